Background: an optimization exercise with open tools, aiming at small area, a short achievable clock period and few clock cycles per item. Do not read the settings as production practice.
RTL that was checked went through simulation tests only; none was proved equivalent to the original.
Order is by start time. A run may have started before the one above it ended, and the first run may already hold edits.
Not every run is shown, and edits may drop behaviour that the tests do not exercise.
Function not checked in runs 1, 5, 6, 14, 15, 23, 25, 30 to 33 and 36 to 38: the RTL went through the layout flow alone.
No activity file was given, so power comes from the tool's default toggle rates.

[config.mk]
export PLATFORM = sky130hd
export DESIGN_NAME = header_parser
export DESIGN_NICKNAME = header_parser
export VERILOG_FILES = /design/flow/design.v
export SDC_FILE = /design/flow/constraint.sdc
export NUM_CORES = 4
export LEC_CHECK = 0
export CAP_MARGIN = 20
export CORE_MARGIN = 2
export CORE_UTILIZATION = 25
export PLACE_DENSITY = 0.5
export SLEW_MARGIN = 20
[design.v]
module cycle_counter ( 
    input logic clk, rst_n,
    output logic [31:0] cycle_count
);
    always_ff @(posedge clk or negedge rst_n) begin
        if(!rst_n) cycle_count <= 0;
        else cycle_count <= cycle_count + 1;
    end
endmodule
module filter_config (
    input  logic        clk,         
    input  logic        rst_n,       
    input  logic        cfg_we,      
    input  logic [3:0]  cfg_waddr,   
    input  logic [31:0] cfg_wdata,   
    input  logic [3:0]  cfg_raddr,   
    output logic [31:0] cfg_rdata,   
    output logic [47:0] local_mac,       
    output logic [15:0] ethertype,       
    output logic [7:0]  ip_protocol,     
    output logic [31:0] ip_base,         
    output logic [31:0] ip_mask,         
    output logic [15:0] udp_dst_port     
);
    logic [31:0] mac_lo;     
    logic [15:0] mac_hi;     
    always_ff @(posedge clk or negedge rst_n) begin
        if (!rst_n) begin
            mac_lo         <= 32'hDEADBEEF;   
            mac_hi         <= 16'hCAFE;       
            ethertype      <= 16'h0800;       
            ip_protocol    <= 8'h11;          
            ip_base        <= 32'h0A000100;   
            ip_mask        <= 32'hFFFFFFFC;   
            udp_dst_port   <= 16'd25565;      
        end else if (cfg_we) begin
            case (cfg_waddr)
                4'h0: mac_lo         <= cfg_wdata;            
                4'h1: mac_hi         <= cfg_wdata[15:0];      
                4'h2: ethertype      <= cfg_wdata[15:0];      
                4'h3: ip_protocol    <= cfg_wdata[7:0];       
                4'h4: ip_base        <= cfg_wdata;            
                4'h5: ip_mask        <= cfg_wdata;            
                4'h6: udp_dst_port   <= cfg_wdata[15:0];      
                default: ;                                    
            endcase
        end
    end
    always_comb begin
        case (cfg_raddr)
            4'h0: cfg_rdata = mac_lo;                         
            4'h1: cfg_rdata = {16'h0, mac_hi};               
            4'h2: cfg_rdata = {16'h0, ethertype};            
            4'h3: cfg_rdata = {24'h0, ip_protocol};          
            4'h4: cfg_rdata = ip_base;                       
            4'h5: cfg_rdata = ip_mask;                       
            4'h6: cfg_rdata = {16'h0, udp_dst_port};         
            default: cfg_rdata = 32'hDEADBEEF;               
        endcase
    end
    assign local_mac = {mac_hi, mac_lo};
endmodule
module filter_core(
    input  logic        clk,         
    input  logic        rst_n,       
    input  logic [0:511] data,       
    input  logic        cfg_we,      
    input  logic [3:0]  cfg_waddr,   
    input  logic [31:0] cfg_wdata,   
    input  logic [3:0]  cfg_raddr,   
    output logic [31:0] cfg_rdata,   
    output logic        filters_valid   
);
    localparam IP_VERSION = 4;       
    localparam HEADER_LENGTH = 5;    
    logic        eth_valid, ip_valid, udp_valid;
    logic [47:0] cfg_local_mac;      
    logic [15:0] cfg_ethertype;      
    logic [7:0]  cfg_ip_protocol;    
    logic [31:0] cfg_ip_base;        
    logic [31:0] cfg_ip_mask;        
    logic [15:0] cfg_dest_port;      
    filter_config my_configuration (
        .clk, 
        .rst_n, 
        .cfg_we, 
        .cfg_waddr, 
        .cfg_wdata, 
        .cfg_raddr, 
        .cfg_rdata, 
        .local_mac(cfg_local_mac), 
        .ethertype(cfg_ethertype), 
        .ip_protocol(cfg_ip_protocol), 
        .ip_base(cfg_ip_base), 
        .ip_mask(cfg_ip_mask), 
        .udp_dst_port(cfg_dest_port)
    );
    assign eth_valid = (data[464:511]  == cfg_local_mac &&  
                        data[400:415] == cfg_ethertype);         
    assign ip_valid = data[396:399] == IP_VERSION &&            
                      data[392:395] == HEADER_LENGTH &&         
                      data[320:327] == cfg_ip_protocol &&       
                      (data[240:271] & cfg_ip_mask) == cfg_ip_base;   
    assign udp_valid = (data[208:223] == cfg_dest_port);
    assign filters_valid = (eth_valid && ip_valid && udp_valid);
endmodule
module fifo #(
    parameter WIDTH = 256,           
    parameter DEPTH_LOG2 = 2         
)(
    input  logic              clk,       
    input  logic              rst_n,     
    input  logic              wr_en,     
    input  logic [WIDTH-1:0]  wr_data,   
    input  logic [31:0]       wr_keep,   
    input  logic              wr_last,   
    output logic              full,      
    input  logic              rd_en,     
    output logic [WIDTH-1:0]  rd_data,   
    output logic [31:0]       rd_keep,   
    output logic              rd_last,   
    output logic              empty,     
    output logic [DEPTH_LOG2:0] count    
);
    localparam DEPTH = 1 << DEPTH_LOG2;
    logic [WIDTH-1:0] data_mem [0:DEPTH-1];
    logic [31:0]      keep_mem [0:DEPTH-1];
    logic             last_mem [0:DEPTH-1];
    logic [DEPTH_LOG2-1:0] rd_ptr, wr_ptr;   
    assign empty = (count == 0);             
    assign full  = (count == DEPTH);         
    wire do_wr = wr_en && !full;
    wire do_rd = rd_en && !empty;
    always_ff @(posedge clk) begin
        if (do_wr) begin
            data_mem[wr_ptr] <= wr_data;
            keep_mem[wr_ptr] <= wr_keep;
            last_mem[wr_ptr] <= wr_last;
        end
    end
    assign rd_data = data_mem[rd_ptr];
    assign rd_keep = keep_mem[rd_ptr];
    assign rd_last = last_mem[rd_ptr];
    always_ff @(posedge clk or negedge rst_n) begin
        if (!rst_n) begin
            rd_ptr <= 0;
            wr_ptr <= 0;
            count  <= 0;
        end else begin
            if (do_wr) wr_ptr <= wr_ptr + 1'b1;
            if (do_rd) rd_ptr <= rd_ptr + 1'b1;
            if (do_wr && !do_rd) count <= count + 1'b1;
            if (do_rd && !do_wr) count <= count - 1'b1;
        end
    end
endmodule
module header_parser (
    input  logic         clk,         
    input  logic         rst_n,       
    input  logic  [0:255]  in_data,   
    input  logic  [31:0]   in_keep,   
    input  logic           in_valid,  
    input  logic           in_last,   
    output logic  [0:255]  out_data,  
    output logic  [0:31]   out_keep,  
    output logic           out_valid, 
    output logic           out_last,  
    output logic           timestamp_valid,   
    output logic  [31:0]   timestamp,        
    input  logic           out_ready,        
    output logic           in_ready,         
    input  logic           cfg_we,
    input  logic  [3:0]    cfg_waddr,
    input  logic  [31:0]   cfg_wdata,
    input  logic  [3:0]    cfg_raddr,
    output logic  [31:0]   cfg_rdata
);
    localparam [5:0]  HEADER_SIZE = 42-32;                  
    localparam [31:0] HEADER_KEEP = (32'd1 << HEADER_SIZE) - 1;
    localparam        FIFO_DEPTH  = 4;
    typedef enum logic[1:0] {
        IDLE,            
        PARSE_HEADER,    
        STREAM_PAYLOAD,  
        DROP             
    } parse_state;
    parse_state state;
    logic [31:0]  cycle_count;               
    logic [31:0]  packet_start_timestamp;    
    cycle_counter timestamper(.clk, .rst_n, .cycle_count);
    logic in_accept;
    assign in_accept = in_valid && in_ready;
    logic         in_valid_d1;
    logic [0:255] in_data_d1;
    logic [31:0]  in_keep_d1;
    logic         in_last_d1;
    always_ff @(posedge clk or negedge rst_n) begin
        if (~rst_n)
            in_valid_d1 <= 1'b0;
        else
            in_valid_d1 <= in_accept;
    end
    always_ff @(posedge clk) begin
        if (in_accept) begin
            in_data_d1 <= in_data;
            in_keep_d1 <= in_keep;
            in_last_d1 <= in_last;
        end
    end
    logic [0:255] header_beat;
    logic         header_full;      
    logic         filters_valid, header_valid;
    logic [0:511] packet_buffer;     
    assign packet_buffer[0:255]   = in_data_d1;
    assign packet_buffer[256:511] = header_beat;
    filter_core my_filter_core(
        .clk,
        .rst_n,
        .data(packet_buffer),
        .cfg_we,
        .cfg_waddr,
        .cfg_wdata,
        .cfg_raddr,
        .cfg_rdata,
        .filters_valid
    );
    assign header_valid = filters_valid && header_full && ~in_last_d1;
    logic         stream_valid;
    logic [0:255] stream_data;
    logic [31:0]  stream_keep;
    logic         stream_last;
    always_ff @(posedge clk or negedge rst_n) begin
        if(~rst_n) begin
            state                  <= IDLE;
            packet_start_timestamp <= 32'b0;
            timestamp_valid        <= 1'b0;
            stream_valid           <= 1'b0;
            header_full            <= 1'b0;
        end else begin
            timestamp_valid <= 1'b0;
            stream_valid    <= 1'b0;
            if (in_valid_d1) begin
                case (state)
                    IDLE: begin
                        packet_start_timestamp <= cycle_count;
                        header_full            <= &in_keep_d1;
                        if (~in_last_d1)
                            state <= PARSE_HEADER;
                    end
                    PARSE_HEADER: begin
                        if (in_last_d1) begin
                            state <= IDLE;
                        end else if (header_valid) begin
                            state        <= STREAM_PAYLOAD;
                            stream_valid <= 1'b1;
                        end else begin
                            state <= DROP;
                        end
                    end
                    STREAM_PAYLOAD: begin
                        stream_valid <= 1'b1;
                        if (in_last_d1) begin
                            state           <= IDLE;
                            timestamp_valid <= 1'b1;
                        end
                    end
                    default: begin
                        if (in_last_d1)
                            state <= IDLE;
                    end
                endcase
            end
        end
    end
    always_ff @(posedge clk) begin
        if (in_valid_d1 && state == IDLE)
            header_beat <= in_data_d1;
        if (in_valid_d1 && state == STREAM_PAYLOAD && in_last_d1)
            timestamp <= (cycle_count + 1) - packet_start_timestamp;
        if (in_valid_d1) begin
            stream_data <= in_data_d1;
            stream_keep <= (state == PARSE_HEADER) ? (in_keep_d1 & ~HEADER_KEEP) : in_keep_d1;
            stream_last <= in_last_d1;
        end
    end
    logic         fifo_full, fifo_empty;
    logic [2:0]   fifo_count;
    logic [0:255] fifo_data;
    logic [31:0]  fifo_keep;
    logic         fifo_last;
    fifo payload_fifo (
        .clk       (clk),
        .rst_n     (rst_n),
        .wr_en     (stream_valid),
        .wr_data   (stream_data),
        .wr_keep   (stream_keep),
        .wr_last   (stream_last),
        .full      (fifo_full),
        .rd_en     (out_ready),
        .rd_data   (fifo_data),
        .rd_keep   (fifo_keep),
        .rd_last   (fifo_last),
        .empty     (fifo_empty),
        .count     (fifo_count)
    );
    assign out_valid = ~fifo_empty;
    assign out_data  = fifo_data;
    assign out_keep  = fifo_keep;
    assign out_last  = fifo_last;
    assign in_ready = ({1'b0, fifo_count} + in_valid_d1 + stream_valid) < FIFO_DEPTH;
endmodule
[run.sh]
#!/bin/bash
# synth_recipe.tcl (not shown) runs the flow's synth.tcl, then flattens the netlist and writes it again
# the make line also repeats each setting of config.mk as NAME=value (left out here)
make -C /OpenROAD-flow-scripts/flow DESIGN_CONFIG=/design/flow/config.mk WORK_HOME=/design/flow/orfs CLKGATE_MAP_FILE= SYNTH_SCRIPT=/design/flow/synth_recipe.tcl finish
[constraint.sdc]
create_clock -name core_clock -period 5.0 [get_ports {clk}]
set_input_delay 1.0000 -clock core_clock [delete_from_list [all_inputs] [get_ports {clk}]]
set_output_delay 1.0000 -clock core_clock [all_outputs]
set_load 0.01 [all_outputs]
==> out/metrics.cfg, run 1 <==
[synth]
synthTopCellsByArea=edfxtp_1 74%, mux4_2 8.6%, dfrtp_1 4.9%
synth_edf_count=1862
synthesis.nets=3842
postSynthCellCount=3465
syn-mean-instance-area_um2=21.9
yosys.area.top_type_share_pct=73.8
yosys_register_bits=2091
async_flop_share_pct=11.0
yosysTopAreaCell=edfxtp_1
post_synth_instance_area_mm2=0.0758
yosys.cell_types.count=71
ys_warn_count=4
synthFlopType=edfxtp_1
synth_sequential_area_ratio_pct=81.5

[cells_and_area]
nFillCells=28988
syn2layout_area_growth_pct=27.1
finish.net_count=4758
final_layout_size_suffix_gt1_share_pct=21.6
stdcell_count=8572
final_design_area_no_fill_mm2=0.0963
final_core_utilization_pct=31.9

[clocking]
clkLatencyLatePin_ns=0.89
cts_hold_repair.buffers=0
root_buffer=clkbuf_16
cts_resized=0
cts_tree=built
tritoncts_num_sinks=2091
cts_buffer_depth=4
cts_made_buffers=231
clkSlewWorstSetupHoldPaths_ns=0.06
cts_htree_levels=4
post_cts_buffers=0

[timing]
tns_ns=0
period_share_pct=89.1
skew_ns=0.0478
max_freq_ghz=0.225
worstMarginPinSlew_ns=1.00
final-max-slew-violation-count=0
slew_headroom_pct=33.1
final_hold_viol_count=0
timing.final.ws_setup_ns=0.547
final-setup-viol-count=0
post-route-min-period_ns=4.45
hold_ws_ns=0.197
unrepaired_setup_endpoints_after_global_routing=false

[placed_design]
portBuffers=689
dp_cells=8126
place_congestion=0.814
place_hpwl_um=146000
postPlaceCellArea_mm2=0.0887
pre_cts_ws_ns=0.571

[detailed_routing]
post_detailed_routing_wire_length_um=219000
route.vias.total=36806
routedWlPerCell_um=25.6
drtIter0Drc=2942
vias_per_cell=4.29
drc_errors=0
drtAntennaViolNets=0
drt_first_pass_iters=6

[power]
peakVddDrop_mv=0.360
post-layout-total-power_mw=51.9
cellPowerDensity_mw_per_mm2=539
leakage_nw=31.6

[worst_hold_path]
worst_hold_path_type=in2async

[status]
outcome=finished clean

[critical_path]
cp.arrival_ns=3.45
crit_slowest_cell=dfrtp_4
worst-endpoint-required_ns=4.00
timing.critical_path.mode_cell=buf_12
r2r_setup_slack_ns=0.85
cp-end-kind=primary output
cp_slowest_stage_delay_ns=0.71
cp_cell_sequence=buf_12 > buf_12 > mux4_2 > clkdlybuf4s50_1
path_class=reg2out
critPathMaxFanout=30
worst_setup_path_start_kind=flop

[die]
floorplan.die_area_mm2=0.308
core_area_mm2=0.302
row_count=202
die_height_um=555
chipWidth_um=555
initial_utilization_pct=25.1
floorplan.io_pins=690

[global_route]
largest_net_degree_at_the_start_of_global_routing=103
grt_pass1_vias=38393
track_usage_pct=13.9
antenna_found_initial=84
first_pass_grt_wire_length_um=303000
overflow=0

[job]
cap_viol_max_count=0

-- Yosys cell counts, drive strengths merged, types with 36 or more instances --
cell type / n
buf: 42
xnor2: 82
inv: 80
a21oi: 36
xor2: 71
dfstp: 81
edfxtp: 1862
a22oi: 46
nand2: 122
clkbuf: 61
mux2: 149
mux4: 289
dfrtp: 148
ha: 41
nand4: 48
o21ai: 50
-- critical path: cells and delay by family, from the launching register on --
kind / cells / cell delay [ns]
mux: 1 / 0.57
flops: 1 / 0.71
buf+inv: 3 / 1.18
-- layer usage --
metal  track usage [%]  share of wire (%)
met1              17.3                 41
met2              23.5                 49
met3              4.17                7.3
met4              3.55                2.2
met5                 0               0.16
-- placed cells by master (no fill, tap or decap), types with 68 or more instances in the layout --
cell and count:
nand2_1 120, inv_1 78, clkbuf_16 234, clkdlybuf4s50_1 664, buf_4 68, edfxtp_1 1862, dfstp_2 81, xnor2_1 82
dfrtp_1 145, mux2_2 129, mux4_2 289, xor2_1 71
-- cell families (layout without fill, tap and decap cells) --
kind of cell | after synthesis | after routing | synth area share [%]
xor gates and xnor gates | 154 | 154 | 1.80
and+or+nand+nor | 325 | 325 | 2.19
AOI/OAI and AO/OA | 229 | 229 | 2.09
other | 0 | 16 | 0
adders and majority gates | 43 | 43 | 0.730
buffers and inverters | 185 | 1298 | 0.923
DFF | 2091 | 2091 | 81.5
muxes | 438 | 438 | 10.8
-- cell type report --
cell class	instances	area [µm²]	share of cell area [%]
Multi-Input combinational cell	1189	13400	13.9
Clock buffer	289	6090	6.32
Clock inverter	141	1510	1.57
Sequential cell	2091	61800	64.1
Tap cell	3978	4980	5.17
Inverter	82	314	0.326
Antenna cell	16	40.0	0.0416
Timing Repair Buffer	786	8230	8.55
-- state kept, by name, summed over array words and instances, names as in the netlist, 3 cells and up --
register / cells
payload_fifo.keep_mem: 128
my_filter_core.my_configuration.mac_hi: 16
payload_fifo.data_mem: 1024
stream_keep: 32
my_filter_core.my_configuration.udp_dst_port: 16
in_data_d1: 256
my_filter_core.my_configuration.ip_mask: 32
payload_fifo.count: 3
stream_data: 256
timestamp: 32
my_filter_core.my_configuration.ethertype: 16
header_beat: 96
my_filter_core.my_configuration.ip_base: 32
payload_fifo.last_mem: 4
in_keep_d1: 32
packet_start_timestamp: 32
my_filter_core.my_configuration.ip_protocol: 8
timestamper.cycle_count: 32
my_filter_core.my_configuration.mac_lo: 32
-- worst paths after layout --
check | from | end | cells after the start
max | payload_fifo.rd_ptr[0] | out_data[147] | 4
min | rst_n | packet_start_timestamp[28] | 1
max reg2reg | timestamper.cycle_count[0] | timestamp[31] | 18
min reg2reg | in_data_d1[77] | stream_data[77] | 0
max in group asynchronous | rst_n | my_filter_core.my_configuration.ethertype[14] | 2
min in group core_clock | in_data_d1[77] | stream_data[77] | 0
-- power breakdown --
part | total [mW] | internal (mW) | leakage (nW) | switching [mW]
clock | 17.0 | 9.83 | 3.67 | 7.20
sequential | 23.4 | 22.0 | 19.7 | 1.47
combinational | 11.4 | 5.44 | 8.17 | 5.98
total | 51.9 | 37.2 | 31.6 | 14.6
==> run 2: changes to the inputs <==
==> design.v (replaced) <==
module cycle_counter (
    input  logic        clk,
    input  logic        load,
    input  logic        inc,
    output logic [31:0] cycle_count
);
    always_ff @(posedge clk) begin
        if (load)     cycle_count <= 32'd2;
        else if (inc) cycle_count <= cycle_count + 32'd1;
    end
endmodule
module filter_config (
    input  logic        clk,         
    input  logic        rst_n,       
    input  logic        cfg_we,      
    input  logic [3:0]  cfg_waddr,   
    input  logic [31:0] cfg_wdata,   
    input  logic [3:0]  cfg_raddr,   
    output logic [31:0] cfg_rdata,   
    output logic [47:0] local_mac,       
    output logic [15:0] ethertype,       
    output logic [7:0]  ip_protocol,     
    output logic [31:0] ip_base,         
    output logic [31:0] ip_mask,         
    output logic [15:0] udp_dst_port     
);
    logic [31:0] mac_lo;     
    logic [15:0] mac_hi;     
    always_ff @(posedge clk or negedge rst_n) begin
        if (!rst_n) begin
            mac_lo         <= 32'hDEADBEEF;   
            mac_hi         <= 16'hCAFE;       
            ethertype      <= 16'h0800;       
            ip_protocol    <= 8'h11;          
            ip_base        <= 32'h0A000100;   
            ip_mask        <= 32'hFFFFFFFC;   
            udp_dst_port   <= 16'd25565;      
        end else if (cfg_we) begin
            case (cfg_waddr)
                4'h0: mac_lo         <= cfg_wdata;            
                4'h1: mac_hi         <= cfg_wdata[15:0];      
                4'h2: ethertype      <= cfg_wdata[15:0];      
                4'h3: ip_protocol    <= cfg_wdata[7:0];       
                4'h4: ip_base        <= cfg_wdata;            
                4'h5: ip_mask        <= cfg_wdata;            
                4'h6: udp_dst_port   <= cfg_wdata[15:0];      
                default: ;                                    
            endcase
        end
    end
    always_comb begin
        case (cfg_raddr)
            4'h0: cfg_rdata = mac_lo;                         
            4'h1: cfg_rdata = {16'h0, mac_hi};               
            4'h2: cfg_rdata = {16'h0, ethertype};            
            4'h3: cfg_rdata = {24'h0, ip_protocol};          
            4'h4: cfg_rdata = ip_base;                       
            4'h5: cfg_rdata = ip_mask;                       
            4'h6: cfg_rdata = {16'h0, udp_dst_port};         
            default: cfg_rdata = 32'hDEADBEEF;               
        endcase
    end
    assign local_mac = {mac_hi, mac_lo};
endmodule
module filter_core(
    input  logic         clk,
    input  logic         rst_n,
    input  logic [255:0] data,
    input  logic         cfg_we,
    input  logic [3:0]   cfg_waddr,
    input  logic [31:0]  cfg_wdata,
    input  logic [3:0]   cfg_raddr,
    output logic [31:0]  cfg_rdata,
    output logic         beat0_ok,
    output logic         beat1_ok
);
    logic [47:0] cfg_local_mac;
    logic [15:0] cfg_ethertype;
    logic [7:0]  cfg_ip_protocol;
    logic [31:0] cfg_ip_base;
    logic [31:0] cfg_ip_mask;
    logic [15:0] cfg_dest_port;
    filter_config my_configuration (
        .clk,
        .rst_n,
        .cfg_we,
        .cfg_waddr,
        .cfg_wdata,
        .cfg_raddr,
        .cfg_rdata,
        .local_mac(cfg_local_mac),
        .ethertype(cfg_ethertype),
        .ip_protocol(cfg_ip_protocol),
        .ip_base(cfg_ip_base),
        .ip_mask(cfg_ip_mask),
        .udp_dst_port(cfg_dest_port)
    );
    assign beat0_ok = (data[47:0]    == cfg_local_mac) &&                     
                      (data[111:96]  == cfg_ethertype) &&                     
                      (data[119:112] == 8'h54) &&                             
                      (data[191:184] == cfg_ip_protocol) &&                   
                      ((data[255:240] & cfg_ip_mask[15:0]) == cfg_ip_base[15:0]);  
    assign beat1_ok = ((data[15:0] & cfg_ip_mask[31:16]) == cfg_ip_base[31:16]) &&  
                      (data[47:32] == cfg_dest_port);                              
endmodule
module header_parser (
    input  logic         clk,
    input  logic         rst_n,
    input  logic  [0:255]  in_data,
    input  logic  [31:0]   in_keep,
    input  logic           in_valid,
    input  logic           in_last,
    output logic  [0:255]  out_data,
    output logic  [0:31]   out_keep,
    output logic           out_valid,
    output logic           out_last,
    output logic           timestamp_valid,
    output logic  [31:0]   timestamp,
    input  logic           out_ready,
    output logic           in_ready,
    input  logic           cfg_we,
    input  logic  [3:0]    cfg_waddr,
    input  logic  [31:0]   cfg_wdata,
    input  logic  [3:0]    cfg_raddr,
    output logic  [31:0]   cfg_rdata
);
    localparam [31:0] HEADER_KEEP = 32'h0000_03FF;    
    typedef enum logic [1:0] {
        IDLE,     
        HDR1,     
        STREAM,   
        DROP      
    } parse_state;
    parse_state state;
    logic [255:0] d;
    assign d = in_data;
    logic beat0_ok, beat1_ok;
    filter_core my_filter_core (
        .clk,
        .rst_n,
        .data(d),
        .cfg_we,
        .cfg_waddr,
        .cfg_wdata,
        .cfg_raddr,
        .cfg_rdata,
        .beat0_ok,
        .beat1_ok
    );
    logic in_accept;
    assign in_accept = in_valid && in_ready;
    assign in_ready  = out_ready || (state == IDLE) || (state == DROP);
    assign out_valid = in_valid && ((state == STREAM) || (state == HDR1 && beat1_ok && !in_last));
    assign out_data  = in_data;
    assign out_keep  = (state == HDR1) ? (in_keep & ~HEADER_KEEP) : in_keep;
    assign out_last  = in_last;
    always_ff @(posedge clk or negedge rst_n) begin
        if (!rst_n) begin
            state           <= IDLE;
            timestamp_valid <= 1'b0;
        end else begin
            timestamp_valid <= in_accept && in_last && (state == STREAM);
            if (in_accept) begin
                if (in_last)
                    state <= IDLE;
                else case (state)
                    IDLE:    state <= beat0_ok ? HDR1 : DROP;
                    HDR1:    state <= beat1_ok ? STREAM : DROP;
                    default: ;
                endcase
            end
        end
    end
    cycle_counter timestamper (
        .clk,
        .load(in_accept && state == IDLE),
        .inc(state != IDLE && !(in_accept && in_last)),
        .cycle_count(timestamp)
    );
endmodule
==> out/metrics.cfg, run 2 <==
[status]
outcome=finished clean

[synth]
yosys_register_bits=187  ; -91%
synthesized_area_fraction_occupied_by_ao_oa_aoi_and_oai_cells_pct=9.04  ; +7.0 points
synth-simple-area-share_pct=11.3  ; +9.1 points
postSynthCellCount=1177  ; -66%
synth_fa_ha_area_share_pct=0.104  ; -0.63 points
yosysTopAreaCell=dfstp_2
syn-mean-instance-area_um2=10.2  ; -53%
synthesis.nets=1512  ; -61%
dominant_combinational_cell_family_by_area_after_synthesis=buffers and inverters
synthTopCellsByArea=dfstp_2 18%, buf_4 17%, dfrtp_1 15%
synth_common_cells=279 x buf_4, 142 x mux2_2, 81 x dfstp_2, 74 x dfrtp_1, 58 x xor2_1

[cells_and_area]
multi_input_comb_area_mm2=0.00503  ; -62%
final_layout_size_suffix_gt1_share_pct=24.9  ; +3.3 points
final_design_area_no_fill_mm2=0.0148  ; -85%
layout_common_cells=324 x clkdlybuf4s50_1, 142 x mux2_2, 81 x dfstp_2
final_core_utilization_pct=31.2  ; -0.66 points
n_antenna_cell=0  ; -16
syn2layout_area_growth_pct=23.8
most_frequent_standard_cell_in_the_layout_excluding_fill_and_tap_cells=clkdlybuf4s50_1
sequential_cell_area_mm2=0.00462  ; -93%
finish.net_count=1582  ; -67%

[timing]
worstMarginPinSlew_ns=1.04  ; +0.0365 ns
slew_headroom_pct=30.8  ; -2.3 points
timing.final.ws_setup_ns=0.267  ; -0.280 ns
tns_ns=0  ; unchanged
period_share_pct=94.7  ; +5.6 points
post-route-min-period_ns=4.73  ; +0.280 ns
final_hold_viol_count=0  ; unchanged
unrepaired_setup_endpoints_after_global_routing=false

[placed_design]
place_congestion=0.908  ; +12%
pre_cts_ws_ns=-0.137  ; -0.708 ns
portBuffers=325  ; -53%

[detailed_routing]
drt_first_pass_iters=5  ; -1
post_detailed_routing_wire_length_um=64300  ; -71%
route.vias.total=9528  ; -74%
drc_errors=0  ; unchanged

[global_route]
track_usage_pct=25.0  ; +11 points
largest_net_degree_at_the_start_of_global_routing=106  ; +2.9%
first_pass_grt_wire_length_um=84600  ; -72%
overflow=0  ; unchanged
antenna_found_initial=4  ; -95%
grt_pass1_vias=9559  ; -75%

[critical_path]
cp-end-kind=primary output
timing.rr.end=state[1]
crit_slowest_cell=clkdlybuf4s50_1
path_class=in2out
crit_path_start=in_data[208]
cp_slowest_stage_delay_ns=0.60  ; -0.11 ns
cp_cell_sequence=clkdlybuf4s50_1 > xor2_1 > nor4_2 > buf_4 > nand3_1 > nor4_2 > nand2_1 > a21boi_1 > clkdlybuf4s50_1
r2r_setup_slack_ns=2.39  ; +1.54 ns
worst_setup_path_start_kind=input port
cp.arrival_ns=3.73  ; +0.28 ns
rr_worst_depth=6  ; -12
critical_path.endpoint=out_valid
worst-endpoint-required_ns=4.00  ; about the same

[die]
die_height_um=223  ; -60%
row_count=80  ; -60%
chipWidth_um=223  ; -60%
floorplan.die_area_mm2=0.0497  ; -84%
floorplan.io_pins=690  ; unchanged

[power]
peakVddDrop_mv=0.263  ; -27%
leakage_nw=5.72  ; -82%

[clocking]
cts_buffer_depth=2  ; -2
cts_htree_levels=4  ; unchanged
clkLatencyLatePin_ns=0.45  ; -0.44 ns
root_buffer=clkbuf_16
post_cts_buffers=0  ; unchanged
clkSlewWorstSetupHoldPaths_ns=0.07  ; about the same

[worst_hold_path]
worst_hold_path_type=reg2reg

[job]
cap_viol_max_count=0  ; unchanged

==> run 2: layer usage <==
layer | wire, µm | global-route usage, % | vias up
li1 | - | - | 4012
met1 | 22400 | 26.4 | 4733
met2 | 29800 | 40.3 | 703
met3 | 10700 | 17.7 | 72
met4 | 1260 | 5.59 | 8
met5 | 128 | 1.56 | -
==> run 2: logic make-up after synthesis <==
logic type      count (synthesis)
buf+inv                       350
simple gates                  249
flops                         187
mux                           152
compound gates                144
xor+xnor                       94
fa+ha+maj                       1
==> run 2: where the power goes <==
| group | total [mW] | leakage (nW) | internal [mW] | switching, mW |
|---|---|---|---|---|
| combinational | 1.40 | 3.36 | 0.731 | 0.668 |
| clock | 1.56 | 0.338 | 0.932 | 0.632 |
| sequential | 2.29 | 2.02 | 1.94 | 0.355 |
| total | 5.25 | 5.72 | 3.60 | 1.65 |
==> run 2: repair_timing <==
item,4_1_cts,5_1_grt
endpoints found under the setup margin,1,1
hold buffers,0,0
gates resized for setup,1,1
endpoints found under the hold margin,0,0
==> run 2: critical path, delay by kind of cell <==
family                 cells  cell delay, ns
buffers and inverters      3            1.26
AND/OR/NAND/NOR            4            1.05
AO/OA/AOI/OAI              1            0.23
XOR/XNOR                   1            0.20
==> run 2: worst min path at each step <==
stage,start,to,slack [ns]
final,timestamper.cycle_count[28],timestamper.cycle_count[28],0.52
after global routing,timestamper.cycle_count[16],timestamper.cycle_count[16],0.56
after CTS,timestamper.cycle_count[28],timestamper.cycle_count[28],0.52
after detailed placement,timestamper.cycle_count[28],timestamper.cycle_count[28],0.51
after global placement,timestamper.cycle_count[6],timestamper.cycle_count[6],0.49
after floorplan,my_filter_core.my_configuration.udp_dst_port[11],my_filter_core.my_configuration.udp_dst_port[11],0.50
==> run 2: layout make-up <==
cell class / instances / share of cell area, %
Multi-Input combinational cell: 640 / 33.9
Sequential cell: 187 / 31.1
Timing Repair Buffer: 365 / 24.3
Tap cell: 615 / 5.19
Clock buffer: 24 / 3.74
Inverter: 36 / 0.911
Clock inverter: 8 / 0.810
Testbench counts for the RTL of run 2, summed over its fixed seeds: cycles 26,111, packets 2,400.
==> run 3: changes to the inputs <==
--- a/config.mk
+++ b/config.mk
@@ -6,7 +6,9 @@
 export NUM_CORES = 4
 export LEC_CHECK = 0
+export ABC_CLOCK_PERIOD_IN_PS = 2500
 export CAP_MARGIN = 20
 export CORE_MARGIN = 2
-export CORE_UTILIZATION = 25
-export PLACE_DENSITY = 0.5
+export CORE_UTILIZATION = 50
+export PLACE_DENSITY = 0.7
+export SETUP_SLACK_MARGIN = 2.0
 export SLEW_MARGIN = 20
==> out/metrics.cfg, run 3 <==
[synth]
yosys_register_bits=187  ; unchanged
synth_sequential_area_ratio_pct=38.6
postSynthCellCount=1177  ; unchanged
yosys.cell_count.top_type=buf_4
synth_common_cells=279 x buf_4, 142 x mux2_2, 81 x dfstp_2, 74 x dfrtp_1, 58 x xor2_1
synthTopCellsByArea=dfstp_2 18%, buf_4 17%, dfrtp_1 15%
ys_warn_count=3
syn-mean-instance-area_um2=10.2  ; unchanged
async_flop_share_pct=82.9
yosysTopAreaCell=dfstp_2
yosys.area.top_type_share_pct=17.8
yosys.cell_types.count=60
post_synth_instance_area_mm2=0.0120
synth_edf_count=0
synthesis.nets=1512  ; unchanged
synthFlopType=dfstp_2

[status]
error_message=[ERROR PPL-0024] Number of IO pins (690) exceeds maximum number of available positions (568). Increase the die perimeter from 635.22um to 938.40um.
outcome=aborted with a tool error
last-stage-reached=3_2_place_iop

[die]
initial_utilization_pct=51.1
row_count=56  ; -30%
die_height_um=159  ; -29%
chipWidth_um=159  ; -29%

[run 3: cell counts after synthesis]
Identical to the previous run, type by type.
[run 3: logic make-up after synthesis]
kind of cell / Yosys count / share of synthesized area [%]
xor gates and xnor gates: 94 / 6.87
buffers and inverters: 350 / 19.9
adders and majority gates: 1 / 0.104
AOI/OAI and AO/OA: 144 / 9.04
and+or+nand+nor: 249 / 11.3
muxes: 152 / 14.3
DFF: 187 / 38.6
==> run 4: changes to the inputs <==
--- a/config.mk
+++ b/config.mk
@@ -6,9 +6,8 @@
 export NUM_CORES = 4
 export LEC_CHECK = 0
-export ABC_CLOCK_PERIOD_IN_PS = 2500
 export CAP_MARGIN = 20
 export CORE_MARGIN = 2
-export CORE_UTILIZATION = 50
-export PLACE_DENSITY = 0.7
+export CORE_UTILIZATION = 25
+export PLACE_DENSITY = 0.5
 export SETUP_SLACK_MARGIN = 2.0
 export SLEW_MARGIN = 20
==> out/metrics.cfg, run 4 <==
[power]
power_frac_clock_pct=26.8
powerClk_mw=1.40
power_frac_comb_pct=28.7
cellPowerDensity_mw_per_mm2=321
cellInternalPower_mw=3.49
total_switching_power_mw=1.74
peakVddDrop_mv=0.187
power.largest_group=registers
seq_power_share_pct=44.5
pwr.group.sequential_mw=2.33
leakage_nw=6.66
post-layout-total-power_mw=5.23
power.combinational.total_mw=1.50
power.switching_fraction_pct=33.3

[die]
floorplan.io_pins=690
row_count=80  ; +43%
core_area_mm2=0.0475
die_height_um=223  ; +40%
initial_utilization_pct=25.2  ; -26 points
floorplan.die_area_mm2=0.0497
chipWidth_um=223  ; +40%

[timing]
final-setup-viol-count=0
slew_headroom_pct=46.9
max_freq_ghz=0.274
timing.final.ws_setup_ns=1.35
skew_ns=0.00797
unrepaired_setup_endpoints_after_global_routing=true
post-route-min-period_ns=3.65
worstMarginPinSlew_ns=0.796
final-max-slew-violation-count=0
hold_ws_ns=0.509
final_hold_viol_count=0
period_share_pct=73.0
tns_ns=0

[global_route]
track_usage_pct=27.1
largest_net_degree_at_the_start_of_global_routing=80
first_pass_grt_wire_length_um=91200
antenna_found_initial=5
overflow=0
grt_pass1_vias=10072

[worst_hold_path]
worstHoldPathCells=2
worstHoldStart=timestamper.cycle_count[6]
worst_hold_path_type=reg2reg
hold-path-endpoint=timestamper.cycle_count[6]

[critical_path]
cp-end-kind=primary output
crit-reg2reg-launch=my_filter_core.my_configuration.mac_lo[9]
crit_slowest_cell=nor4_4
cp_slowest_stage_delay_ns=0.34
cp.arrival_ns=2.65
r2r_setup_slack_ns=2.61
worst_setup_path_start_kind=input port
timing.rr.end=state[1]
cp_cell_sequence=buf_2 > xor2_1 > nor4_4 > nand3_2 > nor4_4 > nand2_1 > a21boi_2 > buf_2
worst-endpoint-required_ns=4.00
path_class=in2out
critPathMaxFanout=3
rr_worst_depth=6

[cells_and_area]
layout_common_cells=176 x clkdlybuf4s50_1, 142 x mux2_2, 81 x dfstp_2
sequential_cell_area_mm2=0.00462
final_core_utilization_pct=34.3
stdcell_count=1966
final_design_area_no_fill_mm2=0.0163
most_frequent_standard_cell_in_the_layout_excluding_fill_and_tap_cells=clkdlybuf4s50_1
syn2layout_area_growth_pct=36.1
multi_input_comb_area_mm2=0.00562
finish.net_count=1670
nFillCells=4724
final_layout_size_suffix_gt1_share_pct=40.6

[detailed_routing]
vias_per_cell=5.14
drc_errors=0
route.vias.total=10112
post_detailed_routing_wire_length_um=69900
routedWlPerCell_um=35.5
drtAntennaViolNets=0
drtIter0Drc=934
drt_first_pass_iters=5

[synth]
async_flop_share_pct=82.9  ; unchanged
yosysTopAreaCell=dfstp_2
yosys_register_bits=187  ; unchanged
postSynthCellCount=1177  ; unchanged
post_synth_instance_area_mm2=0.0120  ; unchanged
ys_warn_count=3  ; unchanged
synthesis.nets=1512  ; unchanged
synthTopCellsByArea=dfstp_2 18%, buf_4 17%, dfrtp_1 15%
syn-mean-instance-area_um2=10.2  ; unchanged
yosys.cell_count.top_type=buf_4
yosys.cell_types.count=60  ; unchanged
yosys.area.top_type_share_pct=17.8  ; unchanged
synth_edf_count=0  ; unchanged
synth_common_cells=279 x buf_4, 142 x mux2_2, 81 x dfstp_2, 74 x dfrtp_1, 58 x xor2_1
synthFlopType=dfstp_2
synth_sequential_area_ratio_pct=38.6  ; unchanged

[job]
cap_viol_max_count=0

[clocking]
cts_hold_repair.buffers=0
tritoncts_num_sinks=187
clkLatencyLatePin_ns=0.44
cts_tree=built
clkSlewWorstSetupHoldPaths_ns=0.07
cts_buffer_depth=2
root_buffer=clkbuf_16
cts_htree_levels=4
cts_made_buffers=17

[status]
outcome=finished clean

[placed_design]
postPlaceCellArea_mm2=0.0141
place_hpwl_um=53800
pre_cts_ws_ns=0.130
portBuffers=325
dp_cells=1833
place_congestion=0.980

==> run 4: how the worst max path moves through the flow <==
stage                       from             to  slack (ns)  depth (start not counted)
finish              in_data[217]      out_valid        1.35                          8
global route        in_data[217]      out_valid        1.23                          8
CTS                 in_data[218]      out_valid        1.37                          8
detailed placement  in_data[211]      out_valid        0.13                          8
global placement    in_data[211]      out_valid        0.13                          8
floorplan           cfg_raddr[0]  cfg_rdata[10]        2.00                          5
==> run 4: what timing repair did <==
| item | in CTS | in global routing |
|---|---|---|
| endpoints found under the setup margin | 143 | 38 |
| endpoints found under the hold margin | 0 | 0 |
| buffers inserted | 65 | 23 |
| gates cloned | 9 | 1 |
| pin swaps | 63 | 54 |
| resized for setup | 502 | 55 |
==> run 4: cells by family (layout without fill, tap and decap cells) <==
| family | Yosys count | in the layout | share of synthesized area [%] |
|---|---|---|---|
| buf+inv | 350 | 521 | 19.9 |
| fa+ha+maj | 1 | 1 | 0.104 |
| simple gates | 249 | 249 | 11.3 |
| compound gates | 144 | 144 | 9.04 |
| xor+xnor | 94 | 94 | 6.87 |
| other cells | 0 | 3 | 0 |
| flops | 187 | 187 | 38.6 |
| mux | 152 | 152 | 14.3 |
==> run 4: layer usage <==
layer / part of all wire (%) / up-vias / GRT usage, %
met1: 33 / 4971 / 27.7
met3: 18 / 111 / 20.9
met2: 45 / 833 / 42.6
li1: - / 4185 / -
met4: 2.8 / 12 / 7.49
met5: 0.64 / - / 5.96
==> run 4: layout make-up <==
class | instances | share of cell area, %
clock buffers | 27 | 3.28
clock inverters | 5 | 0.338
diodes | 3 | 0.0460
multi-input cells | 640 | 34.4
inverters | 36 | 0.829
flip-flops and latches | 187 | 28.3
well taps | 615 | 4.72
repair buffers | 453 | 28.0
==> run 4: worst max-delay path: cells and delay by family <==
kind / cells / cell delay [ns]
compound gates: 1 / 0.19
buf+inv: 2 / 0.30
simple gates: 4 / 0.95
xor+xnor: 1 / 0.20
==> run 5: changes to the inputs <==
--- a/design.v
+++ b/design.v
@@ -150,6 +150,9 @@
     logic in_accept;
     assign in_accept = in_valid && in_ready;
-    assign in_ready  = out_ready || (state == IDLE) || (state == DROP);
-    assign out_valid = in_valid && ((state == STREAM) || (state == HDR1 && beat1_ok && !in_last));
+    logic b1_chk, b1_pass;
+    assign in_ready  = (state == IDLE) || (state == DROP) ||
+                       (state == STREAM && out_ready) ||
+                       (state == HDR1 && b1_chk && (out_ready || !b1_pass));
+    assign out_valid = in_valid && ((state == STREAM) || (state == HDR1 && b1_chk && b1_pass));
     assign out_data  = in_data;
     assign out_keep  = (state == HDR1) ? (in_keep & ~HEADER_KEEP) : in_keep;
@@ -159,6 +162,8 @@
             state           <= IDLE;
             timestamp_valid <= 1'b0;
+            b1_chk          <= 1'b0;
         end else begin
             timestamp_valid <= in_accept && in_last && (state == STREAM);
+            b1_chk          <= (state == HDR1) && in_valid && !in_accept;
             if (in_accept) begin
                 if (in_last)
@@ -166,9 +171,13 @@
                 else case (state)
                     IDLE:    state <= beat0_ok ? HDR1 : DROP;
-                    HDR1:    state <= beat1_ok ? STREAM : DROP;
+                    HDR1:    state <= b1_pass ? STREAM : DROP;
                     default: ;
                 endcase
             end
         end
+    end
+    always_ff @(posedge clk) begin
+        if (state == HDR1 && in_valid)
+            b1_pass <= beat1_ok && !in_last;
     end
     cycle_counter timestamper (
--- a/config.mk
+++ b/config.mk
@@ -10,4 +10,4 @@
 export CORE_UTILIZATION = 25
 export PLACE_DENSITY = 0.5
-export SETUP_SLACK_MARGIN = 2.0
+export SETUP_SLACK_MARGIN = 2.5
 export SLEW_MARGIN = 20
==> out/metrics.cfg, run 5 <==
[detailed_routing]
post_detailed_routing_wire_length_um=70600  ; +1.0%
vias_per_cell=5.11  ; -0.64%
drc_errors=0  ; unchanged
drtAntennaViolNets=0  ; unchanged
drt_first_pass_iters=7  ; +2
route.vias.total=10109  ; -0.030%

[synth]
postSynthCellCount=1192  ; +1.3%
yosys.area.top_type_share_pct=17.5  ; -0.25 points
ys_warn_count=3  ; unchanged
async_flop_share_pct=82.5  ; -0.35 points
synthTopCellsByArea=dfstp_2 18%, buf_4 17%, dfrtp_1 15%
synthFlopType=dfstp_2
synth_edf_count=1  ; +1
synth_common_cells=279 x buf_4, 149 x mux2_2, 81 x dfstp_2, 75 x dfrtp_1, 73 x nand2_1
synthesis.nets=1530  ; +1.2%
yosys_register_bits=189  ; +1.1%
yosys.cell_types.count=60  ; unchanged
yosys.cell_count.top_type=buf_4
synth_sequential_area_ratio_pct=38.5  ; -0.083 points

[global_route]
largest_net_degree_at_the_start_of_global_routing=96  ; +20%
overflow=0  ; unchanged
grt_pass1_vias=10073  ; +0.0099%
antenna_found_initial=5  ; unchanged

[timing]
tns_ns=0  ; unchanged
skew_ns=0.00890  ; +0.000926 ns
post-route-min-period_ns=3.42  ; -0.225 ns
final-setup-viol-count=0  ; unchanged
max_freq_ghz=0.292  ; +6.6%
worstMarginPinSlew_ns=0.963  ; +0.166 ns
slew_headroom_pct=35.3  ; -12 points

[critical_path]
crit-reg2reg-launch=state[0]
timing.rr.end=timestamper.cycle_count[31]
cp-end-kind=primary output
crit_slowest_cell=a221oi_2
cp.arrival_ns=2.42  ; -0.23 ns
top_family_by_delay_on_critical_path=buffers and inverters
cp_cell_sequence=buf_12 > nand2b_4 > nor2_4 > buf_12 > buf_16 > buf_8 > buf_6 > buf_6 > a221oi_2 > nand4_1 > buf_4
path_class=in2out
cp_slowest_stage_delay_ns=0.21  ; -0.13 ns
cp_num_buf_inv=7  ; +5
critPathMaxFanout=5  ; +2

[die]
chipWidth_um=224  ; +0.69%
floorplan.io_pins=690  ; unchanged
die_height_um=224  ; +0.69%
initial_utilization_pct=25.4  ; +0.19 points

[power]
post-layout-total-power_mw=6.05  ; +16%
cellInternalPower_mw=3.90  ; +12%
power_frac_clock_pct=24.0  ; -2.8 points
total_switching_power_mw=2.15  ; +24%
seq_power_share_pct=39.8  ; -4.7 points
pwr.group.sequential_mw=2.41  ; +3%
power.switching_fraction_pct=35.5  ; +2.3 points
cellPowerDensity_mw_per_mm2=365  ; +14%
leakage_nw=6.90  ; +3.6%
powerClk_mw=1.45  ; +4%
power.largest_group=registers

[status]
outcome=finished clean

[cells_and_area]
sequential_cell_area_mm2=0.00470  ; +1.6%
most_frequent_standard_cell_in_the_layout_excluding_fill_and_tap_cells=mux2_2
finish.net_count=1687  ; +1.0%
syn2layout_area_growth_pct=36.3
nFillCells=4860  ; +2.9%

[placed_design]
place_congestion=0.895  ; -8.7%
portBuffers=325  ; unchanged

[clocking]
cts_hold_repair.buffers=0  ; unchanged
cts_made_buffers=17  ; unchanged
clkLatencyLatePin_ns=0.46  ; +0.02 ns
tritoncts_num_sinks=189  ; +1.1%
cts_htree_levels=4  ; unchanged

[worst_hold_path]
worstHoldPathCells=1  ; -1
worstHoldStart=timestamper.cycle_count[0]

-- run 5: cell types whose count changed after synthesis, moves of 6 or more --
| cell | change |
|---|---|
| mux2_1 | -7 |
| and3_1 | -7 |
| nand2b_1 | -14 |
| xor2_1 | -6 |
| nand3_1 | -8 |
| nand2_1 | +18 |
| and2_1 | -9 |
| xnor2_1 | +28 |
| nor3_1 | +9 |
| buf_2 | -9 |
| mux2_2 | +7 |
| nor2b_1 | +23 |
-- run 5: layer usage --
layer  vias up  part of all wire (%)  track usage [%]
li1       4210                     -                -
met1      5028                    36             29.4
met2       770                    44             40.7
met3        91                    18             20.7
met4        10                   2.4             6.62
met5         -                  0.31             2.54
-- run 5: kinds of logic (layout without fill, tap and decap cells) --
logic type / after synthesis / count (layout) / share of synthesized area (%)
buffers and inverters: 349 / 518 / 19.5
muxes: 151 / 151 / 14.0
and+or+nand+nor: 263 / 264 / 11.7
other: 0 / 1 / 0
adders and majority gates: 4 / 4 / 0.412
AOI/OAI and AO/OA: 120 / 120 / 7.58
xor gates and xnor gates: 116 / 116 / 8.36
DFF: 189 / 189 / 38.5
-- run 5: cell type report --
class,instances,share of cell area [%]
sequential,189,28.4
clock buffer,22,2.80
timing repair buffer,449,27.0
inverter,37,0.854
tap,615,4.65
clock inverter,10,0.824
antenna,1,0.0151
multi-input combinational,655,35.5
-- run 5: per-stage QoR --
| step | std cells | utilization [%] | setup WS (ns) | cell area (µm²) | hold slack, ns |
|---|---|---|---|---|---|
| after CTS | 1955 | 33.7 | 1.57 | 16100 | 0.506 |
| after global placement | 1836 | 30.1 | 0.522 | 14400 | 0.483 |
| after floorplan | 1192 | - | 2.15 | 12500 | 0.491 |
| final | 1978 | 34.6 | 1.58 | 16600 | 0.506 |
| after global routing | 1977 | 34.6 | 1.54 | 16600 | 0.527 |
| after detailed placement | 1836 | 30.1 | 0.473 | 14400 | 0.496 |
-- run 5: what timing repair did --
item                       CTS  global route
pin swaps                   43            51
resized for setup          988            87
cloned                       4             1
buffers inserted            83            21
setup endpoints to repair  270           128
==> run 6: changes to the inputs <==
--- a/config.mk
+++ b/config.mk
@@ -10,4 +10,4 @@
 export CORE_UTILIZATION = 25
 export PLACE_DENSITY = 0.5
-export SETUP_SLACK_MARGIN = 2.5
+export SETUP_SLACK_MARGIN = 3.0
 export SLEW_MARGIN = 20
==> out/metrics.cfg, run 6 <==
[detailed_routing]
vias_per_cell=5.03  ; -1.6%
drtAntennaViolNets=0  ; unchanged
drt_first_pass_iters=5  ; -2
drc_errors=0  ; unchanged
route.vias.total=10501  ; +3.9%
post_detailed_routing_wire_length_um=65600  ; -7.0%

[timing]
final-setup-viol-count=0  ; unchanged
post-route-min-period_ns=3.23  ; -0.189 ns
skew_ns=0.00686  ; -0.00204 ns
slew_headroom_pct=45.8  ; +11 points
tns_ns=0  ; unchanged
worstMarginPinSlew_ns=0.812  ; -0.150 ns
final_hold_viol_count=0
hold_ws_ns=0.479  ; -0.0271 ns
max_freq_ghz=0.309  ; +5.9%

[critical_path]
timing.rr.end=timestamper.cycle_count[22]
path_class=in2out
crit_slowest_cell=nor4_4
cp_cell_sequence=buf_12 > nor4_4 > buf_6 > buf_12 > buf_6 > a22oi_2 > nand4_1 > buf_2
crit-reg2reg-launch=state[1]
cp_slowest_stage_delay_ns=0.27  ; +0.06 ns
top_family_by_delay_on_critical_path=buffers and inverters
cp_num_buf_inv=5  ; -2
cp.arrival_ns=2.23  ; -0.19 ns
cp-end-kind=primary output
critPathMaxFanout=6  ; +1

[status]
outcome=finished clean

[cells_and_area]
most_frequent_standard_cell_in_the_layout_excluding_fill_and_tap_cells=buf_6
finish.net_count=1797  ; +6.5%
nFillCells=4572  ; -5.9%
syn2layout_area_growth_pct=56.3

[synth]
synth_sequential_area_ratio_pct=38.5  ; unchanged
synthFlopType=dfstp_2
synthTopCellsByArea=dfstp_2 18%, buf_4 17%, dfrtp_1 15%
async_flop_share_pct=82.5  ; unchanged
synthesis.nets=1530  ; unchanged
synth_edf_count=1  ; unchanged
yosys.cell_types.count=60  ; unchanged
yosys.cell_count.top_type=buf_4
synth_common_cells=279 x buf_4, 149 x mux2_2, 81 x dfstp_2, 75 x dfrtp_1, 73 x nand2_1
yosys_register_bits=189  ; unchanged
ys_warn_count=3  ; unchanged
yosys.area.top_type_share_pct=17.5  ; unchanged
postSynthCellCount=1192  ; unchanged

[clocking]
cts_htree_levels=4  ; unchanged
clkLatencyLatePin_ns=0.46  ; about the same
cts_made_buffers=17  ; unchanged
cts_buffer_depth=2
tritoncts_num_sinks=189  ; unchanged
root_buffer=clkbuf_16

[worst_hold_path]
worstHoldPathCells=1  ; unchanged
worstHoldStart=timestamper.cycle_count[0]

[power]
cellPowerDensity_mw_per_mm2=344  ; -5.8%
cellInternalPower_mw=4.28  ; +9.7%
power_frac_clock_pct=23.4  ; -0.6 points
total_switching_power_mw=2.26  ; +5.1%
power.switching_fraction_pct=34.6  ; -0.96 points
seq_power_share_pct=37.1  ; -2.7 points
leakage_nw=8.25  ; +19%

[global_route]
overflow=0  ; unchanged
grt_pass1_vias=10566  ; +4.9%
largest_net_degree_at_the_start_of_global_routing=79  ; -18%
antenna_found_initial=5  ; unchanged

[placed_design]
place_congestion=0.854  ; -4.6%
portBuffers=325  ; unchanged

[die]
floorplan.die_area_mm2=0.0504
initial_utilization_pct=25.4  ; unchanged
row_count=80
chipWidth_um=224  ; unchanged
floorplan.io_pins=690  ; unchanged
die_height_um=224  ; unchanged

==> run 6: kinds of logic (layout without fill, tap and decap cells) <==
kind of cell	Yosys count	count (layout)	share of synthesized area (%)
multiplexers	151	151	14.0
other	0	2	0
adder cells (fa/ha/maj)	4	4	0.412
buffers and inverters	349	627	19.5
AO/OA/AOI/OAI	120	120	7.58
flip-flops	189	189	38.5
AND/OR/NAND/NOR	263	265	11.7
XOR/XNOR	116	116	8.36
==> run 6: final cells by class <==
class / count / area [µm²] / area share (%)
multi-input combinational: 656 / 6560 / 34.5
tap: 615 / 769 / 4.05
inverter: 37 / 141 / 0.744
clock inverter: 11 / 161 / 0.850
antenna: 2 / 5.00 / 0.0264
clock buffer: 21 / 482 / 2.54
timing repair buffer: 558 / 6110 / 32.2
sequential: 189 / 4760 / 25.1
==> run 6: timing repair <==
item | in CTS | in global routing
hold buffers | 0 | 0
endpoints found under the setup margin | 544 | 407
cloned | 8 | 1
pin swaps | 90 | 56
resized for setup | 1807 | 64
buffers inserted | 146 | 60
==> run 6: power by group through the flow <==
stage | logic [mW] | registers (mW) | clock network (mW)
after floorplan | 1.34 | 2.26 | 0
after CTS | 2.38 | 2.41 | 1.55
after global placement | 1.87 | 2.41 | 0
final | 2.58 | 2.42 | 1.53
after global routing | 2.72 | 2.46 | 1.60
after detailed placement | 1.89 | 2.40 | 0
==> run 6: metrics by stage <==
stage	cell area (µm²)	instances	worst slack, ns	total power, mW	utilization (%)
2_1_floorplan	14100	1192	2.15	3.60	-
3_3_place_gp	14800	1840	0.571	4.29	31.0
3_5_place_dp	14800	1840	0.522	4.29	31.0
4_1_cts	18200	2026	1.74	6.34	38.1
5_1_grt	19000	2087	1.70	6.78	39.7
6_report	19000	2089	1.77	6.54	39.7
==> run 6: per-layer routing <==
layer / track usage (%) / up-vias / routed length [µm]
met5: 3.32 / - / 245
met4: 7.69 / 10 / 1990
met3: 14.6 / 117 / 9420
met2: 40.1 / 691 / 30400
met1: 28.0 / 5264 / 23600
li1: - / 4419 / -
==> run 7: changes to the inputs <==
--- a/design.v
+++ b/design.v
@@ -2,10 +2,9 @@
     input  logic        clk,
     input  logic        load,
-    input  logic        inc,
     output logic [31:0] cycle_count
 );
     always_ff @(posedge clk) begin
-        if (load)     cycle_count <= 32'd2;
-        else if (inc) cycle_count <= cycle_count + 32'd1;
+        if (load) cycle_count <= 32'd1;
+        else      cycle_count <= cycle_count + 32'd1;
     end
 endmodule
@@ -126,11 +125,14 @@
 );
     localparam [31:0] HEADER_KEEP = 32'h0000_03FF;    
-    typedef enum logic [1:0] {
+    typedef enum logic [2:0] {
         IDLE,     
         HDR1,     
+        HDR1_OK,  
+        HDR1_NG,  
         STREAM,   
         DROP      
     } parse_state;
-    parse_state state;
+    parse_state state, state_next;
+    logic free, pass, b1;
     logic [255:0] d;
     assign d = in_data;
@@ -150,39 +152,37 @@
     logic in_accept;
     assign in_accept = in_valid && in_ready;
-    logic b1_chk, b1_pass;
-    assign in_ready  = (state == IDLE) || (state == DROP) ||
-                       (state == STREAM && out_ready) ||
-                       (state == HDR1 && b1_chk && (out_ready || !b1_pass));
-    assign out_valid = in_valid && ((state == STREAM) || (state == HDR1 && b1_chk && b1_pass));
+    assign in_ready  = free || (pass && out_ready);
+    assign out_valid = in_valid && pass;
     assign out_data  = in_data;
-    assign out_keep  = (state == HDR1) ? (in_keep & ~HEADER_KEEP) : in_keep;
+    assign out_keep  = b1 ? (in_keep & ~HEADER_KEEP) : in_keep;
     assign out_last  = in_last;
+    always_comb begin
+        state_next = state;
+        case (state)
+            IDLE:    if (in_accept) state_next = in_last ? IDLE : (beat0_ok ? HDR1 : DROP);
+            HDR1:    if (in_valid)  state_next = (beat1_ok && !in_last) ? HDR1_OK : HDR1_NG;
+            HDR1_OK: if (in_accept) state_next = STREAM;    
+            HDR1_NG: if (in_accept) state_next = in_last ? IDLE : DROP;
+            default: if (in_accept && in_last) state_next = IDLE;
+        endcase
+    end
     always_ff @(posedge clk or negedge rst_n) begin
         if (!rst_n) begin
             state           <= IDLE;
+            free            <= 1'b1;
+            pass            <= 1'b0;
+            b1              <= 1'b0;
             timestamp_valid <= 1'b0;
-            b1_chk          <= 1'b0;
         end else begin
+            state           <= state_next;
+            free            <= (state_next == IDLE) || (state_next == HDR1_NG) || (state_next == DROP);
+            pass            <= (state_next == HDR1_OK) || (state_next == STREAM);
+            b1              <= (state_next == HDR1_OK);
             timestamp_valid <= in_accept && in_last && (state == STREAM);
-            b1_chk          <= (state == HDR1) && in_valid && !in_accept;
-            if (in_accept) begin
-                if (in_last)
-                    state <= IDLE;
-                else case (state)
-                    IDLE:    state <= beat0_ok ? HDR1 : DROP;
-                    HDR1:    state <= b1_pass ? STREAM : DROP;
-                    default: ;
-                endcase
-            end
         end
-    end
-    always_ff @(posedge clk) begin
-        if (state == HDR1 && in_valid)
-            b1_pass <= beat1_ok && !in_last;
     end
     cycle_counter timestamper (
         .clk,
         .load(in_accept && state == IDLE),
-        .inc(state != IDLE && !(in_accept && in_last)),
         .cycle_count(timestamp)
     );
--- a/config.mk
+++ b/config.mk
@@ -10,4 +10,4 @@
 export CORE_UTILIZATION = 25
 export PLACE_DENSITY = 0.5
-export SETUP_SLACK_MARGIN = 3.0
+export SETUP_SLACK_MARGIN = 2.5
 export SLEW_MARGIN = 20
==> out/metrics.cfg, run 7 <==
[power]
power.combinational.total_mw=1.96  ; -24%
total_switching_power_mw=2.20  ; -2.7%
power_frac_clock_pct=23.3  ; about the same
pwr.group.sequential_mw=2.66  ; +9.9%
leakage_nw=6.29  ; -24%
powerClk_mw=1.40  ; -8%
seq_power_share_pct=44.2  ; +7.1 points
power.switching_fraction_pct=36.5  ; +1.9 points
power.largest_group=registers
cellPowerDensity_mw_per_mm2=394  ; +14%

[timing]
final_hold_viol_count=0  ; unchanged
timing.final.ws_setup_ns=1.66  ; -0.105 ns
max_freq_ghz=0.300  ; -3.1%
worstMarginPinSlew_ns=1.00  ; +0.192 ns
tns_ns=0  ; unchanged
final-setup-viol-count=0  ; unchanged
post-route-min-period_ns=3.34  ; +0.105 ns
slew_headroom_pct=33.0  ; -13 points
skew_ns=0.0150  ; +0.00815 ns

[die]
die_height_um=222  ; -1.0%
floorplan.io_pins=690  ; unchanged
initial_utilization_pct=25.5  ; +0.058 points
row_count=79  ; -1.3%
core_area_mm2=0.0468

[synth]
postSynthCellCount=1144  ; -4.0%
async_flop_share_pct=83.2  ; +0.71 points
synth_sequential_area_ratio_pct=39.7  ; +1.2 points
ys_warn_count=3  ; unchanged
synthFlopType=dfstp_2
yosys_register_bits=191  ; +1.1%
synth_edf_count=0  ; -1
synthesis.nets=1479  ; -3.3%
yosys.cell_types.count=52  ; -13%
synth_common_cells=279 x buf_4, 152 x mux2_2, 83 x xor2_1, 82 x dfstp_2, 77 x dfrtp_1
yosys.cell_count.top_type=buf_4
synthTopCellsByArea=dfstp_2 18%, buf_4 18%, dfrtp_1 16%

[status]
outcome=finished clean

[placed_design]
portBuffers=325  ; unchanged
place_congestion=0.878  ; +2.9%
pre_cts_ws_ns=0.660  ; +0.139 ns

[cells_and_area]
multi_input_comb_area_mm2=0.00566  ; -14%
most_frequent_standard_cell_in_the_layout_excluding_fill_and_tap_cells=mux2_2
final_design_area_no_fill_mm2=0.0153  ; -19%
sequential_cell_area_mm2=0.00473  ; -0.74%
finish.net_count=1572  ; -13%
stdcell_count=1859  ; -11%
syn2layout_area_growth_pct=28.6
nFillCells=4779  ; +4.5%

[detailed_routing]
route.vias.total=9184  ; -13%
post_detailed_routing_wire_length_um=64100  ; -2.4%
drc_errors=0  ; unchanged
drt_first_pass_iters=5  ; unchanged
vias_per_cell=4.94  ; -1.7%
drtAntennaViolNets=0  ; unchanged

[clocking]
cts_made_buffers=17  ; unchanged
tritoncts_num_sinks=191  ; +1.1%
clkLatencyLatePin_ns=0.46  ; about the same
cts_htree_levels=4  ; unchanged
root_buffer=clkbuf_16
cts_buffer_depth=2  ; unchanged

[critical_path]
crit-reg2reg-launch=timestamper.cycle_count[2]
crit_slowest_cell=nor4_4
cp-end-kind=primary output
path_class=in2out
cp_cell_sequence=buf_8 > buf_6 > nor4_4 > buf_6 > buf_12 > buf_16 > a221oi_2 > nand4_1 > buf_2
timing.rr.end=timestamper.cycle_count[26]

[global_route]
antenna_found_initial=7  ; +2
grt_pass1_vias=9428  ; -11%
largest_net_degree_at_the_start_of_global_routing=104  ; +32%
overflow=0  ; unchanged

[worst_hold_path]
worstHoldStart=timestamper.cycle_count[0]

==> run 7: changes by cell type after synthesis, sizes merged, moves of 6 or more <==
| cell | change |
|---|---|
| nor2b | -14 |
| xnor2 | -12 |
| inv | -30 |
| nand2 | -8 |
| nor3 | -8 |
| xor2 | +31 |
| o22ai | -6 |
| nor2 | +6 |
==> run 7: what timing repair did <==
item | 4_1_cts | 5_1_grt
resized for setup | 934 | 88
endpoints found under the setup margin | 225 | 81
gates cloned | 3 | 1
setup buffers | 21 | 11
pin swaps | 75 | 34
hold buffers | 0 | 0
endpoints found under the hold margin | 0 | 0
==> run 7: worst max-delay path: cells and delay by family <==
family	cells	cell delay [ns]
compound gates	1	0.06
simple gates	2	0.43
buf+inv	6	0.83
==> run 7: through the flow <==
| stage | util [%] | hold slack [ns] | total power [mW] |
|---|---|---|---|
| after floorplan | - | 0.466 | 3.60 |
| after global placement | 30.1 | 0.477 | 4.57 |
| after detailed placement | 30.1 | 0.494 | 4.59 |
| after CTS | 32.4 | 0.467 | 6.04 |
| after global routing | 32.7 | 0.482 | 6.33 |
| final | 32.7 | 0.465 | 6.03 |
==> run 7: metal layers <==
metal  vias up  global-route usage, %  share of wire (%)
li1       3912                      -                  -
met1      4557                   25.9                 35
met2       610                   39.5                 45
met3        93                   19.4                 17
met4        12                   7.11                2.6
met5         -                   2.15               0.31
==> run 7: cell families (layout without fill, tap and decap cells) <==
group,Yosys count,in the layout,share of synthesized area [%]
buffers and inverters,318,424,18.8
xor gates and xnor gates,135,135,9.93
AOI/OAI and AO/OA,106,106,6.60
muxes,152,152,14.4
DFF,191,191,39.7
other,0,2,0
and+or+nand+nor,241,241,10.5
adders and majority gates,1,1,0.105
==> run 7: area by class of cell <==
class                   instances  share of cell area, %
well taps                     607                   4.96
clock buffers                  24                   3.43
flip-flops and latches        191                   30.9
diodes                          2                 0.0327
repair buffers                385                   23.1
multi-input cells             635                   37.0
clock inverters                 8                  0.409
inverters                       7                  0.172
Testbench counts for the RTL of run 7, summed over its fixed seeds: cycles 28,240, packets 2,400.
==> run 8: changes to the inputs <==
==> flow/run.sh (new file) <==
#!/bin/bash
cp standard.sh standard_sh.txt
export BUFFER_PORTS_ARGS="-buffer_cell sky130_fd_sc_hd__buf_1"
bash standard.sh > standard.log 2>&1
==> standard.sh (new file) <==
#!/bin/bash
# synth_recipe.tcl (not shown) runs the flow's synth.tcl, then flattens the netlist and writes it again
# the make line also repeats each setting of config.mk as NAME=value (left out here)
make -C /OpenROAD-flow-scripts/flow DESIGN_CONFIG=/design/flow/config.mk WORK_HOME=/design/flow/orfs CLKGATE_MAP_FILE= SYNTH_SCRIPT=/design/flow/synth_recipe.tcl "${@:-finish}"
removed: run.sh
==> out/metrics.cfg, run 8 <==
[status]
outcome=finished clean

[clocking]
cts_htree_levels=4  ; unchanged
clkLatencyLatePin_ns=0.46  ; about the same
tritoncts_num_sinks=191  ; unchanged
cts_hold_repair.buffers=0  ; unchanged
cts_made_buffers=17  ; unchanged
cts_buffer_depth=2  ; unchanged
root_buffer=clkbuf_16

[power]
seq_power_share_pct=45.3  ; +1.1 points
power_frac_comb_pct=29.8
pwr.group.sequential_mw=2.63  ; about the same
power.largest_group=registers
cellPowerDensity_mw_per_mm2=423  ; +7.5%
total_switching_power_mw=2.17  ; -1.2%
leakage_nw=5.34  ; -15%
power_frac_clock_pct=25.0  ; +1.7 points
post-layout-total-power_mw=5.80  ; -3.7%
power.combinational.total_mw=1.73  ; -12%
power.switching_fraction_pct=37.4  ; +0.94 points

[timing]
final-setup-viol-count=0  ; unchanged
tns_ns=0  ; unchanged
max_freq_ghz=0.295  ; -1.7%
worstMarginPinSlew_ns=1.14  ; +0.134 ns
slew_headroom_pct=24.0  ; -9.0 points
timing.final.ws_setup_ns=1.60  ; -0.0574 ns
skew_ns=0.0133  ; -0.00174 ns
post-route-min-period_ns=3.40  ; +0.0574 ns

[cells_and_area]
finish.net_count=1579  ; +0.45%
final_design_area_no_fill_mm2=0.0137  ; -10%
stdcell_count=1864  ; +0.27%
syn2layout_area_growth_pct=15.2
n_antenna_cell=0  ; -2
most_frequent_standard_cell_in_the_layout_excluding_fill_and_tap_cells=buf_1

[synth]
synth_sequential_area_ratio_pct=39.7  ; unchanged
yosys-mux-area-fraction_pct=14.4  ; unchanged
yosys.area_share.xor_xnor_pct=9.93  ; unchanged
synthFlopType=dfstp_2
synth-simple-area-share_pct=10.5  ; unchanged
yosys_register_bits=191  ; unchanged
synth_edf_count=0  ; unchanged
yosys.cell_types.count=52  ; unchanged
synthTopCellsByArea=dfstp_2 18%, buf_4 18%, dfrtp_1 16%
async_flop_share_pct=83.2  ; unchanged
synth_fa_ha_area_share_pct=0.105  ; unchanged
synthesized_area_fraction_occupied_by_ao_oa_aoi_and_oai_cells_pct=6.60  ; unchanged
yosys.cell_count.top_type=buf_4
dominant_combinational_cell_family_by_area_after_synthesis=buffers and inverters
synthesis.nets=1479  ; unchanged

[detailed_routing]
vias_per_cell=4.96  ; +0.43%
drtAntennaViolNets=0  ; unchanged
route.vias.total=9248  ; +0.70%
drc_errors=0  ; unchanged
post_detailed_routing_wire_length_um=63900  ; -0.24%

[die]
core_area_mm2=0.0468  ; unchanged
chipWidth_um=222
die_height_um=222  ; unchanged
row_count=79  ; unchanged
initial_utilization_pct=25.5  ; unchanged

[global_route]
groute.layer.met2.usage_pct=38.8  ; -0.71 points
antenna_found_initial=4  ; -3
gr-usage-met3_pct=19.1  ; -0.28 points
overflow=0  ; unchanged
global_route.peak_usage_layer=met2
grt_pass1_vias=8879  ; -5.8%

[critical_path]
crit-reg2reg-launch=timestamper.cycle_count[2]
timing.rr.end=timestamper.cycle_count[30]
cp-end-kind=primary output
worst_setup_path_start_kind=input port
path_class=in2out

[placed_design]
pre_cts_ws_ns=1.10  ; +0.443 ns
portBuffers=325  ; unchanged

run 8: changes by cell type in the layout (fill, tap and decap cells not counted), moves of 4 or more:
cell and delta:
clkdlybuf4s15_2 -86, clkbuf_2 -9, xor2_2 -5, clkdlybuf4s15_1 -12, buf_12 +7, buf_2 -26, nor2b_1 +4, buf_1 +248
dlygate4sd2_1 -51, xnor2_2 -9, xnor2_1 +10, buf_6 -13, xor2_1 +8, clkdlybuf4s50_1 -49
run 8: how the worst max path moves through the flow:
stage / to / from / cells past startpoint / slack, ns
after detailed placement: cfg_rdata[13] / cfg_raddr[2] / 7 / 1.10
after floorplan: cfg_rdata[0] / cfg_raddr[0] / 6 / 2.14
after CTS: cfg_rdata[29] / cfg_raddr[3] / 8 / 1.67
after global routing: cfg_rdata[13] / cfg_raddr[3] / 7 / 1.58
final: cfg_rdata[29] / cfg_raddr[3] / 8 / 1.60
after global placement: cfg_rdata[13] / cfg_raddr[2] / 7 / 1.13
run 8: worst max-delay path, stage by stage:
cell	delay, ns
buf_12	0.08
nand2b_4	0.15
nor3_4	0.07
buf_12	0.13
buf_16	0.13
a222oi_1	0.59
inv_1	0.08
buf_2	0.16
run 8: per-layer routing:
metal / vias up / share of wire, %
li1: 3920 / -
met1: 4589 / 34
met2: 634 / 46
met3: 99 / 18
met4: 6 / 2.7
met5: - / 0.21
run 8: layout make-up:
cell class,instances,area [µm²]
timing repair buffer,392,2280
sequential,191,4720
clock buffer,21,493
clock inverter,11,114
multi-input combinational,635,5320
fill,4906,33000
inverter,7,26.3
tap,607,759
run 8: logic make-up after synthesis:
| logic type | after synthesis |
|---|---|
| xor gates and xnor gates | 135 |
| buffers and inverters | 318 |
| AOI/OAI and AO/OA | 106 |
| muxes | 152 |
| and+or+nand+nor | 241 |
| DFF | 191 |
| adders and majority gates | 1 |
run 8: what timing repair did:
action                                  CTS  global route
endpoints found under the setup margin  101            44
buffers inserted                         21            25
pin swaps                                30            30
resized for setup                       120            70
endpoints found under the hold margin     0             0
cloned                                    2             4
==> run 9: changes to the inputs <==
--- a/config.mk
+++ b/config.mk
@@ -6,4 +6,5 @@
 export NUM_CORES = 4
 export LEC_CHECK = 0
+export ABC_CLOCK_PERIOD_IN_PS = 1000
 export CAP_MARGIN = 20
 export CORE_MARGIN = 2
==> out/metrics.cfg, run 9 <==
[global_route]
antenna_found_initial=4  ; unchanged
grt_pass1_vias=8879  ; unchanged
overflow=0  ; unchanged
grt_util_met1_pct=25.0
groute.layer.met2.usage_pct=38.8  ; unchanged
gr-usage-met3_pct=19.1  ; unchanged
track_usage_pct=24.6
global_route.peak_usage_layer=met2

[synth]
ys_warn_count=3
synth_fa_ha_area_share_pct=0.105  ; unchanged
syn-mean-instance-area_um2=10.4
yosys.cell_types.count=52  ; unchanged
synth_sequential_area_ratio_pct=39.7  ; unchanged
dominant_combinational_cell_family_by_area_after_synthesis=buffers and inverters
synthTopCellsByArea=dfstp_2 18%, buf_4 18%, dfrtp_1 16%
yosys-mux-area-fraction_pct=14.4  ; unchanged
yosys_register_bits=191  ; unchanged
synth_edf_count=0  ; unchanged
yosys.area_share.xor_xnor_pct=9.93  ; unchanged
synthFlopType=dfstp_2
synth_common_cells=279 x buf_4, 152 x mux2_2, 83 x xor2_1, 82 x dfstp_2, 77 x dfrtp_1
synthesized_area_fraction_occupied_by_ao_oa_aoi_and_oai_cells_pct=6.60  ; unchanged
yosys.cell_count.top_type=buf_4
synth-simple-area-share_pct=10.5  ; unchanged

[cells_and_area]
finish.net_count=1579  ; unchanged
final_layout_size_suffix_gt1_share_pct=37.8
syn2layout_area_growth_pct=15.2  ; unchanged
n_antenna_cell=0  ; unchanged
nFillCells=4906  ; unchanged
final_design_area_no_fill_mm2=0.0137  ; unchanged
most_frequent_standard_cell_in_the_layout_excluding_fill_and_tap_cells=buf_1

[status]
outcome=finished clean

[critical_path]
top_family_by_delay_on_critical_path=compound AO/OA/AOI/OAI gates
worst_setup_path_start_kind=input port
critPathMaxFanout=6
timing.critical_path.mode_cell=buf_12
crit_path_start=cfg_raddr[3]
cp_cell_sequence=buf_12 > nand2b_4 > nor3_4 > buf_12 > buf_16 > a222oi_1 > inv_1 > buf_2
crit-reg2reg-launch=timestamper.cycle_count[2]
crit_slowest_cell=a222oi_1
path_class=in2out
cp_slowest_stage_delay_ns=0.59  ; about the same
cp-end-kind=primary output
cp_num_buf_inv=5  ; unchanged

[timing]
skew_ns=0.0133  ; unchanged
worstMarginPinSlew_ns=1.14  ; unchanged
slew_headroom_pct=24.0  ; unchanged
final-setup-viol-count=0  ; unchanged
max_freq_ghz=0.295  ; unchanged
period_share_pct=67.9
tns_ns=0  ; unchanged
post-route-min-period_ns=3.40  ; unchanged

[clocking]
root_buffer=clkbuf_16
clkLatencyLatePin_ns=0.46  ; about the same
cts_made_buffers=17  ; unchanged
cts_buffer_depth=2  ; unchanged
cts_htree_levels=4  ; unchanged

[detailed_routing]
post_detailed_routing_wire_length_um=63900  ; unchanged
drc_errors=0  ; unchanged
drt_first_pass_iters=5
route.vias.total=9248  ; unchanged
vias_per_cell=4.96  ; unchanged

[die]
floorplan.die_area_mm2=0.0494
die_height_um=222  ; unchanged
core_area_mm2=0.0468  ; unchanged
row_count=79  ; unchanged
initial_utilization_pct=25.5  ; unchanged
chipWidth_um=222  ; unchanged

[power]
cellPowerDensity_mw_per_mm2=423  ; unchanged
leakage_nw=5.34  ; unchanged

[job]
cap_viol_max_count=0

-- run 9: cell counts after synthesis --
No cell type changed its count.
-- run 9: through the flow --
stage / util (%) / worst slack [ns] / hold slack, ns / power [mW] / std cells
3_3_place_gp: 25.6 / 1.13 / 0.469 / 4.21 / 1779
6_report: 29.3 / 1.60 / 0.485 / 5.80 / 1864
2_1_floorplan: - / 2.14 / 0.466 / 3.60 / 1144
4_1_cts: 28.3 / 1.67 / 0.490 / 5.78 / 1835
5_1_grt: 29.3 / 1.58 / 0.517 / 6.06 / 1864
3_5_place_dp: 25.6 / 1.10 / 0.470 / 4.24 / 1780
-- run 9: worst paths after layout --
path,to,slack [ns],cells after the start
setup / recovery,cfg_rdata[29],1.60,8
hold / removal,timestamper.cycle_count[0],0.48,1
setup reg to reg,timestamper.cycle_count[30],2.63,6
hold reg to reg,timestamper.cycle_count[0],0.48,1
max in group asynchronous,free,3.45,2
min in group asynchronous,my_filter_core.my_configuration.ethertype[8],0.61,1
-- run 9: final cells by class --
class	count	area [µm²]	share of cell area (%)
inverters	7	26.3	0.192
clock buffers	21	493	3.60
repair buffers	392	2280	16.6
clock inverters	11	114	0.830
flip-flops and latches	191	4720	34.4
well taps	607	759	5.54
multi-input cells	635	5320	38.8
-- run 9: repair_timing --
item | 4_1_cts | 5_1_grt
hold endpoints to repair | 0 | 0
hold buffers | 0 | 0
pin swaps | 30 | 30
endpoints found under the setup margin | 101 | 44
resized for setup | 120 | 70
cloned | 2 | 4
setup buffers | 21 | 25
-- run 9: report_power, final --
part           leakage, nW  total, mW  switching [mW]  internal (mW)
Combinational         2.96       1.73           0.972          0.755
Sequential            2.07       2.63           0.527           2.10
Clock                0.305       1.45           0.672          0.775
-- run 9: layer usage --
layer | part of all wire [%] | wire length, µm
met5 | 0.21 | 137
met4 | 2.7 | 1710
met3 | 18 | 11400
met2 | 46 | 29200
met1 | 34 | 21500
==> run 10: changes to the inputs <==
--- a/config.mk
+++ b/config.mk
@@ -6,5 +6,5 @@
 export NUM_CORES = 4
 export LEC_CHECK = 0
-export ABC_CLOCK_PERIOD_IN_PS = 1000
+export ABC_CLOCK_PERIOD_IN_PS = 1500
 export CAP_MARGIN = 20
 export CORE_MARGIN = 2
==> out/metrics.cfg, run 10 <==
[detailed_routing]
drt_first_pass_iters=5  ; unchanged
drtIter0Drc=549
wl_met2_um=29200  ; unchanged
drc_errors=0  ; unchanged
routed-wl-met3_um=11400  ; unchanged
maxUsedRoutingLayer=met5
post_detailed_routing_wire_length_um=63900  ; unchanged
met1_length_um=21500  ; unchanged

[global_route]
track_usage_pct=24.6  ; unchanged
antenna_found_initial=4  ; unchanged
grt_pass1_vias=8879  ; unchanged
overflow=0  ; unchanged

[synth]
synthesized_area_fraction_occupied_by_ao_oa_aoi_and_oai_cells_pct=6.60  ; unchanged
synth_common_cells=279 x buf_4, 152 x mux2_2, 83 x xor2_1, 82 x dfstp_2, 77 x dfrtp_1
ys_warn_count=3  ; unchanged
post_synth_instance_area_mm2=0.0119
yosys.area_share.xor_xnor_pct=9.93  ; unchanged
dominant_combinational_cell_family_by_area_after_synthesis=buffers and inverters
syn-mean-instance-area_um2=10.4  ; unchanged
synthTopCellsByArea=dfstp_2 18%, buf_4 18%, dfrtp_1 16%
synth_sequential_area_ratio_pct=39.7  ; unchanged
yosys-mux-area-fraction_pct=14.4  ; unchanged
yosys_register_bits=191  ; unchanged
yosys.cell_count.top_type=buf_4
synth_edf_count=0  ; unchanged
yosys.cell_types.count=52  ; unchanged
synth_fa_ha_area_share_pct=0.105  ; unchanged

[timing]
hold_ws_ns=0.485  ; unchanged
worstMarginPinSlew_ns=1.14  ; unchanged
max_freq_ghz=0.295  ; unchanged
period_share_pct=67.9  ; unchanged
post-route-min-period_ns=3.40  ; unchanged
skew_ns=0.0133  ; unchanged
timing.final.ws_setup_ns=1.60  ; unchanged
tns_ns=0  ; unchanged
slew_headroom_pct=24.0  ; unchanged

[cells_and_area]
sequential_cell_area_mm2=0.00472  ; unchanged
final_core_utilization_pct=29.3  ; unchanged
syn2layout_area_growth_pct=15.2  ; unchanged
most_frequent_standard_cell_in_the_layout_excluding_fill_and_tap_cells=buf_1
final_design_area_no_fill_mm2=0.0137  ; unchanged
n_antenna_cell=0  ; unchanged
finish.net_count=1579  ; unchanged
nFillCells=4906  ; unchanged
multi_input_comb_area_mm2=0.00532  ; unchanged
final_layout_size_suffix_gt1_share_pct=37.8  ; unchanged

[job]
cap_viol_max_count=0  ; unchanged

[status]
outcome=finished clean

[clocking]
root_buffer=clkbuf_16
cts_buffer_depth=2  ; unchanged
cts_htree_levels=4  ; unchanged
clkLatencyLatePin_ns=0.46  ; about the same
cts_made_buffers=17  ; unchanged

[worst_hold_path]
worst_hold_path_type=reg2reg

[die]
chipWidth_um=222  ; unchanged
row_count=79  ; unchanged
core_area_mm2=0.0468  ; unchanged
initial_utilization_pct=25.5  ; unchanged
die_height_um=222  ; unchanged
floorplan.die_area_mm2=0.0494  ; unchanged

[power]
leakage_nw=5.34  ; unchanged
post-layout-total-power_mw=5.80  ; unchanged
cellPowerDensity_mw_per_mm2=423  ; unchanged

[critical_path]
critPathMaxFanout=6  ; unchanged
cp-end-kind=primary output
path_class=in2out
cp.arrival_ns=2.40

[placed_design]
pre_cts_ws_ns=1.10  ; unchanged
dp_cells=1780  ; unchanged
postPlaceCellArea_mm2=0.0120
portBuffers=325

==> run 10: cell counts after synthesis <==
No cell type changed its count.
==> run 10: layout make-up <==
| cell class | instances | share of cell area, % |
|---|---|---|
| flip-flops and latches | 191 | 34.4 |
| clock buffers | 21 | 3.60 |
| repair buffers | 392 | 16.6 |
| clock inverters | 11 | 0.830 |
| well taps | 607 | 5.54 |
| inverters | 7 | 0.192 |
| multi-input cells | 635 | 38.8 |
==> run 10: worst paths after layout <==
path	start	to	slack (ns)	depth (start not counted)
setup reg to reg	timestamper.cycle_count[2]	timestamper.cycle_count[30]	2.63	6
hold / removal	timestamper.cycle_count[0]	timestamper.cycle_count[0]	0.48	1
min in group asynchronous	rst_n	my_filter_core.my_configuration.ethertype[8]	0.61	1
hold reg to reg	timestamper.cycle_count[0]	timestamper.cycle_count[0]	0.48	1
setup / recovery	cfg_raddr[3]	cfg_rdata[29]	1.60	8
max in group asynchronous	rst_n	free	3.45	2
==> run 10: cells by family after synthesis <==
kind of cell | Yosys count
AO/OA/AOI/OAI | 106
AND/OR/NAND/NOR | 241
XOR/XNOR | 135
multiplexers | 152
buffers and inverters | 318
adder cells (fa/ha/maj) | 1
flip-flops | 191
==> run 10: worst max-delay path: stages <==
cell and delay [ns]:
buf_12 0.08, nand2b_4 0.15, nor3_4 0.07, buf_12 0.13, buf_16 0.13, a222oi_1 0.59, inv_1 0.08, buf_2 0.16
==> run 10: layer usage <==
metal  track usage, %  vias up
met5             1.86        -
met4             6.97        6
met3             19.1       99
met2             38.8      634
met1             25.0     4589
li1                 -     3920
==> run 10: what timing repair did <==
item                                    4_1_cts  5_1_grt
endpoints found under the setup margin      101       44
setup buffers                                21       25
pin swaps                                    30       30
gates cloned                                  2        4
gates resized for setup                     120       70
hold endpoints to repair                      0        0
hold buffers                                  0        0
==> run 10: report_power, final <==
group	leakage (nW)	switching, mW	internal, mW	total (mW)
registers	2.07	0.527	2.10	2.63
logic	2.96	0.972	0.755	1.73
clock network	0.305	0.672	0.775	1.45
total	5.34	2.17	3.63	5.80
==> run 11: changes to the inputs <==
--- a/design.v
+++ b/design.v
@@ -48,16 +48,12 @@
         end
     end
-    always_comb begin
-        case (cfg_raddr)
-            4'h0: cfg_rdata = mac_lo;                         
-            4'h1: cfg_rdata = {16'h0, mac_hi};               
-            4'h2: cfg_rdata = {16'h0, ethertype};            
-            4'h3: cfg_rdata = {24'h0, ip_protocol};          
-            4'h4: cfg_rdata = ip_base;                       
-            4'h5: cfg_rdata = ip_mask;                       
-            4'h6: cfg_rdata = {16'h0, udp_dst_port};         
-            default: cfg_rdata = 32'hDEADBEEF;               
-        endcase
-    end
+    logic [31:0] r01, r23, r45, r67, r03, r47;
+    assign r01 = cfg_raddr[0] ? {16'h0, mac_hi} : mac_lo;
+    assign r23 = cfg_raddr[0] ? {24'h0, ip_protocol} : {16'h0, ethertype};
+    assign r45 = cfg_raddr[0] ? ip_mask : ip_base;
+    assign r67 = cfg_raddr[0] ? 32'hDEADBEEF : {16'h0, udp_dst_port};
+    assign r03 = cfg_raddr[1] ? r23 : r01;
+    assign r47 = cfg_raddr[1] ? r67 : r45;
+    assign cfg_rdata = cfg_raddr[3] ? 32'hDEADBEEF : (cfg_raddr[2] ? r47 : r03);
     assign local_mac = {mac_hi, mac_lo};
 endmodule
--- a/config.mk
+++ b/config.mk
@@ -6,5 +6,4 @@
 export NUM_CORES = 4
 export LEC_CHECK = 0
-export ABC_CLOCK_PERIOD_IN_PS = 1500
 export CAP_MARGIN = 20
 export CORE_MARGIN = 2
==> out/metrics.cfg, run 11 <==
[timing]
worstMarginPinSlew_ns=0.795  ; -0.344 ns
period_share_pct=67.1  ; -0.84 points
slew_headroom_pct=47.0  ; +23 points
post-route-min-period_ns=3.35  ; -0.0419 ns
skew_ns=0.0134  ; +0.000134 ns
tns_ns=0  ; unchanged
max_freq_ghz=0.298  ; +1.2%

[detailed_routing]
post_detailed_routing_wire_length_um=62500  ; -2.2%
drt_first_pass_iters=5  ; unchanged
drc_errors=0  ; unchanged
drtIter0Drc=493  ; -10%

[synth]
yosys.cell_count.top_type=buf_4
yosys_register_bits=191  ; unchanged
dominant_combinational_cell_family_by_area_after_synthesis=buffers and inverters
yosys-mux-area-fraction_pct=18.2  ; +3.8 points
yosys.area_share.xor_xnor_pct=9.34  ; -0.59 points
post_synth_instance_area_mm2=0.0125  ; +4.6%
syn-mean-instance-area_um2=10.3  ; -0.99%
ys_warn_count=3  ; unchanged
synth_common_cells=279 x buf_4, 168 x mux2_2, 89 x nor2_1, 82 x dfstp_2, 77 x dfrtp_1
synth_fa_ha_area_share_pct=0.100  ; -0.0047 points
yosys.cell_types.count=64  ; +23%
synthTopCellsByArea=dfstp_2 17%, buf_4 17%, dfrtp_1 15%
synthesized_area_fraction_occupied_by_ao_oa_aoi_and_oai_cells_pct=5.85  ; -0.75 points

[clocking]
cts_hold_repair.buffers=0  ; unchanged
cts_made_buffers=17  ; unchanged
cts_buffer_depth=2  ; unchanged
root_buffer=clkbuf_16
cts_htree_levels=4  ; unchanged
clkLatencyLatePin_ns=0.46  ; about the same

[critical_path]
path_class=in2out
cp_slowest_stage_delay_ns=0.52  ; -0.07 ns
crit_path_start=cfg_raddr[0]
critPathMaxFanout=6  ; unchanged
critical_path.endpoint=cfg_rdata[2]
r2r_setup_slack_ns=2.69  ; +0.06 ns
cp-end-kind=primary output
crit_slowest_cell=mux4_2
timing.rr.end=free
top_family_by_delay_on_critical_path=multiplexers
cp_num_buf_inv=3  ; -2
critical_path_cell_count=7  ; -1

[global_route]
groute.layer.met2.usage_pct=35.9  ; -3.0 points
grt_util_met1_pct=24.4  ; -0.60 points
grt_pass1_vias=9210  ; +3.7%
gr-usage-met3_pct=20.4  ; +1.3 points
overflow=0  ; unchanged
track_usage_pct=23.6  ; -0.99 points

[power]
seq_power_share_pct=43.0  ; -2.3 points
power_frac_comb_pct=32.2  ; +2.4 points
total_switching_power_mw=2.28  ; +4.9%
power_frac_clock_pct=24.9  ; about the same
cellPowerDensity_mw_per_mm2=427  ; +0.99%
cellInternalPower_mw=3.79  ; +4.3%
power.switching_fraction_pct=37.6  ; +0.13 points
leakage_nw=5.48  ; +2.6%

[cells_and_area]
nFillCells=5277  ; +7.6%
final_design_area_no_fill_mm2=0.0142  ; +3.5%
most_frequent_standard_cell_in_the_layout_excluding_fill_and_tap_cells=buf_1
final_layout_size_suffix_gt1_share_pct=39.6  ; +1.8 points

[die]
floorplan.die_area_mm2=0.0516  ; +4.6%
core_area_mm2=0.0491  ; +4.9%

[status]
outcome=finished clean

[job]
cap_viol_max_count=0  ; unchanged

[worst_hold_path]
worstHoldStart=timestamper.cycle_count[0]
worstHoldPathCells=1  ; unchanged
hold-path-endpoint=timestamper.cycle_count[0]
worst_hold_path_type=reg2reg

[placed_design]
portBuffers=325  ; unchanged
postPlaceCellArea_mm2=0.0126  ; +4.9%
dp_cells=1894  ; +6.4%

run 11: per-stage QoR:
| step | worst slack [ns] | hold slack, ns |
|---|---|---|
| 2_1_floorplan | 2.01 | 0.442 |
| 3_3_place_gp | 1.10 | 0.416 |
| 3_5_place_dp | 1.08 | 0.424 |
| 4_1_cts | 1.64 | 0.442 |
| 5_1_grt | 1.60 | 0.466 |
| 6_report | 1.65 | 0.443 |
run 11: cell type report:
type / count / area [µm²] / share of cell area [%]
Sequential cell: 191 / 4720 / 33.3
Tap cell: 664 / 831 / 5.85
Inverter: 10 / 46.3 / 0.326
Multi-Input combinational cell: 692 / 6020 / 42.4
Timing Repair Buffer: 359 / 1940 / 13.7
Clock inverter: 14 / 194 / 1.37
Clock buffer: 18 / 439 / 3.09
Antenna cell: 1 / 2.50 / 0.0176
run 11: routing by layer:
metal | routed length, µm | vias up | share of wire, %
met2 | 27800 | 592 | 44
met5 | 213 | - | 0.34
met4 | 1130 | 8 | 1.8
met1 | 21600 | 4628 | 35
li1 | - | 4008 | -
met3 | 11800 | 82 | 19
run 11: cell families (layout without fill, tap and decap cells):
kind of cell / count (synthesis) / count (layout)
AOI/OAI and AO/OA: 111 / 111
other: 0 / 1
xor gates and xnor gates: 132 / 132
and+or+nand+nor: 252 / 253
buffers and inverters: 327 / 401
adders and majority gates: 1 / 1
muxes: 195 / 195
DFF: 191 / 191
run 11: power by group through the flow:
stage                     Combinational, mW  Clock, mW  Sequential (mW)
after global placement                 1.79          0             2.59
after CTS                              1.94       1.54             2.59
after detailed placement               1.81          0             2.60
after global routing                   2.11       1.60             2.67
final                                  1.95       1.51             2.61
after floorplan                        1.28          0             2.51
run 11: repair_timing:
| item | in CTS | in global routing |
|---|---|---|
| resized for setup | 152 | 58 |
| setup buffers | 16 | 1 |
| pin swaps | 20 | 13 |
| cloned | 4 | 0 |
| endpoints found under the setup margin | 111 | 41 |
Testbench counts for the RTL of run 11, summed over its fixed seeds: cycles 28,240, packets 2,400.
==> run 12: changes to the inputs <==
--- a/config.mk
+++ b/config.mk
@@ -6,4 +6,5 @@
 export NUM_CORES = 4
 export LEC_CHECK = 0
+export ABC_AREA = 1
 export CAP_MARGIN = 20
 export CORE_MARGIN = 2
==> out/metrics.cfg, run 12 <==
[power]
total_switching_power_mw=2.00  ; -12%
cellInternalPower_mw=3.27  ; -14%
pwr.group.sequential_mw=2.30  ; -12%
power_frac_comb_pct=30.1  ; -2.1 points
power.combinational.total_mw=1.58  ; -19%
power.largest_group=registers
power.switching_fraction_pct=37.9  ; +0.33 points
peakVddDrop_mv=0.224
seq_power_share_pct=43.7  ; +0.7 points
powerClk_mw=1.38  ; -9%

[timing]
post-route-min-period_ns=3.15  ; -0.202 ns
timing.final.ws_setup_ns=1.85  ; +0.202 ns
hold_ws_ns=0.440  ; -0.00260 ns
worstMarginPinSlew_ns=1.22  ; +0.423 ns
skew_ns=0.0110  ; -0.00241 ns
slew_headroom_pct=18.7  ; -28 points
period_share_pct=63.0  ; -4.0 points
max_freq_ghz=0.317  ; +6.4%
unrepaired_setup_endpoints_after_global_routing=true

[critical_path]
critPathMaxFanout=8  ; +2
top_family_by_delay_on_critical_path=buffers and inverters
cp-end-kind=primary output
path_class=in2out
cp_num_buf_inv=4  ; +1
r2r_setup_slack_ns=2.83  ; +0.14 ns
crit_slowest_cell=a2111oi_4
cp_slowest_stage_delay_ns=0.36  ; -0.16 ns
crit-reg2reg-launch=free

[synth]
synth_sequential_area_ratio_pct=36.3
synthTopCellsByArea=dfstp_2 17%, buf_4 16%, dfrtp_1 15%
yosys_register_bits=191  ; unchanged
syn-mean-instance-area_um2=7.31  ; -29%
yosys.cell_types.count=46  ; -28%
synth_common_cells=389 x nand2_1, 279 x buf_4, 202 x o21ai_0, 177 x inv_1, 141 x nor2_1
post_synth_instance_area_mm2=0.0130  ; +4.4%
yosys.cell_count.top_type=nand2_1
ys_warn_count=3  ; unchanged

[status]
outcome=finished clean

[global_route]
track_usage_pct=21.4  ; -2.2 points
grt_pass1_vias=11236  ; +22%
overflow=0  ; unchanged

[detailed_routing]
post_detailed_routing_wire_length_um=59300  ; -5.1%
routed-wl-met3_um=5800  ; -51%
wl_met2_um=27800  ; +0.23%
maxUsedRoutingLayer=met5
drtIter0Drc=860  ; +74%
met1_length_um=23200  ; +7.2%
drc_errors=0  ; unchanged
drt_first_pass_iters=7  ; +2

[placed_design]
pre_cts_ws_ns=1.21  ; +0.125 ns
dp_cells=2461  ; +30%
portBuffers=325  ; unchanged
postPlaceCellArea_mm2=0.0131  ; +4.4%

[job]
cap_viol_max_count=0  ; unchanged

[die]
floorplan.die_area_mm2=0.0538  ; +4.3%
initial_utilization_pct=25.3
core_area_mm2=0.0514  ; +4.8%

[clocking]
cts_buffer_depth=2  ; unchanged
cts_htree_levels=4  ; unchanged
cts_made_buffers=17  ; unchanged
cts_tree=built
clkLatencyLatePin_ns=0.49  ; +0.03 ns
root_buffer=clkbuf_16

[worst_hold_path]
worst_hold_path_type=reg2reg
worstHoldPathCells=1  ; unchanged
hold-path-endpoint=timestamper.cycle_count[0]
worstHoldStart=timestamper.cycle_count[0]

[cells_and_area]
finish.net_count=2171
final_core_utilization_pct=29.1
final_design_area_no_fill_mm2=0.0150  ; +5.4%
most_frequent_standard_cell_in_the_layout_excluding_fill_and_tap_cells=nand2_1

[run 12: cell count changes in the layout (fill, tap and decap cells not counted), moves of 17 or more]
cell | previous run | this run
nand3_1 | 13 | 65
mux2_2 | 158 | 0
nor2_1 | 74 | 125
o21ai_0 | 9 | 173
o21ai_1 | 0 | 22
nand2_1 | 41 | 383
xor2_1 | 64 | 24
mux2i_1 | 18 | 1
inv_1 | 7 | 172
nand3_2 | 1 | 26
a21oi_1 | 22 | 46
[run 12: area by class of cell]
type,count,area (µm²)
diodes,2,5.00
clock buffers,19,433
clock inverters,13,130
fillers,5598,36500
inverters,181,747
multi-input cells,1067,5860
flip-flops and latches,191,4720
well taps,680,851
repair buffers,375,2170
repair inverters,3,28.8
[run 12: layer usage]
| layer | vias to the layer above | track usage [%] |
|---|---|---|
| met5 | - | 1.56 |
| met4 | 14 | 8.39 |
| met3 | 116 | 8.91 |
| met2 | 555 | 34.8 |
| met1 | 5565 | 24.8 |
| li1 | 5521 | - |
[run 12: what timing repair did]
item / 4_1_cts / 5_1_grt
hold buffers: 0 / 0
endpoints found under the setup margin: 56 / 65
cloned: 8 / 3
gates resized for setup: 178 / 74
buffers inserted: 22 / 3
pin swaps: 36 / 31
[run 12: cell families (layout without fill, tap and decap cells)]
logic type,after synthesis,after routing,share of synthesized area [%]
simple gates,679,680,22.2
buf+inv,522,591,23.1
compound gates,304,304,12.7
flops,191,191,36.3
xor+xnor,80,80,5.39
mux,2,2,0.154
fa+ha+maj,1,1,0.0962
other cells,0,2,0
[run 12: worst max-delay path by stage]
stage                            start  depth (start not counted)  slack (ns)             to
after floorplan           cfg_raddr[2]                          5        2.23  cfg_rdata[14]
after global placement    cfg_raddr[1]                          5        1.27  cfg_rdata[14]
after detailed placement  cfg_raddr[1]                          5        1.21  cfg_rdata[14]
after CTS                 cfg_raddr[0]                          5        1.86  cfg_rdata[17]
after global routing      cfg_raddr[0]                          8        1.82   cfg_rdata[8]
final                     cfg_raddr[0]                          7        1.85  cfg_rdata[14]
==> run 13: changes to the inputs <==
--- a/config.mk
+++ b/config.mk
@@ -6,9 +6,8 @@
 export NUM_CORES = 4
 export LEC_CHECK = 0
-export ABC_AREA = 1
 export CAP_MARGIN = 20
 export CORE_MARGIN = 2
 export CORE_UTILIZATION = 25
 export PLACE_DENSITY = 0.5
-export SETUP_SLACK_MARGIN = 2.5
+export SETUP_SLACK_MARGIN = 3.0
 export SLEW_MARGIN = 20
==> out/metrics.cfg, run 13 <==
[status]
outcome=finished clean

[synth]
synthTopCellsByArea=dfstp_2 17%, buf_4 17%, dfrtp_1 15%
ys_warn_count=3  ; unchanged
yosys_register_bits=191  ; unchanged
synth_sequential_area_ratio_pct=37.9  ; +1.6 points
yosys.cell_types.count=64  ; +39%
post_synth_instance_area_mm2=0.0125  ; -4.2%
syn-mean-instance-area_um2=10.3  ; +41%
synth_common_cells=279 x buf_4, 168 x mux2_2, 89 x nor2_1, 82 x dfstp_2, 77 x dfrtp_1

[power]
power.largest_group=registers
pwr.group.sequential_mw=2.67  ; +16%
power_frac_comb_pct=36.8  ; +6.7 points
total_switching_power_mw=2.25  ; +13%
powerClk_mw=1.40  ; about the same
seq_power_share_pct=41.5  ; -2.2 points
peakVddDrop_mv=0.308  ; +38%
power.switching_fraction_pct=35.0  ; -2.9 points
power.combinational.total_mw=2.37  ; +50%
cellInternalPower_mw=4.19  ; +28%

[critical_path]
top_family_by_delay_on_critical_path=multiplexers
cp_num_buf_inv=3  ; -1
critPathMaxFanout=5  ; -3
cp_slowest_stage_delay_ns=0.52  ; +0.16 ns
crit_slowest_cell=mux4_2
r2r_setup_slack_ns=2.67  ; -0.16 ns
crit_path_start=cfg_raddr[0]
critical_path.endpoint=cfg_rdata[1]
critical_path_cell_count=7  ; unchanged
crit-reg2reg-launch=my_filter_core.my_configuration.ip_mask[10]
path_class=in2out
cp-end-kind=primary output

[job]
cap_viol_max_count=0  ; unchanged

[clocking]
root_buffer=clkbuf_16
cts_buffer_depth=2  ; unchanged
cts_resized=818  ; +360%
cts_hold_repair.buffers=0  ; unchanged
cts_htree_levels=4  ; unchanged
clkLatencyLatePin_ns=0.46  ; -0.03 ns
post_cts_buffers=55  ; +150%
cts_made_buffers=17  ; unchanged
cts_tree=built

[detailed_routing]
drc_errors=0  ; unchanged
routed-wl-met3_um=6700  ; +15%
drtIter0Drc=489  ; -43%
drt_first_pass_iters=4  ; -3
wl_met2_um=27900  ; +0.36%
post_detailed_routing_wire_length_um=58700  ; -1.1%
maxUsedRoutingLayer=met5
met1_length_um=21300  ; -8.2%

[global_route]
gr-usage-met3_pct=10.5  ; +1.5 points
grt_pass1_vias=10059  ; -10%
groute.layer.met2.usage_pct=35.5  ; +0.76 points
overflow=0  ; unchanged
track_usage_pct=21.8  ; +0.42 points
first_pass_grt_wire_length_um=78000
grt_util_met1_pct=24.5  ; -0.25 points

[timing]
unrepaired_setup_endpoints_after_global_routing=true
hold_ws_ns=0.457  ; +0.0169 ns
worstMarginPinSlew_ns=1.01  ; -0.208 ns
period_share_pct=67.2  ; +4.1 points
slew_headroom_pct=32.7  ; +14 points
skew_ns=0.0128  ; +0.00177 ns
max_freq_ghz=0.298  ; -6.2%

[worst_hold_path]
worst_hold_path_type=reg2reg
worstHoldPathCells=1  ; unchanged

[die]
floorplan.die_area_mm2=0.0516  ; -4.1%
initial_utilization_pct=25.4  ; +0.10 points

[cells_and_area]
nFillCells=4871  ; -13%
finish.net_count=1666  ; -23%
most_frequent_standard_cell_in_the_layout_excluding_fill_and_tap_cells=buf_6

[placed_design]
portBuffers=325  ; unchanged

[run 13: cell count changes in the layout (fill, tap and decap cells not counted), sizes merged, moves of 13 or more]
cell	previous run	this run
nor2	149	89
nand2	395	44
mux2i	2	18
inv	189	14
mux2	0	169
buf	361	401
nor2b	0	13
o21ai	206	20
xor2	24	64
o22ai	3	20
a21oi	57	34
nand3	93	14
[run 13: logic make-up (layout without fill, tap and decap cells)]
group,after synthesis,in the layout,share of synthesized area (%)
AO/OA/AOI/OAI,111,111,5.85
XOR/XNOR,132,132,9.34
adder cells (fa/ha/maj),1,1,0.100
buffers and inverters,327,460,18.3
flip-flops,191,191,37.9
multiplexers,195,195,18.2
other,0,1,0
AND/OR/NAND/NOR,252,254,10.3
[run 13: final cells by class]
type                            count  area [µm²]  share of cell area [%]
Multi-Input combinational cell    693        6500                    37.6
Sequential cell                   191        4790                    27.7
Timing Repair Buffer              418        4520                    26.2
Tap cell                          664         831                    4.81
Clock buffer                       23         520                    3.01
Clock inverter                      9        66.3                   0.384
Inverter                           10        48.8                   0.282
Antenna cell                        1        2.50                  0.0145
[run 13: worst min path at each step]
stage,end,startpoint
after global placement,timestamper.cycle_count[0],timestamper.cycle_count[0]
after CTS,timestamper.cycle_count[0],timestamper.cycle_count[0]
final,timestamper.cycle_count[0],timestamper.cycle_count[0]
after global routing,timestamper.cycle_count[0],timestamper.cycle_count[0]
after floorplan,timestamper.cycle_count[0],timestamper.cycle_count[0]
after detailed placement,timestamper.cycle_count[0],timestamper.cycle_count[0]
[run 13: per-stage QoR]
step / instance area [µm²] / util, % / total power [mW] / worst slack [ns] / instances
finish: 17300 / 35.2 / 6.44 / 1.64 / 2009
CTS: 16800 / 34.2 / 6.35 / 1.65 / 1992
global placement: 12900 / 26.2 / 4.39 / 1.26 / 1898
floorplan: 14100 / - / 3.95 / 2.01 / 1209
global route: 17300 / 35.2 / 6.76 / 1.61 / 2008
detailed placement: 12900 / 26.3 / 4.42 / 1.26 / 1900
==> run 14: changes to the inputs <==
--- a/design.v
+++ b/design.v
@@ -121,9 +121,7 @@
 );
     localparam [31:0] HEADER_KEEP = 32'h0000_03FF;    
-    typedef enum logic [2:0] {
+    typedef enum logic [1:0] {
         IDLE,     
         HDR1,     
-        HDR1_OK,  
-        HDR1_NG,  
         STREAM,   
         DROP      
@@ -148,6 +146,6 @@
     logic in_accept;
     assign in_accept = in_valid && in_ready;
-    assign in_ready  = free || (pass && out_ready);
-    assign out_valid = in_valid && pass;
+    assign in_ready  = free || out_ready;
+    assign out_valid = in_valid && (pass || (b1 && beat1_ok && !in_last));
     assign out_data  = in_data;
     assign out_keep  = b1 ? (in_keep & ~HEADER_KEEP) : in_keep;
@@ -157,7 +155,5 @@
         case (state)
             IDLE:    if (in_accept) state_next = in_last ? IDLE : (beat0_ok ? HDR1 : DROP);
-            HDR1:    if (in_valid)  state_next = (beat1_ok && !in_last) ? HDR1_OK : HDR1_NG;
-            HDR1_OK: if (in_accept) state_next = STREAM;    
-            HDR1_NG: if (in_accept) state_next = in_last ? IDLE : DROP;
+            HDR1:    if (in_accept) state_next = in_last ? IDLE : (beat1_ok ? STREAM : DROP);
             default: if (in_accept && in_last) state_next = IDLE;
         endcase
@@ -172,7 +168,7 @@
         end else begin
             state           <= state_next;
-            free            <= (state_next == IDLE) || (state_next == HDR1_NG) || (state_next == DROP);
-            pass            <= (state_next == HDR1_OK) || (state_next == STREAM);
-            b1              <= (state_next == HDR1_OK);
+            free            <= (state_next == IDLE) || (state_next == DROP);
+            pass            <= (state_next == STREAM);
+            b1              <= (state_next == HDR1);
             timestamp_valid <= in_accept && in_last && (state == STREAM);
         end
==> flow/run.sh (replaced) <==
#!/bin/bash
cp standard.sh standard_sh.txt
export BUFFER_PORTS_ARGS="-buffer_cell sky130_fd_sc_hd__buf_1"
bash standard.sh IO_CONSTRAINTS=$PWD/flow/io.tcl > standard.log 2>&1
==> flow/io.tcl (new file) <==
# Keep the configuration read port together so the read mux sits next to its pins.
set_io_pin_constraint -group -pin_names {cfg_raddr[0] cfg_raddr[1] cfg_raddr[2] cfg_raddr[3] cfg_rdata[0] cfg_rdata[1] cfg_rdata[2] cfg_rdata[3] cfg_rdata[4] cfg_rdata[5] cfg_rdata[6] cfg_rdata[7] cfg_rdata[8] cfg_rdata[9] cfg_rdata[10] cfg_rdata[11] cfg_rdata[12] cfg_rdata[13] cfg_rdata[14] cfg_rdata[15] cfg_rdata[16] cfg_rdata[17] cfg_rdata[18] cfg_rdata[19] cfg_rdata[20] cfg_rdata[21] cfg_rdata[22] cfg_rdata[23] cfg_rdata[24] cfg_rdata[25] cfg_rdata[26] cfg_rdata[27] cfg_rdata[28] cfg_rdata[29] cfg_rdata[30] cfg_rdata[31]}
--- a/config.mk
+++ b/config.mk
@@ -10,4 +10,4 @@
 export CORE_UTILIZATION = 25
 export PLACE_DENSITY = 0.5
-export SETUP_SLACK_MARGIN = 3.0
+export SETUP_SLACK_MARGIN = 2.5
 export SLEW_MARGIN = 20
==> out/metrics.cfg, run 14 <==
[detailed_routing]
drtIter0Drc=654  ; +34%
routedWlPerCell_um=31.6
route.vias.total=9746
wl_met2_um=29400  ; +5.3%
met1_length_um=21600  ; +1.5%
drtAntennaViolNets=0
routed-wl-met3_um=9070  ; +35%
post_detailed_routing_wire_length_um=62400  ; +6.4%
drt_first_pass_iters=5  ; +1
vias_per_cell=4.94
drc_errors=0  ; unchanged
maxUsedRoutingLayer=met5

[power]
power.combinational.total_mw=1.67  ; -30%
power.largest_group=registers
power.switching_fraction_pct=35.8  ; +0.77 points
leakage_nw=5.75
power_frac_comb_pct=30.3  ; -6.5 points
peakVddDrop_mv=0.297  ; -3.5%
cellInternalPower_mw=3.53  ; -16%
powerClk_mw=1.44  ; +3%
seq_power_share_pct=43.5  ; +2.0 points
pwr.group.sequential_mw=2.39  ; -10%
total_switching_power_mw=1.97  ; -13%

[timing]
worstMarginPinSlew_ns=1.09  ; +0.0763 ns
final_hold_viol_count=0
skew_ns=0.0121  ; -0.000677 ns
post-route-min-period_ns=3.65
slew_headroom_pct=27.5  ; -5.2 points
tns_ns=0
final-setup-viol-count=0
unrepaired_setup_endpoints_after_global_routing=true
period_share_pct=73.0  ; +5.9 points
max_freq_ghz=0.274  ; -8.1%

[global_route]
first_pass_grt_wire_length_um=80700  ; +3.4%
gr-usage-met3_pct=14.5  ; +4.1 points
grt_util_met1_pct=23.9  ; -0.66 points
groute.layer.met2.usage_pct=37.9  ; +2.4 points
largest_net_degree_at_the_start_of_global_routing=71
overflow=0  ; unchanged
grt_pass1_vias=9371  ; -6.8%
track_usage_pct=23.2  ; +1.4 points
antenna_found_initial=3

[job]
cap_viol_max_count=0  ; unchanged

[clocking]
cts_buffer_depth=2  ; unchanged
cts_hold_repair.buffers=0  ; unchanged
cts_tree=built
tritoncts_num_sinks=190
cts_made_buffers=17  ; unchanged
cts_htree_levels=4  ; unchanged
clkLatencyLatePin_ns=0.47  ; about the same
root_buffer=clkbuf_16

[critical_path]
cp.arrival_ns=2.65
r2r_setup_slack_ns=2.49  ; -0.18 ns
crit_path_start=in_data[220]
crit-reg2reg-launch=my_filter_core.my_configuration.ip_mask[19]
path_class=in2out
cp-end-kind=primary output
critPathMaxFanout=3  ; -2
timing.rr.end=b1
worst_setup_path_start_kind=input port
top_family_by_delay_on_critical_path=simple AND/OR/NAND/NOR gates
cp_num_buf_inv=3  ; unchanged
critical_path_cell_count=8  ; +1
cp_slowest_stage_delay_ns=0.36  ; -0.16 ns
rr_worst_depth=6
critical_path.endpoint=out_valid
timing.critical_path.mode_cell=nor4_4
worst-endpoint-required_ns=4.00
crit_slowest_cell=nor4_4

[synth]
async_flop_share_pct=83.2
synthFlopType=dfstp_2
yosysTopAreaCell=dfstp_2
post_synth_instance_area_mm2=0.0125  ; about the same
synth_sequential_area_ratio_pct=37.7  ; -0.21 points
yosys.cell_types.count=54  ; -16%
synth_common_cells=279 x buf_4, 169 x mux2_2, 82 x dfstp_2, 77 x nor2_1, 76 x dfrtp_1
yosys.area.top_type_share_pct=17.3
yosys_register_bits=190  ; -0.52%
synthTopCellsByArea=dfstp_2 17%, buf_4 17%, mux2_2 15%
syn-mean-instance-area_um2=10.2  ; -0.64%
synth_edf_count=0
yosys.cell_count.top_type=buf_4
ys_warn_count=3  ; unchanged

[cells_and_area]
syn2layout_area_growth_pct=20.8
stdcell_count=1974  ; -1.7%
final_layout_size_suffix_gt1_share_pct=43.4
most_frequent_standard_cell_in_the_layout_excluding_fill_and_tap_cells=buf_1
finish.net_count=1632  ; -2.0%

[die]
row_count=81
floorplan.io_pins=690
chipWidth_um=227
initial_utilization_pct=25.4  ; about the same
floorplan.die_area_mm2=0.0516  ; about the same
core_area_mm2=0.0491

[worst_hold_path]
worstHoldPathCells=1  ; unchanged
worstHoldStart=timestamper.cycle_count[0]
worst_hold_path_type=reg2reg
hold-path-endpoint=timestamper.cycle_count[0]

[placed_design]
dp_cells=1906  ; +0.32%
place_congestion=0.872
portBuffers=325  ; unchanged

[status]
outcome=finished clean

## run 14: changes by cell type after synthesis, moves of 5 or more
cell     change
xnor2_1     -11
and3_1      +15
nor4_1      +11
nand2_1     -22
a21oi_1     +17
nor2_1      -12
and2_1       -5
xor2_1       -9
nand3_1      +5
## run 14: cell families (layout without fill, tap and decap cells)
| group | after synthesis | in the layout | share of synthesized area (%) |
|---|---|---|---|
| buffers and inverters | 331 | 421 | 18.4 |
| muxes | 195 | 195 | 18.2 |
| other | 0 | 2 | 0 |
| and+or+nand+nor | 248 | 249 | 10.7 |
| adders and majority gates | 3 | 3 | 0.301 |
| xor gates and xnor gates | 111 | 111 | 7.81 |
| DFF | 190 | 190 | 37.7 |
| AOI/OAI and AO/OA | 139 | 139 | 6.89 |
## run 14: final cells by class
class	instances	area (µm²)
multi-input cells	697	6550
fillers	5132	34000
well taps	664	831
flip-flops and latches	190	4700
inverters	10	48.8
clock inverters	14	155
clock buffers	18	439
diodes	2	5.00
repair buffers	379	2310
## run 14: per-stage QoR
step | hold slack (ns) | worst slack (ns) | area [µm²] | utilization (%) | total power, mW
2_1_floorplan | 0.452 | 1.91 | 13000 | - | 3.38
3_3_place_gp | 0.460 | 0.782 | 12700 | 26.0 | 3.75
3_5_place_dp | 0.470 | 0.800 | 12800 | 26.0 | 3.77
4_1_cts | 0.447 | 1.39 | 14600 | 29.8 | 5.43
5_1_grt | 0.480 | 1.32 | 15000 | 30.7 | 5.72
6_report | 0.447 | 1.35 | 15000 | 30.7 | 5.50
## run 14: worst register-to-register path: cells and delay by family, from the launching register on
| kind | cells | cell delay, ns |
|---|---|---|
| AND/OR/NAND/NOR | 3 | 1.30 |
| flip-flops | 1 | 0.58 |
| AO/OA/AOI/OAI | 2 | 0.29 |
| adder cells (fa/ha/maj) | 1 | 0.25 |
## run 14: what timing repair did
action	in CTS	in global routing
setup endpoints to repair	72	42
setup buffers	17	9
gates cloned	7	1
gates resized for setup	242	78
pin swaps	51	33
==> run 15: changes to the inputs <==
--- a/config.mk
+++ b/config.mk
@@ -6,4 +6,5 @@
 export NUM_CORES = 4
 export LEC_CHECK = 0
+export ABC_AREA = 1
 export CAP_MARGIN = 20
 export CORE_MARGIN = 2
==> out/metrics.cfg, run 15 <==
[cells_and_area]
syn2layout_area_growth_pct=19.8
layout_common_cells=439 x nand2_1, 235 x buf_1, 200 x inv_1
nFillCells=5725  ; +12%
final_core_utilization_pct=30.2  ; -0.51 points
final_layout_size_suffix_gt1_share_pct=23.4  ; -20 points
finish.net_count=2262  ; +39%
final_design_area_no_fill_mm2=0.0158  ; +4.9%
n_antenna_cell=0  ; -2
stdcell_count=2626  ; +33%
most_frequent_standard_cell_in_the_layout_excluding_fill_and_tap_cells=nand2_1

[synth]
yosys.cell_count.top_type=nand2_1
synth_sequential_area_ratio_pct=35.7  ; -2.0 points
synth_edf_count=0  ; unchanged
syn-mean-instance-area_um2=7.12  ; -30%
postSynthCellCount=1850
yosysTopAreaCell=dfstp_2
synthFlopType=dfstp_2
synth_common_cells=459 x nand2_1, 280 x buf_4, 222 x o21ai_0, 205 x inv_1, 142 x nor2_1
yosys.area.top_type_share_pct=16.4  ; -0.94 points
yosys.cell_types.count=45  ; -17%
synthesis.nets=2187
yosys_register_bits=190  ; unchanged
post_synth_instance_area_mm2=0.0132  ; +5.7%
async_flop_share_pct=83.2  ; unchanged
synthTopCellsByArea=dfstp_2 16%, buf_4 16%, dfrtp_1 14%
ys_warn_count=3  ; unchanged

[placed_design]
dp_cells=2540  ; +33%
place_hpwl_um=55600
portBuffers=325  ; unchanged
place_congestion=0.907  ; +4.0%
postPlaceCellArea_mm2=0.0132  ; +3.6%
pre_cts_ws_ns=1.13  ; +0.330 ns

[detailed_routing]
drc_errors=0  ; unchanged
drt_first_pass_iters=8  ; +3
routedWlPerCell_um=26.7  ; -15%
drtIter0Drc=953  ; +46%
route.vias.total=12613  ; +29%
post_detailed_routing_wire_length_um=70200  ; +12%
drtAntennaViolNets=0  ; unchanged
vias_per_cell=4.80  ; -2.7%

[clocking]
cts_tree=built
root_buffer=clkbuf_16
tritoncts_num_sinks=190  ; unchanged
clkLatencyLatePin_ns=0.48  ; about the same
cts_htree_levels=4  ; unchanged
cts_buffer_depth=2  ; unchanged
clkSlewWorstSetupHoldPaths_ns=0.08
cts_made_buffers=17  ; unchanged

[die]
die_height_um=234
chipWidth_um=234  ; +2.8%
core_area_mm2=0.0523  ; +6.7%
floorplan.io_pins=690  ; unchanged
initial_utilization_pct=25.2  ; -0.23 points
floorplan.die_area_mm2=0.0545  ; +5.6%
row_count=84  ; +3.7%

[timing]
final-setup-viol-count=0  ; unchanged
final-max-slew-violation-count=0
unrepaired_setup_endpoints_after_global_routing=true
final_hold_viol_count=0  ; unchanged
skew_ns=0.0130  ; +0.000910 ns
timing.final.ws_setup_ns=1.68  ; +0.335 ns
max_freq_ghz=0.301  ; +10%
tns_ns=0  ; unchanged
period_share_pct=66.4  ; -6.7 points
slew_headroom_pct=31.3  ; +3.8 points
hold_ws_ns=0.493  ; +0.0463 ns
post-route-min-period_ns=3.32  ; -0.335 ns
worstMarginPinSlew_ns=1.03  ; -0.0579 ns

[status]
outcome=finished clean

[global_route]
track_usage_pct=24.9  ; +1.6 points
first_pass_grt_wire_length_um=93700  ; +16%
grt_pass1_vias=11792  ; +26%
overflow=0  ; unchanged
largest_net_degree_at_the_start_of_global_routing=68  ; -4.2%
antenna_found_initial=1  ; -2

[critical_path]
cp.arrival_ns=2.32  ; -0.33 ns
worst-endpoint-required_ns=4.00  ; about the same
crit-reg2reg-launch=my_filter_core.my_configuration.mac_hi[0]
cp-end-kind=primary output
worst_setup_path_start_kind=input port
crit_path_start=in_data[209]
path_class=in2out
critPathMaxFanout=3  ; unchanged

[worst_hold_path]
worst_hold_path_type=reg2reg
worstHoldStart=my_filter_core.my_configuration.ip_base[12]

[power]
peakVddDrop_mv=0.263  ; -12%
leakage_nw=6.71  ; +17%
cellPowerDensity_mw_per_mm2=349
post-layout-total-power_mw=5.51  ; +0.29%

[job]
cap_viol_max_count=0  ; unchanged

[run 15: final cells by class]
type	count	area, µm²	share of cell area, %
inverter	216	878	5.57
tap	688	861	5.45
timing repair buffer	384	2380	15.1
timing repair inverter	8	87.6	0.555
multi-input combinational	1108	6300	39.9
clock buffer	19	464	2.94
clock inverter	13	119	0.753
sequential	190	4700	29.8
[run 15: cells by family (layout without fill, tap and decap cells)]
family	after synthesis	after routing	share of synthesized area (%)
AOI/OAI and AO/OA	320	320	13.1
xor gates and xnor gates	63	63	4.19
adders and majority gates	3	3	0.285
buffers and inverters	552	640	23.8
DFF	190	190	35.7
and+or+nand+nor	722	722	23.0
[run 15: final timing paths]
kind	slack, ns	endpoint	cells after the start
max	1.68	out_valid	8
min	0.49	my_filter_core.my_configuration.ip_base[12]	2
max reg2reg	2.76	free	10
min reg2reg	0.49	my_filter_core.my_configuration.ip_base[12]	2
max in group asynchronous	3.27	my_filter_core.my_configuration.ip_mask[19]	2
min in group asynchronous	0.69	my_filter_core.my_configuration.mac_hi[10]	1
[run 15: power breakdown]
part | total, mW | internal, mW | switching, mW
logic | 1.73 | 0.628 | 1.10
registers | 2.34 | 1.95 | 0.393
clock network | 1.43 | 0.703 | 0.732
total | 5.51 | 3.28 | 2.23
[run 15: layer usage]
| metal | wire length, µm | vias to the layer above | GRT usage, % |
|---|---|---|---|
| li1 | - | 5716 | - |
| met1 | 25500 | 6012 | 27.6 |
| met2 | 33500 | 744 | 41.7 |
| met3 | 7980 | 141 | 10.3 |
| met4 | 3150 | 0 | 10.8 |
| met5 | 0 | - | 0 |
[run 15: what timing repair did]
item	4_1_cts	5_1_grt
setup endpoints to repair	56	45
resized for setup	301	115
gates cloned	15	1
pin swaps	38	44
setup buffers	27	11
hold buffers	0	0
[run 15: worst max-delay path, stage by stage]
cell and delay, ns:
buf_2 0.15, xor2_2 0.17, nor3_2 0.23, nand2_2 0.11, nor2_4 0.25, nand3_4 0.11
a21boi_2 0.16, buf_6 0.13
==> run 16: changes to the inputs <==
--- a/design.v
+++ b/design.v
@@ -121,7 +121,9 @@
 );
     localparam [31:0] HEADER_KEEP = 32'h0000_03FF;    
-    typedef enum logic [1:0] {
+    typedef enum logic [2:0] {
         IDLE,     
         HDR1,     
+        HDR1_OK,  
+        HDR1_NG,  
         STREAM,   
         DROP      
@@ -146,6 +148,6 @@
     logic in_accept;
     assign in_accept = in_valid && in_ready;
-    assign in_ready  = free || out_ready;
-    assign out_valid = in_valid && (pass || (b1 && beat1_ok && !in_last));
+    assign in_ready  = free || (pass && out_ready);
+    assign out_valid = in_valid && pass;
     assign out_data  = in_data;
     assign out_keep  = b1 ? (in_keep & ~HEADER_KEEP) : in_keep;
@@ -155,5 +157,7 @@
         case (state)
             IDLE:    if (in_accept) state_next = in_last ? IDLE : (beat0_ok ? HDR1 : DROP);
-            HDR1:    if (in_accept) state_next = in_last ? IDLE : (beat1_ok ? STREAM : DROP);
+            HDR1:    if (in_valid)  state_next = (beat1_ok && !in_last) ? HDR1_OK : HDR1_NG;
+            HDR1_OK: if (in_accept) state_next = STREAM;    
+            HDR1_NG: if (in_accept) state_next = in_last ? IDLE : DROP;
             default: if (in_accept && in_last) state_next = IDLE;
         endcase
@@ -168,7 +172,7 @@
         end else begin
             state           <= state_next;
-            free            <= (state_next == IDLE) || (state_next == DROP);
-            pass            <= (state_next == STREAM);
-            b1              <= (state_next == HDR1);
+            free            <= (state_next == IDLE) || (state_next == HDR1_NG) || (state_next == DROP);
+            pass            <= (state_next == HDR1_OK) || (state_next == STREAM);
+            b1              <= (state_next == HDR1_OK);
             timestamp_valid <= in_accept && in_last && (state == STREAM);
         end
--- a/config.mk
+++ b/config.mk
@@ -6,5 +6,4 @@
 export NUM_CORES = 4
 export LEC_CHECK = 0
-export ABC_AREA = 1
 export CAP_MARGIN = 20
 export CORE_MARGIN = 2
==> out/metrics.cfg, run 16 <==
[synth]
async_flop_share_pct=83.2  ; +0.088 points
synth_common_cells=279 x buf_4, 168 x mux2_2, 89 x nor2_1, 82 x dfstp_2, 77 x dfrtp_1
synthesis.nets=1544  ; -29%
post_synth_instance_area_mm2=0.0125  ; -5.4%
yosys.area.top_type_share_pct=17.3  ; +0.94 points
yosys.cell_types.count=64  ; +42%
synth_sequential_area_ratio_pct=37.9  ; +2.3 points
synthTopCellsByArea=dfstp_2 17%, buf_4 17%, dfrtp_1 15%
yosys.cell_count.top_type=buf_4
synth_edf_count=0  ; unchanged
yosysTopAreaCell=dfstp_2
synthFlopType=dfstp_2
syn-mean-instance-area_um2=10.3  ; +45%

[cells_and_area]
multi_input_gate_count=691  ; -38%
nFillCells=5153  ; -10%
syn2layout_area_growth_pct=13.6
count_of_clock_buffers_in_the_final_design=20  ; +1
finish.net_count=1610  ; -29%
stdcell_count=1954  ; -26%
n_antenna_cell=2  ; +2
multi_input_area_share_pct=42.4  ; +2.5 points
layout.buffer.nonclock.area_share_pct=13.6  ; -1.4 points
layout_common_cells=254 x buf_1, 156 x mux2_2, 82 x dfstp_2
most_frequent_standard_cell_in_the_layout_excluding_fill_and_tap_cells=buf_1
design.seq.count=191  ; +0.53%
layout.cells.largest_class=multi-input combinational cells

[timing]
final-max-slew-violation-count=0  ; unchanged
skew_ns=0.0115  ; -0.00153 ns
final-setup-viol-count=0  ; unchanged
tns_ns=0  ; unchanged
timing.final.ws_setup_ns=1.59  ; -0.0875 ns
slew_headroom_pct=25.4  ; -5.9 points
max_freq_ghz=0.294  ; -2.6%
unrepaired_setup_endpoints_after_global_routing=true
period_share_pct=68.1  ; +1.8 points

[status]
outcome=finished clean

[placed_design]
pre_cts_ws_ns=1.25  ; +0.117 ns
place_congestion=0.914  ; +0.86%
portBuffers=325  ; unchanged
dp_cells=1894  ; -25%
postPlaceCellArea_mm2=0.0126  ; -4.7%

[global_route]
overflow=0  ; unchanged
largest_net_degree_at_the_start_of_global_routing=91  ; +34%
antenna_found_initial=3  ; +2
first_pass_grt_wire_length_um=81200  ; -13%

[power]
peakVddDrop_mv=0.286  ; +8.8%
cellInternalPower_mw=3.78  ; +15%
leakage_nw=5.48  ; -18%
cellPowerDensity_mw_per_mm2=433  ; +24%
power_frac_comb_pct=33.3  ; +1.9 points

[clocking]
cts_htree_levels=4  ; unchanged
cts_hold_repair.buffers=0  ; unchanged
root_buffer=clkbuf_16
cts_made_buffers=17  ; unchanged
clkLatencyLatePin_ns=0.48  ; about the same

[critical_path]
critPathMaxFanout=6  ; +3
cp-end-kind=primary output
worst_setup_path_start_kind=input port
worst-endpoint-required_ns=4.00  ; about the same
cp.arrival_ns=2.41  ; +0.09 ns

[detailed_routing]
drtIter0Drc=688  ; -28%
post_detailed_routing_wire_length_um=62200  ; -11%
routedWlPerCell_um=31.8  ; +19%
drtAntennaViolNets=0  ; unchanged
drt_first_pass_iters=5  ; -3

[die]
row_count=81  ; -3.6%
floorplan.die_area_mm2=0.0516  ; -5.4%
floorplan.io_pins=690  ; unchanged
die_height_um=227  ; -2.7%
chipWidth_um=227  ; -2.7%

[worst_hold_path]
worstHoldStart=timestamper.cycle_count[0]

[run 16: cell types whose count changed in the layout (fill, tap and decap cells not counted), moves of 23 or more]
| cell | previous run | this run |
|---|---|---|
| inv_1 | 200 | 7 |
| xnor2_1 | 13 | 67 |
| nor2_1 | 117 | 81 |
| mux2_2 | 0 | 156 |
| buf_6 | 40 | 16 |
| a21oi_1 | 48 | 22 |
| o21ai_1 | 23 | 0 |
| o21ai_0 | 181 | 9 |
| nand2_1 | 439 | 41 |
[run 16: kinds of logic after synthesis]
logic type,share of synthesized area (%)
compound gates,5.85
xor+xnor,9.34
fa+ha+maj,0.100
buf+inv,18.3
flops,37.9
mux,18.2
simple gates,10.3
[run 16: per-layer routing]
metal	vias up	wire length, µm	GRT usage [%]
li1	4033	-	-
met1	4628	21000	24.8
met2	669	28500	36.6
met3	95	11100	17.6
met4	12	1350	5.50
met5	-	315	3.98
[run 16: worst paths after layout]
check / to / slack (ns) / depth (start not counted)
setup / recovery: cfg_rdata[2] / 1.59 / 7
hold / removal: timestamper.cycle_count[0] / 0.46 / 1
setup reg to reg: free / 2.65 / 7
hold reg to reg: timestamper.cycle_count[0] / 0.46 / 1
max in group asynchronous: my_filter_core.my_configuration.ip_base[25] / 3.28 / 2
min in group asynchronous: my_filter_core.my_configuration.ip_base[12] / 0.66 / 1
[run 16: worst max-delay path, stage by stage]
cell       delay (ns)
clkbuf_16        0.16
buf_12           0.14
mux4_2           0.51
nor2_2           0.11
a21oi_2          0.05
or2_4            0.29
buf_6            0.13
[run 16: repair_timing]
action,in CTS,in global routing
pin swaps,18,26
setup buffers,18,3
gates cloned,4,1
gates resized for setup,131,66
endpoints found under the setup margin,62,47
[run 16: power by group through the flow]
stage,Clock [mW],Combinational [mW],Sequential (mW)
after floorplan,0,1.28,2.51
after global placement,0,1.80,2.64
after detailed placement,0,1.82,2.65
after CTS,1.48,1.97,2.63
after global routing,1.54,2.20,2.70
final,1.44,2.04,2.64
Testbench counts for the RTL of run 16, summed over its fixed seeds: cycles 28,240, packets 2,400.
==> run 17: changes to the inputs <==
--- a/config.mk
+++ b/config.mk
@@ -10,4 +10,4 @@
 export CORE_UTILIZATION = 25
 export PLACE_DENSITY = 0.5
-export SETUP_SLACK_MARGIN = 2.5
+export SETUP_SLACK_MARGIN = 2.0
 export SLEW_MARGIN = 20
==> out/metrics.cfg, run 17 <==
[critical_path]
worst-endpoint-required_ns=4.00  ; about the same
top_family_by_delay_on_critical_path=multiplexers
cp-end-kind=primary output
cp_slowest_stage_delay_ns=0.51  ; about the same
cp.arrival_ns=2.37  ; -0.04 ns
crit_slowest_cell=mux4_2
worst_setup_path_start_kind=input port
critPathMaxFanout=13  ; +7
cp_cell_sequence=clkbuf_16 > buf_8 > mux4_2 > nor2_1 > a21oi_1 > or2_4 > buf_1
cp_num_buf_inv=3  ; unchanged
r2r_setup_slack_ns=2.19  ; -0.46 ns

[cells_and_area]
final_design_area_no_fill_mm2=0.0137
stdcell_count=1942  ; -0.61%
nFillCells=5247  ; +1.8%
syn2layout_area_growth_pct=9.83
layout_common_cells=298 x buf_1, 168 x mux2_2, 82 x dfstp_2
finish.net_count=1598  ; -0.75%

[synth]
yosys.cell_count.top_type=buf_4
synthTopCellsByArea=dfstp_2 17%, buf_4 17%, dfrtp_1 15%
synth_fa_ha_area_share_pct=0.100  ; unchanged
yosysTopAreaCell=dfstp_2
async_flop_share_pct=83.2  ; unchanged
synthesis.nets=1544  ; unchanged
yosys.area_share.xor_xnor_pct=9.34  ; unchanged
yosys.cell_types.count=64  ; unchanged
synth_common_cells=279 x buf_4, 168 x mux2_2, 89 x nor2_1, 82 x dfstp_2, 77 x dfrtp_1
post_synth_instance_area_mm2=0.0125  ; unchanged
synth-simple-area-share_pct=10.3  ; unchanged
dominant_combinational_cell_family_by_area_after_synthesis=buffers and inverters
yosys.area.top_type_share_pct=17.3  ; unchanged
synthesized_area_fraction_occupied_by_ao_oa_aoi_and_oai_cells_pct=5.85  ; unchanged
synthFlopType=dfstp_2
yosys-mux-area-fraction_pct=18.2  ; unchanged
synth_sequential_area_ratio_pct=37.9  ; unchanged
synth_edf_count=0  ; unchanged
syn-mean-instance-area_um2=10.3  ; unchanged

[die]
floorplan.die_area_mm2=0.0516  ; unchanged
chipWidth_um=227  ; unchanged
die_height_um=227  ; unchanged

[global_route]
overflow=0  ; unchanged
largest_net_degree_at_the_start_of_global_routing=160  ; +76%
antenna_found_initial=6  ; +3
first_pass_grt_wire_length_um=82200  ; +1.3%

[clocking]
post_cts_buffers=7  ; -11
cts_hold_repair.buffers=0  ; unchanged
cts_made_buffers=17  ; unchanged
root_buffer=clkbuf_16
cts_resized=95  ; -27%
clkLatencyLatePin_ns=0.47  ; about the same
cts_htree_levels=4  ; unchanged

[placed_design]
portBuffers=325  ; unchanged
postPlaceCellArea_mm2=0.0124  ; -1.2%
dp_cells=1895  ; +0.053%
pre_cts_ws_ns=0.943  ; -0.304 ns
place_congestion=0.893  ; -2.3%

[timing]
max_freq_ghz=0.296  ; +0.93%
final-setup-viol-count=0  ; unchanged
unrepaired_setup_endpoints_after_global_routing=true
final-max-slew-violation-count=0  ; unchanged
slew_headroom_pct=30.7  ; +5.3 points
tns_ns=0  ; unchanged
timing.final.ws_setup_ns=1.63  ; +0.0314 ns
period_share_pct=67.5  ; -0.63 points
skew_ns=0.0120  ; +0.000565 ns

[detailed_routing]
drt_first_pass_iters=5  ; unchanged
routedWlPerCell_um=32.7  ; +2.8%
post_detailed_routing_wire_length_um=63500  ; +2.2%
drtIter0Drc=699  ; +1.6%
drtAntennaViolNets=0  ; unchanged

[status]
outcome=finished clean

[power]
cellPowerDensity_mw_per_mm2=432  ; -0.27%

==> run 17: cell count changes in the layout (fill, tap and decap cells not counted), moves of 6 or more <==
cell / before / now
buf_1: 254 / 298
buf_2: 45 / 15
buf_4: 26 / 13
mux2_2: 156 / 168
mux2_4: 12 / 0
nor2b_1: 3 / 13
nor2b_4: 10 / 0
buf_6: 16 / 8
a21oi_2: 11 / 4
mux2i_1: 18 / 12
==> run 17: routing by layer <==
metal  track usage (%)  part of all wire [%]  vias to the layer above
li1                  -                     -                     4004
met1              24.8                    34                     4685
met2              35.9                    44                      665
met3              18.8                    19                      112
met4              8.48                   3.2                       12
met5              3.23                  0.34                        -
==> run 17: layout make-up <==
class | instances | area, µm² | area share (%)
Clock inverter | 11 | 128 | 0.933
Clock buffer | 21 | 450 | 3.29
Tap cell | 664 | 831 | 6.07
Multi-Input combinational cell | 692 | 5850 | 42.8
Inverter | 10 | 48.8 | 0.357
Timing Repair Buffer | 351 | 1640 | 12.0
Antenna cell | 2 | 5.00 | 0.0366
Sequential cell | 191 | 4720 | 34.5
==> run 17: cell families after synthesis <==
| family | count (synthesis) |
|---|---|
| buffers and inverters | 327 |
| DFF | 191 |
| and+or+nand+nor | 252 |
| adders and majority gates | 1 |
| xor gates and xnor gates | 132 |
| AOI/OAI and AO/OA | 111 |
| muxes | 195 |
==> run 17: path summary, 6_finish.rpt <==
path | from | endpoint | cells after the start
worst max-delay path | cfg_raddr[0] | cfg_rdata[6] | 7
worst min-delay path | timestamper.cycle_count[0] | timestamper.cycle_count[0] | 1
worst max register to register | my_filter_core.my_configuration.ip_mask[5] | free | 7
worst min register to register | timestamper.cycle_count[0] | timestamper.cycle_count[0] | 1
max in group asynchronous | rst_n | my_filter_core.my_configuration.mac_lo[17] | 2
min in group asynchronous | rst_n | my_filter_core.my_configuration.ip_base[11] | 2
==> run 17: power by group <==
group,switching [mW],leakage (nW),internal (mW)
sequential,0.536,2.07,2.10
clock,0.660,0.287,0.756
combinational,1.01,2.76,0.838
==> run 18: changes to the inputs <==
--- a/config.mk
+++ b/config.mk
@@ -10,4 +10,4 @@
 export CORE_UTILIZATION = 25
 export PLACE_DENSITY = 0.5
-export SETUP_SLACK_MARGIN = 2.0
+export SETUP_SLACK_MARGIN = 1.5
 export SLEW_MARGIN = 20
==> out/metrics.cfg, run 18 <==
[status]
outcome=finished clean

[synth]
synth_fa_ha_area_share_pct=0.100  ; unchanged
synth_common_cells=279 x buf_4, 168 x mux2_2, 89 x nor2_1, 82 x dfstp_2, 77 x dfrtp_1
synth-simple-area-share_pct=10.3  ; unchanged
yosys.area.top_type_share_pct=17.3  ; unchanged
post_synth_instance_area_mm2=0.0125  ; unchanged
syn-mean-instance-area_um2=10.3  ; unchanged
yosys.cell_count.top_type=buf_4
synthesized_area_fraction_occupied_by_ao_oa_aoi_and_oai_cells_pct=5.85  ; unchanged
synth_edf_count=0  ; unchanged
yosys-mux-area-fraction_pct=18.2  ; unchanged
yosys.area_share.xor_xnor_pct=9.34  ; unchanged
synthFlopType=dfstp_2
yosysTopAreaCell=dfstp_2
synth_sequential_area_ratio_pct=37.9  ; unchanged
synthesis.nets=1544  ; unchanged
synthTopCellsByArea=dfstp_2 17%, buf_4 17%, dfrtp_1 15%

[worst_hold_path]
worstHoldStart=timestamper.cycle_count[0]
hold-path-endpoint=timestamper.cycle_count[0]

[die]
floorplan.die_area_mm2=0.0516  ; unchanged
die_height_um=227  ; unchanged
core_area_mm2=0.0491
chipWidth_um=227  ; unchanged

[critical_path]
r2r_setup_slack_ns=2.29  ; +0.10 ns
rr_worst_depth=7  ; unchanged
worst-endpoint-required_ns=4.00  ; about the same
timing.rr.end=free
critPathMaxFanout=41  ; +28
crit_path_start=cfg_raddr[1]
cp-end-kind=primary output
worst_setup_path_start_kind=input port
cp.arrival_ns=2.56  ; +0.19 ns
crit-reg2reg-launch=my_filter_core.my_configuration.ethertype[12]

[cells_and_area]
nFillCells=5311  ; +1.2%
n_antenna_cell=0  ; -2
final_design_area_no_fill_mm2=0.0131  ; -4.2%
stdcell_count=1927  ; -0.77%
finish.net_count=1585  ; -0.81%
layout_common_cells=321 x buf_1, 168 x mux2_2, 88 x nor2_1

[detailed_routing]
drt_first_pass_iters=5  ; unchanged
post_detailed_routing_wire_length_um=63700  ; +0.20%
drtIter0Drc=716  ; +2.4%
drtAntennaViolNets=0  ; unchanged
routedWlPerCell_um=33.0  ; +0.98%

[placed_design]
postPlaceCellArea_mm2=0.0124  ; -0.30%
pre_cts_ws_ns=0.968  ; +0.0250 ns
place_congestion=0.896  ; +0.30%
place_hpwl_um=53300
portBuffers=325  ; unchanged

[power]
seq_power_share_pct=45.2  ; +0.5 points
cellPowerDensity_mw_per_mm2=449  ; +4.0%
peakVddDrop_mv=0.224
power_frac_clock_pct=24.5  ; +0.5 points
power.switching_fraction_pct=38.2  ; +0.75 points
power_frac_comb_pct=30.3  ; -1.0 points
cellInternalPower_mw=3.64  ; -1.6%
total_switching_power_mw=2.24  ; +1.6%

[global_route]
overflow=0  ; unchanged
antenna_found_initial=5  ; -1
first_pass_grt_wire_length_um=81800  ; -0.57%
largest_net_degree_at_the_start_of_global_routing=127  ; -21%

[timing]
final-setup-viol-count=0  ; unchanged
final-max-slew-violation-count=0  ; unchanged
timing.final.ws_setup_ns=1.44  ; -0.182 ns
max_freq_ghz=0.281  ; -5.1%
tns_ns=0  ; unchanged

[clocking]
root_buffer=clkbuf_16
cts_tree=built
cts_hold_repair.buffers=0  ; unchanged
cts_htree_levels=4  ; unchanged
cts_made_buffers=17  ; unchanged

-- run 18: changes by cell type in the layout (fill, tap and decap cells not counted), moves of 10 or more --
cell,before,now
or2_2,1,13
buf_1,298,321
o21ai_2,10,0
buf_2,15,0
or2_4,12,0
o21ai_0,9,20
-- run 18: logic make-up after synthesis --
group	after synthesis
multiplexers	195
AND/OR/NAND/NOR	252
AO/OA/AOI/OAI	111
adder cells (fa/ha/maj)	1
flip-flops	191
XOR/XNOR	132
buffers and inverters	327
-- run 18: area by class of cell --
cell class                 instances  area (µm²)  area share [%]
inverter                          10        37.5           0.286
sequential                       191        4720            36.0
clock inverter                    15         173            1.32
tap                              664         831            6.34
clock buffer                      17         425            3.25
timing repair buffer             339        1420            10.9
multi-input combinational        691        5490            41.9
-- run 18: per-layer routing --
layer	wire, µm	vias to the layer above	GRT usage, %
li1	-	3968	-
met1	22100	4641	26.0
met2	27700	690	35.3
met3	12000	108	18.9
met4	1530	14	6.35
met5	338	-	4.08
-- run 18: worst max-delay path by stage --
stage / end / slack, ns / depth (start not counted)
final: cfg_rdata[1] / 1.44 / 7
after global routing: cfg_rdata[2] / 1.37 / 7
after CTS: cfg_rdata[4] / 1.51 / 8
after detailed placement: cfg_rdata[15] / 0.97 / 7
after global placement: cfg_rdata[15] / 1.00 / 7
after floorplan: cfg_rdata[10] / 1.67 / 6
-- run 18: power groups by stage --
stage	registers [mW]	logic, mW	clock network (mW)
final	2.66	1.78	1.44
after global routing	2.71	1.91	1.53
after CTS	2.65	1.79	1.47
after detailed placement	2.67	1.77	0
after global placement	2.66	1.75	0
after floorplan	2.51	1.24	0
-- run 18: critical path, cell delays in order --
cell      delay, ns
clkbuf_2       0.10
buf_6          0.31
nand2_2        0.30
o22ai_1        0.24
a21oi_1        0.11
or2_2          0.32
buf_1          0.14
-- run 18: repair_timing --
action | 4_1_cts | 5_1_grt
gates cloned | 1 | 0
setup endpoints to repair | 32 | 16
hold endpoints to repair | 0 | 0
buffers inserted | 0 | 0
gates resized for setup | 13 | 1
==> run 19: changes to the inputs <==
--- a/config.mk
+++ b/config.mk
@@ -10,4 +10,4 @@
 export CORE_UTILIZATION = 25
 export PLACE_DENSITY = 0.5
-export SETUP_SLACK_MARGIN = 1.5
+export SETUP_SLACK_MARGIN = 1.0
 export SLEW_MARGIN = 20
==> out/metrics.cfg, run 19 <==
[clocking]
cts_hold_repair.buffers=0  ; unchanged
root_buffer=clkbuf_16
clkSlewWorstSetupHoldPaths_ns=0.07
cts_htree_levels=4  ; unchanged
cts_made_buffers=17  ; unchanged
post_cts_buffers=0  ; unchanged
tritoncts_num_sinks=191
cts_tree=built
cts_resized=1  ; -12
clkLatencyLatePin_ns=0.47
cts_buffer_depth=2

[global_route]
largest_net_degree_at_the_start_of_global_routing=127  ; unchanged
antenna_found_initial=5  ; unchanged
overflow=0  ; unchanged
first_pass_grt_wire_length_um=81500  ; -0.31%
track_usage_pct=23.8
grt_pass1_vias=8974

[synth]
postSynthCellCount=1209
syn-mean-instance-area_um2=10.3  ; unchanged
synth_sequential_area_ratio_pct=37.9  ; unchanged
async_flop_share_pct=83.2
synth_common_cells=279 x buf_4, 168 x mux2_2, 89 x nor2_1, 82 x dfstp_2, 77 x dfrtp_1
yosys.cell_count.top_type=buf_4
synthesis.nets=1544  ; unchanged
synth_edf_count=0  ; unchanged
yosys.cell_types.count=64
synthTopCellsByArea=dfstp_2 17%, buf_4 17%, dfrtp_1 15%
post_synth_instance_area_mm2=0.0125  ; unchanged
yosysTopAreaCell=dfstp_2
ys_warn_count=3
synthFlopType=dfstp_2
yosys_register_bits=191
yosys.area.top_type_share_pct=17.3  ; unchanged

[detailed_routing]
drc_errors=0
drtAntennaViolNets=0  ; unchanged
vias_per_cell=4.88
routedWlPerCell_um=33.0  ; -0.21%
post_detailed_routing_wire_length_um=63500  ; -0.26%
route.vias.total=9407
drt_first_pass_iters=6  ; +1
drtIter0Drc=815  ; +14%

[critical_path]
cp_slowest_stage_delay_ns=0.54  ; +0.22 ns
cp.arrival_ns=2.89  ; +0.33 ns
path_class=in2out
cp-end-kind=primary output
r2r_setup_slack_ns=2.29  ; about the same
cp_cell_sequence=buf_2 > buf_6 > mux4_2 > nor2_1 > a21oi_1 > or2_2 > buf_1
worst-endpoint-required_ns=4.00  ; about the same
critPathMaxFanout=22  ; -46%
worst_setup_path_start_kind=input port
crit_slowest_cell=mux4_2

[die]
core_area_mm2=0.0491  ; unchanged
chipWidth_um=227  ; unchanged
floorplan.die_area_mm2=0.0516  ; unchanged
row_count=81
floorplan.io_pins=690
initial_utilization_pct=25.4
die_height_um=227  ; unchanged

[cells_and_area]
nFillCells=5318  ; +0.13%
most_frequent_standard_cell_in_the_layout_excluding_fill_and_tap_cells=buf_1
n_antenna_cell=0  ; unchanged
layout_common_cells=321 x buf_1, 168 x mux2_2, 88 x nor2_1
syn2layout_area_growth_pct=4.51
finish.net_count=1584  ; -0.063%
final_layout_size_suffix_gt1_share_pct=26.9
final_core_utilization_pct=26.5
multi_input_comb_area_mm2=0.00548  ; -0.25%
sequential_cell_area_mm2=0.00472  ; unchanged

[power]
cellPowerDensity_mw_per_mm2=451  ; +0.47%
peakVddDrop_mv=0.224  ; +0.21%
leakage_nw=4.85

[placed_design]
portBuffers=325  ; unchanged
place_congestion=0.896  ; unchanged
place_hpwl_um=53300  ; unchanged

[timing]
final-setup-viol-count=0  ; unchanged
max_freq_ghz=0.257  ; -8.6%
slew_headroom_pct=23.6
worstMarginPinSlew_ns=1.15
period_share_pct=77.8
skew_ns=0.0126
post-route-min-period_ns=3.89
tns_ns=0  ; unchanged
final_hold_viol_count=0
final-max-slew-violation-count=0  ; unchanged
unrepaired_setup_endpoints_after_global_routing=false

[worst_hold_path]
worst_hold_path_type=reg2reg

[job]
cap_viol_max_count=0

[status]
outcome=finished clean

run 19: cell families after synthesis:
family	count (synthesis)	synth area share [%]
flip-flops	191	37.9
buffers and inverters	327	18.3
multiplexers	195	18.2
XOR/XNOR	132	9.34
adder cells (fa/ha/maj)	1	0.100
AO/OA/AOI/OAI	111	5.85
AND/OR/NAND/NOR	252	10.3
run 19: stage by stage:
stage                     power, mW  area [µm²]  instances  hold slack [ns]  setup WS [ns]
after CTS                      5.90       13000       1926            0.444           1.03
after global routing           6.14       13000       1926            0.455           1.01
after detailed placement       4.44       12400       1894            0.426          0.968
final                          5.87       13000       1926            0.440           1.11
after floorplan                3.74       12500       1209            0.442           1.67
after global placement         4.41       12400       1893            0.414           1.00
run 19: critical path, delay by kind of cell:
kind	cells	cell delay (ns)
compound gates	1	0.06
buf+inv	3	0.85
mux	1	0.54
simple gates	2	0.43
run 19: layout make-up:
class / count / area share [%]
multi-input cells: 691 / 42.1
flip-flops and latches: 191 / 36.3
well taps: 664 / 6.38
repair buffers: 338 / 10.4
clock buffers: 17 / 3.27
inverters: 10 / 0.288
clock inverters: 15 / 1.33
run 19: path summary, 6_finish.rpt:
check	start	to	cells past startpoint
setup / recovery	cfg_raddr[0]	cfg_rdata[2]	7
hold / removal	timestamper.cycle_count[0]	timestamper.cycle_count[0]	1
setup reg to reg	my_filter_core.my_configuration.ethertype[12]	free	7
hold reg to reg	timestamper.cycle_count[0]	timestamper.cycle_count[0]	1
max in group asynchronous	rst_n	my_filter_core.my_configuration.mac_lo[29]	2
min in group asynchronous	rst_n	my_filter_core.my_configuration.ip_base[11]	1
run 19: report_power, final:
part           switching, mW  internal (mW)
logic                  0.996          0.775
clock network          0.691          0.754
registers              0.553           2.10
total                   2.24           3.63
run 19: per-layer routing:
metal | global-route usage [%] | part of all wire [%]
met1 | 26.1 | 35
met2 | 35.2 | 44
met3 | 18.7 | 19
met4 | 6.22 | 2.4
met5 | 4.36 | 0.58
==> run 20: changes to the inputs <==
--- a/config.mk
+++ b/config.mk
@@ -9,5 +9,6 @@
 export CORE_MARGIN = 2
 export CORE_UTILIZATION = 25
+export CTS_CLUSTER_SIZE = 30
 export PLACE_DENSITY = 0.5
-export SETUP_SLACK_MARGIN = 1.0
+export SETUP_SLACK_MARGIN = 2.0
 export SLEW_MARGIN = 20
==> out/metrics.cfg, run 20 <==
[global_route]
track_usage_pct=23.9  ; +0.073 points
grt_pass1_vias=9176  ; +2.3%
antenna_found_initial=6  ; +1
overflow=0  ; unchanged
largest_net_degree_at_the_start_of_global_routing=160  ; +26%
first_pass_grt_wire_length_um=82200  ; +0.89%

[detailed_routing]
drt_first_pass_iters=5  ; -1
drtAntennaViolNets=0  ; unchanged
drtIter0Drc=699  ; -14%
route.vias.total=9478  ; +0.75%
drc_errors=0  ; unchanged
post_detailed_routing_wire_length_um=63500  ; about the same

[placed_design]
postPlaceCellArea_mm2=0.0124  ; +0.30%
place_hpwl_um=52200  ; -2.2%

[critical_path]
top_family_by_delay_on_critical_path=multiplexers
crit-reg2reg-launch=my_filter_core.my_configuration.ip_mask[5]
timing.rr.end=free
cp_slowest_stage_delay_ns=0.51  ; -0.03 ns
critical_path_cell_count=7  ; unchanged
cp.arrival_ns=2.37  ; -0.52 ns
worst-endpoint-required_ns=4.00  ; about the same
worst_setup_path_start_kind=input port
rr_worst_depth=7  ; unchanged
r2r_setup_slack_ns=2.19  ; -0.10 ns
cp_num_buf_inv=3  ; unchanged
critPathMaxFanout=13  ; -41%
cp-end-kind=primary output
crit_path_start=cfg_raddr[0]

[synth]
yosysTopAreaCell=dfstp_2
yosys.cell_count.top_type=buf_4
synth_fa_ha_area_share_pct=0.100  ; unchanged
yosys_register_bits=191  ; unchanged
synth_sequential_area_ratio_pct=37.9  ; unchanged
async_flop_share_pct=83.2  ; unchanged
synthFlopType=dfstp_2
synth-simple-area-share_pct=10.3  ; unchanged
synth_edf_count=0  ; unchanged
synthesized_area_fraction_occupied_by_ao_oa_aoi_and_oai_cells_pct=5.85  ; unchanged
dominant_combinational_cell_family_by_area_after_synthesis=buffers and inverters
synthTopCellsByArea=dfstp_2 17%, buf_4 17%, dfrtp_1 15%
yosys-mux-area-fraction_pct=18.2  ; unchanged
yosys.area_share.xor_xnor_pct=9.34  ; unchanged
yosys.cell_types.count=64  ; unchanged
synthesis.nets=1544  ; unchanged
post_synth_instance_area_mm2=0.0125  ; unchanged
synth_common_cells=279 x buf_4, 168 x mux2_2, 89 x nor2_1, 82 x dfstp_2, 77 x dfrtp_1

[clocking]
cts_buffer_depth=2  ; unchanged
cts_tree=built
cts_hold_repair.buffers=0  ; unchanged
tritoncts_num_sinks=191  ; unchanged

[timing]
final-max-slew-violation-count=0  ; unchanged
skew_ns=0.0120  ; -0.000546 ns
period_share_pct=67.5  ; -10 points
final_hold_viol_count=0  ; unchanged
worstMarginPinSlew_ns=1.04  ; -0.108 ns

[power]
cellPowerDensity_mw_per_mm2=432  ; -4.3%
power.combinational.total_mw=1.85  ; +5%
power_frac_comb_pct=31.3  ; +1.1 points
cellInternalPower_mw=3.70  ; +1.8%
powerClk_mw=1.42  ; about the same
peakVddDrop_mv=0.253  ; +13%
power.switching_fraction_pct=37.4  ; -0.75 points
pwr.group.sequential_mw=2.64  ; about the same

[status]
outcome=finished clean

[cells_and_area]
syn2layout_area_growth_pct=9.83
finish.net_count=1598  ; +0.88%
final_design_area_no_fill_mm2=0.0137  ; +5.1%
final_core_utilization_pct=27.9  ; +1.3 points
most_frequent_standard_cell_in_the_layout_excluding_fill_and_tap_cells=buf_1

[die]
floorplan.die_area_mm2=0.0516  ; unchanged
chipWidth_um=227  ; unchanged

-- run 20: cell counts after synthesis --
Identical to the previous run, type by type.
-- run 20: what timing repair did --
action,CTS,global route
setup buffers,7,2
pin swaps,9,6
endpoints found under the setup margin,33,34
gates cloned,2,1
resized for setup,95,48
-- run 20: per-layer routing --
layer / track usage, % / up-vias / wire (µm)
met3: 18.8 / 112 / 11900
met4: 8.48 / 12 / 2010
met1: 24.8 / 4685 / 21400
li1: - / 4004 / -
met2: 35.9 / 665 / 28000
met5: 3.23 / - / 218
-- run 20: cell type report --
class / count / area (µm²) / share of cell area [%]
diodes: 2 / 5.00 / 0.0366
clock buffers: 21 / 450 / 3.29
clock inverters: 11 / 128 / 0.933
inverters: 10 / 48.8 / 0.357
multi-input cells: 692 / 5850 / 42.8
flip-flops and latches: 191 / 4720 / 34.5
well taps: 664 / 831 / 6.07
repair buffers: 351 / 1640 / 12.0
-- run 20: how the worst min path moves through the flow --
stage,startpoint,endpoint,cells past startpoint
floorplan,timestamper.cycle_count[0],timestamper.cycle_count[0],1
global placement,timestamper.cycle_count[0],timestamper.cycle_count[0],1
detailed placement,timestamper.cycle_count[0],timestamper.cycle_count[0],1
CTS,timestamper.cycle_count[0],timestamper.cycle_count[0],1
global route,timestamper.cycle_count[0],timestamper.cycle_count[0],1
finish,timestamper.cycle_count[0],timestamper.cycle_count[0],1
-- run 20: cells by family after synthesis --
kind of cell / Yosys count
and+or+nand+nor: 252
buffers and inverters: 327
AOI/OAI and AO/OA: 111
DFF: 191
xor gates and xnor gates: 132
adders and majority gates: 1
muxes: 195
-- run 20: stage by stage --
step	total power [mW]	cells	hold WS, ns	worst slack [ns]
floorplan	3.75	1209	0.442	1.95
global placement	4.34	1893	0.411	0.937
detailed placement	4.38	1895	0.426	0.943
CTS	5.89	1936	0.446	1.64
global route	6.18	1941	0.460	1.60
finish	5.90	1942	0.440	1.63
==> run 21: changes to the inputs <==
==> flow/run.sh (replaced) <==
#!/bin/bash
set -euo pipefail
cp standard.sh standard_sh.txt
export BUFFER_PORTS_ARGS="-buffer_cell sky130_fd_sc_hd__buf_1"
ARGS="IO_CONSTRAINTS=$PWD/flow/io.tcl"
bash standard.sh $ARGS synth > synth.log 2>&1
R=$PWD/orfs/results/$FLOW_PLATFORM/header_parser/base
cp $R/1_2_yosys.v standard_synth.v
LIB=$FLOW_HOME/platforms/$FLOW_PLATFORM/lib/sky130_fd_sc_hd__tt_025C_1v80.lib \
IN=$PWD/standard_synth.v OUT=$PWD/remapped.v TOP=$FLOW_TOP ABC_SCRIPT=$PWD/flow/remap.abc \
  yosys -c flow/remap.tcl > remap.log 2>&1
cp remapped.v $R/1_2_yosys.v
rm -f $R/1_synth.odb $R/1_synth.sdc
bash standard.sh $ARGS > standard.log 2>&1
==> flow/remap.abc (new file) <==
strash
dch
map -D 1200
buffer -p
upsize -D 1200
dnsize -D 1200
==> flow/remap.tcl (new file) <==
# Re-map the combinational logic of the standard synthesis netlist with ABC
# (delay-targeted map, then sizing). Flip-flops are kept as they are: the
# flip-flop cells are read as black boxes, so their instances, names and
# types do not change. Run by yosys -c with LIB, IN and OUT in the environment.
yosys read_liberty -ignore_miss_func $::env(LIB)
yosys read_verilog $::env(IN)
yosys hierarchy -top $::env(TOP)
yosys blackbox sky130_fd_sc_hd__df*
yosys flatten
yosys rename -hide w:_*_.*
yosys opt_clean
yosys cd $::env(TOP)
yosys abc -liberty $::env(LIB) -dont_use sky130_fd_sc_hd__probe_p_8 -dont_use sky130_fd_sc_hd__probec_p_8 -dont_use sky130_fd_sc_hd__lpflow_bleeder_1 -dont_use sky130_fd_sc_hd__lpflow_clkbufkapwr_1 -dont_use sky130_fd_sc_hd__lpflow_clkbufkapwr_16 -dont_use sky130_fd_sc_hd__lpflow_clkbufkapwr_2 -dont_use sky130_fd_sc_hd__lpflow_clkbufkapwr_4 -dont_use sky130_fd_sc_hd__lpflow_clkbufkapwr_8 -dont_use sky130_fd_sc_hd__lpflow_clkinvkapwr_1 -dont_use sky130_fd_sc_hd__lpflow_clkinvkapwr_16 -dont_use sky130_fd_sc_hd__lpflow_clkinvkapwr_2 -dont_use sky130_fd_sc_hd__lpflow_clkinvkapwr_4 -dont_use sky130_fd_sc_hd__lpflow_clkinvkapwr_8 -dont_use sky130_fd_sc_hd__lpflow_decapkapwr_12 -dont_use sky130_fd_sc_hd__lpflow_decapkapwr_3 -dont_use sky130_fd_sc_hd__lpflow_decapkapwr_4 -dont_use sky130_fd_sc_hd__lpflow_decapkapwr_6 -dont_use sky130_fd_sc_hd__lpflow_decapkapwr_8 -dont_use sky130_fd_sc_hd__lpflow_inputiso0n_1 -dont_use sky130_fd_sc_hd__lpflow_inputiso0p_1 -dont_use sky130_fd_sc_hd__lpflow_inputiso1n_1 -dont_use sky130_fd_sc_hd__lpflow_inputiso1p_1 -dont_use sky130_fd_sc_hd__lpflow_inputisolatch_1 -dont_use sky130_fd_sc_hd__lpflow_isobufsrc_1 -dont_use sky130_fd_sc_hd__lpflow_isobufsrc_16 -dont_use sky130_fd_sc_hd__lpflow_isobufsrc_2 -dont_use sky130_fd_sc_hd__lpflow_isobufsrc_4 -dont_use sky130_fd_sc_hd__lpflow_isobufsrc_8 -dont_use sky130_fd_sc_hd__lpflow_isobufsrckapwr_16 -dont_use sky130_fd_sc_hd__lpflow_lsbuf_lh_hl_isowell_tap_1 -dont_use sky130_fd_sc_hd__lpflow_lsbuf_lh_hl_isowell_tap_2 -dont_use sky130_fd_sc_hd__lpflow_lsbuf_lh_hl_isowell_tap_4 -dont_use sky130_fd_sc_hd__lpflow_lsbuf_lh_isowell_4 -dont_use sky130_fd_sc_hd__lpflow_lsbuf_lh_isowell_tap_1 -dont_use sky130_fd_sc_hd__lpflow_lsbuf_lh_isowell_tap_2 -dont_use sky130_fd_sc_hd__lpflow_lsbuf_lh_isowell_tap_4  -script $::env(ABC_SCRIPT)
yosys opt_clean -purge
yosys stat -liberty $::env(LIB)
yosys cd
yosys select $::env(TOP)
yosys write_verilog -noattr -selected $::env(OUT)
--- a/config.mk
+++ b/config.mk
@@ -9,5 +9,4 @@
 export CORE_MARGIN = 2
 export CORE_UTILIZATION = 25
-export CTS_CLUSTER_SIZE = 30
 export PLACE_DENSITY = 0.5
 export SETUP_SLACK_MARGIN = 2.0
==> out/metrics.cfg, run 21 <==
[cells_and_area]
final_layout_size_suffix_gt1_share_pct=14.5
n_antenna_cell=0  ; -2
final_core_utilization_pct=33.0  ; +5.1 points
multi_input_comb_area_mm2=0.00485  ; -17%
sequential_cell_area_mm2=0.00472  ; unchanged
most_frequent_standard_cell_in_the_layout_excluding_fill_and_tap_cells=buf_1
final_design_area_no_fill_mm2=0.0130  ; -4.6%
layout_common_cells=307 x buf_1, 198 x nand2_1, 163 x o21ai_0
stdcell_count=2115  ; +8.9%
syn2layout_area_growth_pct=30.7
finish.net_count=1911  ; +20%
nFillCells=4247

[critical_path]
top_family_by_delay_on_critical_path=buffers and inverters
cp.arrival_ns=2.38  ; about the same
r2r_setup_slack_ns=2.04  ; -0.15 ns
critPathMaxFanout=12  ; -1
crit_path_start=cfg_raddr[0]
cp_cell_sequence=buf_8 > buf_12 > clkinvlp_4 > buf_12 > o21ai_4 > buf_4 > o311ai_2 > buf_2
cp-end-kind=primary output
critical_path_cell_count=8  ; +1
critical_path.endpoint=cfg_rdata[10]
timing.critical_path.mode_cell=buf_12
cp_slowest_stage_delay_ns=0.34  ; -0.17 ns
rr_worst_depth=9  ; +2
worst_setup_path_start_kind=input port
crit-reg2reg-launch=my_filter_core.my_configuration.ip_mask[5]
path_class=in2out
timing.rr.end=free
crit_slowest_cell=o311ai_2
worst-endpoint-required_ns=4.00  ; about the same
cp_num_buf_inv=6  ; +3

[timing]
tns_ns=0
worstMarginPinSlew_ns=0.930  ; -0.107 ns
unrepaired_setup_endpoints_after_global_routing=true
final_hold_viol_count=0  ; unchanged
max_freq_ghz=0.295
period_share_pct=67.7  ; +0.22 points
final-setup-viol-count=0
skew_ns=0.0156  ; +0.00352 ns
final-max-slew-violation-count=0  ; unchanged
slew_headroom_pct=38.0
post-route-min-period_ns=3.38

[clocking]
cts_made_buffers=17
clkSlewWorstSetupHoldPaths_ns=0.07
cts_buffer_depth=2  ; unchanged
clkLatencyLatePin_ns=0.46
cts_htree_levels=4
cts_hold_repair.buffers=0  ; unchanged
root_buffer=clkbuf_16
cts_tree=built
tritoncts_num_sinks=191  ; unchanged

[power]
power_frac_clock_pct=27.9
seq_power_share_pct=47.4
total_switching_power_mw=1.84
powerClk_mw=1.39  ; about the same
power.largest_group=registers
leakage_nw=5.38
power_frac_comb_pct=24.8  ; -6.5 points
pwr.group.sequential_mw=2.37  ; -10%
post-layout-total-power_mw=5.00  ; -15%
peakVddDrop_mv=0.270  ; +6.5%
cellInternalPower_mw=3.16  ; -15%
power.combinational.total_mw=1.24  ; -33%
cellPowerDensity_mw_per_mm2=383  ; -11%
power.switching_fraction_pct=36.9  ; -0.53 points

[die]
die_height_um=204
core_area_mm2=0.0395
floorplan.io_pins=690
chipWidth_um=204  ; -10%
floorplan.die_area_mm2=0.0415  ; -20%
row_count=73
initial_utilization_pct=25.2

[placed_design]
place_hpwl_um=51200  ; -1.9%
dp_cells=2056  ; +8.5%
portBuffers=325
postPlaceCellArea_mm2=0.0119  ; -4.8%
place_congestion=1.03

[global_route]
track_usage_pct=30.2  ; +6.3 points
largest_net_degree_at_the_start_of_global_routing=65  ; -59%
antenna_found_initial=1  ; -5
overflow=0  ; unchanged
grt_pass1_vias=10097  ; +10%
first_pass_grt_wire_length_um=84700  ; +3.0%

[status]
outcome=finished clean

[synth]
postSynthCellCount=1233
syn-mean-instance-area_um2=8.09
post_synth_instance_area_mm2=0.00998  ; -20%
synthesis.nets=1567  ; +1.5%
ys_warn_count=3

[detailed_routing]
drtIter0Drc=1034  ; +48%
routedWlPerCell_um=30.4
vias_per_cell=5.21
drt_first_pass_iters=7  ; +2
drc_errors=0  ; unchanged
post_detailed_routing_wire_length_um=64200  ; +1.0%
drtAntennaViolNets=0  ; unchanged
route.vias.total=11018  ; +16%

[worst_hold_path]
worst_hold_path_type=reg2reg
worstHoldPathCells=1  ; unchanged

[job]
cap_viol_max_count=0

==> run 21: cell types whose count changed in the layout (fill, tap and decap cells not counted), moves of 13 or more <==
cell / previous run / this run
o21ai_1: 0 / 19
mux2_2: 168 / 0
nor2b_1: 13 / 0
o21ai_0: 9 / 163
o211ai_1: 1 / 16
xnor2_1: 67 / 24
inv_1: 7 / 112
nor3_1: 6 / 28
a21oi_1: 25 / 65
nand2_1: 41 / 198
nor2_1: 79 / 132
==> run 21: per-stage QoR <==
step / setup WS [ns] / hold slack (ns)
2_1_floorplan: 1.91 / 0.423
3_3_place_gp: 1.20 / 0.408
3_5_place_dp: 1.08 / 0.412
4_1_cts: 1.68 / 0.429
5_1_grt: 1.62 / 0.464
6_report: 1.62 / 0.428
==> run 21: repair_timing <==
action                     CTS  global route
setup buffers               15             7
gates cloned                 3             2
resized for setup           82            49
pin swaps                    6            11
setup endpoints to repair   33            35
==> run 21: layer usage <==
layer | up-vias | global-route usage (%) | share of wire, %
li1 | 4867 | - | -
met1 | 5109 | 36.1 | 38
met2 | 841 | 40.1 | 39
met3 | 191 | 15.5 | 14
met4 | 10 | 22.1 | 8.2
met5 | - | 10.8 | 0.93
==> run 21: layout make-up <==
cell class | instances | area share (%)
inverters | 118 | 3.58
repair buffers | 370 | 13.6
flip-flops and latches | 191 | 36.2
clock inverters | 12 | 1.05
multi-input cells | 879 | 37.1
well taps | 525 | 5.03
clock buffers | 20 | 3.35
==> run 21: worst min-delay path by stage <==
stage | startpoint | slack [ns] | to
final | timestamper.cycle_count[0] | 0.43 | timestamper.cycle_count[0]
after detailed placement | timestamper.cycle_count[0] | 0.41 | timestamper.cycle_count[0]
after global placement | timestamper.cycle_count[0] | 0.41 | timestamper.cycle_count[0]
after floorplan | state[1] | 0.42 | timestamp_valid
after CTS | timestamper.cycle_count[0] | 0.43 | timestamper.cycle_count[0]
after global routing | timestamper.cycle_count[0] | 0.46 | timestamper.cycle_count[0]
==> run 22: changes to the inputs <==
==> flow/run.sh (replaced) <==
#!/bin/bash
cp standard.sh standard_sh.txt
export BUFFER_PORTS_ARGS="-buffer_cell sky130_fd_sc_hd__buf_1"
bash standard.sh IO_CONSTRAINTS=$PWD/flow/io.tcl > standard.log 2>&1
--- a/config.mk
+++ b/config.mk
@@ -9,5 +9,5 @@
 export CORE_MARGIN = 2
 export CORE_UTILIZATION = 25
-export PLACE_DENSITY = 0.5
+export PLACE_DENSITY = 0.8
 export SETUP_SLACK_MARGIN = 2.0
 export SLEW_MARGIN = 20
removed: flow/remap.abc
removed: flow/remap.tcl
==> out/metrics.cfg, run 22 <==
[status]
outcome=finished clean

[critical_path]
crit-reg2reg-launch=my_filter_core.my_configuration.ip_mask[5]
cp.arrival_ns=2.41  ; +0.03 ns
crit_slowest_cell=a211oi_2
rr_worst_depth=7  ; -2
cp-end-kind=primary output
worst_setup_path_start_kind=input port
worst-endpoint-required_ns=4.00  ; about the same
r2r_setup_slack_ns=2.27  ; +0.23 ns
timing.rr.end=free
cp_cell_sequence=clkbuf_16 > buf_4 > clkinvlp_4 > buf_4 > buf_4 > o22ai_1 > nor2_1 > a21oi_1 > a211oi_2 > buf_2
top_family_by_delay_on_critical_path=buffers and inverters

[synth]
ys_warn_count=3  ; unchanged
syn-mean-instance-area_um2=10.3  ; +27%
synthesis.nets=1544  ; -1.5%
post_synth_instance_area_mm2=0.0125  ; +25%

[cells_and_area]
seq_area_share_pct=33.9  ; -2.3 points
most_frequent_standard_cell_in_the_layout_excluding_fill_and_tap_cells=buf_1
finish.net_count=1609  ; -16%
syn2layout_area_growth_pct=11.7
final_design_area_no_fill_mm2=0.0139  ; +6.7%
n_all_inverters=10  ; -92%
nFillCells=5081  ; +20%
design.seq.count=191  ; unchanged
layout_common_cells=297 x buf_1, 167 x mux2_2, 83 x nor2_1
sequential_cell_area_mm2=0.00472  ; unchanged
multi_input_gate_count=692  ; -21%
clock_area_share_pct=4.52  ; +0.12 points
n_antenna_cell=5  ; +5
count_of_clock_buffers_in_the_final_design=17  ; -15%

[clocking]
cts_tree=built
cts_hold_repair.buffers=0  ; unchanged
cts_made_buffers=17  ; unchanged
clkSlewWorstSetupHoldPaths_ns=0.08  ; about the same
root_buffer=clkbuf_16
clkLatencyLatePin_ns=0.44  ; -0.02 ns
cts_htree_levels=4  ; unchanged
tritoncts_num_sinks=191  ; unchanged

[detailed_routing]
routedWlPerCell_um=34.0  ; +12%
routed-wl-met3_um=13800  ; +55%
met1_length_um=19900  ; -18%
vias_per_cell=5.20  ; -0.21%
drt_first_pass_iters=5  ; -2
route.vias.total=10168  ; -7.7%

[global_route]
antenna_found_initial=8  ; +7
largest_net_degree_at_the_start_of_global_routing=68  ; +4.6%
grt_pass1_vias=9694  ; -4.0%
gr-usage-met3_pct=18.8  ; +3.4 points
overflow=0  ; unchanged
grt_util_met1_pct=24.3  ; -12 points
global_route.peak_usage_layer=met2

[die]
core_area_mm2=0.0491  ; +24%
row_count=81  ; +11%
floorplan.io_pins=690  ; unchanged
die_height_um=227  ; +11%

[timing]
final-setup-viol-count=0  ; unchanged
tns_ns=0  ; unchanged
slew_headroom_pct=21.1  ; -17 points
final_hold_viol_count=0  ; unchanged
skew_ns=0.0115  ; -0.00408 ns

[placed_design]
place_hpwl_um=55200  ; +7.9%
portBuffers=325  ; unchanged
place_congestion=0.991  ; -4.2%

[power]
seq_power_share_pct=44.7  ; -2.7 points
total_switching_power_mw=2.37  ; +28%
power.switching_fraction_pct=39.3  ; +2.4 points
power_frac_comb_pct=31.4  ; +6.6 points
cellInternalPower_mw=3.65  ; +16%

[worst_hold_path]
hold-path-endpoint=timestamper.cycle_count[0]
worstHoldStart=timestamper.cycle_count[0]
worst_hold_path_type=reg2reg

## run 22: how the worst max path moves through the flow
stage | from | slack, ns | end | cells past startpoint
final | cfg_raddr[0] | 1.59 | cfg_rdata[14] | 10
after global routing | cfg_raddr[0] | 1.60 | cfg_rdata[8] | 10
after CTS | cfg_raddr[0] | 1.66 | cfg_rdata[1] | 7
after detailed placement | cfg_raddr[0] | 1.22 | cfg_rdata[1] | 7
after global placement | cfg_raddr[0] | 1.25 | cfg_rdata[13] | 7
after floorplan | cfg_raddr[0] | 1.95 | cfg_rdata[10] | 6
## run 22: logic make-up (layout without fill, tap and decap cells)
kind of cell / after synthesis / count (layout) / share of synthesized area (%)
compound gates: 111 / 111 / 5.85
xor+xnor: 132 / 132 / 9.34
fa+ha+maj: 1 / 1 / 0.100
buf+inv: 327 / 404 / 18.3
flops: 191 / 191 / 37.9
mux: 195 / 195 / 18.2
other cells: 0 / 5 / 0
simple gates: 252 / 253 / 10.3
## run 22: through the flow
step / setup WS [ns] / std cells / total power [mW] / util (%) / hold slack (ns)
finish: 1.59 / 1956 / 6.02 / 28.4 / 0.453
global route: 1.60 / 1952 / 6.25 / 28.3 / 0.479
CTS: 1.66 / 1937 / 5.91 / 27.6 / 0.444
detailed placement: 1.22 / 1893 / 4.41 / 25.3 / 0.425
global placement: 1.25 / 1893 / 4.34 / 25.3 / 0.419
floorplan: 1.95 / 1209 / 3.75 / - / 0.442
## run 22: timing repair
action                     4_1_cts  5_1_grt
gates cloned                     4        2
setup endpoints to repair       35       34
setup buffers                    8       12
gates resized for setup         96       52
pin swaps                       15       15
## run 22: power groups by stage
stage          sequential, mW  combinational [mW]  clock [mW]
2_1_floorplan            2.51                1.25           0
3_3_place_gp             2.65                1.69           0
3_5_place_dp             2.68                1.73           0
4_1_cts                  2.66                1.81        1.44
5_1_grt                  2.73                2.02        1.50
6_report                 2.69                1.89        1.44
==> run 23: changes to the inputs <==
--- a/design.v
+++ b/design.v
@@ -121,9 +121,7 @@
 );
     localparam [31:0] HEADER_KEEP = 32'h0000_03FF;    
-    typedef enum logic [2:0] {
+    typedef enum logic [1:0] {
         IDLE,     
         HDR1,     
-        HDR1_OK,  
-        HDR1_NG,  
         STREAM,   
         DROP      
@@ -148,6 +146,6 @@
     logic in_accept;
     assign in_accept = in_valid && in_ready;
-    assign in_ready  = free || (pass && out_ready);
-    assign out_valid = in_valid && pass;
+    assign in_ready  = free || out_ready;
+    assign out_valid = in_valid && (pass || (b1 && beat1_ok && !in_last));
     assign out_data  = in_data;
     assign out_keep  = b1 ? (in_keep & ~HEADER_KEEP) : in_keep;
@@ -157,7 +155,5 @@
         case (state)
             IDLE:    if (in_accept) state_next = in_last ? IDLE : (beat0_ok ? HDR1 : DROP);
-            HDR1:    if (in_valid)  state_next = (beat1_ok && !in_last) ? HDR1_OK : HDR1_NG;
-            HDR1_OK: if (in_accept) state_next = STREAM;    
-            HDR1_NG: if (in_accept) state_next = in_last ? IDLE : DROP;
+            HDR1:    if (in_accept) state_next = in_last ? IDLE : (beat1_ok ? STREAM : DROP);
             default: if (in_accept && in_last) state_next = IDLE;
         endcase
@@ -172,7 +168,7 @@
         end else begin
             state           <= state_next;
-            free            <= (state_next == IDLE) || (state_next == HDR1_NG) || (state_next == DROP);
-            pass            <= (state_next == HDR1_OK) || (state_next == STREAM);
-            b1              <= (state_next == HDR1_OK);
+            free            <= (state_next == IDLE) || (state_next == DROP);
+            pass            <= (state_next == STREAM);
+            b1              <= (state_next == HDR1);
             timestamp_valid <= in_accept && in_last && (state == STREAM);
         end
==> flow/run.sh (replaced) <==
#!/bin/bash
set -euo pipefail
cp standard.sh standard_sh.txt
export BUFFER_PORTS_ARGS="-buffer_cell sky130_fd_sc_hd__buf_1"
ARGS="IO_CONSTRAINTS=$PWD/flow/io.tcl"
bash standard.sh $ARGS synth > synth.log 2>&1
R=$PWD/orfs/results/$FLOW_PLATFORM/header_parser/base
cp $R/1_2_yosys.v standard_synth.v
LIB=$FLOW_HOME/platforms/$FLOW_PLATFORM/lib/sky130_fd_sc_hd__tt_025C_1v80.lib \
IN=$PWD/standard_synth.v OUT=$PWD/remapped.v TOP=$FLOW_TOP ABC_SCRIPT=$PWD/flow/remap.abc \
  yosys -c flow/remap.tcl > remap.log 2>&1
cp remapped.v $R/1_2_yosys.v
rm -f $R/1_synth.odb $R/1_synth.sdc
bash standard.sh $ARGS > standard.log 2>&1
==> flow/remap.abc (new file) <==
strash
dch
map -D 1200
buffer -p
upsize -D 1200
dnsize -D 1200
==> flow/remap.tcl: back to that of run 21 <==
--- a/config.mk
+++ b/config.mk
@@ -9,5 +9,5 @@
 export CORE_MARGIN = 2
 export CORE_UTILIZATION = 25
-export PLACE_DENSITY = 0.8
+export PLACE_DENSITY = 0.5
 export SETUP_SLACK_MARGIN = 2.0
 export SLEW_MARGIN = 20
==> out/metrics.cfg, run 23 <==
[critical_path]
cp_num_buf_inv=3
path_class=in2out
top_family_by_delay_on_critical_path=simple AND/OR/NAND/NOR gates
crit_slowest_cell=nor4_4
cp_slowest_stage_delay_ns=0.31
worst-endpoint-required_ns=4.00  ; about the same
critPathMaxFanout=3
cp_cell_sequence=buf_1 > buf_6 > xnor2_2 > nand4_1 > nor4_4 > and3_4 > nand4_1 > nand2_1 > buf_6
cp.arrival_ns=2.48  ; +0.07 ns
cp-end-kind=primary output
worst_setup_path_start_kind=input port

[global_route]
grt_pass1_vias=10104  ; +4.2%
antenna_found_initial=0  ; -8
largest_net_degree_at_the_start_of_global_routing=129  ; +90%
overflow=0  ; unchanged
first_pass_grt_wire_length_um=79700
track_usage_pct=28.0

[cells_and_area]
final_layout_size_suffix_gt1_share_pct=20.8
stdcell_count=2114  ; +8.1%
n_antenna_cell=0  ; -5
layout_common_cells=268 x buf_1, 198 x nand2_1, 141 x nor2_1
finish.net_count=1910  ; +19%
syn2layout_area_growth_pct=37.2
final_design_area_no_fill_mm2=0.0137  ; -1.7%
most_frequent_standard_cell_in_the_layout_excluding_fill_and_tap_cells=buf_1

[placed_design]
dp_cells=2052  ; +8.4%
portBuffers=325  ; unchanged
place_hpwl_um=46500  ; -16%
place_congestion=0.957  ; -3.5%
postPlaceCellArea_mm2=0.0119

[synth]
synthesis.nets=1561  ; +1.1%
ys_warn_count=3  ; unchanged
syn-mean-instance-area_um2=8.13  ; -21%
postSynthCellCount=1227
post_synth_instance_area_mm2=0.00997  ; -20%

[timing]
final-max-slew-violation-count=0
final_hold_viol_count=0  ; unchanged
hold_ws_ns=0.496  ; +0.0424 ns
period_share_pct=69.6
slew_headroom_pct=46.5  ; +25 points
skew_ns=0.0124  ; +0.000978 ns
post-route-min-period_ns=3.48
tns_ns=0  ; unchanged
final-setup-viol-count=0  ; unchanged
worstMarginPinSlew_ns=0.801
unrepaired_setup_endpoints_after_global_routing=true
max_freq_ghz=0.287

[detailed_routing]
drtIter0Drc=1168
drtAntennaViolNets=0
post_detailed_routing_wire_length_um=59600
drt_first_pass_iters=8  ; +3
drc_errors=0
route.vias.total=11137  ; +9.5%
routedWlPerCell_um=28.2  ; -17%
vias_per_cell=5.27  ; +1.3%

[power]
peakVddDrop_mv=0.271
cellPowerDensity_mw_per_mm2=380
leakage_nw=5.64

[die]
row_count=73  ; -9.9%
initial_utilization_pct=25.2
chipWidth_um=204
floorplan.io_pins=690  ; unchanged
core_area_mm2=0.0395  ; -19%
die_height_um=204  ; -10%
floorplan.die_area_mm2=0.0415

[clocking]
tritoncts_num_sinks=190  ; -0.52%
cts_htree_levels=4  ; unchanged
cts_tree=built
clkLatencyLatePin_ns=0.47  ; +0.03 ns
root_buffer=clkbuf_16
cts_made_buffers=17  ; unchanged
clkSlewWorstSetupHoldPaths_ns=0.07  ; about the same
cts_buffer_depth=2

[job]
cap_viol_max_count=0

[status]
outcome=finished clean

[worst_hold_path]
worst_hold_path_type=reg2reg

run 23: routing by layer:
layer / track usage, % / part of all wire (%) / routed length (µm) / up-vias
met5: 9.17 / 0.82 / 489 / -
met4: 16.9 / 6.5 / 3860 / 8
met3: 15.4 / 15 / 8800 / 179
met2: 35.9 / 39 / 23000 / 901
met1: 35.2 / 39 / 23500 / 5229
li1: - / - / - / 4820
run 23: what timing repair did:
action                                  CTS  global route
hold buffers                              0             0
gates cloned                              9             2
pin swaps                                32            37
resized for setup                       200            63
buffers inserted                          9            10
endpoints found under the setup margin   35            35
run 23: worst paths after layout:
path	start	end	slack, ns	cells past startpoint
worst min-delay path	timestamper.cycle_count[13]	timestamper.cycle_count[13]	0.50	1
worst max-delay path	in_data[217]	out_valid	1.52	9
worst max register to register	my_filter_core.my_configuration.ip_mask[14]	pass	2.35	6
min in group asynchronous	rst_n	timestamp_valid	0.52	1
max in group asynchronous	rst_n	my_filter_core.my_configuration.udp_dst_port[10]	3.39	2
worst min register to register	timestamper.cycle_count[13]	timestamper.cycle_count[13]	0.50	1
run 23: metrics by stage:
stage                     utilization [%]  total power, mW  setup slack, ns
after floorplan                         -             2.96             2.01
after global placement               30.0             3.64            0.903
after detailed placement             30.0             3.65            0.948
after CTS                            33.7             5.15             1.52
after global routing                 34.6             5.45             1.46
final                                34.6             5.20             1.52
run 23: worst reg2reg max path, delay by kind of cell (launching register included):
family	cells	cell delay, ns
DFF	1	0.56
and+or+nand+nor	4	0.96
AOI/OAI and AO/OA	2	1.02
run 23: final cells by class:
cell class | count | area (µm²)
flip-flops and latches | 190 | 4700
inverters | 110 | 440
clock buffers | 21 | 493
repair buffers | 374 | 2080
well taps | 525 | 657
clock inverters | 11 | 73.8
fillers | 4122 | 25900
multi-input cells | 881 | 5230
repair inverters | 2 | 16.3
run 23: power by group:
group          leakage, nW  internal (mW)  total, mW  switching, mW
logic                 3.28          0.563       1.42          0.858
registers             2.08           1.97       2.42          0.447
clock network        0.289          0.712       1.36          0.648
==> run 24: changes to the inputs <==
--- a/design.v
+++ b/design.v
@@ -121,7 +121,9 @@
 );
     localparam [31:0] HEADER_KEEP = 32'h0000_03FF;    
-    typedef enum logic [1:0] {
+    typedef enum logic [2:0] {
         IDLE,     
         HDR1,     
+        HDR1_OK,  
+        HDR1_NG,  
         STREAM,   
         DROP      
@@ -146,6 +148,6 @@
     logic in_accept;
     assign in_accept = in_valid && in_ready;
-    assign in_ready  = free || out_ready;
-    assign out_valid = in_valid && (pass || (b1 && beat1_ok && !in_last));
+    assign in_ready  = free || (pass && out_ready);
+    assign out_valid = in_valid && pass;
     assign out_data  = in_data;
     assign out_keep  = b1 ? (in_keep & ~HEADER_KEEP) : in_keep;
@@ -155,5 +157,7 @@
         case (state)
             IDLE:    if (in_accept) state_next = in_last ? IDLE : (beat0_ok ? HDR1 : DROP);
-            HDR1:    if (in_accept) state_next = in_last ? IDLE : (beat1_ok ? STREAM : DROP);
+            HDR1:    if (in_valid)  state_next = (beat1_ok && !in_last) ? HDR1_OK : HDR1_NG;
+            HDR1_OK: if (in_accept) state_next = STREAM;    
+            HDR1_NG: if (in_accept) state_next = in_last ? IDLE : DROP;
             default: if (in_accept && in_last) state_next = IDLE;
         endcase
@@ -168,7 +172,7 @@
         end else begin
             state           <= state_next;
-            free            <= (state_next == IDLE) || (state_next == DROP);
-            pass            <= (state_next == STREAM);
-            b1              <= (state_next == HDR1);
+            free            <= (state_next == IDLE) || (state_next == HDR1_NG) || (state_next == DROP);
+            pass            <= (state_next == HDR1_OK) || (state_next == STREAM);
+            b1              <= (state_next == HDR1_OK);
             timestamp_valid <= in_accept && in_last && (state == STREAM);
         end
--- a/flow/run.sh
+++ b/flow/run.sh
@@ -3,5 +3,5 @@
 cp standard.sh standard_sh.txt
 export BUFFER_PORTS_ARGS="-buffer_cell sky130_fd_sc_hd__buf_1"
-ARGS="IO_CONSTRAINTS=$PWD/flow/io.tcl"
+ARGS="IO_CONSTRAINTS=$PWD/flow/io.tcl RECOVER_POWER=100"
 bash standard.sh $ARGS synth > synth.log 2>&1
 R=$PWD/orfs/results/$FLOW_PLATFORM/header_parser/base
==> out/metrics.cfg, run 24 <==
[status]
outcome=complete, but fails checks
layout.failed_checks=capacitance limit, slew limit

[timing]
post-route-min-period_ns=4.10  ; +0.617 ns
max_freq_ghz=0.244  ; -15%
slew_headroom_pct=-101  ; -150 points
final-max-slew-violation-count=266  ; +266
skew_ns=0.0163  ; +0.00389 ns
tns_ns=0  ; unchanged
final-setup-viol-count=0  ; unchanged
worstMarginPinSlew_ns=3.02  ; +2.22 ns
timing.final.ws_setup_ns=0.904  ; -0.617 ns
unrepaired_setup_endpoints_after_global_routing=true
period_share_pct=81.9  ; +12 points
final_hold_viol_count=0  ; unchanged

[placed_design]
pre_cts_ws_ns=1.08  ; +0.131 ns
place_hpwl_um=51200  ; +10%
place_congestion=1.03  ; +8.2%
portBuffers=325  ; unchanged
postPlaceCellArea_mm2=0.0119  ; -0.11%

[critical_path]
cp_cell_sequence=buf_8 > clkbuf_1 > clkinvlp_2 > clkbuf_1 > nand2_1 > nand2_1 > o211ai_1 > o311ai_0 > buf_2
r2r_setup_slack_ns=1.82  ; -0.53 ns
worst-endpoint-required_ns=4.00  ; about the same
crit_slowest_cell=clkinvlp_2
worst_setup_path_start_kind=input port
top_family_by_delay_on_critical_path=buffers and inverters
cp-end-kind=primary output
critPathMaxFanout=6  ; +3
path_class=in2out
cp_slowest_stage_delay_ns=0.45  ; +0.14 ns
timing.rr.end=free
crit-reg2reg-launch=my_filter_core.my_configuration.ip_mask[5]
cp.arrival_ns=3.10  ; +0.62 ns
rr_worst_depth=9  ; +3
cp_num_buf_inv=5  ; +2

[detailed_routing]
drtIter0Drc=1150  ; -1.5%
routedWlPerCell_um=30.5  ; +8.2%
drc_errors=0  ; unchanged
drt_first_pass_iters=8  ; unchanged
post_detailed_routing_wire_length_um=64600  ; +8.3%
vias_per_cell=5.28  ; +0.16%
route.vias.total=11160  ; +0.21%
drtAntennaViolNets=0  ; unchanged

[synth]
postSynthCellCount=1233  ; +0.49%
synthesis.nets=1567  ; +0.38%
post_synth_instance_area_mm2=0.00998  ; about the same
syn-mean-instance-area_um2=8.09  ; -0.40%
ys_warn_count=3  ; unchanged

[worst_hold_path]
worstHoldPathCells=1  ; unchanged
hold-path-endpoint=timestamper.cycle_count[0]
worstHoldStart=timestamper.cycle_count[0]
worst_hold_path_type=reg2reg

[cells_and_area]
final_layout_size_suffix_gt1_share_pct=12.9  ; -7.9 points
layout_common_cells=266 x buf_1, 199 x nand2_1, 168 x o21ai_0
finish.net_count=1911  ; +0.052%
most_frequent_standard_cell_in_the_layout_excluding_fill_and_tap_cells=buf_1
syn2layout_area_growth_pct=29.5
final_design_area_no_fill_mm2=0.0129  ; -5.6%
n_antenna_cell=0  ; unchanged

[power]
leakage_nw=5.30  ; -6.0%
peakVddDrop_mv=0.270  ; -0.22%
cellPowerDensity_mw_per_mm2=387  ; +1.8%

[clocking]
clkLatencyLatePin_ns=0.46  ; about the same
cts_htree_levels=4  ; unchanged
tritoncts_num_sinks=191  ; +0.53%
clkSlewWorstSetupHoldPaths_ns=0.07  ; about the same
cts_tree=built
cts_buffer_depth=2  ; unchanged
cts_made_buffers=17  ; unchanged
root_buffer=clkbuf_16
cts_hold_repair.buffers=0  ; unchanged

[die]
floorplan.die_area_mm2=0.0415  ; about the same
floorplan.io_pins=690  ; unchanged
initial_utilization_pct=25.2  ; about the same
row_count=73  ; unchanged
chipWidth_um=204  ; about the same
die_height_um=204  ; about the same
core_area_mm2=0.0395  ; unchanged

[global_route]
overflow=0  ; unchanged
track_usage_pct=30.2  ; +2.2 points
largest_net_degree_at_the_start_of_global_routing=65  ; -50%
first_pass_grt_wire_length_um=84700  ; +6.2%
antenna_found_initial=1  ; +1
grt_pass1_vias=10097  ; -0.069%

[job]
cap_viol_max_count=5  ; +5

run 24: per-stage QoR:
step | std cells | power [mW] | util (%) | hold slack, ns
4_1_cts | 2106 | 4.97 | 32.5 | 0.429
2_1_floorplan | 1233 | 2.82 | - | 0.423
5_1_grt | 2115 | 5.21 | 32.7 | 0.460
3_5_place_dp | 2056 | 3.51 | 30.0 | 0.412
6_report | 2115 | 5.00 | 32.7 | 0.423
3_3_place_gp | 2056 | 3.50 | 30.0 | 0.408
run 24: final cells by class:
cell class | count | area, µm²
timing repair buffer | 370 | 1700
fill | 4274 | 26600
tap | 525 | 657
clock buffer | 20 | 437
clock inverter | 12 | 138
multi-input combinational | 879 | 4800
sequential | 191 | 4720
inverter | 118 | 464
run 24: how the worst max path moves through the flow:
stage	slack, ns	startpoint	cells after the start	end
CTS	1.68	cfg_raddr[1]	10	cfg_rdata[10]
floorplan	1.91	cfg_raddr[1]	4	cfg_rdata[10]
global placement	1.20	cfg_raddr[0]	7	cfg_rdata[15]
finish	0.90	cfg_raddr[0]	9	cfg_rdata[10]
global route	0.84	cfg_we	8	my_filter_core.my_configuration.ip_mask[31]
detailed placement	1.08	cfg_raddr[0]	7	cfg_rdata[15]
run 24: repair_timing:
action,in CTS,in global routing
endpoints found under the setup margin,33,35
setup buffers,15,7
cloned,3,2
resized for setup,82,49
pin swaps,6,11
run 24: metal layers:
layer / track usage [%] / share of wire, % / up-vias
met5: 10.8 / 0.93 / -
met4: 22.1 / 8.3 / 10
met3: 15.5 / 13 / 192
met2: 40.1 / 39 / 823
met1: 36.1 / 38 / 5264
li1: - / - / 4871
run 24: power by group:
part | internal, mW | switching, mW
Clock | 0.742 | 0.656
Sequential | 1.96 | 0.416
Combinational | 0.451 | 0.776
Testbench counts for the RTL of run 24, summed over its fixed seeds: cycles 28,240, packets 2,400.
==> run 25: changes to the inputs <==
--- a/design.v
+++ b/design.v
@@ -48,12 +48,25 @@
         end
     end
-    logic [31:0] r01, r23, r45, r67, r03, r47;
-    assign r01 = cfg_raddr[0] ? {16'h0, mac_hi} : mac_lo;
-    assign r23 = cfg_raddr[0] ? {24'h0, ip_protocol} : {16'h0, ethertype};
-    assign r45 = cfg_raddr[0] ? ip_mask : ip_base;
-    assign r67 = cfg_raddr[0] ? 32'hDEADBEEF : {16'h0, udp_dst_port};
-    assign r03 = cfg_raddr[1] ? r23 : r01;
-    assign r47 = cfg_raddr[1] ? r67 : r45;
-    assign cfg_rdata = cfg_raddr[3] ? 32'hDEADBEEF : (cfg_raddr[2] ? r47 : r03);
+    logic [15:0] lo, hi;
+    always_comb begin
+        case (cfg_raddr)
+            4'h0: lo = mac_lo[15:0];
+            4'h1: lo = mac_hi;
+            4'h2: lo = ethertype;
+            4'h3: lo = {8'h0, ip_protocol};
+            4'h4: lo = ip_base[15:0];
+            4'h5: lo = ip_mask[15:0];
+            4'h6: lo = udp_dst_port;
+            default: lo = 16'hBEEF;
+        endcase
+        case (cfg_raddr)
+            4'h0: hi = mac_lo[31:16];
+            4'h4: hi = ip_base[31:16];
+            4'h5: hi = ip_mask[31:16];
+            4'h1, 4'h2, 4'h3, 4'h6: hi = 16'h0;
+            default: hi = 16'hDEAD;
+        endcase
+    end
+    assign cfg_rdata = {hi, lo};
     assign local_mac = {mac_hi, mac_lo};
 endmodule
--- a/flow/run.sh
+++ b/flow/run.sh
@@ -3,5 +3,5 @@
 cp standard.sh standard_sh.txt
 export BUFFER_PORTS_ARGS="-buffer_cell sky130_fd_sc_hd__buf_1"
-ARGS="IO_CONSTRAINTS=$PWD/flow/io.tcl RECOVER_POWER=100"
+ARGS="IO_CONSTRAINTS=$PWD/flow/io.tcl"
 bash standard.sh $ARGS synth > synth.log 2>&1
 R=$PWD/orfs/results/$FLOW_PLATFORM/header_parser/base
==> flow/remap.abc (replaced) <==
strash
dch
map -a
==> out/metrics.cfg, run 25 <==
[timing]
timing.final.ws_setup_ns=1.61  ; +0.707 ns
slew_headroom_pct=32.4  ; +130 points
period_share_pct=67.8  ; -14 points
skew_ns=0.0140  ; -0.00236 ns
hold_ws_ns=0.434  ; +0.0113 ns
final-setup-viol-count=0  ; unchanged
post-route-min-period_ns=3.39  ; -0.707 ns
final-max-slew-violation-count=0  ; -100%
unrepaired_setup_endpoints_after_global_routing=true
worstMarginPinSlew_ns=1.01  ; -2.01 ns
max_freq_ghz=0.295  ; +21%
tns_ns=0  ; unchanged
final_hold_viol_count=0  ; unchanged

[clocking]
cts_made_buffers=17  ; unchanged
cts_htree_levels=4  ; unchanged
root_buffer=clkbuf_16
cts_tree=built
cts_hold_repair.buffers=0  ; unchanged
cts_buffer_depth=2  ; unchanged
tritoncts_num_sinks=191  ; unchanged
clkSlewWorstSetupHoldPaths_ns=0.07  ; about the same
clkLatencyLatePin_ns=0.46  ; about the same

[detailed_routing]
drc_errors=0  ; unchanged
vias_per_cell=5.22  ; -0.99%
post_detailed_routing_wire_length_um=62100  ; -3.8%
drt_first_pass_iters=5  ; -3
routedWlPerCell_um=29.7  ; -2.7%
drtAntennaViolNets=0  ; unchanged
drtIter0Drc=1023  ; -11%
route.vias.total=10924  ; -2.1%

[critical_path]
rr_worst_depth=12  ; +3
cp-end-kind=primary output
worst_setup_path_start_kind=input port
worst-endpoint-required_ns=4.00  ; about the same
r2r_setup_slack_ns=2.22  ; +0.40 ns
cp.arrival_ns=2.39  ; -0.71 ns
crit-reg2reg-launch=my_filter_core.my_configuration.ip_mask[7]
timing.rr.end=free
path_class=in2out
critPathMaxFanout=4  ; -2

[synth]
syn-mean-instance-area_um2=8.26  ; +2.1%
synthesis.nets=1495  ; -4.6%
post_synth_instance_area_mm2=0.00959  ; -3.9%
ys_warn_count=3  ; unchanged
postSynthCellCount=1161  ; -5.8%

[cells_and_area]
nFillCells=4030  ; -5.7%
final_core_utilization_pct=36.2  ; +3.5 points
final_design_area_no_fill_mm2=0.0137  ; +5.8%
finish.net_count=1901  ; -0.52%
n_antenna_cell=0  ; unchanged
syn2layout_area_growth_pct=42.5
layout_common_cells=286 x buf_1, 203 x nand2_1, 150 x o21ai_0
stdcell_count=2091  ; -1.1%
final_layout_size_suffix_gt1_share_pct=20.1  ; +7.2 points
most_frequent_standard_cell_in_the_layout_excluding_fill_and_tap_cells=buf_1

[placed_design]
portBuffers=325  ; unchanged
dp_cells=2012  ; -2.1%
pre_cts_ws_ns=0.818  ; -0.260 ns
place_congestion=0.931  ; -10%
place_hpwl_um=48300  ; -5.7%
postPlaceCellArea_mm2=0.0118  ; about the same

[worst_hold_path]
worstHoldPathCells=1  ; unchanged
worstHoldStart=timestamper.cycle_count[0]
hold-path-endpoint=timestamper.cycle_count[0]
worst_hold_path_type=reg2reg

[power]
cellPowerDensity_mw_per_mm2=405  ; +4.6%
post-layout-total-power_mw=5.53  ; +11%
peakVddDrop_mv=0.262  ; -3.1%
leakage_nw=5.28  ; -0.49%

[global_route]
grt_pass1_vias=10072  ; -0.25%
largest_net_degree_at_the_start_of_global_routing=75  ; +15%
overflow=0  ; unchanged
first_pass_grt_wire_length_um=82600  ; -2.4%
track_usage_pct=30.7  ; +0.49 points
antenna_found_initial=4  ; +3

[die]
row_count=71  ; -2.7%
core_area_mm2=0.0378  ; -4.5%
floorplan.die_area_mm2=0.0400  ; -3.8%
floorplan.io_pins=690  ; unchanged
initial_utilization_pct=25.4  ; +0.18 points
die_height_um=200  ; -1.9%
chipWidth_um=200  ; -1.9%

[status]
outcome=finished clean

[job]
cap_viol_max_count=0  ; -5

==> run 25: changes by cell type in the layout (fill, tap and decap cells not counted), sizes merged, moves of 24 or more <==
cell	delta
nor2	-24
o21ai	-31
clkinv	+126
clkbuf	-55
buf	+70
inv	-104
==> run 25: timing repair <==
item                                   in CTS  in global routing
buffers inserted                           32                 11
gates cloned                                4                  0
setup endpoints to repair                  33                 41
pin swaps                                  23                 24
resized for setup                         113                 77
endpoints found under the hold margin       0                  0
==> run 25: final cells by class <==
type                    instances  area (µm²)  share of cell area [%]
clock buffers                  20         457                    3.34
clock inverters                12         170                    1.24
inverters                     136         614                    4.49
multi-input cells             835        4970                    36.4
flip-flops and latches        191        4720                    34.5
well taps                     511         639                    4.68
repair buffers                384        2080                    15.2
repair inverters                2        17.5                   0.128
==> run 25: how the worst max path moves through the flow <==
stage	endpoint	slack (ns)	from
2_1_floorplan	cfg_rdata[12]	1.79	cfg_raddr[2]
4_1_cts	cfg_rdata[14]	1.58	cfg_raddr[2]
3_5_place_dp	cfg_rdata[6]	0.82	cfg_raddr[2]
5_1_grt	cfg_rdata[2]	1.56	cfg_raddr[2]
3_3_place_gp	cfg_rdata[9]	0.80	cfg_raddr[1]
6_report	cfg_rdata[14]	1.61	cfg_raddr[2]
==> run 25: report_power, final <==
group	leakage [nW]	switching (mW)	internal [mW]
logic	2.88	0.969	0.554
clock network	0.303	0.673	0.829
registers	2.09	0.491	2.02
total	5.28	2.13	3.40
==> run 25: worst max-delay path, cell delays in order <==
cell and delay (ns):
buf_12 0.11, clkinv_16 0.05, nor2_4 0.09, inv_4 0.05, nor2_4 0.09, inv_4 0.05
nor2_4 0.21, buf_12 0.15, nor2_4 0.03, o311ai_4 0.35, buf_2 0.20
==> run 25: per-layer routing <==
metal	GRT usage, %	wire, µm
met5	6.54	362
met4	13.5	2730
met3	18.7	9630
met2	38.2	23000
met1	40.8	26400
==> run 26: changes to the inputs <==
--- a/design.v
+++ b/design.v
@@ -48,25 +48,16 @@
         end
     end
-    logic [15:0] lo, hi;
     always_comb begin
         case (cfg_raddr)
-            4'h0: lo = mac_lo[15:0];
-            4'h1: lo = mac_hi;
-            4'h2: lo = ethertype;
-            4'h3: lo = {8'h0, ip_protocol};
-            4'h4: lo = ip_base[15:0];
-            4'h5: lo = ip_mask[15:0];
-            4'h6: lo = udp_dst_port;
-            default: lo = 16'hBEEF;
-        endcase
-        case (cfg_raddr)
-            4'h0: hi = mac_lo[31:16];
-            4'h4: hi = ip_base[31:16];
-            4'h5: hi = ip_mask[31:16];
-            4'h1, 4'h2, 4'h3, 4'h6: hi = 16'h0;
-            default: hi = 16'hDEAD;
+            4'h0: cfg_rdata = mac_lo;                         
+            4'h1: cfg_rdata = {16'h0, mac_hi};               
+            4'h2: cfg_rdata = {16'h0, ethertype};            
+            4'h3: cfg_rdata = {24'h0, ip_protocol};          
+            4'h4: cfg_rdata = ip_base;                       
+            4'h5: cfg_rdata = ip_mask;                       
+            4'h6: cfg_rdata = {16'h0, udp_dst_port};         
+            default: cfg_rdata = 32'hDEADBEEF;               
         endcase
     end
-    assign cfg_rdata = {hi, lo};
     assign local_mac = {mac_hi, mac_lo};
 endmodule
==> out/metrics.cfg, run 26 <==
[status]
outcome=finished clean

[critical_path]
crit-reg2reg-launch=my_filter_core.my_configuration.mac_hi[4]
timing.rr.end=pass
path_class=in2out
top_family_by_delay_on_critical_path=buffers and inverters
cp_slowest_stage_delay_ns=0.39  ; +0.04 ns
worst-endpoint-required_ns=4.00  ; about the same
cp_cell_sequence=buf_6 > nor2_4 > clkinv_4 > nor3_4 > buf_4 > clkinv_2 > o211ai_1 > buf_1
rr_worst_depth=12  ; unchanged
worst_setup_path_start_kind=input port
cp-end-kind=primary output
cp.arrival_ns=2.41  ; +0.02 ns
critPathMaxFanout=5  ; +1
r2r_setup_slack_ns=2.13  ; -0.09 ns
critical_path_cell_count=8  ; -3

[global_route]
first_pass_grt_wire_length_um=77800  ; -5.9%
largest_net_degree_at_the_start_of_global_routing=86  ; +15%
groute.layer.met2.usage_pct=39.7  ; +1.5 points
track_usage_pct=29.0  ; -1.7 points
grt_pass1_vias=9702  ; -3.7%

[die]
die_height_um=199  ; -0.66%
initial_utilization_pct=25.2  ; -0.16 points
floorplan.tapcells=511  ; unchanged
row_count=71  ; unchanged
chipWidth_um=199  ; -0.66%
core_area_mm2=0.0375  ; -0.71%

[cells_and_area]
layout.buffer.nonclock.area_share_pct=14.9  ; -0.34 points
multi_input_comb_area_mm2=0.00478  ; -3.9%
count_of_non_cts_buffers_in_the_layout=381  ; -0.78%
multi_input_area_share_pct=36.0  ; -0.38 points
nFillCells=3976  ; -1.3%
layout_common_cells=285 x buf_1, 209 x nand2_1, 161 x o21ai_0
design.seq.count=191  ; unchanged
sequential_cell_area_mm2=0.00472  ; unchanged
syn2layout_area_growth_pct=40.3
multi_input_gate_count=799  ; -4.3%
seq_area_share_pct=35.6  ; +1.0 points
final_core_utilization_pct=35.4  ; -0.79 points
clock_area_share_pct=4.23  ; -0.35 points
finish.net_count=1867  ; -1.8%
layout.cells.largest_class=multi-input combinational cells
count_of_clock_buffers_in_the_final_design=21  ; +5.0%
n_antenna_cell=0  ; unchanged

[synth]
syn-mean-instance-area_um2=8.38  ; +1.5%
postSynthCellCount=1129  ; -2.8%
post_synth_instance_area_mm2=0.00946  ; -1.3%
ys_warn_count=3  ; unchanged

[worst_hold_path]
worstHoldPathCells=1  ; unchanged
worstHoldStart=timestamper.cycle_count[0]
hold-path-endpoint=timestamper.cycle_count[0]
worst_hold_path_type=reg2reg

[detailed_routing]
drt_first_pass_iters=5  ; unchanged
drc_errors=0  ; unchanged
routedWlPerCell_um=28.5  ; -3.9%
drtAntennaViolNets=0  ; unchanged

[power]
post-layout-total-power_mw=5.14  ; -7.1%
leakage_nw=5.02  ; -4.8%

[clocking]
tritoncts_num_sinks=191  ; unchanged
cts_tree=built
cts_made_buffers=17  ; unchanged
cts_htree_levels=4  ; unchanged

[timing]
final-setup-viol-count=0  ; unchanged
skew_ns=0.0161  ; +0.00210 ns
slew_headroom_pct=50.2  ; +18 points
post-route-min-period_ns=3.41  ; +0.0199 ns
period_share_pct=68.2  ; +0.40 points
hold_ws_ns=0.437  ; +0.00307 ns
final-max-slew-violation-count=0  ; unchanged
max_freq_ghz=0.293  ; -0.58%
worstMarginPinSlew_ns=0.747  ; -0.265 ns

[placed_design]
portBuffers=325  ; unchanged

run 26: cell count changes in the layout (fill, tap and decap cells not counted), moves of 7 or more:
cell | previous run | this run
nand2_2 | 12 | 3
o21ai_0 | 150 | 161
nor2_1 | 103 | 88
a22oi_1 | 20 | 31
buf_6 | 30 | 23
a221oi_2 | 6 | 13
a21oi_1 | 66 | 43
buf_4 | 26 | 36
nor2_4 | 15 | 5
run 26: power by group:
group,internal (mW),total [mW],switching (mW)
logic,0.494,1.37,0.872
clock network,0.707,1.36,0.649
registers,1.98,2.42,0.443
total,3.18,5.14,1.96
run 26: metal layers:
| metal | wire length (µm) | vias to the layer above |
|---|---|---|
| met5 | 244 | - |
| met4 | 3350 | 10 |
| met3 | 8970 | 149 |
| met2 | 23500 | 840 |
| met1 | 22600 | 4939 |
| li1 | - | 4714 |
run 26: worst reg2reg max path, stage by stage (launching register included):
cell and delay (ns):
dfstp_2 0.59, inv_2 0.08, a22oi_2 0.17, o221ai_2 0.12
a2111oi_2 0.38, nand4_1 0.20, nor4_4 0.36, nand4_1 0.27
nand2_1 0.16, o21ai_2 0.08, or2_4 0.24, nand2_1 0.06
nor2_1 0.04
run 26: repair_timing:
item / 4_1_cts / 5_1_grt
endpoints found under the setup margin: 34 / 35
cloned: 4 / 1
pin swaps: 21 / 35
resized for setup: 100 / 85
buffers inserted: 29 / 15
run 26: how the worst max path moves through the flow:
| stage | from | endpoint | slack [ns] |
|---|---|---|---|
| 6_report | cfg_raddr[3] | cfg_rdata[25] | 1.59 |
| 5_1_grt | cfg_raddr[2] | cfg_rdata[14] | 1.55 |
| 4_1_cts | cfg_raddr[2] | cfg_rdata[28] | 1.55 |
| 3_5_place_dp | cfg_raddr[2] | cfg_rdata[28] | 0.78 |
| 3_3_place_gp | cfg_raddr[2] | cfg_rdata[28] | 0.82 |
| 2_1_floorplan | cfg_raddr[2] | cfg_rdata[16] | 1.76 |
Testbench counts for the RTL of run 26, summed over its fixed seeds: cycles 28,240, packets 2,400.
==> run 27: changes to the inputs <==
==> flow/io.tcl (replaced) <==
# Keep the configuration port, the timestamp and the clock and reset on one
# edge, so the registers they feed cluster there, and keep the read port together.
set_io_pin_constraint -region left:* -pin_names {cfg_raddr[0] cfg_raddr[1] cfg_raddr[2] cfg_raddr[3] cfg_rdata[0] cfg_rdata[1] cfg_rdata[2] cfg_rdata[3] cfg_rdata[4] cfg_rdata[5] cfg_rdata[6] cfg_rdata[7] cfg_rdata[8] cfg_rdata[9] cfg_rdata[10] cfg_rdata[11] cfg_rdata[12] cfg_rdata[13] cfg_rdata[14] cfg_rdata[15] cfg_rdata[16] cfg_rdata[17] cfg_rdata[18] cfg_rdata[19] cfg_rdata[20] cfg_rdata[21] cfg_rdata[22] cfg_rdata[23] cfg_rdata[24] cfg_rdata[25] cfg_rdata[26] cfg_rdata[27] cfg_rdata[28] cfg_rdata[29] cfg_rdata[30] cfg_rdata[31] cfg_we cfg_waddr[0] cfg_waddr[1] cfg_waddr[2] cfg_waddr[3] cfg_wdata[0] cfg_wdata[1] cfg_wdata[2] cfg_wdata[3] cfg_wdata[4] cfg_wdata[5] cfg_wdata[6] cfg_wdata[7] cfg_wdata[8] cfg_wdata[9] cfg_wdata[10] cfg_wdata[11] cfg_wdata[12] cfg_wdata[13] cfg_wdata[14] cfg_wdata[15] cfg_wdata[16] cfg_wdata[17] cfg_wdata[18] cfg_wdata[19] cfg_wdata[20] cfg_wdata[21] cfg_wdata[22] cfg_wdata[23] cfg_wdata[24] cfg_wdata[25] cfg_wdata[26] cfg_wdata[27] cfg_wdata[28] cfg_wdata[29] cfg_wdata[30] cfg_wdata[31] timestamp_valid timestamp[0] timestamp[1] timestamp[2] timestamp[3] timestamp[4] timestamp[5] timestamp[6] timestamp[7] timestamp[8] timestamp[9] timestamp[10] timestamp[11] timestamp[12] timestamp[13] timestamp[14] timestamp[15] timestamp[16] timestamp[17] timestamp[18] timestamp[19] timestamp[20] timestamp[21] timestamp[22] timestamp[23] timestamp[24] timestamp[25] timestamp[26] timestamp[27] timestamp[28] timestamp[29] timestamp[30] timestamp[31] clk rst_n}
set_io_pin_constraint -group -pin_names {cfg_raddr[0] cfg_raddr[1] cfg_raddr[2] cfg_raddr[3] cfg_rdata[0] cfg_rdata[1] cfg_rdata[2] cfg_rdata[3] cfg_rdata[4] cfg_rdata[5] cfg_rdata[6] cfg_rdata[7] cfg_rdata[8] cfg_rdata[9] cfg_rdata[10] cfg_rdata[11] cfg_rdata[12] cfg_rdata[13] cfg_rdata[14] cfg_rdata[15] cfg_rdata[16] cfg_rdata[17] cfg_rdata[18] cfg_rdata[19] cfg_rdata[20] cfg_rdata[21] cfg_rdata[22] cfg_rdata[23] cfg_rdata[24] cfg_rdata[25] cfg_rdata[26] cfg_rdata[27] cfg_rdata[28] cfg_rdata[29] cfg_rdata[30] cfg_rdata[31]}
==> out/metrics.cfg, run 27 <==
[die]
die_height_um=199  ; unchanged
floorplan.die_area_mm2=0.0394
floorplan.io_pins=690
row_count=71  ; unchanged
chipWidth_um=199  ; unchanged
initial_utilization_pct=25.2  ; unchanged
core_area_mm2=0.0375  ; unchanged

[clocking]
cts_buffer_depth=2
tritoncts_num_sinks=191  ; unchanged
cts_htree_levels=4  ; unchanged
cts_made_buffers=17  ; unchanged
root_buffer=clkbuf_16
clkSlewWorstSetupHoldPaths_ns=0.08
cts_tree=built
clkLatencyLatePin_ns=0.45

[synth]
post_synth_instance_area_mm2=0.00946  ; unchanged
syn-mean-instance-area_um2=8.38  ; unchanged
synthesis.nets=1463
postSynthCellCount=1129  ; unchanged
ys_warn_count=3  ; unchanged

[detailed_routing]
drtAntennaViolNets=0  ; unchanged
drtIter0Drc=902
drt_first_pass_iters=5  ; unchanged
routedWlPerCell_um=28.4  ; -0.42%
drc_errors=0  ; unchanged
post_detailed_routing_wire_length_um=58400
route.vias.total=10479
vias_per_cell=5.10

[timing]
final-setup-viol-count=0  ; unchanged
hold_ws_ns=0.434  ; -0.00375 ns
worstMarginPinSlew_ns=1.10  ; +0.351 ns
max_freq_ghz=0.303  ; +3.3%
period_share_pct=66.0  ; -2.2 points
final_hold_viol_count=0
post-route-min-period_ns=3.30  ; -0.109 ns
skew_ns=0.0134  ; -0.00268 ns
timing.final.ws_setup_ns=1.70
tns_ns=0
slew_headroom_pct=26.1  ; -24 points
final-max-slew-violation-count=0  ; unchanged
unrepaired_setup_endpoints_after_global_routing=true

[critical_path]
crit_path_start=cfg_raddr[2]
worst_setup_path_start_kind=input port
r2r_setup_slack_ns=2.15  ; +0.02 ns
cp.arrival_ns=2.30  ; -0.11 ns
crit-reg2reg-launch=my_filter_core.my_configuration.mac_hi[4]
critPathMaxFanout=8  ; +3
path_class=in2out
worst-endpoint-required_ns=4.00  ; about the same
cp-end-kind=primary output

[global_route]
track_usage_pct=29.1  ; +0.11 points
first_pass_grt_wire_length_um=77200  ; -0.72%
antenna_found_initial=10
overflow=0
grt_pass1_vias=9562  ; -1.4%
largest_net_degree_at_the_start_of_global_routing=77  ; -10%

[cells_and_area]
final_core_utilization_pct=35.4  ; about the same
finish.net_count=1864  ; -0.16%
syn2layout_area_growth_pct=40.2  ; about the same
final_layout_size_suffix_gt1_share_pct=19.8
nFillCells=4044  ; +1.7%
layout_common_cells=280 x buf_1, 205 x nand2_1, 158 x o21ai_0
final_design_area_no_fill_mm2=0.0133
most_frequent_standard_cell_in_the_layout_excluding_fill_and_tap_cells=buf_1
stdcell_count=2056

[job]
cap_viol_max_count=0

[placed_design]
pre_cts_ws_ns=0.888
place_congestion=1.00
postPlaceCellArea_mm2=0.0116
portBuffers=325  ; unchanged
dp_cells=1979
place_hpwl_um=47300

[power]
post-layout-total-power_mw=5.19  ; +0.99%
leakage_nw=5.07  ; +0.89%
peakVddDrop_mv=0.195
cellPowerDensity_mw_per_mm2=391

[status]
outcome=finished clean

[worst_hold_path]
worstHoldStart=timestamper.cycle_count[0]
worst_hold_path_type=reg2reg

## run 27: area by class of cell
cell class,count,area [µm²],area share [%]
repair inverters,2,13.8,0.104
clock inverters,12,134,1.01
inverters,140,591,4.45
multi-input cells,800,4700,35.4
flip-flops and latches,191,4720,35.6
well taps,511,639,4.82
diodes,2,5.00,0.0377
clock buffers,20,468,3.53
repair buffers,378,1990,15.0
## run 27: timing repair
action / 4_1_cts / 5_1_grt
endpoints found under the setup margin: 35 / 39
pin swaps: 24 / 30
hold endpoints to repair: 0 / 0
buffers inserted: 24 / 13
gates resized for setup: 132 / 74
cloned: 6 / 0
hold buffers: 0 / 0
## run 27: final timing paths
path,endpoint,depth (start not counted)
setup / recovery,cfg_rdata[2],10
hold / removal,timestamper.cycle_count[0],1
setup reg to reg,pass,12
hold reg to reg,timestamper.cycle_count[0],1
max in group asynchronous,my_filter_core.my_configuration.mac_hi[11],2
min in group asynchronous,my_filter_core.my_configuration.mac_lo[29],1
## run 27: per-layer routing
layer / vias to the layer above / GRT usage (%) / wire [µm]
li1: 4709 / - / -
met1: 4871 / 36.1 / 23400
met2: 751 / 38.8 / 22800
met3: 126 / 17.5 / 8810
met4: 22 / 14.5 / 3060
met5: - / 5.36 / 357
## run 27: worst max-delay path, stage by stage
cell	delay [ns]
buf_12	0.12
nor2_4	0.12
clkinv_4	0.08
nor3_4	0.30
buf_6	0.20
nand2_2	0.06
o21ai_2	0.06
a221oi_2	0.05
nand3_1	0.15
buf_6	0.14
## run 27: where the power goes
part | total [mW] | switching, mW | internal (mW)
clock network | 1.43 | 0.676 | 0.752
registers | 2.42 | 0.442 | 1.98
logic | 1.35 | 0.851 | 0.496
total | 5.19 | 1.97 | 3.22
==> run 28: changes to the inputs <==
--- a/design.v
+++ b/design.v
@@ -48,16 +48,12 @@
         end
     end
-    always_comb begin
-        case (cfg_raddr)
-            4'h0: cfg_rdata = mac_lo;                         
-            4'h1: cfg_rdata = {16'h0, mac_hi};               
-            4'h2: cfg_rdata = {16'h0, ethertype};            
-            4'h3: cfg_rdata = {24'h0, ip_protocol};          
-            4'h4: cfg_rdata = ip_base;                       
-            4'h5: cfg_rdata = ip_mask;                       
-            4'h6: cfg_rdata = {16'h0, udp_dst_port};         
-            default: cfg_rdata = 32'hDEADBEEF;               
-        endcase
-    end
+    logic [31:0] r01, r23, r45, r67, r03, r47;
+    assign r01 = cfg_raddr[0] ? {16'h0, mac_hi} : mac_lo;
+    assign r23 = cfg_raddr[0] ? {24'h0, ip_protocol} : {16'h0, ethertype};
+    assign r45 = cfg_raddr[0] ? ip_mask : ip_base;
+    assign r67 = cfg_raddr[0] ? 32'hDEADBEEF : {16'h0, udp_dst_port};
+    assign r03 = cfg_raddr[1] ? r23 : r01;
+    assign r47 = cfg_raddr[1] ? r67 : r45;
+    assign cfg_rdata = cfg_raddr[3] ? 32'hDEADBEEF : (cfg_raddr[2] ? r47 : r03);
     assign local_mac = {mac_hi, mac_lo};
 endmodule
==> flow/io.tcl (replaced) <==
# Keep the configuration read port together so the read mux sits next to its pins.
set_io_pin_constraint -group -pin_names {cfg_raddr[0] cfg_raddr[1] cfg_raddr[2] cfg_raddr[3] cfg_rdata[0] cfg_rdata[1] cfg_rdata[2] cfg_rdata[3] cfg_rdata[4] cfg_rdata[5] cfg_rdata[6] cfg_rdata[7] cfg_rdata[8] cfg_rdata[9] cfg_rdata[10] cfg_rdata[11] cfg_rdata[12] cfg_rdata[13] cfg_rdata[14] cfg_rdata[15] cfg_rdata[16] cfg_rdata[17] cfg_rdata[18] cfg_rdata[19] cfg_rdata[20] cfg_rdata[21] cfg_rdata[22] cfg_rdata[23] cfg_rdata[24] cfg_rdata[25] cfg_rdata[26] cfg_rdata[27] cfg_rdata[28] cfg_rdata[29] cfg_rdata[30] cfg_rdata[31]}
==> out/metrics.cfg, run 28 <==
[placed_design]
place_congestion=0.959  ; -4.3%
pre_cts_ws_ns=0.920  ; +0.0320 ns
portBuffers=325  ; unchanged

[cells_and_area]
sequential_cell_area_mm2=0.00472  ; about the same
final_layout_size_suffix_gt1_share_pct=18.2  ; -1.6 points
most_frequent_standard_cell_in_the_layout_excluding_fill_and_tap_cells=buf_1
layout_common_cells=291 x buf_1, 201 x nand2_1, 172 x o21ai_0
finish.net_count=1901  ; +2.0%
nFillCells=4111  ; +1.7%

[global_route]
global_route.peak_usage_layer=met2
groute.layer.met2.usage_pct=39.7  ; +0.85 points
largest_net_degree_at_the_start_of_global_routing=160  ; +110%
grt_pass1_vias=10111  ; +5.7%
first_pass_grt_wire_length_um=81300  ; +5.3%
overflow=0  ; unchanged
antenna_found_initial=2  ; -8

[detailed_routing]
route.vias.total=11009  ; +5.1%
routed-wl-met3_um=8450  ; -4.2%
wl_met2_um=23700  ; +4.2%
drtAntennaViolNets=0  ; unchanged
routedWlPerCell_um=28.6  ; +0.66%
drt_first_pass_iters=6  ; +1
drtIter0Drc=1087  ; +21%
post_detailed_routing_wire_length_um=59800  ; +2.4%
maxUsedRoutingLayer=met5
drc_errors=0  ; unchanged

[timing]
hold_ws_ns=0.422  ; -0.0114 ns
final_hold_viol_count=0  ; unchanged
max_freq_ghz=0.302  ; -0.26%
final-max-slew-violation-count=0  ; unchanged
final-setup-viol-count=0  ; unchanged
post-route-min-period_ns=3.31  ; +0.00847 ns
slew_headroom_pct=31.5  ; +5.4 points
period_share_pct=66.2  ; +0.17 points
skew_ns=0.0151  ; +0.00173 ns
unrepaired_setup_endpoints_after_global_routing=true

[die]
chipWidth_um=200  ; +0.88%
initial_utilization_pct=25.5  ; +0.21 points
die_height_um=200  ; +0.88%
floorplan.die_area_mm2=0.0401  ; +1.8%
floorplan.io_pins=690  ; unchanged
row_count=71  ; unchanged
core_area_mm2=0.0378  ; +0.95%

[clocking]
cts_made_buffers=17  ; unchanged
cts_buffer_depth=2  ; unchanged
cts_tree=built
tritoncts_num_sinks=191  ; unchanged
cts_htree_levels=4  ; unchanged
root_buffer=clkbuf_16
clkLatencyLatePin_ns=0.45  ; about the same
clkSlewWorstSetupHoldPaths_ns=0.07  ; about the same

[synth]
ys_warn_count=3  ; unchanged
syn-mean-instance-area_um2=8.23  ; -1.8%
post_synth_instance_area_mm2=0.00963  ; +1.8%

[critical_path]
cp-end-kind=primary output
cp_cell_sequence=buf_8 > buf_8 > buf_12 > nor2_4 > clkinv_4 > o211ai_1 > o311ai_2 > buf_2
crit_path_start=cfg_raddr[0]
critPathMaxFanout=6  ; -2
worst-endpoint-required_ns=4.00  ; about the same
path_class=in2out
timing.rr.end=timestamper.cycle_count[31]
crit-reg2reg-launch=timestamper.cycle_count[0]
crit_slowest_cell=o211ai_1
rr_worst_depth=30  ; +18
critical_path.endpoint=cfg_rdata[11]
cp_slowest_stage_delay_ns=0.23  ; -0.07 ns
worst_setup_path_start_kind=input port
cp.arrival_ns=2.31  ; about the same

[power]
leakage_nw=5.11  ; +0.86%
cellPowerDensity_mw_per_mm2=382  ; -2.4%

[status]
outcome=finished clean

-- run 28: cell count changes in the layout (fill, tap and decap cells not counted), sizes merged, moves of 10 or more --
cell    before  now
a22oi       45   11
a21oi       47   61
xnor2       20   30
a221oi      17    2
clkinv     138  117
nor3        32   22
nor2        97  150
o21ai      171  190
-- run 28: final cells by class --
type | instances | share of cell area [%]
diodes | 1 | 0.0190
clock buffers | 21 | 3.41
repair inverters | 5 | 0.332
clock inverters | 10 | 0.683
inverters | 120 | 3.90
flip-flops and latches | 191 | 35.8
repair buffers | 370 | 13.7
multi-input cells | 862 | 37.3
well taps | 511 | 4.84
-- run 28: report_power, final --
part / internal (mW) / switching (mW) / leakage, nW
sequential: 1.98 / 0.458 / 2.09
clock: 0.697 / 0.621 / 0.260
combinational: 0.489 / 0.799 / 2.76
total: 3.16 / 1.88 / 5.11
-- run 28: timing repair --
item / CTS / global route
resized for setup: 127 / 78
pin swaps: 17 / 17
cloned: 8 / 1
buffers inserted: 20 / 12
hold endpoints to repair: 0 / 0
endpoints found under the setup margin: 40 / 38
-- run 28: worst min-delay path by stage --
stage	start	endpoint	slack, ns	cells after the start
after floorplan	timestamper.cycle_count[0]	timestamper.cycle_count[0]	0.43	1
after global placement	timestamper.cycle_count[0]	timestamper.cycle_count[0]	0.40	1
after detailed placement	timestamper.cycle_count[0]	timestamper.cycle_count[0]	0.41	1
after CTS	timestamper.cycle_count[0]	timestamper.cycle_count[0]	0.43	1
after global routing	timestamper.cycle_count[0]	timestamper.cycle_count[0]	0.44	1
final	timestamper.cycle_count[0]	timestamper.cycle_count[0]	0.42	1
-- run 28: through the flow --
step	area (µm²)	util, %
2_1_floorplan	9680	-
3_3_place_gp	11700	30.8
3_5_place_dp	11700	30.8
4_1_cts	12800	33.8
5_1_grt	13200	34.9
6_report	13200	34.9
-- run 28: worst max-delay path: cells and delay by family --
kind	cells	cell delay [ns]
AO/OA/AOI/OAI	2	0.42
buffers and inverters	5	0.66
AND/OR/NAND/NOR	1	0.21
Testbench counts for the RTL of run 28, summed over its fixed seeds: cycles 28,240, packets 2,400.
==> run 29: changes to the inputs <==
--- a/design.v
+++ b/design.v
@@ -48,12 +48,16 @@
         end
     end
-    logic [31:0] r01, r23, r45, r67, r03, r47;
-    assign r01 = cfg_raddr[0] ? {16'h0, mac_hi} : mac_lo;
-    assign r23 = cfg_raddr[0] ? {24'h0, ip_protocol} : {16'h0, ethertype};
-    assign r45 = cfg_raddr[0] ? ip_mask : ip_base;
-    assign r67 = cfg_raddr[0] ? 32'hDEADBEEF : {16'h0, udp_dst_port};
-    assign r03 = cfg_raddr[1] ? r23 : r01;
-    assign r47 = cfg_raddr[1] ? r67 : r45;
-    assign cfg_rdata = cfg_raddr[3] ? 32'hDEADBEEF : (cfg_raddr[2] ? r47 : r03);
+    always_comb begin
+        case (cfg_raddr)
+            4'h0: cfg_rdata = mac_lo;                         
+            4'h1: cfg_rdata = {16'h0, mac_hi};               
+            4'h2: cfg_rdata = {16'h0, ethertype};            
+            4'h3: cfg_rdata = {24'h0, ip_protocol};          
+            4'h4: cfg_rdata = ip_base;                       
+            4'h5: cfg_rdata = ip_mask;                       
+            4'h6: cfg_rdata = {16'h0, udp_dst_port};         
+            default: cfg_rdata = 32'hDEADBEEF;               
+        endcase
+    end
     assign local_mac = {mac_hi, mac_lo};
 endmodule
--- a/flow/run.sh
+++ b/flow/run.sh
@@ -7,8 +7,10 @@
 R=$PWD/orfs/results/$FLOW_PLATFORM/header_parser/base
 cp $R/1_2_yosys.v standard_synth.v
+python3 flow/rmux.py cut standard_synth.v cut.v > rmux_cut.log 2>&1
 LIB=$FLOW_HOME/platforms/$FLOW_PLATFORM/lib/sky130_fd_sc_hd__tt_025C_1v80.lib \
-IN=$PWD/standard_synth.v OUT=$PWD/remapped.v TOP=$FLOW_TOP ABC_SCRIPT=$PWD/flow/remap.abc \
+IN=$PWD/cut.v OUT=$PWD/remapped.v TOP=$FLOW_TOP ABC_SCRIPT=$PWD/flow/remap.abc \
   yosys -c flow/remap.tcl > remap.log 2>&1
-cp remapped.v $R/1_2_yosys.v
+python3 flow/rmux.py add remapped.v final_synth.v > rmux_add.log 2>&1
+cp final_synth.v $R/1_2_yosys.v
 rm -f $R/1_synth.odb $R/1_synth.sdc
 bash standard.sh $ARGS > standard.log 2>&1
==> flow/io.tcl (replaced) <==
# Keep the configuration port, the timestamp and the clock and reset on one
# edge, so the registers they feed cluster there, and keep the read port together.
set_io_pin_constraint -region left:* -pin_names {cfg_raddr[0] cfg_raddr[1] cfg_raddr[2] cfg_raddr[3] cfg_rdata[0] cfg_rdata[1] cfg_rdata[2] cfg_rdata[3] cfg_rdata[4] cfg_rdata[5] cfg_rdata[6] cfg_rdata[7] cfg_rdata[8] cfg_rdata[9] cfg_rdata[10] cfg_rdata[11] cfg_rdata[12] cfg_rdata[13] cfg_rdata[14] cfg_rdata[15] cfg_rdata[16] cfg_rdata[17] cfg_rdata[18] cfg_rdata[19] cfg_rdata[20] cfg_rdata[21] cfg_rdata[22] cfg_rdata[23] cfg_rdata[24] cfg_rdata[25] cfg_rdata[26] cfg_rdata[27] cfg_rdata[28] cfg_rdata[29] cfg_rdata[30] cfg_rdata[31] cfg_we cfg_waddr[0] cfg_waddr[1] cfg_waddr[2] cfg_waddr[3] cfg_wdata[0] cfg_wdata[1] cfg_wdata[2] cfg_wdata[3] cfg_wdata[4] cfg_wdata[5] cfg_wdata[6] cfg_wdata[7] cfg_wdata[8] cfg_wdata[9] cfg_wdata[10] cfg_wdata[11] cfg_wdata[12] cfg_wdata[13] cfg_wdata[14] cfg_wdata[15] cfg_wdata[16] cfg_wdata[17] cfg_wdata[18] cfg_wdata[19] cfg_wdata[20] cfg_wdata[21] cfg_wdata[22] cfg_wdata[23] cfg_wdata[24] cfg_wdata[25] cfg_wdata[26] cfg_wdata[27] cfg_wdata[28] cfg_wdata[29] cfg_wdata[30] cfg_wdata[31] timestamp_valid timestamp[0] timestamp[1] timestamp[2] timestamp[3] timestamp[4] timestamp[5] timestamp[6] timestamp[7] timestamp[8] timestamp[9] timestamp[10] timestamp[11] timestamp[12] timestamp[13] timestamp[14] timestamp[15] timestamp[16] timestamp[17] timestamp[18] timestamp[19] timestamp[20] timestamp[21] timestamp[22] timestamp[23] timestamp[24] timestamp[25] timestamp[26] timestamp[27] timestamp[28] timestamp[29] timestamp[30] timestamp[31] clk rst_n}
set_io_pin_constraint -group -pin_names {cfg_raddr[0] cfg_raddr[1] cfg_raddr[2] cfg_raddr[3] cfg_rdata[0] cfg_rdata[1] cfg_rdata[2] cfg_rdata[3] cfg_rdata[4] cfg_rdata[5] cfg_rdata[6] cfg_rdata[7] cfg_rdata[8] cfg_rdata[9] cfg_rdata[10] cfg_rdata[11] cfg_rdata[12] cfg_rdata[13] cfg_rdata[14] cfg_rdata[15] cfg_rdata[16] cfg_rdata[17] cfg_rdata[18] cfg_rdata[19] cfg_rdata[20] cfg_rdata[21] cfg_rdata[22] cfg_rdata[23] cfg_rdata[24] cfg_rdata[25] cfg_rdata[26] cfg_rdata[27] cfg_rdata[28] cfg_rdata[29] cfg_rdata[30] cfg_rdata[31]}
==> flow/rmux.py (new file) <==
#!/usr/bin/env python3
"""Replace the configuration read mux of a gate netlist by a hand-built one.

cut IN OUT : the cells that drive cfg_rdata now drive rmx_old instead, so the
             next synthesis step drops them as unused logic.
add IN OUT : adds the read mux, built from sky130 cells, driving cfg_rdata:
             a one-hot decode of cfg_raddr (one 4-input gate per register),
             then per bit AND-OR-INVERT gates of (select, register bit) pairs
             and a final NAND. Register bits are found as the Q nets of the
             flip-flops my_filter_core.my_configuration.<reg>[i].
"""
import re, sys

P = 'sky130_fd_sc_hd__'
DB = 0xDEADBEEF
# (address, register, width)
REGS = [(0, 'mac_lo', 32), (1, 'mac_hi', 16), (2, 'ethertype', 16), (3, 'ip_protocol', 8),
        (4, 'ip_base', 32), (5, 'ip_mask', 32), (6, 'udp_dst_port', 16)]


def cut(src):
    head, sep, body = src.partition('  wire [31:0] cfg_rdata;\n')
    assert sep, 'cfg_rdata declaration not found'
    n = body.count('(cfg_rdata[')
    assert n == 32, f'expected 32 cfg_rdata drivers, found {n}'
    body = body.replace('(cfg_rdata[', '(rmx_old[')
    return head + sep + '  wire [31:0] rmx_old;\n' + body


def add(src):
    q = {}
    for m in re.finditer(r'\n\s*' + P + r'df\w+\s+\\my_filter_core\.my_configuration\.(\w+)\[(\d+)\]\S*\s*\((.*?)\);', src, re.S):
        qm = re.search(r'\.Q\(\s*(.*?)\s*\)', m.group(3), re.S)
        q[(m.group(1), int(m.group(2)))] = qm.group(1)
    for _, r, w in REGS:
        for i in range(w):
            assert (r, i) in q, f'no flip-flop for {r}[{i}]'
    cells, wires = [], []
    def net(n):
        wires.append(n)
        return n
    def cell(typ, pins):
        name = f'rmx_c{len(cells)}'
        conns = ', '.join(f'.{p}({n} )' if n.startswith('\\') else f'.{p}({n})' for p, n in pins)
        cells.append(f'  {P}{typ} {name} ({conns});\n')
    a = [f'cfg_raddr[{i}]' for i in range(4)]
    sel = {}
    # one-hot decode, a3 must be 0 for addresses 0..6
    sel[0] = net('rmx_sel0'); cell('nor4_2', [('A', a[0]), ('B', a[1]), ('C', a[2]), ('D', a[3]), ('Y', sel[0])])
    sel[1] = net('rmx_sel1'); cell('nor4b_2', [('A', a[1]), ('B', a[2]), ('C', a[3]), ('D_N', a[0]), ('Y', sel[1])])
    sel[2] = net('rmx_sel2'); cell('nor4b_2', [('A', a[0]), ('B', a[2]), ('C', a[3]), ('D_N', a[1]), ('Y', sel[2])])
    sel[3] = net('rmx_sel3'); cell('and4bb_2', [('A_N', a[3]), ('B_N', a[2]), ('C', a[1]), ('D', a[0]), ('X', sel[3])])
    sel[4] = net('rmx_sel4'); cell('nor4b_2', [('A', a[0]), ('B', a[1]), ('C', a[3]), ('D_N', a[2]), ('Y', sel[4])])
    sel[5] = net('rmx_sel5'); cell('and4bb_2', [('A_N', a[3]), ('B_N', a[1]), ('C', a[2]), ('D', a[0]), ('X', sel[5])])
    sel[6] = net('rmx_sel6'); cell('and4bb_2', [('A_N', a[3]), ('B_N', a[0]), ('C', a[2]), ('D', a[1]), ('X', sel[6])])
    # low when the address reads the default value (7..15)
    nseld = net('rmx_nseld'); cell('a31oi_2', [('A1', a[2]), ('A2', a[1]), ('A3', a[0]), ('B1', a[3]), ('Y', nseld)])
    for i in range(32):
        pairs = [(sel[ad], q[(r, i)]) for ad, r, w in REGS if i < w]
        parts = []
        k = 0
        while k < len(pairs):
            grp = pairs[k:k + 3]
            k += len(grp)
            o = net(f'rmx_p{i}_{len(parts)}')
            if len(grp) == 3:
                cell('a222oi_1', [('A1', grp[0][0]), ('A2', grp[0][1]), ('B1', grp[1][0]), ('B2', grp[1][1]),
                                  ('C1', grp[2][0]), ('C2', grp[2][1]), ('Y', o)])
            elif len(grp) == 2:
                cell('a22oi_1', [('A1', grp[0][0]), ('A2', grp[0][1]), ('B1', grp[1][0]), ('B2', grp[1][1]), ('Y', o)])
            else:
                cell('nand2_1', [('A', grp[0][0]), ('B', grp[0][1]), ('Y', o)])
            parts.append(o)
        if (DB >> i) & 1:
            parts.append(nseld)
        out = f'cfg_rdata[{i}]'
        if len(parts) == 1:
            cell('inv_1', [('A', parts[0]), ('Y', out)])
        else:
            typ = {2: 'nand2_1', 3: 'nand3_1', 4: 'nand4_1'}[len(parts)]
            cell(typ, [(p, n) for p, n in zip('ABCD', parts)] + [('Y', out)])
    body, sep, tail = src.rpartition('endmodule')
    assert sep
    decl = ''.join(f'  wire {w};\n' for w in wires)
    return body + decl + ''.join(cells) + sep + tail


if __name__ == '__main__':
    mode, fin, fout = sys.argv[1:4]
    src = open(fin).read()
    open(fout, 'w').write({'cut': cut, 'add': add}[mode](src))
==> out/metrics.cfg, run 29 <==
[timing]
skew_ns=0.0126  ; -0.00249 ns
final-max-slew-violation-count=0  ; unchanged
tns_ns=0
slew_headroom_pct=31.6  ; +0.094 points
hold_ws_ns=0.437  ; +0.0143 ns
max_freq_ghz=0.270  ; -11%
period_share_pct=74.1  ; +7.9 points
unrepaired_setup_endpoints_after_global_routing=true
final_hold_viol_count=0  ; unchanged
worstMarginPinSlew_ns=1.03
timing.final.ws_setup_ns=1.30
post-route-min-period_ns=3.70  ; +0.395 ns
final-setup-viol-count=0  ; unchanged

[critical_path]
critical_path.endpoint=cfg_rdata[13]
timing.rr.end=free
cp_slowest_stage_delay_ns=0.68  ; +0.45 ns
worst_setup_path_start_kind=input port
cp_cell_sequence=buf_12 > nor4b_4 > buf_12 > buf_12 > a222oi_1 > nand3_1 > buf_2
cp.arrival_ns=2.70  ; +0.39 ns
top_family_by_delay_on_critical_path=compound AO/OA/AOI/OAI gates
cp-end-kind=primary output
crit_slowest_cell=a222oi_1
worst-endpoint-required_ns=4.00  ; about the same
crit_path_start=cfg_raddr[2]
critical_path_cell_count=7  ; -1
crit-reg2reg-launch=my_filter_core.my_configuration.ip_mask[3]
critPathMaxFanout=6  ; unchanged
r2r_setup_slack_ns=2.31
rr_worst_depth=9  ; -70%
timing.critical_path.mode_cell=buf_12
path_class=in2out
cp_num_buf_inv=4  ; -1

[worst_hold_path]
hold-path-endpoint=timestamper.cycle_count[0]
worstHoldStart=timestamper.cycle_count[0]
worstHoldPathCells=1  ; unchanged
worst_hold_path_type=reg2reg

[clocking]
tritoncts_num_sinks=191  ; unchanged
cts_htree_levels=4  ; unchanged
root_buffer=clkbuf_16
cts_tree=built
cts_hold_repair.buffers=0
cts_made_buffers=17  ; unchanged
clkSlewWorstSetupHoldPaths_ns=0.08  ; about the same
clkLatencyLatePin_ns=0.45  ; about the same
cts_buffer_depth=2  ; unchanged

[die]
chipWidth_um=197  ; -1.7%
die_height_um=197  ; -1.7%
core_area_mm2=0.0366  ; -3.3%
floorplan.io_pins=690  ; unchanged
floorplan.die_area_mm2=0.0388  ; -3.3%
row_count=70  ; -1.4%
initial_utilization_pct=25.4  ; -0.034 points

[power]
power_frac_comb_pct=25.1  ; -0.5 points
peakVddDrop_mv=0.244
cellPowerDensity_mw_per_mm2=401  ; +4.9%
leakage_nw=4.89  ; -4.3%
seq_power_share_pct=47.4  ; -0.9 points
total_switching_power_mw=1.86  ; -0.81%
cellInternalPower_mw=3.18  ; +0.65%
power_frac_clock_pct=27.5  ; +1.3 points
power.switching_fraction_pct=36.9  ; -0.34 points

[placed_design]
portBuffers=325  ; unchanged
place_congestion=0.973  ; +1.5%
pre_cts_ws_ns=0.777  ; -0.143 ns
place_hpwl_um=44600

[synth]
ys_warn_count=3  ; unchanged
post_synth_instance_area_mm2=0.00931  ; -3.4%
synthesis.nets=1377
postSynthCellCount=1043
syn-mean-instance-area_um2=8.92  ; +8.4%

[detailed_routing]
post_detailed_routing_wire_length_um=57300  ; -4.2%
vias_per_cell=5.47
drt_first_pass_iters=10  ; +4
route.vias.total=10538  ; -4.3%
routedWlPerCell_um=29.8  ; +4.0%
drc_errors=0  ; unchanged
drtIter0Drc=1469  ; +35%
drtAntennaViolNets=0  ; unchanged

[cells_and_area]
most_frequent_standard_cell_in_the_layout_excluding_fill_and_tap_cells=buf_1
layout_common_cells=305 x buf_1, 195 x nand2_1, 131 x o21ai_0
nFillCells=3830  ; -6.8%
final_core_utilization_pct=34.4  ; -0.47 points
finish.net_count=1778  ; -6.5%
final_layout_size_suffix_gt1_share_pct=15.2  ; -3.0 points
syn2layout_area_growth_pct=35.3

[global_route]
grt_pass1_vias=9400  ; -7.0%
overflow=0  ; unchanged
track_usage_pct=28.7
largest_net_degree_at_the_start_of_global_routing=160  ; unchanged
antenna_found_initial=3  ; +1
first_pass_grt_wire_length_um=76300  ; -6.1%

[job]
cap_viol_max_count=0

[status]
outcome=finished clean

## run 29: timing repair
item	4_1_cts	5_1_grt
resized for setup	40	61
buffers inserted	13	26
pin swaps	16	25
cloned	2	3
setup endpoints to repair	35	39
## run 29: through the flow
step / power, mW / std cells / area (µm²)
finish: 5.05 / 1926 / 12600
global route: 5.30 / 1925 / 12600
CTS: 5.00 / 1896 / 12100
detailed placement: 3.57 / 1849 / 11300
global placement: 3.58 / 1849 / 11300
floorplan: 2.92 / 1043 / 9340
## run 29: per-layer routing
layer / share of wire, % / track usage (%)
met5: 0.71 / 7.66
met4: 3.6 / 9.72
met3: 18 / 19.3
met2: 35 / 33.9
met1: 43 / 39.5
## run 29: power groups by stage
| stage | Combinational [mW] | Clock, mW | Sequential [mW] |
|---|---|---|---|
| 2_1_floorplan | 0.687 | 0 | 2.23 |
| 3_3_place_gp | 1.17 | 0 | 2.41 |
| 3_5_place_dp | 1.18 | 0 | 2.40 |
| 4_1_cts | 1.21 | 1.42 | 2.37 |
| 5_1_grt | 1.40 | 1.48 | 2.42 |
| 6_report | 1.27 | 1.39 | 2.39 |
## run 29: final cells by class
cell class | count | area [µm²] | share of cell area (%)
Multi-Input combinational cell | 761 | 4410 | 35.0
Tap cell | 468 | 586 | 4.65
Timing Repair Buffer | 379 | 1940 | 15.4
Sequential cell | 191 | 4720 | 37.5
Clock buffer | 18 | 439 | 3.49
Inverter | 94 | 353 | 2.80
Clock inverter | 14 | 145 | 1.15
Antenna cell | 1 | 2.50 | 0.0199
Testbench counts for the RTL of run 29, summed over its fixed seeds: cycles 28,240, packets 2,400.
==> run 30: changes to the inputs <==
==> design.v: back to that of run 14 <==
==> out/metrics.cfg, run 30 <==
[status]
outcome=finished clean

[critical_path]
cp_slowest_stage_delay_ns=0.52  ; -0.16 ns
crit_slowest_cell=a222oi_1
worst_setup_path_start_kind=input port
path_class=in2out
cp.arrival_ns=2.53  ; -0.17 ns
critPathMaxFanout=7  ; +1
cp-end-kind=primary output
cp_cell_sequence=buf_12 > nor4b_4 > buf_6 > buf_6 > buf_16 > buf_8 > a222oi_1 > nand2_1 > buf_1
crit-reg2reg-launch=my_filter_core.my_configuration.mac_hi[14]
r2r_setup_slack_ns=2.44  ; +0.13 ns
timing.rr.end=free
worst-endpoint-required_ns=4.00  ; about the same
rr_worst_depth=8  ; -1
timing.critical_path.mode_cell=buf_6

[timing]
worstMarginPinSlew_ns=0.967  ; -0.0596 ns
final_hold_viol_count=0  ; unchanged
max_freq_ghz=0.283  ; +4.9%
post-route-min-period_ns=3.53  ; -0.172 ns
slew_headroom_pct=35.5  ; +4.0 points
timing.final.ws_setup_ns=1.47  ; +0.172 ns
period_share_pct=70.6  ; -3.4 points
final-setup-viol-count=0  ; unchanged
tns_ns=0  ; unchanged
final-max-slew-violation-count=0  ; unchanged
hold_ws_ns=0.434  ; -0.00207 ns
skew_ns=0.0131  ; +0.000446 ns
unrepaired_setup_endpoints_after_global_routing=true

[die]
initial_utilization_pct=25.4  ; -0.062 points
die_height_um=196  ; -0.24%
floorplan.io_pins=690  ; unchanged
row_count=70  ; unchanged
chipWidth_um=196  ; -0.24%
floorplan.die_area_mm2=0.0386  ; -0.47%
core_area_mm2=0.0365  ; -0.24%

[cells_and_area]
final_core_utilization_pct=34.9  ; +0.48 points
most_frequent_standard_cell_in_the_layout_excluding_fill_and_tap_cells=buf_1
final_layout_size_suffix_gt1_share_pct=17.2  ; +2.0 points
finish.net_count=1785  ; +0.39%
layout_common_cells=279 x buf_1, 190 x nand2_1, 132 x o21ai_0
syn2layout_area_growth_pct=37.6
final_design_area_no_fill_mm2=0.0127  ; +1.2%
stdcell_count=1934  ; +0.42%

[worst_hold_path]
hold-path-endpoint=timestamper.cycle_count[0]
worst_hold_path_type=reg2reg
worstHoldPathCells=1  ; unchanged
worstHoldStart=timestamper.cycle_count[0]

[detailed_routing]
routedWlPerCell_um=28.7  ; -3.6%
vias_per_cell=5.34  ; -2.3%
post_detailed_routing_wire_length_um=55500  ; -3.2%
drc_errors=0  ; unchanged
drt_first_pass_iters=6  ; -4
route.vias.total=10336  ; -1.9%
drtIter0Drc=1121  ; -24%
drtAntennaViolNets=0  ; unchanged

[global_route]
grt_pass1_vias=9645  ; +2.6%
first_pass_grt_wire_length_um=74800  ; -2.0%
overflow=0  ; unchanged
largest_net_degree_at_the_start_of_global_routing=68  ; -57%
antenna_found_initial=5  ; +2
track_usage_pct=28.1  ; -0.60 points

[placed_design]
place_congestion=0.856  ; -12%
postPlaceCellArea_mm2=0.0113  ; about the same
portBuffers=325  ; unchanged
dp_cells=1868  ; +1.0%
place_hpwl_um=43100  ; -3.4%
pre_cts_ws_ns=0.965  ; +0.188 ns

[synth]
post_synth_instance_area_mm2=0.00926  ; -0.48%
ys_warn_count=3  ; unchanged
syn-mean-instance-area_um2=8.79  ; -1.5%
synthesis.nets=1388  ; +0.80%
postSynthCellCount=1054  ; +1.1%

[power]
leakage_nw=5.04  ; +3.1%
peakVddDrop_mv=0.287  ; +18%
cellPowerDensity_mw_per_mm2=380  ; -5.1%
post-layout-total-power_mw=4.84  ; -4.0%

[clocking]
clkLatencyLatePin_ns=0.44  ; about the same
cts_buffer_depth=2  ; unchanged
cts_made_buffers=17  ; unchanged
cts_tree=built
root_buffer=clkbuf_16
cts_htree_levels=4  ; unchanged
clkSlewWorstSetupHoldPaths_ns=0.06  ; -0.02 ns
tritoncts_num_sinks=190  ; -0.52%
cts_hold_repair.buffers=0  ; unchanged

[job]
cap_viol_max_count=0  ; unchanged

run 30: critical path: cells and delay by family:
family	cells	cell delay (ns)
compound gates	1	0.52
buf+inv	6	0.78
simple gates	2	0.22
run 30: layer usage:
metal,routed length [µm],global-route usage (%),part of all wire [%]
met2,21100,36.4,38
met5,289,5.11,0.52
met1,23100,37.8,42
met4,1930,10.0,3.5
met3,9110,16.1,16
run 30: cell type report:
| type | count | area (µm²) |
|---|---|---|
| fill | 3791 | 23800 |
| timing repair buffer | 376 | 2040 |
| antenna | 2 | 5.00 |
| clock inverter | 4 | 25.0 |
| multi-input combinational | 758 | 4450 |
| clock buffer | 28 | 528 |
| inverter | 108 | 405 |
| tap | 468 | 586 |
| sequential | 190 | 4700 |
run 30: how the worst max path moves through the flow:
stage	end	depth (start not counted)	startpoint
finish	cfg_rdata[31]	9	cfg_raddr[2]
CTS	out_valid	10	in_data[240]
floorplan	cfg_rdata[10]	3	cfg_raddr[0]
global route	out_valid	9	in_data[242]
detailed placement	out_valid	10	in_data[253]
global placement	out_valid	10	in_data[240]
run 30: where the power goes:
part	internal (mW)	total (mW)	switching [mW]
clock	0.722	1.31	0.590
sequential	1.97	2.33	0.362
combinational	0.470	1.20	0.732
run 30: what timing repair did:
item	CTS	global route
setup buffers	15	8
gates cloned	9	0
endpoints found under the setup margin	39	45
pin swaps	41	34
resized for setup	114	43
==> run 31: changes to the inputs <==
--- a/flow/rmux.py
+++ b/flow/rmux.py
@@ -6,6 +6,6 @@
 add IN OUT : adds the read mux, built from sky130 cells, driving cfg_rdata:
              a one-hot decode of cfg_raddr (one 4-input gate per register),
-             then per bit AND-OR-INVERT gates of (select, register bit) pairs
-             and a final NAND. Register bits are found as the Q nets of the
+             then per bit AND-OR-INVERT gates (a22oi, sizable) of (select, register
+             bit) pairs and a final NAND. Register bits are found as the Q nets of the
              flip-flops my_filter_core.my_configuration.<reg>[i].
 """
@@ -54,23 +54,29 @@
     sel[5] = net('rmx_sel5'); cell('and4bb_2', [('A_N', a[3]), ('B_N', a[1]), ('C', a[2]), ('D', a[0]), ('X', sel[5])])
     sel[6] = net('rmx_sel6'); cell('and4bb_2', [('A_N', a[3]), ('B_N', a[0]), ('C', a[2]), ('D', a[1]), ('X', sel[6])])
-    # low when the address reads the default value (7..15)
+    # high when the address reads the default value (7..15), and its inverse
+    seld = net('rmx_seld'); cell('a31o_2', [('A1', a[2]), ('A2', a[1]), ('A3', a[0]), ('B1', a[3]), ('X', seld)])
     nseld = net('rmx_nseld'); cell('a31oi_2', [('A1', a[2]), ('A2', a[1]), ('A3', a[0]), ('B1', a[3]), ('Y', nseld)])
     for i in range(32):
         pairs = [(sel[ad], q[(r, i)]) for ad, r, w in REGS if i < w]
+        db = (DB >> i) & 1
         parts = []
-        k = 0
-        while k < len(pairs):
-            grp = pairs[k:k + 3]
-            k += len(grp)
+        # active-low partial sums: a22oi for two (select, bit) pairs; a left-over
+        # pair takes the default term in an a21oi, or a nand2 without it
+        while len(pairs) >= 2:
+            (s0, q0), (s1, q1) = pairs[:2]
+            pairs = pairs[2:]
             o = net(f'rmx_p{i}_{len(parts)}')
-            if len(grp) == 3:
-                cell('a222oi_1', [('A1', grp[0][0]), ('A2', grp[0][1]), ('B1', grp[1][0]), ('B2', grp[1][1]),
-                                  ('C1', grp[2][0]), ('C2', grp[2][1]), ('Y', o)])
-            elif len(grp) == 2:
-                cell('a22oi_1', [('A1', grp[0][0]), ('A2', grp[0][1]), ('B1', grp[1][0]), ('B2', grp[1][1]), ('Y', o)])
+            cell('a22oi_1', [('A1', s0), ('A2', q0), ('B1', s1), ('B2', q1), ('Y', o)])
+            parts.append(o)
+        if pairs:
+            (s0, q0), = pairs
+            o = net(f'rmx_p{i}_{len(parts)}')
+            if db:
+                cell('a21oi_1', [('A1', s0), ('A2', q0), ('B1', seld), ('Y', o)])
+                db = 0
             else:
-                cell('nand2_1', [('A', grp[0][0]), ('B', grp[0][1]), ('Y', o)])
+                cell('nand2_1', [('A', s0), ('B', q0), ('Y', o)])
             parts.append(o)
-        if (DB >> i) & 1:
+        if db:
             parts.append(nseld)
         out = f'cfg_rdata[{i}]'
==> out/metrics.cfg, run 31 <==
[status]
outcome=finished clean

[detailed_routing]
drt_first_pass_iters=5  ; -1
drc_errors=0  ; unchanged
routedWlPerCell_um=29.4  ; +2.5%
vias_per_cell=5.38  ; +0.61%
drtIter0Drc=980  ; -13%
post_detailed_routing_wire_length_um=58300  ; +5.0%
route.vias.total=10657  ; +3.1%
drtAntennaViolNets=0  ; unchanged

[cells_and_area]
final_design_area_no_fill_mm2=0.0133  ; +4.4%
syn2layout_area_growth_pct=42.1
stdcell_count=1982  ; +2.5%
final_layout_size_suffix_gt1_share_pct=22.1  ; +4.9 points
finish.net_count=1834  ; +2.7%
layout_common_cells=267 x buf_1, 187 x nand2_1, 132 x o21ai_0
final_core_utilization_pct=36.2  ; +1.3 points
most_frequent_standard_cell_in_the_layout_excluding_fill_and_tap_cells=buf_1

[global_route]
overflow=0  ; unchanged
grt_pass1_vias=9811  ; +1.7%
antenna_found_initial=4  ; -1
largest_net_degree_at_the_start_of_global_routing=65  ; -4.4%
first_pass_grt_wire_length_um=77400  ; +3.4%
track_usage_pct=28.9  ; +0.82 points

[synth]
post_synth_instance_area_mm2=0.00937  ; +1.1%
ys_warn_count=3  ; unchanged
postSynthCellCount=1087  ; +3.1%
syn-mean-instance-area_um2=8.62  ; -2.0%
synthesis.nets=1421  ; +2.4%

[critical_path]
critPathMaxFanout=3  ; -4
path_class=in2out
cp-end-kind=primary output
r2r_setup_slack_ns=2.25  ; -0.19 ns
crit_path_start=in_data[254]
worst-endpoint-required_ns=4.00  ; about the same
worst_setup_path_start_kind=input port
critical_path.endpoint=out_valid
timing.rr.end=free
rr_worst_depth=8  ; unchanged
cp.arrival_ns=2.55  ; +0.02 ns
crit-reg2reg-launch=my_filter_core.my_configuration.mac_hi[14]

[timing]
unrepaired_setup_endpoints_after_global_routing=true
slew_headroom_pct=34.1  ; -1.4 points
post-route-min-period_ns=3.55  ; +0.0198 ns
timing.final.ws_setup_ns=1.45  ; -0.0198 ns
final_hold_viol_count=0  ; unchanged
final-max-slew-violation-count=0  ; unchanged
tns_ns=0  ; unchanged
period_share_pct=71.0  ; +0.40 points
skew_ns=0.0159  ; +0.00277 ns
final-setup-viol-count=0  ; unchanged
max_freq_ghz=0.282  ; -0.56%
worstMarginPinSlew_ns=0.988  ; +0.0216 ns
hold_ws_ns=0.428  ; -0.00678 ns

[power]
cellPowerDensity_mw_per_mm2=377  ; -0.75%
post-layout-total-power_mw=5.02  ; +3.7%
seq_power_share_pct=47.4  ; -0.7 points
cellInternalPower_mw=3.13  ; -0.98%
peakVddDrop_mv=0.281  ; -2.1%
power_frac_clock_pct=27.9  ; +0.8 points
power.switching_fraction_pct=37.7  ; +2.9 points
power_frac_comb_pct=24.6  ; -0.2 points
leakage_nw=5.20  ; +3.1%
total_switching_power_mw=1.89  ; +12%

[clocking]
cts_buffer_depth=2  ; unchanged
cts_made_buffers=17  ; unchanged
clkSlewWorstSetupHoldPaths_ns=0.08  ; +0.02 ns
root_buffer=clkbuf_16
tritoncts_num_sinks=190  ; unchanged
cts_htree_levels=4  ; unchanged
clkLatencyLatePin_ns=0.45  ; about the same
cts_hold_repair.buffers=0  ; unchanged
cts_tree=built

[placed_design]
place_congestion=0.914  ; +6.7%
dp_cells=1897  ; +1.6%
place_hpwl_um=45100  ; +4.5%
postPlaceCellArea_mm2=0.0113  ; +0.64%
portBuffers=325  ; unchanged
pre_cts_ws_ns=1.03  ; +0.0607 ns

[die]
chipWidth_um=198  ; +0.54%
core_area_mm2=0.0368  ; +0.72%
initial_utilization_pct=25.5  ; +0.098 points
floorplan.die_area_mm2=0.0390  ; +1.1%
die_height_um=198  ; +0.54%
row_count=70  ; unchanged
floorplan.io_pins=690  ; unchanged

[worst_hold_path]
worstHoldPathCells=1  ; unchanged
worstHoldStart=timestamper.cycle_count[0]
hold-path-endpoint=timestamper.cycle_count[0]
worst_hold_path_type=reg2reg

[job]
cap_viol_max_count=0  ; unchanged

-- run 31: cell types whose count changed in the layout (fill, tap and decap cells not counted), moves of 6 or more --
cell | before | now
a22oi_2 | 0 | 38
buf_6 | 19 | 34
nand4_1 | 24 | 31
a22oi_1 | 6 | 32
buf_1 | 279 | 267
nand3_1 | 17 | 11
a222oi_1 | 48 | 0
buf_4 | 27 | 40
a21oi_1 | 60 | 73
-- run 31: cell type report --
type | instances | area, µm²
multi-input combinational | 795 | 4790
tap | 468 | 586
inverter | 103 | 387
sequential | 190 | 4700
clock inverter | 14 | 165
antenna | 1 | 2.50
clock buffer | 18 | 429
timing repair buffer | 393 | 2250
fill | 3804 | 23500
-- run 31: power by group through the flow --
stage | Sequential, mW | Clock (mW) | Combinational (mW)
2_1_floorplan | 2.22 | 0 | 0.618
3_3_place_gp | 2.37 | 0 | 1.10
3_5_place_dp | 2.36 | 0 | 1.11
4_1_cts | 2.36 | 1.41 | 1.20
5_1_grt | 2.42 | 1.48 | 1.35
6_report | 2.38 | 1.40 | 1.24
-- run 31: per-layer routing --
metal	vias to the layer above	track usage, %	share of wire [%]
met2	926	37.4	38
li1	4616	-	-
met3	110	16.9	17
met4	14	12.4	4.5
met5	-	8.68	0.73
met1	4991	37.5	40
-- run 31: critical path, stage by stage --
cell     delay [ns]
buf_8          0.11
nand2_4        0.07
nor2_2         0.04
a31oi_1        0.16
nand4_1        0.24
nor3_2         0.30
nand2_1        0.13
nor3_4         0.20
nand4_1        0.11
nand2_1        0.08
buf_2          0.12
-- run 31: timing repair --
action | CTS | global route
setup endpoints to repair | 43 | 43
resized for setup | 191 | 37
pin swaps | 45 | 30
gates cloned | 8 | 2
buffers inserted | 24 | 18
endpoints found under the hold margin | 0 | 0
==> run 32: changes to the inputs <==
--- a/flow/io.tcl
+++ b/flow/io.tcl
@@ -3,2 +3,5 @@
 set_io_pin_constraint -region left:* -pin_names {cfg_raddr[0] cfg_raddr[1] cfg_raddr[2] cfg_raddr[3] cfg_rdata[0] cfg_rdata[1] cfg_rdata[2] cfg_rdata[3] cfg_rdata[4] cfg_rdata[5] cfg_rdata[6] cfg_rdata[7] cfg_rdata[8] cfg_rdata[9] cfg_rdata[10] cfg_rdata[11] cfg_rdata[12] cfg_rdata[13] cfg_rdata[14] cfg_rdata[15] cfg_rdata[16] cfg_rdata[17] cfg_rdata[18] cfg_rdata[19] cfg_rdata[20] cfg_rdata[21] cfg_rdata[22] cfg_rdata[23] cfg_rdata[24] cfg_rdata[25] cfg_rdata[26] cfg_rdata[27] cfg_rdata[28] cfg_rdata[29] cfg_rdata[30] cfg_rdata[31] cfg_we cfg_waddr[0] cfg_waddr[1] cfg_waddr[2] cfg_waddr[3] cfg_wdata[0] cfg_wdata[1] cfg_wdata[2] cfg_wdata[3] cfg_wdata[4] cfg_wdata[5] cfg_wdata[6] cfg_wdata[7] cfg_wdata[8] cfg_wdata[9] cfg_wdata[10] cfg_wdata[11] cfg_wdata[12] cfg_wdata[13] cfg_wdata[14] cfg_wdata[15] cfg_wdata[16] cfg_wdata[17] cfg_wdata[18] cfg_wdata[19] cfg_wdata[20] cfg_wdata[21] cfg_wdata[22] cfg_wdata[23] cfg_wdata[24] cfg_wdata[25] cfg_wdata[26] cfg_wdata[27] cfg_wdata[28] cfg_wdata[29] cfg_wdata[30] cfg_wdata[31] timestamp_valid timestamp[0] timestamp[1] timestamp[2] timestamp[3] timestamp[4] timestamp[5] timestamp[6] timestamp[7] timestamp[8] timestamp[9] timestamp[10] timestamp[11] timestamp[12] timestamp[13] timestamp[14] timestamp[15] timestamp[16] timestamp[17] timestamp[18] timestamp[19] timestamp[20] timestamp[21] timestamp[22] timestamp[23] timestamp[24] timestamp[25] timestamp[26] timestamp[27] timestamp[28] timestamp[29] timestamp[30] timestamp[31] clk rst_n}
 set_io_pin_constraint -group -pin_names {cfg_raddr[0] cfg_raddr[1] cfg_raddr[2] cfg_raddr[3] cfg_rdata[0] cfg_rdata[1] cfg_rdata[2] cfg_rdata[3] cfg_rdata[4] cfg_rdata[5] cfg_rdata[6] cfg_rdata[7] cfg_rdata[8] cfg_rdata[9] cfg_rdata[10] cfg_rdata[11] cfg_rdata[12] cfg_rdata[13] cfg_rdata[14] cfg_rdata[15] cfg_rdata[16] cfg_rdata[17] cfg_rdata[18] cfg_rdata[19] cfg_rdata[20] cfg_rdata[21] cfg_rdata[22] cfg_rdata[23] cfg_rdata[24] cfg_rdata[25] cfg_rdata[26] cfg_rdata[27] cfg_rdata[28] cfg_rdata[29] cfg_rdata[30] cfg_rdata[31]}
+# Keep the handshake pins and the data bits the beat-1 check reads next to
+# the configuration edge, so the out_valid logic is short.
+set_io_pin_constraint -region bottom:0-90 -pin_names {in_valid in_last out_valid out_ready in_ready out_last in_data[240] in_data[241] in_data[242] in_data[243] in_data[244] in_data[245] in_data[246] in_data[247] in_data[248] in_data[249] in_data[250] in_data[251] in_data[252] in_data[253] in_data[254] in_data[255] in_data[208] in_data[209] in_data[210] in_data[211] in_data[212] in_data[213] in_data[214] in_data[215] in_data[216] in_data[217] in_data[218] in_data[219] in_data[220] in_data[221] in_data[222] in_data[223] out_data[240] out_data[241] out_data[242] out_data[243] out_data[244] out_data[245] out_data[246] out_data[247] out_data[248] out_data[249] out_data[250] out_data[251] out_data[252] out_data[253] out_data[254] out_data[255] out_data[208] out_data[209] out_data[210] out_data[211] out_data[212] out_data[213] out_data[214] out_data[215] out_data[216] out_data[217] out_data[218] out_data[219] out_data[220] out_data[221] out_data[222] out_data[223]}
==> flow/rmux.py: back to that of run 29 <==
==> out/metrics.cfg, run 32 <==
[detailed_routing]
vias_per_cell=5.42  ; +0.76%
drc_errors=0  ; unchanged
route.vias.total=10478  ; -1.7%
drt_first_pass_iters=12  ; +7
post_detailed_routing_wire_length_um=58100  ; -0.29%
routedWlPerCell_um=30.0  ; +2.2%

[clocking]
root_buffer=clkbuf_16
cts_made_buffers=17  ; unchanged
cts_hold_repair.buffers=0  ; unchanged
clkLatencyLatePin_ns=0.46  ; about the same
tritoncts_num_sinks=190  ; unchanged
cts_tree=built
cts_htree_levels=4  ; unchanged

[critical_path]
crit_slowest_cell=a222oi_1
worst-endpoint-required_ns=4.00  ; about the same
timing.rr.end=free
crit-reg2reg-launch=free
path_class=in2out
worst_setup_path_start_kind=input port
critPathMaxFanout=8  ; +5
r2r_setup_slack_ns=2.19  ; -0.06 ns
crit_path_start=cfg_raddr[2]
cp.arrival_ns=2.51  ; -0.04 ns
cp_cell_sequence=buf_12 > and4bb_4 > a222oi_1 > nand4_1 > buf_2
critical_path.endpoint=cfg_rdata[1]

[power]
seq_power_share_pct=48.2  ; +0.8 points
cellInternalPower_mw=3.19  ; +2.1%
leakage_nw=5.05  ; -2.8%
power.switching_fraction_pct=36.8  ; -0.92 points
cellPowerDensity_mw_per_mm2=396  ; +5.1%
peakVddDrop_mv=0.276  ; -2.1%
power_frac_comb_pct=23.4  ; -1.2 points

[cells_and_area]
layout_common_cells=273 x buf_1, 190 x nand2_1, 132 x o21ai_0
n_antenna_cell=0  ; -1
final_layout_size_suffix_gt1_share_pct=17.7  ; -4.4 points
finish.net_count=1787  ; -2.6%
syn2layout_area_growth_pct=37.6
final_design_area_no_fill_mm2=0.0127  ; -4.2%
final_core_utilization_pct=34.9  ; -1.3 points

[synth]
syn-mean-instance-area_um2=8.79  ; +2.0%

[die]
chipWidth_um=196  ; -0.54%
core_area_mm2=0.0365  ; -0.71%
initial_utilization_pct=25.4  ; -0.098 points
row_count=70  ; unchanged
floorplan.io_pins=690  ; unchanged
die_height_um=196  ; -0.54%

[placed_design]
portBuffers=325  ; unchanged
postPlaceCellArea_mm2=0.0113  ; -0.62%
pre_cts_ws_ns=1.10  ; +0.0775 ns
place_congestion=0.993  ; +8.7%
dp_cells=1864  ; -1.7%

[global_route]
grt_pass1_vias=9505  ; -3.1%
track_usage_pct=29.0  ; +0.064 points
largest_net_degree_at_the_start_of_global_routing=67  ; +3.1%
global_route.peak_usage_layer=met2
groute.layer.met2.usage_pct=39.0  ; +1.6 points
gr-usage-met3_pct=14.4  ; -2.4 points
grt_util_met1_pct=37.9  ; +0.39 points

[timing]
slew_headroom_pct=33.1  ; -1.0 points
worstMarginPinSlew_ns=0.995  ; +0.00616 ns
hold_ws_ns=0.433  ; +0.00499 ns
max_freq_ghz=0.285  ; +1.2%
final-setup-viol-count=0  ; unchanged
period_share_pct=70.2  ; -0.86 points
final-max-slew-violation-count=0  ; unchanged
final_hold_viol_count=0  ; unchanged
unrepaired_setup_endpoints_after_global_routing=true
skew_ns=0.0255  ; +0.00961 ns

[job]
cap_viol_max_count=0  ; unchanged

[status]
outcome=finished clean

[worst_hold_path]
worst_hold_path_type=reg2reg

run 32: cell count changes in the layout (fill, tap and decap cells not counted), moves of 4 or more:
cell | before | now
buf_1 | 267 | 273
nand3_1 | 11 | 15
a222oi_1 | 0 | 48
clkinv_8 | 5 | 0
xnor2_1 | 23 | 27
a21oi_2 | 5 | 0
buf_6 | 34 | 22
inv_1 | 0 | 5
buf_4 | 40 | 28
a21oi_1 | 73 | 60
a22oi_2 | 38 | 0
nand4_1 | 31 | 24
a22oi_1 | 32 | 6
run 32: layout make-up:
cell class                 instances  area [µm²]
clock buffer                      21         483
clock inverter                    11         115
fill                            3812       23800
inverter                         108         405
multi-input combinational        759        4430
sequential                       190        4700
tap                              468         586
timing repair buffer             377        2040
run 32: worst min-delay path by stage:
stage,start,slack (ns),end,depth (start not counted)
finish,timestamper.cycle_count[0],0.43,timestamper.cycle_count[0],1
global route,timestamper.cycle_count[0],0.46,timestamper.cycle_count[0],1
CTS,timestamper.cycle_count[0],0.43,timestamper.cycle_count[0],1
detailed placement,timestamper.cycle_count[0],0.41,timestamper.cycle_count[0],1
global placement,timestamper.cycle_count[0],0.40,timestamper.cycle_count[0],1
floorplan,timestamper.cycle_count[0],0.43,timestamper.cycle_count[0],1
run 32: per-layer routing:
layer,share of wire (%),up-vias
met2,39,913
met1,40,4907
met5,0.55,-
li1,-,4501
met4,4.9,10
met3,15,147
run 32: power groups by stage:
stage / logic (mW) / registers, mW / clock network (mW)
4_1_cts: 1.16 / 2.42 / 1.45
3_5_place_dp: 1.09 / 2.43 / 0
2_1_floorplan: 0.619 / 2.22 / 0
3_3_place_gp: 1.08 / 2.45 / 0
6_report: 1.18 / 2.44 / 1.43
5_1_grt: 1.30 / 2.45 / 1.50
run 32: critical path, delay by kind of cell:
kind                   cells  cell delay [ns]
AND/OR/NAND/NOR            2             0.56
AO/OA/AOI/OAI              1             0.63
buffers and inverters      2             0.32
==> run 33: changes to the inputs <==
--- a/design.v
+++ b/design.v
@@ -155,5 +155,5 @@
         case (state)
             IDLE:    if (in_accept) state_next = in_last ? IDLE : (beat0_ok ? HDR1 : DROP);
-            HDR1:    if (in_accept) state_next = in_last ? IDLE : (beat1_ok ? STREAM : DROP);
+            HDR1:    if (in_accept) state_next = in_last ? IDLE : (out_valid ? STREAM : DROP);
             default: if (in_accept && in_last) state_next = IDLE;
         endcase
==> flow/io.tcl (replaced) <==
# Keep the configuration port, the timestamp and the clock and reset on one
# edge, so the registers they feed cluster there, and keep the read port together.
set_io_pin_constraint -region left:* -pin_names {cfg_raddr[0] cfg_raddr[1] cfg_raddr[2] cfg_raddr[3] cfg_rdata[0] cfg_rdata[1] cfg_rdata[2] cfg_rdata[3] cfg_rdata[4] cfg_rdata[5] cfg_rdata[6] cfg_rdata[7] cfg_rdata[8] cfg_rdata[9] cfg_rdata[10] cfg_rdata[11] cfg_rdata[12] cfg_rdata[13] cfg_rdata[14] cfg_rdata[15] cfg_rdata[16] cfg_rdata[17] cfg_rdata[18] cfg_rdata[19] cfg_rdata[20] cfg_rdata[21] cfg_rdata[22] cfg_rdata[23] cfg_rdata[24] cfg_rdata[25] cfg_rdata[26] cfg_rdata[27] cfg_rdata[28] cfg_rdata[29] cfg_rdata[30] cfg_rdata[31] cfg_we cfg_waddr[0] cfg_waddr[1] cfg_waddr[2] cfg_waddr[3] cfg_wdata[0] cfg_wdata[1] cfg_wdata[2] cfg_wdata[3] cfg_wdata[4] cfg_wdata[5] cfg_wdata[6] cfg_wdata[7] cfg_wdata[8] cfg_wdata[9] cfg_wdata[10] cfg_wdata[11] cfg_wdata[12] cfg_wdata[13] cfg_wdata[14] cfg_wdata[15] cfg_wdata[16] cfg_wdata[17] cfg_wdata[18] cfg_wdata[19] cfg_wdata[20] cfg_wdata[21] cfg_wdata[22] cfg_wdata[23] cfg_wdata[24] cfg_wdata[25] cfg_wdata[26] cfg_wdata[27] cfg_wdata[28] cfg_wdata[29] cfg_wdata[30] cfg_wdata[31] timestamp_valid timestamp[0] timestamp[1] timestamp[2] timestamp[3] timestamp[4] timestamp[5] timestamp[6] timestamp[7] timestamp[8] timestamp[9] timestamp[10] timestamp[11] timestamp[12] timestamp[13] timestamp[14] timestamp[15] timestamp[16] timestamp[17] timestamp[18] timestamp[19] timestamp[20] timestamp[21] timestamp[22] timestamp[23] timestamp[24] timestamp[25] timestamp[26] timestamp[27] timestamp[28] timestamp[29] timestamp[30] timestamp[31] clk rst_n}
set_io_pin_constraint -group -pin_names {cfg_raddr[0] cfg_raddr[1] cfg_raddr[2] cfg_raddr[3] cfg_rdata[0] cfg_rdata[1] cfg_rdata[2] cfg_rdata[3] cfg_rdata[4] cfg_rdata[5] cfg_rdata[6] cfg_rdata[7] cfg_rdata[8] cfg_rdata[9] cfg_rdata[10] cfg_rdata[11] cfg_rdata[12] cfg_rdata[13] cfg_rdata[14] cfg_rdata[15] cfg_rdata[16] cfg_rdata[17] cfg_rdata[18] cfg_rdata[19] cfg_rdata[20] cfg_rdata[21] cfg_rdata[22] cfg_rdata[23] cfg_rdata[24] cfg_rdata[25] cfg_rdata[26] cfg_rdata[27] cfg_rdata[28] cfg_rdata[29] cfg_rdata[30] cfg_rdata[31]}
--- a/flow/rmux.py
+++ b/flow/rmux.py
@@ -4,8 +4,10 @@
 cut IN OUT : the cells that drive cfg_rdata now drive rmx_old instead, so the
              next synthesis step drops them as unused logic.
-add IN OUT : adds the read mux, built from sky130 cells, driving cfg_rdata:
+           The cell that drives out_valid is cut the same way, and a black-box
+           placeholder drives out_valid until the add step.
+add IN OUT : adds the out_valid logic (the beat-1 check) and the read mux, built from sky130 cells, driving cfg_rdata:
              a one-hot decode of cfg_raddr (one 4-input gate per register),
-             then per bit AND-OR-INVERT gates of (select, register bit) pairs
-             and a final NAND. Register bits are found as the Q nets of the
+             then per bit AND-OR-INVERT gates (a22oi, sizable) of (select, register
+             bit) pairs and a final NAND. Register bits are found as the Q nets of the
              flip-flops my_filter_core.my_configuration.<reg>[i].
 """
@@ -25,5 +27,12 @@
     assert n == 32, f'expected 32 cfg_rdata drivers, found {n}'
     body = body.replace('(cfg_rdata[', '(rmx_old[')
-    return head + sep + '  wire [31:0] rmx_old;\n' + body
+    # out_valid: its driver now drives ovx_old; a black-box placeholder drives
+    # out_valid (other logic may read it) until the add step replaces it
+    body, n = re.subn(r'\.([XY])\(out_valid\)', r'.\1(ovx_old)', body)
+    assert n == 1, f'expected one out_valid driver, found {n}'
+    body, sep2, tail = body.rpartition('endmodule')
+    body += '  RMX_HOLD rmx_hold (.Y(out_valid));\n'
+    tail += '\n(* blackbox *)\nmodule RMX_HOLD(Y);\n  output Y;\nendmodule\n'
+    return head + sep + '  wire [31:0] rmx_old;\n  wire ovx_old;\n' + body + sep2 + tail
 
 
@@ -54,23 +63,29 @@
     sel[5] = net('rmx_sel5'); cell('and4bb_2', [('A_N', a[3]), ('B_N', a[1]), ('C', a[2]), ('D', a[0]), ('X', sel[5])])
     sel[6] = net('rmx_sel6'); cell('and4bb_2', [('A_N', a[3]), ('B_N', a[0]), ('C', a[2]), ('D', a[1]), ('X', sel[6])])
-    # low when the address reads the default value (7..15)
+    # high when the address reads the default value (7..15), and its inverse
+    seld = net('rmx_seld'); cell('a31o_2', [('A1', a[2]), ('A2', a[1]), ('A3', a[0]), ('B1', a[3]), ('X', seld)])
     nseld = net('rmx_nseld'); cell('a31oi_2', [('A1', a[2]), ('A2', a[1]), ('A3', a[0]), ('B1', a[3]), ('Y', nseld)])
     for i in range(32):
         pairs = [(sel[ad], q[(r, i)]) for ad, r, w in REGS if i < w]
+        db = (DB >> i) & 1
         parts = []
-        k = 0
-        while k < len(pairs):
-            grp = pairs[k:k + 3]
-            k += len(grp)
+        # active-low partial sums: a22oi for two (select, bit) pairs; a left-over
+        # pair takes the default term in an a21oi, or a nand2 without it
+        while len(pairs) >= 2:
+            (s0, q0), (s1, q1) = pairs[:2]
+            pairs = pairs[2:]
             o = net(f'rmx_p{i}_{len(parts)}')
-            if len(grp) == 3:
-                cell('a222oi_1', [('A1', grp[0][0]), ('A2', grp[0][1]), ('B1', grp[1][0]), ('B2', grp[1][1]),
-                                  ('C1', grp[2][0]), ('C2', grp[2][1]), ('Y', o)])
-            elif len(grp) == 2:
-                cell('a22oi_1', [('A1', grp[0][0]), ('A2', grp[0][1]), ('B1', grp[1][0]), ('B2', grp[1][1]), ('Y', o)])
+            cell('a22oi_1', [('A1', s0), ('A2', q0), ('B1', s1), ('B2', q1), ('Y', o)])
+            parts.append(o)
+        if pairs:
+            (s0, q0), = pairs
+            o = net(f'rmx_p{i}_{len(parts)}')
+            if db:
+                cell('a21oi_1', [('A1', s0), ('A2', q0), ('B1', seld), ('Y', o)])
+                db = 0
             else:
-                cell('nand2_1', [('A', grp[0][0]), ('B', grp[0][1]), ('Y', o)])
+                cell('nand2_1', [('A', s0), ('B', q0), ('Y', o)])
             parts.append(o)
-        if (DB >> i) & 1:
+        if db:
             parts.append(nseld)
         out = f'cfg_rdata[{i}]'
@@ -80,4 +95,39 @@
             typ = {2: 'nand2_1', 3: 'nand3_1', 4: 'nand4_1'}[len(parts)]
             cell(typ, [(p, n) for p, n in zip('ABCD', parts)] + [('Y', out)])
+    # out_valid = in_valid & (pass | b1 & !in_last & beat1_ok), with beat1_ok
+    # the beat-1 check: ip bytes 32,33 ({d[15:8], d[7:0]} & ip_mask[31:16] ==
+    # ip_base[31:16]) and the UDP port (d[47:32] == udp_dst_port); d[k] is
+    # in_data[255-k]. Mismatch bits, then a NOR/NAND tree.
+    def ffq(name):
+        m = re.search(r'\n\s*' + P + r'df\w+\s+\\' + re.escape(name) + r'\$\S*\s*\((.*?)\);', src, re.S)
+        assert m, f'no flip-flop {name}'
+        return re.search(r'\.Q\(\s*(.*?)\s*\)', m.group(1), re.S).group(1)
+    qpass, qb1 = ffq('pass'), ffq('b1')
+    mm = []
+    for i in range(16):
+        d = f'in_data[{255 - i}]'
+        # mismatch = (d & mask) ^ base = xnor(nand(d, mask), base)
+        x = net(f'ovx_x{i}'); cell('nand2_1', [('A', d), ('B', q[('ip_mask', 16 + i)]), ('Y', x)])
+        m = net(f'ovx_m{i}'); cell('xnor2_1', [('A', x), ('B', q[('ip_base', 16 + i)]), ('Y', m)])
+        mm.append(m)
+    for i in range(16):
+        d = f'in_data[{255 - 32 - i}]'
+        m = net(f'ovx_m{16 + i}'); cell('xor2_1', [('A', d), ('B', q[('udp_dst_port', i)]), ('X', m)])
+        mm.append(m)
+    lvl, pol = mm, 1          # pol 1: signals are high on a mismatch
+    n = 0
+    while len(lvl) > 2:
+        nxt = []
+        for j in range(0, len(lvl), 2):
+            o = net(f'ovx_t{n}'); n += 1
+            cell('nor2_1' if pol else 'nand2_1', [('A', lvl[j]), ('B', lvl[j + 1]), ('Y', o)])
+            nxt.append(o)
+        lvl, pol = nxt, 1 - pol
+    assert pol == 1 and len(lvl) == 2
+    b1n = net('ovx_b1n'); cell('inv_1', [('A', qb1), ('Y', b1n)])
+    t = net('ovx_t'); cell('nor4_2', [('A', b1n), ('B', 'in_last'), ('C', lvl[0]), ('D', lvl[1]), ('Y', t)])
+    cell('o21a_2', [('A1', qpass), ('A2', t), ('B1', 'in_valid'), ('X', 'out_valid')])
+    src, nh = re.subn(r'\n\s*RMX_HOLD\s+\\?rmx_hold\s*\(.*?\);', '', src, flags=re.S)
+    assert nh == 1, 'placeholder not found'
     body, sep, tail = src.rpartition('endmodule')
     assert sep
==> out/metrics.cfg, run 33 <==
[die]
floorplan.die_area_mm2=0.0412
die_height_um=203  ; +3.3%
row_count=72  ; +2.9%
floorplan.io_pins=690  ; unchanged
core_area_mm2=0.0388  ; +6.3%
chipWidth_um=203  ; +3.3%
initial_utilization_pct=25.5  ; +0.12 points

[clocking]
cts_buffer_depth=2
cts_made_buffers=17  ; unchanged
cts_htree_levels=4  ; unchanged
clkSlewWorstSetupHoldPaths_ns=0.07
cts_tree=built
cts_hold_repair.buffers=0  ; unchanged
root_buffer=clkbuf_16
tritoncts_num_sinks=190  ; unchanged
clkLatencyLatePin_ns=0.44  ; -0.02 ns

[cells_and_area]
layout_common_cells=258 x buf_1, 207 x nand2_1, 144 x o21ai_0
multi_input_comb_area_mm2=0.00532  ; +20%
final_design_area_no_fill_mm2=0.0141  ; +11%
nFillCells=4059  ; +6.5%
most_frequent_standard_cell_in_the_layout_excluding_fill_and_tap_cells=buf_1
finish.net_count=1948  ; +9.0%
stdcell_count=2146
final_layout_size_suffix_gt1_share_pct=23.4  ; +5.6 points
sequential_cell_area_mm2=0.00470  ; +0.16%
syn2layout_area_growth_pct=42.8

[timing]
final_hold_viol_count=0  ; unchanged
max_freq_ghz=0.298  ; +4.7%
worstMarginPinSlew_ns=0.953  ; -0.0417 ns
period_share_pct=67.0  ; -3.1 points
final-setup-viol-count=0  ; unchanged
tns_ns=0
unrepaired_setup_endpoints_after_global_routing=true
final-max-slew-violation-count=0  ; unchanged
slew_headroom_pct=36.5  ; +3.4 points
skew_ns=0.00828  ; -0.0172 ns
post-route-min-period_ns=3.35

[detailed_routing]
post_detailed_routing_wire_length_um=60600  ; +4.3%
met1_length_um=25100  ; +8.0%
routedWlPerCell_um=28.2  ; -6.0%
route.vias.total=11485  ; +9.6%
drt_first_pass_iters=6  ; -6
routed-wl-met3_um=8480  ; -4.7%
wl_met2_um=24100  ; +6.0%
drtAntennaViolNets=0
vias_per_cell=5.35  ; -1.2%
maxUsedRoutingLayer=met5
drc_errors=0  ; unchanged
drtIter0Drc=1162

[global_route]
track_usage_pct=28.1  ; -0.87 points
antenna_found_initial=8
overflow=0
groute.layer.met2.usage_pct=38.4  ; -0.65 points
grt_util_met1_pct=36.9  ; -0.98 points
global_route.peak_usage_layer=met2
largest_net_degree_at_the_start_of_global_routing=74  ; +10%
gr-usage-met3_pct=13.6  ; -0.81 points
first_pass_grt_wire_length_um=80100
grt_pass1_vias=10379  ; +9.2%

[placed_design]
place_congestion=0.932  ; -6.1%
dp_cells=2052  ; +10%
portBuffers=325  ; unchanged
postPlaceCellArea_mm2=0.0119  ; +5.9%
place_hpwl_um=46500

[synth]
ys_warn_count=3
syn-mean-instance-area_um2=8.28  ; -5.8%
postSynthCellCount=1195
synthesis.nets=1529
post_synth_instance_area_mm2=0.00989

[power]
leakage_nw=5.52  ; +9.3%
cellPowerDensity_mw_per_mm2=368  ; -7.1%
peakVddDrop_mv=0.261  ; -5.2%
seq_power_share_pct=46.7  ; -1.5 points
power_frac_clock_pct=27.7
power_frac_comb_pct=25.5  ; +2.1 points
total_switching_power_mw=1.89
power.switching_fraction_pct=36.3  ; -0.45 points
cellInternalPower_mw=3.31  ; +3.8%

[critical_path]
cp_slowest_stage_delay_ns=0.25
worst_setup_path_start_kind=input port
path_class=in2out
critPathMaxFanout=3  ; -5
critical_path_cell_count=11  ; +6
crit-reg2reg-launch=timestamper.cycle_count[0]
cp_cell_sequence=buf_1 > buf_6 > nand2_4 > xnor2_1 > nor2_1 > nand2_1 > nor2_1 > nand2_2 > nor4_4 > o21a_2 > buf_6
cp_num_buf_inv=3  ; +1
cp.arrival_ns=2.35  ; -0.16 ns
worst-endpoint-required_ns=4.00  ; about the same
top_family_by_delay_on_critical_path=simple AND/OR/NAND/NOR gates
crit_path_start=in_data[240]
crit_slowest_cell=nor4_4
cp-end-kind=primary output
rr_worst_depth=28

[worst_hold_path]
worstHoldPathCells=1  ; unchanged
worst_hold_path_type=reg2reg
worstHoldStart=timestamper.cycle_count[0]

[status]
outcome=finished clean

[job]
cap_viol_max_count=0  ; unchanged

[run 33: cell types whose count changed in the layout (fill, tap and decap cells not counted), sizes merged, moves of 16 or more]
cell / previous run / this run
nand2: 200 / 235
nor2: 111 / 134
a222oi: 48 / 0
a22oi: 6 / 75
clkinv: 104 / 121
buf: 374 / 390
[run 33: final timing paths]
path | to | slack [ns]
setup / recovery | out_valid | 1.65
hold / removal | timestamper.cycle_count[0] | 0.44
hold reg to reg | timestamper.cycle_count[0] | 0.44
max in group asynchronous | my_filter_core.my_configuration.mac_hi[9] | 3.28
setup reg to reg | timestamper.cycle_count[12] | 2.13
min in group asynchronous | my_filter_core.my_configuration.ip_base[23] | 0.72
[run 33: power groups by stage]
stage                     clock network, mW  logic [mW]  registers (mW)
after floorplan                           0       0.675            2.22
after CTS                              1.46        1.25            2.39
after global routing                   1.52        1.46            2.46
final                                  1.44        1.33            2.43
after global placement                    0        1.16            2.40
after detailed placement                  0        1.17            2.39
[run 33: final cells by class]
class	count	share of cell area [%]
Antenna cell	1	0.0177
Clock buffer	23	3.38
Clock inverter	9	0.947
Inverter	127	3.44
Multi-Input combinational cell	882	37.7
Sequential cell	190	33.3
Tap cell	518	4.59
Timing Repair Buffer	396	16.7
[run 33: timing repair]
item | CTS | global route
endpoints found under the setup margin | 46 | 53
cloned | 11 | 3
setup buffers | 21 | 26
resized for setup | 171 | 101
pin swaps | 39 | 59
[run 33: stage by stage]
stage | hold slack [ns] | util, % | worst slack (ns) | power, mW
final | 0.439 | 36.4 | 1.65 | 5.21
after global routing | 0.453 | 36.4 | 1.58 | 5.44
after CTS | 0.419 | 34.8 | 1.72 | 5.10
after detailed placement | 0.411 | 30.7 | 0.901 | 3.57
after global placement | 0.405 | 30.7 | 0.943 | 3.56
after floorplan | 0.431 | - | 1.70 | 2.89
==> run 34: changes to the inputs <==
==> design.v: back to that of run 7 <==
--- a/flow/rmux.py
+++ b/flow/rmux.py
@@ -2,9 +2,10 @@
 """Replace the configuration read mux of a gate netlist by a hand-built one.
 
-cut IN OUT : the cells that drive cfg_rdata now drive rmx_old instead, so the
+cut IN OUT [ov] : the cells that drive cfg_rdata now drive rmx_old instead, so the
              next synthesis step drops them as unused logic.
-           The cell that drives out_valid is cut the same way, and a black-box
-           placeholder drives out_valid until the add step.
-add IN OUT : adds the out_valid logic (the beat-1 check) and the read mux, built from sky130 cells, driving cfg_rdata:
+           With ov, the cell that drives out_valid is cut the same way, and a
+           black-box placeholder drives out_valid until the add step.
+add IN OUT [ov] : adds the read mux (and with ov the out_valid logic, the beat-1
+             check), built from sky130 cells, driving cfg_rdata:
              a one-hot decode of cfg_raddr (one 4-input gate per register),
              then per bit AND-OR-INVERT gates (a22oi, sizable) of (select, register
@@ -21,5 +22,5 @@
 
 
-def cut(src):
+def cut(src, ov):
     head, sep, body = src.partition('  wire [31:0] cfg_rdata;\n')
     assert sep, 'cfg_rdata declaration not found'
@@ -29,4 +30,6 @@
     # out_valid: its driver now drives ovx_old; a black-box placeholder drives
     # out_valid (other logic may read it) until the add step replaces it
+    if not ov:
+        return head + sep + '  wire [31:0] rmx_old;\n' + body
     body, n = re.subn(r'\.([XY])\(out_valid\)', r'.\1(ovx_old)', body)
     assert n == 1, f'expected one out_valid driver, found {n}'
@@ -37,5 +40,5 @@
 
 
-def add(src):
+def add(src, ov):
     q = {}
     for m in re.finditer(r'\n\s*' + P + r'df\w+\s+\\my_filter_core\.my_configuration\.(\w+)\[(\d+)\]\S*\s*\((.*?)\);', src, re.S):
@@ -54,17 +57,28 @@
         cells.append(f'  {P}{typ} {name} ({conns});\n')
     a = [f'cfg_raddr[{i}]' for i in range(4)]
-    sel = {}
-    # one-hot decode, a3 must be 0 for addresses 0..6
-    sel[0] = net('rmx_sel0'); cell('nor4_2', [('A', a[0]), ('B', a[1]), ('C', a[2]), ('D', a[3]), ('Y', sel[0])])
-    sel[1] = net('rmx_sel1'); cell('nor4b_2', [('A', a[1]), ('B', a[2]), ('C', a[3]), ('D_N', a[0]), ('Y', sel[1])])
-    sel[2] = net('rmx_sel2'); cell('nor4b_2', [('A', a[0]), ('B', a[2]), ('C', a[3]), ('D_N', a[1]), ('Y', sel[2])])
-    sel[3] = net('rmx_sel3'); cell('and4bb_2', [('A_N', a[3]), ('B_N', a[2]), ('C', a[1]), ('D', a[0]), ('X', sel[3])])
-    sel[4] = net('rmx_sel4'); cell('nor4b_2', [('A', a[0]), ('B', a[1]), ('C', a[3]), ('D_N', a[2]), ('Y', sel[4])])
-    sel[5] = net('rmx_sel5'); cell('and4bb_2', [('A_N', a[3]), ('B_N', a[1]), ('C', a[2]), ('D', a[0]), ('X', sel[5])])
-    sel[6] = net('rmx_sel6'); cell('and4bb_2', [('A_N', a[3]), ('B_N', a[0]), ('C', a[2]), ('D', a[1]), ('X', sel[6])])
-    # high when the address reads the default value (7..15), and its inverse
-    seld = net('rmx_seld'); cell('a31o_2', [('A1', a[2]), ('A2', a[1]), ('A3', a[0]), ('B1', a[3]), ('X', seld)])
-    nseld = net('rmx_nseld'); cell('a31oi_2', [('A1', a[2]), ('A2', a[1]), ('A3', a[0]), ('B1', a[3]), ('Y', nseld)])
+    # one-hot decode, a3 must be 0 for addresses 0..6; one decoder per byte
+    # of cfg_rdata, so each select drives at most 8 gates
+    def decoder(g, ads):
+        sel = {}
+        def s_(k, typ, pins):
+            sel[k] = net(f'rmx_g{g}_sel{k}')
+            cell(typ, pins + [('X' if typ.startswith('and') else 'Y', sel[k])])
+        if 0 in ads: s_(0, 'nor4_2', [('A', a[0]), ('B', a[1]), ('C', a[2]), ('D', a[3])])
+        if 1 in ads: s_(1, 'nor4b_2', [('A', a[1]), ('B', a[2]), ('C', a[3]), ('D_N', a[0])])
+        if 2 in ads: s_(2, 'nor4b_2', [('A', a[0]), ('B', a[2]), ('C', a[3]), ('D_N', a[1])])
+        if 3 in ads: s_(3, 'and4bb_2', [('A_N', a[3]), ('B_N', a[2]), ('C', a[1]), ('D', a[0])])
+        if 4 in ads: s_(4, 'nor4b_2', [('A', a[0]), ('B', a[1]), ('C', a[3]), ('D_N', a[2])])
+        if 5 in ads: s_(5, 'and4bb_2', [('A_N', a[3]), ('B_N', a[1]), ('C', a[2]), ('D', a[0])])
+        if 6 in ads: s_(6, 'and4bb_2', [('A_N', a[3]), ('B_N', a[0]), ('C', a[2]), ('D', a[1])])
+        # high when the address reads the default value (7..15), and its inverse
+        sel['d'] = net(f'rmx_g{g}_seld')
+        cell('a31o_2', [('A1', a[2]), ('A2', a[1]), ('A3', a[0]), ('B1', a[3]), ('X', sel['d'])])
+        sel['nd'] = net(f'rmx_g{g}_nseld')
+        cell('a31oi_2', [('A1', a[2]), ('A2', a[1]), ('A3', a[0]), ('B1', a[3]), ('Y', sel['nd'])])
+        return sel
+    sels = [decoder(g, {ad for ad, r, w in REGS if 8 * g < w}) for g in range(4)]
     for i in range(32):
+        sel = sels[i // 8]
+        seld, nseld = sel['d'], sel['nd']
         pairs = [(sel[ad], q[(r, i)]) for ad, r, w in REGS if i < w]
         db = (DB >> i) & 1
@@ -103,4 +117,8 @@
         assert m, f'no flip-flop {name}'
         return re.search(r'\.Q\(\s*(.*?)\s*\)', m.group(1), re.S).group(1)
+    if not ov:
+        body, sep, tail = src.rpartition('endmodule')
+        decl = ''.join(f'  wire {w};\n' for w in wires)
+        return body + decl + ''.join(cells) + sep + tail
     qpass, qb1 = ffq('pass'), ffq('b1')
     mm = []
@@ -138,4 +156,5 @@
 if __name__ == '__main__':
     mode, fin, fout = sys.argv[1:4]
+    ov = sys.argv[4:5] == ['ov']      # also rebuild out_valid (no-stall design)
     src = open(fin).read()
-    open(fout, 'w').write({'cut': cut, 'add': add}[mode](src))
+    open(fout, 'w').write({'cut': cut, 'add': add}[mode](src, ov))
==> out/metrics.cfg, run 34 <==
[die]
floorplan.die_area_mm2=0.0399  ; -3.0%
initial_utilization_pct=25.4  ; -0.075 points
core_area_mm2=0.0378  ; -2.8%
floorplan.io_pins=690  ; unchanged
chipWidth_um=200  ; -1.5%
row_count=71  ; -1.4%
die_height_um=200  ; -1.5%

[cells_and_area]
final_layout_size_suffix_gt1_share_pct=21.0  ; -2.4 points
stdcell_count=2014  ; -6.2%
final_design_area_no_fill_mm2=0.0134  ; -5.1%
finish.net_count=1822  ; -6.5%
most_frequent_standard_cell_in_the_layout_excluding_fill_and_tap_cells=buf_1
final_core_utilization_pct=35.5  ; -0.89 points
nFillCells=3955  ; -2.6%
layout_common_cells=286 x buf_1, 182 x nand2_1, 131 x o21ai_0
syn2layout_area_growth_pct=39.8

[detailed_routing]
drtIter0Drc=1027  ; -12%
vias_per_cell=5.19  ; -3.1%
drtAntennaViolNets=0  ; unchanged
routedWlPerCell_um=30.6  ; +8.5%
drt_first_pass_iters=5  ; -1
route.vias.total=10448  ; -9.0%
post_detailed_routing_wire_length_um=61700  ; +1.8%
drc_errors=0  ; unchanged

[placed_design]
dp_cells=1940  ; -5.5%
place_congestion=0.989  ; +6.1%
portBuffers=325  ; unchanged
place_hpwl_um=49900  ; +7.2%
postPlaceCellArea_mm2=0.0116  ; -2.7%

[timing]
worstMarginPinSlew_ns=0.796  ; -0.157 ns
tns_ns=0  ; unchanged
max_freq_ghz=0.308  ; +3.2%
final-max-slew-violation-count=0  ; unchanged
final-setup-viol-count=0  ; unchanged
post-route-min-period_ns=3.25  ; -0.103 ns
final_hold_viol_count=0  ; unchanged
skew_ns=0.0114  ; +0.00312 ns
slew_headroom_pct=46.8  ; +10 points
unrepaired_setup_endpoints_after_global_routing=true
period_share_pct=65.0  ; -2.1 points

[global_route]
largest_net_degree_at_the_start_of_global_routing=65  ; -12%
grt_pass1_vias=9661  ; -6.9%
antenna_found_initial=5  ; -3
overflow=0  ; unchanged
track_usage_pct=30.3  ; +2.2 points
first_pass_grt_wire_length_um=80700  ; +0.72%

[clocking]
cts_tree=built
cts_htree_levels=4  ; unchanged
cts_buffer_depth=2  ; unchanged
cts_made_buffers=17  ; unchanged
tritoncts_num_sinks=191  ; +0.53%
clkLatencyLatePin_ns=0.45  ; about the same
clkSlewWorstSetupHoldPaths_ns=0.08  ; about the same
root_buffer=clkbuf_16

[critical_path]
crit_path_start=cfg_raddr[0]
cp.arrival_ns=2.25  ; -0.10 ns
crit-reg2reg-launch=my_filter_core.my_configuration.mac_lo[28]
critical_path.endpoint=cfg_rdata[9]
timing.rr.end=free
r2r_setup_slack_ns=2.20  ; +0.07 ns
path_class=in2out
worst-endpoint-required_ns=4.00  ; about the same
rr_worst_depth=11  ; -61%
cp-end-kind=primary output
worst_setup_path_start_kind=input port
critPathMaxFanout=8  ; +5

[power]
leakage_nw=5.11  ; -7.6%
cellPowerDensity_mw_per_mm2=391  ; +6.2%
peakVddDrop_mv=0.185  ; -29%
post-layout-total-power_mw=5.25  ; +0.79%

[synth]
syn-mean-instance-area_um2=8.80  ; +6.3%
postSynthCellCount=1090  ; -8.8%
synthesis.nets=1424  ; -6.9%
post_synth_instance_area_mm2=0.00959  ; -3.0%
ys_warn_count=3  ; unchanged

[worst_hold_path]
worstHoldStart=timestamper.cycle_count[0]
worst_hold_path_type=reg2reg

[job]
cap_viol_max_count=0  ; unchanged

[status]
outcome=finished clean

-- run 34: layer usage --
layer	vias up	part of all wire (%)	GRT usage [%]
li1	4596	-	-
met5	-	0.61	6.30
met1	4906	39	37.8
met3	140	16	18.8
met2	792	39	40.1
met4	14	4.9	13.8
-- run 34: how the worst min path moves through the flow --
stage,endpoint,slack [ns],cells past startpoint
2_1_floorplan,timestamp_valid,0.43,1
3_3_place_gp,timestamper.cycle_count[0],0.41,1
3_5_place_dp,timestamper.cycle_count[0],0.42,1
4_1_cts,timestamper.cycle_count[0],0.43,1
5_1_grt,timestamper.cycle_count[0],0.46,1
6_report,timestamper.cycle_count[0],0.44,1
-- run 34: area by class of cell --
| class | instances | area, µm² | share of cell area [%] |
|---|---|---|---|
| Multi-Input combinational cell | 810 | 5040 | 37.6 |
| Antenna cell | 2 | 5.00 | 0.0373 |
| Inverter | 89 | 334 | 2.49 |
| Sequential cell | 191 | 4720 | 35.2 |
| Timing Repair Buffer | 379 | 2060 | 15.4 |
| Tap cell | 511 | 639 | 4.77 |
| Clock inverter | 14 | 151 | 1.13 |
| Clock buffer | 18 | 450 | 3.36 |
-- run 34: through the flow --
stage               worst slack, ns  hold slack, ns
finish                         1.75           0.437
global route                   1.74           0.464
global placement              0.866           0.406
detailed placement            0.872           0.415
CTS                            1.81           0.435
floorplan                      2.04           0.432
-- run 34: report_power, final --
part / internal, mW / switching [mW] / leakage (nW)
Sequential: 1.98 / 0.478 / 2.09
Combinational: 0.525 / 0.837 / 2.72
Clock: 0.708 / 0.721 / 0.296
Total: 3.21 / 2.04 / 5.11
-- run 34: repair_timing --
item,CTS,global route
hold buffers,0,0
endpoints found under the setup margin,36,39
gates cloned,4,0
setup buffers,21,15
pin swaps,43,34
gates resized for setup,164,42
-- run 34: critical path, cell delays in order --
cell	delay, ns
buf_16	0.12
buf_8	0.13
nor4b_4	0.29
buf_4	0.20
a22oi_2	0.08
nand4_1	0.23
buf_4	0.19
Testbench counts for the RTL of run 34, summed over its fixed seeds: cycles 28,240, packets 2,400.
==> run 35: changes to the inputs <==
==> flow/rmux.py: back to that of run 31 <==
==> out/metrics.cfg, run 35 <==
[global_route]
track_usage_pct=29.5  ; -0.76 points
overflow=0  ; unchanged
gr-usage-met3_pct=16.7  ; -2.1 points
first_pass_grt_wire_length_um=78100  ; -3.2%
largest_net_degree_at_the_start_of_global_routing=65  ; unchanged
grt_util_met1_pct=37.4  ; -0.38 points
global_route.peak_usage_layer=met2
grt_pass1_vias=9520  ; -1.5%
groute.layer.met2.usage_pct=39.4  ; -0.73 points
antenna_found_initial=3  ; -2

[timing]
period_share_pct=64.8  ; -0.22 points
tns_ns=0  ; unchanged
final-setup-viol-count=0  ; unchanged
post-route-min-period_ns=3.24  ; -0.0108 ns
slew_headroom_pct=38.9  ; -7.9 points
max_freq_ghz=0.309  ; +0.33%
final-max-slew-violation-count=0  ; unchanged
unrepaired_setup_endpoints_after_global_routing=true
timing.final.ws_setup_ns=1.76  ; +0.0108 ns
worstMarginPinSlew_ns=0.914  ; +0.118 ns
hold_ws_ns=0.426  ; -0.0104 ns
skew_ns=0.00709  ; -0.00432 ns
final_hold_viol_count=0  ; unchanged

[clocking]
cts_tree=built
clkLatencyLatePin_ns=0.45  ; about the same
root_buffer=clkbuf_16
cts_buffer_depth=2  ; unchanged
tritoncts_num_sinks=191  ; unchanged
clkSlewWorstSetupHoldPaths_ns=0.07  ; about the same
cts_hold_repair.buffers=0  ; unchanged
cts_htree_levels=4  ; unchanged
cts_made_buffers=17  ; unchanged

[power]
leakage_nw=4.85  ; -5.0%
peakVddDrop_mv=0.219  ; +18%
cellPowerDensity_mw_per_mm2=406  ; +3.6%

[die]
die_height_um=198  ; -0.92%
initial_utilization_pct=25.2  ; -0.24 points
core_area_mm2=0.0374  ; -0.94%
chipWidth_um=198  ; -0.92%
floorplan.die_area_mm2=0.0392  ; -1.8%
row_count=71  ; unchanged
floorplan.io_pins=690  ; unchanged

[detailed_routing]
post_detailed_routing_wire_length_um=59200  ; -4.1%
met1_length_um=23100  ; -4.9%
drtAntennaViolNets=0  ; unchanged
vias_per_cell=5.27  ; +1.6%
route.vias.total=10455  ; +0.067%
drc_errors=0  ; unchanged
wl_met2_um=22900  ; -4.4%
drtIter0Drc=1148  ; +12%
maxUsedRoutingLayer=met5
routed-wl-met3_um=9690  ; -3.8%
routedWlPerCell_um=29.8  ; -2.6%
drt_first_pass_iters=6  ; +1

[critical_path]
cp-end-kind=primary output
worst_setup_path_start_kind=input port
timing.critical_path.mode_cell=buf_12
cp_slowest_stage_delay_ns=0.30  ; about the same
cp_num_buf_inv=4  ; unchanged
top_family_by_delay_on_critical_path=buffers and inverters
cp.arrival_ns=2.24  ; about the same
worst-endpoint-required_ns=4.00  ; about the same
critPathMaxFanout=7  ; -1
cp_cell_sequence=buf_12 > nor4b_4 > buf_4 > buf_12 > a22oi_2 > nand4_1 > buf_2
r2r_setup_slack_ns=2.32  ; +0.12 ns
crit_slowest_cell=nor4b_4
path_class=in2out

[job]
cap_viol_max_count=0  ; unchanged

[placed_design]
place_hpwl_um=46600  ; -6.6%
dp_cells=1925  ; -0.77%
place_congestion=0.965  ; -2.5%
portBuffers=325  ; unchanged
pre_cts_ws_ns=1.14  ; +0.271 ns

[cells_and_area]
nFillCells=3936  ; -0.48%
layout_common_cells=286 x buf_1, 195 x nand2_1, 130 x o21ai_0
finish.net_count=1791  ; -1.7%
final_layout_size_suffix_gt1_share_pct=16.1  ; -4.9 points
syn2layout_area_growth_pct=34.7
most_frequent_standard_cell_in_the_layout_excluding_fill_and_tap_cells=buf_1
stdcell_count=1983  ; -1.5%

[synth]
synthesis.nets=1410  ; -0.98%
post_synth_instance_area_mm2=0.00941  ; -1.9%
postSynthCellCount=1076  ; -1.3%
ys_warn_count=3  ; unchanged
syn-mean-instance-area_um2=8.75  ; -0.60%

[status]
outcome=finished clean

[worst_hold_path]
worst_hold_path_type=reg2reg

==> run 35: worst register-to-register path: cells and delay by family (launching register included) <==
kind,cells,cell delay [ns]
simple gates,7,1.15
compound gates,2,0.68
flops,1,0.51
xor+xnor,1,0.23
==> run 35: through the flow <==
step / area, µm² / util, % / power (mW)
final: 12700 / 33.9 / 5.14
after global routing: 12700 / 33.9 / 5.37
after CTS: 12500 / 33.5 / 5.09
after detailed placement: 11500 / 30.6 / 3.64
after global placement: 11500 / 30.6 / 3.65
after floorplan: 9440 / - / 2.92
==> run 35: final cells by class <==
cell class	count	area, µm²	area share, %
multi-input cells	799	4610	36.4
flip-flops and latches	191	4720	37.3
repair buffers	359	1770	13.9
inverters	89	334	2.64
well taps	511	639	5.05
diodes	2	5.00	0.0395
clock buffers	18	439	3.47
clock inverters	14	154	1.21
==> run 35: power breakdown <==
| group | total [mW] | internal [mW] | switching (mW) |
|---|---|---|---|
| clock | 1.41 | 0.722 | 0.685 |
| sequential | 2.47 | 1.98 | 0.494 |
| combinational | 1.26 | 0.483 | 0.780 |
| total | 5.14 | 3.18 | 1.96 |
==> run 35: worst paths after layout <==
path                                                       startpoint                                     endpoint  depth (start not counted)
max                                                      cfg_raddr[3]                                 cfg_rdata[3]                          7
min                                        timestamper.cycle_count[0]                   timestamper.cycle_count[0]                          1
max reg2reg                my_filter_core.my_configuration.mac_lo[24]                                         pass                         10
min reg2reg                                timestamper.cycle_count[0]                   timestamper.cycle_count[0]                          1
max in group asynchronous                                       rst_n  my_filter_core.my_configuration.ip_mask[15]                          2
min in group asynchronous                                       rst_n  my_filter_core.my_configuration.ip_base[20]                          1
==> run 35: repair_timing <==
action | 4_1_cts | 5_1_grt
resized for setup | 92 | 21
gates cloned | 10 | 0
endpoints found under the setup margin | 34 | 39
buffers inserted | 8 | 6
pin swaps | 24 | 11
## Run 36: large edit since run 35, in outline
changed, not shown: flow/rmux.py
--- a/design.v
+++ b/design.v
@@ -48,16 +48,12 @@
         end
     end
-    always_comb begin
-        case (cfg_raddr)
-            4'h0: cfg_rdata = mac_lo;                         
-            4'h1: cfg_rdata = {16'h0, mac_hi};               
-            4'h2: cfg_rdata = {16'h0, ethertype};            
-            4'h3: cfg_rdata = {24'h0, ip_protocol};          
-            4'h4: cfg_rdata = ip_base;                       
-            4'h5: cfg_rdata = ip_mask;                       
-            4'h6: cfg_rdata = {16'h0, udp_dst_port};         
-            default: cfg_rdata = 32'hDEADBEEF;               
-        endcase
-    end
+    logic [31:0] r01, r23, r45, r67, r03, r47;
+    assign r01 = cfg_raddr[0] ? {16'h0, mac_hi} : mac_lo;
+    assign r23 = cfg_raddr[0] ? {24'h0, ip_protocol} : {16'h0, ethertype};
+    assign r45 = cfg_raddr[0] ? ip_mask : ip_base;
+    assign r67 = cfg_raddr[0] ? 32'hDEADBEEF : {16'h0, udp_dst_port};
+    assign r03 = cfg_raddr[1] ? r23 : r01;
+    assign r47 = cfg_raddr[1] ? r67 : r45;
+    assign cfg_rdata = cfg_raddr[3] ? 32'hDEADBEEF : (cfg_raddr[2] ? r47 : r03);
     assign local_mac = {mac_hi, mac_lo};
 endmodule
@@ -125,9 +121,7 @@
 );
     localparam [31:0] HEADER_KEEP = 32'h0000_03FF;    
-    typedef enum logic [2:0] {
+    typedef enum logic [1:0] {
         IDLE,     
         HDR1,     
-        HDR1_OK,  
-        HDR1_NG,  
         STREAM,   
         DROP      
@@ -135,4 +129,5 @@
     parse_state state, state_next;
     logic free, pass, b1;
+    logic b0ok;    
     logic [255:0] d;
     assign d = in_data;
@@ -152,6 +147,6 @@
     logic in_accept;
     assign in_accept = in_valid && in_ready;
-    assign in_ready  = free || (pass && out_ready);
-    assign out_valid = in_valid && pass;
+    assign in_ready  = free || out_ready || (b1 && !b0ok);
+    assign out_valid = in_valid && (pass || (b1 && b0ok && beat1_ok && !in_last));
     assign out_data  = in_data;
     assign out_keep  = b1 ? (in_keep & ~HEADER_KEEP) : in_keep;
@@ -160,8 +155,6 @@
         state_next = state;
         case (state)
-            IDLE:    if (in_accept) state_next = in_last ? IDLE : (beat0_ok ? HDR1 : DROP);
-            HDR1:    if (in_valid)  state_next = (beat1_ok && !in_last) ? HDR1_OK : HDR1_NG;
-            HDR1_OK: if (in_accept) state_next = STREAM;    
-            HDR1_NG: if (in_accept) state_next = in_last ? IDLE : DROP;
+            IDLE:    if (in_accept) state_next = in_last ? IDLE : HDR1;
+            HDR1:    if (in_accept) state_next = in_last ? IDLE : (out_valid ? STREAM : DROP);
             default: if (in_accept && in_last) state_next = IDLE;
         endcase
@@ -176,9 +169,13 @@
         end else begin
             state           <= state_next;
-            free            <= (state_next == IDLE) || (state_next == HDR1_NG) || (state_next == DROP);
-            pass            <= (state_next == HDR1_OK) || (state_next == STREAM);
-            b1              <= (state_next == HDR1_OK);
+            free            <= (state_next == IDLE) || (state_next == DROP);
+            pass            <= (state_next == STREAM);
+            b1              <= (state_next == HDR1);
             timestamp_valid <= in_accept && in_last && (state == STREAM);
         end
+    end
+    always_ff @(posedge clk) begin
+        if (state == IDLE)
+            b0ok <= beat0_ok;
     end
     cycle_counter timestamper (
--- a/flow/run.sh
+++ b/flow/run.sh
@@ -7,9 +7,9 @@
 R=$PWD/orfs/results/$FLOW_PLATFORM/header_parser/base
 cp $R/1_2_yosys.v standard_synth.v
-python3 flow/rmux.py cut standard_synth.v cut.v > rmux_cut.log 2>&1
+python3 flow/rmux.py cut standard_synth.v cut.v ov > rmux_cut.log 2>&1
 LIB=$FLOW_HOME/platforms/$FLOW_PLATFORM/lib/sky130_fd_sc_hd__tt_025C_1v80.lib \
 IN=$PWD/cut.v OUT=$PWD/remapped.v TOP=$FLOW_TOP ABC_SCRIPT=$PWD/flow/remap.abc \
   yosys -c flow/remap.tcl > remap.log 2>&1
-python3 flow/rmux.py add remapped.v final_synth.v > rmux_add.log 2>&1
+python3 flow/rmux.py add remapped.v final_synth.v ov > rmux_add.log 2>&1
 cp final_synth.v $R/1_2_yosys.v
 rm -f $R/1_synth.odb $R/1_synth.sdc
--- a/flow/remap.tcl
+++ b/flow/remap.tcl
@@ -6,5 +6,5 @@
 yosys read_verilog $::env(IN)
 yosys hierarchy -top $::env(TOP)
-yosys blackbox sky130_fd_sc_hd__df*
+yosys blackbox sky130_fd_sc_hd__df* sky130_fd_sc_hd__edf* sky130_fd_sc_hd__sdf* sky130_fd_sc_hd__dl*
 yosys flatten
 yosys rename -hide w:_*_.*
==> out/metrics.cfg, run 36 <==
[status]
outcome=finished clean

[global_route]
track_usage_pct=30.9  ; +1.3 points
largest_net_degree_at_the_start_of_global_routing=76  ; +17%
antenna_found_initial=2  ; -1
grt_pass1_vias=10343  ; +8.6%
overflow=0  ; unchanged
first_pass_grt_wire_length_um=86800  ; +11%

[power]
powerClk_mw=1.44  ; about the same
pwr.group.sequential_mw=2.64  ; +7%
power.largest_group=registers
power.combinational.total_mw=1.37  ; +9%
leakage_nw=5.20  ; +7.3%
cellInternalPower_mw=3.24  ; +1.7%
post-layout-total-power_mw=5.44  ; +5.9%
power_frac_comb_pct=25.1  ; +0.5 points
seq_power_share_pct=48.5  ; +0.4 points
power_frac_clock_pct=26.4  ; -1.0 points

[detailed_routing]
wl_met2_um=24300  ; +6.5%
maxUsedRoutingLayer=met5
routed-wl-met3_um=10900  ; +13%
met1_length_um=27300  ; +18%
route.vias.total=11411  ; +9.1%
drt_first_pass_iters=6  ; unchanged
drc_errors=0  ; unchanged
drtAntennaViolNets=0  ; unchanged

[timing]
max_freq_ghz=0.306  ; -0.77%
worstMarginPinSlew_ns=0.821  ; -0.0932 ns
unrepaired_setup_endpoints_after_global_routing=true
skew_ns=0.0152  ; +0.00814 ns
hold_ws_ns=0.432  ; +0.00543 ns
final_hold_viol_count=0  ; unchanged
period_share_pct=65.3  ; +0.51 points
final-setup-viol-count=0  ; unchanged

[critical_path]
crit_slowest_cell=nor4_2
cp-end-kind=primary output
cp_cell_sequence=buf_4 > nand2_1 > xnor2_1 > nor2_1 > nand2_1 > nor2_2 > nand2_2 > nor4_2 > o21a_2 > buf_6
crit-reg2reg-launch=my_filter_core.my_configuration.ip_mask[23]
path_class=in2out
worst_setup_path_start_kind=input port
timing.rr.end=free
timing.critical_path.mode_cell=nand2_1
r2r_setup_slack_ns=2.10  ; -0.22 ns
cp.arrival_ns=2.26  ; +0.02 ns

[worst_hold_path]
worstHoldPathCells=1  ; unchanged
worst_hold_path_type=reg2reg

[cells_and_area]
layout_common_cells=257 x buf_1, 229 x nand2_1, 139 x nor2_1
final_core_utilization_pct=34.7  ; +0.83 points
most_frequent_standard_cell_in_the_layout_excluding_fill_and_tap_cells=buf_1
nFillCells=4194  ; +6.6%
final_layout_size_suffix_gt1_share_pct=21.6  ; +5.5 points
n_antenna_cell=0  ; -2
stdcell_count=2133  ; +7.6%

[clocking]
root_buffer=clkbuf_16
cts_htree_levels=4  ; unchanged
tritoncts_num_sinks=191  ; unchanged
cts_tree=built
clkLatencyLatePin_ns=0.48  ; +0.03 ns
clkSlewWorstSetupHoldPaths_ns=0.08  ; about the same

[die]
die_height_um=205  ; +3.8%
floorplan.die_area_mm2=0.0422  ; +7.7%
chipWidth_um=205  ; +3.8%
row_count=73  ; +2.8%
floorplan.io_pins=690  ; unchanged

[placed_design]
place_hpwl_um=54200  ; +16%
portBuffers=325  ; unchanged
place_congestion=1.04  ; +7.8%

[synth]
post_synth_instance_area_mm2=0.0101  ; +7.8%
syn-mean-instance-area_um2=8.40  ; -3.9%
ys_warn_count=3  ; unchanged
synthesis.nets=1542  ; +9.4%

[job]
cap_viol_max_count=0  ; unchanged

-- run 36: changes by cell type in the layout (fill, tap and decap cells not counted), sizes merged, moves of 4 or more --
| cell | change |
|---|---|
| a21oi | +4 |
| buf | +6 |
| nor2 | +36 |
| nand4 | +10 |
| nor3 | -5 |
| and2 | +7 |
| inv | +6 |
| xor2 | -30 |
| or2 | +19 |
| clkbuf | +4 |
| nand2 | +36 |
| xnor2 | +29 |
-- run 36: cell type report --
type                    count  area (µm²)  share of cell area, %
multi-input cells         922        5510                   39.8
flip-flops and latches    191        4730                   34.1
well taps                 525         657                   4.74
repair buffers            368        2010                   14.5
inverters                  95         357                   2.57
clock inverters            14         150                   1.08
clock buffers              18         450                   3.25
-- run 36: critical path, delay by kind of cell --
kind | cells | cell delay [ns]
AOI/OAI and AO/OA | 1 | 0.16
buffers and inverters | 2 | 0.24
xor gates and xnor gates | 1 | 0.13
and+or+nand+nor | 6 | 0.75
-- run 36: worst max path at each step --
stage                       from                                    endpoint  slack (ns)  cells after the start
floorplan                 cfg_we  my_filter_core.my_configuration.ip_mask[0]        1.60                      5
global placement    cfg_raddr[2]                               cfg_rdata[15]        1.05                      5
detailed placement  cfg_raddr[3]                                cfg_rdata[1]        0.94                      6
CTS                 in_data[218]                                   out_valid        1.73                      9
global route        in_data[251]                                   out_valid        1.67                     10
finish              in_data[251]                                   out_valid        1.74                     10
-- run 36: through the flow --
stage               setup slack [ns]  cell area, µm²
floorplan                       1.60           10200
global placement                1.05           12200
detailed placement             0.935           12200
CTS                             1.73           13600
global route                    1.67           13900
finish                          1.74           13900
-- run 36: timing repair --
action                     in CTS  in global routing
pin swaps                      49                 44
resized for setup             199                 51
setup endpoints to repair      35                 35
hold buffers                    0                  0
buffers inserted               19                  7
gates cloned                    1                  1
-- run 36: metal layers --
layer	vias to the layer above	track usage [%]
li1	4952	-
met1	5380	40.9
met2	927	38.7
met3	140	18.7
met4	12	13.0
met5	-	5.83
==> run 37: changes to the inputs <==
--- a/flow/rmux.py
+++ b/flow/rmux.py
@@ -6,5 +6,5 @@
            With ov, the cell that drives out_valid is cut the same way, and a
            black-box placeholder drives out_valid until the add step.
-add IN OUT [ov] : adds the read mux (and with ov the out_valid logic, the beat-1
+add IN OUT [ov] [dup] : adds the read mux (and with ov the out_valid logic, the beat-1
              check), built from sky130 cells, driving cfg_rdata:
              a one-hot decode of cfg_raddr (one 4-input gate per register),
@@ -40,5 +40,5 @@
 
 
-def add(src, ov):
+def add(src, ov, dup):
     q = {}
     for m in re.finditer(r'\n\s*' + P + r'\w*df\w+\s+\\my_filter_core\.my_configuration\.(\w+)\[(\d+)\]\S*\s*\((.*?)\);', src, re.S):
@@ -57,6 +57,6 @@
         cells.append(f'  {P}{typ} {name} ({conns});\n')
     a = [f'cfg_raddr[{i}]' for i in range(4)]
-    # one-hot decode, a3 must be 0 for addresses 0..6; one decoder per byte
-    # of cfg_rdata, so each select drives at most 8 gates
+    # one-hot decode, a3 must be 0 for addresses 0..6; with dup, one decoder
+    # per byte of cfg_rdata, so each select drives at most 8 gates
     def decoder(g, ads):
         sel = {}
@@ -77,5 +77,8 @@
         cell('a31oi_2', [('A1', a[2]), ('A2', a[1]), ('A3', a[0]), ('B1', a[3]), ('Y', sel['nd'])])
         return sel
-    sels = [decoder(g, {ad for ad, r, w in REGS if 8 * g < w}) for g in range(4)]
+    if dup:
+        sels = [decoder(g, {ad for ad, r, w in REGS if 8 * g < w}) for g in range(4)]
+    else:
+        sels = [decoder(0, {ad for ad, r, w in REGS})] * 4
     for i in range(32):
         sel = sels[i // 8]
@@ -162,5 +165,6 @@
 if __name__ == '__main__':
     mode, fin, fout = sys.argv[1:4]
-    ov = sys.argv[4:5] == ['ov']      # also rebuild out_valid (no-stall design)
+    ov = 'ov' in sys.argv[4:]      # also rebuild out_valid (no-stall design)
+    dup = 'dup' in sys.argv[4:]    # one read-select decoder per byte
     src = open(fin).read()
-    open(fout, 'w').write({'cut': cut, 'add': add}[mode](src, ov))
+    open(fout, 'w').write(cut(src, ov) if mode == 'cut' else add(src, ov, dup))
==> out/metrics.cfg, run 37 <==
[timing]
final_hold_viol_count=0  ; unchanged
timing.final.ws_setup_ns=1.55  ; -0.187 ns
tns_ns=0
skew_ns=0.0226  ; +0.00740 ns
period_share_pct=69.0  ; +3.7 points
hold_ws_ns=0.435  ; +0.00324 ns
worstMarginPinSlew_ns=0.881  ; +0.0602 ns
max_freq_ghz=0.290  ; -5.4%
final-setup-viol-count=0  ; unchanged
slew_headroom_pct=40.7
unrepaired_setup_endpoints_after_global_routing=true
final-max-slew-violation-count=0
post-route-min-period_ns=3.45

[detailed_routing]
drc_errors=0  ; unchanged
drtAntennaViolNets=0  ; unchanged
post_detailed_routing_wire_length_um=67300
route.vias.total=11690  ; +2.4%
vias_per_cell=5.47
drt_first_pass_iters=8  ; +2
drtIter0Drc=1335
routedWlPerCell_um=31.4

[critical_path]
crit_path_start=in_data[219]
cp.arrival_ns=2.45  ; +0.19 ns
r2r_setup_slack_ns=2.26  ; +0.16 ns
cp-end-kind=primary output
path_class=in2out
timing.rr.end=b0ok
crit-reg2reg-launch=my_filter_core.my_configuration.ip_mask[4]
critPathMaxFanout=4
worst_setup_path_start_kind=input port
critical_path.endpoint=out_valid
rr_worst_depth=6
worst-endpoint-required_ns=4.00

[global_route]
largest_net_degree_at_the_start_of_global_routing=76  ; unchanged
grt_pass1_vias=10424  ; +0.78%
first_pass_grt_wire_length_um=88800  ; +2.3%
overflow=0  ; unchanged
track_usage_pct=31.6  ; +0.74 points
antenna_found_initial=1  ; -1

[clocking]
clkSlewWorstSetupHoldPaths_ns=0.07  ; about the same
cts_tree=built
root_buffer=clkbuf_16
cts_buffer_depth=2
tritoncts_num_sinks=191  ; unchanged
cts_made_buffers=17
clkLatencyLatePin_ns=0.46  ; -0.02 ns
cts_htree_levels=4  ; unchanged

[worst_hold_path]
worst_hold_path_type=reg2reg
worstHoldPathCells=1  ; unchanged

[placed_design]
postPlaceCellArea_mm2=0.0120  ; -1.3%
place_congestion=1.04  ; about the same
portBuffers=325  ; unchanged
pre_cts_ws_ns=0.793  ; -0.143 ns
dp_cells=2060
place_hpwl_um=53400  ; -1.5%

[cells_and_area]
most_frequent_standard_cell_in_the_layout_excluding_fill_and_tap_cells=buf_1
finish.net_count=1935
layout_common_cells=264 x buf_1, 224 x nand2_1, 142 x nor2_1
n_antenna_cell=0  ; unchanged
nFillCells=4134  ; -1.4%
syn2layout_area_growth_pct=39.4
final_design_area_no_fill_mm2=0.0139  ; +0.31%
stdcell_count=2139  ; +0.28%
final_layout_size_suffix_gt1_share_pct=22.7  ; +1.1 points
final_core_utilization_pct=35.1  ; +0.43 points

[die]
row_count=73  ; unchanged
initial_utilization_pct=25.2
core_area_mm2=0.0395
chipWidth_um=204  ; -0.88%
floorplan.die_area_mm2=0.0415  ; -1.7%
floorplan.io_pins=690  ; unchanged
die_height_um=204  ; -0.88%

[power]
leakage_nw=5.23  ; +0.47%
cellPowerDensity_mw_per_mm2=389
peakVddDrop_mv=0.194
post-layout-total-power_mw=5.40  ; -0.76%

[status]
outcome=finished clean

[synth]
synthesis.nets=1528  ; -0.91%
syn-mean-instance-area_um2=8.35  ; -0.62%
ys_warn_count=3  ; unchanged
post_synth_instance_area_mm2=0.00997  ; -1.8%
postSynthCellCount=1194

[job]
cap_viol_max_count=0  ; unchanged

[run 37: worst min path at each step]
stage / start / endpoint / slack, ns
after floorplan: timestamper.cycle_count[0] / timestamper.cycle_count[0] / 0.43
after global placement: timestamper.cycle_count[0] / timestamper.cycle_count[0] / 0.40
after detailed placement: timestamper.cycle_count[0] / timestamper.cycle_count[0] / 0.41
after CTS: timestamper.cycle_count[0] / timestamper.cycle_count[0] / 0.43
after global routing: timestamper.cycle_count[0] / timestamper.cycle_count[0] / 0.47
final: timestamper.cycle_count[0] / timestamper.cycle_count[0] / 0.43
[run 37: area by class of cell]
class | instances | area [µm²] | area share (%)
clock buffer | 18 | 429 | 3.09
clock inverter | 14 | 163 | 1.17
inverter | 95 | 357 | 2.57
multi-input combinational | 912 | 5460 | 39.3
sequential | 191 | 4730 | 34.0
tap | 525 | 657 | 4.73
timing repair buffer | 384 | 2110 | 15.2
[run 37: repair_timing]
item / 4_1_cts / 5_1_grt
gates cloned: 10 / 1
resized for setup: 168 / 59
pin swaps: 41 / 37
hold buffers: 0 / 0
setup buffers: 31 / 5
setup endpoints to repair: 33 / 36
[run 37: critical path, stage by stage]
cell and delay, ns:
buf_1 0.07, buf_4 0.17, xor2_1 0.17, nor2_1 0.17
nand2_1 0.11, nor2_1 0.21, nand2_2 0.14, nor4_4 0.16
o21a_2 0.16, buf_6 0.10
[run 37: metal layers]
metal	vias up	part of all wire (%)	track usage [%]
li1	4934	-	-
met1	5421	37	39.4
met2	1134	37	39.1
met3	191	19	21.3
met4	10	6.5	17.2
met5	-	0.70	8.21
[run 37: report_power, final]
group | total (mW) | internal [mW] | leakage [nW] | switching (mW)
sequential | 2.66 | 1.98 | 2.09 | 0.676
combinational | 1.35 | 0.544 | 2.85 | 0.804
clock | 1.40 | 0.675 | 0.290 | 0.723
total | 5.40 | 3.20 | 5.23 | 2.20
==> run 38: changes to the inputs <==
--- a/design.v
+++ b/design.v
@@ -48,12 +48,16 @@
         end
     end
-    logic [31:0] r01, r23, r45, r67, r03, r47;
-    assign r01 = cfg_raddr[0] ? {16'h0, mac_hi} : mac_lo;
-    assign r23 = cfg_raddr[0] ? {24'h0, ip_protocol} : {16'h0, ethertype};
-    assign r45 = cfg_raddr[0] ? ip_mask : ip_base;
-    assign r67 = cfg_raddr[0] ? 32'hDEADBEEF : {16'h0, udp_dst_port};
-    assign r03 = cfg_raddr[1] ? r23 : r01;
-    assign r47 = cfg_raddr[1] ? r67 : r45;
-    assign cfg_rdata = cfg_raddr[3] ? 32'hDEADBEEF : (cfg_raddr[2] ? r47 : r03);
+    always_comb begin
+        case (cfg_raddr)
+            4'h0: cfg_rdata = mac_lo;                         
+            4'h1: cfg_rdata = {16'h0, mac_hi};               
+            4'h2: cfg_rdata = {16'h0, ethertype};            
+            4'h3: cfg_rdata = {24'h0, ip_protocol};          
+            4'h4: cfg_rdata = ip_base;                       
+            4'h5: cfg_rdata = ip_mask;                       
+            4'h6: cfg_rdata = {16'h0, udp_dst_port};         
+            default: cfg_rdata = 32'hDEADBEEF;               
+        endcase
+    end
     assign local_mac = {mac_hi, mac_lo};
 endmodule
@@ -121,12 +125,14 @@
 );
     localparam [31:0] HEADER_KEEP = 32'h0000_03FF;    
-    typedef enum logic [1:0] {
+    typedef enum logic [2:0] {
         IDLE,     
         HDR1,     
+        HDR1_OK,  
+        HDR1_NG,  
         STREAM,   
         DROP      
     } parse_state;
     parse_state state, state_next;
-    logic free, pass, b1;
+    logic free, pass, b1, h1;
     logic b0ok;    
     logic [255:0] d;
@@ -147,6 +153,6 @@
     logic in_accept;
     assign in_accept = in_valid && in_ready;
-    assign in_ready  = free || out_ready || (b1 && !b0ok);
-    assign out_valid = in_valid && (pass || (b1 && b0ok && beat1_ok && !in_last));
+    assign in_ready  = free || (pass && out_ready) || (h1 && !b0ok);
+    assign out_valid = in_valid && pass;
     assign out_data  = in_data;
     assign out_keep  = b1 ? (in_keep & ~HEADER_KEEP) : in_keep;
@@ -156,5 +162,11 @@
         case (state)
             IDLE:    if (in_accept) state_next = in_last ? IDLE : HDR1;
-            HDR1:    if (in_accept) state_next = in_last ? IDLE : (out_valid ? STREAM : DROP);
+            HDR1:    if (!b0ok) begin
+                         if (in_accept) state_next = in_last ? IDLE : DROP;
+                     end else if (in_valid) begin
+                         state_next = (beat1_ok && !in_last) ? HDR1_OK : HDR1_NG;
+                     end
+            HDR1_OK: if (in_accept) state_next = STREAM;    
+            HDR1_NG: if (in_accept) state_next = in_last ? IDLE : DROP;
             default: if (in_accept && in_last) state_next = IDLE;
         endcase
@@ -166,10 +178,12 @@
             pass            <= 1'b0;
             b1              <= 1'b0;
+            h1              <= 1'b0;
             timestamp_valid <= 1'b0;
         end else begin
             state           <= state_next;
-            free            <= (state_next == IDLE) || (state_next == DROP);
-            pass            <= (state_next == STREAM);
-            b1              <= (state_next == HDR1);
+            free            <= (state_next == IDLE) || (state_next == HDR1_NG) || (state_next == DROP);
+            pass            <= (state_next == HDR1_OK) || (state_next == STREAM);
+            b1              <= (state_next == HDR1_OK);
+            h1              <= (state_next == HDR1);
             timestamp_valid <= in_accept && in_last && (state == STREAM);
         end
--- a/flow/run.sh
+++ b/flow/run.sh
@@ -7,9 +7,9 @@
 R=$PWD/orfs/results/$FLOW_PLATFORM/header_parser/base
 cp $R/1_2_yosys.v standard_synth.v
-python3 flow/rmux.py cut standard_synth.v cut.v ov > rmux_cut.log 2>&1
+python3 flow/rmux.py cut standard_synth.v cut.v > rmux_cut.log 2>&1
 LIB=$FLOW_HOME/platforms/$FLOW_PLATFORM/lib/sky130_fd_sc_hd__tt_025C_1v80.lib \
 IN=$PWD/cut.v OUT=$PWD/remapped.v TOP=$FLOW_TOP ABC_SCRIPT=$PWD/flow/remap.abc \
   yosys -c flow/remap.tcl > remap.log 2>&1
-python3 flow/rmux.py add remapped.v final_synth.v ov > rmux_add.log 2>&1
+python3 flow/rmux.py add remapped.v final_synth.v > rmux_add.log 2>&1
 cp final_synth.v $R/1_2_yosys.v
 rm -f $R/1_synth.odb $R/1_synth.sdc
==> out/metrics.cfg, run 38 <==
[status]
outcome=finished clean

[detailed_routing]
post_detailed_routing_wire_length_um=60900  ; -9.4%
drtIter0Drc=1236  ; -7.4%
route.vias.total=10892  ; -6.8%
drt_first_pass_iters=6  ; -2
vias_per_cell=5.35  ; -2.1%
routedWlPerCell_um=29.9  ; -4.9%
drtAntennaViolNets=0  ; unchanged
drc_errors=0  ; unchanged

[clocking]
cts_tree=built
cts_made_buffers=17  ; unchanged
clkLatencyLatePin_ns=0.44  ; -0.02 ns
cts_hold_repair.buffers=0  ; unchanged
cts_htree_levels=4  ; unchanged
clkSlewWorstSetupHoldPaths_ns=0.08  ; about the same
tritoncts_num_sinks=193  ; +1.0%
cts_buffer_depth=2  ; unchanged
root_buffer=clkbuf_16

[timing]
hold_ws_ns=0.438  ; +0.00256 ns
timing.final.ws_setup_ns=1.75  ; +0.201 ns
unrepaired_setup_endpoints_after_global_routing=true
period_share_pct=65.0  ; -4.0 points
skew_ns=0.0110  ; -0.0117 ns
tns_ns=0  ; unchanged
max_freq_ghz=0.308  ; +6.2%
slew_headroom_pct=29.3  ; -11 points
post-route-min-period_ns=3.25  ; -0.201 ns
final_hold_viol_count=0  ; unchanged
worstMarginPinSlew_ns=1.06  ; +0.177 ns
final-max-slew-violation-count=0  ; unchanged
final-setup-viol-count=0  ; unchanged

[power]
post-layout-total-power_mw=5.14  ; -4.8%
cellPowerDensity_mw_per_mm2=399  ; +2.6%
leakage_nw=4.80  ; -8.2%
peakVddDrop_mv=0.221  ; +14%

[critical_path]
cp_num_buf_inv=5  ; +2
worst-endpoint-required_ns=4.00  ; about the same
cp_slowest_stage_delay_ns=0.33  ; +0.12 ns
cp_cell_sequence=buf_12 > nor4_4 > buf_4 > buf_6 > buf_8 > a22oi_1 > nand2_1 > buf_2
top_family_by_delay_on_critical_path=buffers and inverters
critPathMaxFanout=8  ; +4
path_class=in2out
worst_setup_path_start_kind=input port
cp-end-kind=primary output
crit_slowest_cell=nor4_4
cp.arrival_ns=2.25  ; -0.20 ns

[placed_design]
pre_cts_ws_ns=1.24  ; +0.445 ns
place_hpwl_um=48100  ; -9.8%
place_congestion=1.01  ; -2.5%
portBuffers=325  ; unchanged

[cells_and_area]
final_layout_size_suffix_gt1_share_pct=16.6  ; -6.1 points
finish.net_count=1846  ; -4.6%
syn2layout_area_growth_pct=34.2
layout_common_cells=288 x buf_1, 205 x nand2_1, 129 x o21ai_0
sequential_cell_area_mm2=0.00478  ; +1.1%
nFillCells=3954  ; -4.4%
n_antenna_cell=0  ; unchanged
most_frequent_standard_cell_in_the_layout_excluding_fill_and_tap_cells=buf_1
multi_input_comb_area_mm2=0.00466  ; -15%

[die]
chipWidth_um=200  ; -1.8%
floorplan.die_area_mm2=0.0400  ; -3.5%
initial_utilization_pct=25.5  ; +0.25 points
row_count=71  ; -2.7%
floorplan.io_pins=690  ; unchanged
core_area_mm2=0.0378  ; -4.5%
die_height_um=200  ; -1.8%

[global_route]
track_usage_pct=30.0  ; -1.6 points
grt_pass1_vias=9697  ; -7.0%
antenna_found_initial=7  ; +6
first_pass_grt_wire_length_um=80900  ; -8.8%
overflow=0  ; unchanged
largest_net_degree_at_the_start_of_global_routing=161  ; +110%

[job]
cap_viol_max_count=0  ; unchanged

[synth]
ys_warn_count=3  ; unchanged
synthesis.nets=1468  ; -3.9%
postSynthCellCount=1134  ; -5.0%
syn-mean-instance-area_um2=8.48  ; +1.5%
post_synth_instance_area_mm2=0.00961  ; -3.6%

[worst_hold_path]
worst_hold_path_type=reg2reg

==> run 38: layout make-up <==
class                           instances  share of cell area (%)
Timing Repair Buffer                  358                    14.2
Clock buffer                           22                    3.61
Inverter                              111                    3.23
Clock inverter                         10                   0.757
Multi-Input combinational cell        831                    36.2
Sequential cell                       193                    37.0
Tap cell                              511                    4.96
==> run 38: report_power, final <==
| group | switching, mW | total, mW | internal, mW |
|---|---|---|---|
| Clock | 0.649 | 1.37 | 0.725 |
| Combinational | 0.769 | 1.26 | 0.486 |
| Sequential | 0.510 | 2.51 | 2.00 |
==> run 38: path summary, 6_finish.rpt <==
check / start / to / slack (ns) / depth (start not counted)
max in group asynchronous: rst_n / my_filter_core.my_configuration.udp_dst_port[5] / 3.61 / 2
setup / recovery: cfg_raddr[2] / cfg_rdata[18] / 1.75 / 8
hold reg to reg: timestamper.cycle_count[0] / timestamper.cycle_count[0] / 0.44 / 1
min in group asynchronous: rst_n / my_filter_core.my_configuration.ip_base[7] / 0.75 / 2
setup reg to reg: my_filter_core.my_configuration.ip_mask[13] / b0ok / 2.30 / 6
hold / removal: timestamper.cycle_count[0] / timestamper.cycle_count[0] / 0.44 / 1
==> run 38: through the flow <==
stage,cell area [µm²],utilization (%),cells
6_report,12900,34.2,2036
5_1_grt,12900,34.2,2036
3_5_place_dp,11600,30.8,1983
3_3_place_gp,11600,30.8,1983
4_1_cts,12700,33.8,2030
2_1_floorplan,9640,-,1134
==> run 38: repair_timing <==
action                                  CTS  global route
cloned                                    8             1
buffers inserted                          7             5
endpoints found under the setup margin   33            35
hold endpoints to repair                  0             0
resized for setup                       100            17
pin swaps                                23            14
==> run 38: routing by layer <==
layer  GRT usage [%]  vias up  wire length (µm)
li1                -     4707                 -
met5            2.47        -               162
met4            15.7       12              3570
met3            15.4      155              9990
met2            38.9      988             23300
met1            39.8     5030             23900
==> run 39: changes to the inputs <==
--- a/design.v
+++ b/design.v
@@ -48,16 +48,12 @@
         end
     end
-    always_comb begin
-        case (cfg_raddr)
-            4'h0: cfg_rdata = mac_lo;                         
-            4'h1: cfg_rdata = {16'h0, mac_hi};               
-            4'h2: cfg_rdata = {16'h0, ethertype};            
-            4'h3: cfg_rdata = {24'h0, ip_protocol};          
-            4'h4: cfg_rdata = ip_base;                       
-            4'h5: cfg_rdata = ip_mask;                       
-            4'h6: cfg_rdata = {16'h0, udp_dst_port};         
-            default: cfg_rdata = 32'hDEADBEEF;               
-        endcase
-    end
+    logic [31:0] r01, r23, r45, r67, r03, r47;
+    assign r01 = cfg_raddr[0] ? {16'h0, mac_hi} : mac_lo;
+    assign r23 = cfg_raddr[0] ? {24'h0, ip_protocol} : {16'h0, ethertype};
+    assign r45 = cfg_raddr[0] ? ip_mask : ip_base;
+    assign r67 = cfg_raddr[0] ? 32'hDEADBEEF : {16'h0, udp_dst_port};
+    assign r03 = cfg_raddr[1] ? r23 : r01;
+    assign r47 = cfg_raddr[1] ? r67 : r45;
+    assign cfg_rdata = cfg_raddr[3] ? 32'hDEADBEEF : (cfg_raddr[2] ? r47 : r03);
     assign local_mac = {mac_hi, mac_lo};
 endmodule
@@ -128,12 +124,12 @@
         IDLE,     
         HDR1,     
-        HDR1_OK,  
-        HDR1_NG,  
+        SD,       
         STREAM,   
         DROP      
     } parse_state;
     parse_state state, state_next;
-    logic free, pass, b1, h1;
+    logic free, pass, b1, sd;
     logic b0ok;    
+    logic ov_q;    
     logic [255:0] d;
     assign d = in_data;
@@ -153,6 +149,6 @@
     logic in_accept;
     assign in_accept = in_valid && in_ready;
-    assign in_ready  = free || (pass && out_ready) || (h1 && !b0ok);
-    assign out_valid = in_valid && pass;
+    assign in_ready  = free || out_ready || (b1 && !b0ok) || (sd && !ov_q);
+    assign out_valid = in_valid && (pass || (sd && ov_q) || (b1 && b0ok && beat1_ok && !in_last));
     assign out_data  = in_data;
     assign out_keep  = b1 ? (in_keep & ~HEADER_KEEP) : in_keep;
@@ -162,11 +158,6 @@
         case (state)
             IDLE:    if (in_accept) state_next = in_last ? IDLE : HDR1;
-            HDR1:    if (!b0ok) begin
-                         if (in_accept) state_next = in_last ? IDLE : DROP;
-                     end else if (in_valid) begin
-                         state_next = (beat1_ok && !in_last) ? HDR1_OK : HDR1_NG;
-                     end
-            HDR1_OK: if (in_accept) state_next = STREAM;    
-            HDR1_NG: if (in_accept) state_next = in_last ? IDLE : DROP;
+            HDR1:    if (in_accept) state_next = in_last ? IDLE : SD;
+            SD:      if (in_accept) state_next = in_last ? IDLE : (ov_q ? STREAM : DROP);
             default: if (in_accept && in_last) state_next = IDLE;
         endcase
@@ -178,13 +169,13 @@
             pass            <= 1'b0;
             b1              <= 1'b0;
-            h1              <= 1'b0;
+            sd              <= 1'b0;
             timestamp_valid <= 1'b0;
         end else begin
             state           <= state_next;
-            free            <= (state_next == IDLE) || (state_next == HDR1_NG) || (state_next == DROP);
-            pass            <= (state_next == HDR1_OK) || (state_next == STREAM);
-            b1              <= (state_next == HDR1_OK);
-            h1              <= (state_next == HDR1);
-            timestamp_valid <= in_accept && in_last && (state == STREAM);
+            free            <= (state_next == IDLE) || (state_next == DROP);
+            pass            <= (state_next == STREAM);
+            b1              <= (state_next == HDR1);
+            sd              <= (state_next == SD);
+            timestamp_valid <= in_accept && in_last && ((state == STREAM) || (state == SD && ov_q));
         end
     end
@@ -192,4 +183,6 @@
         if (state == IDLE)
             b0ok <= beat0_ok;
+        if (b1)
+            ov_q <= out_valid;
     end
     cycle_counter timestamper (
--- a/flow/run.sh
+++ b/flow/run.sh
@@ -7,9 +7,9 @@
 R=$PWD/orfs/results/$FLOW_PLATFORM/header_parser/base
 cp $R/1_2_yosys.v standard_synth.v
-python3 flow/rmux.py cut standard_synth.v cut.v > rmux_cut.log 2>&1
+python3 flow/rmux.py cut standard_synth.v cut.v ov > rmux_cut.log 2>&1
 LIB=$FLOW_HOME/platforms/$FLOW_PLATFORM/lib/sky130_fd_sc_hd__tt_025C_1v80.lib \
 IN=$PWD/cut.v OUT=$PWD/remapped.v TOP=$FLOW_TOP ABC_SCRIPT=$PWD/flow/remap.abc \
   yosys -c flow/remap.tcl > remap.log 2>&1
-python3 flow/rmux.py add remapped.v final_synth.v > rmux_add.log 2>&1
+python3 flow/rmux.py add remapped.v final_synth.v ov > rmux_add.log 2>&1
 cp final_synth.v $R/1_2_yosys.v
 rm -f $R/1_synth.odb $R/1_synth.sdc
--- a/flow/remap.tcl
+++ b/flow/remap.tcl
@@ -8,4 +8,6 @@
 yosys blackbox sky130_fd_sc_hd__df* sky130_fd_sc_hd__edf* sky130_fd_sc_hd__sdf* sky130_fd_sc_hd__dl*
 yosys flatten
+# keep every flip-flop, also one whose output the cut logic no longer reads
+yosys setattr -set keep 1 t:sky130_fd_sc_hd__df* t:sky130_fd_sc_hd__edf* t:sky130_fd_sc_hd__sdf*
 yosys rename -hide w:_*_.*
 yosys opt_clean
--- a/flow/rmux.py
+++ b/flow/rmux.py
@@ -112,5 +112,5 @@
             typ = {2: 'nand2_1', 3: 'nand3_1', 4: 'nand4_1'}[len(parts)]
             cell(typ, [(p, n) for p, n in zip('ABCD', parts)] + [('Y', out)])
-    # out_valid = in_valid & (pass | b1 [& b0ok] & !in_last & beat1_ok), with beat1_ok
+    # out_valid = in_valid & (pass [| sd & ov_q] | b1 [& b0ok] & !in_last & beat1_ok), with beat1_ok
     # the beat-1 check: ip bytes 32,33 ({d[15:8], d[7:0]} & ip_mask[31:16] ==
     # ip_base[31:16]) and the UDP port (d[47:32] == udp_dst_port); d[k] is
@@ -154,5 +154,10 @@
         cell('inv_1', [('A', qb1), ('Y', b1n)])
     t = net('ovx_t'); cell('nor4_2', [('A', b1n), ('B', 'in_last'), ('C', lvl[0]), ('D', lvl[1]), ('Y', t)])
-    cell('o21a_2', [('A1', qpass), ('A2', t), ('B1', 'in_valid'), ('X', 'out_valid')])
+    if re.search(r'\n\s*' + P + r'\w*df\w+\s+\\sd\$', src):
+        # after beat 1, ov_q (beat 1 was sent) stands for pass until the next beat
+        sdov = net('ovx_sdov'); cell('and2_1', [('A', ffq('sd')), ('B', ffq('ov_q')), ('X', sdov)])
+        cell('o31a_2', [('A1', qpass), ('A2', sdov), ('A3', t), ('B1', 'in_valid'), ('X', 'out_valid')])
+    else:
+        cell('o21a_2', [('A1', qpass), ('A2', t), ('B1', 'in_valid'), ('X', 'out_valid')])
     src, nh = re.subn(r'\n\s*RMX_HOLD\s+\\?rmx_hold\s*\(.*?\);', '', src, flags=re.S)
     assert nh == 1, 'placeholder not found'
==> out/metrics.cfg, run 39 <==
[status]
outcome=finished clean

[global_route]
groute.layer.met2.usage_pct=40.5  ; +1.6 points
antenna_found_initial=7  ; unchanged
grt_pass1_vias=10131  ; +4.5%
overflow=0  ; unchanged
track_usage_pct=31.1  ; +1.1 points
global_route.peak_usage_layer=met2
gr-usage-met3_pct=16.7  ; +1.4 points
grt_util_met1_pct=40.3  ; +0.49 points
first_pass_grt_wire_length_um=85400  ; +5.6%
largest_net_degree_at_the_start_of_global_routing=65  ; -60%

[detailed_routing]
post_detailed_routing_wire_length_um=64400  ; +5.7%
drtAntennaViolNets=0  ; unchanged
met1_length_um=25300  ; +5.8%
drt_first_pass_iters=6  ; unchanged
vias_per_cell=5.35  ; about the same
drc_errors=0  ; unchanged
route.vias.total=11099  ; +1.9%
routed-wl-met3_um=10400  ; +4.1%
drtIter0Drc=1187  ; -4.0%
routedWlPerCell_um=31.0  ; +3.7%
maxUsedRoutingLayer=met5
wl_met2_um=24500  ; +5.3%

[critical_path]
rr_worst_depth=25  ; +19
cp-end-kind=primary output
cp.arrival_ns=2.28  ; +0.03 ns
r2r_setup_slack_ns=2.32  ; +0.02 ns
path_class=in2out
critPathMaxFanout=8  ; unchanged
worst_setup_path_start_kind=input port
timing.rr.end=timestamper.cycle_count[31]
crit-reg2reg-launch=timestamper.cycle_count[0]
worst-endpoint-required_ns=4.00  ; about the same

[clocking]
clkLatencyLatePin_ns=0.45  ; about the same
tritoncts_num_sinks=194  ; +0.52%
cts_made_buffers=17  ; unchanged
cts_htree_levels=4  ; unchanged
cts_buffer_depth=2  ; unchanged
cts_tree=built
clkSlewWorstSetupHoldPaths_ns=0.08  ; about the same
root_buffer=clkbuf_16

[synth]
syn-mean-instance-area_um2=8.45  ; -0.27%
postSynthCellCount=1138  ; +0.35%
synthesis.nets=1472  ; +0.27%
post_synth_instance_area_mm2=0.00962  ; about the same
ys_warn_count=3  ; unchanged

[power]
post-layout-total-power_mw=5.41  ; +5.3%
peakVddDrop_mv=0.226  ; +1.9%
cellPowerDensity_mw_per_mm2=390  ; -2.3%
leakage_nw=5.36  ; +12%

[timing]
final-max-slew-violation-count=0  ; unchanged
tns_ns=0  ; unchanged
skew_ns=0.0133  ; +0.00235 ns
timing.final.ws_setup_ns=1.72  ; -0.0329 ns
slew_headroom_pct=40.6  ; +11 points
post-route-min-period_ns=3.28  ; +0.0329 ns
worstMarginPinSlew_ns=0.888  ; -0.169 ns
hold_ws_ns=0.428  ; -0.00941 ns
unrepaired_setup_endpoints_after_global_routing=true
final-setup-viol-count=0  ; unchanged
period_share_pct=65.6  ; +0.66 points
final_hold_viol_count=0  ; unchanged
max_freq_ghz=0.305  ; -1.0%

[placed_design]
pre_cts_ws_ns=1.04  ; -0.196 ns
portBuffers=325  ; unchanged
place_congestion=0.955  ; -5.8%
place_hpwl_um=50000  ; +4.0%

[die]
chipWidth_um=200  ; about the same
die_height_um=200  ; about the same
row_count=71  ; unchanged
floorplan.die_area_mm2=0.0401  ; about the same
initial_utilization_pct=25.5  ; about the same
core_area_mm2=0.0378  ; unchanged
floorplan.io_pins=690  ; unchanged

[worst_hold_path]
worstHoldPathCells=1  ; unchanged
hold-path-endpoint=timestamper.cycle_count[0]
worst_hold_path_type=reg2reg
worstHoldStart=timestamper.cycle_count[0]

[cells_and_area]
syn2layout_area_growth_pct=44.4
final_layout_size_suffix_gt1_share_pct=23.6  ; +7.0 points
most_frequent_standard_cell_in_the_layout_excluding_fill_and_tap_cells=buf_1
layout_common_cells=259 x buf_1, 188 x nand2_1, 138 x nor2_1
finish.net_count=1879  ; +1.8%

[job]
cap_viol_max_count=0  ; unchanged

-- run 39: cell types whose count changed in the layout (fill, tap and decap cells not counted), sizes merged, moves of 5 or more --
cell    previous run  this run
a21oi             81        90
a22oi             73        68
buf              354       385
clkinv           114        98
diode              0         5
inv                6        13
nor2             118       149
o21ai            130       123
xor2              20        33
-- run 39: how the worst max path moves through the flow --
stage,from,endpoint,slack (ns),cells after the start
2_1_floorplan,cfg_raddr[0],cfg_rdata[0],1.70,3
3_3_place_gp,cfg_raddr[0],cfg_rdata[27],1.06,5
3_5_place_dp,cfg_raddr[0],cfg_rdata[9],1.04,5
4_1_cts,in_data[210],out_valid,1.71,9
5_1_grt,in_data[248],out_valid,1.69,10
6_report,cfg_raddr[1],cfg_rdata[10],1.72,7
-- run 39: layout make-up --
class	count	area (µm²)
Antenna cell	5	12.5
Clock buffer	22	539
Clock inverter	10	92.6
Fill cell	3887	23900
Inverter	101	382
Multi-Input combinational cell	845	5020
Sequential cell	194	4810
Tap cell	511	639
Timing Repair Buffer	386	2400
-- run 39: report_power, final --
part,total [mW],switching [mW],internal (mW),leakage (nW)
registers,2.57,0.554,2.02,2.12
logic,1.36,0.810,0.548,2.92
clock network,1.49,0.694,0.792,0.315
total,5.41,2.06,3.36,5.36
-- run 39: metrics by stage --
step | instances | utilization, % | instance area, µm²
2_1_floorplan | 1138 | - | 9650
3_3_place_gp | 1989 | 30.9 | 11700
3_5_place_dp | 1989 | 30.9 | 11700
4_1_cts | 2051 | 35.5 | 13400
5_1_grt | 2069 | 36.8 | 13900
6_report | 2074 | 36.8 | 13900
-- run 39: what timing repair did --
item | CTS | global route
resized for setup | 208 | 100
setup buffers | 18 | 18
pin swaps | 45 | 56
gates cloned | 12 | 0
endpoints found under the setup margin | 41 | 42
hold buffers | 0 | 0
-- run 39: worst max-delay path, cell delays in order --
cell and delay [ns]:
buf_12 0.12, nor4b_4 0.32, buf_4 0.18, buf_12 0.14
a22oi_2 0.06, nand4_1 0.26, buf_2 0.20
Testbench counts for the RTL of run 39, summed over its fixed seeds: cycles 26,111, packets 2,400.
==> run 40: changes to the inputs <==
==> design.v: back to that of run 7 <==
--- a/flow/run.sh
+++ b/flow/run.sh
@@ -7,9 +7,9 @@
 R=$PWD/orfs/results/$FLOW_PLATFORM/header_parser/base
 cp $R/1_2_yosys.v standard_synth.v
-python3 flow/rmux.py cut standard_synth.v cut.v ov > rmux_cut.log 2>&1
+python3 flow/rmux.py cut standard_synth.v cut.v > rmux_cut.log 2>&1
 LIB=$FLOW_HOME/platforms/$FLOW_PLATFORM/lib/sky130_fd_sc_hd__tt_025C_1v80.lib \
 IN=$PWD/cut.v OUT=$PWD/remapped.v TOP=$FLOW_TOP ABC_SCRIPT=$PWD/flow/remap.abc \
   yosys -c flow/remap.tcl > remap.log 2>&1
-python3 flow/rmux.py add remapped.v final_synth.v ov > rmux_add.log 2>&1
+python3 flow/rmux.py add remapped.v final_synth.v > rmux_add.log 2>&1
 cp final_synth.v $R/1_2_yosys.v
 rm -f $R/1_synth.odb $R/1_synth.sdc
--- a/flow/remap.tcl
+++ b/flow/remap.tcl
@@ -6,8 +6,6 @@
 yosys read_verilog $::env(IN)
 yosys hierarchy -top $::env(TOP)
-yosys blackbox sky130_fd_sc_hd__df* sky130_fd_sc_hd__edf* sky130_fd_sc_hd__sdf* sky130_fd_sc_hd__dl*
+yosys blackbox sky130_fd_sc_hd__df*
 yosys flatten
-# keep every flip-flop, also one whose output the cut logic no longer reads
-yosys setattr -set keep 1 t:sky130_fd_sc_hd__df* t:sky130_fd_sc_hd__edf* t:sky130_fd_sc_hd__sdf*
 yosys rename -hide w:_*_.*
 yosys opt_clean
==> flow/rmux.py: back to that of run 31 <==
--- a/config.mk
+++ b/config.mk
@@ -10,4 +10,4 @@
 export CORE_UTILIZATION = 25
 export PLACE_DENSITY = 0.5
-export SETUP_SLACK_MARGIN = 2.0
+export SETUP_SLACK_MARGIN = 1.7
 export SLEW_MARGIN = 20
==> out/metrics.cfg, run 40 <==
[status]
outcome=finished clean

[job]
cap_viol_max_count=0  ; unchanged

[critical_path]
critical_path.endpoint=cfg_rdata[10]
crit-reg2reg-launch=my_filter_core.my_configuration.mac_hi[2]
cp-end-kind=primary output
r2r_setup_slack_ns=2.12  ; -0.20 ns
cp.arrival_ns=2.33  ; +0.05 ns
path_class=in2out
critPathMaxFanout=10  ; +2
crit_path_start=cfg_raddr[2]
rr_worst_depth=9  ; -64%
timing.rr.end=free
worst_setup_path_start_kind=input port
worst-endpoint-required_ns=4.00  ; about the same

[detailed_routing]
drc_errors=0  ; unchanged
routedWlPerCell_um=29.6  ; -4.7%
drtIter0Drc=1278  ; +7.7%
route.vias.total=10389  ; -6.4%
post_detailed_routing_wire_length_um=58100  ; -9.8%
drt_first_pass_iters=6  ; unchanged
drtAntennaViolNets=0  ; unchanged
vias_per_cell=5.29  ; -1.2%

[global_route]
antenna_found_initial=3  ; -4
track_usage_pct=28.9  ; -2.1 points
grt_pass1_vias=9244  ; -8.8%
overflow=0  ; unchanged
first_pass_grt_wire_length_um=76400  ; -11%
largest_net_degree_at_the_start_of_global_routing=98  ; +51%

[timing]
final-max-slew-violation-count=0  ; unchanged
period_share_pct=66.6  ; +0.96 points
post-route-min-period_ns=3.33  ; +0.0482 ns
unrepaired_setup_endpoints_after_global_routing=true
final_hold_viol_count=0  ; unchanged
slew_headroom_pct=38.4  ; -2.2 points
skew_ns=0.0138  ; +0.000447 ns
tns_ns=0  ; unchanged
worstMarginPinSlew_ns=0.924  ; +0.0358 ns
timing.final.ws_setup_ns=1.67  ; -0.0482 ns
max_freq_ghz=0.300  ; -1.4%
final-setup-viol-count=0  ; unchanged

[placed_design]
place_congestion=0.999  ; +4.6%
place_hpwl_um=46900  ; -6.3%
pre_cts_ws_ns=1.24  ; +0.195 ns
portBuffers=325  ; unchanged
dp_cells=1926  ; -3.2%

[die]
die_height_um=198  ; -1.1%
row_count=71  ; unchanged
floorplan.die_area_mm2=0.0392  ; -2.1%
chipWidth_um=198  ; -1.1%
initial_utilization_pct=25.2  ; -0.32 points
floorplan.io_pins=690  ; unchanged
core_area_mm2=0.0374  ; -0.94%

[synth]
postSynthCellCount=1076  ; -5.4%
synthesis.nets=1410  ; -4.2%
post_synth_instance_area_mm2=0.00941  ; -2.2%
syn-mean-instance-area_um2=8.75  ; +3.5%
ys_warn_count=3  ; unchanged

[clocking]
cts_htree_levels=4  ; unchanged
cts_tree=built
cts_made_buffers=17  ; unchanged
clkSlewWorstSetupHoldPaths_ns=0.08  ; about the same
cts_buffer_depth=2  ; unchanged
tritoncts_num_sinks=191  ; -1.5%
clkLatencyLatePin_ns=0.45  ; about the same
root_buffer=clkbuf_16

[cells_and_area]
layout_common_cells=304 x buf_1, 197 x nand2_1, 131 x o21ai_0
syn2layout_area_growth_pct=28.8
multi_input_comb_area_mm2=0.00444  ; -11%
final_layout_size_suffix_gt1_share_pct=12.0  ; -12 points
sequential_cell_area_mm2=0.00472  ; -1.8%
stdcell_count=1964  ; -5.3%
nFillCells=3995  ; +2.8%
most_frequent_standard_cell_in_the_layout_excluding_fill_and_tap_cells=buf_1
finish.net_count=1771  ; -5.7%

[power]
cellPowerDensity_mw_per_mm2=412  ; +5.9%
leakage_nw=4.58  ; -15%
post-layout-total-power_mw=5.00  ; -7.6%
peakVddDrop_mv=0.225  ; -0.51%

[worst_hold_path]
worst_hold_path_type=reg2reg

[run 40: power by group]
group | switching [mW] | internal [mW] | total (mW)
clock | 0.663 | 0.680 | 1.34
combinational | 0.740 | 0.445 | 1.19
sequential | 0.494 | 1.98 | 2.47
total | 1.90 | 3.10 | 5.00
[run 40: how the worst min path moves through the flow]
stage,startpoint,cells after the start,slack [ns],end
CTS,timestamper.cycle_count[0],1,0.44,timestamper.cycle_count[0]
global route,timestamper.cycle_count[0],1,0.45,timestamper.cycle_count[0]
global placement,timestamper.cycle_count[0],1,0.41,timestamper.cycle_count[0]
floorplan,state[1],1,0.43,timestamp_valid
detailed placement,timestamper.cycle_count[0],1,0.42,timestamper.cycle_count[0]
finish,timestamper.cycle_count[0],1,0.44,timestamper.cycle_count[0]
[run 40: repair_timing]
action,in CTS,in global routing
setup endpoints to repair,32,21
gates cloned,0,2
buffers inserted,0,1
pin swaps,0,9
gates resized for setup,10,33
hold buffers,0,0
[run 40: layout make-up]
cell class	count	area share, %
antenna	3	0.0619
inverter	89	2.76
sequential	191	38.9
multi-input combinational	797	36.6
tap	511	5.27
clock inverter	11	0.795
timing repair buffer	341	11.7
clock buffer	21	3.80
[run 40: stage by stage]
step           util, %  area, µm²  hold WS (ns)
2_1_floorplan        -       9440         0.432
3_3_place_gp      30.6      11400         0.406
3_5_place_dp      30.6      11400         0.424
4_1_cts           32.1      12000         0.442
5_1_grt           32.4      12100         0.453
6_report          32.4      12100         0.442
[run 40: critical path, cell delays in order]
cell	delay, ns
buf_4	0.16
nor4b_4	0.14
buf_4	0.16
buf_4	0.18
a22oi_2	0.27
nand4_1	0.21
buf_2	0.20
[run 40: layer usage]
metal	global-route usage, %	routed length (µm)
met4	13.7	3230
met2	38.1	22100
met5	2.55	112
met3	15.5	8900
met1	37.9	23700
Testbench counts for the RTL of run 40, summed over its fixed seeds: cycles 28,240, packets 2,400.
==> run 41: changes to the inputs <==
==> design.v: back to that of run 39 <==
--- a/flow/run.sh
+++ b/flow/run.sh
@@ -7,9 +7,9 @@
 R=$PWD/orfs/results/$FLOW_PLATFORM/header_parser/base
 cp $R/1_2_yosys.v standard_synth.v
-python3 flow/rmux.py cut standard_synth.v cut.v > rmux_cut.log 2>&1
+python3 flow/rmux.py cut standard_synth.v cut.v ov > rmux_cut.log 2>&1
 LIB=$FLOW_HOME/platforms/$FLOW_PLATFORM/lib/sky130_fd_sc_hd__tt_025C_1v80.lib \
 IN=$PWD/cut.v OUT=$PWD/remapped.v TOP=$FLOW_TOP ABC_SCRIPT=$PWD/flow/remap.abc \
   yosys -c flow/remap.tcl > remap.log 2>&1
-python3 flow/rmux.py add remapped.v final_synth.v > rmux_add.log 2>&1
+python3 flow/rmux.py add remapped.v final_synth.v ov > rmux_add.log 2>&1
 cp final_synth.v $R/1_2_yosys.v
 rm -f $R/1_synth.odb $R/1_synth.sdc
--- a/flow/remap.tcl
+++ b/flow/remap.tcl
@@ -6,6 +6,8 @@
 yosys read_verilog $::env(IN)
 yosys hierarchy -top $::env(TOP)
-yosys blackbox sky130_fd_sc_hd__df*
+yosys blackbox sky130_fd_sc_hd__df* sky130_fd_sc_hd__edf* sky130_fd_sc_hd__sdf* sky130_fd_sc_hd__dl*
 yosys flatten
+# keep every flip-flop, also one whose output the cut logic no longer reads
+yosys setattr -set keep 1 t:sky130_fd_sc_hd__df* t:sky130_fd_sc_hd__edf* t:sky130_fd_sc_hd__sdf*
 yosys rename -hide w:_*_.*
 yosys opt_clean
==> flow/rmux.py: back to that of run 39 <==
--- a/config.mk
+++ b/config.mk
@@ -10,4 +10,4 @@
 export CORE_UTILIZATION = 25
 export PLACE_DENSITY = 0.5
-export SETUP_SLACK_MARGIN = 1.7
+export SETUP_SLACK_MARGIN = 1.3
 export SLEW_MARGIN = 20
==> out/metrics.cfg, run 41 <==
[clocking]
cts_htree_levels=4  ; unchanged
root_buffer=clkbuf_16
cts_tree=built
clkSlewWorstSetupHoldPaths_ns=0.08  ; about the same
clkLatencyLatePin_ns=0.44  ; about the same
cts_buffer_depth=2  ; unchanged
post_cts_buffers=0  ; unchanged
cts_hold_repair.buffers=0  ; unchanged
cts_made_buffers=17  ; unchanged
tritoncts_num_sinks=194  ; +1.6%

[timing]
period_share_pct=72.4  ; +5.8 points
worstMarginPinSlew_ns=0.764  ; -0.161 ns
skew_ns=0.0149  ; +0.00114 ns
post-route-min-period_ns=3.62  ; +0.289 ns
max_freq_ghz=0.276  ; -8.0%
slew_headroom_pct=49.1  ; +11 points
final_hold_viol_count=0  ; unchanged
tns_ns=0  ; unchanged
final-max-slew-violation-count=0  ; unchanged
final-setup-viol-count=0  ; unchanged
unrepaired_setup_endpoints_after_global_routing=false

[global_route]
antenna_found_initial=1  ; -2
overflow=0  ; unchanged
largest_net_degree_at_the_start_of_global_routing=94  ; -4.1%
grt_pass1_vias=9664  ; +4.5%
track_usage_pct=28.6  ; -0.35 points
first_pass_grt_wire_length_um=79300  ; +3.9%

[detailed_routing]
drtAntennaViolNets=0  ; unchanged
drtIter0Drc=1304  ; +2.0%
routedWlPerCell_um=29.2  ; -1.2%
drt_first_pass_iters=6  ; unchanged
vias_per_cell=5.26  ; -0.47%
route.vias.total=10656  ; +2.6%
post_detailed_routing_wire_length_um=59100  ; +1.9%
drc_errors=0  ; unchanged

[worst_hold_path]
worstHoldStart=timestamper.cycle_count[0]
worst_hold_path_type=reg2reg
worstHoldPathCells=1  ; unchanged
hold-path-endpoint=timestamper.cycle_count[0]

[job]
cap_viol_max_count=0  ; unchanged

[die]
core_area_mm2=0.0378  ; +0.95%
row_count=71  ; unchanged
chipWidth_um=200  ; +1.1%
floorplan.die_area_mm2=0.0401  ; +2.2%
initial_utilization_pct=25.5  ; +0.32 points
die_height_um=200  ; +1.1%
floorplan.io_pins=690  ; unchanged

[placed_design]
dp_cells=1991  ; +3.4%
place_hpwl_um=48300  ; +3.0%
portBuffers=325  ; unchanged
place_congestion=1.01  ; +1.1%

[critical_path]
worst-endpoint-required_ns=4.00  ; about the same
crit-reg2reg-launch=timestamper.cycle_count[0]
timing.critical_path.mode_cell=buf_1
critPathMaxFanout=16  ; +6
cp_cell_sequence=buf_1 > nor4b_2 > buf_4 > a22oi_1 > nand4_1 > buf_1
cp.arrival_ns=2.62  ; +0.29 ns
worst_setup_path_start_kind=input port
cp-end-kind=primary output
path_class=in2out
cp_num_buf_inv=3  ; -1
cp_slowest_stage_delay_ns=0.46  ; +0.19 ns
crit_slowest_cell=buf_1
rr_worst_depth=25  ; +16
r2r_setup_slack_ns=1.81  ; -0.31 ns
timing.rr.end=timestamper.cycle_count[31]
top_family_by_delay_on_critical_path=buffers and inverters

[synth]
ys_warn_count=3  ; unchanged
postSynthCellCount=1138  ; +5.8%
synthesis.nets=1472  ; +4.4%
syn-mean-instance-area_um2=8.45  ; -3.3%
post_synth_instance_area_mm2=0.00962  ; +2.2%

[cells_and_area]
layout_common_cells=317 x buf_1, 211 x nand2_1, 148 x nor2_1
finish.net_count=1834  ; +3.6%
nFillCells=4038  ; +1.1%
syn2layout_area_growth_pct=28.3
final_layout_size_suffix_gt1_share_pct=11.3  ; -0.70 points
n_antenna_cell=0  ; -3
stdcell_count=2024  ; +3.1%
most_frequent_standard_cell_in_the_layout_excluding_fill_and_tap_cells=buf_1

[power]
peakVddDrop_mv=0.208  ; -7.3%
leakage_nw=4.63  ; +1.1%
cellPowerDensity_mw_per_mm2=421  ; +2.0%

[status]
outcome=finished clean

==> run 41: through the flow <==
stage / power [mW] / cell area [µm²] / hold WS [ns] / util [%] / worst slack [ns]
finish: 5.19 / 12300 / 0.439 / 32.7 / 1.38
global route: 5.42 / 12300 / 0.458 / 32.7 / 1.28
CTS: 5.18 / 12300 / 0.439 / 32.6 / 1.35
detailed placement: 3.70 / 11700 / 0.418 / 30.9 / 1.20
global placement: 3.70 / 11700 / 0.418 / 30.9 / 1.30
floorplan: 2.97 / 9640 / 0.435 / - / 1.59
==> run 41: worst max path at each step <==
stage | cells past startpoint | slack (ns) | end | start
floorplan | 5 | 1.59 | my_filter_core.my_configuration.ip_mask[0] | cfg_we
global placement | 5 | 1.30 | cfg_rdata[13] | cfg_raddr[0]
detailed placement | 5 | 1.20 | cfg_rdata[13] | cfg_raddr[0]
CTS | 10 | 1.35 | out_valid | in_data[251]
global route | 22 | 1.28 | timestamper.cycle_count[27] | timestamper.cycle_count[0]
finish | 6 | 1.38 | cfg_rdata[4] | cfg_raddr[1]
==> run 41: timing repair <==
| action | in CTS | in global routing |
|---|---|---|
| gates cloned | 0 | 1 |
| pin swaps | 0 | 1 |
| resized for setup | 1 | 10 |
| setup endpoints to repair | 12 | 9 |
| endpoints found under the hold margin | 0 | 0 |
==> run 41: report_power, final <==
group | internal [mW] | switching, mW
sequential | 2.01 | 0.537
clock | 0.818 | 0.660
combinational | 0.442 | 0.722
==> run 41: layout make-up <==
class	instances	area (µm²)	share of cell area, %
Clock buffer	22	528	4.28
Tap cell	511	639	5.18
Inverter	101	379	3.07
Clock inverter	10	109	0.882
Timing Repair Buffer	342	1370	11.1
Multi-Input combinational cell	844	4510	36.5
Sequential cell	194	4810	38.9
==> run 41: metal layers <==
layer  part of all wire (%)  GRT usage, %  vias up
met5                   0.76          7.74        -
met4                    3.7          10.0       10
met3                     17          17.4      126
met2                     37          36.2      974
met1                     41          38.3     4926
li1                       -             -     4620
Testbench counts for the RTL of run 41, summed over its fixed seeds: cycles 26,111, packets 2,400.
==> run 42: changes to the inputs <==
==> design.v: back to that of run 7 <==
--- a/flow/run.sh
+++ b/flow/run.sh
@@ -7,9 +7,9 @@
 R=$PWD/orfs/results/$FLOW_PLATFORM/header_parser/base
 cp $R/1_2_yosys.v standard_synth.v
-python3 flow/rmux.py cut standard_synth.v cut.v ov > rmux_cut.log 2>&1
+python3 flow/rmux.py cut standard_synth.v cut.v > rmux_cut.log 2>&1
 LIB=$FLOW_HOME/platforms/$FLOW_PLATFORM/lib/sky130_fd_sc_hd__tt_025C_1v80.lib \
 IN=$PWD/cut.v OUT=$PWD/remapped.v TOP=$FLOW_TOP ABC_SCRIPT=$PWD/flow/remap.abc \
   yosys -c flow/remap.tcl > remap.log 2>&1
-python3 flow/rmux.py add remapped.v final_synth.v ov > rmux_add.log 2>&1
+python3 flow/rmux.py add remapped.v final_synth.v > rmux_add.log 2>&1
 cp final_synth.v $R/1_2_yosys.v
 rm -f $R/1_synth.odb $R/1_synth.sdc
--- a/flow/remap.tcl
+++ b/flow/remap.tcl
@@ -6,8 +6,6 @@
 yosys read_verilog $::env(IN)
 yosys hierarchy -top $::env(TOP)
-yosys blackbox sky130_fd_sc_hd__df* sky130_fd_sc_hd__edf* sky130_fd_sc_hd__sdf* sky130_fd_sc_hd__dl*
+yosys blackbox sky130_fd_sc_hd__df*
 yosys flatten
-# keep every flip-flop, also one whose output the cut logic no longer reads
-yosys setattr -set keep 1 t:sky130_fd_sc_hd__df* t:sky130_fd_sc_hd__edf* t:sky130_fd_sc_hd__sdf*
 yosys rename -hide w:_*_.*
 yosys opt_clean
==> flow/rmux.py: back to that of run 31 <==
--- a/config.mk
+++ b/config.mk
@@ -10,4 +10,4 @@
 export CORE_UTILIZATION = 25
 export PLACE_DENSITY = 0.5
-export SETUP_SLACK_MARGIN = 1.3
+export SETUP_SLACK_MARGIN = 1.4
 export SLEW_MARGIN = 20
==> out/metrics.cfg, run 42 <==
[cells_and_area]
most_frequent_standard_cell_in_the_layout_excluding_fill_and_tap_cells=buf_1
final_layout_size_suffix_gt1_share_pct=10.4  ; -0.87 points
syn2layout_area_growth_pct=28.4  ; about the same
layout_common_cells=320 x buf_1, 198 x nand2_1, 131 x o21ai_0
finish.net_count=1768  ; -3.6%
final_core_utilization_pct=32.3  ; -0.38 points
final_design_area_no_fill_mm2=0.0121  ; -2.1%
stdcell_count=1960  ; -3.2%

[die]
die_height_um=198  ; -1.1%
row_count=71  ; unchanged
initial_utilization_pct=25.2  ; -0.32 points
floorplan.die_area_mm2=0.0392  ; -2.1%
chipWidth_um=198  ; -1.1%
floorplan.io_pins=690  ; unchanged
core_area_mm2=0.0374  ; -0.94%

[detailed_routing]
drtAntennaViolNets=0  ; unchanged
drtIter0Drc=1163  ; -11%
routedWlPerCell_um=28.5  ; -2.4%
vias_per_cell=5.17  ; -1.9%
drc_errors=0  ; unchanged
route.vias.total=10126  ; -5.0%
drt_first_pass_iters=5  ; -1
post_detailed_routing_wire_length_um=55900  ; -5.5%

[clocking]
cts_buffer_depth=2  ; unchanged
cts_htree_levels=4  ; unchanged
cts_made_buffers=17  ; unchanged
cts_tree=built
clkSlewWorstSetupHoldPaths_ns=0.07  ; about the same
cts_hold_repair.buffers=0  ; unchanged
clkLatencyLatePin_ns=0.45  ; about the same
tritoncts_num_sinks=191  ; -1.5%
root_buffer=clkbuf_16

[timing]
max_freq_ghz=0.286  ; +3.5%
final_hold_viol_count=0  ; unchanged
final-max-slew-violation-count=0  ; unchanged
post-route-min-period_ns=3.50  ; -0.124 ns
final-setup-viol-count=0  ; unchanged
hold_ws_ns=0.433  ; -0.00552 ns
unrepaired_setup_endpoints_after_global_routing=false
period_share_pct=69.9  ; -2.5 points
timing.final.ws_setup_ns=1.50  ; +0.124 ns
skew_ns=0.0158  ; +0.000867 ns
worstMarginPinSlew_ns=0.854  ; +0.0905 ns
slew_headroom_pct=42.3  ; -6.8 points
tns_ns=0  ; unchanged

[critical_path]
cp.arrival_ns=2.50  ; -0.12 ns
worst_setup_path_start_kind=input port
worst-endpoint-required_ns=4.00  ; about the same
r2r_setup_slack_ns=2.08  ; +0.27 ns
cp-end-kind=primary output
timing.rr.end=pass
crit-reg2reg-launch=my_filter_core.my_configuration.ip_mask[3]
crit_path_start=cfg_raddr[0]
rr_worst_depth=10  ; -60%
critPathMaxFanout=32  ; +16
path_class=in2out

[placed_design]
pre_cts_ws_ns=1.17  ; -0.0335 ns
place_congestion=1.01  ; -0.20%
dp_cells=1925  ; -3.3%
place_hpwl_um=44700  ; -7.6%
portBuffers=325  ; unchanged
postPlaceCellArea_mm2=0.0114  ; -1.9%

[synth]
synthesis.nets=1410  ; -4.2%
syn-mean-instance-area_um2=8.75  ; +3.5%
postSynthCellCount=1076  ; -5.4%
post_synth_instance_area_mm2=0.00941  ; -2.2%
ys_warn_count=3  ; unchanged

[global_route]
track_usage_pct=27.7  ; -0.91 points
grt_pass1_vias=9097  ; -5.9%
overflow=0  ; unchanged
antenna_found_initial=4  ; +3
first_pass_grt_wire_length_um=73700  ; -7.1%
largest_net_degree_at_the_start_of_global_routing=65  ; -31%

[worst_hold_path]
worst_hold_path_type=reg2reg
worstHoldStart=timestamper.cycle_count[0]
hold-path-endpoint=timestamper.cycle_count[0]
worstHoldPathCells=1  ; unchanged

[power]
leakage_nw=4.55  ; -1.7%
cellPowerDensity_mw_per_mm2=419  ; -0.52%
post-layout-total-power_mw=5.06  ; -2.6%
peakVddDrop_mv=0.216  ; +3.5%

[status]
outcome=finished clean

[job]
cap_viol_max_count=0  ; unchanged

-- run 42: cell count changes in the layout (fill, tap and decap cells not counted), sizes merged, moves of 6 or more --
cell,before,now
xnor2,52,41
o21ai,123,131
or2,13,3
clkinv,105,92
xor2,33,64
nand2,212,199
clkbuf,30,24
nand4,30,24
nor2,149,108
a21oi,90,76
-- run 42: how the worst max path moves through the flow --
stage / end / slack [ns]
final: cfg_rdata[7] / 1.50
after global placement: cfg_rdata[9] / 1.19
after CTS: cfg_rdata[9] / 1.41
after detailed placement: cfg_rdata[9] / 1.17
after global routing: cfg_rdata[7] / 1.47
after floorplan: my_filter_core.my_configuration.ip_mask[0] / 1.58
-- run 42: worst max-delay path, cell delays in order --
cell	delay [ns]
clkbuf_2	0.22
nor4b_4	0.33
buf_6	0.31
a22oi_1	0.14
nand4_1	0.28
buf_1	0.19
-- run 42: what timing repair did --
action | 4_1_cts | 5_1_grt
gates cloned | 0 | 1
gates resized for setup | 2 | 7
buffers inserted | 0 | 0
endpoints found under the setup margin | 28 | 16
-- run 42: cell type report --
| class | count | area [µm²] |
|---|---|---|
| repair buffers | 338 | 1360 |
| clock inverters | 13 | 138 |
| well taps | 511 | 639 |
| multi-input cells | 797 | 4420 |
| clock buffers | 19 | 464 |
| flip-flops and latches | 191 | 4720 |
| fillers | 3979 | 25300 |
| diodes | 2 | 5.00 |
| inverters | 89 | 334 |
-- run 42: metal layers --
metal  part of all wire [%]  track usage [%]  up-vias
li1                       -                -     4447
met1                     41             35.9     4729
met2                     39             36.9      830
met3                     15             14.8      114
met4                    4.7             12.3        6
met5                   0.51             6.13        -
-- run 42: power by group --
part / internal [mW] / switching [mW]
Sequential: 1.98 / 0.450
Combinational: 0.440 / 0.757
Clock: 0.752 / 0.683
Total: 3.17 / 1.89
Testbench counts for the RTL of run 42, summed over its fixed seeds: cycles 28,240, packets 2,400.
==> run 43: changes to the inputs <==
==> design.v: back to that of run 39 <==
--- a/flow/run.sh
+++ b/flow/run.sh
@@ -7,9 +7,9 @@
 R=$PWD/orfs/results/$FLOW_PLATFORM/header_parser/base
 cp $R/1_2_yosys.v standard_synth.v
-python3 flow/rmux.py cut standard_synth.v cut.v > rmux_cut.log 2>&1
+python3 flow/rmux.py cut standard_synth.v cut.v ov > rmux_cut.log 2>&1
 LIB=$FLOW_HOME/platforms/$FLOW_PLATFORM/lib/sky130_fd_sc_hd__tt_025C_1v80.lib \
 IN=$PWD/cut.v OUT=$PWD/remapped.v TOP=$FLOW_TOP ABC_SCRIPT=$PWD/flow/remap.abc \
   yosys -c flow/remap.tcl > remap.log 2>&1
-python3 flow/rmux.py add remapped.v final_synth.v > rmux_add.log 2>&1
+python3 flow/rmux.py add remapped.v final_synth.v ov > rmux_add.log 2>&1
 cp final_synth.v $R/1_2_yosys.v
 rm -f $R/1_synth.odb $R/1_synth.sdc
--- a/flow/remap.tcl
+++ b/flow/remap.tcl
@@ -6,6 +6,8 @@
 yosys read_verilog $::env(IN)
 yosys hierarchy -top $::env(TOP)
-yosys blackbox sky130_fd_sc_hd__df*
+yosys blackbox sky130_fd_sc_hd__df* sky130_fd_sc_hd__edf* sky130_fd_sc_hd__sdf* sky130_fd_sc_hd__dl*
 yosys flatten
+# keep every flip-flop, also one whose output the cut logic no longer reads
+yosys setattr -set keep 1 t:sky130_fd_sc_hd__df* t:sky130_fd_sc_hd__edf* t:sky130_fd_sc_hd__sdf*
 yosys rename -hide w:_*_.*
 yosys opt_clean
==> flow/rmux.py: back to that of run 39 <==
--- a/config.mk
+++ b/config.mk
@@ -10,4 +10,4 @@
 export CORE_UTILIZATION = 25
 export PLACE_DENSITY = 0.5
-export SETUP_SLACK_MARGIN = 1.4
+export SETUP_SLACK_MARGIN = 1.6
 export SLEW_MARGIN = 20
==> out/metrics.cfg, run 43 <==
[power]
peakVddDrop_mv=0.263  ; +22%
cellPowerDensity_mw_per_mm2=419  ; +0.16%
leakage_nw=4.70  ; +3.4%

[cells_and_area]
finish.net_count=1832  ; +3.6%
layout_common_cells=290 x buf_1, 205 x nand2_1, 142 x nor2_1
sequential_cell_area_mm2=0.00481  ; +1.8%
n_antenna_cell=0  ; -2
final_core_utilization_pct=32.9  ; +0.61 points
syn2layout_area_growth_pct=29.2
most_frequent_standard_cell_in_the_layout_excluding_fill_and_tap_cells=buf_1
nFillCells=4009  ; +0.75%
multi_input_comb_area_mm2=0.00456  ; +3.2%
final_layout_size_suffix_gt1_share_pct=13.8  ; +3.3 points

[placed_design]
place_congestion=1.03  ; +2.0%
place_hpwl_um=49300  ; +10%
portBuffers=325  ; unchanged

[clocking]
clkLatencyLatePin_ns=0.45  ; about the same
cts_made_buffers=17  ; unchanged
cts_htree_levels=4  ; unchanged
root_buffer=clkbuf_16
tritoncts_num_sinks=194  ; +1.6%
cts_buffer_depth=2  ; unchanged
cts_hold_repair.buffers=0  ; unchanged
clkSlewWorstSetupHoldPaths_ns=0.07  ; about the same
cts_tree=built

[timing]
worstMarginPinSlew_ns=0.865  ; +0.0107 ns
slew_headroom_pct=42.4  ; +0.091 points
max_freq_ghz=0.295  ; +3.0%
tns_ns=0  ; unchanged
final-max-slew-violation-count=0  ; unchanged
post-route-min-period_ns=3.39  ; -0.102 ns
period_share_pct=67.9  ; -2.0 points
skew_ns=0.0126  ; -0.00320 ns
final-setup-viol-count=0  ; unchanged
final_hold_viol_count=0  ; unchanged
unrepaired_setup_endpoints_after_global_routing=false

[synth]
postSynthCellCount=1138  ; +5.8%
post_synth_instance_area_mm2=0.00962  ; +2.2%
syn-mean-instance-area_um2=8.45  ; -3.3%
synthesis.nets=1472  ; +4.4%
ys_warn_count=3  ; unchanged

[critical_path]
r2r_setup_slack_ns=2.06  ; -0.02 ns
critPathMaxFanout=3  ; -91%
timing.rr.end=timestamper.cycle_count[31]
top_family_by_delay_on_critical_path=simple AND/OR/NAND/NOR gates
path_class=in2out
cp.arrival_ns=2.39  ; -0.11 ns
cp-end-kind=primary output
worst-endpoint-required_ns=4.00  ; about the same
cp_slowest_stage_delay_ns=0.34  ; about the same
cp_num_buf_inv=2  ; -1
crit-reg2reg-launch=timestamper.cycle_count[0]
timing.critical_path.mode_cell=nand2_1
rr_worst_depth=25  ; +15
crit_slowest_cell=o31a_2
worst_setup_path_start_kind=input port
cp_cell_sequence=buf_2 > xor2_2 > nor2_1 > nand2_1 > nor2_4 > nand2_1 > nor4_2 > o31a_2 > buf_4

[global_route]
grt_pass1_vias=9787  ; +7.6%
first_pass_grt_wire_length_um=81300  ; +10%
track_usage_pct=29.5  ; +1.8 points
largest_net_degree_at_the_start_of_global_routing=71  ; +9.2%
overflow=0  ; unchanged
antenna_found_initial=2  ; -2

[detailed_routing]
drc_errors=0  ; unchanged
route.vias.total=10714  ; +5.8%
vias_per_cell=5.30  ; +2.6%
post_detailed_routing_wire_length_um=60400  ; +8.0%
drt_first_pass_iters=6  ; +1
routedWlPerCell_um=29.9  ; +4.7%
drtIter0Drc=1218  ; +4.7%
drtAntennaViolNets=0  ; unchanged

[die]
row_count=71  ; unchanged
initial_utilization_pct=25.5  ; +0.32 points
floorplan.io_pins=690  ; unchanged
die_height_um=200  ; +1.1%
chipWidth_um=200  ; +1.1%
floorplan.die_area_mm2=0.0401  ; +2.2%
core_area_mm2=0.0378  ; +0.95%

[worst_hold_path]
hold-path-endpoint=timestamper.cycle_count[0]
worst_hold_path_type=reg2reg
worstHoldPathCells=1  ; unchanged
worstHoldStart=timestamper.cycle_count[0]

[status]
outcome=finished clean

[job]
cap_viol_max_count=0  ; unchanged

## run 43: cell count changes in the layout (fill, tap and decap cells not counted), sizes merged, moves of 13 or more
cell,before,now
nor2,108,149
xor2,64,33
clkbuf,24,41
a21oi,76,90
nand2,199,212
## run 43: power breakdown
group          switching [mW]  internal [mW]
Sequential              0.558           2.01
Clock                   0.654          0.794
Combinational           0.736          0.452
## run 43: final cells by class
cell class              instances  area share, %
clock buffers                  25           4.52
clock inverters                 7          0.433
inverters                     101           3.05
multi-input cells             844           36.7
flip-flops and latches        194           38.7
well taps                     511           5.14
repair buffers                340           11.4
## run 43: metrics by stage
step                worst slack, ns  power [mW]  hold WS [ns]  area, µm²  instances
finish                         1.61        5.21         0.439      12400       2022
global placement               1.31        3.72         0.419      11600       1987
global route                   1.60        5.44         0.466      12400       2022
floorplan                      1.70        2.97         0.435       9650       1138
CTS                            1.61        5.16         0.440      12300       2020
detailed placement             1.25        3.71         0.422      11600       1987
## run 43: routing by layer
layer	track usage [%]	up-vias	part of all wire [%]
met5	8.21	-	0.67
met2	37.1	963	37
met4	11.9	12	4.2
li1	-	4614	-
met1	38.7	4985	41
met3	18.4	140	17
## run 43: timing repair
action	4_1_cts	5_1_grt
resized for setup	30	37
buffers inserted	0	2
hold endpoints to repair	0	0
setup endpoints to repair	33	23
pin swaps	1	14
cloned	1	0
## run 43: worst max path at each step
| stage | startpoint | end | slack (ns) | cells past startpoint |
|---|---|---|---|---|
| floorplan | cfg_raddr[0] | cfg_rdata[0] | 1.70 | 3 |
| global placement | cfg_raddr[0] | cfg_rdata[11] | 1.31 | 5 |
| detailed placement | cfg_raddr[0] | cfg_rdata[13] | 1.25 | 5 |
| CTS | in_data[219] | out_valid | 1.61 | 9 |
| global route | in_data[250] | out_valid | 1.60 | 10 |
| finish | in_data[212] | out_valid | 1.61 | 9 |
Testbench counts for the RTL of run 43, summed over its fixed seeds: cycles 26,111, packets 2,400.
==> run 44: changes to the inputs <==
--- a/config.mk
+++ b/config.mk
@@ -10,4 +10,4 @@
 export CORE_UTILIZATION = 25
 export PLACE_DENSITY = 0.5
-export SETUP_SLACK_MARGIN = 1.6
+export SETUP_SLACK_MARGIN = 1.8
 export SLEW_MARGIN = 20
==> out/metrics.cfg, run 44 <==
[status]
outcome=finished clean

[critical_path]
cp_num_buf_inv=3  ; +1
worst-endpoint-required_ns=4.00  ; about the same
r2r_setup_slack_ns=2.16  ; +0.10 ns
cp-end-kind=primary output
cp.arrival_ns=2.35  ; -0.04 ns
crit-reg2reg-launch=timestamper.cycle_count[0]
top_family_by_delay_on_critical_path=compound AO/OA/AOI/OAI gates
crit_slowest_cell=a31o_4
worst_setup_path_start_kind=input port
path_class=in2out
timing.rr.end=timestamper.cycle_count[31]
critPathMaxFanout=18  ; +15
rr_worst_depth=25  ; unchanged
cp_cell_sequence=buf_16 > buf_4 > a31o_4 > a21oi_1 > nand4_1 > clkbuf_2
cp_slowest_stage_delay_ns=0.31  ; -0.03 ns

[die]
core_area_mm2=0.0378  ; unchanged
chipWidth_um=200  ; unchanged
row_count=71  ; unchanged
initial_utilization_pct=25.5  ; unchanged
die_height_um=200  ; unchanged
floorplan.io_pins=690  ; unchanged
floorplan.die_area_mm2=0.0401  ; unchanged

[worst_hold_path]
hold-path-endpoint=timestamper.cycle_count[0]
worst_hold_path_type=reg2reg
worstHoldPathCells=1  ; unchanged
worstHoldStart=timestamper.cycle_count[0]

[clocking]
clkSlewWorstSetupHoldPaths_ns=0.08  ; about the same
cts_tree=built
cts_buffer_depth=2  ; unchanged
cts_hold_repair.buffers=0  ; unchanged
clkLatencyLatePin_ns=0.45  ; about the same
cts_made_buffers=17  ; unchanged
tritoncts_num_sinks=194  ; unchanged
root_buffer=clkbuf_16
cts_htree_levels=4  ; unchanged

[cells_and_area]
layout_common_cells=260 x buf_1, 196 x nand2_1, 141 x nor2_1
syn2layout_area_growth_pct=39.2
nFillCells=3917  ; -2.3%
most_frequent_standard_cell_in_the_layout_excluding_fill_and_tap_cells=buf_1
final_design_area_no_fill_mm2=0.0134  ; +7.7%
finish.net_count=1864  ; +1.7%
final_layout_size_suffix_gt1_share_pct=19.9  ; +6.1 points

[detailed_routing]
drtAntennaViolNets=0  ; unchanged
drc_errors=0  ; unchanged
post_detailed_routing_wire_length_um=63900  ; +5.8%
met1_length_um=25400  ; +3.1%
routedWlPerCell_um=31.0  ; +3.9%
maxUsedRoutingLayer=met5
drtIter0Drc=1199  ; -1.6%
drt_first_pass_iters=5  ; -1
wl_met2_um=24000  ; +7.2%
route.vias.total=11050  ; +3.1%
routed-wl-met3_um=10300  ; -0.54%
vias_per_cell=5.37  ; +1.3%

[global_route]
track_usage_pct=30.6  ; +1.2 points
largest_net_degree_at_the_start_of_global_routing=65  ; -8.5%
overflow=0  ; unchanged
grt_pass1_vias=9970  ; +1.9%
antenna_found_initial=7  ; +5
first_pass_grt_wire_length_um=84100  ; +3.5%

[timing]
final_hold_viol_count=0  ; unchanged
hold_ws_ns=0.443  ; +0.00330 ns
skew_ns=0.0119  ; -0.000692 ns
unrepaired_setup_endpoints_after_global_routing=true
final-setup-viol-count=0  ; unchanged
final-max-slew-violation-count=0  ; unchanged
post-route-min-period_ns=3.35  ; -0.0424 ns
period_share_pct=67.0  ; -0.85 points
max_freq_ghz=0.298  ; +1.3%
tns_ns=0  ; unchanged
worstMarginPinSlew_ns=0.908  ; +0.0434 ns
slew_headroom_pct=39.3  ; -3.0 points
timing.final.ws_setup_ns=1.65  ; +0.0424 ns

[synth]
synthesis.nets=1472  ; unchanged
post_synth_instance_area_mm2=0.00962  ; unchanged
syn-mean-instance-area_um2=8.45  ; unchanged
postSynthCellCount=1138  ; unchanged
ys_warn_count=3  ; unchanged

[power]
peakVddDrop_mv=0.232  ; -12%
cellPowerDensity_mw_per_mm2=399  ; -4.8%
leakage_nw=5.16  ; +9.8%
post-layout-total-power_mw=5.34  ; +2.5%

[placed_design]
postPlaceCellArea_mm2=0.0117  ; +0.28%
portBuffers=325  ; unchanged
place_congestion=0.955  ; -7.2%
pre_cts_ws_ns=1.04  ; -0.205 ns
place_hpwl_um=50000  ; +1.5%

[job]
cap_viol_max_count=0  ; unchanged

run 44: area by class of cell:
| class | count | area, µm² | share of cell area (%) |
|---|---|---|---|
| antenna | 5 | 12.5 | 0.0935 |
| clock buffer | 22 | 539 | 4.03 |
| clock inverter | 10 | 92.6 | 0.692 |
| inverter | 101 | 379 | 2.83 |
| multi-input combinational | 846 | 4810 | 35.9 |
| sequential | 194 | 4810 | 35.9 |
| tap | 511 | 639 | 4.78 |
| timing repair buffer | 370 | 2110 | 15.8 |
run 44: metal layers:
metal  global-route usage [%]  vias to the layer above
li1                         -                     4688
met1                     39.7                     5168
met2                     39.5                     1022
met3                     17.1                      160
met4                     14.9                       12
met5                     8.33                        -
run 44: worst max-delay path by stage:
stage	startpoint	endpoint	slack, ns	cells past startpoint
CTS	in_data[210]	out_valid	1.71	9
finish	cfg_raddr[3]	cfg_rdata[6]	1.65	6
global placement	cfg_raddr[0]	cfg_rdata[27]	1.06	5
floorplan	cfg_raddr[0]	cfg_rdata[0]	1.70	3
detailed placement	cfg_raddr[0]	cfg_rdata[9]	1.04	5
global route	my_filter_core.my_configuration.ip_mask[21]	out_valid	1.66	9
run 44: report_power, final:
| group | total [mW] | internal (mW) | switching (mW) |
|---|---|---|---|
| Sequential | 2.55 | 2.01 | 0.533 |
| Clock | 1.48 | 0.792 | 0.690 |
| Combinational | 1.31 | 0.520 | 0.793 |
| Total | 5.34 | 3.32 | 2.02 |
run 44: stage by stage:
step,utilization [%],instances
2_1_floorplan,-,1138
3_3_place_gp,30.9,1989
3_5_place_dp,30.9,1989
4_1_cts,34.1,2037
5_1_grt,35.4,2054
6_report,35.5,2059
run 44: repair_timing:
| item | 4_1_cts | 5_1_grt |
|---|---|---|
| cloned | 7 | 5 |
| setup endpoints to repair | 35 | 43 |
| hold endpoints to repair | 0 | 0 |
| buffers inserted | 9 | 12 |
| gates resized for setup | 129 | 100 |
| pin swaps | 31 | 37 |
==> run 45: changes to the inputs <==
--- a/config.mk
+++ b/config.mk
@@ -9,5 +9,6 @@
 export CORE_MARGIN = 2
 export CORE_UTILIZATION = 25
+export CTS_BUF_LIST = sky130_fd_sc_hd__clkbuf_8
 export PLACE_DENSITY = 0.5
-export SETUP_SLACK_MARGIN = 1.8
+export SETUP_SLACK_MARGIN = 1.6
 export SLEW_MARGIN = 20
==> out/metrics.cfg, run 45 <==
[global_route]
groute.layer.met2.usage_pct=37.9  ; -1.6 points
first_pass_grt_wire_length_um=81400  ; -3.2%
gr-usage-met3_pct=21.0  ; +3.9 points
largest_net_degree_at_the_start_of_global_routing=71  ; +9.2%
track_usage_pct=29.5  ; -1.2 points
grt_util_met1_pct=36.9  ; -2.8 points
overflow=0  ; unchanged
antenna_found_initial=2  ; -5
global_route.peak_usage_layer=met2
grt_pass1_vias=9764  ; -2.1%

[cells_and_area]
nFillCells=4028  ; +2.8%
syn2layout_area_growth_pct=27.6
final_design_area_no_fill_mm2=0.0123  ; -8.3%
multi_input_comb_area_mm2=0.00456  ; -5.2%
sequential_cell_area_mm2=0.00481  ; unchanged
finish.net_count=1835  ; -1.6%
most_frequent_standard_cell_in_the_layout_excluding_fill_and_tap_cells=buf_1
layout_common_cells=290 x buf_1, 205 x nand2_1, 142 x nor2_1
n_antenna_cell=0  ; -5
final_core_utilization_pct=32.5  ; -2.9 points
stdcell_count=2025  ; -1.7%
final_layout_size_suffix_gt1_share_pct=13.9  ; -6.0 points

[power]
post-layout-total-power_mw=4.96  ; -7.2%
leakage_nw=4.65  ; -10%
cellPowerDensity_mw_per_mm2=404  ; +1.2%
total_switching_power_mw=1.89  ; -6.3%
power.switching_fraction_pct=38.1  ; +0.37 points
peakVddDrop_mv=0.236  ; +1.6%
power_frac_clock_pct=24.2  ; -3.6 points
seq_power_share_pct=51.5  ; +3.8 points
cellInternalPower_mw=3.07  ; -7.8%
power_frac_comb_pct=24.3  ; -0.3 points

[timing]
skew_ns=0.0164  ; +0.00453 ns
unrepaired_setup_endpoints_after_global_routing=false
post-route-min-period_ns=3.43  ; +0.0810 ns
hold_ws_ns=0.447  ; +0.00489 ns
final-setup-viol-count=0  ; unchanged
timing.final.ws_setup_ns=1.57  ; -0.0810 ns
period_share_pct=68.6  ; +1.6 points
max_freq_ghz=0.291  ; -2.4%
final_hold_viol_count=0  ; unchanged
slew_headroom_pct=42.4  ; +3.1 points
tns_ns=0  ; unchanged
worstMarginPinSlew_ns=0.863  ; -0.0447 ns
final-max-slew-violation-count=0  ; unchanged

[clocking]
clkSlewWorstSetupHoldPaths_ns=0.10  ; +0.02 ns
cts_htree_levels=4  ; unchanged
tritoncts_num_sinks=194  ; unchanged
cts_made_buffers=17  ; unchanged
clkLatencyLatePin_ns=0.49  ; +0.04 ns
root_buffer=clkbuf_8
cts_buffer_depth=2  ; unchanged
cts_tree=built

[placed_design]
dp_cells=1987  ; -0.10%
postPlaceCellArea_mm2=0.0116  ; -0.28%
place_congestion=1.03  ; +7.7%
place_hpwl_um=49300  ; -1.5%
portBuffers=325  ; unchanged
pre_cts_ws_ns=1.25  ; +0.205 ns

[critical_path]
critPathMaxFanout=3  ; -15
cp-end-kind=primary output
path_class=in2out
cp.arrival_ns=2.43  ; +0.08 ns
worst-endpoint-required_ns=4.00  ; about the same
worst_setup_path_start_kind=input port

[detailed_routing]
post_detailed_routing_wire_length_um=60400  ; -5.4%
vias_per_cell=5.27  ; -1.9%
drt_first_pass_iters=8  ; +3
routedWlPerCell_um=29.8  ; -3.8%
route.vias.total=10662  ; -3.5%
drtAntennaViolNets=0  ; unchanged
drc_errors=0  ; unchanged
drtIter0Drc=1123  ; -6.3%

[synth]
post_synth_instance_area_mm2=0.00962  ; unchanged
ys_warn_count=3  ; unchanged
postSynthCellCount=1138  ; unchanged
syn-mean-instance-area_um2=8.45  ; unchanged
synthesis.nets=1472  ; unchanged

[die]
floorplan.io_pins=690  ; unchanged
chipWidth_um=200  ; unchanged
floorplan.die_area_mm2=0.0401  ; unchanged
initial_utilization_pct=25.5  ; unchanged
die_height_um=200  ; unchanged
row_count=71  ; unchanged
core_area_mm2=0.0378  ; unchanged

[status]
outcome=finished clean

[worst_hold_path]
worst_hold_path_type=reg2reg

[job]
cap_viol_max_count=0  ; unchanged

==> run 45: routing by layer <==
| layer | wire [µm] | up-vias | share of wire [%] |
|---|---|---|---|
| li1 | - | 4616 | - |
| met1 | 23400 | 4936 | 39 |
| met2 | 22700 | 958 | 38 |
| met3 | 11500 | 140 | 19 |
| met4 | 2420 | 12 | 4.0 |
| met5 | 398 | - | 0.66 |
==> run 45: final timing paths <==
path	start	to	slack, ns	cells after the start
worst max register to register	timestamper.cycle_count[0]	timestamper.cycle_count[31]	2.05	25
worst min register to register	timestamper.cycle_count[0]	timestamper.cycle_count[0]	0.45	1
max in group asynchronous	rst_n	my_filter_core.my_configuration.mac_lo[26]	3.27	2
worst min-delay path	timestamper.cycle_count[0]	timestamper.cycle_count[0]	0.45	1
min in group asynchronous	rst_n	my_filter_core.my_configuration.udp_dst_port[5]	0.62	1
worst max-delay path	in_data[212]	out_valid	1.57	9
==> run 45: critical path: stages <==
cell and delay, ns:
buf_2 0.16, xor2_1 0.31, nor2_1 0.12, nand2_1 0.14, nor2_4 0.05, nand2_1 0.11
nor4_2 0.05, o31a_2 0.34, buf_4 0.15
==> run 45: what timing repair did <==
action | in CTS | in global routing
hold buffers | 0 | 0
setup buffers | 0 | 5
gates cloned | 1 | 0
pin swaps | 1 | 13
endpoints found under the setup margin | 33 | 22
resized for setup | 30 | 36
==> run 45: power by group through the flow <==
stage               Combinational [mW]  Sequential [mW]  Clock, mW
floorplan                        0.695             2.27          0
global placement                  1.14             2.58          0
detailed placement                1.15             2.56          0
CTS                               1.17             2.53       1.21
global route                      1.35             2.57       1.28
finish                            1.21             2.55       1.20
==> run 45: cell type report <==
class / instances / share of cell area (%)
clock inverter: 15 / 1.75
clock buffer: 17 / 1.91
inverter: 101 / 3.09
tap: 511 / 5.21
sequential: 194 / 39.2
timing repair buffer: 343 / 11.8
multi-input combinational: 844 / 37.1
==> run 46: changes to the inputs <==
--- a/flow/rmux.py
+++ b/flow/rmux.py
@@ -64,11 +64,8 @@
             sel[k] = net(f'rmx_g{g}_sel{k}')
             cell(typ, pins + [('X' if typ.startswith('and') else 'Y', sel[k])])
-        if 0 in ads: s_(0, 'nor4_2', [('A', a[0]), ('B', a[1]), ('C', a[2]), ('D', a[3])])
-        if 1 in ads: s_(1, 'nor4b_2', [('A', a[1]), ('B', a[2]), ('C', a[3]), ('D_N', a[0])])
-        if 2 in ads: s_(2, 'nor4b_2', [('A', a[0]), ('B', a[2]), ('C', a[3]), ('D_N', a[1])])
-        if 3 in ads: s_(3, 'and4bb_2', [('A_N', a[3]), ('B_N', a[2]), ('C', a[1]), ('D', a[0])])
-        if 4 in ads: s_(4, 'nor4b_2', [('A', a[0]), ('B', a[1]), ('C', a[3]), ('D_N', a[2])])
-        if 5 in ads: s_(5, 'and4bb_2', [('A_N', a[3]), ('B_N', a[1]), ('C', a[2]), ('D', a[0])])
-        if 6 in ads: s_(6, 'and4bb_2', [('A_N', a[3]), ('B_N', a[0]), ('C', a[2]), ('D', a[1])])
+        for k in sorted(ads):
+            # and4 of the address literals for address k (bit 3 must be 0)
+            lits = [a[j] if (k >> j) & 1 else na[j] for j in range(3)] + [na[3]]
+            s_(k, 'and4_2', [('A', lits[0]), ('B', lits[1]), ('C', lits[2]), ('D', lits[3])])
         # high when the address reads the default value (7..15), and its inverse
         sel['d'] = net(f'rmx_g{g}_seld')
@@ -77,4 +74,7 @@
         cell('a31oi_2', [('A1', a[2]), ('A2', a[1]), ('A3', a[0]), ('B1', a[3]), ('Y', sel['nd'])])
         return sel
+    na = [net(f'rmx_na{j}') for j in range(4)]
+    for j in range(4):
+        cell('inv_2', [('A', a[j]), ('Y', na[j])])
     if dup:
         sels = [decoder(g, {ad for ad, r, w in REGS if 8 * g < w}) for g in range(4)]
@@ -146,18 +146,18 @@
         lvl, pol = nxt, 1 - pol
     assert pol == 1 and len(lvl) == 2
-    # low when the input beat is beat 1 and beat 0 passed (b0ok, if the
-    # design keeps beat 0's verdict in its own flip-flop)
-    b1n = net('ovx_b1n')
+    # out_valid = ivu | in_valid & b1ok & !in_last & !bad_a & !bad_b, where
+    # ivu = in_valid & (pass [| sd & ov_q]) and b1ok = b1 [& b0ok]; built as
+    # o31ai(w, bad_a, bad_b, !ivu) with w = !(b1ok & !in_last & in_valid)
+    b1ok = qb1
     if re.search(r'\n\s*' + P + r'\w*df\w+\s+\\b0ok\$', src):
-        cell('nand2_1', [('A', qb1), ('B', ffq('b0ok')), ('Y', b1n)])
-    else:
-        cell('inv_1', [('A', qb1), ('Y', b1n)])
-    t = net('ovx_t'); cell('nor4_2', [('A', b1n), ('B', 'in_last'), ('C', lvl[0]), ('D', lvl[1]), ('Y', t)])
+        b1ok = net('ovx_b1ok'); cell('and2_1', [('A', qb1), ('B', ffq('b0ok')), ('X', b1ok)])
+    u = qpass
     if re.search(r'\n\s*' + P + r'\w*df\w+\s+\\sd\$', src):
         # after beat 1, ov_q (beat 1 was sent) stands for pass until the next beat
-        sdov = net('ovx_sdov'); cell('and2_1', [('A', ffq('sd')), ('B', ffq('ov_q')), ('X', sdov)])
-        cell('o31a_2', [('A1', qpass), ('A2', sdov), ('A3', t), ('B1', 'in_valid'), ('X', 'out_valid')])
-    else:
-        cell('o21a_2', [('A1', qpass), ('A2', t), ('B1', 'in_valid'), ('X', 'out_valid')])
+        u = net('ovx_u'); cell('a21o_1', [('A1', ffq('sd')), ('A2', ffq('ov_q')), ('B1', qpass), ('X', u)])
+    nlast = net('ovx_nlast'); cell('inv_1', [('A', 'in_last'), ('Y', nlast)])
+    w = net('ovx_w'); cell('nand3_1', [('A', b1ok), ('B', nlast), ('C', 'in_valid'), ('Y', w)])
+    nivu = net('ovx_nivu'); cell('nand2_1', [('A', 'in_valid'), ('B', u), ('Y', nivu)])
+    cell('o31ai_2', [('A1', w), ('A2', lvl[0]), ('A3', lvl[1]), ('B1', nivu), ('Y', 'out_valid')])
     src, nh = re.subn(r'\n\s*RMX_HOLD\s+\\?rmx_hold\s*\(.*?\);', '', src, flags=re.S)
     assert nh == 1, 'placeholder not found'
--- a/config.mk
+++ b/config.mk
@@ -9,5 +9,4 @@
 export CORE_MARGIN = 2
 export CORE_UTILIZATION = 25
-export CTS_BUF_LIST = sky130_fd_sc_hd__clkbuf_8
 export PLACE_DENSITY = 0.5
 export SETUP_SLACK_MARGIN = 1.6
==> out/metrics.cfg, run 46 <==
[timing]
period_share_pct=67.2  ; -1.4 points
post-route-min-period_ns=3.36  ; -0.0722 ns
tns_ns=0  ; unchanged
final-setup-viol-count=0  ; unchanged
final_hold_viol_count=0  ; unchanged
final-max-slew-violation-count=0  ; unchanged
unrepaired_setup_endpoints_after_global_routing=false
worstMarginPinSlew_ns=0.849  ; -0.0141 ns
slew_headroom_pct=43.2  ; +0.81 points
timing.final.ws_setup_ns=1.64  ; +0.0722 ns
max_freq_ghz=0.298  ; +2.1%
skew_ns=0.0132  ; -0.00320 ns

[cells_and_area]
n_antenna_cell=0  ; unchanged
nFillCells=4059  ; +0.77%
layout_common_cells=294 x buf_1, 210 x nand2_1, 141 x nor2_1
final_layout_size_suffix_gt1_share_pct=13.9  ; about the same
syn2layout_area_growth_pct=28.4
most_frequent_standard_cell_in_the_layout_excluding_fill_and_tap_cells=buf_1
finish.net_count=1842  ; +0.38%

[placed_design]
pre_cts_ws_ns=1.25  ; +0.00530 ns
portBuffers=325  ; unchanged
place_hpwl_um=49600  ; +0.59%
place_congestion=1.00  ; -2.7%

[clocking]
tritoncts_num_sinks=194  ; unchanged
cts_hold_repair.buffers=0  ; unchanged
cts_made_buffers=17  ; unchanged
cts_tree=built
clkLatencyLatePin_ns=0.45  ; -0.04 ns
clkSlewWorstSetupHoldPaths_ns=0.08  ; -0.02 ns
cts_buffer_depth=2  ; unchanged
root_buffer=clkbuf_16
cts_htree_levels=4  ; unchanged

[die]
initial_utilization_pct=25.5  ; about the same
core_area_mm2=0.0378  ; unchanged
floorplan.io_pins=690  ; unchanged
die_height_um=200  ; about the same
floorplan.die_area_mm2=0.0400  ; about the same
chipWidth_um=200  ; about the same
row_count=71  ; unchanged

[detailed_routing]
drtIter0Drc=1316  ; +17%
route.vias.total=10836  ; +1.6%
drt_first_pass_iters=7  ; -1
post_detailed_routing_wire_length_um=60100  ; -0.55%
drtAntennaViolNets=0  ; unchanged
routedWlPerCell_um=29.6  ; -0.89%
vias_per_cell=5.33  ; +1.3%
drc_errors=0  ; unchanged

[critical_path]
cp.arrival_ns=2.36  ; -0.07 ns
worst_setup_path_start_kind=input port
path_class=in2out
crit-reg2reg-launch=timestamper.cycle_count[0]
cp-end-kind=primary output
critPathMaxFanout=14  ; +11
rr_worst_depth=25  ; unchanged
crit_path_start=cfg_raddr[0]
worst-endpoint-required_ns=4.00  ; about the same
timing.rr.end=timestamper.cycle_count[31]
r2r_setup_slack_ns=2.04  ; about the same

[synth]
synthesis.nets=1478  ; +0.41%
ys_warn_count=3  ; unchanged
post_synth_instance_area_mm2=0.00962  ; about the same
syn-mean-instance-area_um2=8.41  ; -0.56%
postSynthCellCount=1144  ; +0.53%

[global_route]
first_pass_grt_wire_length_um=79700  ; -2.1%
largest_net_degree_at_the_start_of_global_routing=68  ; -4.2%
antenna_found_initial=2  ; unchanged
track_usage_pct=28.8  ; -0.68 points
grt_pass1_vias=9663  ; -1.0%
overflow=0  ; unchanged

[worst_hold_path]
hold-path-endpoint=timestamper.cycle_count[0]
worstHoldPathCells=1  ; unchanged
worst_hold_path_type=reg2reg
worstHoldStart=timestamper.cycle_count[0]

[power]
cellPowerDensity_mw_per_mm2=416  ; +3.1%
peakVddDrop_mv=0.227  ; -3.9%
post-layout-total-power_mw=5.14  ; +3.7%
leakage_nw=4.71  ; +1.4%

[status]
outcome=finished clean

[job]
cap_viol_max_count=0  ; unchanged

[run 46: critical path, stage by stage]
cell and delay, ns:
clkbuf_2 0.15, inv_2 0.07, and4_4 0.27, buf_4 0.16, a22oi_1 0.21, nand4_1 0.28
buf_1 0.21
[run 46: per-layer routing]
| metal | GRT usage [%] | vias up | part of all wire, % |
|---|---|---|---|
| met3 | 14.6 | 145 | 16 |
| met4 | 12.6 | 8 | 5.2 |
| met5 | 5.48 | - | 0.43 |
| li1 | - | 4632 | - |
| met2 | 37.3 | 1005 | 37 |
| met1 | 39.0 | 5046 | 41 |
[run 46: worst max-delay path by stage]
stage | endpoint | slack, ns
2_1_floorplan | cfg_rdata[0] | 2.12
3_3_place_gp | out_valid | 1.29
3_5_place_dp | out_valid | 1.25
4_1_cts | out_valid | 1.53
5_1_grt | out_valid | 1.61
6_report | cfg_rdata[6] | 1.64
[run 46: area by class of cell]
class / count / area [µm²] / share of cell area [%]
Tap cell: 511 / 639 / 5.18
Sequential cell: 194 / 4810 / 38.9
Inverter: 106 / 398 / 3.22
Clock inverter: 14 / 143 / 1.16
Clock buffer: 18 / 429 / 3.48
Multi-Input combinational cell: 844 / 4500 / 36.4
Timing Repair Buffer: 345 / 1430 / 11.6
[run 46: power by group]
group / switching, mW / leakage, nW / total [mW] / internal [mW]
sequential: 0.547 / 2.12 / 2.56 / 2.01
clock: 0.705 / 0.279 / 1.37 / 0.667
combinational: 0.755 / 2.31 / 1.21 / 0.451
[run 46: what timing repair did]
action	CTS	global route
endpoints found under the setup margin	29	29
resized for setup	15	38
buffers inserted	0	5
pin swaps	2	11
[run 46: per-stage QoR]
step                      utilization (%)  hold slack (ns)  instance area, µm²  cells
after global placement               30.8            0.408               11600   1994
final                                32.7            0.431               12300   2032
after global routing                 32.7            0.458               12300   2032
after detailed placement             30.8            0.412               11600   1994
after floorplan                         -            0.435                9630   1144
after CTS                            32.4            0.434               12200   2026
==> run 47: changes to the inputs <==
--- a/flow/run.sh
+++ b/flow/run.sh
@@ -11,5 +11,5 @@
 IN=$PWD/cut.v OUT=$PWD/remapped.v TOP=$FLOW_TOP ABC_SCRIPT=$PWD/flow/remap.abc \
   yosys -c flow/remap.tcl > remap.log 2>&1
-python3 flow/rmux.py add remapped.v final_synth.v ov > rmux_add.log 2>&1
+python3 flow/rmux.py add remapped.v final_synth.v ov dup > rmux_add.log 2>&1
 cp final_synth.v $R/1_2_yosys.v
 rm -f $R/1_synth.odb $R/1_synth.sdc
==> out/metrics.cfg, run 47 <==
[cells_and_area]
n_antenna_cell=0  ; unchanged
final_design_area_no_fill_mm2=0.0124  ; +0.27%
final_core_utilization_pct=32.1  ; -0.59 points
final_layout_size_suffix_gt1_share_pct=13.5  ; -0.36 points
nFillCells=4176  ; +2.9%
most_frequent_standard_cell_in_the_layout_excluding_fill_and_tap_cells=buf_1
syn2layout_area_growth_pct=27.0
layout_common_cells=298 x buf_1, 207 x nand2_1, 145 x nor2_1
finish.net_count=1845  ; +0.16%

[synth]
post_synth_instance_area_mm2=0.00975  ; +1.4%
syn-mean-instance-area_um2=8.42  ; +0.21%
synthesis.nets=1492  ; +0.95%
ys_warn_count=3  ; unchanged
postSynthCellCount=1158  ; +1.2%

[global_route]
first_pass_grt_wire_length_um=77600  ; -2.6%
largest_net_degree_at_the_start_of_global_routing=81  ; +19%
antenna_found_initial=0  ; -2
track_usage_pct=27.6  ; -1.2 points
overflow=0  ; unchanged
grt_pass1_vias=9606  ; -0.59%

[timing]
final-setup-viol-count=0  ; unchanged
worstMarginPinSlew_ns=0.763  ; -0.0862 ns
tns_ns=0  ; unchanged
max_freq_ghz=0.293  ; -1.4%
unrepaired_setup_endpoints_after_global_routing=true
final_hold_viol_count=0  ; unchanged
skew_ns=0.0150  ; +0.00176 ns
final-max-slew-violation-count=0  ; unchanged
slew_headroom_pct=48.7  ; +5.4 points
hold_ws_ns=0.427  ; -0.00399 ns
post-route-min-period_ns=3.41  ; +0.0481 ns
period_share_pct=68.2  ; +0.96 points

[critical_path]
crit_slowest_cell=nor2_1
cp.arrival_ns=2.41  ; +0.05 ns
worst_setup_path_start_kind=input port
cp_cell_sequence=buf_2 > xor2_1 > nor2_1 > nand2_1 > nor2_1 > nand2_2 > o31ai_4 > buf_2
cp_slowest_stage_delay_ns=0.29  ; about the same
cp-end-kind=primary output
worst-endpoint-required_ns=4.00  ; about the same
critPathMaxFanout=3  ; -11
path_class=in2out

[detailed_routing]
drc_errors=0  ; unchanged
drtIter0Drc=1536  ; +17%
drtAntennaViolNets=0  ; unchanged
drt_first_pass_iters=7  ; unchanged
vias_per_cell=5.27  ; -1.1%
post_detailed_routing_wire_length_um=57400  ; -4.4%
routedWlPerCell_um=28.1  ; -4.9%
route.vias.total=10771  ; -0.60%

[placed_design]
place_congestion=0.997  ; -0.51%
place_hpwl_um=47000  ; -5.2%
portBuffers=325  ; unchanged
postPlaceCellArea_mm2=0.0117  ; +1.0%

[die]
floorplan.io_pins=690  ; unchanged
chipWidth_um=202  ; +0.70%
row_count=72  ; +1.4%
core_area_mm2=0.0386  ; +2.1%
initial_utilization_pct=25.3  ; -0.17 points
die_height_um=202  ; +0.70%
floorplan.die_area_mm2=0.0406  ; +1.4%

[clocking]
cts_tree=built
clkLatencyLatePin_ns=0.45  ; about the same
post_cts_buffers=0  ; unchanged
root_buffer=clkbuf_16
cts_buffer_depth=2  ; unchanged
cts_hold_repair.buffers=0  ; unchanged
tritoncts_num_sinks=194  ; unchanged
cts_made_buffers=17  ; unchanged
cts_htree_levels=4  ; unchanged
clkSlewWorstSetupHoldPaths_ns=0.08  ; about the same

[worst_hold_path]
worst_hold_path_type=reg2reg

[power]
peakVddDrop_mv=0.229  ; +0.76%
leakage_nw=4.71  ; about the same
post-layout-total-power_mw=5.02  ; -2.2%
cellPowerDensity_mw_per_mm2=406  ; -2.5%

[status]
outcome=finished clean

[job]
cap_viol_max_count=0  ; unchanged

run 47: layout make-up:
class | instances | area (µm²) | share of cell area, %
flip-flops and latches | 194 | 4810 | 38.8
multi-input cells | 858 | 4620 | 37.3
repair buffers | 334 | 1340 | 10.9
well taps | 518 | 648 | 5.23
clock buffers | 20 | 467 | 3.77
inverters | 106 | 398 | 3.21
clock inverters | 12 | 97.6 | 0.788
run 47: report_power, final:
part	total [mW]	switching (mW)	internal (mW)
combinational	1.19	0.744	0.450
sequential	2.47	0.457	2.01
clock	1.36	0.671	0.690
run 47: routing by layer:
layer,global-route usage [%],part of all wire [%]
met1,38.3,42
met3,14.2,16
met5,5.83,0.55
met4,11.3,4.2
met2,34.9,37
run 47: timing repair:
item | 4_1_cts | 5_1_grt
pin swaps | 1 | 4
endpoints found under the setup margin | 32 | 13
resized for setup | 13 | 29
gates cloned | 0 | 0
run 47: metrics by stage:
stage | setup WS (ns) | cells
after floorplan | 2.13 | 1158
after global placement | 1.36 | 2010
after detailed placement | 1.35 | 2010
after CTS | 1.55 | 2042
after global routing | 1.60 | 2042
final | 1.59 | 2042
run 47: worst paths after layout:
path | start | end | slack (ns) | depth (start not counted)
setup / recovery | in_data[223] | out_valid | 1.59 | 8
hold / removal | timestamper.cycle_count[0] | timestamper.cycle_count[0] | 0.43 | 1
setup reg to reg | timestamper.cycle_count[0] | timestamper.cycle_count[31] | 2.00 | 25
hold reg to reg | timestamper.cycle_count[0] | timestamper.cycle_count[0] | 0.43 | 1
max in group asynchronous | rst_n | my_filter_core.my_configuration.mac_hi[9] | 3.42 | 2
min in group asynchronous | rst_n | my_filter_core.my_configuration.ip_base[18] | 0.62 | 1
run 47: critical path, delay by kind of cell:
kind / cells / cell delay, ns
buffers and inverters: 2 / 0.34
and+or+nand+nor: 4 / 0.66
AOI/OAI and AO/OA: 1 / 0.22
xor gates and xnor gates: 1 / 0.18
==> run 48: changes to the inputs <==
--- a/flow/run.sh
+++ b/flow/run.sh
@@ -11,5 +11,5 @@
 IN=$PWD/cut.v OUT=$PWD/remapped.v TOP=$FLOW_TOP ABC_SCRIPT=$PWD/flow/remap.abc \
   yosys -c flow/remap.tcl > remap.log 2>&1
-python3 flow/rmux.py add remapped.v final_synth.v ov dup > rmux_add.log 2>&1
+python3 flow/rmux.py add remapped.v final_synth.v ov > rmux_add.log 2>&1
 cp final_synth.v $R/1_2_yosys.v
 rm -f $R/1_synth.odb $R/1_synth.sdc
--- a/config.mk
+++ b/config.mk
@@ -10,4 +10,4 @@
 export CORE_UTILIZATION = 25
 export PLACE_DENSITY = 0.5
-export SETUP_SLACK_MARGIN = 1.6
+export SETUP_SLACK_MARGIN = 1.8
 export SLEW_MARGIN = 20
==> out/metrics.cfg, run 48 <==
[status]
outcome=finished clean

[power]
pwr.group.sequential_mw=2.55  ; +3%
peakVddDrop_mv=0.254  ; +11%
cellPowerDensity_mw_per_mm2=407  ; +0.36%
leakage_nw=4.97  ; +5.6%
power_frac_clock_pct=26.1  ; -1.0 points
power_frac_comb_pct=25.6  ; +1.8 points
power.switching_fraction_pct=39.3  ; +2.0 points
powerClk_mw=1.38  ; about the same
total_switching_power_mw=2.07  ; +11%
power.largest_group=registers
seq_power_share_pct=48.4  ; -0.8 points
cellInternalPower_mw=3.21  ; +1.8%
power.combinational.total_mw=1.35  ; +13%

[global_route]
grt_pass1_vias=9769  ; +1.7%
largest_net_degree_at_the_start_of_global_routing=68  ; -16%
antenna_found_initial=3  ; +3
overflow=0  ; unchanged
first_pass_grt_wire_length_um=80600  ; +3.8%
track_usage_pct=29.1  ; +1.4 points

[timing]
post-route-min-period_ns=3.25  ; -0.160 ns
final_hold_viol_count=0  ; unchanged
final-max-slew-violation-count=0  ; unchanged
period_share_pct=65.0  ; -3.2 points
max_freq_ghz=0.308  ; +4.9%
unrepaired_setup_endpoints_after_global_routing=true
final-setup-viol-count=0  ; unchanged
skew_ns=0.0137  ; -0.00129 ns
tns_ns=0  ; unchanged
worstMarginPinSlew_ns=0.870  ; +0.107 ns
slew_headroom_pct=41.8  ; -6.8 points

[clocking]
cts_tree=built
cts_made_buffers=17  ; unchanged
clkLatencyLatePin_ns=0.45  ; about the same
clkSlewWorstSetupHoldPaths_ns=0.08  ; about the same
cts_buffer_depth=2  ; unchanged
cts_htree_levels=4  ; unchanged
tritoncts_num_sinks=194  ; unchanged
root_buffer=clkbuf_16

[critical_path]
cp_num_buf_inv=3  ; +1
crit_slowest_cell=and4_2
timing.rr.end=timestamper.cycle_count[31]
worst_setup_path_start_kind=input port
crit-reg2reg-launch=timestamper.cycle_count[0]
path_class=in2out
rr_worst_depth=25  ; unchanged
critPathMaxFanout=8  ; +5
cp_cell_sequence=buf_8 > inv_4 > and4_2 > a22oi_2 > nand4_1 > buf_2
crit_path_start=cfg_raddr[2]
worst-endpoint-required_ns=4.00  ; about the same
r2r_setup_slack_ns=2.15  ; +0.15 ns
cp_slowest_stage_delay_ns=0.34  ; +0.05 ns
top_family_by_delay_on_critical_path=simple AND/OR/NAND/NOR gates
critical_path_cell_count=6  ; -2
critical_path.endpoint=cfg_rdata[7]
cp.arrival_ns=2.25  ; -0.16 ns
cp-end-kind=primary output

[cells_and_area]
finish.net_count=1857  ; +0.65%
final_core_utilization_pct=34.3  ; +2.2 points
multi_input_comb_area_mm2=0.00481  ; +4.0%
most_frequent_standard_cell_in_the_layout_excluding_fill_and_tap_cells=buf_1
nFillCells=3995  ; -4.3%
layout_common_cells=282 x buf_1, 195 x nand2_1, 136 x nor2_1
final_layout_size_suffix_gt1_share_pct=18.1  ; +4.6 points
syn2layout_area_growth_pct=34.9
final_design_area_no_fill_mm2=0.0130  ; +4.7%
sequential_cell_area_mm2=0.00481  ; unchanged

[placed_design]
place_hpwl_um=49600  ; +5.5%
portBuffers=325  ; unchanged
postPlaceCellArea_mm2=0.0116  ; -1.0%
place_congestion=1.00  ; +0.51%

[detailed_routing]
drt_first_pass_iters=5  ; -2
drtIter0Drc=1350  ; -12%
drc_errors=0  ; unchanged
drtAntennaViolNets=0  ; unchanged
vias_per_cell=5.37  ; +1.8%
routedWlPerCell_um=29.8  ; +6.0%
route.vias.total=10998  ; +2.1%
post_detailed_routing_wire_length_um=61000  ; +6.3%

[die]
chipWidth_um=200  ; -0.69%
die_height_um=200  ; -0.69%
row_count=71  ; -1.4%
floorplan.die_area_mm2=0.0400  ; -1.4%
core_area_mm2=0.0378  ; -2.1%
initial_utilization_pct=25.5  ; +0.17 points
floorplan.io_pins=690  ; unchanged

[synth]
postSynthCellCount=1144  ; -1.2%
post_synth_instance_area_mm2=0.00962  ; -1.4%
syn-mean-instance-area_um2=8.41  ; -0.20%
synthesis.nets=1478  ; -0.94%
ys_warn_count=3  ; unchanged

[worst_hold_path]
worst_hold_path_type=reg2reg

[job]
cap_viol_max_count=0  ; unchanged

## run 48: timing repair
item / in CTS / in global routing
gates resized for setup: 76 / 131
hold buffers: 0 / 0
setup buffers: 3 / 13
setup endpoints to repair: 35 / 36
pin swaps: 22 / 47
cloned: 3 / 1
hold endpoints to repair: 0 / 0
## run 48: how the worst min path moves through the flow
| stage | start | end | slack, ns | cells past startpoint |
|---|---|---|---|---|
| floorplan | timestamper.cycle_count[0] | timestamper.cycle_count[0] | 0.44 | 1 |
| global placement | timestamper.cycle_count[0] | timestamper.cycle_count[0] | 0.41 | 1 |
| detailed placement | timestamper.cycle_count[0] | timestamper.cycle_count[0] | 0.41 | 1 |
| CTS | timestamper.cycle_count[0] | timestamper.cycle_count[0] | 0.43 | 1 |
| global route | timestamper.cycle_count[0] | timestamper.cycle_count[0] | 0.46 | 1 |
| finish | timestamper.cycle_count[0] | timestamper.cycle_count[0] | 0.43 | 1 |
## run 48: metrics by stage
stage,hold slack (ns),cells,total power [mW],setup WS [ns]
2_1_floorplan,0.435,1144,2.97,2.12
3_3_place_gp,0.408,1994,3.74,1.29
3_5_place_dp,0.412,1994,3.73,1.25
4_1_cts,0.434,2032,5.13,1.72
5_1_grt,0.458,2047,5.49,1.78
6_report,0.431,2048,5.28,1.75
## run 48: routing by layer
metal / track usage [%] / up-vias / wire length, µm
met1: 39.4 / 5132 / 24500
li1: - / 4669 / -
met3: 14.7 / 145 / 10200
met4: 12.9 / 10 / 3140
met2: 37.6 / 1042 / 23000
met5: 5.48 / - / 275
## run 48: area by class of cell
cell class              instances  share of cell area (%)
diodes                          1                  0.0193
inverters                     106                    3.16
clock buffers                  18                    3.31
repair buffers                356                    13.3
flip-flops and latches        194                    37.1
well taps                     511                    4.93
multi-input cells             848                    37.1
clock inverters                14                    1.10
==> run 49: changes to the inputs <==
--- a/config.mk
+++ b/config.mk
@@ -10,4 +10,4 @@
 export CORE_UTILIZATION = 25
 export PLACE_DENSITY = 0.5
-export SETUP_SLACK_MARGIN = 1.8
+export SETUP_SLACK_MARGIN = 1.5
 export SLEW_MARGIN = 20
==> out/metrics.cfg, run 49 <==
[synth]
post_synth_instance_area_mm2=0.00962  ; unchanged
ys_warn_count=3  ; unchanged
syn-mean-instance-area_um2=8.41  ; unchanged
synthesis.nets=1478  ; unchanged
postSynthCellCount=1144  ; unchanged

[clocking]
cts_tree=built
clkSlewWorstSetupHoldPaths_ns=0.09  ; about the same
clkLatencyLatePin_ns=0.45  ; about the same
cts_buffer_depth=2  ; unchanged
post_cts_buffers=0  ; -3
cts_made_buffers=17  ; unchanged
cts_htree_levels=4  ; unchanged
tritoncts_num_sinks=194  ; unchanged
root_buffer=clkbuf_16

[detailed_routing]
drtIter0Drc=1333  ; -1.3%
vias_per_cell=5.33  ; -0.70%
route.vias.total=10782  ; -2.0%
drtAntennaViolNets=0  ; unchanged
drt_first_pass_iters=6  ; +1
routedWlPerCell_um=29.6  ; -0.56%
drc_errors=0  ; unchanged
post_detailed_routing_wire_length_um=59900  ; -1.8%

[global_route]
groute.layer.met2.usage_pct=37.9  ; +0.30 points
grt_util_met1_pct=38.9  ; -0.56 points
antenna_found_initial=0  ; -3
largest_net_degree_at_the_start_of_global_routing=111  ; +63%
first_pass_grt_wire_length_um=79400  ; -1.5%
global_route.peak_usage_layer=met1
overflow=0  ; unchanged
gr-usage-met3_pct=14.7  ; unchanged
track_usage_pct=28.8  ; -0.31 points
grt_pass1_vias=9549  ; -2.3%

[cells_and_area]
finish.net_count=1832  ; -1.3%
nFillCells=4010  ; +0.38%
syn2layout_area_growth_pct=27.4
final_layout_size_suffix_gt1_share_pct=11.8  ; -6.3 points
most_frequent_standard_cell_in_the_layout_excluding_fill_and_tap_cells=buf_1
n_antenna_cell=0  ; -1
sequential_cell_area_mm2=0.00481  ; unchanged
stdcell_count=2022  ; -1.3%
multi_input_comb_area_mm2=0.00447  ; -7.1%
layout_common_cells=310 x buf_1, 211 x nand2_1, 144 x nor2_1

[worst_hold_path]
hold-path-endpoint=timestamper.cycle_count[0]
worstHoldStart=timestamper.cycle_count[0]
worstHoldPathCells=1  ; unchanged
worst_hold_path_type=reg2reg

[critical_path]
top_family_by_delay_on_critical_path=simple AND/OR/NAND/NOR gates
cp_cell_sequence=buf_1 > inv_2 > and4_2 > a22oi_2 > nand4_1 > buf_1
critical_path.endpoint=cfg_rdata[7]
critical_path_cell_count=6  ; unchanged
timing.rr.end=timestamper.cycle_count[31]
crit-reg2reg-launch=timestamper.cycle_count[0]
worst_setup_path_start_kind=input port
cp-end-kind=primary output
rr_worst_depth=25  ; unchanged
cp_slowest_stage_delay_ns=0.36  ; +0.02 ns
timing.critical_path.mode_cell=buf_1
cp.arrival_ns=2.45  ; +0.20 ns
cp_num_buf_inv=3  ; unchanged
crit_slowest_cell=and4_2
critPathMaxFanout=8  ; unchanged
worst-endpoint-required_ns=4.00  ; about the same
path_class=in2out
r2r_setup_slack_ns=1.91  ; -0.24 ns
crit_path_start=cfg_raddr[2]

[timing]
final-max-slew-violation-count=0  ; unchanged
worstMarginPinSlew_ns=0.901  ; +0.0310 ns
hold_ws_ns=0.431  ; -0.000195 ns
skew_ns=0.0159  ; +0.00221 ns
slew_headroom_pct=39.8  ; -2.1 points
tns_ns=0  ; unchanged
final-setup-viol-count=0  ; unchanged
post-route-min-period_ns=3.45  ; +0.204 ns
unrepaired_setup_endpoints_after_global_routing=true
max_freq_ghz=0.290  ; -5.9%
final_hold_viol_count=0  ; unchanged
period_share_pct=69.1  ; +4.1 points

[placed_design]
place_congestion=1.03  ; +3.0%
place_hpwl_um=49300  ; -0.63%
portBuffers=325  ; unchanged
dp_cells=1990  ; -0.20%

[die]
core_area_mm2=0.0378  ; unchanged
die_height_um=200  ; unchanged
initial_utilization_pct=25.5  ; unchanged
chipWidth_um=200  ; unchanged
floorplan.die_area_mm2=0.0400  ; unchanged
row_count=71  ; unchanged
floorplan.io_pins=690  ; unchanged

[status]
outcome=finished clean

[job]
cap_viol_max_count=0  ; unchanged

[power]
cellPowerDensity_mw_per_mm2=423  ; +3.8%
leakage_nw=4.61  ; -7.3%
peakVddDrop_mv=0.261  ; +2.8%
post-layout-total-power_mw=5.18  ; -1.9%

[run 49: changes by cell type in the layout (fill, tap and decap cells not counted), moves of 9 or more]
cell and delta:
buf_4 -24, buf_1 +28, clkbuf_2 +9, nand2_1 +16, buf_6 -18, nand2_2 -10
[run 49: layer usage]
metal	routed length (µm)	part of all wire [%]
met1	24700	41
met2	22800	38
met3	9460	16
met4	2600	4.3
met5	401	0.67
[run 49: cell type report]
type | count | share of cell area [%]
clock buffer | 17 | 3.47
clock inverter | 15 | 1.49
inverter | 106 | 3.25
multi-input combinational | 844 | 36.5
tap | 511 | 5.22
sequential | 194 | 39.2
timing repair buffer | 335 | 10.9
[run 49: worst register-to-register path: stages (launching register included)]
cell,delay (ns)
dfxtp_1,0.38
nand2_1,0.07
clkinv_1,0.07
nand2_1,0.05
clkinv_1,0.06
nand2_1,0.05
clkinv_1,0.07
nand2_1,0.07
nor2_1,0.16
nand2_1,0.10
nor2_1,0.18
nand2_1,0.08
clkinv_1,0.07
nand2_1,0.16
nor2_2,0.18
clkinv_1,0.13
nor2_2,0.14
clkinv_1,0.13
nor4_2,0.25
nand2_1,0.09
clkinv_1,0.09
nand2_1,0.05
clkinv_1,0.07
nand2_1,0.08
o21ai_0,0.16
a21oi_1,0.05
[run 49: through the flow]
stage,worst slack [ns],utilization [%],instance area (µm²)
after CTS,1.45,32.4,12200
after global routing,1.48,32.5,12300
final,1.55,32.5,12300
after floorplan,1.59,-,9620
after detailed placement,1.29,30.7,11600
after global placement,1.28,30.7,11600
[run 49: power breakdown]
| part | internal, mW | leakage [nW] | switching [mW] |
|---|---|---|---|
| Combinational | 0.443 | 2.19 | 0.746 |
| Clock | 0.686 | 0.297 | 0.742 |
| Sequential | 2.01 | 2.12 | 0.548 |
[run 49: timing repair]
action,in CTS,in global routing
setup endpoints to repair,14,14
hold buffers,0,0
gates resized for setup,9,17
==> run 50: changes to the inputs <==
--- a/config.mk
+++ b/config.mk
@@ -10,4 +10,4 @@
 export CORE_UTILIZATION = 25
 export PLACE_DENSITY = 0.5
-export SETUP_SLACK_MARGIN = 1.5
+export SETUP_SLACK_MARGIN = 1.7
 export SLEW_MARGIN = 20
==> out/metrics.cfg, run 50 <==
[status]
outcome=finished clean

[critical_path]
cp-end-kind=primary output
crit_path_start=cfg_raddr[3]
timing.rr.end=timestamper.cycle_count[31]
rr_worst_depth=25  ; unchanged
path_class=in2out
critPathMaxFanout=9  ; +1
cp.arrival_ns=2.30  ; -0.15 ns
worst-endpoint-required_ns=4.00  ; about the same
r2r_setup_slack_ns=2.09  ; +0.18 ns
crit-reg2reg-launch=timestamper.cycle_count[0]
worst_setup_path_start_kind=input port

[global_route]
overflow=0  ; unchanged
grt_pass1_vias=9697  ; +1.5%
track_usage_pct=28.8  ; +0.043 points
antenna_found_initial=1  ; +1
largest_net_degree_at_the_start_of_global_routing=68  ; -39%
first_pass_grt_wire_length_um=79900  ; +0.56%

[placed_design]
portBuffers=325  ; unchanged
place_hpwl_um=49600  ; +0.64%
place_congestion=1.00  ; -2.9%
pre_cts_ws_ns=1.25  ; -0.0425 ns

[cells_and_area]
nFillCells=4050  ; +1.0%
layout_common_cells=289 x buf_1, 209 x nand2_1, 137 x nor2_1
final_core_utilization_pct=33.1  ; +0.64 points
syn2layout_area_growth_pct=29.9
n_antenna_cell=0  ; unchanged
final_layout_size_suffix_gt1_share_pct=14.9  ; +3.1 points
finish.net_count=1843  ; +0.60%
most_frequent_standard_cell_in_the_layout_excluding_fill_and_tap_cells=buf_1

[die]
core_area_mm2=0.0378  ; unchanged
floorplan.io_pins=690  ; unchanged
row_count=71  ; unchanged
floorplan.die_area_mm2=0.0400  ; unchanged
die_height_um=200  ; unchanged
initial_utilization_pct=25.5  ; unchanged
chipWidth_um=200  ; unchanged

[worst_hold_path]
hold-path-endpoint=timestamper.cycle_count[0]
worst_hold_path_type=reg2reg
worstHoldStart=timestamper.cycle_count[0]
worstHoldPathCells=1  ; unchanged

[detailed_routing]
routedWlPerCell_um=29.8  ; +0.40%
route.vias.total=10903  ; +1.1%
drtIter0Drc=1222  ; -8.3%
post_detailed_routing_wire_length_um=60500  ; +0.94%
drt_first_pass_iters=6  ; unchanged
vias_per_cell=5.36  ; +0.58%
drc_errors=0  ; unchanged
drtAntennaViolNets=0  ; unchanged

[power]
cellPowerDensity_mw_per_mm2=414  ; -2.1%
leakage_nw=4.75  ; +3.2%
peakVddDrop_mv=0.254  ; -2.7%

[clocking]
cts_tree=built
tritoncts_num_sinks=194  ; unchanged
clkLatencyLatePin_ns=0.45  ; about the same
clkSlewWorstSetupHoldPaths_ns=0.08  ; about the same
cts_made_buffers=17  ; unchanged
root_buffer=clkbuf_16
cts_hold_repair.buffers=0  ; unchanged
cts_buffer_depth=2  ; unchanged
post_cts_buffers=2  ; +2
cts_htree_levels=4  ; unchanged
cts_resized=24  ; +15

[timing]
post-route-min-period_ns=3.30  ; -0.154 ns
max_freq_ghz=0.303  ; +4.7%
slew_headroom_pct=39.6  ; -0.22 points
final_hold_viol_count=0  ; unchanged
final-setup-viol-count=0  ; unchanged
worstMarginPinSlew_ns=0.905  ; +0.00332 ns
period_share_pct=66.0  ; -3.1 points
skew_ns=0.0139  ; -0.00201 ns
unrepaired_setup_endpoints_after_global_routing=false
final-max-slew-violation-count=0  ; unchanged
tns_ns=0  ; unchanged
timing.final.ws_setup_ns=1.70  ; +0.154 ns

[job]
cap_viol_max_count=0  ; unchanged

[synth]
postSynthCellCount=1144  ; unchanged
post_synth_instance_area_mm2=0.00962  ; unchanged
ys_warn_count=3  ; unchanged
synthesis.nets=1478  ; unchanged
syn-mean-instance-area_um2=8.41  ; unchanged

-- run 50: final cells by class --
cell class	count	area, µm²	share of cell area [%]
inverter	106	403	3.23
clock buffer	18	429	3.44
multi-input combinational	846	4590	36.7
timing repair buffer	344	1480	11.9
clock inverter	14	143	1.14
tap	511	639	5.12
sequential	194	4810	38.5
-- run 50: power breakdown --
part / switching, mW / total, mW / internal [mW]
Clock: 0.704 / 1.37 / 0.667
Combinational: 0.769 / 1.23 / 0.464
Sequential: 0.551 / 2.56 / 2.01
-- run 50: routing by layer --
layer  vias to the layer above  wire [µm]  share of wire (%)  GRT usage (%)
li1                       4644          -                  -              -
met4                         8       3090                5.1           12.3
met5                         -        261               0.43           5.48
met1                      5065      24800                 41           39.2
met3                       135       9770                 16           14.1
met2                      1051      22600                 37           37.5
-- run 50: metrics by stage --
| step | power, mW | cells | hold WS [ns] | cell area, µm² |
|---|---|---|---|---|
| 2_1_floorplan | 2.97 | 1144 | 0.435 | 9630 |
| 3_3_place_gp | 3.74 | 1994 | 0.408 | 11600 |
| 3_5_place_dp | 3.73 | 1994 | 0.412 | 11600 |
| 4_1_cts | 5.11 | 2028 | 0.434 | 12300 |
| 5_1_grt | 5.39 | 2033 | 0.458 | 12500 |
| 6_report | 5.17 | 2033 | 0.431 | 12500 |
-- run 50: how the worst max path moves through the flow --
| stage | to | slack [ns] | depth (start not counted) |
|---|---|---|---|
| floorplan | cfg_rdata[0] | 2.12 | 4 |
| global placement | out_valid | 1.29 | 9 |
| detailed placement | out_valid | 1.25 | 9 |
| CTS | out_valid | 1.59 | 8 |
| global route | out_valid | 1.70 | 8 |
| finish | cfg_rdata[9] | 1.70 | 7 |
-- run 50: worst max-delay path, stage by stage --
cell	delay, ns
clkbuf_2	0.12
inv_2	0.09
and4_4	0.22
buf_12	0.16
a22oi_2	0.23
nand4_1	0.24
buf_2	0.23
==> run 51: changes to the inputs <==
==> flow/io.tcl: back to that of run 32 <==
==> out/metrics.cfg, run 51 <==
[synth]
syn-mean-instance-area_um2=8.41  ; unchanged
synthesis.nets=1478  ; unchanged
postSynthCellCount=1144  ; unchanged
ys_warn_count=3  ; unchanged
post_synth_instance_area_mm2=0.00962  ; unchanged

[timing]
post-route-min-period_ns=3.37  ; +0.0730 ns
final-setup-viol-count=0  ; unchanged
max_freq_ghz=0.297  ; -2.2%
worstMarginPinSlew_ns=0.961  ; +0.0564 ns
slew_headroom_pct=35.9  ; -3.6 points
final_hold_viol_count=0  ; unchanged
tns_ns=0  ; unchanged
timing.final.ws_setup_ns=1.63  ; -0.0730 ns
period_share_pct=67.4  ; +1.5 points
final-max-slew-violation-count=0  ; unchanged
hold_ws_ns=0.435  ; +0.00416 ns
skew_ns=0.0155  ; +0.00166 ns
unrepaired_setup_endpoints_after_global_routing=true

[global_route]
first_pass_grt_wire_length_um=80100  ; +0.30%
antenna_found_initial=2  ; +1
track_usage_pct=28.7  ; -0.12 points
largest_net_degree_at_the_start_of_global_routing=67  ; -1.5%
grt_pass1_vias=9835  ; +1.4%
overflow=0  ; unchanged

[power]
leakage_nw=4.73  ; -0.45%
power_frac_comb_pct=23.4  ; -0.4 points
cellInternalPower_mw=3.20  ; +1.7%
cellPowerDensity_mw_per_mm2=423  ; +2.1%
peakVddDrop_mv=0.263  ; +3.8%
total_switching_power_mw=2.06  ; +1.9%
power.switching_fraction_pct=39.2  ; +0.068 points
post-layout-total-power_mw=5.26  ; +1.8%
seq_power_share_pct=48.3  ; -1.3 points
power_frac_clock_pct=28.3  ; +1.8 points

[worst_hold_path]
worst_hold_path_type=reg2reg

[clocking]
clkLatencyLatePin_ns=0.45  ; about the same
cts_buffer_depth=2  ; unchanged
root_buffer=clkbuf_16
cts_tree=built
cts_made_buffers=17  ; unchanged
cts_htree_levels=4  ; unchanged
tritoncts_num_sinks=194  ; unchanged
cts_hold_repair.buffers=0  ; unchanged
clkSlewWorstSetupHoldPaths_ns=0.09  ; about the same

[detailed_routing]
drt_first_pass_iters=6  ; unchanged
post_detailed_routing_wire_length_um=60600  ; +0.19%
route.vias.total=10885  ; -0.17%
routedWlPerCell_um=29.9  ; +0.34%
drtIter0Drc=1480  ; +21%
drc_errors=0  ; unchanged
vias_per_cell=5.36  ; about the same
drtAntennaViolNets=0  ; unchanged

[die]
die_height_um=200  ; unchanged
floorplan.die_area_mm2=0.0400  ; unchanged
floorplan.io_pins=690  ; unchanged
row_count=71  ; unchanged
initial_utilization_pct=25.5  ; unchanged
core_area_mm2=0.0378  ; unchanged
chipWidth_um=200  ; unchanged

[cells_and_area]
nFillCells=4032  ; -0.44%
final_design_area_no_fill_mm2=0.0124  ; -0.37%
syn2layout_area_growth_pct=29.4
n_antenna_cell=0  ; unchanged
most_frequent_standard_cell_in_the_layout_excluding_fill_and_tap_cells=buf_1
finish.net_count=1840  ; -0.16%
layout_common_cells=294 x buf_1, 211 x nand2_1, 141 x nor2_1
final_layout_size_suffix_gt1_share_pct=13.5  ; -1.4 points
stdcell_count=2030  ; -0.15%
final_core_utilization_pct=33.0  ; -0.12 points

[critical_path]
path_class=in2out
worst_setup_path_start_kind=input port
critPathMaxFanout=10  ; +1
worst-endpoint-required_ns=4.00  ; about the same
cp-end-kind=primary output
cp.arrival_ns=2.37  ; +0.07 ns

[placed_design]
portBuffers=325  ; unchanged
place_congestion=1.01  ; +0.53%
dp_cells=1988  ; -0.30%
postPlaceCellArea_mm2=0.0116  ; -0.24%
pre_cts_ws_ns=1.34  ; +0.0842 ns
place_hpwl_um=48500  ; -2.2%

[job]
cap_viol_max_count=0  ; unchanged

[status]
outcome=finished clean

[run 51: worst paths after layout]
check	from	end	slack, ns	cells past startpoint
setup / recovery	cfg_raddr[0]	cfg_rdata[15]	1.63	6
hold / removal	timestamper.cycle_count[0]	timestamper.cycle_count[0]	0.44	1
setup reg to reg	timestamper.cycle_count[0]	timestamper.cycle_count[31]	2.15	25
hold reg to reg	timestamper.cycle_count[0]	timestamper.cycle_count[0]	0.44	1
max in group asynchronous	rst_n	my_filter_core.my_configuration.mac_hi[1]	3.32	2
min in group asynchronous	rst_n	my_filter_core.my_configuration.ip_base[19]	0.74	1
[run 51: final cells by class]
cell class                      instances  area [µm²]  share of cell area (%)
Clock inverter                         14         188                    1.51
Tap cell                              511         639                    5.14
Timing Repair Buffer                  334        1360                    10.9
Clock buffer                           18         450                    3.62
Inverter                              106         408                    3.28
Multi-Input combinational cell        853        4600                    36.9
Sequential cell                       194        4810                    38.6
[run 51: power groups by stage]
stage	registers, mW	logic, mW	clock network, mW
after detailed placement	2.53	1.18	0
final	2.54	1.23	1.49
after CTS	2.51	1.19	1.51
after global placement	2.56	1.16	0
after floorplan	2.27	0.698	0
after global routing	2.55	1.35	1.57
[run 51: layer usage]
layer / global-route usage (%) / routed length [µm] / vias up
met4: 11.4 / 2920 / 8
met3: 13.9 / 9270 / 173
met5: 3.57 / 226 / -
li1: - / - / 4655
met2: 40.3 / 24300 / 908
met1: 37.3 / 23900 / 5141
[run 51: worst max-delay path, stage by stage]
cell      delay [ns]
clkbuf_4        0.19
inv_4           0.16
and4_2          0.43
a22oi_1         0.13
nand4_1         0.26
buf_1           0.18
[run 51: what timing repair did]
item / 4_1_cts / 5_1_grt
pin swaps: 4 / 6
endpoints found under the setup margin: 34 / 41
cloned: 3 / 6
setup buffers: 0 / 1
gates resized for setup: 29 / 37
==> run 52: changes to the inputs <==
==> flow/io.tcl (replaced) <==
# Keep the configuration port, the timestamp and the clock and reset on one
# edge, so the registers they feed cluster there, and keep the read port together.
set_io_pin_constraint -region left:* -pin_names {cfg_raddr[0] cfg_raddr[1] cfg_raddr[2] cfg_raddr[3] cfg_rdata[0] cfg_rdata[1] cfg_rdata[2] cfg_rdata[3] cfg_rdata[4] cfg_rdata[5] cfg_rdata[6] cfg_rdata[7] cfg_rdata[8] cfg_rdata[9] cfg_rdata[10] cfg_rdata[11] cfg_rdata[12] cfg_rdata[13] cfg_rdata[14] cfg_rdata[15] cfg_rdata[16] cfg_rdata[17] cfg_rdata[18] cfg_rdata[19] cfg_rdata[20] cfg_rdata[21] cfg_rdata[22] cfg_rdata[23] cfg_rdata[24] cfg_rdata[25] cfg_rdata[26] cfg_rdata[27] cfg_rdata[28] cfg_rdata[29] cfg_rdata[30] cfg_rdata[31] cfg_we cfg_waddr[0] cfg_waddr[1] cfg_waddr[2] cfg_waddr[3] cfg_wdata[0] cfg_wdata[1] cfg_wdata[2] cfg_wdata[3] cfg_wdata[4] cfg_wdata[5] cfg_wdata[6] cfg_wdata[7] cfg_wdata[8] cfg_wdata[9] cfg_wdata[10] cfg_wdata[11] cfg_wdata[12] cfg_wdata[13] cfg_wdata[14] cfg_wdata[15] cfg_wdata[16] cfg_wdata[17] cfg_wdata[18] cfg_wdata[19] cfg_wdata[20] cfg_wdata[21] cfg_wdata[22] cfg_wdata[23] cfg_wdata[24] cfg_wdata[25] cfg_wdata[26] cfg_wdata[27] cfg_wdata[28] cfg_wdata[29] cfg_wdata[30] cfg_wdata[31] timestamp_valid timestamp[0] timestamp[1] timestamp[2] timestamp[3] timestamp[4] timestamp[5] timestamp[6] timestamp[7] timestamp[8] timestamp[9] timestamp[10] timestamp[11] timestamp[12] timestamp[13] timestamp[14] timestamp[15] timestamp[16] timestamp[17] timestamp[18] timestamp[19] timestamp[20] timestamp[21] timestamp[22] timestamp[23] timestamp[24] timestamp[25] timestamp[26] timestamp[27] timestamp[28] timestamp[29] timestamp[30] timestamp[31] clk rst_n}
set_io_pin_constraint -group -pin_names {cfg_raddr[0] cfg_raddr[1] cfg_raddr[2] cfg_raddr[3] cfg_rdata[0] cfg_rdata[1] cfg_rdata[2] cfg_rdata[3] cfg_rdata[4] cfg_rdata[5] cfg_rdata[6] cfg_rdata[7] cfg_rdata[8] cfg_rdata[9] cfg_rdata[10] cfg_rdata[11] cfg_rdata[12] cfg_rdata[13] cfg_rdata[14] cfg_rdata[15] cfg_rdata[16] cfg_rdata[17] cfg_rdata[18] cfg_rdata[19] cfg_rdata[20] cfg_rdata[21] cfg_rdata[22] cfg_rdata[23] cfg_rdata[24] cfg_rdata[25] cfg_rdata[26] cfg_rdata[27] cfg_rdata[28] cfg_rdata[29] cfg_rdata[30] cfg_rdata[31]}
--- a/config.mk
+++ b/config.mk
@@ -9,5 +9,5 @@
 export CORE_MARGIN = 2
 export CORE_UTILIZATION = 25
-export PLACE_DENSITY = 0.5
+export PLACE_DENSITY = 0.6
 export SETUP_SLACK_MARGIN = 1.7
 export SLEW_MARGIN = 20
==> out/metrics.cfg, run 52 <==
[global_route]
grt_pass1_vias=9973  ; +1.4%
track_usage_pct=27.8  ; -0.89 points
grt_util_met1_pct=36.9  ; -0.36 points
antenna_found_initial=1  ; -1
global_route.peak_usage_layer=met1
gr-usage-met3_pct=17.3  ; +3.4 points
first_pass_grt_wire_length_um=78000  ; -2.6%
groute.layer.met2.usage_pct=35.6  ; -4.7 points

[synth]
syn-mean-instance-area_um2=8.41  ; unchanged
post_synth_instance_area_mm2=0.00962  ; unchanged

[clocking]
cts_hold_repair.buffers=0  ; unchanged
clkLatencyLatePin_ns=0.45  ; about the same
cts_tree=built
post_cts_buffers=0  ; unchanged
root_buffer=clkbuf_16
cts_buffer_depth=2  ; unchanged
tritoncts_num_sinks=194  ; unchanged
clkSlewWorstSetupHoldPaths_ns=0.08  ; about the same

[power]
cellInternalPower_mw=3.22  ; +0.87%
cellPowerDensity_mw_per_mm2=417  ; -1.3%
leakage_nw=4.75  ; +0.33%
total_switching_power_mw=1.96  ; -4.9%
peakVddDrop_mv=0.310  ; +18%
post-layout-total-power_mw=5.19  ; -1.4%

[detailed_routing]
vias_per_cell=5.40  ; +0.70%
drtAntennaViolNets=0  ; unchanged
maxUsedRoutingLayer=met5
post_detailed_routing_wire_length_um=57900  ; -4.5%
route.vias.total=10929  ; +0.40%
routedWlPerCell_um=28.6  ; -4.2%

[critical_path]
crit-reg2reg-launch=timestamper.cycle_count[0]
cp_cell_sequence=buf_1 > inv_2 > and4_4 > a22oi_1 > nand4_1 > buf_1
timing.rr.end=timestamper.cycle_count[31]
r2r_setup_slack_ns=2.10  ; -0.05 ns
rr_worst_depth=25  ; unchanged
timing.critical_path.mode_cell=buf_1
worst_setup_path_start_kind=input port
cp-end-kind=primary output
path_class=in2out
cp.arrival_ns=2.31  ; -0.06 ns
critPathMaxFanout=16  ; +6
cp_slowest_stage_delay_ns=0.31  ; -0.12 ns
cp_num_buf_inv=3  ; unchanged
worst-endpoint-required_ns=4.00  ; about the same
top_family_by_delay_on_critical_path=simple AND/OR/NAND/NOR gates

[timing]
max_freq_ghz=0.302  ; +2.0%
final-setup-viol-count=0  ; unchanged
final-max-slew-violation-count=0  ; unchanged
worstMarginPinSlew_ns=0.998  ; +0.0373 ns
post-route-min-period_ns=3.31  ; -0.0649 ns
period_share_pct=66.1  ; -1.3 points
hold_ws_ns=0.427  ; -0.00876 ns
unrepaired_setup_endpoints_after_global_routing=false
tns_ns=0  ; unchanged
skew_ns=0.0146  ; -0.000910 ns
final_hold_viol_count=0  ; unchanged

[cells_and_area]
stdcell_count=2024  ; -0.30%
final_layout_size_suffix_gt1_share_pct=14.2  ; +0.71 points
layout_common_cells=288 x buf_1, 207 x nand2_1, 139 x nor2_1
most_frequent_standard_cell_in_the_layout_excluding_fill_and_tap_cells=buf_1
syn2layout_area_growth_pct=29.3  ; about the same
finish.net_count=1834  ; -0.33%
n_antenna_cell=0  ; unchanged

[worst_hold_path]
worstHoldPathCells=1  ; unchanged
worstHoldStart=timestamper.cycle_count[0]
hold-path-endpoint=timestamper.cycle_count[0]

[status]
outcome=finished clean

[placed_design]
place_hpwl_um=46700  ; -3.7%

[die]
row_count=71  ; unchanged
chipWidth_um=200  ; unchanged

[job]
cap_viol_max_count=0  ; unchanged

-- run 52: cell count changes in the layout (fill, tap and decap cells not counted), moves of 4 or more --
cell | previous run | this run
buf_4 | 9 | 18
and4_4 | 13 | 7
buf_1 | 294 | 288
inv_12 | 4 | 0
inv_2 | 1 | 5
inv_4 | 4 | 0
nand2_1 | 211 | 207
nand2_2 | 0 | 4
-- run 52: power by group through the flow --
| stage | clock network, mW | registers [mW] | logic [mW] |
|---|---|---|---|
| after floorplan | 0 | 2.27 | 0.698 |
| after global placement | 0 | 2.53 | 1.12 |
| after detailed placement | 0 | 2.51 | 1.15 |
| after CTS | 1.46 | 2.49 | 1.18 |
| after global routing | 1.52 | 2.54 | 1.34 |
| final | 1.45 | 2.53 | 1.21 |
-- run 52: through the flow --
| stage | setup slack (ns) | util [%] | instance area (µm²) |
|---|---|---|---|
| floorplan | 2.12 | - | 9630 |
| global placement | 1.27 | 30.7 | 11600 |
| detailed placement | 1.24 | 30.7 | 11600 |
| CTS | 1.70 | 32.6 | 12300 |
| global route | 1.67 | 32.9 | 12400 |
| finish | 1.69 | 32.9 | 12400 |
-- run 52: how the worst max path moves through the flow --
stage          slack (ns)                           to                  startpoint  cells after the start
3_5_place_dp         1.24                    out_valid                in_data[244]                      9
2_1_floorplan        2.12                 cfg_rdata[0]                cfg_raddr[3]                      4
6_report             1.69                cfg_rdata[10]                cfg_raddr[3]                      6
3_3_place_gp         1.27                    out_valid                in_data[244]                      9
5_1_grt              1.67  timestamper.cycle_count[31]  timestamper.cycle_count[0]                     25
4_1_cts              1.70                    out_valid                in_data[245]                      9
-- run 52: timing repair --
item,in CTS,in global routing
resized for setup,47,40
gates cloned,1,2
pin swaps,12,16
setup endpoints to repair,33,27
-- run 52: area by class of cell --
class | count | area [µm²]
Fill cell | 4019 | 25300
Clock inverter | 12 | 129
Timing Repair Buffer | 334 | 1380
Clock buffer | 20 | 500
Inverter | 106 | 398
Tap cell | 511 | 639
Multi-Input combinational cell | 847 | 4580
Sequential cell | 194 | 4810
==> run 53: changes to the inputs <==
--- a/config.mk
+++ b/config.mk
@@ -8,6 +8,6 @@
 export CAP_MARGIN = 20
 export CORE_MARGIN = 2
-export CORE_UTILIZATION = 25
-export PLACE_DENSITY = 0.6
+export CORE_UTILIZATION = 28
+export PLACE_DENSITY = 0.5
 export SETUP_SLACK_MARGIN = 1.7
 export SLEW_MARGIN = 20
==> out/metrics.cfg, run 53 <==
[status]
outcome=aborted with a tool error
last-stage-reached=3_2_place_iop
error_message=[ERROR PPL-0024] Number of IO pins (690) exceeds maximum number of available positions (678). Increase the die perimeter from 757.26um to 938.40um.

[die]
row_count=67  ; -5.6%
chipWidth_um=189  ; -5.4%
die_height_um=189
initial_utilization_pct=28.5

[synth]
ys_warn_count=3
postSynthCellCount=1144
post_synth_instance_area_mm2=0.00962  ; unchanged
syn-mean-instance-area_um2=8.41  ; unchanged
synthesis.nets=1478

==> run 54: changes to the inputs <==
--- a/config.mk
+++ b/config.mk
@@ -8,5 +8,5 @@
 export CAP_MARGIN = 20
 export CORE_MARGIN = 2
-export CORE_UTILIZATION = 28
+export CORE_UTILIZATION = 21
 export PLACE_DENSITY = 0.5
 export SETUP_SLACK_MARGIN = 1.7
==> out/metrics.cfg, run 54 <==
[status]
outcome=finished clean

[synth]
postSynthCellCount=1144  ; unchanged
synthesis.nets=1478  ; unchanged
syn-mean-instance-area_um2=8.41  ; unchanged
ys_warn_count=3  ; unchanged
post_synth_instance_area_mm2=0.00962  ; unchanged

[global_route]
antenna_found_initial=4
overflow=0
largest_net_degree_at_the_start_of_global_routing=103
track_usage_pct=25.2
grt_pass1_vias=9595
first_pass_grt_wire_length_um=80700

[placed_design]
place_congestion=0.992
dp_cells=2083
portBuffers=325
place_hpwl_um=49900
pre_cts_ws_ns=1.34

[clocking]
tritoncts_num_sinks=194
cts_tree=built
root_buffer=clkbuf_16
cts_buffer_depth=2
cts_htree_levels=4
cts_made_buffers=17
clkSlewWorstSetupHoldPaths_ns=0.08
cts_hold_repair.buffers=0
clkLatencyLatePin_ns=0.46

[critical_path]
worst-endpoint-required_ns=4.00
worst_setup_path_start_kind=input port
path_class=in2out
cp.arrival_ns=2.42
cp-end-kind=primary output
r2r_setup_slack_ns=2.11
critPathMaxFanout=3

[job]
cap_viol_max_count=0

[timing]
post-route-min-period_ns=3.42
timing.final.ws_setup_ns=1.58
final_hold_viol_count=0
tns_ns=0
slew_headroom_pct=40.5
max_freq_ghz=0.292
final-setup-viol-count=0
skew_ns=0.0177
period_share_pct=68.4
final-max-slew-violation-count=0
unrepaired_setup_endpoints_after_global_routing=true
worstMarginPinSlew_ns=0.893

[detailed_routing]
vias_per_cell=5.08
drtAntennaViolNets=0
routedWlPerCell_um=29.2
drtIter0Drc=1226
drc_errors=0
drt_first_pass_iters=5
post_detailed_routing_wire_length_um=62100
route.vias.total=10810

[power]
leakage_nw=4.75
cellPowerDensity_mw_per_mm2=411
peakVddDrop_mv=0.228
post-layout-total-power_mw=5.18

[cells_and_area]
finish.net_count=1841
syn2layout_area_growth_pct=31.0
most_frequent_standard_cell_in_the_layout_excluding_fill_and_tap_cells=buf_1
layout_common_cells=288 x buf_1, 209 x nand2_1, 139 x nor2_1
final_layout_size_suffix_gt1_share_pct=14.9
stdcell_count=2126
final_core_utilization_pct=27.8

[die]
floorplan.io_pins=690
initial_utilization_pct=21.2  ; -7.3 points
die_height_um=218  ; +15%
chipWidth_um=218  ; +15%
floorplan.die_area_mm2=0.0475
row_count=78  ; +16%
core_area_mm2=0.0453

[worst_hold_path]
worst_hold_path_type=reg2reg

## run 54: area by class of cell
| class | count | area, µm² |
|---|---|---|
| antenna | 6 | 15.0 |
| clock buffer | 19 | 475 |
| clock inverter | 13 | 114 |
| fill | 4951 | 32700 |
| inverter | 106 | 405 |
| multi-input combinational | 847 | 4580 |
| sequential | 194 | 4810 |
| tap | 600 | 751 |
| timing repair buffer | 341 | 1460 |
## run 54: per-stage QoR
stage	area [µm²]	hold WS, ns
4_1_cts	12400	0.449
6_report	12600	0.456
3_5_place_dp	11700	0.430
5_1_grt	12600	0.477
3_3_place_gp	11700	0.425
2_1_floorplan	9630	0.435
## run 54: final timing paths
kind	start	endpoint	depth (start not counted)
max	in_data[219]	out_valid	8
min	timestamper.cycle_count[0]	timestamper.cycle_count[0]	1
max reg2reg	timestamper.cycle_count[0]	timestamper.cycle_count[31]	25
min reg2reg	timestamper.cycle_count[0]	timestamper.cycle_count[0]	1
max in group asynchronous	rst_n	my_filter_core.my_configuration.ip_mask[21]	2
min in group asynchronous	rst_n	my_filter_core.my_configuration.mac_lo[17]	1
## run 54: routing by layer
layer / vias to the layer above / wire [µm] / global-route usage, %
met2: 990 / 22700 / 31.5
met4: 10 / 3830 / 13.9
met1: 4997 / 24600 / 32.0
met3: 174 / 10700 / 15.9
met5: - / 290 / 3.13
li1: 4639 / - / -
## run 54: worst max-delay path, stage by stage
cell     delay, ns
buf_2         0.13
xor2_1        0.17
nor2_2        0.27
nand2_1       0.10
nor2_2        0.15
nand2_2       0.12
o31ai_4       0.29
buf_2         0.18
## run 54: power breakdown
group          internal [mW]  total [mW]  leakage, nW  switching (mW)
Combinational          0.456        1.20         2.33           0.747
Clock                  0.713        1.40        0.295           0.690
Sequential              2.01        2.58         2.12           0.563
Total                   3.18        5.18         4.75            2.00
## run 54: what timing repair did
action,in CTS,in global routing
cloned,2,2
endpoints found under the hold margin,0,0
pin swaps,9,12
gates resized for setup,47,37
endpoints found under the setup margin,33,24
setup buffers,0,1
==> run 55: changes to the inputs <==
--- a/design.v
+++ b/design.v
@@ -121,13 +121,5 @@
 );
     localparam [31:0] HEADER_KEEP = 32'h0000_03FF;    
-    typedef enum logic [2:0] {
-        IDLE,     
-        HDR1,     
-        SD,       
-        STREAM,   
-        DROP      
-    } parse_state;
-    parse_state state, state_next;
-    logic free, pass, b1, sd;
+    logic idle, b1, sd, pass, drop;
     logic b0ok;    
     logic ov_q;    
@@ -149,37 +141,31 @@
     logic in_accept;
     assign in_accept = in_valid && in_ready;
-    assign in_ready  = free || out_ready || (b1 && !b0ok) || (sd && !ov_q);
+    assign in_ready  = idle || drop || out_ready || (b1 && !b0ok) || (sd && !ov_q);
     assign out_valid = in_valid && (pass || (sd && ov_q) || (b1 && b0ok && beat1_ok && !in_last));
     assign out_data  = in_data;
     assign out_keep  = b1 ? (in_keep & ~HEADER_KEEP) : in_keep;
     assign out_last  = in_last;
-    always_comb begin
-        state_next = state;
-        case (state)
-            IDLE:    if (in_accept) state_next = in_last ? IDLE : HDR1;
-            HDR1:    if (in_accept) state_next = in_last ? IDLE : SD;
-            SD:      if (in_accept) state_next = in_last ? IDLE : (ov_q ? STREAM : DROP);
-            default: if (in_accept && in_last) state_next = IDLE;
-        endcase
-    end
+    logic acc_last, acc_more;
+    assign acc_last = in_accept && in_last;
+    assign acc_more = in_accept && !in_last;
     always_ff @(posedge clk or negedge rst_n) begin
         if (!rst_n) begin
-            state           <= IDLE;
-            free            <= 1'b1;
-            pass            <= 1'b0;
+            idle            <= 1'b1;
             b1              <= 1'b0;
             sd              <= 1'b0;
+            pass            <= 1'b0;
+            drop            <= 1'b0;
             timestamp_valid <= 1'b0;
         end else begin
-            state           <= state_next;
-            free            <= (state_next == IDLE) || (state_next == DROP);
-            pass            <= (state_next == STREAM);
-            b1              <= (state_next == HDR1);
-            sd              <= (state_next == SD);
-            timestamp_valid <= in_accept && in_last && ((state == STREAM) || (state == SD && ov_q));
+            idle            <= (idle && !in_accept) || acc_last;
+            b1              <= (idle && acc_more) || (b1 && !in_accept);
+            sd              <= (b1 && acc_more) || (sd && !in_accept);
+            pass            <= (sd && acc_more && ov_q) || (pass && !acc_last);
+            drop            <= (sd && acc_more && !ov_q) || (drop && !acc_last);
+            timestamp_valid <= acc_last && (pass || (sd && ov_q));
         end
     end
     always_ff @(posedge clk) begin
-        if (state == IDLE)
+        if (idle)
             b0ok <= beat0_ok;
         if (b1)
@@ -188,5 +174,5 @@
     cycle_counter timestamper (
         .clk,
-        .load(in_accept && state == IDLE),
+        .load(in_valid && idle),    
         .cycle_count(timestamp)
     );
--- a/config.mk
+++ b/config.mk
@@ -8,5 +8,5 @@
 export CAP_MARGIN = 20
 export CORE_MARGIN = 2
-export CORE_UTILIZATION = 21
+export CORE_UTILIZATION = 25
 export PLACE_DENSITY = 0.5
 export SETUP_SLACK_MARGIN = 1.7
==> out/metrics.cfg, run 55 <==
[clocking]
cts_buffer_depth=2  ; unchanged
root_buffer=clkbuf_16
cts_hold_repair.buffers=0  ; unchanged
tritoncts_num_sinks=192  ; -1.0%
cts_htree_levels=4  ; unchanged
clkLatencyLatePin_ns=0.45  ; about the same
cts_tree=built
cts_made_buffers=17  ; unchanged
clkSlewWorstSetupHoldPaths_ns=0.07  ; about the same

[cells_and_area]
final_layout_size_suffix_gt1_share_pct=13.6  ; -1.4 points
final_core_utilization_pct=32.6  ; +4.8 points
nFillCells=4055  ; -18%
finish.net_count=1847  ; +0.33%
most_frequent_standard_cell_in_the_layout_excluding_fill_and_tap_cells=buf_1
syn2layout_area_growth_pct=28.4
layout_common_cells=295 x buf_1, 204 x nand2_1, 136 x o21ai_0

[detailed_routing]
drtIter0Drc=1196  ; -2.4%
route.vias.total=10961  ; +1.4%
post_detailed_routing_wire_length_um=60800  ; -2.1%
routedWlPerCell_um=29.8  ; +2.1%
drt_first_pass_iters=6  ; +1
drtAntennaViolNets=0  ; unchanged
vias_per_cell=5.38  ; +5.7%
drc_errors=0  ; unchanged

[synth]
synthesis.nets=1487  ; +0.61%
ys_warn_count=3  ; unchanged
syn-mean-instance-area_um2=8.32  ; -0.97%
postSynthCellCount=1153  ; +0.79%
post_synth_instance_area_mm2=0.00960  ; -0.20%

[global_route]
track_usage_pct=29.7  ; +4.5 points
grt_pass1_vias=9781  ; +1.9%
first_pass_grt_wire_length_um=80000  ; -0.96%
overflow=0  ; unchanged
largest_net_degree_at_the_start_of_global_routing=65  ; -37%
antenna_found_initial=1  ; -3

[critical_path]
worst_setup_path_start_kind=input port
rr_worst_depth=19  ; -24%
cp-end-kind=primary output
crit_path_start=cfg_raddr[0]
worst-endpoint-required_ns=4.00  ; about the same
timing.rr.end=timestamper.cycle_count[31]
crit_slowest_cell=and4_2
cp_slowest_stage_delay_ns=0.35  ; +0.06 ns
cp.arrival_ns=2.35  ; -0.07 ns
critical_path.endpoint=cfg_rdata[7]
cp_cell_sequence=clkbuf_2 > inv_2 > and4_2 > a22oi_1 > nand4_1 > buf_1
path_class=in2out
critPathMaxFanout=8  ; +5
r2r_setup_slack_ns=2.52  ; +0.41 ns
crit-reg2reg-launch=timestamper.cycle_count[0]

[power]
leakage_nw=4.62  ; -2.7%
cellPowerDensity_mw_per_mm2=392  ; -4.8%
peakVddDrop_mv=0.223  ; -2.3%

[timing]
final_hold_viol_count=0  ; unchanged
worstMarginPinSlew_ns=0.888  ; -0.00512 ns
slew_headroom_pct=40.8  ; +0.34 points
period_share_pct=66.9  ; -1.5 points
skew_ns=0.0132  ; -0.00451 ns
tns_ns=0  ; unchanged
final-max-slew-violation-count=0  ; unchanged
unrepaired_setup_endpoints_after_global_routing=true
max_freq_ghz=0.299  ; +2.3%
final-setup-viol-count=0  ; unchanged
post-route-min-period_ns=3.35  ; -0.0761 ns

[die]
initial_utilization_pct=25.4  ; +4.2 points
floorplan.die_area_mm2=0.0400  ; -16%
chipWidth_um=200  ; -8.3%
floorplan.io_pins=690  ; unchanged
die_height_um=200  ; -8.3%
core_area_mm2=0.0378  ; -17%
row_count=71  ; -9.0%

[worst_hold_path]
worstHoldPathCells=1  ; unchanged
hold-path-endpoint=timestamper.cycle_count[0]
worst_hold_path_type=reg2reg
worstHoldStart=timestamper.cycle_count[0]

[job]
cap_viol_max_count=0  ; unchanged

[placed_design]
place_congestion=1.00  ; +1.1%
portBuffers=325  ; unchanged
place_hpwl_um=48200  ; -3.4%

[status]
outcome=finished clean

run 55: routing by layer:
layer	up-vias	global-route usage, %	share of wire [%]	wire length [µm]
met3	179	20.0	19	11700
met5	-	5.06	0.42	257
met4	4	14.1	5.6	3410
li1	4708	-	-	-
met1	5043	37.0	37	22800
met2	1027	38.1	37	22700
run 55: through the flow:
| step | power [mW] | setup WS (ns) | area (µm²) | hold WS, ns | std cells |
|---|---|---|---|---|---|
| after global routing | 5.04 | 1.65 | 12300 | 0.440 | 2037 |
| after detailed placement | 3.44 | 1.41 | 11600 | 0.405 | 2000 |
| after CTS | 4.80 | 1.70 | 12200 | 0.423 | 2034 |
| after global placement | 3.45 | 1.34 | 11600 | 0.401 | 2000 |
| after floorplan | 2.79 | 1.59 | 9600 | 0.431 | 1153 |
| final | 4.82 | 1.65 | 12300 | 0.419 | 2039 |
run 55: repair_timing:
item	CTS	global route
endpoints found under the setup margin	33	26
resized for setup	33	42
gates cloned	2	3
pin swaps	6	27
buffers inserted	0	0
run 55: worst max-delay path, delay by kind of cell:
family,cells,cell delay (ns)
AO/OA/AOI/OAI,1,0.27
buffers and inverters,3,0.51
AND/OR/NAND/NOR,2,0.56
run 55: cell type report:
cell class	instances	area [µm²]	area share, %
sequential	192	4760	38.6
multi-input combinational	840	4510	36.6
timing repair buffer	336	1390	11.3
tap	511	639	5.19
inverter	126	473	3.84
clock buffer	20	457	3.71
clock inverter	12	95.1	0.772
antenna	2	5.00	0.0406
run 55: where the power goes:
group	leakage, nW	internal, mW	switching [mW]	total (mW)
clock	0.279	0.676	0.663	1.34
sequential	2.10	1.96	0.472	2.43
combinational	2.24	0.402	0.649	1.05
total	4.62	3.04	1.78	4.82
Testbench counts for the RTL of run 55, summed over its fixed seeds: cycles 26,111, packets 2,400.
==> run 56: changes to the inputs <==
--- a/flow/rmux.py
+++ b/flow/rmux.py
@@ -8,5 +8,6 @@
 add IN OUT [ov] [dup] : adds the read mux (and with ov the out_valid logic, the beat-1
              check), built from sky130 cells, driving cfg_rdata:
-             a one-hot decode of cfg_raddr (one 4-input gate per register),
+             a one-hot decode of cfg_raddr (predecoded address bit pairs, then
+             one and2 per register),
              then per bit AND-OR-INVERT gates (a22oi, sizable) of (select, register
              bit) pairs and a final NAND. Register bits are found as the Q nets of the
@@ -65,7 +66,6 @@
             cell(typ, pins + [('X' if typ.startswith('and') else 'Y', sel[k])])
         for k in sorted(ads):
-            # and4 of the address literals for address k (bit 3 must be 0)
-            lits = [a[j] if (k >> j) & 1 else na[j] for j in range(3)] + [na[3]]
-            s_(k, 'and4_2', [('A', lits[0]), ('B', lits[1]), ('C', lits[2]), ('D', lits[3])])
+            # and2 of the predecoded address bits 1:0 and 3:2 (bit 3 must be 0)
+            s_(k, 'and2_4', [('A', pre01[k & 3]), ('B', pre23[k >> 2])])
         # high when the address reads the default value (7..15), and its inverse
         sel['d'] = net(f'rmx_g{g}_seld')
@@ -74,7 +74,14 @@
         cell('a31oi_2', [('A1', a[2]), ('A2', a[1]), ('A3', a[0]), ('B1', a[3]), ('Y', sel['nd'])])
         return sel
-    na = [net(f'rmx_na{j}') for j in range(4)]
-    for j in range(4):
-        cell('inv_2', [('A', a[j]), ('Y', na[j])])
+    # predecode: pre01[j] is high when cfg_raddr[1:0] == j, pre23[j] when
+    # cfg_raddr[3:2] == j (j = 0, 1)
+    pre01 = [net(f'rmx_pa{j}') for j in range(4)]
+    cell('nor2_2', [('A', a[1]), ('B', a[0]), ('Y', pre01[0])])
+    cell('nor2b_2', [('A', a[1]), ('B_N', a[0]), ('Y', pre01[1])])
+    cell('nor2b_2', [('A', a[0]), ('B_N', a[1]), ('Y', pre01[2])])
+    cell('and2_2', [('A', a[1]), ('B', a[0]), ('X', pre01[3])])
+    pre23 = [net(f'rmx_pb{j}') for j in range(2)]
+    cell('nor2_2', [('A', a[3]), ('B', a[2]), ('Y', pre23[0])])
+    cell('nor2b_2', [('A', a[3]), ('B_N', a[2]), ('Y', pre23[1])])
     if dup:
         sels = [decoder(g, {ad for ad, r, w in REGS if 8 * g < w}) for g in range(4)]
--- a/config.mk
+++ b/config.mk
@@ -10,4 +10,4 @@
 export CORE_UTILIZATION = 25
 export PLACE_DENSITY = 0.5
-export SETUP_SLACK_MARGIN = 1.7
+export SETUP_SLACK_MARGIN = 1.6
 export SLEW_MARGIN = 20
==> out/metrics.cfg, run 56 <==
[power]
power_frac_comb_pct=22.0  ; +0.2 points
cellPowerDensity_mw_per_mm2=392  ; about the same
total_switching_power_mw=1.71  ; -4.0%
power_frac_clock_pct=28.6  ; +0.8 points
cellInternalPower_mw=3.09  ; +1.5%
peakVddDrop_mv=0.217  ; -2.6%
leakage_nw=4.58  ; -0.98%
seq_power_share_pct=49.4  ; -1.0 points
power.switching_fraction_pct=35.7  ; -1.3 points

[global_route]
first_pass_grt_wire_length_um=79000  ; -1.2%
antenna_found_initial=3  ; +2
grt_pass1_vias=9660  ; -1.2%
groute.layer.met2.usage_pct=35.8  ; -2.3 points
gr-usage-met3_pct=15.2  ; -4.8 points
largest_net_degree_at_the_start_of_global_routing=65  ; unchanged
track_usage_pct=28.3  ; -1.4 points
grt_util_met1_pct=37.9  ; +0.86 points
global_route.peak_usage_layer=met1
overflow=0  ; unchanged

[die]
core_area_mm2=0.0378  ; unchanged
die_height_um=200  ; +0.12%
chipWidth_um=200  ; +0.12%
floorplan.io_pins=690  ; unchanged
initial_utilization_pct=25.5  ; +0.060 points
floorplan.die_area_mm2=0.0401  ; +0.23%
row_count=71  ; unchanged

[timing]
tns_ns=0  ; unchanged
final-setup-viol-count=0  ; unchanged
post-route-min-period_ns=3.42  ; +0.0754 ns
worstMarginPinSlew_ns=0.938  ; +0.0507 ns
hold_ws_ns=0.427  ; +0.00764 ns
max_freq_ghz=0.292  ; -2.2%
timing.final.ws_setup_ns=1.58  ; -0.0754 ns
skew_ns=0.0105  ; -0.00276 ns
slew_headroom_pct=37.4  ; -3.4 points
unrepaired_setup_endpoints_after_global_routing=true
final-max-slew-violation-count=0  ; unchanged
final_hold_viol_count=0  ; unchanged
period_share_pct=68.4  ; +1.5 points

[critical_path]
critPathMaxFanout=4  ; -4
timing.rr.end=timestamper.cycle_count[31]
cp.arrival_ns=2.42  ; +0.07 ns
crit-reg2reg-launch=timestamper.cycle_count[0]
worst-endpoint-required_ns=4.00  ; about the same
rr_worst_depth=19  ; unchanged
worst_setup_path_start_kind=input port
cp-end-kind=primary output
r2r_setup_slack_ns=2.45  ; -0.07 ns
path_class=in2out

[clocking]
cts_htree_levels=4  ; unchanged
tritoncts_num_sinks=192  ; unchanged
clkLatencyLatePin_ns=0.44  ; about the same
cts_tree=built
cts_buffer_depth=2  ; unchanged
cts_made_buffers=17  ; unchanged
clkSlewWorstSetupHoldPaths_ns=0.07  ; about the same
cts_hold_repair.buffers=0  ; unchanged
root_buffer=clkbuf_16

[synth]
synthesis.nets=1489  ; +0.13%
post_synth_instance_area_mm2=0.00962  ; +0.23%
postSynthCellCount=1155  ; +0.17%
ys_warn_count=3  ; unchanged
syn-mean-instance-area_um2=8.33  ; about the same

[detailed_routing]
maxUsedRoutingLayer=met5
routed-wl-met3_um=9270  ; -21%
drtAntennaViolNets=0  ; unchanged
vias_per_cell=5.28  ; -1.7%
post_detailed_routing_wire_length_um=58900  ; -3.2%
route.vias.total=10768  ; -1.8%
met1_length_um=24400  ; +7.0%
routedWlPerCell_um=28.9  ; -3.1%
drt_first_pass_iters=6  ; unchanged
drc_errors=0  ; unchanged
wl_met2_um=21600  ; -4.5%
drtIter0Drc=1225  ; +2.4%

[job]
cap_viol_max_count=0  ; unchanged

[worst_hold_path]
worst_hold_path_type=reg2reg
worstHoldStart=timestamper.cycle_count[0]
hold-path-endpoint=timestamper.cycle_count[0]
worstHoldPathCells=1  ; unchanged

[placed_design]
portBuffers=325  ; unchanged
place_congestion=0.976  ; -2.8%
place_hpwl_um=47300  ; -1.8%
dp_cells=2000  ; unchanged
pre_cts_ws_ns=1.50  ; +0.0896 ns

[status]
outcome=finished clean

[cells_and_area]
layout_common_cells=310 x buf_1, 210 x nand2_1, 136 x nor2_1, 136 x o21ai_0, 121 x clkinv_1
syn2layout_area_growth_pct=27.4
most_frequent_standard_cell_in_the_layout_excluding_fill_and_tap_cells=buf_1
finish.net_count=1847  ; unchanged
nFillCells=4078  ; +0.57%
final_layout_size_suffix_gt1_share_pct=11.9  ; -1.7 points
stdcell_count=2038  ; -0.049%

## run 56: cell type report
cell class / instances / area (µm²) / area share, %
sequential: 192 / 4760 / 38.8
multi-input combinational: 846 / 4510 / 36.8
timing repair buffer: 334 / 1310 / 10.7
tap: 511 / 639 / 5.22
clock buffer: 22 / 507 / 4.14
inverter: 122 / 458 / 3.74
clock inverter: 10 / 70.1 / 0.572
antenna: 1 / 2.50 / 0.0204
## run 56: through the flow
stage	power, mW	area, µm²	utilization, %
2_1_floorplan	2.79	9620	-
3_3_place_gp	3.40	11600	30.7
3_5_place_dp	3.40	11600	30.7
4_1_cts	4.78	12200	32.3
5_1_grt	5.02	12300	32.4
6_report	4.80	12300	32.5
## run 56: worst max-delay path, cell delays in order
cell     delay, ns
buf_1         0.32
xor2_1        0.16
nor2_1        0.16
nand2_1       0.07
nor2_1        0.10
nand2_1       0.17
o31ai_4       0.25
buf_2         0.18
## run 56: worst max-delay path by stage
stage / cells after the start / slack, ns / endpoint / startpoint
CTS: 9 / 1.58 / out_valid / in_data[252]
global route: 9 / 1.56 / out_valid / in_data[252]
detailed placement: 9 / 1.50 / out_valid / in_data[253]
finish: 8 / 1.58 / out_valid / in_data[216]
global placement: 9 / 1.52 / out_valid / in_data[246]
floorplan: 5 / 1.59 / my_filter_core.my_configuration.ip_mask[1] / cfg_we
## run 56: repair_timing
action,in CTS,in global routing
setup buffers,0,0
gates cloned,2,3
endpoints found under the setup margin,7,32
pin swaps,1,5
gates resized for setup,9,17
## run 56: power groups by stage
| stage | logic, mW | clock network [mW] | registers [mW] |
|---|---|---|---|
| 6_report | 1.06 | 1.37 | 2.37 |
| 5_1_grt | 1.17 | 1.46 | 2.39 |
| 4_1_cts | 1.04 | 1.40 | 2.35 |
| 3_5_place_dp | 1.03 | 0 | 2.38 |
| 3_3_place_gp | 1.01 | 0 | 2.39 |
| 2_1_floorplan | 0.598 | 0 | 2.20 |
==> run 57: changes to the inputs <==
--- a/config.mk
+++ b/config.mk
@@ -10,4 +10,4 @@
 export CORE_UTILIZATION = 25
 export PLACE_DENSITY = 0.5
-export SETUP_SLACK_MARGIN = 1.6
+export SETUP_SLACK_MARGIN = 1.8
 export SLEW_MARGIN = 20
==> out/metrics.cfg, run 57 <==
[clocking]
cts_tree=built
cts_htree_levels=4  ; unchanged
cts_buffer_depth=2  ; unchanged
cts_hold_repair.buffers=0  ; unchanged
tritoncts_num_sinks=192  ; unchanged
cts_made_buffers=17  ; unchanged
clkSlewWorstSetupHoldPaths_ns=0.07  ; about the same
root_buffer=clkbuf_16
clkLatencyLatePin_ns=0.45  ; about the same

[global_route]
gr-usage-met3_pct=16.2  ; +0.99 points
grt_util_met1_pct=38.2  ; +0.25 points
grt_pass1_vias=9801  ; +1.5%
track_usage_pct=28.8  ; +0.50 points
groute.layer.met2.usage_pct=36.2  ; +0.38 points
global_route.peak_usage_layer=met1
overflow=0  ; unchanged
largest_net_degree_at_the_start_of_global_routing=65  ; unchanged
antenna_found_initial=4  ; +1
first_pass_grt_wire_length_um=80300  ; +1.7%

[critical_path]
cp-end-kind=primary output
worst-endpoint-required_ns=4.00  ; about the same
cp_slowest_stage_delay_ns=0.22  ; -0.10 ns
timing.critical_path.mode_cell=nor2_2
cp_cell_sequence=clkbuf_4 > xor2_1 > nor2_2 > nand2_1 > nor2_2 > nand2_2 > o31ai_4 > buf_2
crit_path_start=in_data[215]
crit-reg2reg-launch=timestamper.cycle_count[0]
cp.arrival_ns=2.22  ; -0.20 ns
crit_slowest_cell=o31ai_4
path_class=in2out
worst_setup_path_start_kind=input port
critPathMaxFanout=4  ; unchanged

[power]
post-layout-total-power_mw=4.89  ; +1.9%
leakage_nw=4.85  ; +5.9%
peakVddDrop_mv=0.221  ; +1.9%
cellPowerDensity_mw_per_mm2=383  ; -2.2%

[synth]
post_synth_instance_area_mm2=0.00962  ; unchanged
synthesis.nets=1489  ; unchanged
postSynthCellCount=1155  ; unchanged
syn-mean-instance-area_um2=8.33  ; unchanged
ys_warn_count=3  ; unchanged

[detailed_routing]
drtAntennaViolNets=0  ; unchanged
drc_errors=0  ; unchanged
drt_first_pass_iters=6  ; unchanged
vias_per_cell=5.30  ; +0.37%
routedWlPerCell_um=29.2  ; +1.2%
post_detailed_routing_wire_length_um=60000  ; +1.9%
drtIter0Drc=1279  ; +4.4%
route.vias.total=10882  ; +1.1%

[cells_and_area]
stdcell_count=2052  ; +0.69%
final_design_area_no_fill_mm2=0.0128  ; +4.2%
most_frequent_standard_cell_in_the_layout_excluding_fill_and_tap_cells=buf_1
syn2layout_area_growth_pct=32.8
finish.net_count=1859  ; +0.65%
final_layout_size_suffix_gt1_share_pct=17.0  ; +5.1 points
layout_common_cells=279 x buf_1, 195 x nand2_1, 136 x o21ai_0

[timing]
max_freq_ghz=0.310  ; +6.2%
skew_ns=0.0109  ; +0.000456 ns
unrepaired_setup_endpoints_after_global_routing=true
tns_ns=0  ; unchanged
timing.final.ws_setup_ns=1.78  ; +0.201 ns
final-max-slew-violation-count=0  ; unchanged
post-route-min-period_ns=3.22  ; -0.201 ns
period_share_pct=64.4  ; -4.0 points
final_hold_viol_count=0  ; unchanged
final-setup-viol-count=0  ; unchanged
worstMarginPinSlew_ns=0.949  ; +0.0105 ns
slew_headroom_pct=36.7  ; -0.70 points

[die]
floorplan.io_pins=690  ; unchanged
die_height_um=200  ; unchanged
core_area_mm2=0.0378  ; unchanged
initial_utilization_pct=25.5  ; unchanged
floorplan.die_area_mm2=0.0401  ; unchanged
row_count=71  ; unchanged
chipWidth_um=200  ; unchanged

[placed_design]
dp_cells=2000  ; unchanged
pre_cts_ws_ns=1.50  ; unchanged
place_congestion=0.976  ; unchanged
postPlaceCellArea_mm2=0.0116  ; unchanged
portBuffers=325  ; unchanged
place_hpwl_um=47300  ; unchanged

[status]
outcome=finished clean

[job]
cap_viol_max_count=0  ; unchanged

[worst_hold_path]
worst_hold_path_type=reg2reg
worstHoldStart=timestamper.cycle_count[0]

## run 57: repair_timing
action	CTS	global route
gates resized for setup	58	128
setup buffers	1	2
pin swaps	12	46
endpoints found under the setup margin	33	32
gates cloned	11	3
## run 57: area by class of cell
class / instances / area (µm²)
multi-input combinational: 855 / 4820
clock buffer: 22 / 507
fill: 4044 / 25000
tap: 511 / 639
inverter: 122 / 458
timing repair buffer: 337 / 1520
clock inverter: 10 / 70.1
antenna: 3 / 7.51
sequential: 192 / 4760
## run 57: report_power, final
group	switching [mW]	internal (mW)
logic	0.685	0.444
clock network	0.649	0.729
registers	0.424	1.96
total	1.76	3.13
## run 57: metrics by stage
step / hold slack, ns / utilization (%)
final: 0.427 / 33.8
after CTS: 0.430 / 32.8
after floorplan: 0.431 / -
after detailed placement: 0.412 / 30.7
after global routing: 0.465 / 33.8
after global placement: 0.400 / 30.7
## run 57: path summary, 6_finish.rpt
path | to | slack, ns | cells after the start
worst min register to register | timestamper.cycle_count[0] | 0.43 | 1
max in group asynchronous | my_filter_core.my_configuration.ip_base[8] | 3.17 | 2
worst min-delay path | timestamper.cycle_count[0] | 0.43 | 1
worst max-delay path | out_valid | 1.78 | 8
min in group asynchronous | my_filter_core.my_configuration.ip_protocol[7] | 0.71 | 1
worst max register to register | timestamper.cycle_count[31] | 2.44 | 19
## run 57: metal layers
metal  wire length, µm  up-vias  part of all wire (%)
li1                  -     4726                     -
met1             24400     5029                    41
met2             22100      957                    37
met3              9710      156                    16
met4              3280       14                   5.5
met5               479        -                  0.80
## run 57: worst max-delay path: cells and delay by family
kind	cells	cell delay, ns
simple gates	4	0.49
buf+inv	2	0.33
compound gates	1	0.22
xor+xnor	1	0.16
==> run 58: changes to the inputs <==
--- a/config.mk
+++ b/config.mk
@@ -10,4 +10,4 @@
 export CORE_UTILIZATION = 25
 export PLACE_DENSITY = 0.5
-export SETUP_SLACK_MARGIN = 1.8
+export SETUP_SLACK_MARGIN = 1.7
 export SLEW_MARGIN = 20
==> out/metrics.cfg, run 58 <==
[status]
outcome=finished clean

[global_route]
first_pass_grt_wire_length_um=79600  ; -0.88%
track_usage_pct=28.5  ; -0.33 points
antenna_found_initial=3  ; -1
largest_net_degree_at_the_start_of_global_routing=65  ; unchanged
overflow=0  ; unchanged
grt_pass1_vias=9693  ; -1.1%

[detailed_routing]
routedWlPerCell_um=29.1  ; -0.39%
wl_met2_um=22000  ; -0.43%
drc_errors=0  ; unchanged
route.vias.total=10812  ; -0.64%
maxUsedRoutingLayer=met5
met1_length_um=24100  ; -1.3%
routed-wl-met3_um=9880  ; +1.7%
drtAntennaViolNets=0  ; unchanged
drt_first_pass_iters=6  ; unchanged
vias_per_cell=5.30  ; -0.11%
drtIter0Drc=1217  ; -4.8%
post_detailed_routing_wire_length_um=59400  ; -0.93%

[critical_path]
cp-end-kind=primary output
cp.arrival_ns=2.30  ; +0.08 ns
critPathMaxFanout=16  ; +12
timing.critical_path.mode_cell=nand2_1
worst_setup_path_start_kind=input port
path_class=in2out
crit_slowest_cell=and2_4
cp_cell_sequence=clkbuf_2 > nor2b_4 > and2_4 > nand2_1 > nand2_1 > buf_1
worst-endpoint-required_ns=4.00  ; about the same
r2r_setup_slack_ns=2.44  ; about the same
cp_slowest_stage_delay_ns=0.32  ; +0.10 ns

[die]
die_height_um=200  ; unchanged
initial_utilization_pct=25.5  ; unchanged
floorplan.io_pins=690  ; unchanged
core_area_mm2=0.0378  ; unchanged
floorplan.die_area_mm2=0.0401  ; unchanged
row_count=71  ; unchanged
chipWidth_um=200  ; unchanged

[clocking]
cts_htree_levels=4  ; unchanged
cts_tree=built
tritoncts_num_sinks=192  ; unchanged
clkLatencyLatePin_ns=0.44  ; about the same
clkSlewWorstSetupHoldPaths_ns=0.07  ; about the same
root_buffer=clkbuf_16
cts_made_buffers=17  ; unchanged
cts_buffer_depth=2  ; unchanged
cts_hold_repair.buffers=0  ; unchanged

[cells_and_area]
stdcell_count=2041  ; -0.54%
multi_input_comb_area_mm2=0.00459  ; -4.6%
final_layout_size_suffix_gt1_share_pct=13.5  ; -3.4 points
sequential_cell_area_mm2=0.00476  ; unchanged
most_frequent_standard_cell_in_the_layout_excluding_fill_and_tap_cells=buf_1
nFillCells=4074  ; +0.74%
finish.net_count=1851  ; -0.43%
n_antenna_cell=0  ; -3
syn2layout_area_growth_pct=28.4
final_core_utilization_pct=32.7  ; -1.1 points
layout_common_cells=297 x buf_1, 206 x nand2_1, 136 x o21ai_0

[placed_design]
dp_cells=2000  ; unchanged
pre_cts_ws_ns=1.50  ; unchanged
portBuffers=325  ; unchanged
place_hpwl_um=47300  ; unchanged
place_congestion=0.976  ; unchanged

[timing]
final-max-slew-violation-count=0  ; unchanged
worstMarginPinSlew_ns=0.930  ; -0.0189 ns
tns_ns=0  ; unchanged
unrepaired_setup_endpoints_after_global_routing=true
timing.final.ws_setup_ns=1.70  ; -0.0743 ns
period_share_pct=65.9  ; +1.5 points
final_hold_viol_count=0  ; unchanged
final-setup-viol-count=0  ; unchanged
max_freq_ghz=0.303  ; -2.3%
slew_headroom_pct=38.0  ; +1.3 points
post-route-min-period_ns=3.30  ; +0.0743 ns
skew_ns=0.0101  ; -0.000840 ns

[worst_hold_path]
worst_hold_path_type=reg2reg

[power]
seq_power_share_pct=49.1  ; +0.4 points
peakVddDrop_mv=0.219  ; -0.89%
cellInternalPower_mw=3.09  ; -1.3%
cellPowerDensity_mw_per_mm2=390  ; +2.0%
leakage_nw=4.65  ; -4.1%
power.switching_fraction_pct=35.9  ; -0.077 points
power_frac_clock_pct=28.6  ; +0.4 points
power_frac_comb_pct=22.3  ; -0.8 points
post-layout-total-power_mw=4.82  ; -1.4%
total_switching_power_mw=1.73  ; -1.6%

[job]
cap_viol_max_count=0  ; unchanged

[synth]
postSynthCellCount=1155  ; unchanged
synthesis.nets=1489  ; unchanged
ys_warn_count=3  ; unchanged
syn-mean-instance-area_um2=8.33  ; unchanged
post_synth_instance_area_mm2=0.00962  ; unchanged

-- run 58: power by group through the flow --
stage	Sequential, mW	Clock, mW	Combinational (mW)
floorplan	2.20	0	0.598
global placement	2.39	0	1.01
detailed placement	2.38	0	1.03
CTS	2.35	1.40	1.05
global route	2.39	1.46	1.19
finish	2.37	1.38	1.08
-- run 58: worst paths after layout --
check | endpoint | cells past startpoint | startpoint
max | cfg_rdata[20] | 6 | cfg_raddr[0]
min | timestamper.cycle_count[0] | 1 | timestamper.cycle_count[0]
max reg2reg | timestamper.cycle_count[31] | 19 | timestamper.cycle_count[0]
min reg2reg | timestamper.cycle_count[0] | 1 | timestamper.cycle_count[0]
max in group asynchronous | my_filter_core.my_configuration.mac_lo[26] | 2 | rst_n
min in group asynchronous | my_filter_core.my_configuration.ip_protocol[7] | 1 | rst_n
-- run 58: worst max-delay path: cells and delay by family --
family,cells,cell delay [ns]
simple gates,4,0.89
buf+inv,2,0.39
-- run 58: area by class of cell --
type / instances / area share, %
clock inverters: 10 / 0.567
well taps: 511 / 5.18
inverters: 122 / 3.71
multi-input cells: 850 / 37.2
repair buffers: 334 / 10.7
flip-flops and latches: 192 / 38.5
clock buffers: 22 / 4.10
-- run 58: routing by layer --
layer | vias to the layer above | global-route usage, %
li1 | 4696 | -
met4 | 16 | 12.8
met1 | 5003 | 38.0
met5 | - | 8.10
met3 | 138 | 15.6
met2 | 959 | 36.2
-- run 58: what timing repair did --
item / 4_1_cts / 5_1_grt
endpoints found under the setup margin: 27 / 28
gates cloned: 5 / 4
buffers inserted: 0 / 0
resized for setup: 26 / 31
pin swaps: 6 / 15
-- run 58: stage by stage --
step | hold slack (ns) | cell area, µm²
CTS | 0.430 | 12200
floorplan | 0.431 | 9620
global placement | 0.400 | 11600
finish | 0.427 | 12400
global route | 0.465 | 12400
detailed placement | 0.412 | 11600
==> run 59: changes to the inputs <==
--- a/config.mk
+++ b/config.mk
@@ -6,4 +6,5 @@
 export NUM_CORES = 4
 export LEC_CHECK = 0
+export ABC_AREA = 1
 export CAP_MARGIN = 20
 export CORE_MARGIN = 2
==> out/metrics.cfg, run 59 <==
[status]
outcome=finished clean

[timing]
tns_ns=0  ; unchanged
final-setup-viol-count=0  ; unchanged
final-max-slew-violation-count=0  ; unchanged
timing.final.ws_setup_ns=1.68  ; -0.0276 ns
hold_ws_ns=0.441  ; +0.0140 ns
unrepaired_setup_endpoints_after_global_routing=true
slew_headroom_pct=40.1  ; +2.2 points

[synth]
syn-mean-instance-area_um2=8.43  ; +1.2%
synthesis.nets=1481  ; -0.54%

[die]
core_area_mm2=0.0384  ; +1.6%
floorplan.die_area_mm2=0.0403  ; +0.54%
die_height_um=201  ; +0.27%
chipWidth_um=201  ; +0.27%
row_count=72  ; +1.4%

[critical_path]
cp_slowest_stage_delay_ns=0.29  ; -0.03 ns
cp_cell_sequence=buf_2 > nor2b_4 > and2_4 > a22oi_1 > nand4_1 > buf_1
r2r_setup_slack_ns=2.04  ; -0.40 ns
cp-end-kind=primary output
rr_worst_depth=16  ; -3
cp.arrival_ns=2.32  ; +0.02 ns
worst-endpoint-required_ns=4.00  ; about the same
timing.rr.end=timestamper.cycle_count[31]
crit_slowest_cell=and2_4
critPathMaxFanout=8  ; -8
crit-reg2reg-launch=timestamper.cycle_count[0]
worst_setup_path_start_kind=input port

[detailed_routing]
drt_first_pass_iters=8  ; +2
drtIter0Drc=1177  ; -3.3%
routedWlPerCell_um=28.0  ; -3.9%
drc_errors=0  ; unchanged
vias_per_cell=5.23  ; -1.3%
post_detailed_routing_wire_length_um=57200  ; -3.8%
route.vias.total=10680  ; -1.2%

[placed_design]
dp_cells=1998  ; -0.10%
place_congestion=0.966  ; -0.97%
place_hpwl_um=44900  ; -5.0%
pre_cts_ws_ns=1.39  ; -0.117 ns
postPlaceCellArea_mm2=0.0116  ; +0.54%
portBuffers=325  ; unchanged

[cells_and_area]
n_antenna_cell=0  ; unchanged
final_design_area_no_fill_mm2=0.0125  ; +0.99%
sequential_cell_area_mm2=0.00476  ; unchanged
most_frequent_standard_cell_in_the_layout_excluding_fill_and_tap_cells=buf_1
finish.net_count=1846  ; -0.27%
stdcell_count=2043  ; +0.098%
final_layout_size_suffix_gt1_share_pct=14.2  ; +0.70 points
syn2layout_area_growth_pct=29.0
nFillCells=4152  ; +1.9%

[worst_hold_path]
hold-path-endpoint=timestamper.cycle_count[0]
worst_hold_path_type=reg2reg
worstHoldPathCells=1  ; unchanged
worstHoldStart=timestamper.cycle_count[0]

[power]
power_frac_comb_pct=22.5  ; +0.2 points
power.switching_fraction_pct=35.5  ; -0.37 points
peakVddDrop_mv=0.215  ; -1.7%
total_switching_power_mw=1.65  ; -4.8%
cellPowerDensity_mw_per_mm2=372  ; -4.8%
leakage_nw=4.64  ; -0.12%

[clocking]
cts_tree=built
cts_buffer_depth=2  ; unchanged
clkLatencyLatePin_ns=0.44  ; about the same
cts_hold_repair.buffers=0  ; unchanged
clkSlewWorstSetupHoldPaths_ns=0.07  ; about the same
root_buffer=clkbuf_16
cts_htree_levels=4  ; unchanged

[global_route]
antenna_found_initial=0  ; -3
track_usage_pct=27.6  ; -0.91 points
largest_net_degree_at_the_start_of_global_routing=158  ; +140%
first_pass_grt_wire_length_um=77400  ; -2.8%

[job]
cap_viol_max_count=0  ; unchanged

==> run 59: changes by cell type in the layout (fill, tap and decap cells not counted), moves of 5 or more <==
cell	delta
nor2_1	-31
o21ai_0	+20
a21oi_1	-19
nand2_1	+17
xnor2_1	+16
buf_1	-10
nor3_1	-9
nand4_1	+6
a22oi_1	-5
==> run 59: area by class of cell <==
type,count,area share (%)
sequential,192,38.1
multi-input combinational,844,37.6
timing repair buffer,337,11.4
tap,518,5.20
inverter,120,3.61
clock buffer,22,3.56
clock inverter,10,0.542
==> run 59: timing repair <==
action | in CTS | in global routing
endpoints found under the setup margin | 32 | 38
buffers inserted | 0 | 4
resized for setup | 21 | 76
pin swaps | 3 | 23
cloned | 8 | 1
==> run 59: how the worst max path moves through the flow <==
| stage | start | to | slack (ns) | cells past startpoint |
|---|---|---|---|---|
| 2_1_floorplan | cfg_waddr[0] | my_filter_core.my_configuration.udp_dst_port[10] | 1.91 | 4 |
| 3_3_place_gp | in_data[211] | out_valid | 1.40 | 8 |
| 3_5_place_dp | in_data[211] | out_valid | 1.39 | 8 |
| 4_1_cts | in_data[242] | out_valid | 1.54 | 9 |
| 5_1_grt | in_data[210] | out_valid | 1.67 | 8 |
| 6_report | cfg_raddr[0] | cfg_rdata[12] | 1.68 | 6 |
==> run 59: power groups by stage <==
stage	Combinational, mW	Sequential (mW)	Clock [mW]
after floorplan	0.585	2.18	0
after global placement	0.986	2.35	0
after detailed placement	1.00	2.34	0
after CTS	1.01	2.32	1.28
after global routing	1.15	2.36	1.34
final	1.04	2.33	1.26
==> run 59: critical path: cells and delay by family <==
| family | cells | cell delay (ns) |
|---|---|---|
| buffers and inverters | 2 | 0.40 |
| AND/OR/NAND/NOR | 3 | 0.80 |
| AO/OA/AOI/OAI | 1 | 0.12 |
==> run 59: metal layers <==
metal  up-vias  GRT usage, %  wire length, µm
li1       4667             -                -
met1      4981          36.2            23100
met2       914          36.7            22200
met3       112          15.0             9150
met4         6          11.6             2540
met5         -          4.64              251
==> run 60: changes to the inputs <==
--- a/config.mk
+++ b/config.mk
@@ -6,5 +6,4 @@
 export NUM_CORES = 4
 export LEC_CHECK = 0
-export ABC_AREA = 1
 export CAP_MARGIN = 20
 export CORE_MARGIN = 2
@@ -13,2 +12,3 @@
 export SETUP_SLACK_MARGIN = 1.7
 export SLEW_MARGIN = 20
+export TNS_END_PERCENT = 5
==> out/metrics.cfg, run 60 <==
[timing]
worstMarginPinSlew_ns=0.927
period_share_pct=67.2
final_hold_viol_count=0
tns_ns=0  ; unchanged
slew_headroom_pct=38.2  ; -1.9 points
final-max-slew-violation-count=0  ; unchanged
post-route-min-period_ns=3.36
max_freq_ghz=0.298
final-setup-viol-count=0  ; unchanged
skew_ns=0.0109
unrepaired_setup_endpoints_after_global_routing=true

[detailed_routing]
drtAntennaViolNets=0
vias_per_cell=5.28  ; +0.97%
route.vias.total=10768  ; +0.82%
drtIter0Drc=1245  ; +5.8%
drt_first_pass_iters=9  ; +1
post_detailed_routing_wire_length_um=59200  ; +3.5%
routedWlPerCell_um=29.0  ; +3.6%
drc_errors=0  ; unchanged

[power]
peakVddDrop_mv=0.219  ; +1.7%
cellPowerDensity_mw_per_mm2=391  ; +5.1%
leakage_nw=4.64  ; -0.16%

[clocking]
cts_htree_levels=4  ; unchanged
root_buffer=clkbuf_16
cts_tree=built
cts_buffer_depth=2  ; unchanged
cts_made_buffers=17
clkSlewWorstSetupHoldPaths_ns=0.07  ; about the same
tritoncts_num_sinks=192
clkLatencyLatePin_ns=0.44  ; about the same

[critical_path]
rr_worst_depth=19  ; +3
cp.arrival_ns=2.36  ; +0.04 ns
crit-reg2reg-launch=timestamper.cycle_count[0]
worst-endpoint-required_ns=4.00  ; about the same
timing.rr.end=timestamper.cycle_count[31]
path_class=in2out
cp-end-kind=primary output
critPathMaxFanout=16  ; +8
worst_setup_path_start_kind=input port
r2r_setup_slack_ns=2.45  ; +0.41 ns

[placed_design]
dp_cells=2000  ; +0.10%
postPlaceCellArea_mm2=0.0116  ; -0.54%
place_hpwl_um=47300  ; +5.3%
portBuffers=325  ; unchanged
place_congestion=0.976  ; +0.98%

[cells_and_area]
most_frequent_standard_cell_in_the_layout_excluding_fill_and_tap_cells=buf_1
layout_common_cells=298 x buf_1, 206 x nand2_1, 136 x o21ai_0
final_design_area_no_fill_mm2=0.0123  ; -1.2%
final_core_utilization_pct=32.7
stdcell_count=2040  ; -0.15%
final_layout_size_suffix_gt1_share_pct=13.4  ; -0.82 points
nFillCells=4076  ; -1.8%
n_antenna_cell=0  ; unchanged
finish.net_count=1850  ; +0.22%
syn2layout_area_growth_pct=28.2

[synth]
syn-mean-instance-area_um2=8.33  ; -1.2%
synthesis.nets=1489  ; +0.54%
post_synth_instance_area_mm2=0.00962
postSynthCellCount=1155
ys_warn_count=3

[worst_hold_path]
worstHoldPathCells=1  ; unchanged
worstHoldStart=timestamper.cycle_count[0]
worst_hold_path_type=reg2reg
hold-path-endpoint=timestamper.cycle_count[0]

[job]
cap_viol_max_count=0  ; unchanged

[global_route]
first_pass_grt_wire_length_um=79500  ; +2.8%
antenna_found_initial=3  ; +3
track_usage_pct=28.5  ; +0.90 points
largest_net_degree_at_the_start_of_global_routing=65  ; -59%
overflow=0
grt_pass1_vias=9694

[die]
initial_utilization_pct=25.5
floorplan.io_pins=690
die_height_um=200  ; -0.27%
row_count=71  ; -1.4%
floorplan.die_area_mm2=0.0401  ; -0.53%
core_area_mm2=0.0378  ; -1.6%
chipWidth_um=200  ; -0.27%

[status]
outcome=finished clean

run 60: worst max path at each step:
| stage | start | slack, ns | cells past startpoint | end |
|---|---|---|---|---|
| global route | cfg_raddr[1] | 1.66 | 6 | cfg_rdata[10] |
| floorplan | cfg_we | 1.59 | 5 | my_filter_core.my_configuration.ip_mask[1] |
| CTS | cfg_raddr[0] | 1.70 | 6 | cfg_rdata[2] |
| global placement | in_data[246] | 1.52 | 9 | out_valid |
| detailed placement | in_data[253] | 1.50 | 9 | out_valid |
| finish | cfg_raddr[1] | 1.64 | 6 | cfg_rdata[1] |
run 60: through the flow:
stage	hold WS (ns)	power, mW	worst slack, ns
after floorplan	0.431	2.79	1.59
after global placement	0.400	3.40	1.52
after detailed placement	0.412	3.40	1.50
after CTS	0.430	4.79	1.70
after global routing	0.465	5.04	1.66
final	0.427	4.82	1.64
run 60: per-layer routing:
metal,GRT usage [%],vias to the layer above,routed length [µm]
li1,-,4695,-
met1,38.0,4938,24400
met2,36.2,962,21700
met3,15.6,157,9470
met4,12.8,16,3110
met5,8.10,-,490
run 60: power breakdown:
part           internal [mW]  total, mW  switching [mW]
combinational          0.404       1.07           0.669
clock                  0.729       1.38           0.648
sequential              1.96       2.37           0.409
run 60: cell type report:
| class | count | area (µm²) | area share [%] |
|---|---|---|---|
| Clock inverter | 10 | 70.1 | 0.568 |
| Multi-Input combinational cell | 849 | 4570 | 37.1 |
| Inverter | 122 | 458 | 3.71 |
| Sequential cell | 192 | 4760 | 38.6 |
| Clock buffer | 22 | 507 | 4.11 |
| Tap cell | 511 | 639 | 5.18 |
| Timing Repair Buffer | 334 | 1330 | 10.8 |
run 60: timing repair:
action	4_1_cts	5_1_grt
gates cloned	5	3
pin swaps	6	14
endpoints found under the setup margin	27	28
hold buffers	0	0
resized for setup	26	26
buffers inserted	0	0
run 60: critical path, stage by stage:
cell	delay [ns]
buf_2	0.16
nor2b_2	0.27
and2_4	0.33
a22oi_1	0.15
nand4_1	0.23
buf_1	0.19
==> run 61: changes to the inputs <==
--- a/config.mk
+++ b/config.mk
@@ -9,6 +9,6 @@
 export CORE_MARGIN = 2
 export CORE_UTILIZATION = 25
+export CTS_BUF_LIST = sky130_fd_sc_hd__clkbuf_8 sky130_fd_sc_hd__clkbuf_16
 export PLACE_DENSITY = 0.5
 export SETUP_SLACK_MARGIN = 1.7
 export SLEW_MARGIN = 20
-export TNS_END_PERCENT = 5
==> out/metrics.cfg, run 61 <==
[placed_design]
postPlaceCellArea_mm2=0.0116  ; unchanged
place_congestion=0.976  ; unchanged
pre_cts_ws_ns=1.50  ; unchanged
place_hpwl_um=47300  ; unchanged
portBuffers=325  ; unchanged
dp_cells=2000  ; unchanged

[clocking]
cts_made_buffers=17  ; unchanged
root_buffer=clkbuf_16
cts_buffer_depth=2  ; unchanged
cts_tree=built
tritoncts_num_sinks=192  ; unchanged
cts_htree_levels=4  ; unchanged
clkLatencyLatePin_ns=0.44  ; about the same
clkSlewWorstSetupHoldPaths_ns=0.07  ; about the same

[cells_and_area]
most_frequent_standard_cell_in_the_layout_excluding_fill_and_tap_cells=buf_1
final_layout_size_suffix_gt1_share_pct=13.5  ; +0.12 points
stdcell_count=2041  ; +0.049%
sequential_cell_area_mm2=0.00476  ; unchanged
nFillCells=4074  ; -0.049%
final_design_area_no_fill_mm2=0.0124  ; +0.17%
multi_input_comb_area_mm2=0.00459  ; +0.44%
finish.net_count=1851  ; +0.054%
syn2layout_area_growth_pct=28.4
final_core_utilization_pct=32.7  ; +0.056 points
n_antenna_cell=0  ; unchanged
layout_common_cells=297 x buf_1, 206 x nand2_1, 136 x o21ai_0

[global_route]
grt_pass1_vias=9693  ; -0.010%
overflow=0  ; unchanged
groute.layer.met2.usage_pct=36.2  ; about the same
global_route.peak_usage_layer=met1
antenna_found_initial=3  ; unchanged
grt_util_met1_pct=38.0  ; about the same
track_usage_pct=28.5  ; about the same
largest_net_degree_at_the_start_of_global_routing=65  ; unchanged
gr-usage-met3_pct=15.6  ; +0.033 points
first_pass_grt_wire_length_um=79600  ; about the same

[detailed_routing]
drtAntennaViolNets=0  ; unchanged
post_detailed_routing_wire_length_um=59400  ; +0.41%
drtIter0Drc=1217  ; -2.2%
drt_first_pass_iters=6  ; -3
drc_errors=0  ; unchanged
vias_per_cell=5.30  ; +0.33%
routedWlPerCell_um=29.1  ; +0.36%
route.vias.total=10809  ; +0.38%

[timing]
final-max-slew-violation-count=0  ; unchanged
unrepaired_setup_endpoints_after_global_routing=true
final_hold_viol_count=0  ; unchanged
timing.final.ws_setup_ns=1.70  ; +0.0617 ns
worstMarginPinSlew_ns=0.930  ; +0.00338 ns
max_freq_ghz=0.303  ; +1.9%
final-setup-viol-count=0  ; unchanged
slew_headroom_pct=38.0  ; -0.23 points
period_share_pct=65.9  ; -1.2 points
hold_ws_ns=0.427  ; +0.0000530 ns
tns_ns=0  ; unchanged
skew_ns=0.00985  ; -0.00107 ns
post-route-min-period_ns=3.30  ; -0.0617 ns

[power]
cellPowerDensity_mw_per_mm2=390  ; -0.12%
leakage_nw=4.65  ; +0.37%
post-layout-total-power_mw=4.82  ; about the same
peakVddDrop_mv=0.220  ; +0.33%

[die]
initial_utilization_pct=25.5  ; unchanged
core_area_mm2=0.0378  ; unchanged
floorplan.io_pins=690  ; unchanged
floorplan.die_area_mm2=0.0401  ; unchanged
row_count=71  ; unchanged
chipWidth_um=200  ; unchanged
die_height_um=200  ; unchanged

[status]
outcome=finished clean

[synth]
ys_warn_count=3  ; unchanged
postSynthCellCount=1155  ; unchanged
synthesis.nets=1489  ; unchanged
syn-mean-instance-area_um2=8.33  ; unchanged
post_synth_instance_area_mm2=0.00962  ; unchanged

[critical_path]
worst-endpoint-required_ns=4.00  ; about the same
path_class=in2out
critPathMaxFanout=16  ; unchanged
cp-end-kind=primary output
cp.arrival_ns=2.30  ; -0.06 ns
worst_setup_path_start_kind=input port

[worst_hold_path]
worst_hold_path_type=reg2reg

[job]
cap_viol_max_count=0  ; unchanged

[run 61: where the power goes]
group / leakage, nW / internal (mW) / total (mW) / switching (mW)
clock network: 0.298 / 0.727 / 1.38 / 0.649
logic: 2.26 / 0.405 / 1.08 / 0.671
registers: 2.10 / 1.96 / 2.37 / 0.410
total: 4.65 / 3.09 / 4.82 / 1.73
[run 61: metal layers]
layer	vias to the layer above	share of wire (%)
met1	4997	41
met2	961	37
met3	139	17
li1	4696	-
met4	16	5.0
met5	-	0.82
[run 61: final timing paths]
check,start,end,slack [ns],cells after the start
min in group asynchronous,rst_n,my_filter_core.my_configuration.ip_protocol[7],0.71,1
setup reg to reg,timestamper.cycle_count[0],timestamper.cycle_count[31],2.44,19
setup / recovery,cfg_raddr[0],cfg_rdata[20],1.70,6
max in group asynchronous,rst_n,my_filter_core.my_configuration.mac_lo[26],3.17,2
hold / removal,timestamper.cycle_count[0],timestamper.cycle_count[0],0.43,1
hold reg to reg,timestamper.cycle_count[0],timestamper.cycle_count[0],0.43,1
[run 61: critical path: stages]
cell and delay, ns:
clkbuf_2 0.19, nor2b_4 0.27, and2_4 0.32, nand2_1 0.09, nand2_1 0.21, buf_1 0.20
[run 61: area by class of cell]
class                   instances  share of cell area, %
flip-flops and latches        192                   38.5
multi-input cells             850                   37.2
clock inverters                11                  0.598
repair buffers                334                   10.7
well taps                     511                   5.18
clock buffers                  21                   4.07
inverters                     122                   3.71
[run 61: timing repair]
item	in CTS	in global routing
resized for setup	26	31
hold buffers	0	0
cloned	5	4
pin swaps	6	15
endpoints found under the setup margin	27	28
hold endpoints to repair	0	0
setup buffers	0	0

[static timing again, ports no longer ideal]
In the flow no input, the clock included, has a driving cell. The finished layouts below were timed again as built, in two steps. Step 1: set_driving_cell puts a clkbuf_16 on clk and a buf_2 on each other input, an assumption about the parent block. Step 2 also shifts input and output timing later by t, the mid clock arrival at the registers, as if the neighbouring blocks saw the same clock. Three values: no drivers, after step 1, after step 2; two values: the first two.
run	t, ns	slack for setup (ns)	slew at the worst register clock pin (ns)
run 1	0.954	0.547 / 0.451 / 0.476	0.07 / 0.07
run 2	0.493	0.267 / 0.218 / 0.218	0.07 / 0.07
run 4	0.491	1.352 / 1.329 / 1.329	0.07 / 0.07
run 5	0.508	1.578 / 1.497 / 1.497	0.07 / 0.07
run 6	0.505	1.767 / 1.707 / 1.707	0.07 / 0.07
run 7	0.506	1.662 / 1.604 / 1.604	0.08 / 0.08
run 8	0.504	1.605 / 1.527 / 1.527	0.08 / 0.08
run 9	0.504	1.605 / 1.527 / 1.527	0.08 / 0.08
run 10	0.504	1.605 / 1.527 / 1.527	0.08 / 0.08
run 11	0.516	1.647 / 1.591 / 1.591	0.09 / 0.09
run 12	0.542	1.849 / 1.767 / 1.767	0.08 / 0.08
run 13	0.512	1.642 / 1.540 / 1.540	0.08 / 0.08
run 14	0.517	1.348 / 1.297 / 1.297	0.09 / 0.09
run 15	0.522	1.682 / 1.646 / 1.646	0.09 / 0.09
run 16	0.532	1.595 / 1.535 / 1.535	0.08 / 0.08
run 17	0.518	1.626 / 1.572 / 1.572	0.08 / 0.08
run 18	0.516	1.444 / 1.415 / 1.415	0.08 / 0.08
run 19	0.518	1.109 / 1.056 / 1.056	0.08 / 0.08
run 20	0.518	1.626 / 1.572 / 1.572	0.08 / 0.08
run 21	0.504	1.615 / 1.577 / 1.520	0.08 / 0.08
run 22	0.492	1.594 / 1.473 / 1.473	0.09 / 0.09
run 23	0.508	1.521 / 1.499 / 1.499	0.08 / 0.08
run 24	0.505	0.904 / 0.855 / 0.814	0.08 / 0.08
run 25	0.504	1.611 / 1.534 / 1.534	0.08 / 0.08
run 26	0.499	1.591 / 1.526 / 1.526	0.08 / 0.08
run 27	0.492	1.700 / 1.652 / 1.646	0.08 / 0.08
run 28	0.486	1.691 / 1.639 / 1.639	0.08 / 0.08
run 29	0.476	1.296 / 1.238 / 1.238	0.08 / 0.08
run 30	0.469	1.468 / 1.330 / 1.330	0.07 / 0.07
run 31	0.487	1.448 / 1.405 / 1.405	0.09 / 0.09
run 32	0.485	1.491 / 1.398 / 1.398	0.09 / 0.09
run 33	0.486	1.648 / 1.569 / 1.569	0.07 / 0.07
run 34	0.495	1.751 / 1.670 / 1.565	0.08 / 0.08
run 35	0.485	1.762 / 1.662 / 1.593	0.08 / 0.08
run 36	0.515	1.737 / 1.666 / 1.487	0.09 / 0.09
run 37	0.489	1.550 / 1.530 / 1.530	0.10 / 0.10
run 38	0.492	1.751 / 1.682 / 1.667	0.08 / 0.08
run 39	0.491	1.718 / 1.621 / 1.621	0.08 / 0.08
run 40	0.481	1.670 / 1.647 / 1.315	0.08 / 0.08
run 41	0.473	1.381 / 1.356 / 1.356	0.08 / 0.08
run 42	0.477	1.505 / 1.484 / 1.327	0.09 / 0.09
run 43	0.496	1.606 / 1.584 / 1.584	0.08 / 0.08
run 44	0.489	1.649 / 1.559 / 1.559	0.08 / 0.08
run 45	0.530	1.568 / 1.546 / 1.546	0.11 / 0.11
run 46	0.477	1.640 / 1.615 / 1.615	0.08 / 0.08
run 47	0.489	1.592 / 1.572 / 1.572	0.08 / 0.08
run 48	0.475	1.752 / 1.703 / 1.703	0.09 / 0.09
run 49	0.489	1.547 / 1.523 / 1.523	0.09 / 0.09
run 50	0.476	1.702 / 1.678 / 1.678	0.08 / 0.08
run 51	0.478	1.629 / 1.606 / 1.606	0.09 / 0.09
run 52	0.483	1.693 / 1.671 / 1.671	0.08 / 0.08
run 54	0.499	1.578 / 1.560 / 1.560	0.08 / 0.08
run 55	0.486	1.654 / 1.632 / 1.632	0.08 / 0.08
run 56	0.487	1.578 / 1.557 / 1.557	0.08 / 0.08
run 57	0.492	1.779 / 1.746 / 1.746	0.08 / 0.08
run 58	0.489	1.705 / 1.676 / 1.676	0.08 / 0.08
run 59	0.485	1.677 / 1.656 / 1.656	0.08 / 0.08
run 60	0.489	1.642 / 1.617 / 1.617	0.08 / 0.08
run 61	0.490	1.704 / 1.676 / 1.676	0.07 / 0.07
The setup slack of run 40, which loses most, moves by -0.023 ns with the drivers and by -0.355 ns with both steps.
